Background: an optimization exercise with open tools, aiming at small area, a short achievable clock period and few clock cycles per item. Do not read the settings as production practice. Where RTL was checked, it was by simulation tests only, not by an equivalence proof against the original. Order is by start time. A run may have started before the one above it ended, and the first run may already hold edits. The series may have gaps, and a smaller design here may also do less where the tests do not look. Only the layout flow was run in runs 3 to 5, 8, 9, 11 to 13, 18 and 26; the RTL was not checked for function there. Power and IR drop assume default switching activity.

`flow/run.sh`:
```
#!/bin/bash
# synth_recipe.tcl (not shown) runs the flow's synth.tcl, then flattens the netlist and writes it again
# the make line also repeats each setting of config.mk as NAME=value (left out here)
make -C /OpenROAD-flow-scripts/flow DESIGN_CONFIG=/design/flow/config.mk WORK_HOME=/design/flow/orfs CLKGATE_MAP_FILE= SYNTH_SCRIPT=/design/flow/synth_recipe.tcl finish
```
`flow/config.mk`:
```
export PLATFORM = sky130hd
export DESIGN_NAME = SequentialMultiplier128Bit
export DESIGN_NICKNAME = SequentialMultiplier128Bit
export VERILOG_FILES = /design/flow/design.v
export SDC_FILE = /design/flow/constraint.sdc
export NUM_CORES = 4
export LEC_CHECK = 0
export CAP_MARGIN = 20
export CORE_MARGIN = 2
export CORE_UTILIZATION = 40
export SLEW_MARGIN = 20
```
`flow/constraint.sdc`:
```
create_clock -name core_clock -period 5.5 [get_ports {clk}]
set_input_delay 1.1000 -clock core_clock [delete_from_list [all_inputs] [get_ports {clk}]]
set_output_delay 1.1000 -clock core_clock [all_outputs]
set_load 0.01 [all_outputs]
```
`flow/design.v`:
```
`timescale 1ns / 1ps
module BlockA(
	input a,
	input b,
	input c_in,
	output s,
	output g,
	output p
	);
assign s = a ^ b ^ c_in;
assign g = a & b;
assign p = a | b;
endmodule
module BlockB(
	input c_in,
	input G_ij,
	input G_jk,
	input P_ij,
	input P_jk,
	output c_pass,
	output c_out,
	output G_out,
	output P_out
	);
assign G_out = G_jk | (P_jk & G_ij);
assign P_out = P_jk & P_ij;
assign c_pass = c_in;
assign c_out = G_ij | (P_ij & c_in);
endmodule
`timescale 1ns / 1ps
module CLATreeAdder128Bit(
		input [127:0] a,
		input [127:0] b,
		input carry_in,
		output [127:0] s,
		output carry_out
		);
		wire c [0:254];
		wire g [0:254];
		wire p [0:254];
		assign c[254] = carry_in;
		assign carry_out = g[254]|(p[254]&carry_in);
		generate
		genvar i;
			for(i = 0; i<128; i = i+1)
			begin: Block_Generator
				BlockA A(
					.a(a[i]),
					.b(b[i]),
					.s(s[i]),
					.g(g[i]),
					.p(p[i]),
					.c_in(c[i])
					);
				if	(i < 127)
					BlockB B(
						.c_in(c[i+128]),
						.c_pass(c[2*i]),
						.c_out(c[2*i+1]),
						.G_ij(g[2*i]),
						.G_jk(g[2*i+1]),
						.G_out(g[i+128]),
						.P_ij(p[2*i]),
						.P_jk(p[2*i+1]),
						.P_out(p[i+128])
						);
			end
		endgenerate
endmodule
`timescale 1ns / 1ps
module SequentialMultiplier128Bit(
    input [127:0] a,
    input [127:0] b,
	 input reset_n,
	 input clk,
    output [255:0] p,
	 output done
    );
	 parameter [1:0] 	START = 2'b00,
							ACCUM = 2'b01,
							SHIFT = 2'b10,
							DONE = 2'b11;
	 reg [127:0] a_shift, sum_shift;
	 reg [7:0] counter;
	 reg [1:0] state ;
	 reg c_reg;
	 wire [127:0] ab, sum;
	 wire carry;
	 CLATreeAdder128Bit add (
		.a(ab),
		.b(sum_shift),
		.carry_in(1'b0),
		.s(sum),
		.carry_out(carry)
		);
	 generate
	 genvar i;
		 for(i = 0; i<128; i = i+1)
		 begin: a_gen
			assign ab[i] = a_shift[0]&b[i];
		 end
	 endgenerate
	 always @(posedge clk or negedge reset_n)
	 begin
		if (!reset_n) 
			state <= START;
		else
		begin
		case (state)
			START :	begin
							a_shift <= a;
							sum_shift <= 128'h00000000000000000000000000000000;
							counter <= 8'b00000000;
							state <= ACCUM;
						end
			ACCUM :	begin
							sum_shift <= sum;
							c_reg <= carry;
							state <= SHIFT;
						end
			SHIFT :	begin
							{c_reg, sum_shift, a_shift} <= {1'b0, c_reg, sum_shift, a_shift[127:1]};
							counter <= counter + 1;
							state <= (counter == 127)? DONE : ACCUM;
						end
			DONE :	begin
							state <= DONE;
						end
		endcase
		end
	 end
	 assign p = {sum_shift, a_shift};
	 assign done = state[0]&state[1];
endmodule
```
==> results.txt, run 1 <==
CP Capture Type=flop; Ys Warns=2; FFs w/ async S/R, synth=0.7491%; hpwl dp=46.20 mm; Final ANT Viol Nets=0; count of cell types in the netlist=65; vias in the first global route=16510; setup repair after global routing missed its margin=false; CTS Buffer Depth=3; global placer's final weighted congestion=0.8454; Synth Net Count=2623; Starting DRT DRC Count=793; DRT Wirelength=62.34 mm; DRC=0; Leak Pwr=0.01214 uW; Total Power=6739 uW; slowest stage delay, CP=0.46 ns; final cell count without fillers=3167; root buf cell=clkbuf_16; number of nets in the layout=3029; H-tree depth=2; Buf/Inv on CP=4; sequential share of the synthesized area=37.53%; Min Hold Slack=0.5710 ns; share of cells above drive strength 1=10.30%; CTS tree=yes; Total Negative Setup Slacks=0 ns; Clock Latency Late Sink=0.56 ns; Final Max Slew Viols=0; Main synth FF type=edfxtp_1; I/O pin count=515; pin count of the biggest net entering global routing=202; Layout area overhead=30.21%; DR vias=15650; final worst path period need=5.116 ns; power density cells=242.6 nW/um2; GRT Util Overall=22.19%; DR vias/cell=4.940; Die X=235.0 um; fmax=195.5 MHz; Req. time, crit path=5.79 ns; EDFF count, synth=265; Layout Skew=0.02132 ns; final period utilization=93.02%; clock buffer count from CTS=36; Setup Viol. Count Final=0; die height=235.0 um; Hold Buf Count CTS=0; crit-path max FO=3; Largest delay share family, worst path=compound AO/OA/AOI/OAI gates; 1st-pass router iterations=5; critical path launch point type=input pin; grt ovf=0; drt wl/cell=19.68 um; crit-path cells=clkdlybuf4s50_1, and2_1, ha_1, inv_1, fa_1, o21ba_1, nor2_2, a21boi_2, a2111o_1, o2111a_2, nor4_4, buf_4, o21ai_2, buf_4, o21ai_2, a21oi_1, o31ai_1, fa_1, a22oi_1, nor2b_1; first-pass GRT wire length=96.22 mm; Hold Fails Final Rpt=0; HP Class=reg -> reg; Synth Register Bits=267; Sink Count=267; Worst path slowest cell=fa_1; # port buffers=514; worst-margin pin slew=1.340 ns; Avg Cell Area, Syn=10.45 um2; core area=52660 um2; CP arrival=5.40 ns; Worst-path clk slew=0.06 ns; Post-Syn Area=21340 um2; post_cts resized=0; Synth Instances=2042; worst vdd ir=0.2477 mV; Crit Path Category=in -> reg; Initial Utilization=40.52%; DIE AREA=55200 um2; Placed Cells incl. Taps=3098; initial antenna violation count=7; status=complete, no violations; max-cap violations=0; slew margin rel.=10.66%; # Post-CTS Setup Buffers=0; Cell Rows=84
[layout by cell type (no fill, tap or decap), types with 6 or more instances in the layout]
cell               n
xnor2_1           30
a21boi_0          33
nor3_1             7
inv_1            317
nor2_1            56
a22oi_1          100
fa_1              64
buf_4             48
nand2b_1          32
nand2_1          175
clkbuf_1           9
ha_1             256
buf_12             6
mux2_2           128
clkinv_1          10
edfxtp_1         265
clkbuf_16         37
xor2_1            36
nand3_1            7
o31ai_1           14
o21ai_0           16
o21bai_1          19
and2_1            18
nor2b_1          108
a21oi_1           63
nor4_1            19
clkdlybuf4s50_1  514
[layer usage]
metal,vias up,global-route usage [%],part of all wire [%]
met5,-,0,0.058
met2,451,37.77,49
met4,6,6.463,2.3
met3,83,6.461,7.8
li1,7489,-,-
met1,7616,27.21,41
[stage by stage]
step	util [%]	cell area, um2	worst slack, ns
detailed placement	50.60	26640	-0.1789
global route	52.75	27780	0.1228
global placement	50.60	26640	-0.05391
CTS	52.74	27770	0.4280
finish	52.76	27780	0.3839
floorplan	-	21340	0.5807
[path summary, 6_finish.rpt]
kind,slack (ns),endpoint,from,depth (start not counted)
worst min register to register,0.57,a_shift[20],a_shift[21],1
max in group asynchronous,4.52,state[1],reset_n,1
min in group asynchronous,0.78,state[0],reset_n,1
worst max-delay path,0.38,sum_shift[78],b[0],20
worst max register to register,0.66,sum_shift[78],a_shift[0],18
worst min-delay path,0.57,a_shift[20],a_shift[21],1
[Yosys cell counts (all sizes together), types with 18 or more instances]
library cell,instances,area [um2]
a21boi,37,285.3
a21oi,64,324.1
a22oi,100,750.7
and2,18,112.6
buf,133,979.7
clkbuf,67,251.5
edfxtp,265,7958
fa,64,1281
ha,259,3241
inv,317,1190
mux2,128,1441
nand2,175,656.9
nand2b,33,209.0
nor2,58,227.7
nor2b,109,681.9
nor4,21,152.6
o21ai,20,111.4
o21bai,19,142.6
o31ai,19,185.2
xnor2,30,262.8
xor2,36,315.3
[where the power goes]
group	switching (uW)	leakage [uW]	internal (uW)	total, uW
Combinational	804	0.00906	968	1770
Clock	983	0.000546	1340	2320
Sequential	178	0.00253	2470	2640
[final cells by class]
type | count | area, um2
antenna | 4 | 10.01
clock buffer | 46 | 959.7
clock inverter | 19 | 168.9
fill | 4697 | 24870
inverter | 317 | 1190
multi-input combinational | 1258 | 10960
sequential | 267 | 8008
tap | 688 | 860.8
timing repair buffer | 568 | 5625
[cells by family after synthesis]
family                     after synthesis  share of synthesized area (%)
and+or+nand+nor                        444                          10.44
xor gates and xnor gates                66                          2.709
buffers and inverters                  517                          11.35
muxes                                  128                          6.756
AOI/OAI and AO/OA                      297                          10.02
DFF                                    267                          37.53
adders and majority gates              323                          21.19
Testbench counts, summed over its fixed seeds: cycles 99,072, items 384.
==> run 2: too many edits to list; what changed since run 1 <==
flow/design.v: 134 -> 1935 lines; modules unchanged: 0
  SequentialMultiplier128Bit: edited, 64 -> 1934 lines, shown in part
  removed: BlockA, BlockB, CLATreeAdder128Bit
  code outside the modules changed too, not shown
==> module SequentialMultiplier128Bit, changes in run 2, first 81 of 1993 lines <==
@@ -1,64 +1,1934 @@
 module SequentialMultiplier128Bit(
     input [127:0] a,
     input [127:0] b,
-	 input reset_n,
-	 input clk,
+    input reset_n,
+    input clk,
     output [255:0] p,
-	 output done
+    output done
     );
-	 parameter [1:0] 	START = 2'b00,
-							ACCUM = 2'b01,
-							SHIFT = 2'b10,
-							DONE = 2'b11;
-	 reg [127:0] a_shift, sum_shift;
-	 reg [7:0] counter;
-	 reg [1:0] state ;
-	 reg c_reg;
-	 wire [127:0] ab, sum;
-	 wire carry;
-	 CLATreeAdder128Bit add (
-		.a(ab),
-		.b(sum_shift),
-		.carry_in(1'b0),
-		.s(sum),
-		.carry_out(carry)
-		);
-	 generate
-	 genvar i;
-		 for(i = 0; i<128; i = i+1)
-		 begin: a_gen
-			assign ab[i] = a_shift[0]&b[i];
-		 end
-	 endgenerate
-	 always @(posedge clk or negedge reset_n)
-	 begin
-		if (!reset_n) 
-			state <= START;
-		else
-		begin
-		case (state)
-			START :	begin
-							a_shift <= a;
-							sum_shift <= 128'h00000000000000000000000000000000;
-							counter <= 8'b00000000;
-							state <= ACCUM;
-						end
-			ACCUM :	begin
-							sum_shift <= sum;
-							c_reg <= carry;
-							state <= SHIFT;
-						end
-			SHIFT :	begin
-							{c_reg, sum_shift, a_shift} <= {1'b0, c_reg, sum_shift, a_shift[127:1]};
-							counter <= counter + 1;
-							state <= (counter == 127)? DONE : ACCUM;
-						end
-			DONE :	begin
-							state <= DONE;
-						end
-		endcase
-		end
-	 end
-	 assign p = {sum_shift, a_shift};
-	 assign done = state[0]&state[1];
+  reg [4:0] cnt;
+  reg done_r;
+  reg [130:0] S, C;
+  reg [127:0] pl;
+  reg [7:0] Sp;
+  reg [7:1] Cp;
+  reg n3p;
+  reg [1:0] cv;
+  reg [3:0] one, two, neg;
+  wire ld = ~reset_n;
+  wire fin = cnt[4];
+  wire [3:0] nneg = ~neg;
+  wire [128:0] pp0;
+  assign pp0 = (({129{one[0]}} & {1'b0, b}) | ({129{two[0]}} & {b, 1'b0})) ^ {129{neg[0]}};
==> run 2 against run 1 <==
- synthesized cell count increased by 120%
- clock power increased by 64%
- sequential power increased by 44%
- worst hold slack got worse by 0.22 ns
- cell area increased by 87%
- non-clock buffer count increased by 52
- global-route usage increased by 6.4 points
- sequential cell count increased by 157
- synthesized area increased by 110%
- core utilization decreased by 5.7 points
- via count increased by 130%
- critical path type is now reg -> reg
==> results.txt, run 2 <==
die height=336.9 um; DRC=0; Starting DRT DRC Count=3395; Post-Syn Area=44330 um2; status=complete, no violations; Compound-Gate Fraction of Synth Area=19.41%; Largest delay share family, worst path=compound AO/OA/AOI/OAI gates; CP arrival=5.68 ns; 1st-pass router iterations=9; first-pass GRT wire length=244.9 mm; Synth Register Bits=424; clock buffer count from CTS=54; Die X=336.9 um; Req. time, crit path=5.96 ns; number of nets in the layout=5484; Buf/Inv on CP=3; sequential share of the synthesized area=22.11%; DR vias=36100; # port buffers=514; CTS tree=yes; Post-Synth Adder-Cell Area=27.70%; Layout Skew=0.05785 ns; commonest non-fill, non-tap cell in the layout=xnor2_1; slew margin rel.=20.97%; share of cells above drive strength 1=8.259%; Sink Count=424; root buf cell=clkbuf_16; Final ANT Viol Nets=0; Synth Instances=4454; pin count of the biggest net entering global routing=100; Reg area=9849 um2; critical path's most frequent cell=a21oi_2; crit-path cells=fa_2, ha_1, a21o_1, a21oi_2, o21bai_1, a21oi_2, o21bai_1, a21oi_2, xnor2_2, fa_2, buf_4, buf_4, a31oi_4, nor3_4, or4b_4, a21o_1, a21oi_2, buf_6, o41ai_1, a21o_1, a41oi_1, o21ai_0, xnor2_1, o21ai_0; max FFs per register=130; most common library cells after synthesis=xnor2_1 (595), a22oi_1 (586), fa_1 (517), clkbuf_1 (355), dfxtp_1 (290); Hold Fails Final Rpt=0; Ys Warns=1; count leader, synth=xnor2_1; critical path launch point type=flop; Total Power=16140 uW; fmax=191.7 MHz; DR vias/cell=5.922; Worst path slowest cell=or4b_4; most frequent cells in the layout=xnor2_1 (594), a22oi_1 (586), fa_1 (514); I/O pin count=515; global placer's final weighted congestion=0.9635; Synth Net Count=5383; hpwl dp=128.5 mm; Post-Synth Simple-Gate Area=7.265%; Layout area overhead=17.05%; multi-input logic area=31840 um2; initial antenna violation count=21; Setup Viol. Count Final=0; DRT Wirelength=165.0 mm; DIE AREA=113500 um2; Area contributors post-synth=fa_1 (23%), dfxtp_1 (13%), xnor2_1 (12%); grt ovf=0; # fillers=10400; XOR/XNOR share of the synthesized area=12.76%; slowest stage delay, CP=0.54 ns; CTS Buffer Depth=3; vias in the first global route=36480; H-tree depth=2; HP Class=in -> async; Min Hold Slack=0.3533 ns; crit-path max FO=5; mux cell area share after synthesis=4.276%; Cell Rows=122; Main synth FF type=dfxtp_1; CP Capture Type=flop; EDFF count, synth=128; Final Max Slew Viols=0; FFs w/ async S/R, synth=1.415%; final worst path period need=5.217 ns; drt wl/cell=27.07 um; GRT Util Overall=28.55%; Worst-path clk slew=0.06 ns; worst-margin pin slew=1.185 ns; count of cell types in the netlist=75; Avg Cell Area, Syn=9.952 um2; worst vdd ir=0.2667 mV; max-cap violations=0; post-synth top area share=23.35%; Crit Path Category=reg -> reg; final period utilization=94.85%; power density cells=311.0 nW/um2; Leak Pwr=0.01969 uW; Initial Utilization=40.17%; core area=110400 um2; largest family of logic cells by synthesized area=adder cells; Clock Latency Late Sink=0.68 ns; largest area contributor in the netlist=fa_1; register name with the most flops=C; Hold Buf Count CTS=0
## run 2: changes by cell type after synthesis, sizes merged, moves of 210 or more
cell	previous run	this run
a22oi	100	586
xnor2	30	595
fa	64	517
dfxtp	0	290
o21ai	20	230
clkbuf	67	360
inv	317	54
## run 2: per-stage QoR
| step | worst slack, ns | std cells | util [%] | TNS, ns | area (um2) |
|---|---|---|---|---|---|
| detailed placement | -0.1860 | 5982 | 45.11 | -1.728 | 49790 |
| global route | -0.01630 | 6092 | 47.01 | -0.01901 | 51880 |
| global placement | -0.1247 | 5982 | 45.11 | -0.6033 | 49790 |
| CTS | 0.006765 | 6084 | 46.85 | 0 | 51710 |
| finish | 0.2830 | 6095 | 47.01 | 0 | 51890 |
| floorplan | 0.2832 | 4454 | - | 0 | 44330 |
## run 2: timing repair
item | CTS | global route
resized for setup | 7 | 25
setup buffers | 0 | 5
pin swaps | 1 | 21
endpoints found under the setup margin | 21 | 62
## run 2: layout make-up
| type | count | area share [%] |
|---|---|---|
| clock buffers | 68 | 2.802 |
| clock inverters | 34 | 0.8151 |
| flip-flops and latches | 424 | 18.98 |
| multi-input cells | 3401 | 61.37 |
| diodes | 6 | 0.02894 |
| inverters | 54 | 0.4003 |
| well taps | 1488 | 3.588 |
| repair buffers | 620 | 12.01 |
## run 2: where the power goes
group	total [uW]	switching [uW]	internal [uW]
Combinational	8520	4530	4000
Sequential	3800	392	3410
Clock	3810	1600	2220
## run 2: logic make-up after synthesis
family	after synthesis
AO/OA/AOI/OAI	1269
adder cells (fa/ha/maj)	671
XOR/XNOR	646
multiplexers	174
AND/OR/NAND/NOR	641
buffers and inverters	629
flip-flops	424
## run 2: final timing paths
kind | start | end | slack (ns) | depth (start not counted)
max | Sp[1] | p[195] | 0.28 | 24
min in group core_clock | cnt[2] | cnt[2] | 0.50 | 1
max in group asynchronous | reset_n | cnt[4] | 4.00 | 2
min | reset_n | done_r | 0.35 | 1
min reg2reg | cnt[2] | cnt[2] | 0.50 | 1
max reg2reg | Sp[1] | p[195] | 0.28 | 24
## run 2: metal layers
layer | up-vias | GRT usage (%) | share of wire, %
met3 | 268 | 6.022 | 8.3
met1 | 18350 | 37.28 | 40
met2 | 1644 | 47.78 | 48
li1 | 15810 | - | -
met5 | - | 0 | 0.11
met4 | 28 | 7.751 | 2.6
Testbench counts for the RTL of run 2, summed over its fixed seeds: cycles 6,912, items 384.
==> inputs of run 3 (changes only) <==
--- a/flow/design.v
+++ b/flow/design.v
@@ -1881,8 +1881,11 @@
   assign Cn[137] = 1'b0;
   assign Sn[138] = 1'b0;
   assign Cn[138] = 1'b0;
-  wire [9:0] L = {2'b00, Sp} + {2'b00, Cp, 1'b0} + {2'b00, n3p, 7'b0} + {8'b0, cv};
-  wire [127:0] H = S[127:0] + C[127:0] + {127'b0, L[8]};
+  wire [135:0] X = {S[127:0], Sp} + {C[127:0], Cp, cv[0]} + {135'b0, cv[1]};
+  wire c8 = X[8] ^ S[0] ^ C[0];
+  wire [7:0] Lb = {X[7] ^ n3p, X[6:0]};
+  wire [1:0] cvn = {X[7] & n3p, c8};
+  wire [127:0] H = X[135:8];
   wire [8:0] wa = ld ? {a[8:1], 1'b0} : {pl[16] & (cnt != 5'd14), pl[15:8]};
   wire [3:0] one_n, two_n, neg_n;
   genvar g;
@@ -1919,15 +1922,15 @@
       Cp <= 7'd0;
       n3p <= 1'b0;
       cv <= 2'd0;
-      if (!done_r) pl <= {L[7:0], pl[127:8]};
+      if (!done_r) pl <= {Lb, pl[127:8]};
     end else begin
       S <= Sn[138:8];
       C <= Cn[138:8];
       Sp <= Sn[7:0];
       Cp <= Cn[7:1];
       n3p <= neg[3];
-      cv <= L[9:8];
-      pl <= {L[7:0], pl[127:8]};
+      cv <= cvn;
+      pl <= {Lb, pl[127:8]};
     end
   end
   assign p = {S[127:0], pl};
--- a/flow/config.mk
+++ b/flow/config.mk
@@ -5,7 +5,9 @@
 export SDC_FILE = /design/flow/constraint.sdc
 export NUM_CORES = 4
 export LEC_CHECK = 0
+export ABC_CLOCK_PERIOD_IN_PS = 2200
 export CAP_MARGIN = 20
 export CORE_MARGIN = 2
-export CORE_UTILIZATION = 40
+export CORE_UTILIZATION = 55
+export SETUP_SLACK_MARGIN = 3.3
 export SLEW_MARGIN = 20
==> run 3 against run 2 <==
- final cell count up 1.6%
- clock power down 3%
- cell area increased by 22%
- sequential share of layout area shrank 2.5 points
- routed wire length up 18%
==> results.txt, run 3 <==
Synth Register Bits=424; max FFs per register=130; multi-input logic area=37750 um2; DIE AREA=83390 um2; power density cells=292.6 nW/um2; Post-Place Setup Slack=1.035 ns; die height=288.8 um; CP Capture Type=flop; worst vdd ir=0.2736 mV; Req. time, crit path=6.02 ns; post-synth top area share=23.07%; FFs w/ async S/R, synth=1.415%; H-tree depth=2; sequential share of the synthesized area=21.97%; Synth Net Count=5452; # fillers=5057; Placed Cells incl. Taps=5596; vias in the first global route=41430; hpwl dp=122.8 mm; most frequent cells in the layout=xnor2_1 (444), a22oi_1 (347), fa_2 (347); core area=80420 um2; Crit Path Category=reg -> reg; Util after Layout=78.42%; Hold Fails Final Rpt=0; met3 WL post-DR=23.16 mm; Avg Cell Area, Syn=9.844 um2; EDFF count, synth=128; root buf cell=clkbuf_16; worst-margin pin slew=1.303 ns; DR vias/cell=6.658; commonest non-fill, non-tap cell in the layout=xnor2_1; DR vias=41220; max-cap violations=0; Hold Buf Count CTS=0; Setup Viol. Count Final=0; Final Max Slew Viols=0; HP Class=reg -> reg; critical path launch point type=flop; # port buffers=514; Main synth FF type=dfxtp_1; pin count of the biggest net entering global routing=78; clock buffer count from CTS=51; final period utilization=70.79%; slew margin rel.=12.99%; Leak Pwr=0.02399 uW; Starting DRT DRC Count=4140; CP arrival=4.41 ns; grt ovf=0; number of nets in the layout=5998; met1 WL=70.02 mm; Worst-path clk slew=0.07 ns; CTS Buffer Depth=3; Cell Rows=104; Sink Count=424; Total Negative Setup Slacks=0 ns; CTS tree=yes; count of cell types in the netlist=84; Die X=288.8 um; final worst path period need=3.893 ns; global placer's final weighted congestion=1.002; crit-path max FO=2; Reg area=10380 um2; Ys Warns=1; final cell count without fillers=6190; register name with the most flops=C; setup repair after global routing missed its margin=true; Post-Syn Area=44600 um2; most common library cells after synthesis=xnor2_1 (606), a22oi_1 (588), fa_1 (514), clkbuf_1 (359), dfxtp_1 (290); Initial Utilization=55.46%; Layout area overhead=41.39%; Area contributors post-synth=fa_1 (23%), dfxtp_1 (13%), xnor2_1 (12%); fmax=256.8 MHz; DRT Wirelength=195.4 mm; largest area contributor in the netlist=fa_1; Final ANT Viol Nets=0; final worst setup slack=1.607 ns; Met2 Wirelength=87.47 mm; Clock Latency Late Sink=0.66 ns; status=complete, no violations; Synth Instances=4531; DRC=0; uppermost routed layer=met5; I/O pin count=515; GRT Util Overall=45.24%; 1st-pass router iterations=8; drt wl/cell=31.57 um; DP Area=50990 um2; count leader, synth=xnor2_1; Layout Skew=0.05982 ns; share of cells above drive strength 1=47.35%; initial antenna violation count=28; Final Cell Area=63060 um2; first-pass GRT wire length=278.7 mm
[run 3: cell types whose count changed in the layout (fill, tap and decap cells not counted), moves of 149 or more]
cell and change:
clkdlybuf4s50_1 -385, fa_1 -347, fa_2 +344, buf_6 +321
a22oi_2 +241, a22oi_1 -239, buf_4 +183, dfxtp_1 -166
buf_2 +156, xnor2_1 -150, xnor2_2 +149
[run 3: final cells by class]
| class | count | area share [%] |
|---|---|---|
| clock buffer | 67 | 2.296 |
| sequential | 424 | 16.47 |
| tap | 1060 | 2.103 |
| multi-input combinational | 3462 | 59.85 |
| clock inverter | 28 | 0.5793 |
| inverter | 64 | 0.4226 |
| antenna | 11 | 0.04365 |
| timing repair buffer | 1074 | 18.24 |
[run 3: routing by layer]
metal	up-vias	global-route usage [%]
met4	36	26.17
met3	816	13.62
met2	2744	69.74
met5	-	0
li1	17000	-
met1	20620	56.51
[run 3: path summary, 6_finish.rpt]
path / slack (ns) / from / endpoint / cells after the start
min in group asynchronous: 0.76 / reset_n / cnt[4] / 2
max in group asynchronous: 4.49 / reset_n / done_r / 2
worst max register to register: 1.61 / Sp[0] / p[224] / 17
worst max-delay path: 1.61 / Sp[0] / p[224] / 17
worst min register to register: 0.51 / cnt[3] / cnt[3] / 1
worst min-delay path: 0.51 / cnt[3] / cnt[3] / 1
[run 3: report_power, final]
group / switching (uW) / internal (uW)
Clock: 1600 / 2110
Sequential: 203 / 3400
Combinational: 5730 / 5400
[run 3: cells by family after synthesis]
family,count (synthesis),synth area share (%)
AO/OA/AOI/OAI,1275,19.35
multiplexers,165,4.048
buffers and inverters,646,6.570
flip-flops,424,21.97
XOR/XNOR,654,12.84
adder cells (fa/ha/maj),663,27.25
AND/OR/NAND/NOR,704,7.972
[run 3: worst max-delay path, stage by stage, from the launching register on]
cell and delay, ns:
dfxtp_2 0.32, fa_2 0.41, fa_2 0.36, a21o_1 0.19, buf_6 0.12, buf_6 0.11, a221oi_4 0.23, nand4b_1 0.22
a2111oi_4 0.12, o31ai_2 0.25, o2111a_2 0.38, nor2_4 0.08, buf_6 0.15, a31oi_4 0.18, nor2b_4 0.24, buf_6 0.13
xor2_2 0.18, o21ai_0 0.10
[run 3: stage by stage]
stage                     power (uW)  hold slack, ns
final                          18450          0.5094
after global routing           19530          0.5344
after CTS                      17890          0.5112
after detailed placement       12800          0.5010
after global placement         12680          0.4891
after floorplan                10170          0.4679
[run 3: repair_timing]
item | in CTS | in global routing
pin swaps | 541 | 300
buffers inserted | 369 | 81
gates resized for setup | 2778 | 363
cloned | 37 | 1
setup endpoints to repair | 748 | 529
==> inputs of run 4 (changes only) <==
--- a/flow/config.mk
+++ b/flow/config.mk
@@ -5,9 +5,9 @@
 export SDC_FILE = /design/flow/constraint.sdc
 export NUM_CORES = 4
 export LEC_CHECK = 0
-export ABC_CLOCK_PERIOD_IN_PS = 2200
+export ABC_CLOCK_PERIOD_IN_PS = 2700
 export CAP_MARGIN = 20
 export CORE_MARGIN = 2
-export CORE_UTILIZATION = 55
-export SETUP_SLACK_MARGIN = 3.3
+export CORE_UTILIZATION = 40
+export SETUP_SLACK_MARGIN = 2.8
 export SLEW_MARGIN = 20
==> run 4 against run 3 <==
- sequential cell count is the same
- non-clock buffer count shrank 214
- clock skew down 0.0053 ns
- clock-buffer cell count is 4 lower
- still clean
- global-route usage decreased by 13 points
- die area grew 37%
- worst setup slack improved by 0.088 ns
- synthesized area is the same
- clock power down 6.2%
- routed wire length shrank 4.1%
- core utilization is 24 points lower
- combinational power decreased by 5%
- highest routed layer unchanged
- critical endpoint is now p[254]
==> results.txt, run 4 <==
Final Max Slew Viols=0; number of nets in the layout=5783; I/O pin count=515; die height=337.9 um; Worst path slowest cell=fa_2; root buf cell=clkbuf_16; count leader, synth=xnor2_1; Initial Utilization=40.30%; final period utilization=69.18%; Setup Viol. Count Final=0; DIE AREA=114200 um2; GRT Util Overall=31.89%; initial antenna violation count=17; CP Capture Type=flop; worst vdd ir=0.2790 mV; slowest stage delay, CP=0.39 ns; crit-path cells=fa_2, fa_2, a21o_1, a31o_1, and3_4, a211oi_4, o31ai_4, a31o_4, buf_6, a31oi_4, o41ai_4, buf_4, a21oi_4, o21ai_2, xnor2_1, o21ai_1; register name with the most flops=C; grt ovf=0; Placed Cells incl. Taps=6007; Req. time, crit path=6.05 ns; critical path launch point type=flop; # port buffers=514; setup repair after global routing missed its margin=true; Synth Instances=4531; Sink Count=424; clock buffer count from CTS=51; Buf/Inv on CP=2; Layout Skew=0.05452 ns; max FFs per register=130; fmax=262.8 MHz; core area=110700 um2; Area contributors post-synth=fa_1 (23%), dfxtp_1 (13%), xnor2_1 (12%); sequential share of the synthesized area=21.97%; Final ANT Viol Nets=0; Layout area overhead=35.54%; DR vias/cell=6.049; Largest delay share family, worst path=compound AO/OA/AOI/OAI gates; FFs w/ async S/R, synth=1.415%; Hold Buf Count CTS=0; RR Startpoint=Sp[0]; largest area contributor in the netlist=fa_1; most frequent cells in the layout=xnor2_1 (470), a22oi_1 (346), fa_2 (329); R2R Setup Slk=1.69 ns; CTS Buffer Depth=3; DRT Wirelength=187.4 mm; count of cell types in the netlist=84; Synth Net Count=5452; most common library cells after synthesis=xnor2_1 (606), a22oi_1 (588), fa_1 (514), clkbuf_1 (359), dfxtp_1 (290); hpwl dp=126.4 mm; H-tree depth=2; CTS tree=yes; Post-Syn Area=44600 um2; Total Negative Setup Slacks=0 ns; drt wl/cell=29.30 um; Clock Latency Late Sink=0.68 ns; Starting DRT DRC Count=3216; first-pass GRT wire length=270.5 mm; DR vias=38690; CP Launch Point=Sp[0]; DRC=0; status=complete, no violations; max-cap violations=0; pin count of the biggest net entering global routing=128; share of cells above drive strength 1=36.67%; Synth Register Bits=424; final worst path period need=3.805 ns; Leak Pwr=0.02265 uW; commonest non-fill, non-tap cell in the layout=xnor2_1; power density cells=290.9 nW/um2; slew margin rel.=20.64%; worst-margin pin slew=1.189 ns; 1st-pass router iterations=6; Hold Fails Final Rpt=0; Worst-path clk slew=0.07 ns; critical path's most frequent cell=fa_2; Die X=337.9 um; global placer's final weighted congestion=0.9299; vias in the first global route=39690; crit-path max FO=4; EDFF count, synth=128; Cell Rows=122; Util after Layout=54.63%; Crit Path Category=reg -> reg; HP Class=in -> async; post-synth top area share=23.07%; Avg Cell Area, Syn=9.844 um2; CP arrival=4.35 ns; final cell count without fillers=6395; Ys Warns=1; Main synth FF type=dfxtp_1
==> run 4: worst paths after layout <==
check,depth (start not counted),endpoint
max,16,p[254]
min,1,cnt[3]
max reg2reg,16,p[254]
min reg2reg,1,cnt[3]
max in group asynchronous,1,cnt[4]
min in group core_clock,1,cnt[3]
==> run 4: final cells by class <==
class / count / area, um2
fill: 9588 / 50210
clock inverter: 28 / 311.5
tap: 1488 / 1862
clock buffer: 63 / 1353
antenna: 7 / 17.52
timing repair buffer: 860 / 9627
sequential: 424 / 10000
inverter: 64 / 245.2
multi-input combinational: 3461 / 37040
==> run 4: metal layers <==
metal / GRT usage (%) / share of wire (%)
met1: 40.38 / 40
met2: 53.43 / 48
met3: 6.493 / 8.1
met4: 12.27 / 4.2
met5: 0.04255 / 0.069
==> run 4: what timing repair did <==
action,CTS,global route
endpoints found under the setup margin,625,279
setup buffers,185,71
cloned,31,3
resized for setup,1405,315
pin swaps,475,253
==> run 4: cell families (layout without fill, tap and decap cells) <==
logic type / Yosys count / in the layout / share of synthesized area, %
flops: 424 / 424 / 21.97
fa+ha+maj: 663 / 663 / 27.25
xor+xnor: 654 / 654 / 12.84
simple gates: 704 / 704 / 7.972
compound gates: 1275 / 1275 / 19.35
mux: 165 / 165 / 4.048
buf+inv: 646 / 1015 / 6.570
other cells: 0 / 7 / 0
==> run 4: worst reg2reg max path: cells and delay by family (launching register included) <==
family	cells	cell delay, ns
flops	1	0.32
simple gates	1	0.19
buf+inv	2	0.33
xor+xnor	1	0.19
compound gates	10	1.91
fa+ha+maj	2	0.74
==> run 4: per-stage QoR <==
step / instance area, um2 / setup slack, ns / power, uW / hold WS (ns)
2_1_floorplan: 48330 / 2.176 / 10140 / 0.4679
3_3_place_gp: 51410 / 0.9133 / 12780 / 0.4925
3_5_place_dp: 51410 / 0.8597 / 12910 / 0.5006
4_1_cts: 58570 / 1.542 / 17390 / 0.2800
5_1_grt: 60450 / 1.568 / 18820 / 0.3031
6_report: 60460 / 1.695 / 17590 / 0.3231
==> run 4: power breakdown <==
| part | switching (uW) | total, uW | internal, uW |
|---|---|---|---|
| clock network | 1570 | 3480 | 1910 |
| registers | 228 | 3640 | 3420 |
| logic | 5400 | 10500 | 5060 |
| total | 7200 | 17600 | 10400 |
==> inputs of run 5 (changes only) <==
--- a/flow/design.v
+++ b/flow/design.v
@@ -15,18 +15,23 @@
   reg [7:1] Cp;
   reg n3p;
   reg [1:0] cv;
-  reg [3:0] one, two, neg;
+  reg [3:0] one, two, neg;       
+  reg [3:0] onen, twon, negn;    
   wire ld = ~reset_n;
   wire fin = cnt[4];
   wire [3:0] nneg = ~neg;
   wire [128:0] pp0;
-  assign pp0 = (({129{one[0]}} & {1'b0, b}) | ({129{two[0]}} & {b, 1'b0})) ^ {129{neg[0]}};
+  assign pp0[63:0] = (({64{one[0]}} & b[63:0]) | ({64{two[0]}} & {b[62:0], 1'b0})) ^ {64{neg[0]}};
+  assign pp0[128:64] = ~(({65{onen[0]}} | {1'b1, ~b[127:64]}) & ({65{twon[0]}} | ~b[127:63])) ^ ~{65{negn[0]}};
   wire [128:0] pp1;
-  assign pp1 = (({129{one[1]}} & {1'b0, b}) | ({129{two[1]}} & {b, 1'b0})) ^ {129{neg[1]}};
+  assign pp1[63:0] = (({64{one[1]}} & b[63:0]) | ({64{two[1]}} & {b[62:0], 1'b0})) ^ {64{neg[1]}};
+  assign pp1[128:64] = ~(({65{onen[1]}} | {1'b1, ~b[127:64]}) & ({65{twon[1]}} | ~b[127:63])) ^ ~{65{negn[1]}};
   wire [128:0] pp2;
-  assign pp2 = (({129{one[2]}} & {1'b0, b}) | ({129{two[2]}} & {b, 1'b0})) ^ {129{neg[2]}};
+  assign pp2[63:0] = (({64{one[2]}} & b[63:0]) | ({64{two[2]}} & {b[62:0], 1'b0})) ^ {64{neg[2]}};
+  assign pp2[128:64] = ~(({65{onen[2]}} | {1'b1, ~b[127:64]}) & ({65{twon[2]}} | ~b[127:63])) ^ ~{65{negn[2]}};
   wire [128:0] pp3;
-  assign pp3 = (({129{one[3]}} & {1'b0, b}) | ({129{two[3]}} & {b, 1'b0})) ^ {129{neg[3]}};
+  assign pp3[63:0] = (({64{one[3]}} & b[63:0]) | ({64{two[3]}} & {b[62:0], 1'b0})) ^ {64{neg[3]}};
+  assign pp3[128:64] = ~(({65{onen[3]}} | {1'b1, ~b[127:64]}) & ({65{twon[3]}} | ~b[127:63])) ^ ~{65{negn[3]}};
   wire hs0, hc0;
   assign hs0 = S[0] ^ C[0];
   assign hc0 = S[0] & C[0];
@@ -1881,8 +1886,954 @@
   assign Cn[137] = 1'b0;
   assign Sn[138] = 1'b0;
   assign Cn[138] = 1'b0;
-  wire [135:0] X = {S[127:0], Sp} + {C[127:0], Cp, cv[0]} + {135'b0, cv[1]};
-  wire c8 = X[8] ^ S[0] ^ C[0];
+  wire [135:0] ax = {S[127:0], Sp};
+  wire [135:0] ay = {C[127:0], Cp, cv[0]};
+  wire [135:0] ad_p = ax ^ ay;
+  wire [135:0] ad_g = ax & ay;
+  wire ad_n0_g = ad_g[0] | (ad_p[0] & cv[1]);
+  wire ad_n1_g = ad_g[2] | (ad_p[2] & ad_g[1]);
+  wire ad_n1_p = ad_p[2] & ad_p[1];
+  wire ad_n2_g = ad_g[4] | (ad_p[4] & ad_g[3]);
+  wire ad_n2_p = ad_p[4] & ad_p[3];
+  wire ad_n3_g = ad_g[6] | (ad_p[6] & ad_g[5]);
+  wire ad_n3_p = ad_p[6] & ad_p[5];
+  wire ad_n4_g = ad_g[8] | (ad_p[8] & ad_g[7]);
+  wire ad_n4_p = ad_p[8] & ad_p[7];
+  wire ad_n5_g = ad_g[10] | (ad_p[10] & ad_g[9]);
+  wire ad_n5_p = ad_p[10] & ad_p[9];
+  wire ad_n6_g = ad_g[12] | (ad_p[12] & ad_g[11]);
+  wire ad_n6_p = ad_p[12] & ad_p[11];
+  wire ad_n7_g = ad_g[14] | (ad_p[14] & ad_g[13]);
+  wire ad_n7_p = ad_p[14] & ad_p[13];
+  wire ad_n8_g = ad_g[16] | (ad_p[16] & ad_g[15]);
+  wire ad_n8_p = ad_p[16] & ad_p[15];
+  wire ad_n9_g = ad_g[18] | (ad_p[18] & ad_g[17]);
+  wire ad_n9_p = ad_p[18] & ad_p[17];
+  wire ad_n10_g = ad_g[20] | (ad_p[20] & ad_g[19]);
+  wire ad_n10_p = ad_p[20] & ad_p[19];
+  wire ad_n11_g = ad_g[22] | (ad_p[22] & ad_g[21]);
+  wire ad_n11_p = ad_p[22] & ad_p[21];
+  wire ad_n12_g = ad_g[24] | (ad_p[24] & ad_g[23]);
+  wire ad_n12_p = ad_p[24] & ad_p[23];
+  wire ad_n13_g = ad_g[26] | (ad_p[26] & ad_g[25]);
+  wire ad_n13_p = ad_p[26] & ad_p[25];
+  wire ad_n14_g = ad_g[28] | (ad_p[28] & ad_g[27]);
+  wire ad_n14_p = ad_p[28] & ad_p[27];
+  wire ad_n15_g = ad_g[30] | (ad_p[30] & ad_g[29]);
+  wire ad_n15_p = ad_p[30] & ad_p[29];
+  wire ad_n16_g = ad_g[32] | (ad_p[32] & ad_g[31]);
+  wire ad_n16_p = ad_p[32] & ad_p[31];
+  wire ad_n17_g = ad_g[34] | (ad_p[34] & ad_g[33]);
+  wire ad_n17_p = ad_p[34] & ad_p[33];
+  wire ad_n18_g = ad_g[36] | (ad_p[36] & ad_g[35]);
+  wire ad_n18_p = ad_p[36] & ad_p[35];
+  wire ad_n19_g = ad_g[38] | (ad_p[38] & ad_g[37]);
+  wire ad_n19_p = ad_p[38] & ad_p[37];
+  wire ad_n20_g = ad_g[40] | (ad_p[40] & ad_g[39]);
+  wire ad_n20_p = ad_p[40] & ad_p[39];
+  wire ad_n21_g = ad_g[42] | (ad_p[42] & ad_g[41]);
+  wire ad_n21_p = ad_p[42] & ad_p[41];
+  wire ad_n22_g = ad_g[44] | (ad_p[44] & ad_g[43]);
+  wire ad_n22_p = ad_p[44] & ad_p[43];
+  wire ad_n23_g = ad_g[46] | (ad_p[46] & ad_g[45]);
+  wire ad_n23_p = ad_p[46] & ad_p[45];
+  wire ad_n24_g = ad_g[48] | (ad_p[48] & ad_g[47]);
+  wire ad_n24_p = ad_p[48] & ad_p[47];
+  wire ad_n25_g = ad_g[50] | (ad_p[50] & ad_g[49]);
+  wire ad_n25_p = ad_p[50] & ad_p[49];
+  wire ad_n26_g = ad_g[52] | (ad_p[52] & ad_g[51]);
+  wire ad_n26_p = ad_p[52] & ad_p[51];
+  wire ad_n27_g = ad_g[54] | (ad_p[54] & ad_g[53]);
+  wire ad_n27_p = ad_p[54] & ad_p[53];
+  wire ad_n28_g = ad_g[56] | (ad_p[56] & ad_g[55]);
+  wire ad_n28_p = ad_p[56] & ad_p[55];
+  wire ad_n29_g = ad_g[58] | (ad_p[58] & ad_g[57]);
+  wire ad_n29_p = ad_p[58] & ad_p[57];
+  wire ad_n30_g = ad_g[60] | (ad_p[60] & ad_g[59]);
+  wire ad_n30_p = ad_p[60] & ad_p[59];
+  wire ad_n31_g = ad_g[62] | (ad_p[62] & ad_g[61]);
+  wire ad_n31_p = ad_p[62] & ad_p[61];
+  wire ad_n32_g = ad_g[64] | (ad_p[64] & ad_g[63]);
+  wire ad_n32_p = ad_p[64] & ad_p[63];
+  wire ad_n33_g = ad_g[66] | (ad_p[66] & ad_g[65]);
+  wire ad_n33_p = ad_p[66] & ad_p[65];
+  wire ad_n34_g = ad_g[68] | (ad_p[68] & ad_g[67]);
+  wire ad_n34_p = ad_p[68] & ad_p[67];
+  wire ad_n35_g = ad_g[70] | (ad_p[70] & ad_g[69]);
+  wire ad_n35_p = ad_p[70] & ad_p[69];
+  wire ad_n36_g = ad_g[72] | (ad_p[72] & ad_g[71]);
+  wire ad_n36_p = ad_p[72] & ad_p[71];
+  wire ad_n37_g = ad_g[74] | (ad_p[74] & ad_g[73]);
+  wire ad_n37_p = ad_p[74] & ad_p[73];
+  wire ad_n38_g = ad_g[76] | (ad_p[76] & ad_g[75]);
+  wire ad_n38_p = ad_p[76] & ad_p[75];
+  wire ad_n39_g = ad_g[78] | (ad_p[78] & ad_g[77]);
+  wire ad_n39_p = ad_p[78] & ad_p[77];
+  wire ad_n40_g = ad_g[80] | (ad_p[80] & ad_g[79]);
+  wire ad_n40_p = ad_p[80] & ad_p[79];
+  wire ad_n41_g = ad_g[82] | (ad_p[82] & ad_g[81]);
+  wire ad_n41_p = ad_p[82] & ad_p[81];
+  wire ad_n42_g = ad_g[84] | (ad_p[84] & ad_g[83]);
+  wire ad_n42_p = ad_p[84] & ad_p[83];
+  wire ad_n43_g = ad_g[86] | (ad_p[86] & ad_g[85]);
+  wire ad_n43_p = ad_p[86] & ad_p[85];
+  wire ad_n44_g = ad_g[88] | (ad_p[88] & ad_g[87]);
+  wire ad_n44_p = ad_p[88] & ad_p[87];
+  wire ad_n45_g = ad_g[90] | (ad_p[90] & ad_g[89]);
+  wire ad_n45_p = ad_p[90] & ad_p[89];
+  wire ad_n46_g = ad_g[92] | (ad_p[92] & ad_g[91]);
+  wire ad_n46_p = ad_p[92] & ad_p[91];
+  wire ad_n47_g = ad_g[94] | (ad_p[94] & ad_g[93]);
+  wire ad_n47_p = ad_p[94] & ad_p[93];
+  wire ad_n48_g = ad_g[96] | (ad_p[96] & ad_g[95]);
+  wire ad_n48_p = ad_p[96] & ad_p[95];
+  wire ad_n49_g = ad_g[98] | (ad_p[98] & ad_g[97]);
+  wire ad_n49_p = ad_p[98] & ad_p[97];
+  wire ad_n50_g = ad_g[100] | (ad_p[100] & ad_g[99]);
+  wire ad_n50_p = ad_p[100] & ad_p[99];
+  wire ad_n51_g = ad_g[102] | (ad_p[102] & ad_g[101]);
+  wire ad_n51_p = ad_p[102] & ad_p[101];
+  wire ad_n52_g = ad_g[104] | (ad_p[104] & ad_g[103]);
+  wire ad_n52_p = ad_p[104] & ad_p[103];
+  wire ad_n53_g = ad_g[106] | (ad_p[106] & ad_g[105]);
+  wire ad_n53_p = ad_p[106] & ad_p[105];
+  wire ad_n54_g = ad_g[108] | (ad_p[108] & ad_g[107]);
+  wire ad_n54_p = ad_p[108] & ad_p[107];
+  wire ad_n55_g = ad_g[110] | (ad_p[110] & ad_g[109]);
+  wire ad_n55_p = ad_p[110] & ad_p[109];
+  wire ad_n56_g = ad_g[112] | (ad_p[112] & ad_g[111]);
+  wire ad_n56_p = ad_p[112] & ad_p[111];
+  wire ad_n57_g = ad_g[114] | (ad_p[114] & ad_g[113]);
+  wire ad_n57_p = ad_p[114] & ad_p[113];
+  wire ad_n58_g = ad_g[116] | (ad_p[116] & ad_g[115]);
+  wire ad_n58_p = ad_p[116] & ad_p[115];
+  wire ad_n59_g = ad_g[118] | (ad_p[118] & ad_g[117]);
+  wire ad_n59_p = ad_p[118] & ad_p[117];
+  wire ad_n60_g = ad_g[120] | (ad_p[120] & ad_g[119]);
+  wire ad_n60_p = ad_p[120] & ad_p[119];
+  wire ad_n61_g = ad_g[122] | (ad_p[122] & ad_g[121]);
+  wire ad_n61_p = ad_p[122] & ad_p[121];
+  wire ad_n62_g = ad_g[124] | (ad_p[124] & ad_g[123]);
+  wire ad_n62_p = ad_p[124] & ad_p[123];
+  wire ad_n63_g = ad_g[126] | (ad_p[126] & ad_g[125]);
+  wire ad_n63_p = ad_p[126] & ad_p[125];
+  wire ad_n64_g = ad_g[128] | (ad_p[128] & ad_g[127]);
+  wire ad_n64_p = ad_p[128] & ad_p[127];
+  wire ad_n65_g = ad_g[130] | (ad_p[130] & ad_g[129]);
+  wire ad_n65_p = ad_p[130] & ad_p[129];
+  wire ad_n66_g = ad_g[132] | (ad_p[132] & ad_g[131]);
+  wire ad_n66_p = ad_p[132] & ad_p[131];
+  wire ad_n67_g = ad_g[134] | (ad_p[134] & ad_g[133]);
+  wire ad_n67_p = ad_p[134] & ad_p[133];
+  wire ad_n68_g = ad_g[1] | (ad_p[1] & ad_n0_g);
+  wire ad_n69_g = ad_n1_g | (ad_n1_p & ad_n0_g);
+  wire ad_n70_g = ad_g[5] | (ad_p[5] & ad_n2_g);
+  wire ad_n70_p = ad_p[5] & ad_n2_p;
+  wire ad_n71_g = ad_n3_g | (ad_n3_p & ad_n2_g);
+  wire ad_n71_p = ad_n3_p & ad_n2_p;
+  wire ad_n72_g = ad_g[9] | (ad_p[9] & ad_n4_g);
+  wire ad_n72_p = ad_p[9] & ad_n4_p;
+  wire ad_n73_g = ad_n5_g | (ad_n5_p & ad_n4_g);
+  wire ad_n73_p = ad_n5_p & ad_n4_p;
+  wire ad_n74_g = ad_g[13] | (ad_p[13] & ad_n6_g);
+  wire ad_n74_p = ad_p[13] & ad_n6_p;
+  wire ad_n75_g = ad_n7_g | (ad_n7_p & ad_n6_g);
+  wire ad_n75_p = ad_n7_p & ad_n6_p;
+  wire ad_n76_g = ad_g[17] | (ad_p[17] & ad_n8_g);
+  wire ad_n76_p = ad_p[17] & ad_n8_p;
+  wire ad_n77_g = ad_n9_g | (ad_n9_p & ad_n8_g);
+  wire ad_n77_p = ad_n9_p & ad_n8_p;
+  wire ad_n78_g = ad_g[21] | (ad_p[21] & ad_n10_g);
+  wire ad_n78_p = ad_p[21] & ad_n10_p;
+  wire ad_n79_g = ad_n11_g | (ad_n11_p & ad_n10_g);
+  wire ad_n79_p = ad_n11_p & ad_n10_p;
+  wire ad_n80_g = ad_g[25] | (ad_p[25] & ad_n12_g);
+  wire ad_n80_p = ad_p[25] & ad_n12_p;
+  wire ad_n81_g = ad_n13_g | (ad_n13_p & ad_n12_g);
+  wire ad_n81_p = ad_n13_p & ad_n12_p;
+  wire ad_n82_g = ad_g[29] | (ad_p[29] & ad_n14_g);
+  wire ad_n82_p = ad_p[29] & ad_n14_p;
+  wire ad_n83_g = ad_n15_g | (ad_n15_p & ad_n14_g);
+  wire ad_n83_p = ad_n15_p & ad_n14_p;
+  wire ad_n84_g = ad_g[33] | (ad_p[33] & ad_n16_g);
+  wire ad_n84_p = ad_p[33] & ad_n16_p;
+  wire ad_n85_g = ad_n17_g | (ad_n17_p & ad_n16_g);
+  wire ad_n85_p = ad_n17_p & ad_n16_p;
+  wire ad_n86_g = ad_g[37] | (ad_p[37] & ad_n18_g);
+  wire ad_n86_p = ad_p[37] & ad_n18_p;
+  wire ad_n87_g = ad_n19_g | (ad_n19_p & ad_n18_g);
+  wire ad_n87_p = ad_n19_p & ad_n18_p;
+  wire ad_n88_g = ad_g[41] | (ad_p[41] & ad_n20_g);
+  wire ad_n88_p = ad_p[41] & ad_n20_p;
+  wire ad_n89_g = ad_n21_g | (ad_n21_p & ad_n20_g);
+  wire ad_n89_p = ad_n21_p & ad_n20_p;
+  wire ad_n90_g = ad_g[45] | (ad_p[45] & ad_n22_g);
+  wire ad_n90_p = ad_p[45] & ad_n22_p;
+  wire ad_n91_g = ad_n23_g | (ad_n23_p & ad_n22_g);
+  wire ad_n91_p = ad_n23_p & ad_n22_p;
+  wire ad_n92_g = ad_g[49] | (ad_p[49] & ad_n24_g);
+  wire ad_n92_p = ad_p[49] & ad_n24_p;
+  wire ad_n93_g = ad_n25_g | (ad_n25_p & ad_n24_g);
+  wire ad_n93_p = ad_n25_p & ad_n24_p;
+  wire ad_n94_g = ad_g[53] | (ad_p[53] & ad_n26_g);
+  wire ad_n94_p = ad_p[53] & ad_n26_p;
+  wire ad_n95_g = ad_n27_g | (ad_n27_p & ad_n26_g);
+  wire ad_n95_p = ad_n27_p & ad_n26_p;
+  wire ad_n96_g = ad_g[57] | (ad_p[57] & ad_n28_g);
+  wire ad_n96_p = ad_p[57] & ad_n28_p;
+  wire ad_n97_g = ad_n29_g | (ad_n29_p & ad_n28_g);
+  wire ad_n97_p = ad_n29_p & ad_n28_p;
+  wire ad_n98_g = ad_g[61] | (ad_p[61] & ad_n30_g);
+  wire ad_n98_p = ad_p[61] & ad_n30_p;
+  wire ad_n99_g = ad_n31_g | (ad_n31_p & ad_n30_g);
+  wire ad_n99_p = ad_n31_p & ad_n30_p;
+  wire ad_n100_g = ad_g[65] | (ad_p[65] & ad_n32_g);
+  wire ad_n100_p = ad_p[65] & ad_n32_p;
+  wire ad_n101_g = ad_n33_g | (ad_n33_p & ad_n32_g);
+  wire ad_n101_p = ad_n33_p & ad_n32_p;
+  wire ad_n102_g = ad_g[69] | (ad_p[69] & ad_n34_g);
+  wire ad_n102_p = ad_p[69] & ad_n34_p;
+  wire ad_n103_g = ad_n35_g | (ad_n35_p & ad_n34_g);
+  wire ad_n103_p = ad_n35_p & ad_n34_p;
+  wire ad_n104_g = ad_g[73] | (ad_p[73] & ad_n36_g);
+  wire ad_n104_p = ad_p[73] & ad_n36_p;
+  wire ad_n105_g = ad_n37_g | (ad_n37_p & ad_n36_g);
+  wire ad_n105_p = ad_n37_p & ad_n36_p;
+  wire ad_n106_g = ad_g[77] | (ad_p[77] & ad_n38_g);
+  wire ad_n106_p = ad_p[77] & ad_n38_p;
+  wire ad_n107_g = ad_n39_g | (ad_n39_p & ad_n38_g);
+  wire ad_n107_p = ad_n39_p & ad_n38_p;
+  wire ad_n108_g = ad_g[81] | (ad_p[81] & ad_n40_g);
+  wire ad_n108_p = ad_p[81] & ad_n40_p;
+  wire ad_n109_g = ad_n41_g | (ad_n41_p & ad_n40_g);
+  wire ad_n109_p = ad_n41_p & ad_n40_p;
+  wire ad_n110_g = ad_g[85] | (ad_p[85] & ad_n42_g);
+  wire ad_n110_p = ad_p[85] & ad_n42_p;
+  wire ad_n111_g = ad_n43_g | (ad_n43_p & ad_n42_g);
+  wire ad_n111_p = ad_n43_p & ad_n42_p;
+  wire ad_n112_g = ad_g[89] | (ad_p[89] & ad_n44_g);
+  wire ad_n112_p = ad_p[89] & ad_n44_p;
+  wire ad_n113_g = ad_n45_g | (ad_n45_p & ad_n44_g);
+  wire ad_n113_p = ad_n45_p & ad_n44_p;
+  wire ad_n114_g = ad_g[93] | (ad_p[93] & ad_n46_g);
+  wire ad_n114_p = ad_p[93] & ad_n46_p;
+  wire ad_n115_g = ad_n47_g | (ad_n47_p & ad_n46_g);
+  wire ad_n115_p = ad_n47_p & ad_n46_p;
+  wire ad_n116_g = ad_g[97] | (ad_p[97] & ad_n48_g);
+  wire ad_n116_p = ad_p[97] & ad_n48_p;
+  wire ad_n117_g = ad_n49_g | (ad_n49_p & ad_n48_g);
+  wire ad_n117_p = ad_n49_p & ad_n48_p;
+  wire ad_n118_g = ad_g[101] | (ad_p[101] & ad_n50_g);
+  wire ad_n118_p = ad_p[101] & ad_n50_p;
+  wire ad_n119_g = ad_n51_g | (ad_n51_p & ad_n50_g);
+  wire ad_n119_p = ad_n51_p & ad_n50_p;
+  wire ad_n120_g = ad_g[105] | (ad_p[105] & ad_n52_g);
+  wire ad_n120_p = ad_p[105] & ad_n52_p;
+  wire ad_n121_g = ad_n53_g | (ad_n53_p & ad_n52_g);
+  wire ad_n121_p = ad_n53_p & ad_n52_p;
+  wire ad_n122_g = ad_g[109] | (ad_p[109] & ad_n54_g);
+  wire ad_n122_p = ad_p[109] & ad_n54_p;
+  wire ad_n123_g = ad_n55_g | (ad_n55_p & ad_n54_g);
+  wire ad_n123_p = ad_n55_p & ad_n54_p;
+  wire ad_n124_g = ad_g[113] | (ad_p[113] & ad_n56_g);
+  wire ad_n124_p = ad_p[113] & ad_n56_p;
+  wire ad_n125_g = ad_n57_g | (ad_n57_p & ad_n56_g);
+  wire ad_n125_p = ad_n57_p & ad_n56_p;
+  wire ad_n126_g = ad_g[117] | (ad_p[117] & ad_n58_g);
+  wire ad_n126_p = ad_p[117] & ad_n58_p;
+  wire ad_n127_g = ad_n59_g | (ad_n59_p & ad_n58_g);
+  wire ad_n127_p = ad_n59_p & ad_n58_p;
+  wire ad_n128_g = ad_g[121] | (ad_p[121] & ad_n60_g);
+  wire ad_n128_p = ad_p[121] & ad_n60_p;
+  wire ad_n129_g = ad_n61_g | (ad_n61_p & ad_n60_g);
+  wire ad_n129_p = ad_n61_p & ad_n60_p;
+  wire ad_n130_g = ad_g[125] | (ad_p[125] & ad_n62_g);
+  wire ad_n130_p = ad_p[125] & ad_n62_p;
+  wire ad_n131_g = ad_n63_g | (ad_n63_p & ad_n62_g);
+  wire ad_n131_p = ad_n63_p & ad_n62_p;
+  wire ad_n132_g = ad_g[129] | (ad_p[129] & ad_n64_g);
+  wire ad_n132_p = ad_p[129] & ad_n64_p;
+  wire ad_n133_g = ad_n65_g | (ad_n65_p & ad_n64_g);
+  wire ad_n133_p = ad_n65_p & ad_n64_p;
+  wire ad_n134_g = ad_g[133] | (ad_p[133] & ad_n66_g);
+  wire ad_n134_p = ad_p[133] & ad_n66_p;
+  wire ad_n135_g = ad_n67_g | (ad_n67_p & ad_n66_g);
+  wire ad_n135_p = ad_n67_p & ad_n66_p;
+  wire ad_n136_g = ad_g[3] | (ad_p[3] & ad_n69_g);
+  wire ad_n137_g = ad_n2_g | (ad_n2_p & ad_n69_g);
+  wire ad_n138_g = ad_n70_g | (ad_n70_p & ad_n69_g);
+  wire ad_n139_g = ad_n71_g | (ad_n71_p & ad_n69_g);
+  wire ad_n140_g = ad_g[11] | (ad_p[11] & ad_n73_g);
+  wire ad_n140_p = ad_p[11] & ad_n73_p;
+  wire ad_n141_g = ad_n6_g | (ad_n6_p & ad_n73_g);
+  wire ad_n141_p = ad_n6_p & ad_n73_p;
+  wire ad_n142_g = ad_n74_g | (ad_n74_p & ad_n73_g);
+  wire ad_n142_p = ad_n74_p & ad_n73_p;
+  wire ad_n143_g = ad_n75_g | (ad_n75_p & ad_n73_g);
+  wire ad_n143_p = ad_n75_p & ad_n73_p;
+  wire ad_n144_g = ad_g[19] | (ad_p[19] & ad_n77_g);
+  wire ad_n144_p = ad_p[19] & ad_n77_p;
+  wire ad_n145_g = ad_n10_g | (ad_n10_p & ad_n77_g);
+  wire ad_n145_p = ad_n10_p & ad_n77_p;
+  wire ad_n146_g = ad_n78_g | (ad_n78_p & ad_n77_g);
+  wire ad_n146_p = ad_n78_p & ad_n77_p;
+  wire ad_n147_g = ad_n79_g | (ad_n79_p & ad_n77_g);
+  wire ad_n147_p = ad_n79_p & ad_n77_p;
+  wire ad_n148_g = ad_g[27] | (ad_p[27] & ad_n81_g);
+  wire ad_n148_p = ad_p[27] & ad_n81_p;
+  wire ad_n149_g = ad_n14_g | (ad_n14_p & ad_n81_g);
+  wire ad_n149_p = ad_n14_p & ad_n81_p;
+  wire ad_n150_g = ad_n82_g | (ad_n82_p & ad_n81_g);
+  wire ad_n150_p = ad_n82_p & ad_n81_p;
+  wire ad_n151_g = ad_n83_g | (ad_n83_p & ad_n81_g);
+  wire ad_n151_p = ad_n83_p & ad_n81_p;
+  wire ad_n152_g = ad_g[35] | (ad_p[35] & ad_n85_g);
+  wire ad_n152_p = ad_p[35] & ad_n85_p;
+  wire ad_n153_g = ad_n18_g | (ad_n18_p & ad_n85_g);
+  wire ad_n153_p = ad_n18_p & ad_n85_p;
+  wire ad_n154_g = ad_n86_g | (ad_n86_p & ad_n85_g);
+  wire ad_n154_p = ad_n86_p & ad_n85_p;
+  wire ad_n155_g = ad_n87_g | (ad_n87_p & ad_n85_g);
+  wire ad_n155_p = ad_n87_p & ad_n85_p;
+  wire ad_n156_g = ad_g[43] | (ad_p[43] & ad_n89_g);
+  wire ad_n156_p = ad_p[43] & ad_n89_p;
+  wire ad_n157_g = ad_n22_g | (ad_n22_p & ad_n89_g);
+  wire ad_n157_p = ad_n22_p & ad_n89_p;
+  wire ad_n158_g = ad_n90_g | (ad_n90_p & ad_n89_g);
+  wire ad_n158_p = ad_n90_p & ad_n89_p;
+  wire ad_n159_g = ad_n91_g | (ad_n91_p & ad_n89_g);
+  wire ad_n159_p = ad_n91_p & ad_n89_p;
+  wire ad_n160_g = ad_g[51] | (ad_p[51] & ad_n93_g);
+  wire ad_n160_p = ad_p[51] & ad_n93_p;
+  wire ad_n161_g = ad_n26_g | (ad_n26_p & ad_n93_g);
+  wire ad_n161_p = ad_n26_p & ad_n93_p;
+  wire ad_n162_g = ad_n94_g | (ad_n94_p & ad_n93_g);
+  wire ad_n162_p = ad_n94_p & ad_n93_p;
+  wire ad_n163_g = ad_n95_g | (ad_n95_p & ad_n93_g);
+  wire ad_n163_p = ad_n95_p & ad_n93_p;
+  wire ad_n164_g = ad_g[59] | (ad_p[59] & ad_n97_g);
+  wire ad_n164_p = ad_p[59] & ad_n97_p;
+  wire ad_n165_g = ad_n30_g | (ad_n30_p & ad_n97_g);
+  wire ad_n165_p = ad_n30_p & ad_n97_p;
+  wire ad_n166_g = ad_n98_g | (ad_n98_p & ad_n97_g);
+  wire ad_n166_p = ad_n98_p & ad_n97_p;
+  wire ad_n167_g = ad_n99_g | (ad_n99_p & ad_n97_g);
+  wire ad_n167_p = ad_n99_p & ad_n97_p;
+  wire ad_n168_g = ad_g[67] | (ad_p[67] & ad_n101_g);
+  wire ad_n168_p = ad_p[67] & ad_n101_p;
+  wire ad_n169_g = ad_n34_g | (ad_n34_p & ad_n101_g);
+  wire ad_n169_p = ad_n34_p & ad_n101_p;
+  wire ad_n170_g = ad_n102_g | (ad_n102_p & ad_n101_g);
+  wire ad_n170_p = ad_n102_p & ad_n101_p;
+  wire ad_n171_g = ad_n103_g | (ad_n103_p & ad_n101_g);
+  wire ad_n171_p = ad_n103_p & ad_n101_p;
+  wire ad_n172_g = ad_g[75] | (ad_p[75] & ad_n105_g);
+  wire ad_n172_p = ad_p[75] & ad_n105_p;
+  wire ad_n173_g = ad_n38_g | (ad_n38_p & ad_n105_g);
+  wire ad_n173_p = ad_n38_p & ad_n105_p;
+  wire ad_n174_g = ad_n106_g | (ad_n106_p & ad_n105_g);
+  wire ad_n174_p = ad_n106_p & ad_n105_p;
+  wire ad_n175_g = ad_n107_g | (ad_n107_p & ad_n105_g);
+  wire ad_n175_p = ad_n107_p & ad_n105_p;
+  wire ad_n176_g = ad_g[83] | (ad_p[83] & ad_n109_g);
+  wire ad_n176_p = ad_p[83] & ad_n109_p;
+  wire ad_n177_g = ad_n42_g | (ad_n42_p & ad_n109_g);
+  wire ad_n177_p = ad_n42_p & ad_n109_p;
+  wire ad_n178_g = ad_n110_g | (ad_n110_p & ad_n109_g);
+  wire ad_n178_p = ad_n110_p & ad_n109_p;
+  wire ad_n179_g = ad_n111_g | (ad_n111_p & ad_n109_g);
+  wire ad_n179_p = ad_n111_p & ad_n109_p;
+  wire ad_n180_g = ad_g[91] | (ad_p[91] & ad_n113_g);
+  wire ad_n180_p = ad_p[91] & ad_n113_p;
+  wire ad_n181_g = ad_n46_g | (ad_n46_p & ad_n113_g);
+  wire ad_n181_p = ad_n46_p & ad_n113_p;
+  wire ad_n182_g = ad_n114_g | (ad_n114_p & ad_n113_g);
+  wire ad_n182_p = ad_n114_p & ad_n113_p;
+  wire ad_n183_g = ad_n115_g | (ad_n115_p & ad_n113_g);
+  wire ad_n183_p = ad_n115_p & ad_n113_p;
+  wire ad_n184_g = ad_g[99] | (ad_p[99] & ad_n117_g);
+  wire ad_n184_p = ad_p[99] & ad_n117_p;
+  wire ad_n185_g = ad_n50_g | (ad_n50_p & ad_n117_g);
+  wire ad_n185_p = ad_n50_p & ad_n117_p;
+  wire ad_n186_g = ad_n118_g | (ad_n118_p & ad_n117_g);
+  wire ad_n186_p = ad_n118_p & ad_n117_p;
+  wire ad_n187_g = ad_n119_g | (ad_n119_p & ad_n117_g);
+  wire ad_n187_p = ad_n119_p & ad_n117_p;
+  wire ad_n188_g = ad_g[107] | (ad_p[107] & ad_n121_g);
+  wire ad_n188_p = ad_p[107] & ad_n121_p;
+  wire ad_n189_g = ad_n54_g | (ad_n54_p & ad_n121_g);
+  wire ad_n189_p = ad_n54_p & ad_n121_p;
+  wire ad_n190_g = ad_n122_g | (ad_n122_p & ad_n121_g);
+  wire ad_n190_p = ad_n122_p & ad_n121_p;
+  wire ad_n191_g = ad_n123_g | (ad_n123_p & ad_n121_g);
+  wire ad_n191_p = ad_n123_p & ad_n121_p;
+  wire ad_n192_g = ad_g[115] | (ad_p[115] & ad_n125_g);
+  wire ad_n192_p = ad_p[115] & ad_n125_p;
+  wire ad_n193_g = ad_n58_g | (ad_n58_p & ad_n125_g);
+  wire ad_n193_p = ad_n58_p & ad_n125_p;
+  wire ad_n194_g = ad_n126_g | (ad_n126_p & ad_n125_g);
+  wire ad_n194_p = ad_n126_p & ad_n125_p;
+  wire ad_n195_g = ad_n127_g | (ad_n127_p & ad_n125_g);
+  wire ad_n195_p = ad_n127_p & ad_n125_p;
+  wire ad_n196_g = ad_g[123] | (ad_p[123] & ad_n129_g);
+  wire ad_n196_p = ad_p[123] & ad_n129_p;
+  wire ad_n197_g = ad_n62_g | (ad_n62_p & ad_n129_g);
+  wire ad_n197_p = ad_n62_p & ad_n129_p;
+  wire ad_n198_g = ad_n130_g | (ad_n130_p & ad_n129_g);
+  wire ad_n198_p = ad_n130_p & ad_n129_p;
+  wire ad_n199_g = ad_n131_g | (ad_n131_p & ad_n129_g);
+  wire ad_n199_p = ad_n131_p & ad_n129_p;
+  wire ad_n200_g = ad_g[131] | (ad_p[131] & ad_n133_g);
+  wire ad_n200_p = ad_p[131] & ad_n133_p;
+  wire ad_n201_g = ad_n66_g | (ad_n66_p & ad_n133_g);
+  wire ad_n201_p = ad_n66_p & ad_n133_p;
+  wire ad_n202_g = ad_n134_g | (ad_n134_p & ad_n133_g);
+  wire ad_n202_p = ad_n134_p & ad_n133_p;
+  wire ad_n203_g = ad_n135_g | (ad_n135_p & ad_n133_g);
+  wire ad_n203_p = ad_n135_p & ad_n133_p;
+  wire ad_n204_g = ad_g[7] | (ad_p[7] & ad_n139_g);
+  wire ad_n205_g = ad_n4_g | (ad_n4_p & ad_n139_g);
+  wire ad_n206_g = ad_n72_g | (ad_n72_p & ad_n139_g);
+  wire ad_n207_g = ad_n73_g | (ad_n73_p & ad_n139_g);
+  wire ad_n208_g = ad_n140_g | (ad_n140_p & ad_n139_g);
+  wire ad_n209_g = ad_n141_g | (ad_n141_p & ad_n139_g);
+  wire ad_n210_g = ad_n142_g | (ad_n142_p & ad_n139_g);
+  wire ad_n211_g = ad_n143_g | (ad_n143_p & ad_n139_g);
+  wire ad_n212_g = ad_g[23] | (ad_p[23] & ad_n147_g);
+  wire ad_n212_p = ad_p[23] & ad_n147_p;
+  wire ad_n213_g = ad_n12_g | (ad_n12_p & ad_n147_g);
+  wire ad_n213_p = ad_n12_p & ad_n147_p;
+  wire ad_n214_g = ad_n80_g | (ad_n80_p & ad_n147_g);
+  wire ad_n214_p = ad_n80_p & ad_n147_p;
+  wire ad_n215_g = ad_n81_g | (ad_n81_p & ad_n147_g);
+  wire ad_n215_p = ad_n81_p & ad_n147_p;
+  wire ad_n216_g = ad_n148_g | (ad_n148_p & ad_n147_g);
+  wire ad_n216_p = ad_n148_p & ad_n147_p;
+  wire ad_n217_g = ad_n149_g | (ad_n149_p & ad_n147_g);
+  wire ad_n217_p = ad_n149_p & ad_n147_p;
+  wire ad_n218_g = ad_n150_g | (ad_n150_p & ad_n147_g);
+  wire ad_n218_p = ad_n150_p & ad_n147_p;
+  wire ad_n219_g = ad_n151_g | (ad_n151_p & ad_n147_g);
+  wire ad_n219_p = ad_n151_p & ad_n147_p;
+  wire ad_n220_g = ad_g[39] | (ad_p[39] & ad_n155_g);
+  wire ad_n220_p = ad_p[39] & ad_n155_p;
+  wire ad_n221_g = ad_n20_g | (ad_n20_p & ad_n155_g);
+  wire ad_n221_p = ad_n20_p & ad_n155_p;
+  wire ad_n222_g = ad_n88_g | (ad_n88_p & ad_n155_g);
+  wire ad_n222_p = ad_n88_p & ad_n155_p;
+  wire ad_n223_g = ad_n89_g | (ad_n89_p & ad_n155_g);
+  wire ad_n223_p = ad_n89_p & ad_n155_p;
+  wire ad_n224_g = ad_n156_g | (ad_n156_p & ad_n155_g);
+  wire ad_n224_p = ad_n156_p & ad_n155_p;
+  wire ad_n225_g = ad_n157_g | (ad_n157_p & ad_n155_g);
+  wire ad_n225_p = ad_n157_p & ad_n155_p;
+  wire ad_n226_g = ad_n158_g | (ad_n158_p & ad_n155_g);
+  wire ad_n226_p = ad_n158_p & ad_n155_p;
+  wire ad_n227_g = ad_n159_g | (ad_n159_p & ad_n155_g);
+  wire ad_n227_p = ad_n159_p & ad_n155_p;
+  wire ad_n228_g = ad_g[55] | (ad_p[55] & ad_n163_g);
+  wire ad_n228_p = ad_p[55] & ad_n163_p;
+  wire ad_n229_g = ad_n28_g | (ad_n28_p & ad_n163_g);
+  wire ad_n229_p = ad_n28_p & ad_n163_p;
+  wire ad_n230_g = ad_n96_g | (ad_n96_p & ad_n163_g);
+  wire ad_n230_p = ad_n96_p & ad_n163_p;
+  wire ad_n231_g = ad_n97_g | (ad_n97_p & ad_n163_g);
+  wire ad_n231_p = ad_n97_p & ad_n163_p;
+  wire ad_n232_g = ad_n164_g | (ad_n164_p & ad_n163_g);
+  wire ad_n232_p = ad_n164_p & ad_n163_p;
+  wire ad_n233_g = ad_n165_g | (ad_n165_p & ad_n163_g);
+  wire ad_n233_p = ad_n165_p & ad_n163_p;
+  wire ad_n234_g = ad_n166_g | (ad_n166_p & ad_n163_g);
+  wire ad_n234_p = ad_n166_p & ad_n163_p;
+  wire ad_n235_g = ad_n167_g | (ad_n167_p & ad_n163_g);
+  wire ad_n235_p = ad_n167_p & ad_n163_p;
+  wire ad_n236_g = ad_g[71] | (ad_p[71] & ad_n171_g);
+  wire ad_n236_p = ad_p[71] & ad_n171_p;
+  wire ad_n237_g = ad_n36_g | (ad_n36_p & ad_n171_g);
+  wire ad_n237_p = ad_n36_p & ad_n171_p;
+  wire ad_n238_g = ad_n104_g | (ad_n104_p & ad_n171_g);
+  wire ad_n238_p = ad_n104_p & ad_n171_p;
+  wire ad_n239_g = ad_n105_g | (ad_n105_p & ad_n171_g);
+  wire ad_n239_p = ad_n105_p & ad_n171_p;
+  wire ad_n240_g = ad_n172_g | (ad_n172_p & ad_n171_g);
+  wire ad_n240_p = ad_n172_p & ad_n171_p;
+  wire ad_n241_g = ad_n173_g | (ad_n173_p & ad_n171_g);
+  wire ad_n241_p = ad_n173_p & ad_n171_p;
+  wire ad_n242_g = ad_n174_g | (ad_n174_p & ad_n171_g);
+  wire ad_n242_p = ad_n174_p & ad_n171_p;
+  wire ad_n243_g = ad_n175_g | (ad_n175_p & ad_n171_g);
+  wire ad_n243_p = ad_n175_p & ad_n171_p;
+  wire ad_n244_g = ad_g[87] | (ad_p[87] & ad_n179_g);
+  wire ad_n244_p = ad_p[87] & ad_n179_p;
+  wire ad_n245_g = ad_n44_g | (ad_n44_p & ad_n179_g);
+  wire ad_n245_p = ad_n44_p & ad_n179_p;
+  wire ad_n246_g = ad_n112_g | (ad_n112_p & ad_n179_g);
+  wire ad_n246_p = ad_n112_p & ad_n179_p;
+  wire ad_n247_g = ad_n113_g | (ad_n113_p & ad_n179_g);
+  wire ad_n247_p = ad_n113_p & ad_n179_p;
+  wire ad_n248_g = ad_n180_g | (ad_n180_p & ad_n179_g);
+  wire ad_n248_p = ad_n180_p & ad_n179_p;
+  wire ad_n249_g = ad_n181_g | (ad_n181_p & ad_n179_g);
+  wire ad_n249_p = ad_n181_p & ad_n179_p;
+  wire ad_n250_g = ad_n182_g | (ad_n182_p & ad_n179_g);
+  wire ad_n250_p = ad_n182_p & ad_n179_p;
+  wire ad_n251_g = ad_n183_g | (ad_n183_p & ad_n179_g);
+  wire ad_n251_p = ad_n183_p & ad_n179_p;
+  wire ad_n252_g = ad_g[103] | (ad_p[103] & ad_n187_g);
+  wire ad_n252_p = ad_p[103] & ad_n187_p;
+  wire ad_n253_g = ad_n52_g | (ad_n52_p & ad_n187_g);
+  wire ad_n253_p = ad_n52_p & ad_n187_p;
+  wire ad_n254_g = ad_n120_g | (ad_n120_p & ad_n187_g);
+  wire ad_n254_p = ad_n120_p & ad_n187_p;
+  wire ad_n255_g = ad_n121_g | (ad_n121_p & ad_n187_g);
+  wire ad_n255_p = ad_n121_p & ad_n187_p;
+  wire ad_n256_g = ad_n188_g | (ad_n188_p & ad_n187_g);
+  wire ad_n256_p = ad_n188_p & ad_n187_p;
+  wire ad_n257_g = ad_n189_g | (ad_n189_p & ad_n187_g);
+  wire ad_n257_p = ad_n189_p & ad_n187_p;
+  wire ad_n258_g = ad_n190_g | (ad_n190_p & ad_n187_g);
+  wire ad_n258_p = ad_n190_p & ad_n187_p;
+  wire ad_n259_g = ad_n191_g | (ad_n191_p & ad_n187_g);
+  wire ad_n259_p = ad_n191_p & ad_n187_p;
+  wire ad_n260_g = ad_g[119] | (ad_p[119] & ad_n195_g);
+  wire ad_n260_p = ad_p[119] & ad_n195_p;
+  wire ad_n261_g = ad_n60_g | (ad_n60_p & ad_n195_g);
+  wire ad_n261_p = ad_n60_p & ad_n195_p;
+  wire ad_n262_g = ad_n128_g | (ad_n128_p & ad_n195_g);
+  wire ad_n262_p = ad_n128_p & ad_n195_p;
+  wire ad_n263_g = ad_n129_g | (ad_n129_p & ad_n195_g);
+  wire ad_n263_p = ad_n129_p & ad_n195_p;
+  wire ad_n264_g = ad_n196_g | (ad_n196_p & ad_n195_g);
+  wire ad_n264_p = ad_n196_p & ad_n195_p;
+  wire ad_n265_g = ad_n197_g | (ad_n197_p & ad_n195_g);
+  wire ad_n265_p = ad_n197_p & ad_n195_p;
+  wire ad_n266_g = ad_n198_g | (ad_n198_p & ad_n195_g);
+  wire ad_n266_p = ad_n198_p & ad_n195_p;
+  wire ad_n267_g = ad_n199_g | (ad_n199_p & ad_n195_g);
+  wire ad_n267_p = ad_n199_p & ad_n195_p;
+  wire ad_n268_g = ad_g[135] | (ad_p[135] & ad_n203_g);
+  wire ad_n268_p = ad_p[135] & ad_n203_p;
+  wire ad_n269_g = ad_g[15] | (ad_p[15] & ad_n211_g);
+  wire ad_n270_g = ad_n8_g | (ad_n8_p & ad_n211_g);
+  wire ad_n271_g = ad_n76_g | (ad_n76_p & ad_n211_g);
+  wire ad_n272_g = ad_n77_g | (ad_n77_p & ad_n211_g);
+  wire ad_n273_g = ad_n144_g | (ad_n144_p & ad_n211_g);
+  wire ad_n274_g = ad_n145_g | (ad_n145_p & ad_n211_g);
+  wire ad_n275_g = ad_n146_g | (ad_n146_p & ad_n211_g);
+  wire ad_n276_g = ad_n147_g | (ad_n147_p & ad_n211_g);
+  wire ad_n277_g = ad_n212_g | (ad_n212_p & ad_n211_g);
+  wire ad_n278_g = ad_n213_g | (ad_n213_p & ad_n211_g);
+  wire ad_n279_g = ad_n214_g | (ad_n214_p & ad_n211_g);
+  wire ad_n280_g = ad_n215_g | (ad_n215_p & ad_n211_g);
+  wire ad_n281_g = ad_n216_g | (ad_n216_p & ad_n211_g);
+  wire ad_n282_g = ad_n217_g | (ad_n217_p & ad_n211_g);
+  wire ad_n283_g = ad_n218_g | (ad_n218_p & ad_n211_g);
+  wire ad_n284_g = ad_n219_g | (ad_n219_p & ad_n211_g);
+  wire ad_n285_g = ad_g[47] | (ad_p[47] & ad_n227_g);
+  wire ad_n285_p = ad_p[47] & ad_n227_p;
+  wire ad_n286_g = ad_n24_g | (ad_n24_p & ad_n227_g);
+  wire ad_n286_p = ad_n24_p & ad_n227_p;
+  wire ad_n287_g = ad_n92_g | (ad_n92_p & ad_n227_g);
+  wire ad_n287_p = ad_n92_p & ad_n227_p;
+  wire ad_n288_g = ad_n93_g | (ad_n93_p & ad_n227_g);
+  wire ad_n288_p = ad_n93_p & ad_n227_p;
+  wire ad_n289_g = ad_n160_g | (ad_n160_p & ad_n227_g);
+  wire ad_n289_p = ad_n160_p & ad_n227_p;
+  wire ad_n290_g = ad_n161_g | (ad_n161_p & ad_n227_g);
+  wire ad_n290_p = ad_n161_p & ad_n227_p;
+  wire ad_n291_g = ad_n162_g | (ad_n162_p & ad_n227_g);
+  wire ad_n291_p = ad_n162_p & ad_n227_p;
+  wire ad_n292_g = ad_n163_g | (ad_n163_p & ad_n227_g);
+  wire ad_n292_p = ad_n163_p & ad_n227_p;
+  wire ad_n293_g = ad_n228_g | (ad_n228_p & ad_n227_g);
+  wire ad_n293_p = ad_n228_p & ad_n227_p;
+  wire ad_n294_g = ad_n229_g | (ad_n229_p & ad_n227_g);
+  wire ad_n294_p = ad_n229_p & ad_n227_p;
+  wire ad_n295_g = ad_n230_g | (ad_n230_p & ad_n227_g);
+  wire ad_n295_p = ad_n230_p & ad_n227_p;
+  wire ad_n296_g = ad_n231_g | (ad_n231_p & ad_n227_g);
+  wire ad_n296_p = ad_n231_p & ad_n227_p;
+  wire ad_n297_g = ad_n232_g | (ad_n232_p & ad_n227_g);
+  wire ad_n297_p = ad_n232_p & ad_n227_p;
+  wire ad_n298_g = ad_n233_g | (ad_n233_p & ad_n227_g);
+  wire ad_n298_p = ad_n233_p & ad_n227_p;
+  wire ad_n299_g = ad_n234_g | (ad_n234_p & ad_n227_g);
+  wire ad_n299_p = ad_n234_p & ad_n227_p;
+  wire ad_n300_g = ad_n235_g | (ad_n235_p & ad_n227_g);
+  wire ad_n300_p = ad_n235_p & ad_n227_p;
+  wire ad_n301_g = ad_g[79] | (ad_p[79] & ad_n243_g);
+  wire ad_n301_p = ad_p[79] & ad_n243_p;
+  wire ad_n302_g = ad_n40_g | (ad_n40_p & ad_n243_g);
+  wire ad_n302_p = ad_n40_p & ad_n243_p;
+  wire ad_n303_g = ad_n108_g | (ad_n108_p & ad_n243_g);
+  wire ad_n303_p = ad_n108_p & ad_n243_p;
+  wire ad_n304_g = ad_n109_g | (ad_n109_p & ad_n243_g);
+  wire ad_n304_p = ad_n109_p & ad_n243_p;
+  wire ad_n305_g = ad_n176_g | (ad_n176_p & ad_n243_g);
+  wire ad_n305_p = ad_n176_p & ad_n243_p;
+  wire ad_n306_g = ad_n177_g | (ad_n177_p & ad_n243_g);
+  wire ad_n306_p = ad_n177_p & ad_n243_p;
+  wire ad_n307_g = ad_n178_g | (ad_n178_p & ad_n243_g);
+  wire ad_n307_p = ad_n178_p & ad_n243_p;
+  wire ad_n308_g = ad_n179_g | (ad_n179_p & ad_n243_g);
+  wire ad_n308_p = ad_n179_p & ad_n243_p;
+  wire ad_n309_g = ad_n244_g | (ad_n244_p & ad_n243_g);
+  wire ad_n309_p = ad_n244_p & ad_n243_p;
+  wire ad_n310_g = ad_n245_g | (ad_n245_p & ad_n243_g);
+  wire ad_n310_p = ad_n245_p & ad_n243_p;
+  wire ad_n311_g = ad_n246_g | (ad_n246_p & ad_n243_g);
+  wire ad_n311_p = ad_n246_p & ad_n243_p;
+  wire ad_n312_g = ad_n247_g | (ad_n247_p & ad_n243_g);
+  wire ad_n312_p = ad_n247_p & ad_n243_p;
+  wire ad_n313_g = ad_n248_g | (ad_n248_p & ad_n243_g);
+  wire ad_n313_p = ad_n248_p & ad_n243_p;
+  wire ad_n314_g = ad_n249_g | (ad_n249_p & ad_n243_g);
+  wire ad_n314_p = ad_n249_p & ad_n243_p;
+  wire ad_n315_g = ad_n250_g | (ad_n250_p & ad_n243_g);
+  wire ad_n315_p = ad_n250_p & ad_n243_p;
+  wire ad_n316_g = ad_n251_g | (ad_n251_p & ad_n243_g);
+  wire ad_n316_p = ad_n251_p & ad_n243_p;
+  wire ad_n317_g = ad_g[111] | (ad_p[111] & ad_n259_g);
+  wire ad_n317_p = ad_p[111] & ad_n259_p;
+  wire ad_n318_g = ad_n56_g | (ad_n56_p & ad_n259_g);
+  wire ad_n318_p = ad_n56_p & ad_n259_p;
+  wire ad_n319_g = ad_n124_g | (ad_n124_p & ad_n259_g);
+  wire ad_n319_p = ad_n124_p & ad_n259_p;
+  wire ad_n320_g = ad_n125_g | (ad_n125_p & ad_n259_g);
+  wire ad_n320_p = ad_n125_p & ad_n259_p;
+  wire ad_n321_g = ad_n192_g | (ad_n192_p & ad_n259_g);
+  wire ad_n321_p = ad_n192_p & ad_n259_p;
+  wire ad_n322_g = ad_n193_g | (ad_n193_p & ad_n259_g);
+  wire ad_n322_p = ad_n193_p & ad_n259_p;
+  wire ad_n323_g = ad_n194_g | (ad_n194_p & ad_n259_g);
+  wire ad_n323_p = ad_n194_p & ad_n259_p;
+  wire ad_n324_g = ad_n195_g | (ad_n195_p & ad_n259_g);
+  wire ad_n324_p = ad_n195_p & ad_n259_p;
+  wire ad_n325_g = ad_n260_g | (ad_n260_p & ad_n259_g);
+  wire ad_n325_p = ad_n260_p & ad_n259_p;
+  wire ad_n326_g = ad_n261_g | (ad_n261_p & ad_n259_g);
+  wire ad_n326_p = ad_n261_p & ad_n259_p;
+  wire ad_n327_g = ad_n262_g | (ad_n262_p & ad_n259_g);
+  wire ad_n327_p = ad_n262_p & ad_n259_p;
+  wire ad_n328_g = ad_n263_g | (ad_n263_p & ad_n259_g);
+  wire ad_n328_p = ad_n263_p & ad_n259_p;
+  wire ad_n329_g = ad_n264_g | (ad_n264_p & ad_n259_g);
+  wire ad_n329_p = ad_n264_p & ad_n259_p;
+  wire ad_n330_g = ad_n265_g | (ad_n265_p & ad_n259_g);
+  wire ad_n330_p = ad_n265_p & ad_n259_p;
+  wire ad_n331_g = ad_n266_g | (ad_n266_p & ad_n259_g);
+  wire ad_n331_p = ad_n266_p & ad_n259_p;
+  wire ad_n332_g = ad_n267_g | (ad_n267_p & ad_n259_g);
+  wire ad_n332_p = ad_n267_p & ad_n259_p;
+  wire ad_n333_g = ad_g[31] | (ad_p[31] & ad_n284_g);
+  wire ad_n334_g = ad_n16_g | (ad_n16_p & ad_n284_g);
+  wire ad_n335_g = ad_n84_g | (ad_n84_p & ad_n284_g);
+  wire ad_n336_g = ad_n85_g | (ad_n85_p & ad_n284_g);
+  wire ad_n337_g = ad_n152_g | (ad_n152_p & ad_n284_g);
+  wire ad_n338_g = ad_n153_g | (ad_n153_p & ad_n284_g);
+  wire ad_n339_g = ad_n154_g | (ad_n154_p & ad_n284_g);
+  wire ad_n340_g = ad_n155_g | (ad_n155_p & ad_n284_g);
+  wire ad_n341_g = ad_n220_g | (ad_n220_p & ad_n284_g);
+  wire ad_n342_g = ad_n221_g | (ad_n221_p & ad_n284_g);
+  wire ad_n343_g = ad_n222_g | (ad_n222_p & ad_n284_g);
+  wire ad_n344_g = ad_n223_g | (ad_n223_p & ad_n284_g);
+  wire ad_n345_g = ad_n224_g | (ad_n224_p & ad_n284_g);
+  wire ad_n346_g = ad_n225_g | (ad_n225_p & ad_n284_g);
+  wire ad_n347_g = ad_n226_g | (ad_n226_p & ad_n284_g);
+  wire ad_n348_g = ad_n227_g | (ad_n227_p & ad_n284_g);
+  wire ad_n349_g = ad_n285_g | (ad_n285_p & ad_n284_g);
+  wire ad_n350_g = ad_n286_g | (ad_n286_p & ad_n284_g);
+  wire ad_n351_g = ad_n287_g | (ad_n287_p & ad_n284_g);
+  wire ad_n352_g = ad_n288_g | (ad_n288_p & ad_n284_g);
+  wire ad_n353_g = ad_n289_g | (ad_n289_p & ad_n284_g);
+  wire ad_n354_g = ad_n290_g | (ad_n290_p & ad_n284_g);
+  wire ad_n355_g = ad_n291_g | (ad_n291_p & ad_n284_g);
+  wire ad_n356_g = ad_n292_g | (ad_n292_p & ad_n284_g);
+  wire ad_n357_g = ad_n293_g | (ad_n293_p & ad_n284_g);
+  wire ad_n358_g = ad_n294_g | (ad_n294_p & ad_n284_g);
+  wire ad_n359_g = ad_n295_g | (ad_n295_p & ad_n284_g);
+  wire ad_n360_g = ad_n296_g | (ad_n296_p & ad_n284_g);
+  wire ad_n361_g = ad_n297_g | (ad_n297_p & ad_n284_g);
+  wire ad_n362_g = ad_n298_g | (ad_n298_p & ad_n284_g);
+  wire ad_n363_g = ad_n299_g | (ad_n299_p & ad_n284_g);
+  wire ad_n364_g = ad_n300_g | (ad_n300_p & ad_n284_g);
+  wire ad_n365_g = ad_g[95] | (ad_p[95] & ad_n316_g);
+  wire ad_n365_p = ad_p[95] & ad_n316_p;
+  wire ad_n366_g = ad_n48_g | (ad_n48_p & ad_n316_g);
+  wire ad_n366_p = ad_n48_p & ad_n316_p;
+  wire ad_n367_g = ad_n116_g | (ad_n116_p & ad_n316_g);
+  wire ad_n367_p = ad_n116_p & ad_n316_p;
+  wire ad_n368_g = ad_n117_g | (ad_n117_p & ad_n316_g);
+  wire ad_n368_p = ad_n117_p & ad_n316_p;
+  wire ad_n369_g = ad_n184_g | (ad_n184_p & ad_n316_g);
+  wire ad_n369_p = ad_n184_p & ad_n316_p;
+  wire ad_n370_g = ad_n185_g | (ad_n185_p & ad_n316_g);
+  wire ad_n370_p = ad_n185_p & ad_n316_p;
+  wire ad_n371_g = ad_n186_g | (ad_n186_p & ad_n316_g);
+  wire ad_n371_p = ad_n186_p & ad_n316_p;
+  wire ad_n372_g = ad_n187_g | (ad_n187_p & ad_n316_g);
+  wire ad_n372_p = ad_n187_p & ad_n316_p;
+  wire ad_n373_g = ad_n252_g | (ad_n252_p & ad_n316_g);
+  wire ad_n373_p = ad_n252_p & ad_n316_p;
+  wire ad_n374_g = ad_n253_g | (ad_n253_p & ad_n316_g);
+  wire ad_n374_p = ad_n253_p & ad_n316_p;
+  wire ad_n375_g = ad_n254_g | (ad_n254_p & ad_n316_g);
+  wire ad_n375_p = ad_n254_p & ad_n316_p;
+  wire ad_n376_g = ad_n255_g | (ad_n255_p & ad_n316_g);
+  wire ad_n376_p = ad_n255_p & ad_n316_p;
+  wire ad_n377_g = ad_n256_g | (ad_n256_p & ad_n316_g);
+  wire ad_n377_p = ad_n256_p & ad_n316_p;
+  wire ad_n378_g = ad_n257_g | (ad_n257_p & ad_n316_g);
+  wire ad_n378_p = ad_n257_p & ad_n316_p;
+  wire ad_n379_g = ad_n258_g | (ad_n258_p & ad_n316_g);
+  wire ad_n379_p = ad_n258_p & ad_n316_p;
+  wire ad_n380_g = ad_n259_g | (ad_n259_p & ad_n316_g);
+  wire ad_n380_p = ad_n259_p & ad_n316_p;
+  wire ad_n381_g = ad_n317_g | (ad_n317_p & ad_n316_g);
+  wire ad_n381_p = ad_n317_p & ad_n316_p;
+  wire ad_n382_g = ad_n318_g | (ad_n318_p & ad_n316_g);
+  wire ad_n382_p = ad_n318_p & ad_n316_p;
+  wire ad_n383_g = ad_n319_g | (ad_n319_p & ad_n316_g);
+  wire ad_n383_p = ad_n319_p & ad_n316_p;
+  wire ad_n384_g = ad_n320_g | (ad_n320_p & ad_n316_g);
+  wire ad_n384_p = ad_n320_p & ad_n316_p;
+  wire ad_n385_g = ad_n321_g | (ad_n321_p & ad_n316_g);
+  wire ad_n385_p = ad_n321_p & ad_n316_p;
+  wire ad_n386_g = ad_n322_g | (ad_n322_p & ad_n316_g);
+  wire ad_n386_p = ad_n322_p & ad_n316_p;
+  wire ad_n387_g = ad_n323_g | (ad_n323_p & ad_n316_g);
+  wire ad_n387_p = ad_n323_p & ad_n316_p;
+  wire ad_n388_g = ad_n324_g | (ad_n324_p & ad_n316_g);
+  wire ad_n388_p = ad_n324_p & ad_n316_p;
+  wire ad_n389_g = ad_n325_g | (ad_n325_p & ad_n316_g);
+  wire ad_n389_p = ad_n325_p & ad_n316_p;
+  wire ad_n390_g = ad_n326_g | (ad_n326_p & ad_n316_g);
+  wire ad_n390_p = ad_n326_p & ad_n316_p;
+  wire ad_n391_g = ad_n327_g | (ad_n327_p & ad_n316_g);
+  wire ad_n391_p = ad_n327_p & ad_n316_p;
+  wire ad_n392_g = ad_n328_g | (ad_n328_p & ad_n316_g);
+  wire ad_n392_p = ad_n328_p & ad_n316_p;
+  wire ad_n393_g = ad_n329_g | (ad_n329_p & ad_n316_g);
+  wire ad_n393_p = ad_n329_p & ad_n316_p;
+  wire ad_n394_g = ad_n330_g | (ad_n330_p & ad_n316_g);
+  wire ad_n394_p = ad_n330_p & ad_n316_p;
+  wire ad_n395_g = ad_n331_g | (ad_n331_p & ad_n316_g);
+  wire ad_n395_p = ad_n331_p & ad_n316_p;
+  wire ad_n396_g = ad_n332_g | (ad_n332_p & ad_n316_g);
+  wire ad_n396_p = ad_n332_p & ad_n316_p;
+  wire ad_n397_g = ad_g[63] | (ad_p[63] & ad_n364_g);
+  wire ad_n398_g = ad_n32_g | (ad_n32_p & ad_n364_g);
+  wire ad_n399_g = ad_n100_g | (ad_n100_p & ad_n364_g);
+  wire ad_n400_g = ad_n101_g | (ad_n101_p & ad_n364_g);
+  wire ad_n401_g = ad_n168_g | (ad_n168_p & ad_n364_g);
+  wire ad_n402_g = ad_n169_g | (ad_n169_p & ad_n364_g);
+  wire ad_n403_g = ad_n170_g | (ad_n170_p & ad_n364_g);
+  wire ad_n404_g = ad_n171_g | (ad_n171_p & ad_n364_g);
+  wire ad_n405_g = ad_n236_g | (ad_n236_p & ad_n364_g);
+  wire ad_n406_g = ad_n237_g | (ad_n237_p & ad_n364_g);
+  wire ad_n407_g = ad_n238_g | (ad_n238_p & ad_n364_g);
+  wire ad_n408_g = ad_n239_g | (ad_n239_p & ad_n364_g);
+  wire ad_n409_g = ad_n240_g | (ad_n240_p & ad_n364_g);
+  wire ad_n410_g = ad_n241_g | (ad_n241_p & ad_n364_g);
+  wire ad_n411_g = ad_n242_g | (ad_n242_p & ad_n364_g);
+  wire ad_n412_g = ad_n243_g | (ad_n243_p & ad_n364_g);
+  wire ad_n413_g = ad_n301_g | (ad_n301_p & ad_n364_g);
+  wire ad_n414_g = ad_n302_g | (ad_n302_p & ad_n364_g);
+  wire ad_n415_g = ad_n303_g | (ad_n303_p & ad_n364_g);
+  wire ad_n416_g = ad_n304_g | (ad_n304_p & ad_n364_g);
+  wire ad_n417_g = ad_n305_g | (ad_n305_p & ad_n364_g);
+  wire ad_n418_g = ad_n306_g | (ad_n306_p & ad_n364_g);
+  wire ad_n419_g = ad_n307_g | (ad_n307_p & ad_n364_g);
+  wire ad_n420_g = ad_n308_g | (ad_n308_p & ad_n364_g);
+  wire ad_n421_g = ad_n309_g | (ad_n309_p & ad_n364_g);
+  wire ad_n422_g = ad_n310_g | (ad_n310_p & ad_n364_g);
+  wire ad_n423_g = ad_n311_g | (ad_n311_p & ad_n364_g);
+  wire ad_n424_g = ad_n312_g | (ad_n312_p & ad_n364_g);
+  wire ad_n425_g = ad_n313_g | (ad_n313_p & ad_n364_g);
+  wire ad_n426_g = ad_n314_g | (ad_n314_p & ad_n364_g);
+  wire ad_n427_g = ad_n315_g | (ad_n315_p & ad_n364_g);
+  wire ad_n428_g = ad_n316_g | (ad_n316_p & ad_n364_g);
+  wire ad_n429_g = ad_n365_g | (ad_n365_p & ad_n364_g);
+  wire ad_n430_g = ad_n366_g | (ad_n366_p & ad_n364_g);
+  wire ad_n431_g = ad_n367_g | (ad_n367_p & ad_n364_g);
+  wire ad_n432_g = ad_n368_g | (ad_n368_p & ad_n364_g);
+  wire ad_n433_g = ad_n369_g | (ad_n369_p & ad_n364_g);
+  wire ad_n434_g = ad_n370_g | (ad_n370_p & ad_n364_g);
+  wire ad_n435_g = ad_n371_g | (ad_n371_p & ad_n364_g);
+  wire ad_n436_g = ad_n372_g | (ad_n372_p & ad_n364_g);
+  wire ad_n437_g = ad_n373_g | (ad_n373_p & ad_n364_g);
+  wire ad_n438_g = ad_n374_g | (ad_n374_p & ad_n364_g);
+  wire ad_n439_g = ad_n375_g | (ad_n375_p & ad_n364_g);
+  wire ad_n440_g = ad_n376_g | (ad_n376_p & ad_n364_g);
+  wire ad_n441_g = ad_n377_g | (ad_n377_p & ad_n364_g);
+  wire ad_n442_g = ad_n378_g | (ad_n378_p & ad_n364_g);
+  wire ad_n443_g = ad_n379_g | (ad_n379_p & ad_n364_g);
+  wire ad_n444_g = ad_n380_g | (ad_n380_p & ad_n364_g);
+  wire ad_n445_g = ad_n381_g | (ad_n381_p & ad_n364_g);
+  wire ad_n446_g = ad_n382_g | (ad_n382_p & ad_n364_g);
+  wire ad_n447_g = ad_n383_g | (ad_n383_p & ad_n364_g);
+  wire ad_n448_g = ad_n384_g | (ad_n384_p & ad_n364_g);
+  wire ad_n449_g = ad_n385_g | (ad_n385_p & ad_n364_g);
+  wire ad_n450_g = ad_n386_g | (ad_n386_p & ad_n364_g);
+  wire ad_n451_g = ad_n387_g | (ad_n387_p & ad_n364_g);
+  wire ad_n452_g = ad_n388_g | (ad_n388_p & ad_n364_g);
+  wire ad_n453_g = ad_n389_g | (ad_n389_p & ad_n364_g);
+  wire ad_n454_g = ad_n390_g | (ad_n390_p & ad_n364_g);
+  wire ad_n455_g = ad_n391_g | (ad_n391_p & ad_n364_g);
+  wire ad_n456_g = ad_n392_g | (ad_n392_p & ad_n364_g);
+  wire ad_n457_g = ad_n393_g | (ad_n393_p & ad_n364_g);
+  wire ad_n458_g = ad_n394_g | (ad_n394_p & ad_n364_g);
+  wire ad_n459_g = ad_n395_g | (ad_n395_p & ad_n364_g);
+  wire ad_n460_g = ad_n396_g | (ad_n396_p & ad_n364_g);
+  wire ad_n461_g = ad_g[127] | (ad_p[127] & ad_n460_g);
+  wire ad_n462_g = ad_n64_g | (ad_n64_p & ad_n460_g);
+  wire ad_n463_g = ad_n132_g | (ad_n132_p & ad_n460_g);
+  wire ad_n464_g = ad_n133_g | (ad_n133_p & ad_n460_g);
+  wire ad_n465_g = ad_n200_g | (ad_n200_p & ad_n460_g);
+  wire ad_n466_g = ad_n201_g | (ad_n201_p & ad_n460_g);
+  wire ad_n467_g = ad_n202_g | (ad_n202_p & ad_n460_g);
+  wire ad_n468_g = ad_n203_g | (ad_n203_p & ad_n460_g);
+  wire ad_n469_g = ad_n268_g | (ad_n268_p & ad_n460_g);
+  wire [136:0] ad_c;
+  assign ad_c[0] = cv[1];
+  assign ad_c[1] = ad_n0_g;
+  assign ad_c[2] = ad_n68_g;
+  assign ad_c[3] = ad_n69_g;
+  assign ad_c[4] = ad_n136_g;
+  assign ad_c[5] = ad_n137_g;
+  assign ad_c[6] = ad_n138_g;
+  assign ad_c[7] = ad_n139_g;
+  assign ad_c[8] = ad_n204_g;
+  assign ad_c[9] = ad_n205_g;
+  assign ad_c[10] = ad_n206_g;
+  assign ad_c[11] = ad_n207_g;
+  assign ad_c[12] = ad_n208_g;
+  assign ad_c[13] = ad_n209_g;
+  assign ad_c[14] = ad_n210_g;
+  assign ad_c[15] = ad_n211_g;
+  assign ad_c[16] = ad_n269_g;
+  assign ad_c[17] = ad_n270_g;
+  assign ad_c[18] = ad_n271_g;
+  assign ad_c[19] = ad_n272_g;
+  assign ad_c[20] = ad_n273_g;
+  assign ad_c[21] = ad_n274_g;
+  assign ad_c[22] = ad_n275_g;
+  assign ad_c[23] = ad_n276_g;
+  assign ad_c[24] = ad_n277_g;
+  assign ad_c[25] = ad_n278_g;
+  assign ad_c[26] = ad_n279_g;
+  assign ad_c[27] = ad_n280_g;
+  assign ad_c[28] = ad_n281_g;
+  assign ad_c[29] = ad_n282_g;
+  assign ad_c[30] = ad_n283_g;
+  assign ad_c[31] = ad_n284_g;
+  assign ad_c[32] = ad_n333_g;
+  assign ad_c[33] = ad_n334_g;
+  assign ad_c[34] = ad_n335_g;
+  assign ad_c[35] = ad_n336_g;
+  assign ad_c[36] = ad_n337_g;
+  assign ad_c[37] = ad_n338_g;
+  assign ad_c[38] = ad_n339_g;
+  assign ad_c[39] = ad_n340_g;
+  assign ad_c[40] = ad_n341_g;
+  assign ad_c[41] = ad_n342_g;
+  assign ad_c[42] = ad_n343_g;
+  assign ad_c[43] = ad_n344_g;
+  assign ad_c[44] = ad_n345_g;
+  assign ad_c[45] = ad_n346_g;
+  assign ad_c[46] = ad_n347_g;
+  assign ad_c[47] = ad_n348_g;
+  assign ad_c[48] = ad_n349_g;
+  assign ad_c[49] = ad_n350_g;
+  assign ad_c[50] = ad_n351_g;
+  assign ad_c[51] = ad_n352_g;
+  assign ad_c[52] = ad_n353_g;
+  assign ad_c[53] = ad_n354_g;
+  assign ad_c[54] = ad_n355_g;
+  assign ad_c[55] = ad_n356_g;
+  assign ad_c[56] = ad_n357_g;
+  assign ad_c[57] = ad_n358_g;
+  assign ad_c[58] = ad_n359_g;
+  assign ad_c[59] = ad_n360_g;
+  assign ad_c[60] = ad_n361_g;
+  assign ad_c[61] = ad_n362_g;
+  assign ad_c[62] = ad_n363_g;
+  assign ad_c[63] = ad_n364_g;
+  assign ad_c[64] = ad_n397_g;
+  assign ad_c[65] = ad_n398_g;
+  assign ad_c[66] = ad_n399_g;
+  assign ad_c[67] = ad_n400_g;
+  assign ad_c[68] = ad_n401_g;
+  assign ad_c[69] = ad_n402_g;
+  assign ad_c[70] = ad_n403_g;
+  assign ad_c[71] = ad_n404_g;
+  assign ad_c[72] = ad_n405_g;
+  assign ad_c[73] = ad_n406_g;
+  assign ad_c[74] = ad_n407_g;
+  assign ad_c[75] = ad_n408_g;
+  assign ad_c[76] = ad_n409_g;
+  assign ad_c[77] = ad_n410_g;
+  assign ad_c[78] = ad_n411_g;
+  assign ad_c[79] = ad_n412_g;
+  assign ad_c[80] = ad_n413_g;
+  assign ad_c[81] = ad_n414_g;
+  assign ad_c[82] = ad_n415_g;
+  assign ad_c[83] = ad_n416_g;
+  assign ad_c[84] = ad_n417_g;
+  assign ad_c[85] = ad_n418_g;
+  assign ad_c[86] = ad_n419_g;
+  assign ad_c[87] = ad_n420_g;
+  assign ad_c[88] = ad_n421_g;
+  assign ad_c[89] = ad_n422_g;
+  assign ad_c[90] = ad_n423_g;
+  assign ad_c[91] = ad_n424_g;
+  assign ad_c[92] = ad_n425_g;
+  assign ad_c[93] = ad_n426_g;
+  assign ad_c[94] = ad_n427_g;
+  assign ad_c[95] = ad_n428_g;
+  assign ad_c[96] = ad_n429_g;
+  assign ad_c[97] = ad_n430_g;
+  assign ad_c[98] = ad_n431_g;
+  assign ad_c[99] = ad_n432_g;
+  assign ad_c[100] = ad_n433_g;
+  assign ad_c[101] = ad_n434_g;
+  assign ad_c[102] = ad_n435_g;
+  assign ad_c[103] = ad_n436_g;
+  assign ad_c[104] = ad_n437_g;
+  assign ad_c[105] = ad_n438_g;
+  assign ad_c[106] = ad_n439_g;
+  assign ad_c[107] = ad_n440_g;
+  assign ad_c[108] = ad_n441_g;
+  assign ad_c[109] = ad_n442_g;
+  assign ad_c[110] = ad_n443_g;
+  assign ad_c[111] = ad_n444_g;
+  assign ad_c[112] = ad_n445_g;
+  assign ad_c[113] = ad_n446_g;
+  assign ad_c[114] = ad_n447_g;
+  assign ad_c[115] = ad_n448_g;
+  assign ad_c[116] = ad_n449_g;
+  assign ad_c[117] = ad_n450_g;
+  assign ad_c[118] = ad_n451_g;
+  assign ad_c[119] = ad_n452_g;
+  assign ad_c[120] = ad_n453_g;
+  assign ad_c[121] = ad_n454_g;
+  assign ad_c[122] = ad_n455_g;
+  assign ad_c[123] = ad_n456_g;
+  assign ad_c[124] = ad_n457_g;
+  assign ad_c[125] = ad_n458_g;
+  assign ad_c[126] = ad_n459_g;
+  assign ad_c[127] = ad_n460_g;
+  assign ad_c[128] = ad_n461_g;
+  assign ad_c[129] = ad_n462_g;
+  assign ad_c[130] = ad_n463_g;
+  assign ad_c[131] = ad_n464_g;
+  assign ad_c[132] = ad_n465_g;
+  assign ad_c[133] = ad_n466_g;
+  assign ad_c[134] = ad_n467_g;
+  assign ad_c[135] = ad_n468_g;
+  assign ad_c[136] = ad_n469_g;
+  wire [135:0] X = ad_p ^ ad_c[135:0];
+  wire c8 = ad_c[8];
   wire [7:0] Lb = {X[7] ^ n3p, X[6:0]};
   wire [1:0] cvn = {X[7] & n3p, c8};
   wire [127:0] H = X[135:8];
@@ -1907,6 +2858,9 @@
     one <= one_n;
     two <= two_n;
     neg <= neg_n;
+    onen <= ~one_n;
+    twon <= ~two_n;
+    negn <= ~neg_n;
     if (ld) begin
       S <= {3'b0, b & {128{a[0]}}};
       C <= 131'd1 << 130;
--- a/flow/config.mk
+++ b/flow/config.mk
@@ -5,9 +5,8 @@
 export SDC_FILE = /design/flow/constraint.sdc
 export NUM_CORES = 4
 export LEC_CHECK = 0
-export ABC_CLOCK_PERIOD_IN_PS = 2700
 export CAP_MARGIN = 20
 export CORE_MARGIN = 2
-export CORE_UTILIZATION = 40
+export CORE_UTILIZATION = 50
 export SETUP_SLACK_MARGIN = 2.8
 export SLEW_MARGIN = 20
==> run 5 against run 4 <==
- routed wire length down 5.7%
- clock skew down 0.026 ns
- final cell count down 5.2%
- maximum frequency up 8.7%
- combinational power up 9%
- non-clock buffer count up 241
- clock power up 8.0%
- global-route usage up 7.0 points
==> results.txt, run 5 <==
status=complete, no violations; CP Capture Type=flop; root buf cell=clkbuf_16; commonest non-fill, non-tap cell in the layout=xnor2_1; I/O pin count=515; Largest delay share family, worst path=compound AO/OA/AOI/OAI gates; critical path launch point type=flop; worst-margin pin slew=1.119 ns; Sink Count=436; DR vias=37120; Clock Latency Late Sink=0.66 ns; Synth Net Count=5141; crit-path cells=ha_4, fa_2, a21oi_2, nor2b_1, o31ai_1, nand2_2, o211ai_1, buf_4, and2_4, nand2_4, a21bo_4, a211o_4, o31ai_4, xor2_1, o21ai_1; # port buffers=514; slowest stage delay, CP=0.41 ns; Cell Rows=106; max FFs per register=130; Layout Skew=0.02810 ns; grt ovf=0; Util after Layout=74.28%; # fillers=5597; largest area contributor in the netlist=fa_1; count leader, synth=xnor2_1; EDFF count, synth=128; Reg area=10310 um2; Synth Register Bits=436; DIE AREA=86710 um2; fmax=285.6 MHz; Setup Viol. Count Final=0; Area contributors post-synth=fa_1 (25%), dfxtp_1 (14%), xnor2_1 (12%); Req. time, crit path=5.99 ns; initial antenna violation count=7; Leak Pwr=0.02473 uW; DRC=0; Die X=294.5 um; Starting DRT DRC Count=3279; Main synth FF type=dfxtp_1; final worst path period need=3.502 ns; die height=294.5 um; Worst path slowest cell=a211o_4; register name with the most flops=C; multi-input logic area=34760 um2; H-tree depth=2; slew margin rel.=25.39%; Crit Path Category=reg -> reg; count of cell types in the netlist=74; pin count of the biggest net entering global routing=129; drt wl/cell=29.14 um; Initial Utilization=50.49%; Ys Warns=1; CP arrival=3.99 ns; Avg Cell Area, Syn=10.01 um2; Buf/Inv on CP=1; worst vdd ir=0.2404 mV; FFs w/ async S/R, synth=1.376%; first-pass GRT wire length=250.5 mm; Final ANT Viol Nets=0; CTS Buffer Depth=3; DRT Wirelength=176.7 mm; Total Negative Setup Slacks=0 ns; Hold Fails Final Rpt=0; most common library cells after synthesis=xnor2_1 (585), fa_1 (521), inv_1 (484), a22oi_1 (366), dfxtp_1 (302); share of cells above drive strength 1=45.26%; CTS tree=yes; GRT Util Overall=38.89%; DR vias/cell=6.120; number of nets in the layout=5865; Worst-path clk slew=0.07 ns; most frequent cells in the layout=xnor2_1 (393), inv_1 (340), buf_4 (309); max-cap violations=0; power density cells=305.8 nW/um2; hpwl dp=104.6 mm; Post-Syn Area=42190 um2; setup repair after global routing missed its margin=true; Hold Buf Count CTS=0; vias in the first global route=37790; HP Class=in -> async; post-synth top area share=24.72%; 1st-pass router iterations=5; clock buffer count from CTS=54; Layout area overhead=47.11%; crit-path max FO=4; final period utilization=63.67%; global placer's final weighted congestion=0.8902; core area=83560 um2; Final Max Slew Viols=0; Synth Instances=4213; sequential share of the synthesized area=23.80%
-- run 5: cell count changes in the layout (fill, tap and decap cells not counted), sizes merged, moves of 68 or more --
cell	before	now
a21oi	210	98
a22oi	588	367
buf	384	703
clkdlybuf4s15	87	6
clkdlybuf4s50	138	208
dlygate4sd2	219	151
inv	65	428
nand2	226	97
nor2	111	36
o22ai	3	257
-- run 5: power by group --
part / switching [uW] / leakage (uW) / internal, uW
Combinational: 6040 / 0.0200 / 5390
Clock: 1640 / 0.000874 / 2120
Sequential: 260 / 0.00385 / 3520
-- run 5: per-layer routing --
layer / wire [um] / up-vias / global-route usage, %
met3: 19520 / 582 / 8.461
met4: 9769 / 8 / 17.45
met5: 51 / - / 0
met2: 79340 / 2296 / 59.80
met1: 68050 / 18620 / 52.70
li1: - / 15610 / -
-- run 5: worst paths after layout --
path / start / to / slack, ns / depth (start not counted)
min reg2reg: cnt[3] / cnt[3] / 0.50 / 1
max in group asynchronous: reset_n / done_r / 4.12 / 2
max reg2reg: p[131] / p[210] / 2.00 / 15
max: p[131] / p[210] / 2.00 / 15
min in group core_clock: cnt[3] / cnt[3] / 0.50 / 1
min: reset_n / cnt[3] / 0.43 / 1
-- run 5: per-stage QoR --
stage	instances	hold slack [ns]	setup WS [ns]	power (uW)	cell area, um2
2_1_floorplan	4213	0.4592	2.102	10040	43950
3_3_place_gp	5423	0.4885	1.043	12820	48400
3_5_place_dp	5423	0.4844	1.165	12800	48400
4_1_cts	5929	0.4153	2.119	18160	58910
5_1_grt	6064	0.4241	1.925	20230	62060
6_report	6065	0.4314	1.998	18980	62060
-- run 5: repair_timing --
action,CTS,global route
pin swaps,709,446
endpoints found under the setup margin,442,286
gates cloned,18,2
resized for setup,1921,432
setup buffers,387,131
-- run 5: worst reg2reg max path, cell delays in order, from the launching register on --
cell      delay (ns)
dfxtp_2         0.33
ha_4            0.16
fa_2            0.34
a21oi_2         0.15
nor2b_1         0.07
o31ai_1         0.24
nand2_2         0.11
o211ai_1        0.21
buf_4           0.21
and2_4          0.23
nand2_4         0.12
a21bo_4         0.25
a211o_4         0.41
o31ai_4         0.23
xor2_1          0.20
o21ai_1         0.08
-- run 5: layout make-up --
cell class	instances	area share, %
diodes	3	0.01210
clock buffers	74	2.379
clock inverters	27	0.4980
inverters	492	3.415
multi-input cells	2852	56.00
flip-flops and latches	436	16.62
well taps	1080	2.177
repair buffers	1101	18.90
-- run 5: kinds of logic (layout without fill, tap and decap cells) --
family                   after synthesis  in the layout  synth area share, %
flip-flops                           436            436                23.80
adder cells (fa/ha/maj)              670            670                29.14
XOR/XNOR                             638            638                13.25
other                                  0              3                    0
multiplexers                         134            134                3.532
buffers and inverters                926           1694                9.378
AND/OR/NAND/NOR                      397            398                5.081
AO/OA/AOI/OAI                       1012           1012                15.82
--- run 6: outline of the changes from run 5 ---
flow/design.v: 2892 -> 3054 lines; modules unchanged: 0
  SequentialMultiplier128Bit: edited, 2891 -> 3053 lines, shown in part
==> module SequentialMultiplier128Bit, changes in run 6, first 45 of 2361 lines <==
@@ -802,1089 +802,1251 @@
   wire fs250, fc250;
   assign fs250 = 1'b1 ^ pp1[128] ^ pp2[126];
   assign fc250 = (1'b1 & pp1[128]) | (1'b1 & pp2[126]) | (pp1[128] & pp2[126]);
-  wire hs6, hc6;
-  assign hs6 = neg[0] ^ hc0;
-  assign hc6 = neg[0] & hc0;
-  wire fs251, fc251;
-  assign fs251 = S[2] ^ C[2] ^ hc1;
-  assign fc251 = (S[2] & C[2]) | (S[2] & hc1) | (C[2] & hc1);
-  wire fs252, fc252;
-  assign fs252 = neg[1] ^ hs2 ^ pp0[2];
-  assign fc252 = (neg[1] & hs2) | (neg[1] & pp0[2]) | (hs2 & pp0[2]);
-  wire fs253, fc253;
-  assign fs253 = hc2 ^ hs3 ^ pp0[3];
-  assign fc253 = (hc2 & hs3) | (hc2 & pp0[3]) | (hs3 & pp0[3]);
-  wire fs254, fc254;
-  assign fs254 = hc3 ^ pp2[0] ^ fs0;
-  assign fc254 = (hc3 & pp2[0]) | (hc3 & fs0) | (pp2[0] & fs0);
-  wire fs255, fc255;
-  assign fs255 = fc0 ^ hc4 ^ hs5;
-  assign fc255 = (fc0 & hc4) | (fc0 & hs5) | (hc4 & hs5);
-  wire fs256, fc256;
-  assign fs256 = hc5 ^ fc1 ^ fs2;
-  assign fc256 = (hc5 & fc1) | (hc5 & fs2) | (fc1 & fs2);
-  wire fs257, fc257;
-  assign fs257 = fc2 ^ fc3 ^ fs4;
-  assign fc257 = (fc2 & fc3) | (fc2 & fs4) | (fc3 & fs4);
-  wire fs258, fc258;
-  assign fs258 = fc4 ^ fc5 ^ fs6;
-  assign fc258 = (fc4 & fc5) | (fc4 & fs6) | (fc5 & fs6);
-  wire fs259, fc259;
-  assign fs259 = fc6 ^ fc7 ^ fs8;
-  assign fc259 = (fc6 & fc7) | (fc6 & fs8) | (fc7 & fs8);
-  wire fs260, fc260;
-  assign fs260 = fc8 ^ fc9 ^ fs10;
-  assign fc260 = (fc8 & fc9) | (fc8 & fs10) | (fc9 & fs10);
-  wire fs261, fc261;
-  assign fs261 = fc10 ^ fc11 ^ fs12;
-  assign fc261 = (fc10 & fc11) | (fc10 & fs12) | (fc11 & fs12);
-  wire fs262, fc262;
-  assign fs262 = fc12 ^ fc13 ^ fs14;
-  assign fc262 = (fc12 & fc13) | (fc12 & fs14) | (fc13 & fs14);
-  wire fs263, fc263;
-  assign fs263 = fc14 ^ fc15 ^ fs16;
==> run 6 against run 5 <==
- still clean
- register-to-register slack worse by 0.05 ns
- non-clock buffer count fell by 241
- critical path depth increased by 3
- routed wire length down 2.9%
- worst hold slack better by 0.016 ns
- power up 12%
- critical endpoint is now C[76]
- largest cell class unchanged
- largest power group unchanged
==> results.txt, run 6 <==
R2R Setup Slk=1.94 ns; final period utilization=64.64%; Die X=301.9 um; FFs w/ async S/R, synth=1.379%; worst flop-to-flop path endpoint=C[76]; CP Capture Type=flop; first-pass GRT wire length=246.4 mm; vias in the first global route=39180; Final ANT Viol Nets=0; number of nets in the layout=6169; # port buffers=514; Min Hold Slack=0.4470 ns; core area=88100 um2; commonest non-fill, non-tap cell in the layout=xnor2_1; HP Class=in -> async; final worst path period need=3.555 ns; final worst setup slack=1.945 ns; worst vdd ir=0.3042 mV; EDFF count, synth=128; critical path depth in cells=18; Layout Skew=0.05585 ns; RR Startpoint=S[5]; DR vias=39960; grt ovf=0; GRT Util Overall=35.52%; setup repair after global routing missed its margin=true; max-cap violations=0; Total Negative Setup Slacks=0 ns; most frequent cells in the layout=xnor2_1 (686), xor2_1 (332), nand2_1 (310); Starting DRT DRC Count=3443; crit-path cells=ha_4, nor2b_1, o21ai_0, nand2b_1, a221o_2, a2bb2oi_4, buf_12, buf_12, a21oi_4, buf_12, buf_4, buf_6, o21ai_4, buf_6, a21oi_4, or3_4, nand3_2, nand2_1; count of cell types in the netlist=81; clock buffer count from CTS=56; Final Max Slew Viols=0; met2 Usage GRT=57.84%; Main synth FF type=dfxtp_1; Area contributors post-synth=xnor2_1 (15%), dfxtp_1 (14%), fa_1 (12%); slowest stage delay, CP=0.48 ns; global placer's final weighted congestion=0.8979; CP arrival=4.11 ns; fmax=281.3 MHz; die height=301.9 um; most common library cells after synthesis=xnor2_1 (770), inv_1 (375), xor2_1 (354), a22oi_1 (329), nand2_1 (324); met3 Use GR=6.637%; crit-path max FO=5; status=complete, no violations; post-synth top area share=15.20%; count leader, synth=xnor2_1; Synth Net Count=5691; root buf cell=clkbuf_16; Hold Buf Count CTS=0; Hold Fails Final Rpt=0; DRT Wirelength=171.5 mm; Setup Viol. Count Final=0; Leak Pwr=0.02225 uW; CTS tree=yes; CTS Buffer Depth=3; Critical Path Sink=C[76]; Post-Syn Area=44370 um2; DRC=0; H-tree depth=2; Synth Instances=5030; largest area contributor in the netlist=xnor2_1; Worst-path clk slew=0.07 ns; share of cells above drive strength 1=26.64%; 1st-pass router iterations=6; GR peak layer=met2; Clock Latency Late Sink=0.67 ns; register name with the most flops=C; Ys Warns=1; Initial Utilization=50.36%; DIE AREA=91140 um2; Sink Count=435; Largest delay share family, worst path=compound AO/OA/AOI/OAI gates; hpwl dp=111.8 mm; DP Area=50520 um2; Req. time, crit path=6.05 ns; CP Launch Point=S[5]; Synth Register Bits=435; DR vias/cell=5.946; drt wl/cell=25.52 um; worst-margin pin slew=1.080 ns; Post-Place Setup Slack=1.490 ns; slew margin rel.=27.36%; Total Power=21260 uW; Avg Cell Area, Syn=8.821 um2; pin count of the biggest net entering global routing=151; critical path launch point type=flop; I/O pin count=515; max FFs per register=131; Final Cell Area=57930 um2; Cell Rows=109; Layout area overhead=30.56%; Buf/Inv on CP=6; power density cells=366.9 nW/um2; Crit Path Category=reg -> reg; critical path's most frequent cell=buf_12; r2r worst-path depth=18; GR Layer Usage met1=47.14%; sequential share of the synthesized area=22.58%; initial antenna violation count=23; Worst path slowest cell=a221o_2
## run 6: cell types whose count changed after synthesis, moves of 16 or more
cell | before | now
a22oi_1 | 366 | 329
nand2_1 | 96 | 324
o21ai_0 | 144 | 214
nor2_1 | 36 | 241
a22o_1 | 1 | 17
maj3_1 | 0 | 87
xnor2_1 | 585 | 770
fa_1 | 521 | 256
inv_1 | 484 | 375
xor2_1 | 53 | 354
and2_1 | 152 | 28
a21oi_1 | 97 | 224
## run 6: metal layers
| layer | part of all wire, % | up-vias |
|---|---|---|
| met5 | 0.12 | - |
| met4 | 4.5 | 30 |
| li1 | - | 18040 |
| met1 | 41 | 19670 |
| met3 | 8.1 | 418 |
| met2 | 46 | 1801 |
## run 6: final cells by class
class                   instances  area (um2)
diodes                          3       7.507
clock buffers                  71        1529
clock inverters                31       460.4
fillers                      7389       30170
inverters                     378        1577
multi-input cells            3776       34310
flip-flops and latches        435       10220
well taps                    1165        1458
repair buffers                860        8358
repair inverters                1       11.26
## run 6: worst reg2reg max path, stage by stage (launching register included)
cell       delay, ns
dfxtp_1         0.42
ha_4            0.25
nor2b_1         0.13
o21ai_0         0.18
nand2b_1        0.10
a221o_2         0.48
a2bb2oi_4       0.19
buf_12          0.14
buf_12          0.13
a21oi_4         0.06
buf_12          0.15
buf_4           0.13
buf_6           0.11
o21ai_4         0.23
buf_6           0.15
a21oi_4         0.05
or3_4           0.41
nand3_2         0.09
nand2_1         0.06
## run 6: cells by family (layout without fill, tap and decap cells)
family	Yosys count	after routing	share of synthesized area [%]
AOI/OAI and AO/OA	1233	1233	18.08
and+or+nand+nor	779	781	7.783
other	0	3	0
adders and majority gates	490	490	17.66
buffers and inverters	821	1341	8.028
muxes	148	148	3.683
xor gates and xnor gates	1124	1124	22.19
DFF	435	435	22.58
## run 6: metrics by stage
step	utilization, %	instances
3_3_place_gp	57.34	6326
2_1_floorplan	-	5030
6_report	65.76	6720
5_1_grt	65.75	6719
4_1_cts	63.52	6638
3_5_place_dp	57.34	6326
## run 6: worst min path at each step
stage | from | end | slack, ns | cells after the start
after floorplan | cnt[3] | cnt[3] | 0.46 | 1
after global placement | cnt[2] | cnt[2] | 0.48 | 1
after detailed placement | cnt[3] | cnt[3] | 0.48 | 1
after CTS | reset_n | cnt[0] | 0.40 | 1
after global routing | reset_n | cnt[1] | 0.43 | 1
final | reset_n | cnt[1] | 0.45 | 1
## run 6: timing repair
item | 4_1_cts | 5_1_grt
gates resized for setup | 909 | 404
hold endpoints to repair | 0 | 0
pin swaps | 186 | 201
setup buffers | 208 | 74
endpoints found under the setup margin | 610 | 317
cloned | 2 | 5
## run 6: power breakdown
part	leakage, uW	total [uW]	switching [uW]	internal (uW)
sequential	0.00383	3840	323	3510
combinational	0.0175	13400	6960	6420
clock	0.000955	4050	1650	2400
Testbench counts for the RTL of run 6, summed over its fixed seeds: cycles 6,912, items 384.
==> inputs of run 7 (changes only) <==
--- a/flow/config.mk
+++ b/flow/config.mk
@@ -5,8 +5,10 @@
 export SDC_FILE = /design/flow/constraint.sdc
 export NUM_CORES = 4
 export LEC_CHECK = 0
+export ABC_AREA = 1
 export CAP_MARGIN = 20
 export CORE_MARGIN = 2
 export CORE_UTILIZATION = 50
-export SETUP_SLACK_MARGIN = 2.8
+export SETUP_SLACK_MARGIN = 3.0
 export SLEW_MARGIN = 20
+export TNS_END_PERCENT = 5
==> run 7 against run 6 <==
- still clean on timing, DRC and antenna
- register-to-register slack better by 0.68 ns
- clock-buffer cell count up 10
- via count up 24%
- combinational power up 7%
- sequential share of layout area down 1.5 points
- die area up 6.7%
- worst hold slack better by 0.079 ns
- first-iteration DRC count up 60%
- core utilization up 2.3 points
- clock power down 2%
- highest routed layer unchanged
==> results.txt, run 7 <==
setup repair after global routing missed its margin=true; CTS tree=yes; # port buffers=514; final period utilization=53.06%; power density cells=346.2 nW/um2; global placer's final weighted congestion=0.9150; H-tree depth=2; slowest stage delay, CP=0.49 ns; EDFF count, synth=128; CP arrival=3.50 ns; Sink Count=435; share of cells above drive strength 1=24.36%; Cell Rows=112; DIE AREA=97210 um2; hpwl dp=121.7 mm; DRT Wirelength=199.6 mm; worst-margin pin slew=1.034 ns; Post-Place Setup Slack=1.506 ns; pin count of the biggest net entering global routing=129; commonest non-fill, non-tap cell in the layout=nand2_1; grt ovf=0; CTS Buffer Depth=3; Final ANT Viol Nets=0; final worst path period need=2.918 ns; GRT Util Overall=38.84%; crit-path max FO=7; count of cell types in the netlist=57; register name with the most flops=C; Leak Pwr=0.02903 uW; DR vias=49380; count leader, synth=nand2_1; number of nets in the layout=7982; Area contributors post-synth=dfxtp_1 (13%), nand2_1 (12%), fa_1 (11%); die height=311.8 um; drt wl/cell=23.13 um; CP Capture Type=flop; Req. time, crit path=6.08 ns; Layout Skew=0.05078 ns; fmax=342.7 MHz; slew margin rel.=31.07%; Synth Net Count=7373; Total Power=22050 uW; Min Hold Slack=0.5257 ns; most frequent cells in the layout=nand2_1 (1483), inv_1 (910), xor2_1 (505); Starting DRT DRC Count=5522; Post-Syn Area=47370 um2; worst vdd ir=0.3055 mV; crit-path cells=buf_6, clkinvlp_4, buf_6, o22ai_2, xor2_1, fa_2, xnor2_2, xnor2_1, inv_1, buf_4, a21oi_2, nand2_2, nand2_1, nand2_1, o21ai_1; status=complete, no violations; Avg Cell Area, Syn=7.057 um2; max FFs per register=131; post-synth top area share=12.72%; Setup Viol. Count Final=0; largest area contributor in the netlist=dfxtp_1; root buf cell=clkbuf_16; Main synth FF type=dfxtp_1; final worst setup slack=2.582 ns; Final Max Slew Viols=0; most common library cells after synthesis=nand2_1 (1559), inv_1 (994), xor2_1 (576), o22ai_1 (512), a21oi_1 (436); Crit Path Category=in -> reg; Hold Fails Final Rpt=0; I/O pin count=515; first-pass GRT wire length=289.6 mm; Buf/Inv on CP=5; core area=93610 um2; Largest delay share family, worst path=buffers and inverters; Total Negative Setup Slacks=0 ns; max-cap violations=0; 1st-pass router iterations=6; Synth Instances=6712; FFs w/ async S/R, synth=1.379%; DRC=0; Clock Latency Late Sink=0.72 ns; Worst path slowest cell=fa_2; Layout area overhead=34.48%; critical path launch point type=input pin; Initial Utilization=50.60%; sequential share of the synthesized area=21.15%; Synth Register Bits=435; Die X=311.8 um; DR vias/cell=5.723; clock buffer count from CTS=56; vias in the first global route=46710; Worst-path clk slew=0.06 ns; HP Class=reg -> reg; initial antenna violation count=8; Ys Warns=1
-- run 7: cell count changes after synthesis, moves of 95 or more --
cell     before   now
nor2_1      241   336
a21oi_1     224   436
nand2_1     324  1559
xor2_1      354   576
a22oi_1     329     0
or2_2        13   135
o21ai_0     214   104
mux2_2      121     0
inv_1       375   994
xnor2_1     770   217
nand3_1      35   243
o22ai_1     256   512
-- run 7: per-layer routing --
metal  global-route usage (%)  vias up  share of wire [%]  routed length, um
met3                    9.357      644                 11              22670
met4                    17.26       10                5.2              10450
met1                    51.28    23410                 39              78670
li1                         -    22510                  -                  -
met2                    60.24     2804                 44              87700
met5                        0        -              0.054                108
-- run 7: area by class of cell --
cell class	count	area, um2
Antenna cell	5	12.51
Clock buffer	81	1645
Clock inverter	25	281.5
Fill cell	8048	29910
Inverter	1088	4757
Multi-Input combinational cell	4799	35710
Sequential cell	435	10300
Tap cell	1254	1569
Timing Repair Buffer	896	9100
Timing Repair inverter	45	322.8
-- run 7: worst reg2reg max path, delay by kind of cell, from the launching register on --
kind,cells,cell delay [ns]
flip-flops,1,0.77
AND/OR/NAND/NOR,2,0.65
buffers and inverters,3,0.77
AO/OA/AOI/OAI,2,0.56
-- run 7: cells by family (layout without fill, tap and decap cells) --
| logic type | after synthesis | count (layout) | synth area share [%] |
|---|---|---|---|
| adders and majority gates | 403 | 403 | 14.70 |
| other | 0 | 5 | 0 |
| xor gates and xnor gates | 793 | 793 | 14.66 |
| DFF | 435 | 435 | 21.15 |
| AOI/OAI and AO/OA | 1149 | 1149 | 14.04 |
| buffers and inverters | 1484 | 2135 | 13.08 |
| and+or+nand+nor | 2446 | 2452 | 22.33 |
| muxes | 2 | 2 | 0.04226 |
-- run 7: report_power, final --
group	total [uW]	internal (uW)	switching (uW)
Clock	3970	2230	1740
Sequential	3770	3510	257
Combinational	14300	6480	7840
Total	22100	12200	9840
-- run 7: path summary, 6_finish.rpt --
path	from	to	slack, ns	cells after the start
setup / recovery	b[28]	C[26]	2.58	15
hold / removal	cnt[3]	cnt[3]	0.53	1
setup reg to reg	cnt[4]	two[3]	2.62	7
hold reg to reg	cnt[3]	cnt[3]	0.53	1
max in group asynchronous	reset_n	done_r	3.98	2
min in group asynchronous	reset_n	cnt[2]	0.92	2
-- run 7: what timing repair did --
item                       4_1_cts  5_1_grt
setup endpoints to repair      721      638
pin swaps                      334      210
setup buffers                  230       78
gates cloned                    65        9
gates resized for setup       1260      574
hold buffers                     0        0
-- run 7: per-stage QoR --
step           utilization, %  std cells  cell area (um2)
2_1_floorplan               -       6712            48010
3_3_place_gp            56.74       8135            53110
3_5_place_dp            56.74       8135            53110
4_1_cts                 64.55       8536            60420
5_1_grt                 68.04       8625            63690
6_report                68.05       8628            63700
==> inputs of run 8 (changes only) <==
--- a/flow/design.v
+++ b/flow/design.v
@@ -9,16 +9,18 @@
     );
   reg [4:0] cnt;
   reg done_r;
+  reg shen;      
   reg [130:0] S, C;
   reg [127:0] pl;
   reg [7:0] Sp;
   reg [7:1] Cp;
-  reg n3p;
+  reg nlp;
   reg [1:0] cv;
   reg [3:0] one, two, neg;       
   reg [3:0] onen, twon, negn;    
   wire ld = ~reset_n;
-  wire fin = cnt[4];
+  wire fin = (cnt == 5'd16);
+  wire last = fin;
   wire [3:0] nneg = ~neg;
   wire [128:0] pp0;
   assign pp0[63:0] = (({64{one[0]}} & b[63:0]) | ({64{two[0]}} & {b[62:0], 1'b0})) ^ {64{neg[0]}};
@@ -804,10 +806,10 @@
   assign fs250 = 1'b1 ^ pp1[128] ^ pp2[126];
   assign fc250 = (1'b1 & pp1[128]) | (1'b1 & pp2[126]) | (pp1[128] & pp2[126]);
   wire cx1_0, cx2_0, cx_0, cs0, cc0, co0;
-  assign cx1_0 = neg[0] ^ hc0;
-  assign cx2_0 = hs1 ^ pp0[0];
+  assign cx1_0 = neg[0] ^ hs1;
+  assign cx2_0 = hc0 ^ pp0[0];
   assign cx_0 = cx1_0 ^ cx2_0;
-  assign co0 = cx1_0 ? hs1 : neg[0];
+  assign co0 = cx1_0 ? hc0 : neg[0];
   assign cs0 = cx_0 ^ 1'b0;
   assign cc0 = cx_0 ? 1'b0 : pp0[0];
   wire cx1_1, cx2_1, cx_1, cs1, cc1, co1;
@@ -2995,11 +2997,11 @@
   assign ad_c[135] = ad_n468_g;
   assign ad_c[136] = ad_n469_g;
   wire [135:0] X = ad_p ^ ad_c[135:0];
-  wire c8 = ad_c[8];
-  wire [7:0] Lb = {X[7] ^ n3p, X[6:0]};
-  wire [1:0] cvn = {X[7] & n3p, c8};
+  wire [7:0] Lb = {X[7] ^ nlp, X[6:0]};
+  wire [1:0] cvn = {X[7] & nlp, ad_c[8]};
   wire [127:0] H = X[135:8];
-  wire [8:0] wa = ld ? {a[8:1], 1'b0} : {pl[16] & (cnt != 5'd14), pl[15:8]};
+  wire lastw = (cnt == 5'd14);
+  wire [8:0] wa = ld ? {a[8:1], 1'b0} : {(pl[16] & ~lastw), pl[15], pl[14], pl[13], pl[12], pl[11], pl[10], pl[9], pl[8]};
   wire [3:0] one_n, two_n, neg_n;
   genvar g;
   generate for (g = 0; g < 4; g = g + 1) begin : bd
@@ -3011,9 +3013,11 @@
     if (!reset_n) begin
       cnt <= 5'd0;
       done_r <= 1'b0;
+      shen <= 1'b1;
     end else begin
-      if (!fin) cnt <= cnt + 5'd1;
-      if (fin) done_r <= 1'b1;
+      if (!last) cnt <= cnt + 5'd1;
+      if (last) done_r <= 1'b1;
+      if (fin) shen <= 1'b0;
     end
   end
   always @(posedge clk) begin
@@ -3028,7 +3032,7 @@
       C <= {3'b100, b & {128{a[0]}}};
       Sp <= 8'd0;
       Cp <= 7'd0;
-      n3p <= 1'b0;
+      nlp <= 1'b0;
       cv <= 2'd0;
       pl <= a;
     end else if (fin) begin
@@ -3036,17 +3040,17 @@
       C <= {3'b0, H};
       Sp <= 8'd0;
       Cp <= 7'd0;
-      n3p <= 1'b0;
+      nlp <= 1'b0;
       cv <= 2'd0;
-      if (!done_r) pl <= {Lb, pl[127:8]};
+      if (shen) pl <= {Lb, pl[127:8]};
     end else begin
       S <= Sn[138:8];
       C <= Cn[138:8];
       Sp <= Sn[7:0];
       Cp <= Cn[7:1];
-      n3p <= neg[3];
+      nlp <= neg[3];
       cv <= cvn;
-      pl <= {Lb, pl[127:8]};
+      if (shen) pl <= {Lb, pl[127:8]};
     end
   end
   assign p = {C[127:0], pl};
--- a/flow/config.mk
+++ b/flow/config.mk
@@ -9,6 +9,6 @@
 export CAP_MARGIN = 20
 export CORE_MARGIN = 2
 export CORE_UTILIZATION = 50
-export SETUP_SLACK_MARGIN = 3.0
+export SETUP_SLACK_MARGIN = 3.2
 export SLEW_MARGIN = 20
 export TNS_END_PERCENT = 5
==> run 8 against run 7 <==
- worst setup slack improved by 0.074 ns
- final cell count fell by 0.66%
- worst hold slack got worse by 0.066 ns
- sequential share of layout area fell by 0.088 points
- sequential power barely moved
- critical path type is now reg -> reg
- via count fell by 1.4%
- largest cell class unchanged
- global-route usage rose by 1.3 points
- clock power barely moved
- combinational power rose by 4%
==> results.txt, run 8 <==
P_sw=10060 uW; max-cap violations=0; Worst path slowest cell=fa_2; Total Negative Setup Slacks=0 ns; Switching Share=44.36%; CTS tree=yes; post-synth top area share=12.87%; CP arrival=3.38 ns; largest area contributor in the netlist=dfxtp_1; register name with the most flops=C; Hold Buf Count CTS=0; Crit Path Category=reg -> reg; final cell count without fillers=8571; I/O pin count=515; crit-path max FO=7; GRT Util Overall=40.14%; Post-Syn Area=46820 um2; count leader, synth=nand2_1; H-tree depth=2; Flop pwr share=16.7%; Area contributors post-synth=dfxtp_1 (13%), nand2_1 (12%), xor2_1 (11%); Placed Cells incl. Taps=8040; clock buffer count from CTS=56; status=complete, no violations; fmax=351.6 MHz; Clock Latency Late Sink=0.73 ns; HP Class=reg -> reg; Largest delay share family, worst path=XOR/XNOR gates; most frequent cells in the layout=nand2_1 (1421), inv_1 (870), xor2_1 (514); CTS Buffer Depth=3; Buf/Inv on CP=3; Synth Instances=6617; commonest non-fill, non-tap cell in the layout=nand2_1; Req. time, crit path=6.03 ns; worst-margin pin slew=1.043 ns; worst vdd ir=0.2733 mV; Layout area overhead=36.10%; Layout Skew=0.06313 ns; DRT Wirelength=201.0 mm; # port buffers=514; CP Capture Type=flop; Avg Cell Area, Syn=7.076 um2; Util after Layout=68.49%; FFs w/ async S/R, synth=1.606%; Cell Rows=112; sequential share of the synthesized area=21.45%; Final Max Slew Viols=0; Final ANT Viol Nets=0; initial antenna violation count=10; first-pass GRT wire length=291.0 mm; count of cell types in the netlist=63; max FFs per register=131; EDFF count, synth=128; crit-path cells=inv_16, buf_12, o22ai_2, xor2_1, fa_2, xnor2_2, xnor2_1, inv_1, or2_2, nand3_2, o21ai_1, nand2_1, o21ai_0; DIE AREA=96110 um2; Hold Fails Final Rpt=0; grt ovf=0; Sink Count=436; final worst path period need=2.844 ns; pin count of the biggest net entering global routing=129; drt wl/cell=23.45 um; root buf cell=clkbuf_16; Die X=310.0 um; Ys Warns=1; core area=93050 um2; hpwl dp=119.7 mm; Leak Pwr=0.02929 uW; final period utilization=51.72%; Initial Utilization=50.32%; Synth Net Count=7279; slew margin rel.=30.45%; Clock Power Share=17.5%; Main synth FF type=dfxtp_1; DR vias=48700; power density cells=356.0 nW/um2; share of cells above drive strength 1=24.75%; DR vias/cell=5.682; Worst-path clk slew=0.07 ns; setup repair after global routing missed its margin=true; global placer's final weighted congestion=0.9136; critical path launch point type=flop; vias in the first global route=46860; slowest stage delay, CP=0.54 ns; P_int=12630 uW; number of nets in the layout=7928; most common library cells after synthesis=nand2_1 (1492), inv_1 (947), xor2_1 (593), o22ai_1 (520), a21oi_1 (423); DRC=0; 1st-pass router iterations=6; Comb pwr share=65.9%; Setup Viol. Count Final=0; die height=310.0 um; Synth Register Bits=436; Total Power=22690 uW; Starting DRT DRC Count=4728
-- run 8: changes by cell type in the layout (fill, tap and decap cells not counted), sizes merged, moves of 17 or more --
cell           before   now
dlygate4sd2       132   260
clkdlybuf4s50     262   151
nand3             283   199
nand2            1594  1518
nor2              351   400
inv              1020   972
buf               437   480
o21ai             116   148
clkbuf            125    99
xor2              576   593
-- run 8: power by group through the flow --
stage / combinational (uW) / clock (uW) / sequential (uW)
2_1_floorplan: 9210 / 0 / 3690
3_3_place_gp: 11200 / 0 / 3960
3_5_place_dp: 11300 / 0 / 3960
4_1_cts: 13600 / 3980 / 3760
5_1_grt: 16200 / 4120 / 3790
6_report: 14900 / 3970 / 3780
-- run 8: per-stage QoR --
stage | cell area [um2] | setup WS, ns | hold WS (ns)
global route | 63720 | 2.587 | 0.5000
CTS | 61000 | 2.779 | 0.4658
finish | 63730 | 2.656 | 0.4599
global placement | 52550 | 1.483 | 0.4525
detailed placement | 52550 | 1.457 | 0.4547
floorplan | 47420 | 2.457 | 0.4632
-- run 8: layout make-up --
class | instances | area [um2]
antenna | 5 | 12.51
clock buffer | 80 | 1667
clock inverter | 24 | 282.8
fill | 7828 | 29320
inverter | 1048 | 4609
multi-input combinational | 4739 | 35370
sequential | 436 | 10240
tap | 1254 | 1569
timing repair buffer | 938 | 9641
timing repair inverter | 47 | 334.1
-- run 8: metal layers --
| layer | part of all wire [%] | GRT usage (%) | up-vias |
|---|---|---|---|
| li1 | - | - | 22330 |
| met1 | 39 | 50.19 | 23100 |
| met2 | 46 | 65.74 | 2510 |
| met3 | 9.1 | 7.165 | 751 |
| met4 | 6.8 | 21.82 | 8 |
| met5 | 0.027 | 0 | - |
-- run 8: worst reg2reg max path, cell delays in order (launching register included) --
cell and delay, ns:
dfxtp_4 0.45, inv_16 0.09, buf_12 0.17, o22ai_2 0.18, xor2_1 0.30, fa_2 0.54
xnor2_2 0.16, xnor2_1 0.13, inv_1 0.07, or2_2 0.29, nand3_2 0.07, o21ai_1 0.07
nand2_1 0.05, o21ai_0 0.10
-- run 8: cells by family (layout without fill, tap and decap cells) --
kind of cell,after synthesis,count (layout),share of synthesized area [%]
AND/OR/NAND/NOR,2341,2343,21.00
buffers and inverters,1444,2137,12.82
AO/OA/AOI/OAI,1191,1191,14.84
XOR/XNOR,798,798,14.93
flip-flops,436,436,21.45
adder cells (fa/ha/maj),404,404,14.90
multiplexers,3,3,0.06413
other,0,5,0
-- run 8: repair_timing --
item / in CTS / in global routing
gates resized for setup: 1474 / 435
endpoints found under the hold margin: 0 / 0
cloned: 73 / 8
buffers inserted: 287 / 54
setup endpoints to repair: 750 / 752
pin swaps: 379 / 213
-- run 8: path summary, 6_finish.rpt --
path,startpoint,to,slack (ns),depth (start not counted)
hold / removal,done_r,done_r,0.46,1
max in group asynchronous,reset_n,cnt[1],4.01,2
setup reg to reg,one[2],C[9],2.66,13
setup / recovery,one[2],C[9],2.66,13
min in group asynchronous,reset_n,done_r,0.92,2
hold reg to reg,done_r,done_r,0.46,1
==> inputs of run 9 (changes only) <==
==> flow/flow/run.sh (new file) <==
#!/bin/bash
# Own layout flow: the standard ORFS flow (standard.sh, unchanged synthesis) with two
# layout settings changed:
#  - the port buffers that buffer_ports inserts are sky130_fd_sc_hd__buf_2 instead of the
#    delay-type buffer it picks by default (every input and output port still gets a buffer);
#  - MATCH_CELL_FOOTPRINT=0, so the timing repair may resize a cell to one of another width.
# Each tool's full output goes to standard.log here and to ORFS's own logs under orfs/logs.
set -euo pipefail
export BUFFER_PORTS_ARGS="-buffer_cell sky130_fd_sc_hd__buf_2"
bash standard.sh MATCH_CELL_FOOTPRINT=0 "BUFFER_PORTS_ARGS=-buffer_cell sky130_fd_sc_hd__buf_2" finish > standard.log 2>&1
test -s out/final.def
==> flow/standard.sh (new file) <==
#!/bin/bash
# synth_recipe.tcl (not shown) runs the flow's synth.tcl, then flattens the netlist and writes it again
# the make line also repeats each setting of config.mk as NAME=value (left out here)
make -C /OpenROAD-flow-scripts/flow DESIGN_CONFIG=/design/flow/config.mk WORK_HOME=/design/flow/orfs CLKGATE_MAP_FILE= SYNTH_SCRIPT=/design/flow/synth_recipe.tcl "${@:-finish}"
--- a/flow/config.mk
+++ b/flow/config.mk
@@ -5,7 +5,6 @@
 export SDC_FILE = /design/flow/constraint.sdc
 export NUM_CORES = 4
 export LEC_CHECK = 0
-export ABC_AREA = 1
 export CAP_MARGIN = 20
 export CORE_MARGIN = 2
 export CORE_UTILIZATION = 50
removed: flow/run.sh
==> run 9 against run 8 <==
- still clean on timing, DRC and antenna
- cell area shrank 20%
- first-iteration DRC count shrank 18%
- die area shrank 5.7%
==> results.txt, run 9 <==
CP arrival=4.22 ns; final period utilization=67.82%; hpwl dp=109.4 mm; Setup Viol. Count Final=0; power density cells=386.6 nW/um2; worst vdd ir=0.2970 mV; CTS Buffer Depth=3; worst flop-to-flop path endpoint=C[120]; Post-Syn Area=44130 um2; r2r worst-path depth=16; GRT Util Overall=32.66%; vias in the first global route=37240; Layout Skew=0.04286 ns; Synth Net Count=5613; share of cells above drive strength 1=20.24%; DRC=0; drt wl/cell=24.83 um; setup repair after global routing missed its margin=true; fmax=268.1 MHz; die height=301.1 um; CTS tree=yes; clock buffer count from CTS=56; core area=87160 um2; Buf/Inv on CP=2; Leak Pwr=0.01994 uW; Final ANT Viol Nets=0; Die X=301.1 um; Cell Rows=108; crit-path cells=ha_4, inv_2, fa_2, nand3b_1, nand3_2, a211oi_4, nor4_4, o211ai_1, o211ai_2, o2111a_2, nor2_4, inv_2, fa_2, xor2_1, a22oi_1, o21ai_1; # port buffers=514; critical path launch point type=flop; Layout area overhead=15.21%; Req. time, crit path=5.99 ns; P_int=11310 uW; first-pass GRT wire length=228.3 mm; count leader, synth=xnor2_1; Starting DRT DRC Count=3857; status=complete, no violations; worst-margin pin slew=1.117 ns; final cell count without fillers=6451; slowest stage delay, CP=0.60 ns; Comb pwr share=60.7%; crit-path max FO=5; count of cell types in the netlist=84; Worst-path clk slew=0.06 ns; Area contributors post-synth=xnor2_1 (15%), dfxtp_1 (14%), fa_1 (12%); Util after Layout=58.33%; I/O pin count=515; sequential share of the synthesized area=22.77%; Final Max Slew Viols=0; max FFs per register=131; P_sw=8349 uW; Ys Warns=1; Flop pwr share=19.7%; largest area contributor in the netlist=xnor2_1; 1st-pass router iterations=8; Worst path slowest cell=o211ai_1; RR Startpoint=C[3]; Avg Cell Area, Syn=8.913 um2; most frequent cells in the layout=xnor2_1 (731), buf_2 (504), xor2_1 (381); Placed Cells incl. Taps=6235; global placer's final weighted congestion=0.9322; slew margin rel.=25.54%; Crit Path Category=reg -> reg; number of nets in the layout=5907; Largest delay share family, worst path=compound AO/OA/AOI/OAI gates; FFs w/ async S/R, synth=1.606%; DR vias/cell=5.924; final worst path period need=3.730 ns; post-synth top area share=14.85%; Initial Utilization=50.63%; EDFF count, synth=128; most common library cells after synthesis=xnor2_1 (748), xor2_1 (381), inv_1 (380), a22oi_1 (339), nand2_1 (303); Main synth FF type=dfxtp_1; Hold Buf Count CTS=0; commonest non-fill, non-tap cell in the layout=xnor2_1; Hold Fails Final Rpt=0; Total Negative Setup Slacks=0 ns; # fillers=7904; HP Class=in -> async; Clock Latency Late Sink=0.67 ns; Sink Count=436; grt ovf=0; H-tree depth=2; max-cap violations=0; root buf cell=clkbuf_16; Synth Register Bits=436; register name with the most flops=C; DRT Wirelength=160.2 mm; Clock Power Share=19.6%; DIE AREA=90650 um2; R2R Setup Slk=1.77 ns; Switching Share=42.47%; pin count of the biggest net entering global routing=127; CP Capture Type=flop; Synth Instances=4951; DR vias=38220; initial antenna violation count=18
run 9: cell count changes in the layout (fill, tap and decap cells not counted), sizes merged, moves of 230 or more:
cell         previous run  this run
a22oi                   4       339
dlygate4sd2           260         0
a21oi                 431       201
inv                   972       381
nand2                1518       304
xnor2                 205       748
o22ai                 528       256
run 9: cells by family (layout without fill, tap and decap cells):
group,after synthesis,after routing,synth area share [%]
xor gates and xnor gates,1129,1129,22.41
other,0,4,0
AOI/OAI and AO/OA,1214,1214,17.85
buffers and inverters,823,1164,8.089
and+or+nand+nor,695,695,7.043
muxes,150,150,3.763
adders and majority gates,504,504,18.08
DFF,436,436,22.77
run 9: worst max-delay path by stage:
| stage | cells after the start | startpoint | to |
|---|---|---|---|
| floorplan | 9 | b[84] | C[78] |
| detailed placement | 12 | C[72] | C[109] |
| finish | 16 | C[3] | C[120] |
| global route | 16 | C[3] | C[120] |
| CTS | 16 | C[3] | C[120] |
| global placement | 12 | S[71] | C[113] |
run 9: final cells by class:
cell class | instances | area, um2 | area share, %
Multi-Input combinational cell | 3692 | 31350 | 61.65
Sequential cell | 436 | 10130 | 19.93
Timing Repair Buffer | 677 | 4586 | 9.020
Clock buffer | 74 | 1519 | 2.988
Tap cell | 1155 | 1445 | 2.842
Inverter | 382 | 1439 | 2.830
Clock inverter | 31 | 366.6 | 0.7211
Antenna cell | 4 | 10.01 | 0.01969
run 9: worst register-to-register path, stage by stage (launching register included):
cell and delay, ns:
dfxtp_2 0.33, ha_4 0.16, inv_2 0.05, fa_2 0.19, nand3b_1 0.14, nand3_2 0.10
a211oi_4 0.37, nor4_4 0.07, o211ai_1 0.60, o211ai_2 0.29, o2111a_2 0.37, nor2_4 0.12
inv_2 0.05, fa_2 0.33, xor2_1 0.16, a22oi_1 0.14, o21ai_1 0.09
run 9: power groups by stage:
| stage | Combinational [uW] | Sequential (uW) | Clock, uW |
|---|---|---|---|
| 2_1_floorplan | 9350 | 3690 | 0 |
| 3_3_place_gp | 11100 | 4020 | 0 |
| 3_5_place_dp | 11200 | 4030 | 0 |
| 4_1_cts | 11300 | 3960 | 3880 |
| 5_1_grt | 13000 | 3880 | 4010 |
| 6_report | 11900 | 3860 | 3860 |
run 9: stage by stage:
step / total power, uW / hold WS (ns) / setup slack [ns] / area (um2)
after detailed placement: 15260 / 0.4534 / 0.5632 / 46780
after floorplan: 13040 / 0.4517 / 2.280 / 44170
after CTS: 19170 / 0.3847 / 1.816 / 49290
after global placement: 15120 / 0.4486 / 0.6007 / 46780
after global routing: 20930 / 0.3926 / 1.649 / 50830
final: 19660 / 0.4178 / 1.770 / 50840
run 9: repair_timing:
action	4_1_cts	5_1_grt
pin swaps	43	51
setup buffers	26	68
gates cloned	0	13
gates resized for setup	100	113
endpoints found under the setup margin	555	598
run 9: per-layer routing:
metal,vias up,track usage [%],part of all wire [%]
met4,26,9.927,3.7
met3,334,5.907,8.4
met1,18820,43.59,41
met5,-,0,0.13
met2,1619,53.78,47
li1,17420,-,-
==> inputs of run 10 (changes only) <==
==> flow/design.v: back to that of run 6 <==
==> flow/run.sh (new file) <==
#!/bin/bash
# synth_recipe.tcl (not shown) runs the flow's synth.tcl, then flattens the netlist and writes it again
# the make line also repeats each setting of config.mk as NAME=value (left out here)
make -C /OpenROAD-flow-scripts/flow DESIGN_CONFIG=/design/flow/config.mk WORK_HOME=/design/flow/orfs CLKGATE_MAP_FILE= SYNTH_SCRIPT=/design/flow/synth_recipe.tcl finish
--- a/flow/config.mk
+++ b/flow/config.mk
@@ -8,6 +8,6 @@
 export CAP_MARGIN = 20
 export CORE_MARGIN = 2
 export CORE_UTILIZATION = 50
-export SETUP_SLACK_MARGIN = 3.2
+export SETUP_SLACK_MARGIN = 3.0
 export SLEW_MARGIN = 20
 export TNS_END_PERCENT = 5
removed: flow/flow/run.sh
removed: flow/standard.sh
==> run 10 against run 9 <==
- final cell count is 0.76% higher
- critical path type unchanged
- register-to-register slack better by 0.31 ns
- maximum frequency grew 9.2%
- synthesized cell count increased by 1.6%
- sequential cell count down 1
- clock skew fell by 0.011 ns
- via count is 0.28% lower
- core utilization up 2.1 points
- clock-buffer cell count rose by 4
- non-clock buffer count decreased by 43
==> results.txt, run 10 <==
HP Class=in -> async; CP arrival=3.91 ns; vias in the first global route=37400; Flop pwr share=20.0%; count of cell types in the netlist=81; Leak Pwr=0.01952 uW; H-tree depth=2; most common library cells after synthesis=xnor2_1 (770), inv_1 (375), xor2_1 (354), a22oi_1 (329), nand2_1 (324); Setup Viol. Count Final=0; worst vdd ir=0.2927 mV; pin count of the biggest net entering global routing=149; drt wl/cell=24.22 um; Avg Cell Area, Syn=8.821 um2; Req. time, crit path=5.99 ns; Area contributors post-synth=xnor2_1 (15%), dfxtp_1 (14%), fa_1 (12%); CTS tree=yes; CP Capture Type=flop; Final Max Slew Viols=0; Synth Net Count=5691; sequential share of the synthesized area=22.58%; CTS Buffer Depth=3; Comb pwr share=60.2%; P_int=11410 uW; worst flop-to-flop path endpoint=C[66]; largest area contributor in the netlist=xnor2_1; GRT Util Overall=33.31%; 1st-pass router iterations=6; Min Hold Slack=0.4214 ns; number of nets in the layout=5940; most frequent cells in the layout=xnor2_1 (763), clkdlybuf4s50_1 (481), xor2_1 (354); Starting DRT DRC Count=3177; crit-path max FO=6; global placer's final weighted congestion=0.9086; critical path launch point type=flop; DRC=0; Worst path slowest cell=ha_1; register name with the most flops=C; RR Startpoint=S[13]; DR vias/cell=5.863; Post-Place Setup Slack=1.450 ns; Ys Warns=1; r2r worst-path depth=17; post-synth top area share=15.20%; initial antenna violation count=14; max FFs per register=131; EDFF count, synth=128; max-cap violations=0; DR vias=38110; setup repair after global routing missed its margin=true; Total Negative Setup Slacks=0 ns; final worst path period need=3.417 ns; first-pass GRT wire length=233.4 mm; slowest stage delay, CP=0.37 ns; worst-margin pin slew=1.128 ns; Hold Buf Count CTS=0; FFs w/ async S/R, synth=1.379%; grt ovf=0; DRT Wirelength=157.4 mm; Clock Latency Late Sink=0.66 ns; I/O pin count=515; clock buffer count from CTS=56; # port buffers=514; Layout area overhead=20.05%; Final ANT Viol Nets=0; Hold Fails Final Rpt=0; status=complete, no violations; critical path's most frequent cell=buf_12; final period utilization=62.12%; Clock Power Share=19.7%; Cell Rows=109; crit-path cells=ha_1, nand4_1, nor2_1, o311ai_2, nor2_4, a2bb2oi_4, buf_12, buf_6, buf_12, a21oi_4, buf_12, o21ai_4, buf_6, a21o_4, a21oi_4, mux2i_1, o21ai_1; Initial Utilization=50.36%; Main synth FF type=dfxtp_1; Switching Share=42.05%; R2R Setup Slk=2.08 ns; share of cells above drive strength 1=11.74%; P_sw=8280 uW; Layout Skew=0.03142 ns; Synth Register Bits=435; hpwl dp=109.9 mm; power density cells=369.6 nW/um2; commonest non-fill, non-tap cell in the layout=xnor2_1; Sink Count=435; Post-Syn Area=44370 um2; Crit Path Category=reg -> reg; Die X=301.9 um; Worst-path clk slew=0.06 ns; count leader, synth=xnor2_1; DIE AREA=91140 um2; root buf cell=clkbuf_16; slew margin rel.=24.80%; Synth Instances=5030; final worst setup slack=2.083 ns; die height=301.9 um; fmax=292.7 MHz; core area=88100 um2
[run 10: cell types whose count changed in the layout (fill, tap and decap cells not counted), sizes merged, moves of 20 or more]
| cell | previous run | this run |
|---|---|---|
| a21oi | 201 | 230 |
| buf | 656 | 120 |
| clkdlybuf4s50 | 0 | 481 |
| dlygate4sd2 | 0 | 22 |
| nand2 | 304 | 324 |
| nor2 | 204 | 242 |
| xnor2 | 748 | 770 |
| xor2 | 381 | 354 |
[run 10: area by class of cell]
type / count / area [um2]
antenna: 10 / 25.02
clock buffer: 78 / 1575
clock inverter: 26 / 336.6
fill: 7879 / 34840
inverter: 378 / 1436
multi-input combinational: 3774 / 31950
sequential: 435 / 10150
tap: 1165 / 1458
timing repair buffer: 634 / 6336
[run 10: how the worst max path moves through the flow]
| stage | slack, ns | cells past startpoint | end | start |
|---|---|---|---|---|
| after floorplan | 2.37 | 11 | C[66] | b[72] |
| after global placement | 1.49 | 13 | C[120] | S[74] |
| after detailed placement | 1.45 | 13 | C[120] | S[74] |
| after CTS | 2.13 | 15 | C[98] | Sp[0] |
| after global routing | 1.91 | 17 | C[94] | Sp[0] |
| final | 2.08 | 17 | C[66] | S[13] |
[run 10: power groups by stage]
stage	Sequential, uW	Combinational [uW]	Clock, uW
after floorplan	3680	9390	0
after global placement	4040	11300	0
after detailed placement	4030	11400	0
after CTS	3940	11600	3940
after global routing	3960	13000	4060
final	3950	11900	3890
[run 10: what timing repair did]
| action | in CTS | in global routing |
|---|---|---|
| endpoints found under the setup margin | 665 | 672 |
| pin swaps | 68 | 47 |
| endpoints found under the hold margin | 0 | 0 |
| resized for setup | 240 | 99 |
| setup buffers | 53 | 18 |
[run 10: cells by family after synthesis]
logic type	Yosys count	share of synthesized area, %
AOI/OAI and AO/OA	1233	18.08
xor gates and xnor gates	1124	22.19
buffers and inverters	821	8.028
and+or+nand+nor	779	7.783
adders and majority gates	490	17.66
DFF	435	22.58
muxes	148	3.683
[run 10: critical path, delay by kind of cell (launching register included)]
family                   cells  cell delay, ns
AO/OA/AOI/OAI                7            0.93
AND/OR/NAND/NOR              3            0.71
buffers and inverters        5            0.66
adder cells (fa/ha/maj)      1            0.37
flip-flops                   1            0.35
multiplexers                 1            0.21
[run 10: through the flow]
stage | cell area [um2] | instances | power [uW] | utilization (%)
3_3_place_gp | 49360 | 6315 | 15380 | 56.02
5_1_grt | 53250 | 6493 | 21020 | 60.44
4_1_cts | 52660 | 6472 | 19510 | 59.77
6_report | 53270 | 6500 | 19690 | 60.46
3_5_place_dp | 49360 | 6315 | 15460 | 56.02
2_1_floorplan | 44500 | 5030 | 13070 | -
[run 10: routing by layer]
layer / GRT usage [%] / share of wire, % / vias up
li1: - / - / 17550
met1: 44.45 / 41 / 18530
met2: 53.17 / 45 / 1696
met3: 7.448 / 9.5 / 318
met4: 11.63 / 3.7 / 16
met5: 0 / 0.058 / -
Testbench counts for the RTL of run 10, summed over its fixed seeds: cycles 6,912, items 384.
==> inputs of run 11 (changes only) <==
==> flow/design.v: back to that of run 8 <==
==> flow/flow/run.sh (new file) <==
#!/bin/bash
# Own layout flow: the standard ORFS flow (standard.sh, unchanged synthesis) with two
# layout settings changed:
#  - the port buffers that buffer_ports inserts are sky130_fd_sc_hd__buf_2 instead of the
#    delay-type buffer it picks by default (every input and output port still gets a buffer);
#  - MATCH_CELL_FOOTPRINT=0, so the timing repair may resize a cell to one of another width.
# Each tool's full output goes to standard.log here and to ORFS's own logs under orfs/logs.
set -euo pipefail
export BUFFER_PORTS_ARGS="-buffer_cell sky130_fd_sc_hd__buf_2"
bash standard.sh MATCH_CELL_FOOTPRINT=0 "BUFFER_PORTS_ARGS=-buffer_cell sky130_fd_sc_hd__buf_2" finish > standard.log 2>&1
test -s out/final.def
==> flow/standard.sh (new file) <==
#!/bin/bash
# synth_recipe.tcl (not shown) runs the flow's synth.tcl, then flattens the netlist and writes it again
# the make line also repeats each setting of config.mk as NAME=value (left out here)
make -C /OpenROAD-flow-scripts/flow DESIGN_CONFIG=/design/flow/config.mk WORK_HOME=/design/flow/orfs CLKGATE_MAP_FILE= SYNTH_SCRIPT=/design/flow/synth_recipe.tcl "${@:-finish}"
--- a/flow/config.mk
+++ b/flow/config.mk
@@ -5,9 +5,10 @@
 export SDC_FILE = /design/flow/constraint.sdc
 export NUM_CORES = 4
 export LEC_CHECK = 0
+export ABC_AREA = 1
 export CAP_MARGIN = 20
 export CORE_MARGIN = 2
 export CORE_UTILIZATION = 50
-export SETUP_SLACK_MARGIN = 3.0
+export SETUP_SLACK_MARGIN = 3.2
 export SLEW_MARGIN = 20
 export TNS_END_PERCENT = 5
removed: flow/run.sh
==> run 11 against run 10 <==
- largest power group unchanged
- sequential cell count grew 1
- final cell count grew 33%
- cell area increased by 16%
- worst setup slack improved by 0.51 ns
- via count up 30%
==> results.txt, run 11 <==
Final ANT Viol Nets=0; Cell Rows=112; Clock Latency Late Sink=0.70 ns; critical path's most frequent cell=buf_6; max-cap violations=0; FFs w/ async S/R, synth=1.606%; DRT Wirelength=201.4 mm; Ys Warns=1; 1st-pass router iterations=7; drt wl/cell=23.29 um; global placer's final weighted congestion=0.9193; Synth Register Bits=436; Post-Syn Area=46820 um2; DR vias/cell=5.717; Crit Path Category=in -> reg; count of cell types in the netlist=63; worst-margin pin slew=1.073 ns; Synth Net Count=7279; crit-path max FO=8; EDFF count, synth=128; Req. time, crit path=6.06 ns; Main synth FF type=dfxtp_1; slowest stage delay, CP=0.54 ns; worst vdd ir=0.2877 mV; share of cells above drive strength 1=30.02%; r2r worst-path depth=16; Avg Cell Area, Syn=7.076 um2; count leader, synth=nand2_1; HP Class=in -> async; Leak Pwr=0.02859 uW; Layout area overhead=32.41%; critical path launch point type=input pin; power density cells=366.2 nW/um2; Total Negative Setup Slacks=0 ns; core area=93050 um2; GRT Util Overall=39.35%; max FFs per register=131; register name with the most flops=C; Sink Count=436; die height=310.0 um; H-tree depth=2; Buf/Inv on CP=4; most frequent cells in the layout=nand2_1 (1433), inv_1 (895), xor2_1 (509); sequential share of the synthesized area=21.45%; initial antenna violation count=18; slew margin rel.=28.49%; Worst path slowest cell=fa_2; number of nets in the layout=7996; RR Startpoint=one[3]; Util after Layout=66.63%; CP arrival=3.47 ns; post-synth top area share=12.87%; Worst-path clk slew=0.06 ns; DR vias=49420; DRC=0; final period utilization=52.78%; pin count of the biggest net entering global routing=129; root buf cell=clkbuf_16; # fillers=7908; Hold Fails Final Rpt=0; commonest non-fill, non-tap cell in the layout=nand2_1; Layout Skew=0.06988 ns; Final Max Slew Viols=0; I/O pin count=515; grt ovf=0; hpwl dp=122.1 mm; fmax=344.5 MHz; Starting DRT DRC Count=5693; vias in the first global route=46620; CP Capture Type=flop; clock buffer count from CTS=57; Initial Utilization=50.32%; Die X=310.0 um; R2R Setup Slk=2.67 ns; Setup Viol. Count Final=0; # port buffers=514; DIE AREA=96110 um2; first-pass GRT wire length=286.5 mm; CTS Buffer Depth=3; CTS tree=yes; status=complete, no violations; setup repair after global routing missed its margin=true; crit-path cells=buf_6, clkinvlp_4, buf_6, o22ai_2, xor2_1, fa_2, a21oi_2, inv_1, or2_2, nand3_1, o21ai_1, o21bai_1; Largest delay share family, worst path=buffers and inverters; Synth Instances=6617; most common library cells after synthesis=nand2_1 (1492), inv_1 (947), xor2_1 (593), o22ai_1 (520), a21oi_1 (423); final worst path period need=2.903 ns; worst flop-to-flop path endpoint=C[63]; largest area contributor in the netlist=dfxtp_1; Area contributors post-synth=dfxtp_1 (13%), nand2_1 (12%), xor2_1 (11%)
-- run 11: changes by cell type after synthesis, moves of 135 or more --
cell	delta
a21oi_1	+199
or2_2	+135
nor2_1	+153
xor2_1	+239
inv_1	+572
nand2_1	+1168
nand3_1	+146
o22ai_1	+264
a22oi_1	-325
xnor2_1	-565
-- run 11: layout make-up --
| class | instances | area (um2) | area share, % |
|---|---|---|---|
| clock buffers | 83 | 1654 | 2.668 |
| multi-input cells | 4741 | 35270 | 56.88 |
| inverters | 1048 | 4512 | 7.277 |
| well taps | 1254 | 1569 | 2.531 |
| repair inverters | 43 | 364.1 | 0.5873 |
| repair buffers | 1007 | 8085 | 13.04 |
| flip-flops and latches | 436 | 10210 | 16.46 |
| diodes | 9 | 22.52 | 0.03633 |
| clock inverters | 23 | 320.3 | 0.5166 |
-- run 11: cells by family after synthesis --
group	Yosys count	share of synthesized area, %
simple gates	2341	21.00
mux	3	0.06413
xor+xnor	798	14.93
buf+inv	1444	12.82
flops	436	21.45
fa+ha+maj	404	14.90
compound gates	1191	14.84
-- run 11: repair_timing --
item                       in CTS  in global routing
setup endpoints to repair     781                779
gates cloned                   56                  6
setup buffers                 297                126
hold buffers                    0                  0
resized for setup             896                526
pin swaps                     343                265
-- run 11: per-layer routing --
layer,track usage [%],wire length (um),up-vias,part of all wire (%)
met4,17.51,11270,12,5.6
met1,52.35,78180,23340,39
li1,-,-,22400,-
met3,10.13,24490,715,12
met2,60.10,87360,2952,43
met5,0,66,-,0.033
-- run 11: worst max-delay path by stage --
stage                from     to  depth (start not counted)
global placement    b[63]  C[61]                         11
global route        b[66]  C[59]                         14
detailed placement  b[63]  C[61]                         11
finish              b[94]  C[89]                         12
CTS                  b[5]   C[1]                         13
floorplan           b[10]   C[5]                         11
-- run 11: per-stage QoR --
stage,hold slack [ns],area [um2],setup slack (ns),total power [uW],cells
after floorplan,0.4632,47010,2.390,12790,6617
after detailed placement,0.4577,49600,1.785,15010,8044
after CTS,0.3126,58280,2.759,20840,8503
final,0.3427,62000,2.597,22710,8644
after global routing,0.3344,62000,2.520,24110,8643
after global placement,0.4490,49600,1.818,14840,8044
-- run 11: power by group --
part	internal, uW	switching [uW]	leakage (uW)
Sequential	3510	242	0.00385
Clock	2330	1700	0.000959
Combinational	6710	8210	0.0238
==> inputs of run 12 (changes only) <==
--- a/flow/design.v
+++ b/flow/design.v
@@ -3001,14 +3001,21 @@
   wire [1:0] cvn = {X[7] & nlp, ad_c[8]};
   wire [127:0] H = X[135:8];
   wire lastw = (cnt == 5'd14);
-  wire [8:0] wa = ld ? {a[8:1], 1'b0} : {(pl[16] & ~lastw), pl[15], pl[14], pl[13], pl[12], pl[11], pl[10], pl[9], pl[8]};
-  wire [3:0] one_n, two_n, neg_n;
+  wire [8:0] wp = {(pl[16] & ~lastw), pl[15], pl[14], pl[13], pl[12], pl[11], pl[10], pl[9], pl[8]};
+  wire [8:0] wq = {a[8:1], 1'b0};
+  wire [3:0] one_p, two_p, neg_p, one_q, two_q, neg_q;
   genvar g;
   generate for (g = 0; g < 4; g = g + 1) begin : bd
-    assign neg_n[g] = wa[2*g+2] & ~(wa[2*g+1] & wa[2*g]);
-    assign one_n[g] = wa[2*g+1] ^ wa[2*g];
-    assign two_n[g] = (wa[2*g+2] & ~wa[2*g+1] & ~wa[2*g]) | (~wa[2*g+2] & wa[2*g+1] & wa[2*g]);
+    assign neg_p[g] = wp[2*g+2] & ~(wp[2*g+1] & wp[2*g]);
+    assign one_p[g] = wp[2*g+1] ^ wp[2*g];
+    assign two_p[g] = (wp[2*g+2] & ~wp[2*g+1] & ~wp[2*g]) | (~wp[2*g+2] & wp[2*g+1] & wp[2*g]);
+    assign neg_q[g] = wq[2*g+2] & ~(wq[2*g+1] & wq[2*g]);
+    assign one_q[g] = wq[2*g+1] ^ wq[2*g];
+    assign two_q[g] = (wq[2*g+2] & ~wq[2*g+1] & ~wq[2*g]) | (~wq[2*g+2] & wq[2*g+1] & wq[2*g]);
   end endgenerate
+  wire [3:0] one_n = ld ? one_q : one_p;
+  wire [3:0] two_n = ld ? two_q : two_p;
+  wire [3:0] neg_n = ld ? neg_q : neg_p;
   always @(posedge clk or negedge reset_n) begin
     if (!reset_n) begin
       cnt <= 5'd0;
==> run 12 against run 11 <==
- routed wire length down 4.9%
- register-to-register slack about the same
- clock skew down 0.020 ns
- critical endpoint is now C[44]
- largest cell class unchanged
- clock power up 2%
- cell area down 1.4%
- critical path depth down 1
- worst hold slack better by 0.045 ns
- global-route usage down 1.9 points
- core utilization down 0.96 points
==> results.txt, run 12 <==
R2R Setup Slk=2.67 ns; CTS Buffer Depth=3; Layout area overhead=30.46%; drt wl/cell=22.25 um; DR vias=48630; Total Negative Setup Slacks=0 ns; Main synth FF type=dfxtp_1; Final Max Slew Viols=0; CP Capture Type=flop; crit-path max FO=5; Starting DRT DRC Count=4423; Synth Instances=6632; critical path launch point type=input pin; number of nets in the layout=7966; I/O pin count=515; setup repair after global routing missed its margin=true; # port buffers=514; r2r worst-path depth=13; DIE AREA=96140 um2; crit-path cells=buf_4, clkinvlp_4, o22ai_1, xor2_1, fa_1, xnor2_1, xnor2_1, inv_1, or2_4, a32oi_2, nand2_1; Worst path slowest cell=fa_1; final period utilization=52.71%; Die X=310.1 um; Buf/Inv on CP=3; fmax=344.9 MHz; Avg Cell Area, Syn=7.062 um2; share of cells above drive strength 1=28.73%; CTS tree=yes; Switching Share=43.58%; clock buffer count from CTS=55; initial antenna violation count=11; die height=310.1 um; FFs w/ async S/R, synth=1.606%; Clock Power Share=20.7%; slowest stage delay, CP=0.51 ns; Total Power=19810 uW; status=complete, no violations; Post-Synth Simple-Gate Area=21.10%; worst vdd ir=0.2544 mV; Leak Pwr=0.02821 uW; Compound-Gate Fraction of Synth Area=14.77%; sequential share of the synthesized area=21.45%; post-synth top area share=12.87%; P_int=11180 uW; Post-Synth Adder-Cell Area=14.98%; count leader, synth=nand2_1; power density cells=324.3 nW/um2; DRC=0; Worst-path clk slew=0.07 ns; Synth Register Bits=436; max-cap violations=0; mux cell area share after synthesis=0%; Layout Skew=0.04982 ns; Ys Warns=1; root buf cell=clkbuf_16; max FFs per register=131; Area contributors post-synth=dfxtp_1 (13%), nand2_1 (12%), fa_1 (11%); Clock Latency Late Sink=0.72 ns; DRT Wirelength=191.5 mm; 1st-pass router iterations=6; pin count of the biggest net entering global routing=163; vias in the first global route=45540; first-pass GRT wire length=274.2 mm; Post-Syn Area=46840 um2; most frequent cells in the layout=nand2_1 (1433), inv_1 (923), xor2_1 (498); final worst path period need=2.899 ns; P_sw=8635 uW; core area=93050 um2; Comb pwr share=60.4%; Synth Net Count=7297; Util after Layout=65.67%; Initial Utilization=50.34%; critical path's most frequent cell=xnor2_1; DR vias/cell=5.649; H-tree depth=2; EDFF count, synth=128; Hold Buf Count CTS=0; HP Class=in -> async; most common library cells after synthesis=nand2_1 (1491), inv_1 (967), xor2_1 (580), o22ai_1 (519), a21oi_1 (412); largest area contributor in the netlist=dfxtp_1; Setup Viol. Count Final=0; Final ANT Viol Nets=0; Largest delay share family, worst path=XOR/XNOR gates; Flop pwr share=18.9%; Sink Count=436; DP Area=49740 um2; Crit Path Category=in -> reg; count of cell types in the netlist=63; register name with the most flops=C; grt ovf=0; RR Startpoint=one[0]; worst flop-to-flop path endpoint=C[19]; Req. time, crit path=6.09 ns; Final Cell Area=61110 um2; worst-margin pin slew=1.106 ns; hpwl dp=117.8 mm; global placer's final weighted congestion=0.8979; slew margin rel.=26.28%; Cell Rows=112; XOR/XNOR share of the synthesized area=14.81%; largest family of logic cells by synthesized area=simple AND/OR/NAND/NOR gates; Hold Fails Final Rpt=0; GRT Util Overall=37.43%; commonest non-fill, non-tap cell in the layout=nand2_1; CP arrival=3.49 ns
-- run 12: changes by cell type in the layout (fill, tap and decap cells not counted), moves of 11 or more --
cell / change
buf_6: -49
nand3_2: -17
buf_2: +18
o22ai_2: -31
o22ai_1: +24
xor2_1: -11
buf_4: -11
or2_4: -11
nand3_1: +21
inv_1: +28
nor2_1: -16
-- run 12: how the worst max path moves through the flow --
stage	from	to	slack (ns)	cells after the start
after floorplan	b[10]	C[9]	2.42	12
after global placement	b[3]	C[3]	1.86	16
after detailed placement	b[57]	C[56]	1.88	11
after CTS	cv[1]	C[119]	2.67	18
after global routing	b[47]	C[44]	2.49	11
final	b[47]	C[44]	2.60	11
-- run 12: layout make-up --
cell class                 count  area, um2
inverter                    1067       4552
timing repair inverter        44      359.1
tap                         1254       1569
fill                        8157      31940
clock buffer                  74       1644
clock inverter                30      369.1
multi-input combinational   4739      34950
timing repair buffer         958       7426
antenna                        6      15.01
sequential                   436      10230
-- run 12: logic make-up after synthesis --
logic type,count (synthesis)
compound gates,1191
buf+inv,1461
fa+ha+maj,407
xor+xnor,792
flops,436
simple gates,2345
-- run 12: stage by stage --
step | hold slack [ns] | cells | setup WS [ns]
floorplan | 0.4632 | 6632 | 2.423
global placement | 0.4521 | 8056 | 1.857
detailed placement | 0.4557 | 8056 | 1.880
CTS | 0.3621 | 8412 | 2.669
global route | 0.3789 | 8607 | 2.485
finish | 0.3875 | 8608 | 2.601
-- run 12: timing repair --
item	CTS	global route
setup buffers	200	177
gates resized for setup	525	716
pin swaps	207	341
endpoints found under the hold margin	0	0
gates cloned	52	13
setup endpoints to repair	622	618
-- run 12: routing by layer --
layer  track usage [%]  part of all wire, %  vias to the layer above
met5                 0                0.036                        -
met4             16.63                  5.0                       12
met3             8.718                   10                      600
met2             58.80                   45                     2530
met1             49.04                   40                    23080
li1                  -                    -                    22410
-- run 12: power groups by stage --
stage / logic, uW / clock network (uW) / registers, uW
after floorplan: 7750 / 0 / 3680
after global placement: 9280 / 0 / 3890
after detailed placement: 9420 / 0 / 3890
after CTS: 10600 / 4120 / 3730
after global routing: 13100 / 4250 / 3760
final: 12000 / 4100 / 3750
==> inputs of run 13 (changes only) <==
--- a/flow/config.mk
+++ b/flow/config.mk
@@ -9,6 +9,6 @@
 export CAP_MARGIN = 20
 export CORE_MARGIN = 2
 export CORE_UTILIZATION = 50
-export SETUP_SLACK_MARGIN = 3.2
+export SETUP_SLACK_MARGIN = 2.7
 export SLEW_MARGIN = 20
 export TNS_END_PERCENT = 5
==> run 13 against run 12 <==
- sequential power about the same
- combinational power down 7%
- clock skew up 0.013 ns
- clock-buffer cell count unchanged
- sequential share of layout area up 0.79 points
- non-clock buffer count down 145
- power down 3.9%
==> results.txt, run 13 <==
DR vias/cell=5.620; first-pass GRT wire length=265.4 mm; crit-path max FO=5; Layout area overhead=24.07%; Final Cell Area=58110 um2; die height=310.1 um; worst vdd ir=0.2497 mV; DRT Wirelength=185.0 mm; Flop pwr share=19.7%; power density cells=327.7 nW/um2; slew margin rel.=25.50%; grt ovf=0; fmax=343.4 MHz; Die X=310.1 um; Synth Instances=6632; global placer's final weighted congestion=0.8979; multi-input logic area=33650 um2; Clock Latency Late Sink=0.73 ns; CP Capture Type=flop; Main synth FF type=dfxtp_1; GRT Util Overall=36.18%; Final Max Slew Viols=0; max FFs per register=131; CTS Buffer Depth=3; commonest non-fill, non-tap cell in the layout=nand2_1; Worst-path clk slew=0.07 ns; drt wl/cell=21.88 um; crit-path cells=buf_4, clkinvlp_4, buf_6, o22ai_2, xor2_1, fa_2, xnor2_2, xnor2_1, inv_1, or2_4, nand3_1, o21ai_1, nand2_1, o21ai_1; Final ANT Viol Nets=0; setup repair after global routing missed its margin=true; Sink Count=436; EDFF count, synth=128; sequential share of the synthesized area=21.45%; status=complete, no violations; H-tree depth=2; final worst setup slack=2.588 ns; Layout Skew=0.06266 ns; Synth Net Count=7297; post-synth top area share=12.87%; # port buffers=514; DP Area=49740 um2; Util after Layout=62.45%; Worst path slowest cell=fa_2; Avg Cell Area, Syn=7.062 um2; Initial Utilization=50.34%; P_int=10730 uW; Post-Syn Area=46840 um2; most common library cells after synthesis=nand2_1 (1491), inv_1 (967), xor2_1 (580), o22ai_1 (519), a21oi_1 (412); count of cell types in the netlist=63; worst-margin pin slew=1.118 ns; Crit Path Category=in -> reg; I/O pin count=515; register name with the most flops=C; critical path launch point type=input pin; clock buffer count from CTS=55; Comb pwr share=58.9%; share of cells above drive strength 1=24.18%; Cell Rows=112; core area=93050 um2; critical path's most frequent cell=o21ai_1; HP Class=in -> async; Clock Power Share=21.5%; P_sw=8309 uW; Synth Register Bits=436; DR vias=47500; 1st-pass router iterations=6; largest area contributor in the netlist=dfxtp_1; Ys Warns=1; Req. time, crit path=6.11 ns; Setup Viol. Count Final=0; FFs w/ async S/R, synth=1.606%; slowest stage delay, CP=0.51 ns; final period utilization=52.94%; count leader, synth=nand2_1; Reg area=10180 um2; DRC=0; hpwl dp=117.8 mm; Starting DRT DRC Count=4241; Post-Place Setup Slack=1.880 ns; CP arrival=3.52 ns; final worst path period need=2.912 ns; root buf cell=clkbuf_16; CTS tree=yes; Area contributors post-synth=dfxtp_1 (13%), nand2_1 (12%), fa_1 (11%); vias in the first global route=44050; # fillers=8621; most frequent cells in the layout=nand2_1 (1447), inv_1 (937), xor2_1 (528); initial antenna violation count=14; pin count of the biggest net entering global routing=163; Hold Fails Final Rpt=0; Min Hold Slack=0.4005 ns; Switching Share=43.63%; DIE AREA=96140 um2; Total Negative Setup Slacks=0 ns; Leak Pwr=0.02714 uW; max-cap violations=0; number of nets in the layout=7811
==> run 13: cell types whose count changed in the layout (fill, tap and decap cells not counted), moves of 22 or more <==
cell and change:
o22ai_1 +61, xor2_2 -30, buf_2 +24, xor2_1 +30, clkinvlp_4 -22, buf_6 -44, o22ai_2 -40, buf_4 -124
==> run 13: final timing paths <==
path | startpoint | to | slack (ns) | cells past startpoint
min | reset_n | done_r | 0.40 | 1
max in group asynchronous | reset_n | cnt[4] | 4.15 | 2
min reg2reg | done_r | done_r | 0.47 | 1
max reg2reg | C[54] | C[103] | 2.67 | 12
max | b[18] | C[11] | 2.59 | 14
min in group core_clock | done_r | done_r | 0.47 | 1
==> run 13: per-stage QoR <==
step	std cells	power [uW]
CTS	8259	17810
detailed placement	8056	13310
global placement	8056	13180
global route	8451	20320
finish	8452	19040
floorplan	6632	11430
==> run 13: critical path, delay by kind of cell <==
| kind | cells | cell delay, ns |
|---|---|---|
| buffers and inverters | 4 | 0.70 |
| adder cells (fa/ha/maj) | 1 | 0.51 |
| AND/OR/NAND/NOR | 3 | 0.36 |
| XOR/XNOR | 3 | 0.54 |
| AO/OA/AOI/OAI | 3 | 0.30 |
==> run 13: cells by family after synthesis <==
| group | synth area share, % |
|---|---|
| xor gates and xnor gates | 14.81 |
| DFF | 21.45 |
| AOI/OAI and AO/OA | 14.77 |
| buffers and inverters | 12.89 |
| and+or+nand+nor | 21.10 |
| adders and majority gates | 14.98 |
==> run 13: power by group through the flow <==
stage | combinational [uW] | clock (uW) | sequential, uW
floorplan | 7750 | 0 | 3680
global placement | 9280 | 0 | 3890
detailed placement | 9420 | 0 | 3890
CTS | 9950 | 4120 | 3740
global route | 12300 | 4240 | 3750
finish | 11200 | 4090 | 3740
==> run 13: repair_timing <==
| item | CTS | global route |
|---|---|---|
| gates resized for setup | 245 | 593 |
| hold buffers | 0 | 0 |
| setup endpoints to repair | 257 | 186 |
| endpoints found under the hold margin | 0 | 0 |
| cloned | 21 | 28 |
| pin swaps | 39 | 256 |
| setup buffers | 78 | 160 |
==> run 13: cell type report <==
cell class / instances / area share [%]
clock buffers: 74 / 2.829
clock inverters: 30 / 0.6352
well taps: 1254 / 2.700
diodes: 5 / 0.02153
repair buffers: 813 / 10.22
inverters: 1067 / 7.717
multi-input cells: 4738 / 57.90
repair inverters: 35 / 0.4565
flip-flops and latches: 436 / 17.52
==> run 13: per-layer routing <==
metal  share of wire (%)  up-vias  GRT usage [%]
li1                    -    22130              -
met1                  40    22390          47.98
met2                  45     2444          56.75
met3                  10      518          8.323
met4                 4.7       16          14.94
met5               0.050        -              0
==> inputs of run 14 (changes only) <==
--- a/flow/design.v
+++ b/flow/design.v
@@ -10,6 +10,7 @@
   reg [4:0] cnt;
   reg done_r;
   reg shen;      
+  reg nz;        
   reg [130:0] S, C;
   reg [127:0] pl;
   reg [7:0] Sp;
@@ -19,7 +20,7 @@
   reg [3:0] one, two, neg;       
   reg [3:0] onen, twon, negn;    
   wire ld = ~reset_n;
-  wire fin = (cnt == 5'd16);
+  reg fin;       
   wire last = fin;
   wire [3:0] nneg = ~neg;
   wire [128:0] pp0;
@@ -34,771 +35,773 @@
   wire [128:0] pp3;
   assign pp3[63:0] = (({64{one[3]}} & b[63:0]) | ({64{two[3]}} & {b[62:0], 1'b0})) ^ {64{neg[3]}};
   assign pp3[128:64] = ~(({65{onen[3]}} | {1'b1, ~b[127:64]}) & ({65{twon[3]}} | ~b[127:63])) ^ ~{65{negn[3]}};
+  wire [130:0] Sg = nz ? S : {3'b0, b & {128{pl[0]}}};
+  wire [130:0] Cg = nz ? C : (131'd1 << 130);
   wire hs0, hc0;
-  assign hs0 = S[0] ^ C[0];
-  assign hc0 = S[0] & C[0];
+  assign hs0 = Sg[0] ^ Cg[0];
+  assign hc0 = Sg[0] & Cg[0];
   wire hs1, hc1;
-  assign hs1 = S[1] ^ C[1];
-  assign hc1 = S[1] & C[1];
+  assign hs1 = Cg[1] ^ neg[0];
+  assign hc1 = Cg[1] & neg[0];
   wire hs2, hc2;
-  assign hs2 = S[3] ^ C[3];
-  assign hc2 = S[3] & C[3];
+  assign hs2 = Cg[3] ^ neg[1];
+  assign hc2 = Cg[3] & neg[1];
   wire hs3, hc3;
-  assign hs3 = S[4] ^ C[4];
-  assign hc3 = S[4] & C[4];
+  assign hs3 = Cg[4] ^ Sg[4];
+  assign hc3 = Cg[4] & Sg[4];
   wire fs0, fc0;
-  assign fs0 = S[5] ^ C[5] ^ neg[2];
-  assign fc0 = (S[5] & C[5]) | (S[5] & neg[2]) | (C[5] & neg[2]);
+  assign fs0 = Cg[5] ^ neg[2] ^ Sg[5];
+  assign fc0 = (Cg[5] & neg[2]) | (Cg[5] & Sg[5]) | (neg[2] & Sg[5]);
   wire hs4, hc4;
   assign hs4 = pp0[4] ^ pp1[2];
   assign hc4 = pp0[4] & pp1[2];
   wire fs1, fc1;
-  assign fs1 = S[6] ^ C[6] ^ pp0[5];
-  assign fc1 = (S[6] & C[6]) | (S[6] & pp0[5]) | (C[6] & pp0[5]);
+  assign fs1 = Cg[6] ^ Sg[6] ^ pp0[5];
+  assign fc1 = (Cg[6] & Sg[6]) | (Cg[6] & pp0[5]) | (Sg[6] & pp0[5]);
   wire hs5, hc5;
   assign hs5 = pp1[3] ^ pp2[1];
   assign hc5 = pp1[3] & pp2[1];
   wire fs2, fc2;
-  assign fs2 = S[7] ^ C[7] ^ pp0[6];
-  assign fc2 = (S[7] & C[7]) | (S[7] & pp0[6]) | (C[7] & pp0[6]);
+  assign fs2 = Cg[7] ^ Sg[7] ^ pp0[6];
+  assign fc2 = (Cg[7] & Sg[7]) | (Cg[7] & pp0[6]) | (Sg[7] & pp0[6]);
   wire fs3, fc3;
   assign fs3 = pp1[4] ^ pp2[2] ^ pp3[0];
   assign fc3 = (pp1[4] & pp2[2]) | (pp1[4] & pp3[0]) | (pp2[2] & pp3[0]);
   wire fs4, fc4;
-  assign fs4 = S[8] ^ C[8] ^ pp0[7];
-  assign fc4 = (S[8] & C[8]) | (S[8] & pp0[7]) | (C[8] & pp0[7]);
+  assign fs4 = Cg[8] ^ Sg[8] ^ pp0[7];
+  assign fc4 = (Cg[8] & Sg[8]) | (Cg[8] & pp0[7]) | (Sg[8] & pp0[7]);
   wire fs5, fc5;
   assign fs5 = pp1[5] ^ pp2[3] ^ pp3[1];
   assign fc5 = (pp1[5] & pp2[3]) | (pp1[5] & pp3[1]) | (pp2[3] & pp3[1]);
   wire fs6, fc6;
-  assign fs6 = S[9] ^ C[9] ^ pp0[8];
-  assign fc6 = (S[9] & C[9]) | (S[9] & pp0[8]) | (C[9] & pp0[8]);
+  assign fs6 = Cg[9] ^ Sg[9] ^ pp0[8];
+  assign fc6 = (Cg[9] & Sg[9]) | (Cg[9] & pp0[8]) | (Sg[9] & pp0[8]);
   wire fs7, fc7;
   assign fs7 = pp1[6] ^ pp2[4] ^ pp3[2];
   assign fc7 = (pp1[6] & pp2[4]) | (pp1[6] & pp3[2]) | (pp2[4] & pp3[2]);
   wire fs8, fc8;
-  assign fs8 = S[10] ^ C[10] ^ pp0[9];
-  assign fc8 = (S[10] & C[10]) | (S[10] & pp0[9]) | (C[10] & pp0[9]);
+  assign fs8 = Cg[10] ^ Sg[10] ^ pp0[9];
+  assign fc8 = (Cg[10] & Sg[10]) | (Cg[10] & pp0[9]) | (Sg[10] & pp0[9]);
   wire fs9, fc9;
   assign fs9 = pp1[7] ^ pp2[5] ^ pp3[3];
   assign fc9 = (pp1[7] & pp2[5]) | (pp1[7] & pp3[3]) | (pp2[5] & pp3[3]);
   wire fs10, fc10;
-  assign fs10 = S[11] ^ C[11] ^ pp0[10];
-  assign fc10 = (S[11] & C[11]) | (S[11] & pp0[10]) | (C[11] & pp0[10]);
+  assign fs10 = Cg[11] ^ Sg[11] ^ pp0[10];
+  assign fc10 = (Cg[11] & Sg[11]) | (Cg[11] & pp0[10]) | (Sg[11] & pp0[10]);
   wire fs11, fc11;
   assign fs11 = pp1[8] ^ pp2[6] ^ pp3[4];
   assign fc11 = (pp1[8] & pp2[6]) | (pp1[8] & pp3[4]) | (pp2[6] & pp3[4]);
   wire fs12, fc12;
-  assign fs12 = S[12] ^ C[12] ^ pp0[11];
-  assign fc12 = (S[12] & C[12]) | (S[12] & pp0[11]) | (C[12] & pp0[11]);
+  assign fs12 = Cg[12] ^ Sg[12] ^ pp0[11];
+  assign fc12 = (Cg[12] & Sg[12]) | (Cg[12] & pp0[11]) | (Sg[12] & pp0[11]);
   wire fs13, fc13;
   assign fs13 = pp1[9] ^ pp2[7] ^ pp3[5];
   assign fc13 = (pp1[9] & pp2[7]) | (pp1[9] & pp3[5]) | (pp2[7] & pp3[5]);
   wire fs14, fc14;
-  assign fs14 = S[13] ^ C[13] ^ pp0[12];
-  assign fc14 = (S[13] & C[13]) | (S[13] & pp0[12]) | (C[13] & pp0[12]);
+  assign fs14 = Cg[13] ^ Sg[13] ^ pp0[12];
+  assign fc14 = (Cg[13] & Sg[13]) | (Cg[13] & pp0[12]) | (Sg[13] & pp0[12]);
   wire fs15, fc15;
   assign fs15 = pp1[10] ^ pp2[8] ^ pp3[6];
   assign fc15 = (pp1[10] & pp2[8]) | (pp1[10] & pp3[6]) | (pp2[8] & pp3[6]);
   wire fs16, fc16;
-  assign fs16 = S[14] ^ C[14] ^ pp0[13];
-  assign fc16 = (S[14] & C[14]) | (S[14] & pp0[13]) | (C[14] & pp0[13]);
+  assign fs16 = Cg[14] ^ Sg[14] ^ pp0[13];
+  assign fc16 = (Cg[14] & Sg[14]) | (Cg[14] & pp0[13]) | (Sg[14] & pp0[13]);
   wire fs17, fc17;
   assign fs17 = pp1[11] ^ pp2[9] ^ pp3[7];
   assign fc17 = (pp1[11] & pp2[9]) | (pp1[11] & pp3[7]) | (pp2[9] & pp3[7]);
   wire fs18, fc18;
-  assign fs18 = S[15] ^ C[15] ^ pp0[14];
-  assign fc18 = (S[15] & C[15]) | (S[15] & pp0[14]) | (C[15] & pp0[14]);
+  assign fs18 = Cg[15] ^ Sg[15] ^ pp0[14];
+  assign fc18 = (Cg[15] & Sg[15]) | (Cg[15] & pp0[14]) | (Sg[15] & pp0[14]);
   wire fs19, fc19;
   assign fs19 = pp1[12] ^ pp2[10] ^ pp3[8];
   assign fc19 = (pp1[12] & pp2[10]) | (pp1[12] & pp3[8]) | (pp2[10] & pp3[8]);
   wire fs20, fc20;
-  assign fs20 = S[16] ^ C[16] ^ pp0[15];
-  assign fc20 = (S[16] & C[16]) | (S[16] & pp0[15]) | (C[16] & pp0[15]);
+  assign fs20 = Cg[16] ^ Sg[16] ^ pp0[15];
+  assign fc20 = (Cg[16] & Sg[16]) | (Cg[16] & pp0[15]) | (Sg[16] & pp0[15]);
   wire fs21, fc21;
   assign fs21 = pp1[13] ^ pp2[11] ^ pp3[9];
   assign fc21 = (pp1[13] & pp2[11]) | (pp1[13] & pp3[9]) | (pp2[11] & pp3[9]);
   wire fs22, fc22;
-  assign fs22 = S[17] ^ C[17] ^ pp0[16];
-  assign fc22 = (S[17] & C[17]) | (S[17] & pp0[16]) | (C[17] & pp0[16]);
+  assign fs22 = Cg[17] ^ Sg[17] ^ pp0[16];
+  assign fc22 = (Cg[17] & Sg[17]) | (Cg[17] & pp0[16]) | (Sg[17] & pp0[16]);
   wire fs23, fc23;
   assign fs23 = pp1[14] ^ pp2[12] ^ pp3[10];
   assign fc23 = (pp1[14] & pp2[12]) | (pp1[14] & pp3[10]) | (pp2[12] & pp3[10]);
   wire fs24, fc24;
-  assign fs24 = S[18] ^ C[18] ^ pp0[17];
-  assign fc24 = (S[18] & C[18]) | (S[18] & pp0[17]) | (C[18] & pp0[17]);
+  assign fs24 = Cg[18] ^ Sg[18] ^ pp0[17];
+  assign fc24 = (Cg[18] & Sg[18]) | (Cg[18] & pp0[17]) | (Sg[18] & pp0[17]);
   wire fs25, fc25;
   assign fs25 = pp1[15] ^ pp2[13] ^ pp3[11];
   assign fc25 = (pp1[15] & pp2[13]) | (pp1[15] & pp3[11]) | (pp2[13] & pp3[11]);
   wire fs26, fc26;
-  assign fs26 = S[19] ^ C[19] ^ pp0[18];
-  assign fc26 = (S[19] & C[19]) | (S[19] & pp0[18]) | (C[19] & pp0[18]);
+  assign fs26 = Cg[19] ^ Sg[19] ^ pp0[18];
+  assign fc26 = (Cg[19] & Sg[19]) | (Cg[19] & pp0[18]) | (Sg[19] & pp0[18]);
   wire fs27, fc27;
   assign fs27 = pp1[16] ^ pp2[14] ^ pp3[12];
   assign fc27 = (pp1[16] & pp2[14]) | (pp1[16] & pp3[12]) | (pp2[14] & pp3[12]);
   wire fs28, fc28;
-  assign fs28 = S[20] ^ C[20] ^ pp0[19];
-  assign fc28 = (S[20] & C[20]) | (S[20] & pp0[19]) | (C[20] & pp0[19]);
+  assign fs28 = Cg[20] ^ Sg[20] ^ pp0[19];
+  assign fc28 = (Cg[20] & Sg[20]) | (Cg[20] & pp0[19]) | (Sg[20] & pp0[19]);
   wire fs29, fc29;
   assign fs29 = pp1[17] ^ pp2[15] ^ pp3[13];
   assign fc29 = (pp1[17] & pp2[15]) | (pp1[17] & pp3[13]) | (pp2[15] & pp3[13]);
   wire fs30, fc30;
-  assign fs30 = S[21] ^ C[21] ^ pp0[20];
-  assign fc30 = (S[21] & C[21]) | (S[21] & pp0[20]) | (C[21] & pp0[20]);
+  assign fs30 = Cg[21] ^ Sg[21] ^ pp0[20];
+  assign fc30 = (Cg[21] & Sg[21]) | (Cg[21] & pp0[20]) | (Sg[21] & pp0[20]);
   wire fs31, fc31;
   assign fs31 = pp1[18] ^ pp2[16] ^ pp3[14];
   assign fc31 = (pp1[18] & pp2[16]) | (pp1[18] & pp3[14]) | (pp2[16] & pp3[14]);
   wire fs32, fc32;
-  assign fs32 = S[22] ^ C[22] ^ pp0[21];
-  assign fc32 = (S[22] & C[22]) | (S[22] & pp0[21]) | (C[22] & pp0[21]);
+  assign fs32 = Cg[22] ^ Sg[22] ^ pp0[21];
+  assign fc32 = (Cg[22] & Sg[22]) | (Cg[22] & pp0[21]) | (Sg[22] & pp0[21]);
   wire fs33, fc33;
   assign fs33 = pp1[19] ^ pp2[17] ^ pp3[15];
   assign fc33 = (pp1[19] & pp2[17]) | (pp1[19] & pp3[15]) | (pp2[17] & pp3[15]);
   wire fs34, fc34;
-  assign fs34 = S[23] ^ C[23] ^ pp0[22];
-  assign fc34 = (S[23] & C[23]) | (S[23] & pp0[22]) | (C[23] & pp0[22]);
+  assign fs34 = Cg[23] ^ Sg[23] ^ pp0[22];
+  assign fc34 = (Cg[23] & Sg[23]) | (Cg[23] & pp0[22]) | (Sg[23] & pp0[22]);
   wire fs35, fc35;
   assign fs35 = pp1[20] ^ pp2[18] ^ pp3[16];
   assign fc35 = (pp1[20] & pp2[18]) | (pp1[20] & pp3[16]) | (pp2[18] & pp3[16]);
   wire fs36, fc36;
-  assign fs36 = S[24] ^ C[24] ^ pp0[23];
-  assign fc36 = (S[24] & C[24]) | (S[24] & pp0[23]) | (C[24] & pp0[23]);
+  assign fs36 = Cg[24] ^ Sg[24] ^ pp0[23];
+  assign fc36 = (Cg[24] & Sg[24]) | (Cg[24] & pp0[23]) | (Sg[24] & pp0[23]);
   wire fs37, fc37;
   assign fs37 = pp1[21] ^ pp2[19] ^ pp3[17];
   assign fc37 = (pp1[21] & pp2[19]) | (pp1[21] & pp3[17]) | (pp2[19] & pp3[17]);
   wire fs38, fc38;
-  assign fs38 = S[25] ^ C[25] ^ pp0[24];
-  assign fc38 = (S[25] & C[25]) | (S[25] & pp0[24]) | (C[25] & pp0[24]);
+  assign fs38 = Cg[25] ^ Sg[25] ^ pp0[24];
+  assign fc38 = (Cg[25] & Sg[25]) | (Cg[25] & pp0[24]) | (Sg[25] & pp0[24]);
   wire fs39, fc39;
   assign fs39 = pp1[22] ^ pp2[20] ^ pp3[18];
   assign fc39 = (pp1[22] & pp2[20]) | (pp1[22] & pp3[18]) | (pp2[20] & pp3[18]);
   wire fs40, fc40;
-  assign fs40 = S[26] ^ C[26] ^ pp0[25];
-  assign fc40 = (S[26] & C[26]) | (S[26] & pp0[25]) | (C[26] & pp0[25]);
+  assign fs40 = Cg[26] ^ Sg[26] ^ pp0[25];
+  assign fc40 = (Cg[26] & Sg[26]) | (Cg[26] & pp0[25]) | (Sg[26] & pp0[25]);
   wire fs41, fc41;
   assign fs41 = pp1[23] ^ pp2[21] ^ pp3[19];
   assign fc41 = (pp1[23] & pp2[21]) | (pp1[23] & pp3[19]) | (pp2[21] & pp3[19]);
   wire fs42, fc42;
-  assign fs42 = S[27] ^ C[27] ^ pp0[26];
-  assign fc42 = (S[27] & C[27]) | (S[27] & pp0[26]) | (C[27] & pp0[26]);
+  assign fs42 = Cg[27] ^ Sg[27] ^ pp0[26];
+  assign fc42 = (Cg[27] & Sg[27]) | (Cg[27] & pp0[26]) | (Sg[27] & pp0[26]);
   wire fs43, fc43;
   assign fs43 = pp1[24] ^ pp2[22] ^ pp3[20];
   assign fc43 = (pp1[24] & pp2[22]) | (pp1[24] & pp3[20]) | (pp2[22] & pp3[20]);
   wire fs44, fc44;
-  assign fs44 = S[28] ^ C[28] ^ pp0[27];
-  assign fc44 = (S[28] & C[28]) | (S[28] & pp0[27]) | (C[28] & pp0[27]);
+  assign fs44 = Cg[28] ^ Sg[28] ^ pp0[27];
+  assign fc44 = (Cg[28] & Sg[28]) | (Cg[28] & pp0[27]) | (Sg[28] & pp0[27]);
   wire fs45, fc45;
   assign fs45 = pp1[25] ^ pp2[23] ^ pp3[21];
   assign fc45 = (pp1[25] & pp2[23]) | (pp1[25] & pp3[21]) | (pp2[23] & pp3[21]);
   wire fs46, fc46;
-  assign fs46 = S[29] ^ C[29] ^ pp0[28];
-  assign fc46 = (S[29] & C[29]) | (S[29] & pp0[28]) | (C[29] & pp0[28]);
+  assign fs46 = Cg[29] ^ Sg[29] ^ pp0[28];
+  assign fc46 = (Cg[29] & Sg[29]) | (Cg[29] & pp0[28]) | (Sg[29] & pp0[28]);
   wire fs47, fc47;
   assign fs47 = pp1[26] ^ pp2[24] ^ pp3[22];
   assign fc47 = (pp1[26] & pp2[24]) | (pp1[26] & pp3[22]) | (pp2[24] & pp3[22]);
   wire fs48, fc48;
-  assign fs48 = S[30] ^ C[30] ^ pp0[29];
-  assign fc48 = (S[30] & C[30]) | (S[30] & pp0[29]) | (C[30] & pp0[29]);
+  assign fs48 = Cg[30] ^ Sg[30] ^ pp0[29];
+  assign fc48 = (Cg[30] & Sg[30]) | (Cg[30] & pp0[29]) | (Sg[30] & pp0[29]);
   wire fs49, fc49;
   assign fs49 = pp1[27] ^ pp2[25] ^ pp3[23];
   assign fc49 = (pp1[27] & pp2[25]) | (pp1[27] & pp3[23]) | (pp2[25] & pp3[23]);
   wire fs50, fc50;
-  assign fs50 = S[31] ^ C[31] ^ pp0[30];
-  assign fc50 = (S[31] & C[31]) | (S[31] & pp0[30]) | (C[31] & pp0[30]);
+  assign fs50 = Cg[31] ^ Sg[31] ^ pp0[30];
+  assign fc50 = (Cg[31] & Sg[31]) | (Cg[31] & pp0[30]) | (Sg[31] & pp0[30]);
   wire fs51, fc51;
   assign fs51 = pp1[28] ^ pp2[26] ^ pp3[24];
   assign fc51 = (pp1[28] & pp2[26]) | (pp1[28] & pp3[24]) | (pp2[26] & pp3[24]);
   wire fs52, fc52;
-  assign fs52 = S[32] ^ C[32] ^ pp0[31];
-  assign fc52 = (S[32] & C[32]) | (S[32] & pp0[31]) | (C[32] & pp0[31]);
+  assign fs52 = Cg[32] ^ Sg[32] ^ pp0[31];
+  assign fc52 = (Cg[32] & Sg[32]) | (Cg[32] & pp0[31]) | (Sg[32] & pp0[31]);
   wire fs53, fc53;
   assign fs53 = pp1[29] ^ pp2[27] ^ pp3[25];
   assign fc53 = (pp1[29] & pp2[27]) | (pp1[29] & pp3[25]) | (pp2[27] & pp3[25]);
   wire fs54, fc54;
-  assign fs54 = S[33] ^ C[33] ^ pp0[32];
-  assign fc54 = (S[33] & C[33]) | (S[33] & pp0[32]) | (C[33] & pp0[32]);
+  assign fs54 = Cg[33] ^ Sg[33] ^ pp0[32];
+  assign fc54 = (Cg[33] & Sg[33]) | (Cg[33] & pp0[32]) | (Sg[33] & pp0[32]);
   wire fs55, fc55;
   assign fs55 = pp1[30] ^ pp2[28] ^ pp3[26];
   assign fc55 = (pp1[30] & pp2[28]) | (pp1[30] & pp3[26]) | (pp2[28] & pp3[26]);
   wire fs56, fc56;
-  assign fs56 = S[34] ^ C[34] ^ pp0[33];
-  assign fc56 = (S[34] & C[34]) | (S[34] & pp0[33]) | (C[34] & pp0[33]);
+  assign fs56 = Cg[34] ^ Sg[34] ^ pp0[33];
+  assign fc56 = (Cg[34] & Sg[34]) | (Cg[34] & pp0[33]) | (Sg[34] & pp0[33]);
   wire fs57, fc57;
   assign fs57 = pp1[31] ^ pp2[29] ^ pp3[27];
   assign fc57 = (pp1[31] & pp2[29]) | (pp1[31] & pp3[27]) | (pp2[29] & pp3[27]);
   wire fs58, fc58;
-  assign fs58 = S[35] ^ C[35] ^ pp0[34];
-  assign fc58 = (S[35] & C[35]) | (S[35] & pp0[34]) | (C[35] & pp0[34]);
+  assign fs58 = Cg[35] ^ Sg[35] ^ pp0[34];
+  assign fc58 = (Cg[35] & Sg[35]) | (Cg[35] & pp0[34]) | (Sg[35] & pp0[34]);
   wire fs59, fc59;
   assign fs59 = pp1[32] ^ pp2[30] ^ pp3[28];
   assign fc59 = (pp1[32] & pp2[30]) | (pp1[32] & pp3[28]) | (pp2[30] & pp3[28]);
   wire fs60, fc60;
-  assign fs60 = S[36] ^ C[36] ^ pp0[35];
-  assign fc60 = (S[36] & C[36]) | (S[36] & pp0[35]) | (C[36] & pp0[35]);
+  assign fs60 = Cg[36] ^ Sg[36] ^ pp0[35];
+  assign fc60 = (Cg[36] & Sg[36]) | (Cg[36] & pp0[35]) | (Sg[36] & pp0[35]);
   wire fs61, fc61;
   assign fs61 = pp1[33] ^ pp2[31] ^ pp3[29];
   assign fc61 = (pp1[33] & pp2[31]) | (pp1[33] & pp3[29]) | (pp2[31] & pp3[29]);
   wire fs62, fc62;
-  assign fs62 = S[37] ^ C[37] ^ pp0[36];
-  assign fc62 = (S[37] & C[37]) | (S[37] & pp0[36]) | (C[37] & pp0[36]);
+  assign fs62 = Cg[37] ^ Sg[37] ^ pp0[36];
+  assign fc62 = (Cg[37] & Sg[37]) | (Cg[37] & pp0[36]) | (Sg[37] & pp0[36]);
   wire fs63, fc63;
   assign fs63 = pp1[34] ^ pp2[32] ^ pp3[30];
   assign fc63 = (pp1[34] & pp2[32]) | (pp1[34] & pp3[30]) | (pp2[32] & pp3[30]);
   wire fs64, fc64;
-  assign fs64 = S[38] ^ C[38] ^ pp0[37];
-  assign fc64 = (S[38] & C[38]) | (S[38] & pp0[37]) | (C[38] & pp0[37]);
+  assign fs64 = Cg[38] ^ Sg[38] ^ pp0[37];
+  assign fc64 = (Cg[38] & Sg[38]) | (Cg[38] & pp0[37]) | (Sg[38] & pp0[37]);
   wire fs65, fc65;
   assign fs65 = pp1[35] ^ pp2[33] ^ pp3[31];
   assign fc65 = (pp1[35] & pp2[33]) | (pp1[35] & pp3[31]) | (pp2[33] & pp3[31]);
   wire fs66, fc66;
-  assign fs66 = S[39] ^ C[39] ^ pp0[38];
-  assign fc66 = (S[39] & C[39]) | (S[39] & pp0[38]) | (C[39] & pp0[38]);
+  assign fs66 = Cg[39] ^ Sg[39] ^ pp0[38];
+  assign fc66 = (Cg[39] & Sg[39]) | (Cg[39] & pp0[38]) | (Sg[39] & pp0[38]);
   wire fs67, fc67;
   assign fs67 = pp1[36] ^ pp2[34] ^ pp3[32];
   assign fc67 = (pp1[36] & pp2[34]) | (pp1[36] & pp3[32]) | (pp2[34] & pp3[32]);
   wire fs68, fc68;
-  assign fs68 = S[40] ^ C[40] ^ pp0[39];
-  assign fc68 = (S[40] & C[40]) | (S[40] & pp0[39]) | (C[40] & pp0[39]);
+  assign fs68 = Cg[40] ^ Sg[40] ^ pp0[39];
+  assign fc68 = (Cg[40] & Sg[40]) | (Cg[40] & pp0[39]) | (Sg[40] & pp0[39]);
   wire fs69, fc69;
   assign fs69 = pp1[37] ^ pp2[35] ^ pp3[33];
   assign fc69 = (pp1[37] & pp2[35]) | (pp1[37] & pp3[33]) | (pp2[35] & pp3[33]);
   wire fs70, fc70;
-  assign fs70 = S[41] ^ C[41] ^ pp0[40];
-  assign fc70 = (S[41] & C[41]) | (S[41] & pp0[40]) | (C[41] & pp0[40]);
+  assign fs70 = Cg[41] ^ Sg[41] ^ pp0[40];
+  assign fc70 = (Cg[41] & Sg[41]) | (Cg[41] & pp0[40]) | (Sg[41] & pp0[40]);
   wire fs71, fc71;
   assign fs71 = pp1[38] ^ pp2[36] ^ pp3[34];
   assign fc71 = (pp1[38] & pp2[36]) | (pp1[38] & pp3[34]) | (pp2[36] & pp3[34]);
   wire fs72, fc72;
-  assign fs72 = S[42] ^ C[42] ^ pp0[41];
-  assign fc72 = (S[42] & C[42]) | (S[42] & pp0[41]) | (C[42] & pp0[41]);
+  assign fs72 = Cg[42] ^ Sg[42] ^ pp0[41];
+  assign fc72 = (Cg[42] & Sg[42]) | (Cg[42] & pp0[41]) | (Sg[42] & pp0[41]);
   wire fs73, fc73;
   assign fs73 = pp1[39] ^ pp2[37] ^ pp3[35];
   assign fc73 = (pp1[39] & pp2[37]) | (pp1[39] & pp3[35]) | (pp2[37] & pp3[35]);
   wire fs74, fc74;
-  assign fs74 = S[43] ^ C[43] ^ pp0[42];
-  assign fc74 = (S[43] & C[43]) | (S[43] & pp0[42]) | (C[43] & pp0[42]);
+  assign fs74 = Cg[43] ^ Sg[43] ^ pp0[42];
+  assign fc74 = (Cg[43] & Sg[43]) | (Cg[43] & pp0[42]) | (Sg[43] & pp0[42]);
   wire fs75, fc75;
   assign fs75 = pp1[40] ^ pp2[38] ^ pp3[36];
   assign fc75 = (pp1[40] & pp2[38]) | (pp1[40] & pp3[36]) | (pp2[38] & pp3[36]);
   wire fs76, fc76;
-  assign fs76 = S[44] ^ C[44] ^ pp0[43];
-  assign fc76 = (S[44] & C[44]) | (S[44] & pp0[43]) | (C[44] & pp0[43]);
+  assign fs76 = Cg[44] ^ Sg[44] ^ pp0[43];
+  assign fc76 = (Cg[44] & Sg[44]) | (Cg[44] & pp0[43]) | (Sg[44] & pp0[43]);
   wire fs77, fc77;
   assign fs77 = pp1[41] ^ pp2[39] ^ pp3[37];
   assign fc77 = (pp1[41] & pp2[39]) | (pp1[41] & pp3[37]) | (pp2[39] & pp3[37]);
   wire fs78, fc78;
-  assign fs78 = S[45] ^ C[45] ^ pp0[44];
-  assign fc78 = (S[45] & C[45]) | (S[45] & pp0[44]) | (C[45] & pp0[44]);
+  assign fs78 = Cg[45] ^ Sg[45] ^ pp0[44];
+  assign fc78 = (Cg[45] & Sg[45]) | (Cg[45] & pp0[44]) | (Sg[45] & pp0[44]);
   wire fs79, fc79;
   assign fs79 = pp1[42] ^ pp2[40] ^ pp3[38];
   assign fc79 = (pp1[42] & pp2[40]) | (pp1[42] & pp3[38]) | (pp2[40] & pp3[38]);
   wire fs80, fc80;
-  assign fs80 = S[46] ^ C[46] ^ pp0[45];
-  assign fc80 = (S[46] & C[46]) | (S[46] & pp0[45]) | (C[46] & pp0[45]);
+  assign fs80 = Cg[46] ^ Sg[46] ^ pp0[45];
+  assign fc80 = (Cg[46] & Sg[46]) | (Cg[46] & pp0[45]) | (Sg[46] & pp0[45]);
   wire fs81, fc81;
   assign fs81 = pp1[43] ^ pp2[41] ^ pp3[39];
   assign fc81 = (pp1[43] & pp2[41]) | (pp1[43] & pp3[39]) | (pp2[41] & pp3[39]);
   wire fs82, fc82;
-  assign fs82 = S[47] ^ C[47] ^ pp0[46];
-  assign fc82 = (S[47] & C[47]) | (S[47] & pp0[46]) | (C[47] & pp0[46]);
+  assign fs82 = Cg[47] ^ Sg[47] ^ pp0[46];
+  assign fc82 = (Cg[47] & Sg[47]) | (Cg[47] & pp0[46]) | (Sg[47] & pp0[46]);
   wire fs83, fc83;
   assign fs83 = pp1[44] ^ pp2[42] ^ pp3[40];
   assign fc83 = (pp1[44] & pp2[42]) | (pp1[44] & pp3[40]) | (pp2[42] & pp3[40]);
   wire fs84, fc84;
-  assign fs84 = S[48] ^ C[48] ^ pp0[47];
-  assign fc84 = (S[48] & C[48]) | (S[48] & pp0[47]) | (C[48] & pp0[47]);
+  assign fs84 = Cg[48] ^ Sg[48] ^ pp0[47];
+  assign fc84 = (Cg[48] & Sg[48]) | (Cg[48] & pp0[47]) | (Sg[48] & pp0[47]);
   wire fs85, fc85;
   assign fs85 = pp1[45] ^ pp2[43] ^ pp3[41];
   assign fc85 = (pp1[45] & pp2[43]) | (pp1[45] & pp3[41]) | (pp2[43] & pp3[41]);
   wire fs86, fc86;
-  assign fs86 = S[49] ^ C[49] ^ pp0[48];
-  assign fc86 = (S[49] & C[49]) | (S[49] & pp0[48]) | (C[49] & pp0[48]);
+  assign fs86 = Cg[49] ^ Sg[49] ^ pp0[48];
+  assign fc86 = (Cg[49] & Sg[49]) | (Cg[49] & pp0[48]) | (Sg[49] & pp0[48]);
   wire fs87, fc87;
   assign fs87 = pp1[46] ^ pp2[44] ^ pp3[42];
   assign fc87 = (pp1[46] & pp2[44]) | (pp1[46] & pp3[42]) | (pp2[44] & pp3[42]);
   wire fs88, fc88;
-  assign fs88 = S[50] ^ C[50] ^ pp0[49];
-  assign fc88 = (S[50] & C[50]) | (S[50] & pp0[49]) | (C[50] & pp0[49]);
+  assign fs88 = Cg[50] ^ Sg[50] ^ pp0[49];
+  assign fc88 = (Cg[50] & Sg[50]) | (Cg[50] & pp0[49]) | (Sg[50] & pp0[49]);
   wire fs89, fc89;
   assign fs89 = pp1[47] ^ pp2[45] ^ pp3[43];
   assign fc89 = (pp1[47] & pp2[45]) | (pp1[47] & pp3[43]) | (pp2[45] & pp3[43]);
   wire fs90, fc90;
-  assign fs90 = S[51] ^ C[51] ^ pp0[50];
-  assign fc90 = (S[51] & C[51]) | (S[51] & pp0[50]) | (C[51] & pp0[50]);
+  assign fs90 = Cg[51] ^ Sg[51] ^ pp0[50];
+  assign fc90 = (Cg[51] & Sg[51]) | (Cg[51] & pp0[50]) | (Sg[51] & pp0[50]);
   wire fs91, fc91;
   assign fs91 = pp1[48] ^ pp2[46] ^ pp3[44];
   assign fc91 = (pp1[48] & pp2[46]) | (pp1[48] & pp3[44]) | (pp2[46] & pp3[44]);
   wire fs92, fc92;
-  assign fs92 = S[52] ^ C[52] ^ pp0[51];
-  assign fc92 = (S[52] & C[52]) | (S[52] & pp0[51]) | (C[52] & pp0[51]);
+  assign fs92 = Cg[52] ^ Sg[52] ^ pp0[51];
+  assign fc92 = (Cg[52] & Sg[52]) | (Cg[52] & pp0[51]) | (Sg[52] & pp0[51]);
   wire fs93, fc93;
   assign fs93 = pp1[49] ^ pp2[47] ^ pp3[45];
   assign fc93 = (pp1[49] & pp2[47]) | (pp1[49] & pp3[45]) | (pp2[47] & pp3[45]);
   wire fs94, fc94;
-  assign fs94 = S[53] ^ C[53] ^ pp0[52];
-  assign fc94 = (S[53] & C[53]) | (S[53] & pp0[52]) | (C[53] & pp0[52]);
+  assign fs94 = Cg[53] ^ Sg[53] ^ pp0[52];
+  assign fc94 = (Cg[53] & Sg[53]) | (Cg[53] & pp0[52]) | (Sg[53] & pp0[52]);
   wire fs95, fc95;
   assign fs95 = pp1[50] ^ pp2[48] ^ pp3[46];
   assign fc95 = (pp1[50] & pp2[48]) | (pp1[50] & pp3[46]) | (pp2[48] & pp3[46]);
   wire fs96, fc96;
-  assign fs96 = S[54] ^ C[54] ^ pp0[53];
-  assign fc96 = (S[54] & C[54]) | (S[54] & pp0[53]) | (C[54] & pp0[53]);
+  assign fs96 = Cg[54] ^ Sg[54] ^ pp0[53];
+  assign fc96 = (Cg[54] & Sg[54]) | (Cg[54] & pp0[53]) | (Sg[54] & pp0[53]);
   wire fs97, fc97;
   assign fs97 = pp1[51] ^ pp2[49] ^ pp3[47];
   assign fc97 = (pp1[51] & pp2[49]) | (pp1[51] & pp3[47]) | (pp2[49] & pp3[47]);
   wire fs98, fc98;
-  assign fs98 = S[55] ^ C[55] ^ pp0[54];
-  assign fc98 = (S[55] & C[55]) | (S[55] & pp0[54]) | (C[55] & pp0[54]);
+  assign fs98 = Cg[55] ^ Sg[55] ^ pp0[54];
+  assign fc98 = (Cg[55] & Sg[55]) | (Cg[55] & pp0[54]) | (Sg[55] & pp0[54]);
   wire fs99, fc99;
   assign fs99 = pp1[52] ^ pp2[50] ^ pp3[48];
   assign fc99 = (pp1[52] & pp2[50]) | (pp1[52] & pp3[48]) | (pp2[50] & pp3[48]);
   wire fs100, fc100;
-  assign fs100 = S[56] ^ C[56] ^ pp0[55];
-  assign fc100 = (S[56] & C[56]) | (S[56] & pp0[55]) | (C[56] & pp0[55]);
+  assign fs100 = Cg[56] ^ Sg[56] ^ pp0[55];
+  assign fc100 = (Cg[56] & Sg[56]) | (Cg[56] & pp0[55]) | (Sg[56] & pp0[55]);
   wire fs101, fc101;
   assign fs101 = pp1[53] ^ pp2[51] ^ pp3[49];
   assign fc101 = (pp1[53] & pp2[51]) | (pp1[53] & pp3[49]) | (pp2[51] & pp3[49]);
   wire fs102, fc102;
-  assign fs102 = S[57] ^ C[57] ^ pp0[56];
-  assign fc102 = (S[57] & C[57]) | (S[57] & pp0[56]) | (C[57] & pp0[56]);
+  assign fs102 = Cg[57] ^ Sg[57] ^ pp0[56];
+  assign fc102 = (Cg[57] & Sg[57]) | (Cg[57] & pp0[56]) | (Sg[57] & pp0[56]);
   wire fs103, fc103;
   assign fs103 = pp1[54] ^ pp2[52] ^ pp3[50];
   assign fc103 = (pp1[54] & pp2[52]) | (pp1[54] & pp3[50]) | (pp2[52] & pp3[50]);
   wire fs104, fc104;
-  assign fs104 = S[58] ^ C[58] ^ pp0[57];
-  assign fc104 = (S[58] & C[58]) | (S[58] & pp0[57]) | (C[58] & pp0[57]);
+  assign fs104 = Cg[58] ^ Sg[58] ^ pp0[57];
+  assign fc104 = (Cg[58] & Sg[58]) | (Cg[58] & pp0[57]) | (Sg[58] & pp0[57]);
   wire fs105, fc105;
   assign fs105 = pp1[55] ^ pp2[53] ^ pp3[51];
   assign fc105 = (pp1[55] & pp2[53]) | (pp1[55] & pp3[51]) | (pp2[53] & pp3[51]);
   wire fs106, fc106;
-  assign fs106 = S[59] ^ C[59] ^ pp0[58];
-  assign fc106 = (S[59] & C[59]) | (S[59] & pp0[58]) | (C[59] & pp0[58]);
+  assign fs106 = Cg[59] ^ Sg[59] ^ pp0[58];
+  assign fc106 = (Cg[59] & Sg[59]) | (Cg[59] & pp0[58]) | (Sg[59] & pp0[58]);
   wire fs107, fc107;
   assign fs107 = pp1[56] ^ pp2[54] ^ pp3[52];
   assign fc107 = (pp1[56] & pp2[54]) | (pp1[56] & pp3[52]) | (pp2[54] & pp3[52]);
   wire fs108, fc108;
-  assign fs108 = S[60] ^ C[60] ^ pp0[59];
-  assign fc108 = (S[60] & C[60]) | (S[60] & pp0[59]) | (C[60] & pp0[59]);
+  assign fs108 = Cg[60] ^ Sg[60] ^ pp0[59];
+  assign fc108 = (Cg[60] & Sg[60]) | (Cg[60] & pp0[59]) | (Sg[60] & pp0[59]);
   wire fs109, fc109;
   assign fs109 = pp1[57] ^ pp2[55] ^ pp3[53];
   assign fc109 = (pp1[57] & pp2[55]) | (pp1[57] & pp3[53]) | (pp2[55] & pp3[53]);
   wire fs110, fc110;
-  assign fs110 = S[61] ^ C[61] ^ pp0[60];
-  assign fc110 = (S[61] & C[61]) | (S[61] & pp0[60]) | (C[61] & pp0[60]);
+  assign fs110 = Cg[61] ^ Sg[61] ^ pp0[60];
+  assign fc110 = (Cg[61] & Sg[61]) | (Cg[61] & pp0[60]) | (Sg[61] & pp0[60]);
   wire fs111, fc111;
   assign fs111 = pp1[58] ^ pp2[56] ^ pp3[54];
   assign fc111 = (pp1[58] & pp2[56]) | (pp1[58] & pp3[54]) | (pp2[56] & pp3[54]);
   wire fs112, fc112;
-  assign fs112 = S[62] ^ C[62] ^ pp0[61];
-  assign fc112 = (S[62] & C[62]) | (S[62] & pp0[61]) | (C[62] & pp0[61]);
+  assign fs112 = Cg[62] ^ Sg[62] ^ pp0[61];
+  assign fc112 = (Cg[62] & Sg[62]) | (Cg[62] & pp0[61]) | (Sg[62] & pp0[61]);
   wire fs113, fc113;
   assign fs113 = pp1[59] ^ pp2[57] ^ pp3[55];
   assign fc113 = (pp1[59] & pp2[57]) | (pp1[59] & pp3[55]) | (pp2[57] & pp3[55]);
   wire fs114, fc114;
-  assign fs114 = S[63] ^ C[63] ^ pp0[62];
-  assign fc114 = (S[63] & C[63]) | (S[63] & pp0[62]) | (C[63] & pp0[62]);
+  assign fs114 = Cg[63] ^ Sg[63] ^ pp0[62];
+  assign fc114 = (Cg[63] & Sg[63]) | (Cg[63] & pp0[62]) | (Sg[63] & pp0[62]);
   wire fs115, fc115;
   assign fs115 = pp1[60] ^ pp2[58] ^ pp3[56];
   assign fc115 = (pp1[60] & pp2[58]) | (pp1[60] & pp3[56]) | (pp2[58] & pp3[56]);
   wire fs116, fc116;
-  assign fs116 = S[64] ^ C[64] ^ pp0[63];
-  assign fc116 = (S[64] & C[64]) | (S[64] & pp0[63]) | (C[64] & pp0[63]);
+  assign fs116 = Cg[64] ^ Sg[64] ^ pp0[63];
+  assign fc116 = (Cg[64] & Sg[64]) | (Cg[64] & pp0[63]) | (Sg[64] & pp0[63]);
   wire fs117, fc117;
   assign fs117 = pp1[61] ^ pp2[59] ^ pp3[57];
   assign fc117 = (pp1[61] & pp2[59]) | (pp1[61] & pp3[57]) | (pp2[59] & pp3[57]);
   wire fs118, fc118;
-  assign fs118 = S[65] ^ C[65] ^ pp0[64];
-  assign fc118 = (S[65] & C[65]) | (S[65] & pp0[64]) | (C[65] & pp0[64]);
+  assign fs118 = Cg[65] ^ Sg[65] ^ pp0[64];
+  assign fc118 = (Cg[65] & Sg[65]) | (Cg[65] & pp0[64]) | (Sg[65] & pp0[64]);
   wire fs119, fc119;
   assign fs119 = pp1[62] ^ pp2[60] ^ pp3[58];
   assign fc119 = (pp1[62] & pp2[60]) | (pp1[62] & pp3[58]) | (pp2[60] & pp3[58]);
   wire fs120, fc120;
-  assign fs120 = S[66] ^ C[66] ^ pp0[65];
-  assign fc120 = (S[66] & C[66]) | (S[66] & pp0[65]) | (C[66] & pp0[65]);
+  assign fs120 = Cg[66] ^ Sg[66] ^ pp0[65];
+  assign fc120 = (Cg[66] & Sg[66]) | (Cg[66] & pp0[65]) | (Sg[66] & pp0[65]);
   wire fs121, fc121;
   assign fs121 = pp1[63] ^ pp2[61] ^ pp3[59];
   assign fc121 = (pp1[63] & pp2[61]) | (pp1[63] & pp3[59]) | (pp2[61] & pp3[59]);
   wire fs122, fc122;
-  assign fs122 = S[67] ^ C[67] ^ pp0[66];
-  assign fc122 = (S[67] & C[67]) | (S[67] & pp0[66]) | (C[67] & pp0[66]);
+  assign fs122 = Cg[67] ^ Sg[67] ^ pp0[66];
+  assign fc122 = (Cg[67] & Sg[67]) | (Cg[67] & pp0[66]) | (Sg[67] & pp0[66]);
   wire fs123, fc123;
   assign fs123 = pp1[64] ^ pp2[62] ^ pp3[60];
   assign fc123 = (pp1[64] & pp2[62]) | (pp1[64] & pp3[60]) | (pp2[62] & pp3[60]);
   wire fs124, fc124;
-  assign fs124 = S[68] ^ C[68] ^ pp0[67];
-  assign fc124 = (S[68] & C[68]) | (S[68] & pp0[67]) | (C[68] & pp0[67]);
+  assign fs124 = Cg[68] ^ Sg[68] ^ pp0[67];
+  assign fc124 = (Cg[68] & Sg[68]) | (Cg[68] & pp0[67]) | (Sg[68] & pp0[67]);
   wire fs125, fc125;
   assign fs125 = pp1[65] ^ pp2[63] ^ pp3[61];
   assign fc125 = (pp1[65] & pp2[63]) | (pp1[65] & pp3[61]) | (pp2[63] & pp3[61]);
   wire fs126, fc126;
-  assign fs126 = S[69] ^ C[69] ^ pp0[68];
-  assign fc126 = (S[69] & C[69]) | (S[69] & pp0[68]) | (C[69] & pp0[68]);
+  assign fs126 = Cg[69] ^ Sg[69] ^ pp0[68];
+  assign fc126 = (Cg[69] & Sg[69]) | (Cg[69] & pp0[68]) | (Sg[69] & pp0[68]);
   wire fs127, fc127;
   assign fs127 = pp1[66] ^ pp2[64] ^ pp3[62];
   assign fc127 = (pp1[66] & pp2[64]) | (pp1[66] & pp3[62]) | (pp2[64] & pp3[62]);
   wire fs128, fc128;
-  assign fs128 = S[70] ^ C[70] ^ pp0[69];
-  assign fc128 = (S[70] & C[70]) | (S[70] & pp0[69]) | (C[70] & pp0[69]);
+  assign fs128 = Cg[70] ^ Sg[70] ^ pp0[69];
+  assign fc128 = (Cg[70] & Sg[70]) | (Cg[70] & pp0[69]) | (Sg[70] & pp0[69]);
   wire fs129, fc129;
   assign fs129 = pp1[67] ^ pp2[65] ^ pp3[63];
   assign fc129 = (pp1[67] & pp2[65]) | (pp1[67] & pp3[63]) | (pp2[65] & pp3[63]);
   wire fs130, fc130;
-  assign fs130 = S[71] ^ C[71] ^ pp0[70];
-  assign fc130 = (S[71] & C[71]) | (S[71] & pp0[70]) | (C[71] & pp0[70]);
+  assign fs130 = Cg[71] ^ Sg[71] ^ pp0[70];
+  assign fc130 = (Cg[71] & Sg[71]) | (Cg[71] & pp0[70]) | (Sg[71] & pp0[70]);
   wire fs131, fc131;
   assign fs131 = pp1[68] ^ pp2[66] ^ pp3[64];
   assign fc131 = (pp1[68] & pp2[66]) | (pp1[68] & pp3[64]) | (pp2[66] & pp3[64]);
   wire fs132, fc132;
-  assign fs132 = S[72] ^ C[72] ^ pp0[71];
-  assign fc132 = (S[72] & C[72]) | (S[72] & pp0[71]) | (C[72] & pp0[71]);
+  assign fs132 = Cg[72] ^ Sg[72] ^ pp0[71];
+  assign fc132 = (Cg[72] & Sg[72]) | (Cg[72] & pp0[71]) | (Sg[72] & pp0[71]);
   wire fs133, fc133;
   assign fs133 = pp1[69] ^ pp2[67] ^ pp3[65];
   assign fc133 = (pp1[69] & pp2[67]) | (pp1[69] & pp3[65]) | (pp2[67] & pp3[65]);
   wire fs134, fc134;
-  assign fs134 = S[73] ^ C[73] ^ pp0[72];
-  assign fc134 = (S[73] & C[73]) | (S[73] & pp0[72]) | (C[73] & pp0[72]);
+  assign fs134 = Cg[73] ^ Sg[73] ^ pp0[72];
+  assign fc134 = (Cg[73] & Sg[73]) | (Cg[73] & pp0[72]) | (Sg[73] & pp0[72]);
   wire fs135, fc135;
   assign fs135 = pp1[70] ^ pp2[68] ^ pp3[66];
   assign fc135 = (pp1[70] & pp2[68]) | (pp1[70] & pp3[66]) | (pp2[68] & pp3[66]);
   wire fs136, fc136;
-  assign fs136 = S[74] ^ C[74] ^ pp0[73];
-  assign fc136 = (S[74] & C[74]) | (S[74] & pp0[73]) | (C[74] & pp0[73]);
+  assign fs136 = Cg[74] ^ Sg[74] ^ pp0[73];
+  assign fc136 = (Cg[74] & Sg[74]) | (Cg[74] & pp0[73]) | (Sg[74] & pp0[73]);
   wire fs137, fc137;
   assign fs137 = pp1[71] ^ pp2[69] ^ pp3[67];
   assign fc137 = (pp1[71] & pp2[69]) | (pp1[71] & pp3[67]) | (pp2[69] & pp3[67]);
   wire fs138, fc138;
-  assign fs138 = S[75] ^ C[75] ^ pp0[74];
-  assign fc138 = (S[75] & C[75]) | (S[75] & pp0[74]) | (C[75] & pp0[74]);
+  assign fs138 = Cg[75] ^ Sg[75] ^ pp0[74];
+  assign fc138 = (Cg[75] & Sg[75]) | (Cg[75] & pp0[74]) | (Sg[75] & pp0[74]);
   wire fs139, fc139;
   assign fs139 = pp1[72] ^ pp2[70] ^ pp3[68];
   assign fc139 = (pp1[72] & pp2[70]) | (pp1[72] & pp3[68]) | (pp2[70] & pp3[68]);
   wire fs140, fc140;
-  assign fs140 = S[76] ^ C[76] ^ pp0[75];
-  assign fc140 = (S[76] & C[76]) | (S[76] & pp0[75]) | (C[76] & pp0[75]);
+  assign fs140 = Cg[76] ^ Sg[76] ^ pp0[75];
+  assign fc140 = (Cg[76] & Sg[76]) | (Cg[76] & pp0[75]) | (Sg[76] & pp0[75]);
   wire fs141, fc141;
   assign fs141 = pp1[73] ^ pp2[71] ^ pp3[69];
   assign fc141 = (pp1[73] & pp2[71]) | (pp1[73] & pp3[69]) | (pp2[71] & pp3[69]);
   wire fs142, fc142;
-  assign fs142 = S[77] ^ C[77] ^ pp0[76];
-  assign fc142 = (S[77] & C[77]) | (S[77] & pp0[76]) | (C[77] & pp0[76]);
+  assign fs142 = Cg[77] ^ Sg[77] ^ pp0[76];
+  assign fc142 = (Cg[77] & Sg[77]) | (Cg[77] & pp0[76]) | (Sg[77] & pp0[76]);
   wire fs143, fc143;
   assign fs143 = pp1[74] ^ pp2[72] ^ pp3[70];
   assign fc143 = (pp1[74] & pp2[72]) | (pp1[74] & pp3[70]) | (pp2[72] & pp3[70]);
   wire fs144, fc144;
-  assign fs144 = S[78] ^ C[78] ^ pp0[77];
-  assign fc144 = (S[78] & C[78]) | (S[78] & pp0[77]) | (C[78] & pp0[77]);
+  assign fs144 = Cg[78] ^ Sg[78] ^ pp0[77];
+  assign fc144 = (Cg[78] & Sg[78]) | (Cg[78] & pp0[77]) | (Sg[78] & pp0[77]);
   wire fs145, fc145;
   assign fs145 = pp1[75] ^ pp2[73] ^ pp3[71];
   assign fc145 = (pp1[75] & pp2[73]) | (pp1[75] & pp3[71]) | (pp2[73] & pp3[71]);
   wire fs146, fc146;
-  assign fs146 = S[79] ^ C[79] ^ pp0[78];
-  assign fc146 = (S[79] & C[79]) | (S[79] & pp0[78]) | (C[79] & pp0[78]);
+  assign fs146 = Cg[79] ^ Sg[79] ^ pp0[78];
+  assign fc146 = (Cg[79] & Sg[79]) | (Cg[79] & pp0[78]) | (Sg[79] & pp0[78]);
   wire fs147, fc147;
   assign fs147 = pp1[76] ^ pp2[74] ^ pp3[72];
   assign fc147 = (pp1[76] & pp2[74]) | (pp1[76] & pp3[72]) | (pp2[74] & pp3[72]);
   wire fs148, fc148;
-  assign fs148 = S[80] ^ C[80] ^ pp0[79];
-  assign fc148 = (S[80] & C[80]) | (S[80] & pp0[79]) | (C[80] & pp0[79]);
+  assign fs148 = Cg[80] ^ Sg[80] ^ pp0[79];
+  assign fc148 = (Cg[80] & Sg[80]) | (Cg[80] & pp0[79]) | (Sg[80] & pp0[79]);
   wire fs149, fc149;
   assign fs149 = pp1[77] ^ pp2[75] ^ pp3[73];
   assign fc149 = (pp1[77] & pp2[75]) | (pp1[77] & pp3[73]) | (pp2[75] & pp3[73]);
   wire fs150, fc150;
-  assign fs150 = S[81] ^ C[81] ^ pp0[80];
-  assign fc150 = (S[81] & C[81]) | (S[81] & pp0[80]) | (C[81] & pp0[80]);
+  assign fs150 = Cg[81] ^ Sg[81] ^ pp0[80];
+  assign fc150 = (Cg[81] & Sg[81]) | (Cg[81] & pp0[80]) | (Sg[81] & pp0[80]);
   wire fs151, fc151;
   assign fs151 = pp1[78] ^ pp2[76] ^ pp3[74];
   assign fc151 = (pp1[78] & pp2[76]) | (pp1[78] & pp3[74]) | (pp2[76] & pp3[74]);
   wire fs152, fc152;
-  assign fs152 = S[82] ^ C[82] ^ pp0[81];
-  assign fc152 = (S[82] & C[82]) | (S[82] & pp0[81]) | (C[82] & pp0[81]);
+  assign fs152 = Cg[82] ^ Sg[82] ^ pp0[81];
+  assign fc152 = (Cg[82] & Sg[82]) | (Cg[82] & pp0[81]) | (Sg[82] & pp0[81]);
   wire fs153, fc153;
   assign fs153 = pp1[79] ^ pp2[77] ^ pp3[75];
   assign fc153 = (pp1[79] & pp2[77]) | (pp1[79] & pp3[75]) | (pp2[77] & pp3[75]);
   wire fs154, fc154;
-  assign fs154 = S[83] ^ C[83] ^ pp0[82];
-  assign fc154 = (S[83] & C[83]) | (S[83] & pp0[82]) | (C[83] & pp0[82]);
+  assign fs154 = Cg[83] ^ Sg[83] ^ pp0[82];
+  assign fc154 = (Cg[83] & Sg[83]) | (Cg[83] & pp0[82]) | (Sg[83] & pp0[82]);
   wire fs155, fc155;
   assign fs155 = pp1[80] ^ pp2[78] ^ pp3[76];
   assign fc155 = (pp1[80] & pp2[78]) | (pp1[80] & pp3[76]) | (pp2[78] & pp3[76]);
   wire fs156, fc156;
-  assign fs156 = S[84] ^ C[84] ^ pp0[83];
-  assign fc156 = (S[84] & C[84]) | (S[84] & pp0[83]) | (C[84] & pp0[83]);
+  assign fs156 = Cg[84] ^ Sg[84] ^ pp0[83];
+  assign fc156 = (Cg[84] & Sg[84]) | (Cg[84] & pp0[83]) | (Sg[84] & pp0[83]);
   wire fs157, fc157;
   assign fs157 = pp1[81] ^ pp2[79] ^ pp3[77];
   assign fc157 = (pp1[81] & pp2[79]) | (pp1[81] & pp3[77]) | (pp2[79] & pp3[77]);
   wire fs158, fc158;
-  assign fs158 = S[85] ^ C[85] ^ pp0[84];
-  assign fc158 = (S[85] & C[85]) | (S[85] & pp0[84]) | (C[85] & pp0[84]);
+  assign fs158 = Cg[85] ^ Sg[85] ^ pp0[84];
+  assign fc158 = (Cg[85] & Sg[85]) | (Cg[85] & pp0[84]) | (Sg[85] & pp0[84]);
   wire fs159, fc159;
   assign fs159 = pp1[82] ^ pp2[80] ^ pp3[78];
   assign fc159 = (pp1[82] & pp2[80]) | (pp1[82] & pp3[78]) | (pp2[80] & pp3[78]);
   wire fs160, fc160;
-  assign fs160 = S[86] ^ C[86] ^ pp0[85];
-  assign fc160 = (S[86] & C[86]) | (S[86] & pp0[85]) | (C[86] & pp0[85]);
+  assign fs160 = Cg[86] ^ Sg[86] ^ pp0[85];
+  assign fc160 = (Cg[86] & Sg[86]) | (Cg[86] & pp0[85]) | (Sg[86] & pp0[85]);
   wire fs161, fc161;
   assign fs161 = pp1[83] ^ pp2[81] ^ pp3[79];
   assign fc161 = (pp1[83] & pp2[81]) | (pp1[83] & pp3[79]) | (pp2[81] & pp3[79]);
   wire fs162, fc162;
-  assign fs162 = S[87] ^ C[87] ^ pp0[86];
-  assign fc162 = (S[87] & C[87]) | (S[87] & pp0[86]) | (C[87] & pp0[86]);
+  assign fs162 = Cg[87] ^ Sg[87] ^ pp0[86];
+  assign fc162 = (Cg[87] & Sg[87]) | (Cg[87] & pp0[86]) | (Sg[87] & pp0[86]);
   wire fs163, fc163;
   assign fs163 = pp1[84] ^ pp2[82] ^ pp3[80];
   assign fc163 = (pp1[84] & pp2[82]) | (pp1[84] & pp3[80]) | (pp2[82] & pp3[80]);
   wire fs164, fc164;
-  assign fs164 = S[88] ^ C[88] ^ pp0[87];
-  assign fc164 = (S[88] & C[88]) | (S[88] & pp0[87]) | (C[88] & pp0[87]);
+  assign fs164 = Cg[88] ^ Sg[88] ^ pp0[87];
+  assign fc164 = (Cg[88] & Sg[88]) | (Cg[88] & pp0[87]) | (Sg[88] & pp0[87]);
   wire fs165, fc165;
   assign fs165 = pp1[85] ^ pp2[83] ^ pp3[81];
   assign fc165 = (pp1[85] & pp2[83]) | (pp1[85] & pp3[81]) | (pp2[83] & pp3[81]);
   wire fs166, fc166;
-  assign fs166 = S[89] ^ C[89] ^ pp0[88];
-  assign fc166 = (S[89] & C[89]) | (S[89] & pp0[88]) | (C[89] & pp0[88]);
+  assign fs166 = Cg[89] ^ Sg[89] ^ pp0[88];
+  assign fc166 = (Cg[89] & Sg[89]) | (Cg[89] & pp0[88]) | (Sg[89] & pp0[88]);
   wire fs167, fc167;
   assign fs167 = pp1[86] ^ pp2[84] ^ pp3[82];
   assign fc167 = (pp1[86] & pp2[84]) | (pp1[86] & pp3[82]) | (pp2[84] & pp3[82]);
   wire fs168, fc168;
-  assign fs168 = S[90] ^ C[90] ^ pp0[89];
-  assign fc168 = (S[90] & C[90]) | (S[90] & pp0[89]) | (C[90] & pp0[89]);
+  assign fs168 = Cg[90] ^ Sg[90] ^ pp0[89];
+  assign fc168 = (Cg[90] & Sg[90]) | (Cg[90] & pp0[89]) | (Sg[90] & pp0[89]);
   wire fs169, fc169;
   assign fs169 = pp1[87] ^ pp2[85] ^ pp3[83];
   assign fc169 = (pp1[87] & pp2[85]) | (pp1[87] & pp3[83]) | (pp2[85] & pp3[83]);
   wire fs170, fc170;
-  assign fs170 = S[91] ^ C[91] ^ pp0[90];
-  assign fc170 = (S[91] & C[91]) | (S[91] & pp0[90]) | (C[91] & pp0[90]);
+  assign fs170 = Cg[91] ^ Sg[91] ^ pp0[90];
+  assign fc170 = (Cg[91] & Sg[91]) | (Cg[91] & pp0[90]) | (Sg[91] & pp0[90]);
   wire fs171, fc171;
   assign fs171 = pp1[88] ^ pp2[86] ^ pp3[84];
   assign fc171 = (pp1[88] & pp2[86]) | (pp1[88] & pp3[84]) | (pp2[86] & pp3[84]);
   wire fs172, fc172;
-  assign fs172 = S[92] ^ C[92] ^ pp0[91];
-  assign fc172 = (S[92] & C[92]) | (S[92] & pp0[91]) | (C[92] & pp0[91]);
+  assign fs172 = Cg[92] ^ Sg[92] ^ pp0[91];
+  assign fc172 = (Cg[92] & Sg[92]) | (Cg[92] & pp0[91]) | (Sg[92] & pp0[91]);
   wire fs173, fc173;
   assign fs173 = pp1[89] ^ pp2[87] ^ pp3[85];
   assign fc173 = (pp1[89] & pp2[87]) | (pp1[89] & pp3[85]) | (pp2[87] & pp3[85]);
   wire fs174, fc174;
-  assign fs174 = S[93] ^ C[93] ^ pp0[92];
-  assign fc174 = (S[93] & C[93]) | (S[93] & pp0[92]) | (C[93] & pp0[92]);
+  assign fs174 = Cg[93] ^ Sg[93] ^ pp0[92];
+  assign fc174 = (Cg[93] & Sg[93]) | (Cg[93] & pp0[92]) | (Sg[93] & pp0[92]);
   wire fs175, fc175;
   assign fs175 = pp1[90] ^ pp2[88] ^ pp3[86];
   assign fc175 = (pp1[90] & pp2[88]) | (pp1[90] & pp3[86]) | (pp2[88] & pp3[86]);
   wire fs176, fc176;
-  assign fs176 = S[94] ^ C[94] ^ pp0[93];
-  assign fc176 = (S[94] & C[94]) | (S[94] & pp0[93]) | (C[94] & pp0[93]);
+  assign fs176 = Cg[94] ^ Sg[94] ^ pp0[93];
+  assign fc176 = (Cg[94] & Sg[94]) | (Cg[94] & pp0[93]) | (Sg[94] & pp0[93]);
   wire fs177, fc177;
   assign fs177 = pp1[91] ^ pp2[89] ^ pp3[87];
   assign fc177 = (pp1[91] & pp2[89]) | (pp1[91] & pp3[87]) | (pp2[89] & pp3[87]);
   wire fs178, fc178;
-  assign fs178 = S[95] ^ C[95] ^ pp0[94];
-  assign fc178 = (S[95] & C[95]) | (S[95] & pp0[94]) | (C[95] & pp0[94]);
+  assign fs178 = Cg[95] ^ Sg[95] ^ pp0[94];
+  assign fc178 = (Cg[95] & Sg[95]) | (Cg[95] & pp0[94]) | (Sg[95] & pp0[94]);
   wire fs179, fc179;
   assign fs179 = pp1[92] ^ pp2[90] ^ pp3[88];
   assign fc179 = (pp1[92] & pp2[90]) | (pp1[92] & pp3[88]) | (pp2[90] & pp3[88]);
   wire fs180, fc180;
-  assign fs180 = S[96] ^ C[96] ^ pp0[95];
-  assign fc180 = (S[96] & C[96]) | (S[96] & pp0[95]) | (C[96] & pp0[95]);
+  assign fs180 = Cg[96] ^ Sg[96] ^ pp0[95];
+  assign fc180 = (Cg[96] & Sg[96]) | (Cg[96] & pp0[95]) | (Sg[96] & pp0[95]);
   wire fs181, fc181;
   assign fs181 = pp1[93] ^ pp2[91] ^ pp3[89];
   assign fc181 = (pp1[93] & pp2[91]) | (pp1[93] & pp3[89]) | (pp2[91] & pp3[89]);
   wire fs182, fc182;
-  assign fs182 = S[97] ^ C[97] ^ pp0[96];
-  assign fc182 = (S[97] & C[97]) | (S[97] & pp0[96]) | (C[97] & pp0[96]);
+  assign fs182 = Cg[97] ^ Sg[97] ^ pp0[96];
+  assign fc182 = (Cg[97] & Sg[97]) | (Cg[97] & pp0[96]) | (Sg[97] & pp0[96]);
   wire fs183, fc183;
   assign fs183 = pp1[94] ^ pp2[92] ^ pp3[90];
   assign fc183 = (pp1[94] & pp2[92]) | (pp1[94] & pp3[90]) | (pp2[92] & pp3[90]);
   wire fs184, fc184;
-  assign fs184 = S[98] ^ C[98] ^ pp0[97];
-  assign fc184 = (S[98] & C[98]) | (S[98] & pp0[97]) | (C[98] & pp0[97]);
+  assign fs184 = Cg[98] ^ Sg[98] ^ pp0[97];
+  assign fc184 = (Cg[98] & Sg[98]) | (Cg[98] & pp0[97]) | (Sg[98] & pp0[97]);
   wire fs185, fc185;
   assign fs185 = pp1[95] ^ pp2[93] ^ pp3[91];
   assign fc185 = (pp1[95] & pp2[93]) | (pp1[95] & pp3[91]) | (pp2[93] & pp3[91]);
   wire fs186, fc186;
-  assign fs186 = S[99] ^ C[99] ^ pp0[98];
-  assign fc186 = (S[99] & C[99]) | (S[99] & pp0[98]) | (C[99] & pp0[98]);
+  assign fs186 = Cg[99] ^ Sg[99] ^ pp0[98];
+  assign fc186 = (Cg[99] & Sg[99]) | (Cg[99] & pp0[98]) | (Sg[99] & pp0[98]);
   wire fs187, fc187;
   assign fs187 = pp1[96] ^ pp2[94] ^ pp3[92];
   assign fc187 = (pp1[96] & pp2[94]) | (pp1[96] & pp3[92]) | (pp2[94] & pp3[92]);
   wire fs188, fc188;
-  assign fs188 = S[100] ^ C[100] ^ pp0[99];
-  assign fc188 = (S[100] & C[100]) | (S[100] & pp0[99]) | (C[100] & pp0[99]);
+  assign fs188 = Cg[100] ^ Sg[100] ^ pp0[99];
+  assign fc188 = (Cg[100] & Sg[100]) | (Cg[100] & pp0[99]) | (Sg[100] & pp0[99]);
   wire fs189, fc189;
   assign fs189 = pp1[97] ^ pp2[95] ^ pp3[93];
   assign fc189 = (pp1[97] & pp2[95]) | (pp1[97] & pp3[93]) | (pp2[95] & pp3[93]);
   wire fs190, fc190;
-  assign fs190 = S[101] ^ C[101] ^ pp0[100];
-  assign fc190 = (S[101] & C[101]) | (S[101] & pp0[100]) | (C[101] & pp0[100]);
+  assign fs190 = Cg[101] ^ Sg[101] ^ pp0[100];
+  assign fc190 = (Cg[101] & Sg[101]) | (Cg[101] & pp0[100]) | (Sg[101] & pp0[100]);
   wire fs191, fc191;
   assign fs191 = pp1[98] ^ pp2[96] ^ pp3[94];
   assign fc191 = (pp1[98] & pp2[96]) | (pp1[98] & pp3[94]) | (pp2[96] & pp3[94]);
   wire fs192, fc192;
-  assign fs192 = S[102] ^ C[102] ^ pp0[101];
-  assign fc192 = (S[102] & C[102]) | (S[102] & pp0[101]) | (C[102] & pp0[101]);
+  assign fs192 = Cg[102] ^ Sg[102] ^ pp0[101];
+  assign fc192 = (Cg[102] & Sg[102]) | (Cg[102] & pp0[101]) | (Sg[102] & pp0[101]);
   wire fs193, fc193;
   assign fs193 = pp1[99] ^ pp2[97] ^ pp3[95];
   assign fc193 = (pp1[99] & pp2[97]) | (pp1[99] & pp3[95]) | (pp2[97] & pp3[95]);
   wire fs194, fc194;
-  assign fs194 = S[103] ^ C[103] ^ pp0[102];
-  assign fc194 = (S[103] & C[103]) | (S[103] & pp0[102]) | (C[103] & pp0[102]);
+  assign fs194 = Cg[103] ^ Sg[103] ^ pp0[102];
+  assign fc194 = (Cg[103] & Sg[103]) | (Cg[103] & pp0[102]) | (Sg[103] & pp0[102]);
   wire fs195, fc195;
   assign fs195 = pp1[100] ^ pp2[98] ^ pp3[96];
   assign fc195 = (pp1[100] & pp2[98]) | (pp1[100] & pp3[96]) | (pp2[98] & pp3[96]);
   wire fs196, fc196;
-  assign fs196 = S[104] ^ C[104] ^ pp0[103];
-  assign fc196 = (S[104] & C[104]) | (S[104] & pp0[103]) | (C[104] & pp0[103]);
+  assign fs196 = Cg[104] ^ Sg[104] ^ pp0[103];
+  assign fc196 = (Cg[104] & Sg[104]) | (Cg[104] & pp0[103]) | (Sg[104] & pp0[103]);
   wire fs197, fc197;
   assign fs197 = pp1[101] ^ pp2[99] ^ pp3[97];
   assign fc197 = (pp1[101] & pp2[99]) | (pp1[101] & pp3[97]) | (pp2[99] & pp3[97]);
   wire fs198, fc198;
-  assign fs198 = S[105] ^ C[105] ^ pp0[104];
-  assign fc198 = (S[105] & C[105]) | (S[105] & pp0[104]) | (C[105] & pp0[104]);
+  assign fs198 = Cg[105] ^ Sg[105] ^ pp0[104];
+  assign fc198 = (Cg[105] & Sg[105]) | (Cg[105] & pp0[104]) | (Sg[105] & pp0[104]);
   wire fs199, fc199;
   assign fs199 = pp1[102] ^ pp2[100] ^ pp3[98];
   assign fc199 = (pp1[102] & pp2[100]) | (pp1[102] & pp3[98]) | (pp2[100] & pp3[98]);
   wire fs200, fc200;
-  assign fs200 = S[106] ^ C[106] ^ pp0[105];
-  assign fc200 = (S[106] & C[106]) | (S[106] & pp0[105]) | (C[106] & pp0[105]);
+  assign fs200 = Cg[106] ^ Sg[106] ^ pp0[105];
+  assign fc200 = (Cg[106] & Sg[106]) | (Cg[106] & pp0[105]) | (Sg[106] & pp0[105]);
   wire fs201, fc201;
   assign fs201 = pp1[103] ^ pp2[101] ^ pp3[99];
   assign fc201 = (pp1[103] & pp2[101]) | (pp1[103] & pp3[99]) | (pp2[101] & pp3[99]);
   wire fs202, fc202;
-  assign fs202 = S[107] ^ C[107] ^ pp0[106];
-  assign fc202 = (S[107] & C[107]) | (S[107] & pp0[106]) | (C[107] & pp0[106]);
+  assign fs202 = Cg[107] ^ Sg[107] ^ pp0[106];
+  assign fc202 = (Cg[107] & Sg[107]) | (Cg[107] & pp0[106]) | (Sg[107] & pp0[106]);
   wire fs203, fc203;
   assign fs203 = pp1[104] ^ pp2[102] ^ pp3[100];
   assign fc203 = (pp1[104] & pp2[102]) | (pp1[104] & pp3[100]) | (pp2[102] & pp3[100]);
   wire fs204, fc204;
-  assign fs204 = S[108] ^ C[108] ^ pp0[107];
-  assign fc204 = (S[108] & C[108]) | (S[108] & pp0[107]) | (C[108] & pp0[107]);
+  assign fs204 = Cg[108] ^ Sg[108] ^ pp0[107];
+  assign fc204 = (Cg[108] & Sg[108]) | (Cg[108] & pp0[107]) | (Sg[108] & pp0[107]);
   wire fs205, fc205;
   assign fs205 = pp1[105] ^ pp2[103] ^ pp3[101];
   assign fc205 = (pp1[105] & pp2[103]) | (pp1[105] & pp3[101]) | (pp2[103] & pp3[101]);
   wire fs206, fc206;
-  assign fs206 = S[109] ^ C[109] ^ pp0[108];
-  assign fc206 = (S[109] & C[109]) | (S[109] & pp0[108]) | (C[109] & pp0[108]);
+  assign fs206 = Cg[109] ^ Sg[109] ^ pp0[108];
+  assign fc206 = (Cg[109] & Sg[109]) | (Cg[109] & pp0[108]) | (Sg[109] & pp0[108]);
   wire fs207, fc207;
   assign fs207 = pp1[106] ^ pp2[104] ^ pp3[102];
   assign fc207 = (pp1[106] & pp2[104]) | (pp1[106] & pp3[102]) | (pp2[104] & pp3[102]);
   wire fs208, fc208;
-  assign fs208 = S[110] ^ C[110] ^ pp0[109];
-  assign fc208 = (S[110] & C[110]) | (S[110] & pp0[109]) | (C[110] & pp0[109]);
+  assign fs208 = Cg[110] ^ Sg[110] ^ pp0[109];
+  assign fc208 = (Cg[110] & Sg[110]) | (Cg[110] & pp0[109]) | (Sg[110] & pp0[109]);
   wire fs209, fc209;
   assign fs209 = pp1[107] ^ pp2[105] ^ pp3[103];
   assign fc209 = (pp1[107] & pp2[105]) | (pp1[107] & pp3[103]) | (pp2[105] & pp3[103]);
   wire fs210, fc210;
-  assign fs210 = S[111] ^ C[111] ^ pp0[110];
-  assign fc210 = (S[111] & C[111]) | (S[111] & pp0[110]) | (C[111] & pp0[110]);
+  assign fs210 = Cg[111] ^ Sg[111] ^ pp0[110];
+  assign fc210 = (Cg[111] & Sg[111]) | (Cg[111] & pp0[110]) | (Sg[111] & pp0[110]);
   wire fs211, fc211;
   assign fs211 = pp1[108] ^ pp2[106] ^ pp3[104];
   assign fc211 = (pp1[108] & pp2[106]) | (pp1[108] & pp3[104]) | (pp2[106] & pp3[104]);
   wire fs212, fc212;
-  assign fs212 = S[112] ^ C[112] ^ pp0[111];
-  assign fc212 = (S[112] & C[112]) | (S[112] & pp0[111]) | (C[112] & pp0[111]);
+  assign fs212 = Cg[112] ^ Sg[112] ^ pp0[111];
+  assign fc212 = (Cg[112] & Sg[112]) | (Cg[112] & pp0[111]) | (Sg[112] & pp0[111]);
   wire fs213, fc213;
   assign fs213 = pp1[109] ^ pp2[107] ^ pp3[105];
   assign fc213 = (pp1[109] & pp2[107]) | (pp1[109] & pp3[105]) | (pp2[107] & pp3[105]);
   wire fs214, fc214;
-  assign fs214 = S[113] ^ C[113] ^ pp0[112];
-  assign fc214 = (S[113] & C[113]) | (S[113] & pp0[112]) | (C[113] & pp0[112]);
+  assign fs214 = Cg[113] ^ Sg[113] ^ pp0[112];
+  assign fc214 = (Cg[113] & Sg[113]) | (Cg[113] & pp0[112]) | (Sg[113] & pp0[112]);
   wire fs215, fc215;
   assign fs215 = pp1[110] ^ pp2[108] ^ pp3[106];
   assign fc215 = (pp1[110] & pp2[108]) | (pp1[110] & pp3[106]) | (pp2[108] & pp3[106]);
   wire fs216, fc216;
-  assign fs216 = S[114] ^ C[114] ^ pp0[113];
-  assign fc216 = (S[114] & C[114]) | (S[114] & pp0[113]) | (C[114] & pp0[113]);
+  assign fs216 = Cg[114] ^ Sg[114] ^ pp0[113];
+  assign fc216 = (Cg[114] & Sg[114]) | (Cg[114] & pp0[113]) | (Sg[114] & pp0[113]);
   wire fs217, fc217;
   assign fs217 = pp1[111] ^ pp2[109] ^ pp3[107];
   assign fc217 = (pp1[111] & pp2[109]) | (pp1[111] & pp3[107]) | (pp2[109] & pp3[107]);
   wire fs218, fc218;
-  assign fs218 = S[115] ^ C[115] ^ pp0[114];
-  assign fc218 = (S[115] & C[115]) | (S[115] & pp0[114]) | (C[115] & pp0[114]);
+  assign fs218 = Cg[115] ^ Sg[115] ^ pp0[114];
+  assign fc218 = (Cg[115] & Sg[115]) | (Cg[115] & pp0[114]) | (Sg[115] & pp0[114]);
   wire fs219, fc219;
   assign fs219 = pp1[112] ^ pp2[110] ^ pp3[108];
   assign fc219 = (pp1[112] & pp2[110]) | (pp1[112] & pp3[108]) | (pp2[110] & pp3[108]);
   wire fs220, fc220;
-  assign fs220 = S[116] ^ C[116] ^ pp0[115];
-  assign fc220 = (S[116] & C[116]) | (S[116] & pp0[115]) | (C[116] & pp0[115]);
+  assign fs220 = Cg[116] ^ Sg[116] ^ pp0[115];
+  assign fc220 = (Cg[116] & Sg[116]) | (Cg[116] & pp0[115]) | (Sg[116] & pp0[115]);
   wire fs221, fc221;
   assign fs221 = pp1[113] ^ pp2[111] ^ pp3[109];
   assign fc221 = (pp1[113] & pp2[111]) | (pp1[113] & pp3[109]) | (pp2[111] & pp3[109]);
   wire fs222, fc222;
-  assign fs222 = S[117] ^ C[117] ^ pp0[116];
-  assign fc222 = (S[117] & C[117]) | (S[117] & pp0[116]) | (C[117] & pp0[116]);
+  assign fs222 = Cg[117] ^ Sg[117] ^ pp0[116];
+  assign fc222 = (Cg[117] & Sg[117]) | (Cg[117] & pp0[116]) | (Sg[117] & pp0[116]);
   wire fs223, fc223;
   assign fs223 = pp1[114] ^ pp2[112] ^ pp3[110];
   assign fc223 = (pp1[114] & pp2[112]) | (pp1[114] & pp3[110]) | (pp2[112] & pp3[110]);
   wire fs224, fc224;
-  assign fs224 = S[118] ^ C[118] ^ pp0[117];
-  assign fc224 = (S[118] & C[118]) | (S[118] & pp0[117]) | (C[118] & pp0[117]);
+  assign fs224 = Cg[118] ^ Sg[118] ^ pp0[117];
+  assign fc224 = (Cg[118] & Sg[118]) | (Cg[118] & pp0[117]) | (Sg[118] & pp0[117]);
   wire fs225, fc225;
   assign fs225 = pp1[115] ^ pp2[113] ^ pp3[111];
   assign fc225 = (pp1[115] & pp2[113]) | (pp1[115] & pp3[111]) | (pp2[113] & pp3[111]);
   wire fs226, fc226;
-  assign fs226 = S[119] ^ C[119] ^ pp0[118];
-  assign fc226 = (S[119] & C[119]) | (S[119] & pp0[118]) | (C[119] & pp0[118]);
+  assign fs226 = Cg[119] ^ Sg[119] ^ pp0[118];
+  assign fc226 = (Cg[119] & Sg[119]) | (Cg[119] & pp0[118]) | (Sg[119] & pp0[118]);
   wire fs227, fc227;
   assign fs227 = pp1[116] ^ pp2[114] ^ pp3[112];
   assign fc227 = (pp1[116] & pp2[114]) | (pp1[116] & pp3[112]) | (pp2[114] & pp3[112]);
   wire fs228, fc228;
-  assign fs228 = S[120] ^ C[120] ^ pp0[119];
-  assign fc228 = (S[120] & C[120]) | (S[120] & pp0[119]) | (C[120] & pp0[119]);
+  assign fs228 = Cg[120] ^ Sg[120] ^ pp0[119];
+  assign fc228 = (Cg[120] & Sg[120]) | (Cg[120] & pp0[119]) | (Sg[120] & pp0[119]);
   wire fs229, fc229;
   assign fs229 = pp1[117] ^ pp2[115] ^ pp3[113];
   assign fc229 = (pp1[117] & pp2[115]) | (pp1[117] & pp3[113]) | (pp2[115] & pp3[113]);
   wire fs230, fc230;
-  assign fs230 = S[121] ^ C[121] ^ pp0[120];
-  assign fc230 = (S[121] & C[121]) | (S[121] & pp0[120]) | (C[121] & pp0[120]);
+  assign fs230 = Cg[121] ^ Sg[121] ^ pp0[120];
+  assign fc230 = (Cg[121] & Sg[121]) | (Cg[121] & pp0[120]) | (Sg[121] & pp0[120]);
   wire fs231, fc231;
   assign fs231 = pp1[118] ^ pp2[116] ^ pp3[114];
   assign fc231 = (pp1[118] & pp2[116]) | (pp1[118] & pp3[114]) | (pp2[116] & pp3[114]);
   wire fs232, fc232;
-  assign fs232 = S[122] ^ C[122] ^ pp0[121];
-  assign fc232 = (S[122] & C[122]) | (S[122] & pp0[121]) | (C[122] & pp0[121]);
+  assign fs232 = Cg[122] ^ Sg[122] ^ pp0[121];
+  assign fc232 = (Cg[122] & Sg[122]) | (Cg[122] & pp0[121]) | (Sg[122] & pp0[121]);
   wire fs233, fc233;
   assign fs233 = pp1[119] ^ pp2[117] ^ pp3[115];
   assign fc233 = (pp1[119] & pp2[117]) | (pp1[119] & pp3[115]) | (pp2[117] & pp3[115]);
   wire fs234, fc234;
-  assign fs234 = S[123] ^ C[123] ^ pp0[122];
-  assign fc234 = (S[123] & C[123]) | (S[123] & pp0[122]) | (C[123] & pp0[122]);
+  assign fs234 = Cg[123] ^ Sg[123] ^ pp0[122];
+  assign fc234 = (Cg[123] & Sg[123]) | (Cg[123] & pp0[122]) | (Sg[123] & pp0[122]);
   wire fs235, fc235;
   assign fs235 = pp1[120] ^ pp2[118] ^ pp3[116];
   assign fc235 = (pp1[120] & pp2[118]) | (pp1[120] & pp3[116]) | (pp2[118] & pp3[116]);
   wire fs236, fc236;
-  assign fs236 = S[124] ^ C[124] ^ pp0[123];
-  assign fc236 = (S[124] & C[124]) | (S[124] & pp0[123]) | (C[124] & pp0[123]);
+  assign fs236 = Cg[124] ^ Sg[124] ^ pp0[123];
+  assign fc236 = (Cg[124] & Sg[124]) | (Cg[124] & pp0[123]) | (Sg[124] & pp0[123]);
   wire fs237, fc237;
   assign fs237 = pp1[121] ^ pp2[119] ^ pp3[117];
   assign fc237 = (pp1[121] & pp2[119]) | (pp1[121] & pp3[117]) | (pp2[119] & pp3[117]);
   wire fs238, fc238;
-  assign fs238 = S[125] ^ C[125] ^ pp0[124];
-  assign fc238 = (S[125] & C[125]) | (S[125] & pp0[124]) | (C[125] & pp0[124]);
+  assign fs238 = Cg[125] ^ Sg[125] ^ pp0[124];
+  assign fc238 = (Cg[125] & Sg[125]) | (Cg[125] & pp0[124]) | (Sg[125] & pp0[124]);
   wire fs239, fc239;
   assign fs239 = pp1[122] ^ pp2[120] ^ pp3[118];
   assign fc239 = (pp1[122] & pp2[120]) | (pp1[122] & pp3[118]) | (pp2[120] & pp3[118]);
   wire fs240, fc240;
-  assign fs240 = S[126] ^ C[126] ^ pp0[125];
-  assign fc240 = (S[126] & C[126]) | (S[126] & pp0[125]) | (C[126] & pp0[125]);
+  assign fs240 = Cg[126] ^ Sg[126] ^ pp0[125];
+  assign fc240 = (Cg[126] & Sg[126]) | (Cg[126] & pp0[125]) | (Sg[126] & pp0[125]);
   wire fs241, fc241;
   assign fs241 = pp1[123] ^ pp2[121] ^ pp3[119];
   assign fc241 = (pp1[123] & pp2[121]) | (pp1[123] & pp3[119]) | (pp2[121] & pp3[119]);
   wire fs242, fc242;
-  assign fs242 = S[127] ^ C[127] ^ pp0[126];
-  assign fc242 = (S[127] & C[127]) | (S[127] & pp0[126]) | (C[127] & pp0[126]);
+  assign fs242 = Cg[127] ^ Sg[127] ^ pp0[126];
+  assign fc242 = (Cg[127] & Sg[127]) | (Cg[127] & pp0[126]) | (Sg[127] & pp0[126]);
   wire fs243, fc243;
   assign fs243 = pp1[124] ^ pp2[122] ^ pp3[120];
   assign fc243 = (pp1[124] & pp2[122]) | (pp1[124] & pp3[120]) | (pp2[122] & pp3[120]);
   wire fs244, fc244;
-  assign fs244 = S[128] ^ C[128] ^ pp0[127];
-  assign fc244 = (S[128] & C[128]) | (S[128] & pp0[127]) | (C[128] & pp0[127]);
+  assign fs244 = Cg[128] ^ Sg[128] ^ pp0[127];
+  assign fc244 = (Cg[128] & Sg[128]) | (Cg[128] & pp0[127]) | (Sg[128] & pp0[127]);
   wire fs245, fc245;
   assign fs245 = pp1[125] ^ pp2[123] ^ pp3[121];
   assign fc245 = (pp1[125] & pp2[123]) | (pp1[125] & pp3[121]) | (pp2[123] & pp3[121]);
   wire fs246, fc246;
-  assign fs246 = S[129] ^ C[129] ^ pp0[128];
-  assign fc246 = (S[129] & C[129]) | (S[129] & pp0[128]) | (C[129] & pp0[128]);
+  assign fs246 = Cg[129] ^ Sg[129] ^ pp0[128];
+  assign fc246 = (Cg[129] & Sg[129]) | (Cg[129] & pp0[128]) | (Sg[129] & pp0[128]);
   wire fs247, fc247;
   assign fs247 = pp1[126] ^ pp2[124] ^ pp3[122];
   assign fc247 = (pp1[126] & pp2[124]) | (pp1[126] & pp3[122]) | (pp2[124] & pp3[122]);
   wire fs248, fc248;
-  assign fs248 = S[130] ^ C[130] ^ nneg[0];
-  assign fc248 = (S[130] & C[130]) | (S[130] & nneg[0]) | (C[130] & nneg[0]);
+  assign fs248 = Cg[130] ^ nneg[0] ^ Sg[130];
+  assign fc248 = (Cg[130] & nneg[0]) | (Cg[130] & Sg[130]) | (nneg[0] & Sg[130]);
   wire fs249, fc249;
   assign fs249 = pp1[127] ^ pp2[125] ^ pp3[123];
   assign fc249 = (pp1[127] & pp2[125]) | (pp1[127] & pp3[123]) | (pp2[125] & pp3[123]);
@@ -806,45 +809,45 @@
   assign fs250 = 1'b1 ^ pp1[128] ^ pp2[126];
   assign fc250 = (1'b1 & pp1[128]) | (1'b1 & pp2[126]) | (pp1[128] & pp2[126]);
   wire cx1_0, cx2_0, cx_0, cs0, cc0, co0;
-  assign cx1_0 = neg[0] ^ hs1;
-  assign cx2_0 = hc0 ^ pp0[0];
+  assign cx1_0 = hs1 ^ Sg[1];
+  assign cx2_0 = pp0[0] ^ hc0;
   assign cx_0 = cx1_0 ^ cx2_0;
-  assign co0 = cx1_0 ? hc0 : neg[0];
+  assign co0 = cx1_0 ? pp0[0] : hs1;
   assign cs0 = cx_0 ^ 1'b0;
-  assign cc0 = cx_0 ? 1'b0 : pp0[0];
+  assign cc0 = cx_0 ? 1'b0 : hc0;
   wire cx1_1, cx2_1, cx_1, cs1, cc1, co1;
-  assign cx1_1 = S[2] ^ C[2];
-  assign cx2_1 = hc1 ^ pp0[1];
+  assign cx1_1 = Cg[2] ^ hc1;
+  assign cx2_1 = Sg[2] ^ pp0[1];
   assign cx_1 = cx1_1 ^ cx2_1;
-  assign co1 = cx1_1 ? hc1 : S[2];
+  assign co1 = cx1_1 ? Sg[2] : Cg[2];
   assign cs1 = cx_1 ^ co0;
   assign cc1 = cx_1 ? co0 : pp0[1];
   wire cx1_2, cx2_2, cx_2, cs2, cc2, co2;
-  assign cx1_2 = neg[1] ^ hs2;
+  assign cx1_2 = hs2 ^ Sg[3];
   assign cx2_2 = pp0[2] ^ pp1[0];
   assign cx_2 = cx1_2 ^ cx2_2;
-  assign co2 = cx1_2 ? pp0[2] : neg[1];
+  assign co2 = cx1_2 ? pp0[2] : hs2;
   assign cs2 = cx_2 ^ co1;
   assign cc2 = cx_2 ? co1 : pp1[0];
   wire cx1_3, cx2_3, cx_3, cs3, cc3, co3;
-  assign cx1_3 = hc2 ^ hs3;
-  assign cx2_3 = pp0[3] ^ pp1[1];
+  assign cx1_3 = hc2 ^ pp0[3];
+  assign cx2_3 = pp1[1] ^ hs3;
   assign cx_3 = cx1_3 ^ cx2_3;
-  assign co3 = cx1_3 ? pp0[3] : hc2;
+  assign co3 = cx1_3 ? pp1[1] : hc2;
   assign cs3 = cx_3 ^ co2;
-  assign cc3 = cx_3 ? co2 : pp1[1];
+  assign cc3 = cx_3 ? co2 : hs3;
   wire cx1_4, cx2_4, cx_4, cs4, cc4, co4;
-  assign cx1_4 = hc3 ^ pp2[0];
-  assign cx2_4 = fs0 ^ hs4;
+  assign cx1_4 = pp2[0] ^ hc3;
+  assign cx2_4 = hs4 ^ fs0;
   assign cx_4 = cx1_4 ^ cx2_4;
-  assign co4 = cx1_4 ? fs0 : hc3;
+  assign co4 = cx1_4 ? hs4 : pp2[0];
   assign cs4 = cx_4 ^ co3;
-  assign cc4 = cx_4 ? co3 : hs4;
+  assign cc4 = cx_4 ? co3 : fs0;
   wire cx1_5, cx2_5, cx_5, cs5, cc5, co5;
-  assign cx1_5 = fc0 ^ hc4;
-  assign cx2_5 = hs5 ^ fs1;
+  assign cx1_5 = hc4 ^ hs5;
+  assign cx2_5 = fc0 ^ fs1;
   assign cx_5 = cx1_5 ^ cx2_5;
-  assign co5 = cx1_5 ? hs5 : fc0;
+  assign co5 = cx1_5 ? fc0 : hc4;
   assign cs5 = cx_5 ^ co4;
   assign cc5 = cx_5 ? co4 : fs1;
   wire cx1_6, cx2_6, cx_6, cs6, cc6, co6;
@@ -1709,10 +1712,10 @@
   assign cs128 = cx_128 ^ co127;
   assign cc128 = cx_128 ? co127 : fs247;
   wire cx1_129, cx2_129, cx_129, cs129, cc129, co129;
-  assign cx1_129 = fs248 ^ fc246;
-  assign cx2_129 = fc247 ^ fs249;
+  assign cx1_129 = fc246 ^ fc247;
+  assign cx2_129 = fs248 ^ fs249;
   assign cx_129 = cx1_129 ^ cx2_129;
-  assign co129 = cx1_129 ? fc247 : fs248;
+  assign co129 = cx1_129 ? fs248 : fc246;
   assign cs129 = cx_129 ^ co128;
   assign cc129 = cx_129 ? co128 : fs249;
   wire cx1_130, cx2_130, cx_130, cs130, cc130, co130;
@@ -3021,7 +3024,11 @@
       cnt <= 5'd0;
       done_r <= 1'b0;
       shen <= 1'b1;
+      nz <= 1'b0;
+      fin <= 1'b0;
     end else begin
+      nz <= 1'b1;
+      if (cnt == 5'd15) fin <= 1'b1;
       if (!last) cnt <= cnt + 5'd1;
       if (last) done_r <= 1'b1;
       if (fin) shen <= 1'b0;
@@ -3034,31 +3041,21 @@
     onen <= ~one_n;
     twon <= ~two_n;
     negn <= ~neg_n;
-    if (ld) begin
-      S <= 131'd0;
-      C <= {3'b100, b & {128{a[0]}}};
+    S <= Sn[138:8] & {131{~fin}};
+    C <= fin ? {3'b0, H} : Cn[138:8];
+    if (ld | fin) begin
       Sp <= 8'd0;
       Cp <= 7'd0;
       nlp <= 1'b0;
       cv <= 2'd0;
-      pl <= a;
-    end else if (fin) begin
-      S <= 131'd0;
-      C <= {3'b0, H};
-      Sp <= 8'd0;
-      Cp <= 7'd0;
-      nlp <= 1'b0;
-      cv <= 2'd0;
-      if (shen) pl <= {Lb, pl[127:8]};
     end else begin
-      S <= Sn[138:8];
-      C <= Cn[138:8];
       Sp <= Sn[7:0];
       Cp <= Cn[7:1];
       nlp <= neg[3];
       cv <= cvn;
-      if (shen) pl <= {Lb, pl[127:8]};
     end
+    if (ld) pl <= a;
+    else if (shen) pl <= {Lb, pl[127:8]};
   end
   assign p = {C[127:0], pl};
   assign done = done_r;
==> run 14 against run 13 <==
- critical path type unchanged
- maximum frequency about the same
- core utilization is 4.7 points lower
- highest routed layer unchanged
- register-to-register slack lost 0.05 ns
- largest cell class unchanged
- sequential share of layout area grew 2.1 points
- largest power group unchanged
==> results.txt, run 14 <==
status=complete, no violations; FFs w/ async S/R, synth=2.059%; Layout Skew=0.06464 ns; drt wl/cell=21.86 um; core area=89600 um2; DP Area=47380 um2; Critical Path Sink=p[250]; Setup Viol. Count Final=0; I/O pin count=515; # fillers=8542; fmax=343.6 MHz; setup repair after global routing missed its margin=true; CP arrival=3.44 ns; CTS Buffer Depth=3; root buf cell=clkbuf_16; die height=304.1 um; Ys Warns=1; sequential share of the synthesized area=22.37%; final worst setup slack=2.590 ns; Util after Layout=57.73%; Layout area overhead=14.85%; DRC=0; HP Class=in -> async; crit-path max FO=7; 1st-pass router iterations=6; Starting DRT DRC Count=4119; Final Max Slew Viols=0; R2R Setup Slk=2.62 ns; first-pass GRT wire length=244.3 mm; worst-margin pin slew=1.061 ns; clock buffer count from CTS=56; Total Negative Setup Slacks=0 ns; final worst path period need=2.910 ns; hpwl dp=111.6 mm; Final Cell Area=51730 um2; Synth Register Bits=437; P_sw=10630 uW; Main synth FF type=dfxtp_1; Total Power=22530 uW; initial antenna violation count=12; CP Capture Type=flop; share of cells above drive strength 1=15.48%; most frequent cells in the layout=nand2_1 (1272), xor2_1 (658), buf_2 (512); count of cell types in the netlist=58; vias in the first global route=40980; Clock Latency Late Sink=0.69 ns; Req. time, crit path=6.03 ns; Avg Cell Area, Syn=7.445 um2; Comb pwr share=61.3%; Synth Instances=6049; power density cells=435.5 nW/um2; Post-Place Setup Slack=1.669 ns; commonest non-fill, non-tap cell in the layout=nand2_1; post-synth top area share=13.34%; # port buffers=514; Hold Fails Final Rpt=0; critical path launch point type=input pin; Synth Net Count=6716; CTS tree=yes; EDFF count, synth=128; slew margin rel.=27.44%; r2r worst-path depth=13; DIE AREA=92490 um2; Post-Syn Area=45040 um2; DRT Wirelength=165.6 mm; worst vdd ir=0.2786 mV; largest area contributor in the netlist=dfxtp_1; GRT Util Overall=33.56%; H-tree depth=2; final period utilization=52.91%; worst flop-to-flop path endpoint=p[237]; Crit Path Category=in -> reg; Worst-path clk slew=0.06 ns; pin count of the biggest net entering global routing=129; P_int=11890 uW; max-cap violations=0; Sink Count=437; max FFs per register=129; CP Launch Point=b[122]; Switching Share=47.20%; most common library cells after synthesis=nand2_1 (1291), xor2_1 (666), inv_1 (515), o22ai_1 (510), a21oi_1 (466); Die X=304.1 um; register name with the most flops=S; Area contributors post-synth=dfxtp_1 (13%), xor2_1 (13%), fa_1 (11%); Clock Power Share=17.2%; number of nets in the layout=7014; global placer's final weighted congestion=0.9347; Final ANT Viol Nets=0; grt ovf=0; DR vias/cell=5.790; RR Startpoint=nz; Leak Pwr=0.02386 uW; Flop pwr share=21.5%; count leader, synth=nand2_1; DR vias=43880; Cell Rows=110; Initial Utilization=50.27%
run 14: worst min path at each step:
stage	from	cells past startpoint	to
floorplan	neg[3]	1	C[128]
global placement	done_r	1	done_r
detailed placement	neg[3]	1	C[128]
CTS	reset_n	1	cnt[1]
global route	done_r	1	done_r
finish	reset_n	1	done_r
run 14: power by group through the flow:
stage / logic (uW) / clock network [uW] / registers [uW]
final: 13800 / 3860 / 4850
after global placement: 12500 / 0 / 4900
after floorplan: 10500 / 0 / 4370
after global routing: 15200 / 4030 / 4880
after CTS: 13000 / 3910 / 4810
after detailed placement: 12600 / 0 / 4890
run 14: layout make-up:
type                       count  area, um2  area share, %
timing repair buffer         641       4185          8.091
clock inverter                34      397.9         0.7692
inverter                     541       2346          4.535
timing repair inverter        10      101.3         0.1959
antenna                        7      17.52        0.03386
tap                         1176       1471          2.845
clock buffer                  72       1491          2.883
sequential                   437      10170          19.67
multi-input combinational   4660      31540          60.98
run 14: worst max-delay path, cell delays in order:
cell        delay (ns)
buf_2             0.21
clkinvlp_4        0.21
o22ai_1           0.23
xor2_1            0.13
fa_1              0.50
xnor2_1           0.17
inv_1             0.06
nor2_1            0.12
inv_1             0.07
and3_1            0.18
o21a_1            0.19
o21ai_1           0.18
nand2_1           0.07
run 14: kinds of logic (layout without fill, tap and decap cells):
kind of cell	Yosys count	after routing	synth area share, %
and+or+nand+nor	2014	2015	18.17
AOI/OAI and AO/OA	1372	1372	17.87
buffers and inverters	953	1298	9.176
xor gates and xnor gates	863	863	16.78
DFF	437	437	22.37
adders and majority gates	409	409	15.61
other	1	8	0.008326
run 14: repair_timing:
action | in CTS | in global routing
resized for setup | 156 | 222
hold buffers | 0 | 0
cloned | 9 | 13
pin swaps | 8 | 70
endpoints found under the setup margin | 265 | 254
buffers inserted | 26 | 50
run 14: per-layer routing:
layer / track usage (%) / vias up / share of wire (%)
met5: 0 / - / 0.024
met4: 10.61 / 6 / 3.4
met3: 5.878 / 332 / 9.3
met2: 53.40 / 1934 / 45
met1: 46.33 / 20970 / 42
li1: - / 20640 / -
run 14: metrics by stage:
| stage | hold slack, ns | cells |
|---|---|---|
| global placement | 0.4518 | 7367 |
| floorplan | 0.4198 | 6049 |
| detailed placement | 0.4433 | 7367 |
| finish | 0.4824 | 7578 |
| global route | 0.4921 | 7576 |
| CTS | 0.4462 | 7508 |
Testbench counts for the RTL of run 14, summed over its fixed seeds: cycles 6,912, items 384.
==> inputs of run 15 (changes only) <==
--- a/flow/config.mk
+++ b/flow/config.mk
@@ -8,7 +8,8 @@
 export ABC_AREA = 1
 export CAP_MARGIN = 20
 export CORE_MARGIN = 2
-export CORE_UTILIZATION = 50
+export CORE_UTILIZATION = 65
+export PLACE_DENSITY = 0.7
 export SETUP_SLACK_MARGIN = 2.7
 export SLEW_MARGIN = 20
 export TNS_END_PERCENT = 5
==> run 15 against run 14 <==
- still clean on timing, DRC and antenna
- sequential power barely moved
- sequential cell count unchanged
- via count up 1.9%
- worst hold slack got worse by 0.057 ns
- die area decreased by 23%
- synthesized cell count unchanged
- global-route usage grew 8.0 points
- critical path type is now reg -> reg
- critical endpoint is now p[188]
- largest power group unchanged
==> results.txt, run 15 <==
status=complete, no violations; crit-path max FO=82; DRT Wirelength=155.4 mm; Leak Pwr=0.02363 uW; first-pass GRT wire length=233.0 mm; pin count of the biggest net entering global routing=129; largest area contributor in the netlist=dfxtp_1; max FFs per register=129; met3 Use GR=8.321%; # fillers=5547; hpwl dp=107.5 mm; setup repair after global routing missed its margin=true; most frequent cells in the layout=nand2_1 (1277), xor2_1 (664), buf_2 (513); DR vias=44720; count of cell types in the netlist=58; Worst-path clk slew=0.07 ns; GR Layer Usage met1=53.52%; Synth Register Bits=437; FFs w/ async S/R, synth=2.059%; count leader, synth=nand2_1; HP Class=in -> async; GR peak layer=met2; Synth Instances=6049; Post-Syn Area=45040 um2; Layout Skew=0.05302 ns; Reg area=10140 um2; H-tree depth=2; final period utilization=53.63%; CP arrival=3.48 ns; DRC=0; Req. time, crit path=6.03 ns; max-cap violations=0; final worst path period need=2.950 ns; most common library cells after synthesis=nand2_1 (1291), xor2_1 (666), inv_1 (515), o22ai_1 (510), a21oi_1 (466); Cell Rows=96; DR vias/cell=6.121; R2R Setup Slk=2.55 ns; RR Startpoint=nz; Main synth FF type=dfxtp_1; global placer's final weighted congestion=0.9633; Hold Buf Count CTS=0; die height=267.2 um; Initial Utilization=65.67%; GRT Util Overall=41.55%; DP Area=47060 um2; CTS Buffer Depth=3; critical path launch point type=flop; worst flop-to-flop path endpoint=p[188]; 1st-pass router iterations=8; Hold Fails Final Rpt=0; fmax=339.0 MHz; sequential share of the synthesized area=22.37%; I/O pin count=515; Sink Count=437; Starting DRT DRC Count=5040; number of nets in the layout=6984; clock buffer count from CTS=52; Crit Path Category=reg -> reg; Final Cell Area=50730 um2; register name with the most flops=S; grt ovf=0; Total Negative Setup Slacks=0 ns; commonest non-fill, non-tap cell in the layout=nand2_1; slew margin rel.=28.67%; multi-input logic area=31330 um2; Final Max Slew Viols=0; share of cells above drive strength 1=14.15%; CTS tree=yes; Layout area overhead=12.64%; met2 Usage GRT=66.23%; root buf cell=clkbuf_16; vias in the first global route=41670; Setup Viol. Count Final=0; r2r worst-path depth=9; Final ANT Viol Nets=0; drt wl/cell=21.27 um; Clock Latency Late Sink=0.66 ns; initial antenna violation count=19; Avg Cell Area, Syn=7.445 um2; power density cells=436.8 nW/um2; worst vdd ir=0.3380 mV; EDFF count, synth=128; CP Capture Type=flop; Die X=267.2 um; Synth Net Count=6716; Ys Warns=1; worst-margin pin slew=1.043 ns; # port buffers=514; post-synth top area share=13.34%; DIE AREA=71410 um2; Area contributors post-synth=dfxtp_1 (13%), xor2_1 (13%), fa_1 (11%); core area=68590 um2
[run 15: changes by cell type in the layout (fill, tap and decap cells not counted), moves of 9 or more]
cell / delta
a22oi_1: +14
a22oi_2: -14
buf_4: -14
dfxtp_1: +13
fa_1: +9
fa_2: -9
[run 15: routing by layer]
layer / part of all wire, % / wire (um)
met1: 38 / 59180
met2: 45 / 69250
met3: 11 / 17260
met4: 6.2 / 9631
met5: 0.044 / 68
[run 15: worst max-delay path: stages, from the launching register on]
cell and delay (ns):
dfrtp_4 0.55, buf_4 0.18, buf_16 0.19, a22oi_2 0.39
fa_1 0.53, xnor2_1 0.26, xor2_1 0.29, nor2_1 0.09
o21ai_1 0.16, nand2_1 0.07
[run 15: stage by stage]
| step | util (%) | std cells | hold WS (ns) | power, uW | setup WS (ns) |
|---|---|---|---|---|---|
| floorplan | - | 6049 | 0.4198 | 14880 | 2.553 |
| global placement | 68.61 | 7122 | 0.4320 | 17160 | 1.897 |
| detailed placement | 68.61 | 7122 | 0.4444 | 17400 | 1.907 |
| CTS | 72.80 | 7251 | 0.4185 | 21530 | 2.644 |
| global route | 73.95 | 7302 | 0.4496 | 23630 | 2.465 |
| finish | 73.97 | 7306 | 0.4257 | 22160 | 2.550 |
[run 15: layout make-up]
cell class,count,share of cell area (%)
well taps,931,2.296
repair inverters,3,0.05673
diodes,14,0.06906
repair buffers,617,7.752
flip-flops and latches,437,19.99
clock buffers,70,2.940
multi-input cells,4665,61.76
inverters,541,4.430
clock inverters,28,0.7029
[run 15: logic make-up after synthesis]
kind of cell,share of synthesized area (%)
XOR/XNOR,16.78
AO/OA/AOI/OAI,17.87
adder cells (fa/ha/maj),15.61
flip-flops,22.37
AND/OR/NAND/NOR,18.17
other,0.008326
buffers and inverters,9.176
[run 15: worst max path at each step]
stage,slack [ns],startpoint,cells after the start,end
5_1_grt,2.46,nz,12,p[159]
3_3_place_gp,1.90,nz,11,p[188]
6_report,2.55,nz,9,p[188]
2_1_floorplan,2.55,b[4],10,p[131]
3_5_place_dp,1.91,nz,11,p[188]
4_1_cts,2.64,S[26],16,p[248]
[run 15: power by group]
part / leakage (uW) / switching [uW] / internal, uW
Combinational: 0.0189 / 8010 / 5530
Sequential: 0.00385 / 888 / 3940
Clock: 0.000893 / 1630 / 2170
[run 15: what timing repair did]
item                       in CTS  in global routing
setup buffers                  25                 36
setup endpoints to repair     255                215
resized for setup             195                 85
gates cloned                    6                  5
pin swaps                      20                 35
==> inputs of run 16 (changes only) <==
--- a/flow/config.mk
+++ b/flow/config.mk
@@ -8,8 +8,7 @@
 export ABC_AREA = 1
 export CAP_MARGIN = 20
 export CORE_MARGIN = 2
-export CORE_UTILIZATION = 65
-export PLACE_DENSITY = 0.7
-export SETUP_SLACK_MARGIN = 2.7
+export CORE_UTILIZATION = 50
+export SETUP_SLACK_MARGIN = 3.2
 export SLEW_MARGIN = 20
 export TNS_END_PERCENT = 5
==> run 16 against run 15 <==
- non-clock buffer count grew 68
- register-to-register slack gained 0.03 ns
- combinational power grew 8%
- power grew 4.9%
- synthesized cell count is the same
- core utilization shrank 15 points
- first-iteration DRC count shrank 27%
- still clean
- synthesized area is the same
==> results.txt, run 16 <==
DR vias=44350; root buf cell=clkbuf_16; H-tree depth=2; pin count of the biggest net entering global routing=129; Worst-path clk slew=0.06 ns; Avg Cell Area, Syn=7.445 um2; Starting DRT DRC Count=3692; final cell count without fillers=7616; commonest non-fill, non-tap cell in the layout=nand2_1; Hold Fails Final Rpt=0; Total Power=23240 uW; Die X=304.1 um; Req. time, crit path=6.05 ns; Cell Rows=110; Placed Cells incl. Taps=7368; first-pass GRT wire length=259.1 mm; hpwl dp=112.8 mm; post-synth top area share=13.34%; final period utilization=53.11%; CP Capture Type=flop; CTS tree=yes; Ys Warns=1; EDFF count, synth=128; Post-Syn Area=45040 um2; count of cell types in the netlist=58; Layout area overhead=17.22%; DP Area=47620 um2; vias in the first global route=43360; power density cells=440.2 nW/um2; core area=89600 um2; Setup Viol. Count Final=0; DR vias/cell=5.824; Min Hold Slack=0.3587 ns; HP Class=in -> async; Synth Instances=6049; Crit Path Category=reg -> reg; largest area contributor in the netlist=dfxtp_1; Main synth FF type=dfxtp_1; DRT Wirelength=173.5 mm; Final Max Slew Viols=0; CP arrival=3.47 ns; most frequent cells in the layout=nand2_1 (1262), xor2_1 (660), buf_2 (513); DRC=0; Area contributors post-synth=dfxtp_1 (13%), xor2_1 (13%), fa_1 (11%); drt wl/cell=22.79 um; FFs w/ async S/R, synth=2.059%; max FFs per register=129; initial antenna violation count=9; crit-path max FO=14; Initial Utilization=50.27%; sequential share of the synthesized area=22.37%; worst vdd ir=0.2527 mV; DIE AREA=92490 um2; # port buffers=514; Clock Latency Late Sink=0.70 ns; Total Negative Setup Slacks=0 ns; fmax=342.3 MHz; Final ANT Viol Nets=0; setup repair after global routing missed its margin=true; final worst path period need=2.921 ns; Layout Skew=0.06814 ns; count leader, synth=nand2_1; Leak Pwr=0.02403 uW; register name with the most flops=S; Final Cell Area=52790 um2; die height=304.1 um; 1st-pass router iterations=6; slew margin rel.=30.90%; # fillers=8426; Synth Net Count=6716; GRT Util Overall=35.95%; critical path launch point type=flop; share of cells above drive strength 1=17.99%; CTS Buffer Depth=3; grt ovf=0; most common library cells after synthesis=nand2_1 (1291), xor2_1 (666), inv_1 (515), o22ai_1 (510), a21oi_1 (466); I/O pin count=515; number of nets in the layout=7056; max-cap violations=0; clock buffer count from CTS=55; global placer's final weighted congestion=0.9249; Sink Count=437; Synth Register Bits=437; status=complete, no violations; worst-margin pin slew=1.037 ns
==> run 16: cell counts after synthesis <==
Identical to the previous run, type by type.
==> run 16: what timing repair did <==
action                     CTS  global route
pin swaps                  111            61
gates resized for setup    343            92
setup endpoints to repair  558           590
buffers inserted            82            28
hold buffers                 0             0
cloned                      23             7
==> run 16: kinds of logic (layout without fill, tap and decap cells) <==
group                    Yosys count  count (layout)  share of synthesized area (%)
flip-flops                       437             437                          22.37
buffers and inverters            953            1335                          9.176
AND/OR/NAND/NOR                 2014            2016                          18.17
AO/OA/AOI/OAI                   1372            1372                          17.87
adder cells (fa/ha/maj)          409             409                          15.61
other                              1               8                       0.008326
XOR/XNOR                         863             863                          16.78
==> run 16: power breakdown <==
part	total [uW]	switching, uW	internal [uW]
Clock	3820	1650	2180
Combinational	14600	8370	6210
Sequential	4840	875	3960
==> run 16: path summary, 6_finish.rpt <==
| kind | from | slack (ns) | endpoint | cells past startpoint |
|---|---|---|---|---|
| worst min-delay path | reset_n | 0.36 | cnt[3] | 1 |
| max in group asynchronous | reset_n | 4.23 | nz | 2 |
| min in group core_clock | done_r | 0.47 | done_r | 1 |
| worst min register to register | done_r | 0.47 | done_r | 1 |
| worst max register to register | pl[0] | 2.58 | p[183] | 10 |
| worst max-delay path | pl[0] | 2.58 | p[183] | 10 |
==> run 16: worst max-delay path: stages, from the launching register on <==
cell	delay [ns]
edfxtp_1	0.53
nand2_8	0.23
clkinv_16	0.13
clkbuf_16	0.23
a22oi_1	0.19
fa_1	0.50
xnor2_1	0.23
xor2_1	0.29
o21ai_0	0.17
a21oi_1	0.19
nor2_1	0.06
==> run 16: layer usage <==
layer / up-vias / global-route usage [%] / wire length [um]
li1: 20740 / - / -
met1: 21160 / 44.98 / 68570
met2: 2019 / 61.00 / 82270
met3: 429 / 5.585 / 14230
met4: 4 / 16.44 / 8450
met5: - / 0 / 23
==> run 16: final cells by class <==
class	count	area (um2)	share of cell area, %
diodes	7	17.52	0.03318
clock buffers	74	1518	2.875
clock inverters	27	334.1	0.6328
inverters	541	2416	4.577
multi-input cells	4661	32020	60.65
flip-flops and latches	437	10200	19.31
well taps	1176	1471	2.787
repair buffers	685	4748	8.994
repair inverters	8	72.57	0.1375
==> run 16: per-stage QoR <==
stage / setup WS [ns] / util (%)
floorplan: 2.603 / -
global placement: 1.970 / 53.14
detailed placement: 1.924 / 53.15
CTS: 2.752 / 58.09
global route: 2.480 / 58.91
finish: 2.579 / 58.92
==> inputs of run 17 (changes only) <==
==> flow/flow/run.sh (replaced) <==
#!/bin/bash
# Own layout flow: the standard ORFS flow (standard.sh, unchanged synthesis) with two
# layout settings changed:
#  - the port buffers that buffer_ports inserts are sky130_fd_sc_hd__buf_1 instead of the
#    delay-type buffer it picks by default (every input and output port still gets a buffer);
#  - MATCH_CELL_FOOTPRINT=0, so the timing repair may resize a cell to one of another width.
# Each tool's full output goes to standard.log here and to ORFS's own logs under orfs/logs.
set -euo pipefail
export BUFFER_PORTS_ARGS="-buffer_cell sky130_fd_sc_hd__buf_1"
bash standard.sh MATCH_CELL_FOOTPRINT=0 "BUFFER_PORTS_ARGS=-buffer_cell sky130_fd_sc_hd__buf_1" finish > standard.log 2>&1
test -s out/final.def
--- a/flow/config.mk
+++ b/flow/config.mk
@@ -9,6 +9,6 @@
 export CAP_MARGIN = 20
 export CORE_MARGIN = 2
 export CORE_UTILIZATION = 50
-export SETUP_SLACK_MARGIN = 3.2
+export SETUP_SLACK_MARGIN = 2.7
 export SLEW_MARGIN = 20
 export TNS_END_PERCENT = 5
==> run 17 against run 16 <==
- worst setup slack improved by 0.049 ns
- routed wire length fell by 0.85%
- via count rose by 0.20%
- cell area fell by 1.6%
- core utilization fell by 0.97 points
- critical path type unchanged
- register-to-register slack improved by 0.05 ns
- clock power rose by 8.1%
- first-iteration DRC count rose by 15%
- clock-buffer cell count fell by 2
- synthesized cell count did not move
- final cell count barely moved
- worst hold slack improved by 0.049 ns
==> results.txt, run 17 <==
final worst path period need=2.872 ns; DRC=0; fmax=348.1 MHz; GRT Util Overall=34.03%; Final Cell Area=51930 um2; Hold Fails Final Rpt=0; Crit Path Category=reg -> reg; max-cap violations=0; Cell Rows=110; share of cells above drive strength 1=9.442%; critical path launch point type=flop; Req. time, crit path=6.13 ns; # port buffers=514; global placer's final weighted congestion=0.9253; count of cell types in the netlist=58; Clock Power Share=17.8%; Main synth FF type=dfxtp_1; FFs w/ async S/R, synth=2.059%; post-synth top area share=13.34%; largest area contributor in the netlist=dfxtp_1; Synth Instances=6049; Post-Syn Area=45040 um2; HP Class=in -> async; Final ANT Viol Nets=0; slew margin rel.=26.74%; DP Area=46760 um2; Total Power=23160 uW; # fillers=8512; register name with the most flops=S; crit-path max FO=8; GR peak layer=met2; CTS Buffer Depth=3; H-tree depth=2; Sink Count=437; count leader, synth=nand2_1; DR vias=44440; Synth Net Count=6716; RR Startpoint=nz; commonest non-fill, non-tap cell in the layout=nand2_1; Layout Skew=0.07039 ns; drt wl/cell=22.58 um; worst vdd ir=0.2889 mV; met3 Use GR=6.017%; CTS tree=yes; P_int=12220 uW; clock buffer count from CTS=55; Die X=304.1 um; Clock Latency Late Sink=0.71 ns; Hold Buf Count CTS=0; hpwl dp=111.9 mm; Initial Utilization=50.27%; vias in the first global route=41640; number of nets in the layout=7059; Min Hold Slack=0.4076 ns; P_sw=10930 uW; most frequent cells in the layout=nand2_1 (1256), xor2_1 (659), o22ai_1 (509); Avg Cell Area, Syn=7.445 um2; grt ovf=0; I/O pin count=515; worst flop-to-flop path endpoint=p[182]; GR Layer Usage met1=45.57%; Comb pwr share=61.4%; root buf cell=clkbuf_16; Total Negative Setup Slacks=0 ns; Critical Path Sink=p[182]; Flop pwr share=20.8%; core area=89600 um2; Final Max Slew Viols=0; Layout area overhead=15.30%; die height=304.1 um; Switching Share=47.21%; power density cells=445.9 nW/um2; 1st-pass router iterations=6; final period utilization=52.23%; r2r worst-path depth=12; pin count of the biggest net entering global routing=129; Leak Pwr=0.02286 uW; CP arrival=3.50 ns; EDFF count, synth=128; DR vias/cell=5.832; CP Launch Point=nz; initial antenna violation count=7; max FFs per register=129; Synth Register Bits=437; R2R Setup Slk=2.63 ns; setup repair after global routing missed its margin=true; met2 Usage GRT=55.10%; CP Capture Type=flop; Ys Warns=1; Setup Viol. Count Final=0; sequential share of the synthesized area=22.37%; most common library cells after synthesis=nand2_1 (1291), xor2_1 (666), inv_1 (515), o22ai_1 (510), a21oi_1 (466); Worst-path clk slew=0.06 ns; worst-margin pin slew=1.071 ns; DIE AREA=92490 um2; first-pass GRT wire length=247.2 mm; Area contributors post-synth=dfxtp_1 (13%), xor2_1 (13%), fa_1 (11%); status=complete, no violations; DRT Wirelength=172.1 mm; Starting DRT DRC Count=4259
## run 17: worst min-delay path by stage
stage / start / slack, ns / depth (start not counted) / end
after floorplan: neg[3] / 0.42 / 1 / C[128]
after global placement: neg[3] / 0.43 / 1 / C[128]
after detailed placement: neg[3] / 0.43 / 1 / C[128]
after CTS: reset_n / 0.38 / 1 / cnt[3]
after global routing: reset_n / 0.42 / 1 / cnt[3]
final: reset_n / 0.41 / 1 / nz
## run 17: power by group through the flow
stage / registers (uW) / clock network, uW / logic, uW
floorplan: 4370 / 0 / 10500
global route: 4860 / 4280 / 15600
detailed placement: 4890 / 0 / 12500
finish: 4820 / 4130 / 14200
global placement: 4910 / 0 / 12400
CTS: 4790 / 4160 / 13000
## run 17: area by class of cell
cell class | instances | area [um2] | share of cell area [%]
Timing Repair Buffer | 687 | 4054 | 7.807
Tap cell | 1176 | 1471 | 2.834
Clock inverter | 32 | 431.7 | 0.8313
Sequential cell | 437 | 10170 | 19.59
Inverter | 541 | 2285 | 4.400
Clock buffer | 72 | 1593 | 3.067
Multi-Input combinational cell | 4665 | 31850 | 61.33
Antenna cell | 5 | 12.51 | 0.02410
Timing Repair inverter | 5 | 56.30 | 0.1084
## run 17: kinds of logic after synthesis
kind of cell	share of synthesized area (%)
other	0.008326
AOI/OAI and AO/OA	17.87
xor gates and xnor gates	16.78
and+or+nand+nor	18.17
adders and majority gates	15.61
DFF	22.37
buffers and inverters	9.176
## run 17: layer usage
metal / share of wire (%) / wire length [um]
met1: 41 / 70600
met2: 45 / 77420
met5: 0.013 / 23
met4: 4.6 / 7986
met3: 9.3 / 16040
## run 17: repair_timing
item | CTS | global route
gates cloned | 8 | 16
pin swaps | 19 | 91
setup endpoints to repair | 256 | 254
gates resized for setup | 147 | 282
setup buffers | 33 | 89
## run 17: per-stage QoR
stage                     cells  util, %  setup WS, ns
after detailed placement   7365    52.19         1.823
after CTS                  7510    55.62         2.622
after global placement     7365    52.19         1.888
final                      7620    57.95         2.628
after global routing       7620    57.95         2.400
after floorplan            6049        -         2.553
## run 17: worst max-delay path, stage by stage, from the launching register on
cell and delay, ns:
dfrtp_4 0.50, inv_4 0.07, nand2_8 0.11, clkinv_16 0.10, buf_12 0.18, clkbuf_16 0.19
a22oi_1 0.18, fa_1 0.49, xnor2_1 0.21, xor2_1 0.35, xnor2_2 0.20, nand2_1 0.09
nand2_1 0.09
==> inputs of run 18 (changes only) <==
--- a/flow/design.v
+++ b/flow/design.v
@@ -10,6 +10,7 @@
   reg [4:0] cnt;
   reg done_r;
   reg shen;      
+  reg [127:0] Hr;    
   reg nz;        
   reg [130:0] S, C;
   reg [127:0] pl;
@@ -18,23 +19,23 @@
   reg nlp;
   reg [1:0] cv;
   reg [3:0] one, two, neg;       
-  reg [3:0] onen, twon, negn;    
+  reg [3:0] negn;    
   wire ld = ~reset_n;
   reg fin;       
   wire last = fin;
   wire [3:0] nneg = ~neg;
   wire [128:0] pp0;
   assign pp0[63:0] = (({64{one[0]}} & b[63:0]) | ({64{two[0]}} & {b[62:0], 1'b0})) ^ {64{neg[0]}};
-  assign pp0[128:64] = ~(({65{onen[0]}} | {1'b1, ~b[127:64]}) & ({65{twon[0]}} | ~b[127:63])) ^ ~{65{negn[0]}};
+  assign pp0[128:64] = ~(({65{one[0]}} & {1'b0, b[127:64]}) | ({65{two[0]}} & b[127:63])) ^ {65{negn[0]}};
   wire [128:0] pp1;
   assign pp1[63:0] = (({64{one[1]}} & b[63:0]) | ({64{two[1]}} & {b[62:0], 1'b0})) ^ {64{neg[1]}};
-  assign pp1[128:64] = ~(({65{onen[1]}} | {1'b1, ~b[127:64]}) & ({65{twon[1]}} | ~b[127:63])) ^ ~{65{negn[1]}};
+  assign pp1[128:64] = ~(({65{one[1]}} & {1'b0, b[127:64]}) | ({65{two[1]}} & b[127:63])) ^ {65{negn[1]}};
   wire [128:0] pp2;
   assign pp2[63:0] = (({64{one[2]}} & b[63:0]) | ({64{two[2]}} & {b[62:0], 1'b0})) ^ {64{neg[2]}};
-  assign pp2[128:64] = ~(({65{onen[2]}} | {1'b1, ~b[127:64]}) & ({65{twon[2]}} | ~b[127:63])) ^ ~{65{negn[2]}};
+  assign pp2[128:64] = ~(({65{one[2]}} & {1'b0, b[127:64]}) | ({65{two[2]}} & b[127:63])) ^ {65{negn[2]}};
   wire [128:0] pp3;
   assign pp3[63:0] = (({64{one[3]}} & b[63:0]) | ({64{two[3]}} & {b[62:0], 1'b0})) ^ {64{neg[3]}};
-  assign pp3[128:64] = ~(({65{onen[3]}} | {1'b1, ~b[127:64]}) & ({65{twon[3]}} | ~b[127:63])) ^ ~{65{negn[3]}};
+  assign pp3[128:64] = ~(({65{one[3]}} & {1'b0, b[127:64]}) | ({65{two[3]}} & b[127:63])) ^ {65{negn[3]}};
   wire [130:0] Sg = nz ? S : {3'b0, b & {128{pl[0]}}};
   wire [130:0] Cg = nz ? C : (131'd1 << 130);
   wire hs0, hc0;
@@ -3038,12 +3039,11 @@
     one <= one_n;
     two <= two_n;
     neg <= neg_n;
-    onen <= ~one_n;
-    twon <= ~two_n;
     negn <= ~neg_n;
-    S <= Sn[138:8] & {131{~fin}};
-    C <= fin ? {3'b0, H} : Cn[138:8];
-    if (ld | fin) begin
+    S <= Sn[138:8];
+    C <= Cn[138:8];
+    if (fin & ~done_r) Hr <= H;
+    if (ld) begin
       Sp <= 8'd0;
       Cp <= 7'd0;
       nlp <= 1'b0;
@@ -3057,6 +3057,6 @@
     if (ld) pl <= a;
     else if (shen) pl <= {Lb, pl[127:8]};
   end
-  assign p = {C[127:0], pl};
+  assign p = {Hr, pl};
   assign done = done_r;
 endmodule
==> run 18 against run 17 <==
- clock skew shrank 0.033 ns
- sequential power grew 62%
- maximum frequency shrank 0.65%
- highest routed layer unchanged
- combinational power grew 68%
- final cell count shrank 4.0%
- register-to-register slack lost 0.02 ns
- clock-buffer cell count grew 21
- sequential share of layout area grew 5.6 points
- die area grew 4.8%
- largest cell class unchanged
==> results.txt, run 18 <==
HP Class=reg -> reg; DRC=0; Final ANT Viol Nets=0; Post-Place Setup Slack=1.766 ns; critical path launch point type=flop; r2r worst-path depth=8; Sink Count=556; sequential share of the synthesized area=29.10%; Leak Pwr=0.02443 uW; Synth Instances=5555; 1st-pass router iterations=6; CTS tree=yes; Die X=311.3 um; Largest delay share family, worst path=XOR/XNOR gates; die height=311.3 um; worst vdd ir=0.2837 mV; Req. time, crit path=6.05 ns; CP Capture Type=flop; I/O pin count=515; Final Max Slew Viols=0; Avg Cell Area, Syn=8.498 um2; CP arrival=3.45 ns; hpwl dp=104.5 mm; RR Startpoint=negn[1]; slowest stage delay, CP=0.49 ns; pin count of the biggest net entering global routing=84; slew margin rel.=37.12%; Setup Viol. Count Final=0; post-synth top area share=20.00%; worst hold start=cnt[3]; Synth Register Bits=556; CTS Buffer Depth=3; most frequent cells in the layout=xor2_1 (1076), nand2_1 (970), inv_1 (610); grt ovf=0; Worst path slowest cell=inv_4; Starting DRT DRC Count=3423; share of cells above drive strength 1=7.869%; EDFF count, synth=256; critical path's most frequent cell=xor2_1; Cell Rows=112; met3 Use GR=6.682%; Clock Latency Late Sink=0.67 ns; R2R Setup Slk=2.61 ns; final worst path period need=2.891 ns; # fillers=8471; max-cap violations=0; Buf/Inv on CP=2; status=complete, no violations; final worst setup slack=2.609 ns; crit-path cells=inv_4, buf_6, xor2_1, fa_1, xor2_1, xor2_1, xor2_1, xor2_1; Layout Skew=0.03727 ns; setup repair after global routing missed its margin=true; H-tree depth=3; crit-path max FO=37; worst flop-to-flop path endpoint=C[91]; # port buffers=514; most common library cells after synthesis=xor2_1 (1078), nand2_1 (1008), inv_1 (615), o22ai_1 (510), dfxtp_1 (291); GR peak layer=met2; clock buffer count from CTS=71; Ys Warns=1; GR Layer Usage met1=41.02%; first-pass GRT wire length=234.1 mm; largest area contributor in the netlist=xor2_1; Post-Syn Area=47210 um2; GRT Util Overall=30.80%; Total Negative Setup Slacks=0 ns; Layout area overhead=16.11%; commonest non-fill, non-tap cell in the layout=xor2_1; power density cells=663.0 nW/um2; vias in the first global route=40070; DRT Wirelength=154.6 mm; number of nets in the layout=6672; met2 Usage GRT=49.40%; core area=93470 um2; worst-margin pin slew=0.9432 ns; Crit Path Category=reg -> reg; Synth Net Count=6222; DR vias/cell=5.602; count leader, synth=xor2_1; FFs w/ async S/R, synth=1.619%; root buf cell=clkbuf_16; count of cell types in the netlist=57; Area contributors post-synth=xor2_1 (20%), edfxtp_1 (16%), dfxtp_1 (12%); global placer's final weighted congestion=0.8840; final period utilization=52.57%; hold path endpoint=cnt[3]; Main synth FF type=dfxtp_1; DR vias=41000; Hold Path Depth=1; drt wl/cell=21.12 um; Hold Fails Final Rpt=0; DIE AREA=96890 um2; fmax=345.9 MHz; Initial Utilization=50.51%; Worst-path clk slew=0.06 ns; initial antenna violation count=11
run 18: timing repair:
item | 4_1_cts | 5_1_grt
hold buffers | 0 | 0
setup endpoints to repair | 339 | 376
cloned | 17 | 7
hold endpoints to repair | 0 | 0
resized for setup | 118 | 183
pin swaps | 6 | 31
buffers inserted | 17 | 36
run 18: worst max path at each step:
stage	cells after the start	to	slack [ns]	startpoint
after floorplan	10	Cp[7]	2.54	b[5]
after global placement	10	C[23]	1.86	nz
after detailed placement	10	C[20]	1.77	nz
after CTS	15	Hr[120]	2.55	C[8]
after global routing	8	C[93]	2.49	negn[3]
final	8	C[91]	2.61	negn[1]
run 18: through the flow:
stage	utilization (%)	total power [uW]	area, um2	cells	hold WS, ns
floorplan	-	24370	47240	5555	0.4458
global placement	53.66	28890	50150	7109	0.4647
detailed placement	53.66	29290	50150	7109	0.4663
CTS	57.11	34680	53380	7273	0.4793
global route	58.64	39340	54820	7319	0.5073
finish	58.64	36340	54820	7319	0.4741
run 18: where the power goes:
| group | internal, uW | switching (uW) | leakage (uW) |
|---|---|---|---|
| Combinational | 10000 | 13700 | 0.0183 |
| Clock | 2740 | 2020 | 0.00115 |
| Sequential | 6500 | 1330 | 0.00498 |
| Total | 19200 | 17100 | 0.0244 |
run 18: layer usage:
metal / wire length (um) / vias to the layer above
met5: 115 / -
met4: 5227 / 16
met3: 13930 / 290
met2: 70870 / 1727
met1: 64420 / 19670
li1: - / 19310
run 18: area by class of cell:
| cell class | instances | area, um2 | share of cell area (%) |
|---|---|---|---|
| repair buffers | 619 | 3301 | 6.021 |
| clock inverters | 37 | 357.8 | 0.6528 |
| inverters | 640 | 2618 | 4.775 |
| clock buffers | 93 | 1972 | 3.597 |
| well taps | 1254 | 1569 | 2.862 |
| repair inverters | 10 | 82.58 | 0.1507 |
| diodes | 3 | 7.507 | 0.01370 |
| multi-input cells | 4107 | 31080 | 56.70 |
| flip-flops and latches | 556 | 13830 | 25.22 |
run 18: cells by family (layout without fill, tap and decap cells):
logic type      after synthesis  count (layout)  share of synthesized area (%)
compound gates             1007            1007                          13.05
xor+xnor                   1114            1114                          20.67
fa+ha+maj                   530             530                          17.46
buf+inv                     893            1399                          7.259
flops                       556             556                          29.10
other cells                   1               4                       0.007943
simple gates               1454            1455                          12.45
==> inputs of run 19 (changes only) <==
--- a/flow/design.v
+++ b/flow/design.v
@@ -10,7 +10,6 @@
   reg [4:0] cnt;
   reg done_r;
   reg shen;      
-  reg [127:0] Hr;    
   reg nz;        
   reg [130:0] S, C;
   reg [127:0] pl;
@@ -3040,10 +3039,9 @@
     two <= two_n;
     neg <= neg_n;
     negn <= ~neg_n;
-    S <= Sn[138:8];
-    C <= Cn[138:8];
-    if (fin & ~done_r) Hr <= H;
-    if (ld) begin
+    S <= Sn[138:8] & {131{~fin}};
+    C <= fin ? {3'b0, H} : Cn[138:8];
+    if (ld | fin) begin
       Sp <= 8'd0;
       Cp <= 7'd0;
       nlp <= 1'b0;
@@ -3057,6 +3055,6 @@
     if (ld) pl <= a;
     else if (shen) pl <= {Lb, pl[127:8]};
   end
-  assign p = {Hr, pl};
+  assign p = {C[127:0], pl};
   assign done = done_r;
 endmodule
--- a/flow/config.mk
+++ b/flow/config.mk
@@ -9,6 +9,6 @@
 export CAP_MARGIN = 20
 export CORE_MARGIN = 2
 export CORE_UTILIZATION = 50
-export SETUP_SLACK_MARGIN = 2.7
+export SETUP_SLACK_MARGIN = 2.5
 export SLEW_MARGIN = 20
 export TNS_END_PERCENT = 5
==> run 19 against run 18 <==
- clock power is 18% lower
- synthesized cell count is 8.4% higher
- combinational power is 43% lower
- worst hold slack better by 0.0098 ns
- non-clock buffer count is 11 lower
- clock skew is 0.028 ns higher
- first-iteration DRC count is 37% higher
- via count is 7.2% higher
- core utilization is 1.9 points lower
- routed wire length is 10% higher
- power is 39% lower
- highest routed layer unchanged
==> results.txt, run 19 <==
Total Negative Setup Slacks=0 ns; share of cells above drive strength 1=5.958%; vias in the first global route=41330; final worst path period need=2.976 ns; Buf/Inv on CP=2; slew margin rel.=24.54%; Placed Cells incl. Taps=7320; pin count of the biggest net entering global routing=129; final cell count without fillers=7495; Main synth FF type=dfxtp_1; Req. time, crit path=5.99 ns; root buf cell=clkbuf_16; core area=88780 um2; critical path launch point type=input pin; # fillers=8592; GRT Util Overall=33.16%; Layout area overhead=11.97%; Hold Fails Final Rpt=0; setup repair after global routing missed its margin=true; DR vias/cell=5.864; Synth Net Count=6689; HP Class=in -> async; I/O pin count=515; Hold Buf Count CTS=0; die height=303.9 um; global placer's final weighted congestion=0.9053; Final ANT Viol Nets=0; EDFF count, synth=128; fmax=336.0 MHz; max FFs per register=129; FFs w/ async S/R, synth=2.098%; final period utilization=54.11%; multi-input logic area=31240 um2; Layout Skew=0.06506 ns; Avg Cell Area, Syn=7.466 um2; slowest stage delay, CP=0.49 ns; Area contributors post-synth=xor2_1 (13%), dfxtp_1 (13%), fa_1 (11%); worst-margin pin slew=1.132 ns; Reg area=9972 um2; status=complete, no violations; grt ovf=0; DR vias=43950; DIE AREA=92340 um2; crit-path max FO=8; Starting DRT DRC Count=4689; Setup Viol. Count Final=0; most frequent cells in the layout=nand2_1 (1297), xor2_1 (673), buf_1 (513); CTS tree=yes; H-tree depth=2; hpwl dp=108.8 mm; DRT Wirelength=170.7 mm; Crit Path Category=in -> reg; Clock Latency Late Sink=0.69 ns; commonest non-fill, non-tap cell in the layout=nand2_1; worst vdd ir=0.2726 mV; Initial Utilization=50.64%; initial antenna violation count=9; Worst path slowest cell=fa_1; Post-Syn Area=44960 um2; most common library cells after synthesis=nand2_1 (1306), xor2_1 (674), o22ai_1 (510), inv_1 (495), a21oi_1 (451); largest area contributor in the netlist=xor2_1; Die X=303.9 um; drt wl/cell=22.78 um; Leak Pwr=0.02229 uW; CTS Buffer Depth=3; 1st-pass router iterations=8; Largest delay share family, worst path=XOR/XNOR gates; post-synth top area share=13.13%; Final Max Slew Viols=0; sequential share of the synthesized area=22.05%; CP Capture Type=flop; count leader, synth=nand2_1; Total Power=22120 uW; register name with the most flops=S; crit-path cells=buf_1, inv_1, o22ai_1, xor2_1, fa_1, xnor2_1, xnor2_1, nand2_1, nand2_1, nor2_1, a21oi_2; CP arrival=3.47 ns; Cell Rows=109; Sink Count=429; count of cell types in the netlist=67; first-pass GRT wire length=242.3 mm; Worst-path clk slew=0.06 ns; # port buffers=514; power density cells=439.5 nW/um2; Ys Warns=1; max-cap violations=0; Min Hold Slack=0.4838 ns; Synth Register Bits=429; DRC=0; number of nets in the layout=6952; clock buffer count from CTS=54; Synth Instances=6022
run 19: changes by cell type after synthesis, moves of 13 or more:
cell      before   now
maj3_1       121     1
xnor2_1       36   208
buf_4          2   129
a21oi_1      266   451
edfxtp_1     256   128
clkbuf_1     172   194
xor2_1      1078   674
nor2_1       228   416
o21ai_0       43   157
nand2_2       10    23
nand2_1     1008  1306
inv_1        615   495
run 19: worst reg2reg max path: stages, from the launching register on:
cell and delay [ns]:
dfxtp_1 0.37, bufinv_16 0.27, clkbuf_16 0.33, o22ai_1 0.22
xor2_1 0.20, fa_1 0.49, xnor2_1 0.20, xor2_1 0.25
or2_2 0.15, nand2_1 0.07, a21oi_2 0.20, a21oi_1 0.05
run 19: power breakdown:
part	leakage [uW]	internal [uW]	total, uW	switching, uW
clock network	0.000944	2240	3900	1660
logic	0.0176	5340	13500	8170
registers	0.00379	3880	4720	841
total	0.0223	11500	22100	10700
run 19: path summary, 6_finish.rpt:
check	start	to	slack (ns)	cells after the start
max	b[125]	p[250]	2.52	11
min	reset_n	cnt[0]	0.48	1
max reg2reg	one[1]	p[129]	2.54	11
min reg2reg	done_r	done_r	0.49	1
max in group asynchronous	reset_n	done_r	3.63	2
min in group core_clock	done_r	done_r	0.49	1
run 19: kinds of logic (layout without fill, tap and decap cells):
group / count (synthesis) / in the layout / share of synthesized area (%)
simple gates: 2020 / 2025 / 18.42
compound gates: 1340 / 1340 / 17.55
buf+inv: 940 / 1241 / 9.122
xor+xnor: 882 / 882 / 17.18
flops: 429 / 429 / 22.05
fa+ha+maj: 410 / 410 / 15.66
other cells: 1 / 3 / 0.008340
run 19: per-stage QoR:
| stage | instance area, um2 | worst slack, ns | utilization [%] |
|---|---|---|---|
| floorplan | 44980 | 2.541 | - |
| global placement | 46680 | 1.887 | 52.57 |
| detailed placement | 46680 | 1.817 | 52.57 |
| CTS | 49360 | 2.437 | 55.60 |
| global route | 50340 | 2.360 | 56.70 |
| finish | 50340 | 2.524 | 56.70 |
run 19: final cells by class:
type,instances,share of cell area [%]
multi-input combinational,4658,62.05
sequential,429,19.81
timing repair buffer,608,6.884
inverter,525,4.384
clock buffer,77,3.271
tap,1165,2.895
clock inverter,22,0.5368
timing repair inverter,9,0.1615
antenna,2,0.009941
run 19: timing repair:
action | in CTS | in global routing
endpoints found under the hold margin | 0 | 0
buffers inserted | 13 | 18
pin swaps | 5 | 20
endpoints found under the setup margin | 240 | 192
resized for setup | 103 | 90
cloned | 11 | 32
run 19: layer usage:
| layer | wire length, um | vias up | GRT usage (%) |
|---|---|---|---|
| met3 | 16770 | 408 | 5.954 |
| li1 | - | 20450 | - |
| met5 | 91 | - | 0 |
| met4 | 7226 | 12 | 10.82 |
| met2 | 76520 | 2234 | 53.67 |
| met1 | 70090 | 20840 | 44.83 |
Testbench counts for the RTL of run 19, summed over its fixed seeds: cycles 6,912, items 384.
==> inputs of run 20 (changes only) <==
--- a/flow/config.mk
+++ b/flow/config.mk
@@ -8,7 +8,8 @@
 export ABC_AREA = 1
 export CAP_MARGIN = 20
 export CORE_MARGIN = 2
-export CORE_UTILIZATION = 50
-export SETUP_SLACK_MARGIN = 2.5
+export CORE_UTILIZATION = 65
+export PLACE_DENSITY = 0.7
+export SETUP_SLACK_MARGIN = 2.7
 export SLEW_MARGIN = 20
 export TNS_END_PERCENT = 5
==> run 20 against run 19 <==
- largest power group unchanged
- largest cell class unchanged
- die area fell by 23%
- worst setup slack lost 0.022 ns
- routed wire length fell by 3.7%
- critical path type is now reg -> reg
- combinational power is 6% higher
- clock-buffer cell count is 8 lower
- critical endpoint is now S[16]
- still clean
==> results.txt, run 20 <==
r2r worst-path depth=11; CP Capture Type=flop; most common library cells after synthesis=nand2_1 (1306), xor2_1 (674), o22ai_1 (510), inv_1 (495), a21oi_1 (451); Final Cell Area=50920 um2; Setup Viol. Count Final=0; core area=68590 um2; worst vdd ir=0.3101 mV; final worst path period need=2.998 ns; register name with the most flops=S; grt ovf=0; status=complete, no violations; drt wl/cell=22.50 um; CP arrival=3.53 ns; 1st-pass router iterations=8; Initial Utilization=65.56%; Ys Warns=1; Post-Place Setup Slack=1.528 ns; share of cells above drive strength 1=8.371%; Crit Path Category=reg -> reg; RR Startpoint=nz; Starting DRT DRC Count=5021; Final ANT Viol Nets=0; worst flop-to-flop path endpoint=S[16]; I/O pin count=515; worst-margin pin slew=1.235 ns; DR vias=45210; root buf cell=clkbuf_16; global placer's final weighted congestion=0.9452; Sink Count=429; CTS Buffer Depth=3; DIE AREA=71290 um2; crit-path max FO=9; most frequent cells in the layout=nand2_1 (1294), xor2_1 (666), buf_1 (506); sequential share of the synthesized area=22.05%; Hold Path Depth=1; vias in the first global route=41910; setup repair after global routing missed its margin=true; count leader, synth=nand2_1; Die X=267.0 um; Layout area overhead=13.26%; fmax=333.5 MHz; first-pass GRT wire length=237.0 mm; final worst setup slack=2.502 ns; DRC=0; Reg area=9985 um2; Area contributors post-synth=xor2_1 (13%), dfxtp_1 (13%), fa_1 (11%); critical path launch point type=flop; Total Power=22820 uW; commonest non-fill, non-tap cell in the layout=nand2_1; Layout Skew=0.04593 ns; count of cell types in the netlist=67; Worst-path clk slew=0.06 ns; HP Class=reg -> reg; slew margin rel.=16.59%; # fillers=5567; Final Max Slew Viols=0; EDFF count, synth=128; worst hold start=done_r; max-cap violations=0; DRT Wirelength=164.4 mm; number of nets in the layout=6991; initial antenna violation count=8; FFs w/ async S/R, synth=2.098%; GRT Util Overall=42.71%; power density cells=448.2 nW/um2; clock buffer count from CTS=51; Avg Cell Area, Syn=7.466 um2; Leak Pwr=0.02260 uW; Main synth FF type=dfxtp_1; Synth Net Count=6689; Hold Fails Final Rpt=0; Total Negative Setup Slacks=0 ns; largest area contributor in the netlist=xor2_1; max FFs per register=129; die height=267.0 um; Synth Register Bits=429; DP Area=46370 um2; final period utilization=54.52%; Clock Latency Late Sink=0.67 ns; Synth Instances=6022; multi-input logic area=31700 um2; # port buffers=514; post-synth top area share=13.13%; Cell Rows=96; hpwl dp=104.0 mm; Post-Syn Area=44960 um2; R2R Setup Slk=2.50 ns; hold path endpoint=done_r; H-tree depth=2; pin count of the biggest net entering global routing=129; CTS tree=yes; Req. time, crit path=6.03 ns; DR vias/cell=6.188
-- run 20: cell counts after synthesis --
Identical to the previous run, type by type.
-- run 20: cells by family (layout without fill, tap and decap cells) --
kind of cell	count (synthesis)	after routing	share of synthesized area [%]
other	1	9	0.008340
buffers and inverters	940	1283	9.122
xor gates and xnor gates	882	882	17.18
DFF	429	429	22.05
AOI/OAI and AO/OA	1340	1340	17.55
and+or+nand+nor	2020	2022	18.42
adders and majority gates	410	410	15.66
-- run 20: how the worst max path moves through the flow --
stage	start	slack (ns)	cells past startpoint	endpoint
6_report	nz	2.50	11	S[16]
5_1_grt	nz	2.46	11	p[151]
4_1_cts	nz	2.59	12	p[143]
3_5_place_dp	nz	1.53	12	p[246]
3_3_place_gp	nz	1.60	12	p[246]
2_1_floorplan	b[123]	2.56	12	p[246]
-- run 20: what timing repair did --
action / 4_1_cts / 5_1_grt
hold buffers: 0 / 0
pin swaps: 32 / 57
endpoints found under the setup margin: 267 / 243
buffers inserted: 27 / 51
gates cloned: 20 / 20
gates resized for setup: 169 / 168
-- run 20: through the flow --
stage / util (%) / cells / hold slack [ns]
after floorplan: - / 6022 / 0.4198
after global placement: 67.61 / 7084 / 0.4386
after detailed placement: 67.61 / 7084 / 0.4587
after CTS: 72.17 / 7227 / 0.4845
after global routing: 74.24 / 7304 / 0.5062
final: 74.25 / 7306 / 0.4866
-- run 20: critical path, cell delays in order (launching register included) --
cell	delay, ns
dfrtp_4	0.48
clkinvlp_4	0.20
nand2_8	0.18
clkinv_16	0.13
clkbuf_16	0.20
a22oi_2	0.16
fa_2	0.50
xnor2_2	0.20
xor2_2	0.26
or2_2	0.16
nand2_1	0.10
a21oi_1	0.30
-- run 20: routing by layer --
metal	vias to the layer above	wire length, um	GRT usage [%]
met1	20970	59820	53.71
met2	2974	71770	67.34
met5	-	13	0
met3	732	21070	10.23
li1	20530	-	-
met4	2	11710	24.19
-- run 20: layout make-up --
class                           instances  share of cell area, %
Sequential cell                       429                  19.61
Antenna cell                            8                0.03931
Clock buffer                           69                  2.887
Inverter                              525                  4.351
Multi-Input combinational cell       4655                  62.25
Clock inverter                         27                 0.7985
Timing Repair inverter                 14                 0.2899
Timing Repair Buffer                  648                  7.486
Tap cell                              931                  2.287
-- run 20: power by group --
part	internal, uW	leakage (uW)	switching (uW)
sequential	3880	0.00379	838
combinational	5800	0.0179	8480
clock	2230	0.000897	1590
total	11900	0.0226	10900
==> inputs of run 21 (changes only) <==
--- a/flow/config.mk
+++ b/flow/config.mk
@@ -5,11 +5,9 @@
 export SDC_FILE = /design/flow/constraint.sdc
 export NUM_CORES = 4
 export LEC_CHECK = 0
-export ABC_AREA = 1
 export CAP_MARGIN = 20
 export CORE_MARGIN = 2
-export CORE_UTILIZATION = 65
-export PLACE_DENSITY = 0.7
+export CORE_UTILIZATION = 50
 export SETUP_SLACK_MARGIN = 2.7
 export SLEW_MARGIN = 20
 export TNS_END_PERCENT = 5
==> run 21 against run 20 <==
- combinational power hardly changed
- synthesized cell count is 17% lower
- cell area is 1.9% lower
- first-iteration DRC count is 35% lower
- sequential cell count stayed put
- worst hold slack worse by 0.012 ns
- sequential share of layout area is 0.50 points higher
- routed wire length is 2.8% lower
- via count is 14% lower
- clock power is 4% higher
- maximum frequency is 12% lower
- critical endpoint is now p[240]
- largest power group unchanged
- highest routed layer unchanged
==> results.txt, run 21 <==
DRC=0; critical path's most frequent cell=o2111a_2; Synth Register Bits=429; GRT Util Overall=33.77%; status=complete, no violations; Buf/Inv on CP=1; final period utilization=62.11%; share of cells above drive strength 1=10.91%; RR Startpoint=cv[1]; Crit Path Category=reg -> reg; Met2 Wirelength=74.84 mm; count leader, synth=xnor2_1; Worst path slowest cell=a21boi_0; Starting DRT DRC Count=3262; r2r worst-path depth=12; post-synth top area share=13.19%; Cell Rows=109; worst-margin pin slew=0.9627 ns; hold path endpoint=done_r; crit-path cells=inv_2, fa_2, and3b_2, o221ai_4, nor4_4, o2111a_2, o2111a_2, o211a_4, o21ai_4, a21boi_0, o21a_1, o311ai_0; slew margin rel.=35.82%; Initial Utilization=50.47%; DRT Wirelength=159.8 mm; number of nets in the layout=5810; commonest non-fill, non-tap cell in the layout=xnor2_1; Leak Pwr=0.01842 uW; first-pass GRT wire length=237.8 mm; most frequent cells in the layout=xnor2_1 (672), a22oi_1 (622), buf_1 (513); Worst-path clk slew=0.06 ns; clock buffer count from CTS=54; Layout Skew=0.02754 ns; Final Max Slew Viols=0; most common library cells after synthesis=xnor2_1 (672), a22oi_1 (632), nand2_1 (391), xor2_1 (348), clkbuf_1 (318); DR vias=38880; final cell count without fillers=6356; Setup Viol. Count Final=0; worst vdd ir=0.2819 mV; critical path launch point type=flop; Req. time, crit path=6.00 ns; Final ANT Viol Nets=0; # port buffers=514; Post-Syn Area=44610 um2; count of cell types in the netlist=81; Sink Count=429; Largest delay share family, worst path=compound AO/OA/AOI/OAI gates; Flop pwr share=20.6%; grt ovf=0; register name with the most flops=S; Die X=302.7 um; DIE AREA=91620 um2; CTS Buffer Depth=3; Synth Instances=4982; Synth Net Count=5649; die height=302.7 um; 1st-pass router iterations=6; HP Class=reg -> reg; P_int=12680 uW; pin count of the biggest net entering global routing=162; EDFF count, synth=128; H-tree depth=2; fmax=292.8 MHz; P_sw=10470 uW; Switching Share=45.22%; largest area contributor in the netlist=xnor2_1; sequential share of the synthesized area=22.23%; Hold Fails Final Rpt=0; Placed Cells incl. Taps=6174; CP Capture Type=flop; root buf cell=clkbuf_16; Ys Warns=1; Area contributors post-synth=xnor2_1 (13%), dfxtp_1 (13%), fa_1 (11%); initial antenna violation count=24; max-cap violations=0; Avg Cell Area, Syn=8.953 um2; Hold Path Depth=1; # fillers=8200; uppermost routed layer=met5; hpwl dp=109.4 mm; crit-path max FO=5; Util after Layout=56.51%; I/O pin count=515; Clock Power Share=17.2%; DR vias/cell=6.117; Comb pwr share=62.2%; CTS tree=yes; Total Negative Setup Slacks=0 ns; final worst path period need=3.416 ns; Post-Place Setup Slack=1.662 ns; drt wl/cell=25.15 um; CP arrival=3.91 ns; Clock Latency Late Sink=0.64 ns; setup repair after global routing missed its margin=true; worst flop-to-flop path endpoint=p[240]; max FFs per register=129; Layout area overhead=11.97%; met1 WL=66.22 mm; vias in the first global route=38030; slowest stage delay, CP=0.49 ns; power density cells=463.6 nW/um2; R2R Setup Slk=2.08 ns; worst hold start=done_r; met3 WL post-DR=12.97 mm; final worst setup slack=2.084 ns; Main synth FF type=dfxtp_1; core area=88370 um2; FFs w/ async S/R, synth=2.098%; global placer's final weighted congestion=0.9127
-- run 21: changes by cell type in the layout (fill, tap and decap cells not counted), sizes merged, moves of 137 or more --
| cell | delta |
|---|---|
| o22ai | -504 |
| xor2 | -326 |
| nand2 | -948 |
| inv | -431 |
| a22oi | +507 |
| xnor2 | +464 |
| a21oi | -233 |
| nor2 | -137 |
-- run 21: logic make-up (layout without fill, tap and decap cells) --
group | count (synthesis) | after routing | share of synthesized area, %
flip-flops | 429 | 429 | 22.23
buffers and inverters | 627 | 833 | 6.353
adder cells (fa/ha/maj) | 544 | 544 | 18.79
AND/OR/NAND/NOR | 990 | 991 | 9.972
multiplexers | 127 | 127 | 3.192
AO/OA/AOI/OAI | 1244 | 1244 | 19.42
other | 1 | 3 | 0.008407
XOR/XNOR | 1020 | 1020 | 20.03
-- run 21: power by group through the flow --
stage / Sequential, uW / Clock [uW] / Combinational, uW
final: 4760 / 3990 / 14400
after global routing: 4800 / 4150 / 15800
after CTS: 4710 / 4040 / 14100
after detailed placement: 4810 / 0 / 13800
after global placement: 4800 / 0 / 13700
after floorplan: 4250 / 0 / 11600
-- run 21: per-layer routing --
metal	track usage (%)	vias to the layer above
met5	0	-
met3	6.681	331
met1	44.68	19260
li1	-	17700
met2	55.51	1548
met4	10.67	44
-- run 21: how the worst max path moves through the flow --
stage | start | end | slack [ns] | cells past startpoint
after global placement | S[60] | p[248] | 1.76 | 15
after detailed placement | p[188] | p[233] | 1.66 | 11
after CTS | S[4] | p[248] | 2.14 | 15
after floorplan | p[176] | p[247] | 2.34 | 15
final | cv[1] | p[240] | 2.08 | 12
after global routing | cv[1] | p[247] | 2.04 | 15
-- run 21: area by class of cell --
type / count / area (um2) / share of cell area [%]
Tap cell: 1165 / 1458 / 2.919
Timing Repair Buffer: 639 / 3367 / 6.741
Multi-Input combinational cell: 3927 / 32780 / 65.62
Clock buffer: 69 / 1481 / 2.966
Clock inverter: 33 / 464.2 / 0.9294
Antenna cell: 2 / 5.005 / 0.01002
Sequential cell: 429 / 10040 / 20.10
Inverter: 92 / 352.8 / 0.7065
-- run 21: repair_timing --
item	in CTS	in global routing
endpoints found under the setup margin	259	251
pin swaps	37	38
setup buffers	38	38
hold buffers	0	0
resized for setup	66	111
cloned	2	0
-- run 21: through the flow --
| step | instance area, um2 | power, uW | hold slack [ns] |
|---|---|---|---|
| after detailed placement | 46410 | 18560 | 0.4556 |
| final | 49940 | 23150 | 0.4750 |
| after floorplan | 44940 | 15850 | 0.4530 |
| after global placement | 46410 | 18470 | 0.4527 |
| after CTS | 49080 | 22870 | 0.4624 |
| after global routing | 49940 | 24760 | 0.4903 |
==> inputs of run 22 (changes only) <==
--- a/flow/config.mk
+++ b/flow/config.mk
@@ -5,6 +5,7 @@
 export SDC_FILE = /design/flow/constraint.sdc
 export NUM_CORES = 4
 export LEC_CHECK = 0
+export ABC_AREA = 1
 export CAP_MARGIN = 20
 export CORE_MARGIN = 2
 export CORE_UTILIZATION = 50
==> run 22 against run 21 <==
- clock skew is 0.0097 ns higher
- synthesized cell count is 21% higher
- synthesized area is 0.80% higher
- die area is 0.79% higher
- largest cell class unchanged
- cell area is 3.8% higher
- highest routed layer unchanged
- routed wire length is 5.9% higher
- first-iteration DRC count is 22% higher
- final cell count is 19% higher
- maximum frequency is 22% higher
- clock power is 4% lower
- worst setup slack better by 0.62 ns
- sequential cell count stayed put
==> results.txt, run 22 <==
slew margin rel.=32.31%; Cell Rows=109; setup repair after global routing missed its margin=true; Post-Syn Area=44960 um2; hpwl dp=109.9 mm; Main synth FF type=dfxtp_1; final cell count without fillers=7559; Worst-path clk slew=0.06 ns; drt wl/cell=22.39 um; Synth Instances=6022; Min Hold Slack=0.4650 ns; DR vias=44030; clock buffer count from CTS=53; Final Cell Area=51820 um2; status=complete, no violations; DRT Wirelength=169.2 mm; final worst path period need=2.793 ns; hold path endpoint=C[128]; most frequent cells in the layout=nand2_1 (1273), xor2_1 (670), buf_1 (500); Die X=303.9 um; Hold Fails Final Rpt=0; critical path launch point type=flop; sequential share of the synthesized area=22.05%; critical path depth in cells=12; I/O pin count=515; critical path's most frequent cell=a21oi_1; CP Capture Type=flop; Hold Path Depth=1; global placer's final weighted congestion=0.9005; final period utilization=50.77%; # port buffers=514; R2R Setup Slk=2.71 ns; CTS Buffer Depth=3; commonest non-fill, non-tap cell in the layout=nand2_1; post-synth top area share=13.13%; Clock Latency Late Sink=0.67 ns; die height=303.9 um; max FFs per register=129; Worst path slowest cell=fa_1; H-tree depth=2; Total Negative Setup Slacks=0 ns; pin count of the biggest net entering global routing=129; Crit Path Category=reg -> reg; CP arrival=3.29 ns; Total Power=22860 uW; root buf cell=clkbuf_16; HP Class=reg -> reg; core area=88780 um2; Initial Utilization=50.64%; crit-path max FO=12; DP Area=46690 um2; most common library cells after synthesis=nand2_1 (1306), xor2_1 (674), o22ai_1 (510), inv_1 (495), a21oi_1 (451); Final Max Slew Viols=0; Req. time, crit path=6.00 ns; Largest delay share family, worst path=adder cells; count leader, synth=nand2_1; first-pass GRT wire length=249.5 mm; Setup Viol. Count Final=0; grt ovf=0; max-cap violations=0; register name with the most flops=S; fmax=358.1 MHz; r2r worst-path depth=12; 1st-pass router iterations=6; Synth Register Bits=429; DRC=0; share of cells above drive strength 1=10.28%; slowest stage delay, CP=0.49 ns; Buf/Inv on CP=3; crit-path cells=clkinvlp_4, nand2_8, clkinv_16, buf_16, a22oi_1, fa_1, xnor2_1, xor2_1, or2_2, nand2_1, a21oi_1, a21oi_1; FFs w/ async S/R, synth=2.098%; Starting DRT DRC Count=3988; Layout area overhead=15.26%; power density cells=441.1 nW/um2; RR Startpoint=nz; initial antenna violation count=10; largest area contributor in the netlist=xor2_1; worst-margin pin slew=1.015 ns; count of cell types in the netlist=67; Leak Pwr=0.02272 uW; Final ANT Viol Nets=0; # fillers=8460; worst vdd ir=0.2489 mV; Synth Net Count=6689; CTS tree=yes; worst hold start=neg[3]; Sink Count=429; Placed Cells incl. Taps=7324; EDFF count, synth=128; worst flop-to-flop path endpoint=p[167]; vias in the first global route=42000; Layout Skew=0.03722 ns; Ys Warns=1; number of nets in the layout=7013; Area contributors post-synth=xor2_1 (13%), dfxtp_1 (13%), fa_1 (11%); DIE AREA=92340 um2; Avg Cell Area, Syn=7.466 um2; GRT Util Overall=34.32%; DR vias/cell=5.824
[run 22: worst max path at each step]
stage                     slack [ns]  endpoint   start
after floorplan                 2.56    p[246]  b[123]
after global placement          1.68    p[149]      nz
after detailed placement        1.56    p[149]      nz
after CTS                       2.66    p[236]  b[115]
after global routing            2.59    p[199]   b[71]
final                           2.71    p[167]      nz
[run 22: worst register-to-register path, stage by stage (launching register included)]
cell	delay [ns]
dfrtp_4	0.44
clkinvlp_4	0.15
nand2_8	0.15
clkinv_16	0.13
buf_16	0.20
a22oi_1	0.20
fa_1	0.49
xnor2_1	0.20
xor2_1	0.22
or2_2	0.14
nand2_1	0.05
a21oi_1	0.18
a21oi_1	0.06
[run 22: stage by stage]
step	util, %	setup slack, ns
4_1_cts	56.26	2.660
3_5_place_dp	52.58	1.560
6_report	58.37	2.707
2_1_floorplan	-	2.555
5_1_grt	58.37	2.592
3_3_place_gp	52.58	1.684
[run 22: layout make-up]
class | count | area, um2 | share of cell area (%)
multi-input cells | 4656 | 32040 | 61.83
well taps | 1165 | 1458 | 2.813
clock buffers | 74 | 1600 | 3.088
clock inverters | 25 | 267.8 | 0.5167
repair inverters | 14 | 155.1 | 0.2994
inverters | 525 | 2202 | 4.249
repair buffers | 667 | 4056 | 7.827
diodes | 4 | 10.01 | 0.01931
flip-flops and latches | 429 | 10030 | 19.36
[run 22: metal layers]
layer | GRT usage [%] | routed length, um | share of wire, %
met1 | 45.23 | 69070 | 41
met2 | 55.27 | 75670 | 45
met3 | 7.312 | 16710 | 9.9
met4 | 12.88 | 7581 | 4.5
met5 | 0 | 181 | 0.11
[run 22: kinds of logic (layout without fill, tap and decap cells)]
family | count (synthesis) | after routing | synth area share [%]
XOR/XNOR | 882 | 882 | 17.18
AO/OA/AOI/OAI | 1340 | 1340 | 17.55
AND/OR/NAND/NOR | 2020 | 2023 | 18.42
other | 1 | 5 | 0.008340
flip-flops | 429 | 429 | 22.05
buffers and inverters | 940 | 1305 | 9.122
adder cells (fa/ha/maj) | 410 | 410 | 15.66
[run 22: power breakdown]
part / internal, uW / switching [uW]
Combinational: 5910 / 8410
Sequential: 3900 / 821
Clock: 2150 / 1670
Total: 12000 / 10900
[run 22: what timing repair did]
item | 4_1_cts | 5_1_grt
resized for setup | 181 | 293
hold buffers | 0 | 0
setup endpoints to repair | 267 | 229
cloned | 19 | 20
buffers inserted | 32 | 61
hold endpoints to repair | 0 | 0
pin swaps | 18 | 97
==> inputs of run 23 (changes only) <==
--- a/flow/config.mk
+++ b/flow/config.mk
@@ -9,6 +9,7 @@
 export CAP_MARGIN = 20
 export CORE_MARGIN = 2
 export CORE_UTILIZATION = 50
+export CTS_BUF_LIST = sky130_fd_sc_hd__clkbuf_8
 export SETUP_SLACK_MARGIN = 2.7
 export SLEW_MARGIN = 20
 export TNS_END_PERCENT = 5
==> run 23 against run 22 <==
- routed wire length rose by 1.6%
- register-to-register slack got worse by 0.06 ns
- synthesized area did not move
- via count rose by 0.99%
- non-clock buffer count fell by 2
- worst hold slack got worse by 0.087 ns
- sequential cell count did not move
- sequential power barely moved
- die area did not move
- clock-buffer cell count rose by 28
- global-route usage rose by 0.30 points
- highest routed layer unchanged
- clock skew rose by 0.029 ns
==> results.txt, run 23 <==
status=complete, no violations; P_sw=10990 uW; H-tree depth=3; Reg area=10020 um2; Final Cell Area=51990 um2; final worst path period need=2.853 ns; first-pass GRT wire length=250.5 mm; CTS tree=yes; register name with the most flops=S; most frequent cells in the layout=nand2_1 (1275), xor2_1 (671), inv_1 (516); Die X=303.9 um; crit-path cells=clkinvlp_4, nand2_8, clkinv_16, buf_16, a22oi_1, fa_1, xnor2_1, xor2_1, o21ai_0, a21oi_1, a21oi_1; core area=88780 um2; Clock Power Share=16.3%; 1st-pass router iterations=8; Area contributors post-synth=xor2_1 (13%), dfxtp_1 (13%), fa_1 (11%); Comb pwr share=63.0%; power density cells=438.6 nW/um2; Hold Fails Final Rpt=0; setup repair after global routing missed its margin=true; Initial Utilization=50.64%; post-synth top area share=13.13%; max FFs per register=129; Final ANT Viol Nets=0; Total Negative Setup Slacks=0 ns; crit-path max FO=13; most common library cells after synthesis=nand2_1 (1306), xor2_1 (674), o22ai_1 (510), inv_1 (495), a21oi_1 (451); share of cells above drive strength 1=10.10%; global placer's final weighted congestion=0.9005; Cell Rows=109; Synth Instances=6022; r2r worst-path depth=11; Crit Path Category=reg -> reg; Sink Count=429; Setup Viol. Count Final=0; slowest stage delay, CP=0.50 ns; initial antenna violation count=9; pin count of the biggest net entering global routing=129; multi-input logic area=32080 um2; DRT Wirelength=172.0 mm; worst-margin pin slew=1.026 ns; Leak Pwr=0.02300 uW; fmax=350.5 MHz; Starting DRT DRC Count=4340; worst vdd ir=0.2202 mV; Main synth FF type=dfxtp_1; Total Power=22800 uW; Util after Layout=58.56%; Switching Share=48.21%; Worst path slowest cell=fa_1; Synth Register Bits=429; final period utilization=51.88%; Layout Skew=0.06578 ns; critical path's most frequent cell=a21oi_1; Req. time, crit path=6.16 ns; CP arrival=3.51 ns; count leader, synth=nand2_1; drt wl/cell=22.58 um; die height=303.9 um; Ys Warns=1; Flop pwr share=20.7%; # port buffers=514; Synth Net Count=6689; FFs w/ async S/R, synth=2.098%; DIE AREA=92340 um2; DRC=0; grt ovf=0; Post-Syn Area=44960 um2; slew margin rel.=31.62%; DR vias/cell=5.838; EDFF count, synth=128; Avg Cell Area, Syn=7.466 um2; root buf cell=clkbuf_8; count of cell types in the netlist=67; commonest non-fill, non-tap cell in the layout=nand2_1; max-cap violations=0; largest area contributor in the netlist=xor2_1; I/O pin count=515; clock buffer count from CTS=86; # fillers=8431; hpwl dp=109.9 mm; CP Capture Type=flop; Clock Latency Late Sink=0.80 ns; GRT Util Overall=34.62%; DR vias=44460; critical path launch point type=flop; CTS Buffer Depth=3; number of nets in the layout=7049; P_int=11810 uW; DP Area=46690 um2; Worst-path clk slew=0.07 ns; vias in the first global route=42300; sequential share of the synthesized area=22.05%; Layout area overhead=15.63%; Final Max Slew Viols=0; HP Class=in -> async
[run 23: power by group through the flow]
stage | clock network (uW) | logic, uW | registers [uW]
floorplan | 0 | 10700 | 4310
global placement | 0 | 12600 | 4730
detailed placement | 0 | 12700 | 4720
CTS | 3780 | 13100 | 4650
global route | 3880 | 15800 | 4760
finish | 3720 | 14400 | 4720
[run 23: layer usage]
| metal | up-vias | GRT usage [%] | part of all wire [%] | routed length [um] |
|---|---|---|---|---|
| met3 | 489 | 7.640 | 9.7 | 16750 |
| met2 | 2226 | 55.54 | 45 | 76860 |
| met5 | - | 0 | 0.041 | 70 |
| li1 | 20670 | - | - | - |
| met4 | 12 | 13.34 | 4.8 | 8207 |
| met1 | 21060 | 45.49 | 41 | 70100 |
[run 23: cells by family after synthesis]
group | Yosys count | synth area share (%)
buf+inv | 940 | 9.122
xor+xnor | 882 | 17.18
compound gates | 1340 | 17.55
other cells | 1 | 0.008340
flops | 429 | 22.05
simple gates | 2020 | 18.42
fa+ha+maj | 410 | 15.66
[run 23: worst paths after layout]
path	end	startpoint	slack, ns
setup / recovery	p[135]	nz	2.65
hold / removal	nz	reset_n	0.38
setup reg to reg	p[135]	nz	2.65
hold reg to reg	C[128]	neg[3]	0.47
max in group asynchronous	fin	reset_n	4.64
min in group core_clock	C[128]	neg[3]	0.47
[run 23: timing repair]
action,4_1_cts,5_1_grt
pin swaps,17,131
buffers inserted,29,56
gates cloned,23,27
setup endpoints to repair,267,210
hold endpoints to repair,0,0
hold buffers,0,0
resized for setup,188,261
[run 23: critical path: cells and delay by family, from the launching register on]
family,cells,cell delay (ns)
AOI/OAI and AO/OA,4,0.60
xor gates and xnor gates,2,0.52
adders and majority gates,1,0.50
buffers and inverters,3,0.47
DFF,1,0.45
and+or+nand+nor,1,0.16
[run 23: cell type report]
class	instances	share of cell area [%]
timing repair inverter	16	0.3297
sequential	429	19.28
tap	1165	2.804
clock inverter	51	0.9193
antenna	4	0.01925
timing repair buffer	665	8.007
clock buffer	102	2.700
inverter	525	4.240
multi-input combinational	4659	61.70
[run 23: metrics by stage]
step / hold WS [ns] / worst slack, ns / cells
after CTS: 0.3123 / 2.652 / 7529
after global placement: 0.4523 / 1.684 / 7324
final: 0.3780 / 2.647 / 7616
after global routing: 0.3534 / 2.555 / 7614
after detailed placement: 0.4492 / 1.560 / 7324
after floorplan: 0.4198 / 2.555 / 6022
==> inputs of run 24 (changes only) <==
--- a/flow/config.mk
+++ b/flow/config.mk
@@ -9,7 +9,6 @@
 export CAP_MARGIN = 20
 export CORE_MARGIN = 2
 export CORE_UTILIZATION = 50
-export CTS_BUF_LIST = sky130_fd_sc_hd__clkbuf_8
-export SETUP_SLACK_MARGIN = 2.7
+export SETUP_SLACK_MARGIN = 2.9
 export SLEW_MARGIN = 20
 export TNS_END_PERCENT = 5
==> run 24 against run 23 <==
- final cell count is essentially flat
- first-iteration DRC count about the same
- core utilization grew 1.2 points
- sequential share of layout area decreased by 0.39 points
- cell area up 2.0%
- via count shrank 0.18%
- non-clock buffer count rose by 53
- synthesized area unchanged
- combinational power increased by 4%
- maximum frequency is 0.59% lower
- critical path depth is 2 higher
- global-route usage grew 0.74 points
- critical path type is now in -> reg
- largest cell class unchanged
- largest power group unchanged
- highest routed layer unchanged
==> results.txt, run 24 <==
status=complete, no violations; number of nets in the layout=7068; Reg area=10020 um2; XOR/XNOR share of the synthesized area=17.18%; Layout Skew=0.05469 ns; 1st-pass router iterations=6; slowest stage delay, CP=0.43 ns; final worst path period need=2.870 ns; Layout area overhead=17.97%; Synth Register Bits=429; CTS tree=yes; share of cells above drive strength 1=12.65%; Ys Warns=1; vias in the first global route=42290; slew margin rel.=34.54%; GRT Util Overall=35.36%; I/O pin count=515; commonest non-fill, non-tap cell in the layout=nand2_1; DIE AREA=92340 um2; Hold Buf Count CTS=0; largest area contributor in the netlist=xor2_1; sequential share of the synthesized area=22.05%; crit-path max FO=8; r2r worst-path depth=12; Main synth FF type=dfxtp_1; crit-path cells=clkbuf_2, clkinvlp_4, buf_4, o22ai_1, xor2_1, fa_1, nand2_1, inv_1, nor2_2, xor2_1, o21ai_0, a21oi_1, nor2_1; Final Max Slew Viols=0; Req. time, crit path=6.03 ns; FFs w/ async S/R, synth=2.098%; Cell Rows=109; DRT Wirelength=173.6 mm; Worst-path clk slew=0.06 ns; Hold Fails Final Rpt=0; clock buffer count from CTS=55; DR vias=44380; pin count of the biggest net entering global routing=129; Post-Synth Adder-Cell Area=15.66%; critical path launch point type=input pin; # fillers=8269; Area contributors post-synth=xor2_1 (13%), dfxtp_1 (13%), fa_1 (11%); hpwl dp=109.2 mm; grt ovf=0; count of cell types in the netlist=67; Crit Path Category=in -> reg; Util after Layout=59.74%; # port buffers=514; critical path's most frequent cell=xor2_1; Clock Latency Late Sink=0.68 ns; worst vdd ir=0.2873 mV; H-tree depth=2; EDFF count, synth=128; max-cap violations=0; Synth Net Count=6689; max FFs per register=129; Final ANT Viol Nets=0; Total Negative Setup Slacks=0 ns; power density cells=441.7 nW/um2; Initial Utilization=50.64%; DRC=0; global placer's final weighted congestion=0.9029; first-pass GRT wire length=254.6 mm; DR vias/cell=5.830; CTS Buffer Depth=3; count leader, synth=nand2_1; Setup Viol. Count Final=0; post-synth top area share=13.13%; most common library cells after synthesis=nand2_1 (1306), xor2_1 (674), o22ai_1 (510), inv_1 (495), a21oi_1 (451); Min Hold Slack=0.4112 ns; Sink Count=429; Leak Pwr=0.02310 uW; mux cell area share after synthesis=0%; largest family of logic cells by synthesized area=simple AND/OR/NAND/NOR gates; most frequent cells in the layout=nand2_1 (1276), xor2_1 (660), buf_1 (488); Post-Synth Simple-Gate Area=18.42%; Post-Syn Area=44960 um2; final period utilization=52.18%; CP Capture Type=flop; initial antenna violation count=11; Worst path slowest cell=fa_1; core area=88780 um2; Avg Cell Area, Syn=7.466 um2; multi-input logic area=32630 um2; Die X=303.9 um; Compound-Gate Fraction of Synth Area=17.55%; Synth Instances=6022; setup repair after global routing missed its margin=true; CP arrival=3.40 ns; HP Class=in -> async; fmax=348.4 MHz; worst-margin pin slew=0.9819 ns; drt wl/cell=22.80 um; root buf cell=clkbuf_16; Starting DRT DRC Count=4336; die height=303.9 um; register name with the most flops=S
==> run 24: cell counts after synthesis <==
No cell type changed its count.
==> run 24: metal layers <==
metal | up-vias | part of all wire (%) | global-route usage (%)
met5 | - | 0.048 | 0
met4 | 12 | 5.1 | 15.42
met3 | 483 | 10 | 7.438
met2 | 2217 | 44 | 55.59
met1 | 20970 | 41 | 46.98
li1 | 20700 | - | -
==> run 24: what timing repair did <==
action | 4_1_cts | 5_1_grt
pin swaps | 87 | 145
setup endpoints to repair | 268 | 316
cloned | 31 | 14
resized for setup | 328 | 258
setup buffers | 72 | 64
==> run 24: final cells by class <==
type	count	share of cell area (%)
Multi-Input combinational cell	4657	61.52
Sequential cell	429	18.89
Timing Repair Buffer	718	8.598
Inverter	525	4.437
Clock buffer	70	2.871
Tap cell	1165	2.748
Clock inverter	30	0.5991
Timing Repair inverter	15	0.3184
Antenna cell	4	0.01887
==> run 24: final timing paths <==
| check | start | to | slack (ns) |
|---|---|---|---|
| max reg2reg | nz | p[128] | 2.69 |
| min in group core_clock | done_r | done_r | 0.48 |
| max | b[123] | p[247] | 2.63 |
| min | reset_n | done_r | 0.41 |
| min reg2reg | done_r | done_r | 0.48 |
| max in group asynchronous | reset_n | nz | 4.17 |
==> run 24: worst max-delay path, delay by kind of cell <==
family | cells | cell delay (ns)
buffers and inverters | 4 | 0.64
AO/OA/AOI/OAI | 3 | 0.56
adder cells (fa/ha/maj) | 1 | 0.43
XOR/XNOR | 2 | 0.36
AND/OR/NAND/NOR | 3 | 0.27
==> run 24: cells by family (layout without fill, tap and decap cells) <==
| kind of cell | count (synthesis) | after routing |
|---|---|---|
| AO/OA/AOI/OAI | 1340 | 1340 |
| XOR/XNOR | 882 | 882 |
| adder cells (fa/ha/maj) | 410 | 410 |
| buffers and inverters | 940 | 1358 |
| flip-flops | 429 | 429 |
| other | 1 | 5 |
| AND/OR/NAND/NOR | 2020 | 2024 |
==> run 24: per-stage QoR <==
| step | worst slack (ns) | area (um2) | instances | power, uW |
|---|---|---|---|---|
| detailed placement | 1.813 | 46850 | 7328 | 17440 |
| floorplan | 2.604 | 45130 | 6022 | 14970 |
| CTS | 2.727 | 51140 | 7531 | 22140 |
| global route | 2.585 | 53040 | 7612 | 25030 |
| finish | 2.630 | 53040 | 7613 | 23430 |
| global placement | 1.883 | 46850 | 7328 | 17330 |
==> run 24: where the power goes <==
group	switching [uW]	internal [uW]	total, uW
Combinational	8690	6290	15000
Clock	1640	2110	3750
Sequential	802	3900	4700
Total	11100	12300	23400
==> inputs of run 25 (changes only) <==
--- a/flow/config.mk
+++ b/flow/config.mk
@@ -6,9 +6,9 @@
 export NUM_CORES = 4
 export LEC_CHECK = 0
 export ABC_AREA = 1
-export CAP_MARGIN = 20
+export CAP_MARGIN = 10
 export CORE_MARGIN = 2
 export CORE_UTILIZATION = 50
-export SETUP_SLACK_MARGIN = 2.9
-export SLEW_MARGIN = 20
+export SETUP_SLACK_MARGIN = 2.7
+export SLEW_MARGIN = 10
 export TNS_END_PERCENT = 5
==> run 25 against run 24 <==
- synthesized cell count did not move
- sequential cell count did not move
- combinational power shrank 5%
- global-route usage shrank 1.0 points
- first-iteration DRC count fell by 8.0%
- largest cell class unchanged
- largest power group unchanged
- highest routed layer unchanged
==> results.txt, run 25 <==
Synth Net Count=6689; worst vdd ir=0.2489 mV; first-pass GRT wire length=249.5 mm; slew margin rel.=32.31%; drt wl/cell=22.39 um; RR Startpoint=nz; core area=88780 um2; die height=303.9 um; hpwl dp=109.9 mm; count leader, synth=nand2_1; Total Negative Setup Slacks=0 ns; crit-path cells=clkinvlp_4, nand2_8, clkinv_16, buf_16, a22oi_1, fa_1, xnor2_1, xor2_1, or2_2, nand2_1, a21oi_1, a21oi_1; HP Class=reg -> reg; DRC=0; 1st-pass router iterations=6; Layout Skew=0.03722 ns; final cell count without fillers=7559; Total Power=22860 uW; fmax=358.1 MHz; number of nets in the layout=7013; CP Capture Type=flop; Synth Instances=6022; critical path launch point type=flop; Area contributors post-synth=xor2_1 (13%), dfxtp_1 (13%), fa_1 (11%); Ys Warns=1; grt ovf=0; EDFF count, synth=128; CP Launch Point=nz; crit-path max FO=12; worst-margin pin slew=1.015 ns; CTS Buffer Depth=3; multi-input logic area=32040 um2; DR vias=44030; commonest non-fill, non-tap cell in the layout=nand2_1; H-tree depth=2; max FFs per register=129; Post-Syn Area=44960 um2; R2R Setup Slk=2.71 ns; DR vias/cell=5.824; Layout area overhead=15.26%; count of cell types in the netlist=67; most common library cells after synthesis=nand2_1 (1306), xor2_1 (674), o22ai_1 (510), inv_1 (495), a21oi_1 (451); sequential share of the synthesized area=22.05%; Crit Path Category=reg -> reg; Worst path slowest cell=fa_1; clock buffer count from CTS=53; slowest stage delay, CP=0.49 ns; largest area contributor in the netlist=xor2_1; Hold Fails Final Rpt=0; max-cap violations=0; root buf cell=clkbuf_16; initial antenna violation count=10; Leak Pwr=0.02272 uW; Cell Rows=109; r2r worst-path depth=12; pin count of the biggest net entering global routing=129; GRT Util Overall=34.32%; setup repair after global routing missed its margin=true; # fillers=8460; status=complete, no violations; Main synth FF type=dfxtp_1; CTS tree=yes; Final Max Slew Viols=0; critical path's most frequent cell=a21oi_1; worst hold start=neg[3]; # port buffers=514; vias in the first global route=42000; Setup Viol. Count Final=0; Hold Path Depth=1; Worst-path clk slew=0.06 ns; Placed Cells incl. Taps=7324; power density cells=441.1 nW/um2; share of cells above drive strength 1=10.28%; Initial Utilization=50.64%; Synth Register Bits=429; Die X=303.9 um; Reg area=10030 um2; Avg Cell Area, Syn=7.466 um2; CP arrival=3.29 ns; I/O pin count=515; Clock Latency Late Sink=0.67 ns; final period utilization=50.77%; DRT Wirelength=169.2 mm; global placer's final weighted congestion=0.9005; Sink Count=429; final worst path period need=2.793 ns; post-synth top area share=13.13%; Req. time, crit path=6.00 ns; most frequent cells in the layout=nand2_1 (1273), xor2_1 (670), buf_1 (500); Hold Buf Count CTS=0; DIE AREA=92340 um2; FFs w/ async S/R, synth=2.098%; Starting DRT DRC Count=3988; Final ANT Viol Nets=0; register name with the most flops=S
[run 25: stage by stage]
stage          hold WS [ns]  setup slack (ns)  instance area (um2)  utilization [%]
3_5_place_dp         0.4492             1.560                46690            52.58
4_1_cts              0.4737             2.660                49950            56.26
6_report             0.4650             2.707                51820            58.37
3_3_place_gp         0.4523             1.684                46690            52.58
5_1_grt              0.4775             2.592                51820            58.37
2_1_floorplan        0.4198             2.555                44980                -
[run 25: power breakdown]
part / internal [uW] / switching (uW)
logic: 5910 / 8410
clock network: 2150 / 1670
registers: 3900 / 821
[run 25: timing repair]
item / 4_1_cts / 5_1_grt
gates resized for setup: 181 / 293
cloned: 19 / 20
pin swaps: 18 / 97
setup buffers: 32 / 61
setup endpoints to repair: 267 / 229
[run 25: cells by family after synthesis]
logic type / Yosys count / share of synthesized area [%]
AOI/OAI and AO/OA: 1340 / 17.55
adders and majority gates: 410 / 15.66
buffers and inverters: 940 / 9.122
other: 1 / 0.008340
xor gates and xnor gates: 882 / 17.18
DFF: 429 / 22.05
and+or+nand+nor: 2020 / 18.42
[run 25: cell type report]
type / count / area share, %
Inverter: 525 / 4.249
Timing Repair Buffer: 667 / 7.827
Tap cell: 1165 / 2.813
Clock inverter: 25 / 0.5167
Multi-Input combinational cell: 4656 / 61.83
Timing Repair inverter: 14 / 0.2994
Clock buffer: 74 / 3.088
Sequential cell: 429 / 19.36
Antenna cell: 4 / 0.01931
[run 25: routing by layer]
layer  track usage [%]  vias up  share of wire [%]
li1                  -    20590                  -
met1             45.23    20840                 41
met2             55.27     2162                 45
met3             7.312      428                9.9
met4             12.88       10                4.5
met5                 0        -               0.11
[run 25: path summary, 6_finish.rpt]
path / end
setup / recovery: p[167]
hold / removal: C[128]
setup reg to reg: p[167]
hold reg to reg: C[128]
max in group asynchronous: nz
min in group asynchronous: fin
[run 25: critical path, delay by kind of cell (launching register included)]
kind	cells	cell delay, ns
XOR/XNOR	2	0.42
flip-flops	1	0.44
AND/OR/NAND/NOR	3	0.34
AO/OA/AOI/OAI	3	0.43
buffers and inverters	3	0.47
adder cells (fa/ha/maj)	1	0.49
==> inputs of run 26 (changes only) <==
--- a/flow/design.v
+++ b/flow/design.v
@@ -10,6 +10,7 @@
   reg [4:0] cnt;
   reg done_r;
   reg shen;      
+  reg nzc;       
   reg nz;        
   reg [130:0] S, C;
   reg [127:0] pl;
@@ -36,7 +37,7 @@
   assign pp3[63:0] = (({64{one[3]}} & b[63:0]) | ({64{two[3]}} & {b[62:0], 1'b0})) ^ {64{neg[3]}};
   assign pp3[128:64] = ~(({65{one[3]}} & {1'b0, b[127:64]}) | ({65{two[3]}} & b[127:63])) ^ {65{negn[3]}};
   wire [130:0] Sg = nz ? S : {3'b0, b & {128{pl[0]}}};
-  wire [130:0] Cg = nz ? C : (131'd1 << 130);
+  wire [130:0] Cg = nzc ? C : (131'd1 << 130);
   wire hs0, hc0;
   assign hs0 = Sg[0] ^ Cg[0];
   assign hc0 = Sg[0] & Cg[0];
@@ -3025,9 +3026,11 @@
       done_r <= 1'b0;
       shen <= 1'b1;
       nz <= 1'b0;
+      nzc <= 1'b0;
       fin <= 1'b0;
     end else begin
       nz <= 1'b1;
+      nzc <= reset_n;
       if (cnt == 5'd15) fin <= 1'b1;
       if (!last) cnt <= cnt + 5'd1;
       if (last) done_r <= 1'b1;
--- a/flow/config.mk
+++ b/flow/config.mk
@@ -6,9 +6,9 @@
 export NUM_CORES = 4
 export LEC_CHECK = 0
 export ABC_AREA = 1
-export CAP_MARGIN = 10
+export CAP_MARGIN = 20
 export CORE_MARGIN = 2
 export CORE_UTILIZATION = 50
 export SETUP_SLACK_MARGIN = 2.7
-export SLEW_MARGIN = 10
+export SLEW_MARGIN = 20
 export TNS_END_PERCENT = 5
==> run 26 against run 25 <==
- routed wire length rose by 4.5%
- clock power rose by 2%
- power rose by 1.4%
- non-clock buffer count rose by 25
- first-iteration DRC count rose by 13%
- die area barely moved
- core utilization rose by 0.75 points
- synthesized area barely moved
- still clean
- synthesized cell count rose by 0.38%
==> results.txt, run 26 <==
hpwl dp=108.1 mm; worst flop-to-flop path endpoint=p[179]; Worst path slowest cell=dfrtp_4; number of nets in the layout=7060; Clock Power Share=16.9%; Buf/Inv on CP=4; max-cap violations=0; DR vias/cell=5.887; final cell count without fillers=7609; DIE AREA=92360 um2; first-pass GRT wire length=254.6 mm; count leader, synth=nand2_1; hold path endpoint=done_r; worst vdd ir=0.2691 mV; register name with the most flops=S; I/O pin count=515; critical path launch point type=flop; Synth Instances=6045; Placed Cells incl. Taps=7345; Area contributors post-synth=xor2_1 (13%), dfxtp_1 (13%), fa_1 (11%); post-synth top area share=13.01%; CTS tree=yes; core area=88780 um2; setup repair after global routing missed its margin=true; R2R Setup Slk=2.65 ns; crit-path cells=nor2_4, buf_12, buf_8, buf_12, a22oi_1, fa_1, nor2_1, nor2_1, a21oi_1, o21ai_0, inv_1, nand2_1, and2_1; Req. time, crit path=6.05 ns; RR Startpoint=nz; Starting DRT DRC Count=4510; fmax=350.5 MHz; vias in the first global route=42300; Hold Fails Final Rpt=0; die height=303.9 um; Flop pwr share=20.3%; CTS Buffer Depth=3; CP arrival=3.40 ns; slew margin rel.=29.20%; DRT Wirelength=176.7 mm; count of cell types in the netlist=56; Comb pwr share=62.8%; final period utilization=51.88%; Post-Synth Simple-Gate Area=18.15%; Switching Share=47.81%; r2r worst-path depth=13; # port buffers=514; Leak Pwr=0.02290 uW; GRT Util Overall=35.26%; global placer's final weighted congestion=0.9029; worst hold start=done_r; EDFF count, synth=128; Synth Register Bits=430; Setup Viol. Count Final=0; Clock Latency Late Sink=0.70 ns; DR vias=44800; Total Negative Setup Slacks=0 ns; commonest non-fill, non-tap cell in the layout=nand2_1; pin count of the biggest net entering global routing=129; Hold Path Depth=1; DRC=0; Total Power=23180 uW; # fillers=8331; Compound-Gate Fraction of Synth Area=18.08%; Post-Syn Area=44970 um2; Util after Layout=59.13%; Hold Buf Count CTS=0; worst-margin pin slew=1.062 ns; Avg Cell Area, Syn=7.440 um2; H-tree depth=2; Worst-path clk slew=0.06 ns; FFs w/ async S/R, synth=2.326%; largest area contributor in the netlist=xor2_1; crit-path max FO=8; Sink Count=430; Initial Utilization=50.65%; initial antenna violation count=8; sequential share of the synthesized area=22.10%; drt wl/cell=23.23 um; Post-Synth Adder-Cell Area=15.66%; Synth Net Count=6712; Die X=303.9 um; most common library cells after synthesis=nand2_1 (1292), xor2_1 (668), o22ai_1 (510), inv_1 (505), a21oi_1 (466); share of cells above drive strength 1=10.67%; Layout area overhead=16.72%; clock buffer count from CTS=55; root buf cell=clkbuf_16; Largest delay share family, worst path=buffers and inverters; 1st-pass router iterations=6; max FFs per register=129; Layout Skew=0.05772 ns; Min Hold Slack=0.4777 ns; slowest stage delay, CP=0.52 ns; power density cells=441.6 nW/um2; final worst path period need=2.853 ns; HP Class=reg -> reg; Crit Path Category=reg -> reg; grt ovf=0; Ys Warns=1; mux cell area share after synthesis=0%; Final ANT Viol Nets=0; status=complete, no violations; Cell Rows=109; most frequent cells in the layout=nand2_1 (1265), xor2_1 (647), buf_1 (494); Main synth FF type=dfxtp_1; P_sw=11080 uW; CP Capture Type=flop; largest family of logic cells by synthesized area=simple AND/OR/NAND/NOR gates; Final Max Slew Viols=0; P_int=12100 uW; XOR/XNOR share of the synthesized area=16.87%
## run 26: layout make-up
class | count | area, um2 | area share, %
flip-flops and latches | 430 | 10040 | 19.13
well taps | 1165 | 1458 | 2.777
inverters | 531 | 2305 | 4.390
repair inverters | 13 | 123.9 | 0.2360
repair buffers | 692 | 4324 | 8.237
clock buffers | 70 | 1513 | 2.882
clock inverters | 34 | 400.4 | 0.7627
diodes | 4 | 10.01 | 0.01907
multi-input cells | 4670 | 32320 | 61.56
## run 26: cell families after synthesis
group | Yosys count
buffers and inverters | 947
XOR/XNOR | 866
other | 1
AND/OR/NAND/NOR | 2007
flip-flops | 430
AO/OA/AOI/OAI | 1384
adder cells (fa/ha/maj) | 410
## run 26: worst max-delay path by stage
stage,start,end,cells past startpoint,slack [ns]
floorplan,b[32],p[153],10,2.60
global placement,nz,p[149],9,1.66
detailed placement,nz,p[149],9,1.63
CTS,one[1],p[208],10,2.64
global route,two[3],p[151],12,2.55
finish,nz,p[179],13,2.65
## run 26: repair_timing
item | 4_1_cts | 5_1_grt
endpoints found under the setup margin | 267 | 249
resized for setup | 162 | 330
buffers inserted | 41 | 73
pin swaps | 21 | 112
cloned | 24 | 18
## run 26: power by group through the flow
stage	Sequential (uW)	Combinational, uW	Clock, uW
3_3_place_gp	4730	12400	0
3_5_place_dp	4720	12500	0
2_1_floorplan	4310	10500	0
6_report	4720	14600	3910
4_1_cts	4630	13100	3950
5_1_grt	4760	15900	4060
## run 26: worst register-to-register path: cells and delay by family (launching register included)
family	cells	cell delay [ns]
AO/OA/AOI/OAI	3	0.56
AND/OR/NAND/NOR	5	0.56
adder cells (fa/ha/maj)	1	0.43
flip-flops	1	0.52
buffers and inverters	4	0.64
## run 26: metal layers
| metal | part of all wire, % | global-route usage [%] |
|---|---|---|
| met1 | 41 | 47.51 |
| met3 | 11 | 7.654 |
| met2 | 44 | 55.15 |
| met4 | 4.5 | 13.73 |
| met5 | 0.033 | 0 |
## run 26: stage by stage
| step | cell area, um2 | setup slack [ns] |
|---|---|---|
| 5_1_grt | 52490 | 2.548 |
| 2_1_floorplan | 45090 | 2.602 |
| 6_report | 52490 | 2.647 |
| 3_3_place_gp | 46800 | 1.657 |
| 4_1_cts | 50070 | 2.639 |
| 3_5_place_dp | 46800 | 1.627 |
==> inputs of run 27 (changes only) <==
--- a/flow/design.v
+++ b/flow/design.v
@@ -10,7 +10,6 @@
   reg [4:0] cnt;
   reg done_r;
   reg shen;      
-  reg nzc;       
   reg nz;        
   reg [130:0] S, C;
   reg [127:0] pl;
@@ -37,7 +36,7 @@
   assign pp3[63:0] = (({64{one[3]}} & b[63:0]) | ({64{two[3]}} & {b[62:0], 1'b0})) ^ {64{neg[3]}};
   assign pp3[128:64] = ~(({65{one[3]}} & {1'b0, b[127:64]}) | ({65{two[3]}} & b[127:63])) ^ {65{negn[3]}};
   wire [130:0] Sg = nz ? S : {3'b0, b & {128{pl[0]}}};
-  wire [130:0] Cg = nzc ? C : (131'd1 << 130);
+  wire [130:0] Cg = nz ? C : (131'd1 << 130);
   wire hs0, hc0;
   assign hs0 = Sg[0] ^ Cg[0];
   assign hc0 = Sg[0] & Cg[0];
@@ -3026,11 +3025,9 @@
       done_r <= 1'b0;
       shen <= 1'b1;
       nz <= 1'b0;
-      nzc <= 1'b0;
       fin <= 1'b0;
     end else begin
       nz <= 1'b1;
-      nzc <= reset_n;
       if (cnt == 5'd15) fin <= 1'b1;
       if (!last) cnt <= cnt + 5'd1;
       if (last) done_r <= 1'b1;
--- a/flow/config.mk
+++ b/flow/config.mk
@@ -11,4 +11,4 @@
 export CORE_UTILIZATION = 50
 export SETUP_SLACK_MARGIN = 2.7
 export SLEW_MARGIN = 20
-export TNS_END_PERCENT = 5
+export TNS_END_PERCENT = 15
==> run 27 against run 26 <==
- still clean on timing, DRC and antenna
- register-to-register slack better by 0.07 ns
- sequential share of layout area is 0.17 points higher
- clock skew shrank 0.019 ns
- non-clock buffer count is 26 lower
- critical path depth down 2
- synthesized cell count is 0.38% lower
- routed wire length fell by 3.7%
- worst setup slack gained 0.070 ns
- maximum frequency grew 2.5%
- clock power shrank 2%
- die area about the same
- critical path type is now in -> reg
==> results.txt, run 27 <==
initial antenna violation count=9; max-cap violations=0; Leak Pwr=0.02276 uW; DIE AREA=92340 um2; Die X=303.9 um; HP Class=reg -> reg; number of nets in the layout=7012; # port buffers=514; DRT Wirelength=170.2 mm; Layout Skew=0.03869 ns; Reg area=10040 um2; Synth Net Count=6689; commonest non-fill, non-tap cell in the layout=nand2_1; critical path launch point type=input pin; Final ANT Viol Nets=0; # fillers=8450; Area contributors post-synth=xor2_1 (13%), dfxtp_1 (13%), fa_1 (11%); Req. time, crit path=6.02 ns; Initial Utilization=50.64%; CP arrival=3.31 ns; slew margin rel.=32.24%; DP Area=46690 um2; Synth Register Bits=429; CTS tree=yes; hpwl dp=109.9 mm; Avg Cell Area, Syn=7.466 um2; most common library cells after synthesis=nand2_1 (1306), xor2_1 (674), o22ai_1 (510), inv_1 (495), a21oi_1 (451); status=complete, no violations; Layout area overhead=15.69%; worst vdd ir=0.2485 mV; GRT Util Overall=34.46%; grt ovf=0; clock buffer count from CTS=53; Clock Latency Late Sink=0.67 ns; Final Max Slew Viols=0; share of cells above drive strength 1=11.00%; Hold Fails Final Rpt=0; worst-margin pin slew=1.016 ns; multi-input logic area=32260 um2; Sink Count=429; final period utilization=50.60%; Final Cell Area=52010 um2; CTS Buffer Depth=3; Post-Syn Area=44960 um2; die height=303.9 um; count leader, synth=nand2_1; count of cell types in the netlist=67; EDFF count, synth=128; Crit Path Category=in -> reg; I/O pin count=515; Setup Viol. Count Final=0; first-pass GRT wire length=250.1 mm; Cell Rows=109; 1st-pass router iterations=7; pin count of the biggest net entering global routing=129; post-synth top area share=13.13%; vias in the first global route=42090; fmax=359.3 MHz; DR vias/cell=5.839; global placer's final weighted congestion=0.9005; Starting DRT DRC Count=4082; setup repair after global routing missed its margin=true; DRC=0; Total Negative Setup Slacks=0 ns; sequential share of the synthesized area=22.05%; Main synth FF type=dfxtp_1; Min Hold Slack=0.4787 ns; core area=88780 um2; root buf cell=clkbuf_16; max FFs per register=129; crit-path max FO=8; register name with the most flops=S; Synth Instances=6022; DR vias=44120; largest area contributor in the netlist=xor2_1; CP Capture Type=flop; drt wl/cell=22.52 um; H-tree depth=2; final worst setup slack=2.717 ns; Post-Place Setup Slack=1.560 ns; most frequent cells in the layout=nand2_1 (1269), xor2_1 (660), buf_1 (498); Worst-path clk slew=0.06 ns; power density cells=441.1 nW/um2; final worst path period need=2.783 ns; Ys Warns=1; FFs w/ async S/R, synth=2.098%
[run 27: critical path, stage by stage]
cell        delay (ns)
buf_1             0.14
clkinvlp_4        0.27
o22ai_2           0.23
xor2_1            0.24
fa_1              0.47
xnor2_1           0.22
xor2_1            0.24
or2_2             0.15
nand2_1           0.05
a21oi_1           0.15
a21oi_1           0.05
[run 27: metrics by stage]
stage	utilization [%]	total power, uW	instances
2_1_floorplan	-	14960	6022
6_report	58.59	22940	7556
4_1_cts	56.33	21690	7477
5_1_grt	58.59	24570	7556
3_3_place_gp	52.58	17320	7324
3_5_place_dp	52.58	17420	7324
[run 27: layout make-up]
type,count,share of cell area [%]
Timing Repair inverter,13,0.2718
Antenna cell,2,0.009622
Inverter,525,4.219
Multi-Input combinational cell,4657,62.02
Sequential cell,429,19.30
Clock buffer,74,3.077
Tap cell,1165,2.802
Clock inverter,25,0.5148
Timing Repair Buffer,666,7.782
[run 27: metal layers]
layer	vias up	share of wire [%]	routed length, um	track usage, %
li1	20570	-	-	-
met4	10	4.3	7258	13.00
met5	-	0.039	66	0
met1	20990	41	70020	45.42
met3	417	9.3	15790	7.229
met2	2133	45	77030	55.54
[run 27: report_power, final]
group          internal [uW]  total (uW)  leakage [uW]  switching, uW
Clock                   2150        3820      0.000913           1670
Sequential              3900        4730       0.00380            829
Combinational           5940       14400        0.0181           8450
Total                  12000       22900        0.0228          10900
[run 27: logic make-up after synthesis]
group           Yosys count  synth area share (%)
compound gates         1340                 17.55
simple gates           2020                 18.42
buf+inv                 940                 9.122
other cells               1              0.008340
flops                   429                 22.05
fa+ha+maj               410                 15.66
xor+xnor                882                 17.18
[run 27: repair_timing]
action | in CTS | in global routing
gates resized for setup | 185 | 341
hold buffers | 0 | 0
setup buffers | 33 | 56
endpoints found under the hold margin | 0 | 0
pin swaps | 21 | 113
cloned | 21 | 21
endpoints found under the setup margin | 267 | 225
[run 27: worst paths after layout]
check,start,end,slack (ns),cells after the start
setup / recovery,b[4],p[131],2.72,11
hold / removal,done_r,done_r,0.48,1
setup reg to reg,nz,p[171],2.72,12
hold reg to reg,done_r,done_r,0.48,1
max in group asynchronous,reset_n,nz,4.49,1
min in group asynchronous,reset_n,fin,0.51,1
Testbench counts for the RTL of run 27, summed over its fixed seeds: cycles 6,912, items 384.
==> inputs of run 28 (changes only) <==
--- a/flow/config.mk
+++ b/flow/config.mk
@@ -8,7 +8,7 @@
 export ABC_AREA = 1
 export CAP_MARGIN = 20
 export CORE_MARGIN = 2
-export CORE_UTILIZATION = 50
+export CORE_UTILIZATION = 45
 export SETUP_SLACK_MARGIN = 2.7
 export SLEW_MARGIN = 20
-export TNS_END_PERCENT = 15
+export TNS_END_PERCENT = 5
==> run 28 against run 27 <==
- still clean on timing, DRC and antenna
- clock power about the same
- register-to-register slack about the same
- synthesized area unchanged
- non-clock buffer count up 31
- maximum frequency down 0.99%
- die area up 11%
- routed wire length up 4.7%
- critical path type unchanged
- highest routed layer unchanged
==> results.txt, run 28 <==
Synth Instances=6022; pin count of the biggest net entering global routing=108; Final Cell Area=52440 um2; count of cell types in the netlist=67; DIE AREA=102500 um2; Crit Path Category=in -> reg; Final ANT Viol Nets=0; most frequent cells in the layout=nand2_1 (1277), xor2_1 (664), buf_1 (505); I/O pin count=515; # fillers=9623; Worst-path clk slew=0.06 ns; initial antenna violation count=15; slew margin rel.=37.96%; CTS tree=yes; Starting DRT DRC Count=4351; Synth Net Count=6689; Die X=320.1 um; Final Max Slew Viols=0; DR vias/cell=5.789; vias in the first global route=41510; Hold Fails Final Rpt=0; most common library cells after synthesis=nand2_1 (1306), xor2_1 (674), o22ai_1 (510), inv_1 (495), a21oi_1 (451); HP Class=in -> async; register name with the most flops=S; crit-path max FO=5; post-synth top area share=13.13%; clock buffer count from CTS=54; largest area contributor in the netlist=xor2_1; DR vias=44680; sequential share of the synthesized area=22.05%; die height=320.1 um; power density cells=442.6 nW/um2; max FFs per register=129; count leader, synth=nand2_1; worst-margin pin slew=0.9306 ns; Avg Cell Area, Syn=7.466 um2; 1st-pass router iterations=8; max-cap violations=0; share of cells above drive strength 1=10.52%; DP Area=46870 um2; CP arrival=3.38 ns; Util after Layout=53.13%; final period utilization=51.11%; R2R Setup Slk=2.71 ns; CP Capture Type=flop; fmax=355.8 MHz; CTS Buffer Depth=3; hpwl dp=109.4 mm; DRT Wirelength=178.2 mm; Layout area overhead=16.63%; Leak Pwr=0.02295 uW; Post-Place Setup Slack=1.826 ns; # port buffers=514; Layout Skew=0.05412 ns; Post-Syn Area=44960 um2; first-pass GRT wire length=248.6 mm; final worst setup slack=2.689 ns; Clock Latency Late Sink=0.71 ns; Cell Rows=115; Min Hold Slack=0.3345 ns; status=complete, no violations; FFs w/ async S/R, synth=2.098%; H-tree depth=2; Area contributors post-synth=xor2_1 (13%), dfxtp_1 (13%), fa_1 (11%); Synth Register Bits=429; root buf cell=clkbuf_16; Main synth FF type=dfxtp_1; EDFF count, synth=128; core area=98710 um2; setup repair after global routing missed its margin=true; Sink Count=429; DRC=0; grt ovf=0; worst vdd ir=0.2809 mV; Setup Viol. Count Final=0; Ys Warns=1; final worst path period need=2.811 ns; Req. time, crit path=6.07 ns; Total Negative Setup Slacks=0 ns; drt wl/cell=23.09 um; critical path launch point type=input pin; global placer's final weighted congestion=0.8980; commonest non-fill, non-tap cell in the layout=nand2_1; GRT Util Overall=31.25%; Initial Utilization=45.55%; number of nets in the layout=7047
## run 28: cell counts after synthesis
No cell type changed its count.
## run 28: worst paths after layout
kind                               end    start  depth (start not counted)
worst max-delay path            p[129]     b[4]                         11
min in group core_clock         C[128]   neg[3]                          1
worst min register to register  C[128]   neg[3]                          1
worst max register to register  p[237]       nz                         11
max in group asynchronous           nz  reset_n                          2
worst min-delay path            done_r  reset_n                          1
## run 28: area by class of cell
cell class / count / area [um2] / share of cell area, %
multi-input combinational: 4657 / 32240 / 61.47
sequential: 429 / 10020 / 19.10
clock inverter: 18 / 274.0 / 0.5225
inverter: 525 / 2200 / 4.195
timing repair inverter: 16 / 158.9 / 0.3030
tap: 1287 / 1610 / 3.071
antenna: 7 / 17.52 / 0.03340
clock buffer: 82 / 1578 / 3.009
timing repair buffer: 697 / 4348 / 8.291
## run 28: timing repair
action                     in CTS  in global routing
buffers inserted               34                 69
resized for setup             224                268
hold buffers                    0                  0
pin swaps                      23                117
setup endpoints to repair     261                240
cloned                         23                 35
## run 28: through the flow
| stage | total power [uW] | instances |
|---|---|---|
| global placement | 17330 | 7450 |
| CTS | 21770 | 7607 |
| floorplan | 14960 | 6022 |
| finish | 23210 | 7718 |
| detailed placement | 17460 | 7450 |
| global route | 24790 | 7717 |
## run 28: cells by family (layout without fill, tap and decap cells)
group / Yosys count / count (layout) / synth area share (%)
simple gates: 2020 / 2024 / 18.42
fa+ha+maj: 410 / 410 / 15.66
flops: 429 / 429 / 22.05
xor+xnor: 882 / 882 / 17.18
other cells: 1 / 8 / 0.008340
compound gates: 1340 / 1340 / 17.55
buf+inv: 940 / 1338 / 9.122
## run 28: power by group
| group | total (uW) | internal (uW) | switching [uW] | leakage (uW) |
|---|---|---|---|---|
| Combinational | 14700 | 6080 | 8600 | 0.0183 |
| Sequential | 4710 | 3900 | 812 | 0.00379 |
| Clock | 3820 | 2180 | 1640 | 0.000900 |
| Total | 23200 | 12200 | 11100 | 0.0230 |
## run 28: metal layers
| metal | track usage [%] | vias to the layer above | routed length [um] |
|---|---|---|---|
| met1 | 40.78 | 21260 | 71760 |
| met2 | 50.84 | 2284 | 80020 |
| met4 | 11.13 | 10 | 8117 |
| met3 | 6.845 | 451 | 18250 |
| met5 | 0 | - | 59 |
| li1 | - | 20670 | - |
## run 28: worst max-delay path, stage by stage
cell and delay [ns]:
clkbuf_2 0.17, clkinvlp_4 0.21, o22ai_1 0.24, xor2_1 0.22, fa_1 0.51, xnor2_1 0.22
xor2_1 0.25, or2_2 0.16, nand2_1 0.06, a21oi_1 0.20, a21oi_1 0.06
==> inputs of run 29 (changes only) <==
--- a/flow/config.mk
+++ b/flow/config.mk
@@ -8,7 +8,7 @@
 export ABC_AREA = 1
 export CAP_MARGIN = 20
 export CORE_MARGIN = 2
-export CORE_UTILIZATION = 45
+export CORE_UTILIZATION = 55
 export SETUP_SLACK_MARGIN = 2.7
 export SLEW_MARGIN = 20
 export TNS_END_PERCENT = 5
==> run 29 against run 28 <==
- final cell count decreased by 3.6%
- maximum frequency decreased by 3.6%
- cell area decreased by 1.2%
- critical endpoint is now p[139]
- core utilization increased by 11 points
- combinational power decreased by 3%
- worst hold slack improved by 0.14 ns
- critical path depth increased by 1
- critical path type unchanged
- clock skew decreased by 0.016 ns
- global-route usage increased by 6.0 points
- power decreased by 1.8%
- via count about the same
==> results.txt, run 29 <==
count leader, synth=nand2_1; CTS Buffer Depth=3; commonest non-fill, non-tap cell in the layout=nand2_1; Final Max Slew Viols=0; Total Power=22800 uW; Cell Rows=104; Hold Path Depth=1; H-tree depth=2; FFs w/ async S/R, synth=2.098%; DIE AREA=84050 um2; Final ANT Viol Nets=0; DRT Wirelength=172.7 mm; Min Hold Slack=0.4727 ns; largest area contributor in the netlist=xor2_1; # fillers=7321; Die X=289.9 um; pin count of the biggest net entering global routing=129; crit-path max FO=8; EDFF count, synth=128; register name with the most flops=S; first-pass GRT wire length=245.7 mm; grt ovf=0; share of cells above drive strength 1=9.815%; Worst-path clk slew=0.06 ns; final worst path period need=2.917 ns; final period utilization=53.03%; slew margin rel.=30.51%; r2r worst-path depth=12; Layout Skew=0.03843 ns; Post-Place Setup Slack=1.847 ns; Clock Latency Late Sink=0.67 ns; root buf cell=clkbuf_16; R2R Setup Slk=2.63 ns; Synth Register Bits=429; most frequent cells in the layout=nand2_1 (1276), xor2_1 (665), buf_1 (502); DR vias/cell=6.009; Synth Instances=6022; status=complete, no violations; multi-input logic area=32250 um2; Hold Fails Final Rpt=0; hold path endpoint=C[128]; critical path launch point type=input pin; Main synth FF type=dfxtp_1; Crit Path Category=in -> reg; Req. time, crit path=6.02 ns; CP Capture Type=flop; drt wl/cell=23.21 um; DRC=0; max FFs per register=129; Reg area=10010 um2; most common library cells after synthesis=nand2_1 (1306), xor2_1 (674), o22ai_1 (510), inv_1 (495), a21oi_1 (451); die height=289.9 um; Avg Cell Area, Syn=7.466 um2; worst vdd ir=0.2865 mV; vias in the first global route=41500; count of cell types in the netlist=67; Total Negative Setup Slacks=0 ns; CTS tree=yes; Ys Warns=1; sequential share of the synthesized area=22.05%; final worst setup slack=2.583 ns; I/O pin count=515; DR vias=44710; Layout area overhead=15.22%; clock buffer count from CTS=53; fmax=342.8 MHz; HP Class=reg -> reg; number of nets in the layout=7003; Post-Syn Area=44960 um2; power density cells=440.1 nW/um2; # port buffers=514; Setup Viol. Count Final=0; worst-margin pin slew=1.042 ns; Area contributors post-synth=xor2_1 (13%), dfxtp_1 (13%), fa_1 (11%); max-cap violations=0; Hold Buf Count CTS=0; Leak Pwr=0.02276 uW; RR Startpoint=nz; core area=80680 um2; initial antenna violation count=8; GRT Util Overall=37.28%; Initial Utilization=55.73%; hpwl dp=108.3 mm; Synth Net Count=6689; setup repair after global routing missed its margin=true; worst flop-to-flop path endpoint=p[143]; Starting DRT DRC Count=4183; Sink Count=429; post-synth top area share=13.13%; worst hold start=neg[3]; CP arrival=3.43 ns; 1st-pass router iterations=9; CP Launch Point=b[17]; global placer's final weighted congestion=0.9340
## run 29: power by group
part	internal, uW	total [uW]	switching, uW
Clock	2250	3860	1620
Combinational	5780	14200	8450
Sequential	3890	4710	820
## run 29: area by class of cell
cell class | instances | area share, %
sequential | 429 | 19.32
clock inverter | 25 | 0.6811
timing repair inverter | 14 | 0.2705
clock buffer | 72 | 2.956
inverter | 525 | 4.311
tap | 1060 | 2.560
timing repair buffer | 655 | 7.630
multi-input combinational | 4658 | 62.26
antenna | 3 | 0.01449
## run 29: worst max-delay path by stage
stage | depth (start not counted) | slack [ns] | endpoint
finish | 12 | 2.58 | p[139]
detailed placement | 11 | 1.85 | p[204]
CTS | 16 | 2.62 | p[248]
floorplan | 12 | 2.56 | p[246]
global route | 12 | 2.55 | p[143]
global placement | 11 | 1.88 | p[204]
## run 29: routing by layer
layer,GRT usage [%],routed length (um)
met3,7.843,18690
met1,49.45,68770
met4,15.02,8341
met5,0,154
met2,59.39,76770
## run 29: critical path, stage by stage
cell,delay [ns]
buf_1,0.23
inv_1,0.21
o22ai_1,0.22
xor2_1,0.12
fa_1,0.47
nand2_1,0.09
inv_1,0.06
nor2_1,0.21
xor2_1,0.24
o21ai_0,0.13
a21oi_1,0.27
a21oi_1,0.07
## run 29: logic make-up (layout without fill, tap and decap cells)
group / count (synthesis) / count (layout) / share of synthesized area [%]
AOI/OAI and AO/OA: 1340 / 1340 / 17.55
xor gates and xnor gates: 882 / 882 / 17.18
adders and majority gates: 410 / 410 / 15.66
buffers and inverters: 940 / 1291 / 9.122
DFF: 429 / 429 / 22.05
other: 1 / 4 / 0.008340
and+or+nand+nor: 2020 / 2025 / 18.42
## run 29: timing repair
item                       in CTS  in global routing
resized for setup             182                299
setup buffers                  22                 51
gates cloned                   23                 25
pin swaps                      12                 86
setup endpoints to repair     266                272
## run 29: through the flow
stage	area, um2	instances	util, %
global route	51810	7441	64.21
detailed placement	46560	7220	57.71
floorplan	44980	6022	-
global placement	46560	7220	57.71
CTS	49750	7362	61.67
finish	51810	7441	64.21
==> inputs of run 30 (changes only) <==
--- a/flow/config.mk
+++ b/flow/config.mk
@@ -8,7 +8,8 @@
 export ABC_AREA = 1
 export CAP_MARGIN = 20
 export CORE_MARGIN = 2
-export CORE_UTILIZATION = 55
+export CORE_UTILIZATION = 50
+export GPL_ROUTABILITY_DRIVEN = 0
 export SETUP_SLACK_MARGIN = 2.7
 export SLEW_MARGIN = 20
 export TNS_END_PERCENT = 5
==> run 30 against run 29 <==
- first-iteration DRC count up 2.5%
- synthesized cell count unchanged
- power about the same
- routed wire length up 0.17%
- maximum frequency up 2.4%
- worst hold slack better by 0.0048 ns
- clock-buffer cell count unchanged
- non-clock buffer count up 14
- combinational power about the same
- sequential power about the same
- critical endpoint is now p[159]
- register-to-register slack better by 0.02 ns
==> results.txt, run 30 <==
H-tree depth=2; setup repair after global routing missed its margin=true; # fillers=8470; DR vias/cell=5.821; first-pass GRT wire length=249.9 mm; DRC=0; max FFs per register=129; final worst setup slack=2.651 ns; final period utilization=51.80%; FFs w/ async S/R, synth=2.098%; fmax=351.0 MHz; Worst-path clk slew=0.06 ns; root buf cell=clkbuf_16; clock buffer count from CTS=54; CTS Buffer Depth=3; power density cells=443.0 nW/um2; GRT Util Overall=34.52%; P_int=11890 uW; number of nets in the layout=7018; Synth Register Bits=429; Area contributors post-synth=xor2_1 (13%), dfxtp_1 (13%), fa_1 (11%); CP arrival=3.34 ns; Comb pwr share=62.2%; R2R Setup Slk=2.65 ns; core area=88780 um2; worst flop-to-flop path endpoint=p[159]; Final ANT Viol Nets=0; Initial Utilization=50.64%; slowest stage delay, CP=0.52 ns; r2r worst-path depth=8; Crit Path Category=reg -> reg; grt ovf=0; sequential share of the synthesized area=22.05%; Switching Share=47.83%; Largest delay share family, worst path=compound AO/OA/AOI/OAI gates; count leader, synth=nand2_1; CP Capture Type=flop; Die X=303.9 um; Synth Net Count=6689; Hold Path Depth=1; Post-Syn Area=44960 um2; count of cell types in the netlist=67; DIE AREA=92340 um2; Layout Skew=0.05204 ns; 1st-pass router iterations=5; hold path endpoint=C[128]; most common library cells after synthesis=nand2_1 (1306), xor2_1 (674), o22ai_1 (510), inv_1 (495), a21oi_1 (451); Cell Rows=109; Setup Viol. Count Final=0; initial antenna violation count=5; critical path depth in cells=8; DR vias=44020; hpwl dp=108.5 mm; worst-margin pin slew=1.054 ns; critical path's most frequent cell=a21oi_1; # port buffers=514; critical path launch point type=flop; worst vdd ir=0.2592 mV; Hold Fails Final Rpt=0; I/O pin count=515; Avg Cell Area, Syn=7.466 um2; Ys Warns=1; commonest non-fill, non-tap cell in the layout=nand2_1; EDFF count, synth=128; Post-Place Setup Slack=1.587 ns; DRT Wirelength=173.0 mm; drt wl/cell=22.88 um; Hold Buf Count CTS=0; register name with the most flops=S; status=complete, no violations; HP Class=reg -> reg; RR Startpoint=nz; slew margin rel.=29.70%; vias in the first global route=41680; most frequent cells in the layout=nand2_1 (1285), xor2_1 (669), buf_1 (503); Worst path slowest cell=dfrtp_4; largest area contributor in the netlist=xor2_1; crit-path cells=buf_16, a22oi_1, fa_1, xnor2_1, xor2_1, o21ai_0, a21oi_1, a21oi_1; Main synth FF type=dfxtp_1; Req. time, crit path=5.99 ns; worst hold start=neg[3]; Starting DRT DRC Count=4288; final worst path period need=2.849 ns; Buf/Inv on CP=1; multi-input logic area=31650 um2; P_sw=10900 uW; CTS tree=yes; Layout area overhead=14.40%; pin count of the biggest net entering global routing=129; Clock Latency Late Sink=0.68 ns; share of cells above drive strength 1=8.617%; Synth Instances=6022; max-cap violations=0; Flop pwr share=20.6%; Total Negative Setup Slacks=0 ns; Sink Count=429; Leak Pwr=0.02271 uW; Final Max Slew Viols=0; Clock Power Share=17.2%; post-synth top area share=13.13%; Reg area=10010 um2; crit-path max FO=82; die height=303.9 um
==> run 30: worst max path at each step <==
| stage | slack, ns | startpoint | endpoint |
|---|---|---|---|
| floorplan | 2.56 | b[123] | p[246] |
| global placement | 1.69 | nz | p[184] |
| detailed placement | 1.59 | nz | p[184] |
| CTS | 2.57 | S[8] | p[248] |
| global route | 2.57 | nz | p[155] |
| finish | 2.65 | nz | p[159] |
==> run 30: power by group through the flow <==
| stage | Clock, uW | Combinational [uW] | Sequential, uW |
|---|---|---|---|
| CTS | 3940 | 13200 | 4640 |
| detailed placement | 0 | 12800 | 4710 |
| finish | 3920 | 14200 | 4700 |
| global placement | 0 | 12600 | 4720 |
| global route | 4060 | 15600 | 4740 |
| floorplan | 0 | 10700 | 4310 |
==> run 30: kinds of logic after synthesis <==
family | after synthesis | synth area share, %
other | 1 | 0.008340
adder cells (fa/ha/maj) | 410 | 15.66
AO/OA/AOI/OAI | 1340 | 17.55
AND/OR/NAND/NOR | 2020 | 18.42
XOR/XNOR | 882 | 17.18
flip-flops | 429 | 22.05
buffers and inverters | 940 | 9.122
==> run 30: cell type report <==
type | count | share of cell area (%)
inverter | 525 | 4.308
timing repair inverter | 14 | 0.3235
sequential | 429 | 19.45
tap | 1165 | 2.834
clock buffer | 72 | 2.934
antenna | 3 | 0.01460
multi-input combinational | 4658 | 61.54
timing repair buffer | 669 | 7.826
clock inverter | 27 | 0.7711
==> run 30: per-layer routing <==
metal  GRT usage, %  wire, um  vias up
met5              0        22        -
met4          14.22      8225        4
met3          6.971     17590      431
met2          55.12     77130     2170
met1          45.66     70050    20830
li1               -         -    20580
==> run 30: repair_timing <==
item / in CTS / in global routing
pin swaps: 13 / 104
setup endpoints to repair: 266 / 261
gates cloned: 22 / 25
buffers inserted: 28 / 65
resized for setup: 142 / 234
endpoints found under the hold margin: 0 / 0
==> run 30: metrics by stage <==
stage	hold slack (ns)	power, uW	cells	utilization (%)	instance area, um2
4_1_cts	0.4729	21740	7469	56.12	49820
3_3_place_gp	0.4492	17340	7320	52.56	46670
6_report	0.4775	22790	7562	57.93	51440
5_1_grt	0.4983	24360	7561	57.93	51430
2_1_floorplan	0.4198	14960	6022	-	44980
3_5_place_dp	0.4496	17460	7320	52.56	46670
==> inputs of run 31 (changes only) <==
--- a/flow/config.mk
+++ b/flow/config.mk
@@ -9,7 +9,7 @@
 export CAP_MARGIN = 20
 export CORE_MARGIN = 2
 export CORE_UTILIZATION = 50
-export GPL_ROUTABILITY_DRIVEN = 0
+export GPL_TIMING_DRIVEN = 0
 export SETUP_SLACK_MARGIN = 2.7
 export SLEW_MARGIN = 20
 export TNS_END_PERCENT = 5
==> run 31 against run 30 <==
- sequential cell count unchanged
- non-clock buffer count grew 339
- clock skew down 0.011 ns
- largest power group unchanged
- power is 5.3% higher
- worst hold slack lost 0.21 ns
- final cell count up 4.3%
==> results.txt, run 31 <==
status=complete, no violations; count of cell types in the netlist=67; Req. time, crit path=6.05 ns; root buf cell=clkbuf_16; CP arrival=3.44 ns; Flop pwr share=19.4%; most frequent cells in the layout=nand2_1 (1273), xor2_1 (646), buf_1 (507); Worst-path clk slew=0.06 ns; Avg Cell Area, Syn=7.466 um2; FFs w/ async S/R, synth=2.098%; Post-Syn Area=44960 um2; GRT Util Overall=36.74%; H-tree depth=2; DRT Wirelength=175.7 mm; Sink Count=429; Die X=303.9 um; Ys Warns=1; final worst setup slack=2.612 ns; hpwl dp=134.5 mm; max FFs per register=129; vias in the first global route=42640; 1st-pass router iterations=6; fmax=346.3 MHz; crit-path max FO=8; most common library cells after synthesis=nand2_1 (1306), xor2_1 (674), o22ai_1 (510), inv_1 (495), a21oi_1 (451); Synth Register Bits=429; R2R Setup Slk=2.65 ns; Main synth FF type=dfxtp_1; Util after Layout=60.43%; Clock Latency Late Sink=0.70 ns; post-synth top area share=13.13%; number of nets in the layout=7339; initial antenna violation count=9; Setup Viol. Count Final=0; max-cap violations=0; Final ANT Viol Nets=0; DRC=0; setup repair after global routing missed its margin=true; # port buffers=514; core area=88780 um2; Leak Pwr=0.02391 uW; Switching Share=46.55%; power density cells=447.1 nW/um2; final period utilization=52.51%; Cell Rows=109; count leader, synth=nand2_1; worst vdd ir=0.2993 mV; Total Negative Setup Slacks=0 ns; global placer's final weighted congestion=0.9926; I/O pin count=515; clock buffer count from CTS=54; Layout Skew=0.04090 ns; Synth Instances=6022; sequential share of the synthesized area=22.05%; EDFF count, synth=128; Layout area overhead=19.33%; Crit Path Category=in -> reg; DR vias=45050; P_int=12820 uW; Placed Cells incl. Taps=7704; first-pass GRT wire length=260.2 mm; CP Capture Type=flop; final worst path period need=2.888 ns; die height=303.9 um; drt wl/cell=22.28 um; Total Power=23990 uW; share of cells above drive strength 1=15.06%; CTS tree=yes; Synth Net Count=6689; Area contributors post-synth=xor2_1 (13%), dfxtp_1 (13%), fa_1 (11%); Initial Utilization=50.64%; Comb pwr share=64.6%; worst flop-to-flop path endpoint=p[241]; slew margin rel.=21.57%; P_sw=11170 uW; CTS Buffer Depth=3; commonest non-fill, non-tap cell in the layout=nand2_1; register name with the most flops=S; HP Class=in -> async; r2r worst-path depth=13; grt ovf=0; worst-margin pin slew=1.176 ns; RR Startpoint=nz; DIE AREA=92340 um2; final cell count without fillers=7887; Post-Place Setup Slack=0.7776 ns; Hold Fails Final Rpt=0; Clock Power Share=16.0%; largest area contributor in the netlist=xor2_1; DR vias/cell=5.712; pin count of the biggest net entering global routing=65; critical path launch point type=input pin; Starting DRT DRC Count=4736; Final Max Slew Viols=0
[run 31: changes by cell type in the layout (fill, tap and decap cells not counted), sizes merged]
cell           change
clkinv             +4
clkdlybuf4s15      +1
clkbuf           +161
diode              +1
nand2              -4
bufinv             -5
buf              +175
clkinvlp           -4
inv                -4
[run 31: worst max-delay path: stages]
cell and delay, ns:
buf_1 0.23, inv_1 0.24, o22ai_1 0.30, xor2_1 0.14
fa_1 0.47, nand2_1 0.08, inv_1 0.05, nor2_1 0.14
xor2_1 0.26, o21ai_0 0.16, a21oi_1 0.21, a31oi_1 0.06
[run 31: worst max path at each step]
stage,from,slack (ns),endpoint,depth (start not counted)
2_1_floorplan,b[123],2.56,p[246],12
3_3_place_gp,nz,0.89,p[182],13
3_5_place_dp,one[0],0.78,p[230],12
4_1_cts,b[118],2.56,p[246],13
5_1_grt,one[0],2.55,p[129],15
6_report,b[116],2.61,p[245],12
[run 31: cell type report]
cell class | instances | area, um2
fill | 8496 | 35130
multi-input combinational | 4654 | 32650
sequential | 429 | 9991
buffer | 415 | 2955
timing repair buffer | 593 | 2654
inverter | 525 | 2048
clock buffer | 70 | 1544
tap | 1165 | 1458
clock inverter | 32 | 341.6
antenna | 4 | 10.01
[run 31: power groups by stage]
stage / sequential [uW] / combinational, uW / clock (uW)
floorplan: 4310 / 10700 / 0
global placement: 4630 / 13400 / 0
detailed placement: 4630 / 13500 / 0
CTS: 4610 / 14100 / 3880
global route: 4710 / 16900 / 3980
finish: 4650 / 15500 / 3840
[run 31: cell families (layout without fill, tap and decap cells)]
family / after synthesis / after routing / share of synthesized area [%]
AND/OR/NAND/NOR: 2020 / 2021 / 18.42
XOR/XNOR: 882 / 882 / 17.18
adder cells (fa/ha/maj): 410 / 410 / 15.66
AO/OA/AOI/OAI: 1340 / 1340 / 17.55
other: 1 / 5 / 0.008340
flip-flops: 429 / 429 / 22.05
buffers and inverters: 940 / 1635 / 9.122
[run 31: per-layer routing]
layer / up-vias / global-route usage, % / wire length, um
li1: 21240 / - / -
met1: 21310 / 48.36 / 71900
met2: 2091 / 58.43 / 78740
met3: 403 / 7.682 / 16640
met4: 8 / 15.79 / 8389
met5: - / 0 / 60
[run 31: timing repair]
action	CTS	global route
pin swaps	57	154
endpoints found under the setup margin	395	340
cloned	3	1
gates resized for setup	678	505
setup buffers	38	35
hold buffers	0	0
hold endpoints to repair	0	0
[run 31: metrics by stage]
| stage | hold WS, ns | cell area [um2] |
|---|---|---|
| after floorplan | 0.4198 | 44980 |
| after global placement | 0.4506 | 48370 |
| after detailed placement | 0.4542 | 48460 |
| after CTS | 0.2495 | 51850 |
| after global routing | 0.2717 | 53650 |
| final | 0.2718 | 53650 |

what the ideal ports hide:
The results above use ideal ports. As a check the final layouts listed here were re-extracted and re-timed, cells and wires unchanged. Step 1 (the two cells are an assumption about what drives the block):
set clk [get_ports {clk}]
set_driving_cell -lib_cell sky130_fd_sc_hd__clkbuf_16 $clk
set_driving_cell -lib_cell sky130_fd_sc_hd__buf_2 [delete_from_list [all_inputs] $clk]
Step 2 also shifts input and output timing later by t, the mid clock arrival at the registers, as if the neighbouring blocks saw the same clock. a / b / c = no drivers / after step 1 / after step 2; a / b = the first two.
run	t, ns	slack for setup (ns)	worst setup path at the end	cell pins on the clock port's net
run 1	0.599	0.384 / 0.342 / -0.257	input to register	1
run 2	0.727	0.283 / 0.283 / 0.283	register to register	1
run 3	0.711	1.607 / 1.607 / 1.607	register to register	1
run 4	0.737	1.695 / 1.695 / 1.695	register to register	1
run 5	0.720	1.998 / 1.998 / 1.598	input to register	1
run 6	0.718	1.945 / 1.945 / 1.682	input to register	1
run 7	0.772	2.582 / 2.622 / 1.850	input to register	1
run 8	0.772	2.656 / 2.656 / 1.891	input to register	1
run 9	0.722	1.770 / 1.770 / 1.741	input to register	1
run 10	0.721	2.083 / 2.083 / 1.401	input to register	1
run 11	0.735	2.597 / 2.585 / 1.850	input to register	1
run 12	0.778	2.601 / 2.645 / 1.867	input to register	1
run 13	0.778	2.588 / 2.640 / 1.863	input to register	1
run 14	0.732	2.590 / 2.624 / 1.906	input to register	1
run 15	0.707	2.550 / 2.550 / 1.979	input to register	1
run 16	0.740	2.579 / 2.579 / 1.985	input to register	1
run 17	0.751	2.628 / 2.628 / 1.960	input to register	1
run 18	0.724	2.609 / 2.609 / 1.957	input to register	1
run 19	0.728	2.524 / 2.544 / 1.818	input to register	1
run 20	0.707	2.502 / 2.502 / 1.903	input to register	1
run 21	0.698	2.084 / 2.084 / 1.711	input to register	1
run 22	0.724	2.707 / 2.707 / 1.994	input to register	1
run 23	0.837	2.647 / 2.647 / 1.926	input to register	1
run 24	0.731	2.630 / 2.682 / 1.951	input to register	1
run 25	0.724	2.707 / 2.707 / 1.994	input to register	1
run 26	0.746	2.647 / 2.647 / 2.003	input to register	1
run 27	0.720	2.717 / 2.722 / 2.036	input to register	1
run 28	0.756	2.689 / 2.710 / 1.987	input to register	1
run 29	0.728	2.583 / 2.630 / 1.904	input to register	1
run 30	0.728	2.651 / 2.651 / 1.953	input to register	1
run 31	0.756	2.612 / 2.651 / 1.912	input to register	1
Met with ideal ports but missed after step 2: setup timing in run 1. For run 8, which loses most, drivers alone change the setup slack by 0.000 ns; drivers and shift together by -0.765 ns.
